This is an optimization exercise on Yosys and OpenROAD, whose aim is small area, not a production implementation. RTL that was checked went through simulation tests only; none was proved equivalent to the original. Order is by start time. A run may have started before the one above it ended, and the first run may already hold edits. Not every run is shown, and edits may drop behaviour that the tests do not exercise. For runs 2 to 6, 13 to 16 and 18, only the layout was checked, not whether the RTL still works. In runs 23 to 28 the design's own scripts or RTL, not TritonCTS, make the clock network. The clock port is modelled as an ideal driver, which makes a skipped or thinned clock tree look cheaper than it is; a real chip needs a root buffer or a tree.

==> design/flow/design.v <==
module dff(out_a, in_a, clk);
	parameter bitwidth = 8;
	input signed[bitwidth - 1:0]in_a;
	input clk;
	output signed[bitwidth - 1:0]out_a;
	reg signed[bitwidth - 1:0]out_a;
	always@(posedge clk)
		out_a <= in_a;
 endmodule
module mul(out, in_c, in_a);
	input signed[7:0] in_a, in_c;
	output signed[13:0] out;
	wire signed[15:0]sum;
	assign sum = in_a * in_c;
	assign out = sum[15:2];
endmodule
module adder(sum, a, b, c, d);
	parameter bitwidth = 14;
	input signed[bitwidth - 1:0]a, b, c, d;
	output signed[bitwidth + 1:0]sum;
	assign sum = a + b + c + d;
endmodule
module total_fir(total_out, x_in, clk);
	input clk;
	input signed[7:0]x_in;
	output signed[15:0]total_out;
	wire signed[7:0]c0 = 8'b0_0010001;
	wire signed[7:0]c1 = 8'b1_1010111;
	wire signed[7:0]c2 = 8'b0_0011000;
	wire signed[7:0]c3 = 8'b1_1000110;
	wire signed[7:0]c4 = 8'b1_0001100;
	wire signed[7:0]c5 = 8'b0_1010110;
	wire signed[7:0]c6 = 8'b1_0011010;
	wire signed[7:0]c7 = 8'b0_0111010;
	wire signed[7:0]c8 = 8'b1_1110000;
	wire signed[7:0]c9 = 8'b0_1111111;
	wire signed[7:0]c10 = 8'b0_0001111;
	wire signed[7:0]c11 = 8'b1_1110111;
	wire signed[7:0]c12 = 8'b1_1101011;
	wire signed[7:0]c13 = 8'b1_0110110;
	wire signed[7:0]c14 = 8'b1_0111100;
	wire signed[7:0]c15 = 8'b1_1010000;
	wire signed[7:0]in_a;
	wire signed[7:0]d1_eigh_out, d2_eigh_out, d3_eigh_out, d4_eigh_out, d5_eigh_out, d6_eigh_out,
					d7_eigh_out, d8_eigh_out, d9_eigh_out, d10_eigh_out, d11_eigh_out, d12_eigh_out,
					d13_eigh_out, d14_eigh_out, d15_eigh_out, d16_eigh_out;
	wire signed[13:0]m1_out, m2_out, m3_out, m4_out, m5_out, m6_out, m7_out, m8_out, m9_out, m10_out,
					m11_out, m12_out, m13_out, m14_out, m15_out, m16_out; 
	wire signed[13:0]d1_fort_out, d2_fort_out, d3_fort_out,  d4_fort_out, d5_fort_out, d6_fort_out,
					d7_fort_out, d8_fort_out, d9_fort_out, d10_fort_out, d11_fort_out, d12_fort_out,
					d13_fort_out, d14_fort_out, d15_fort_out, d16_fort_out;
	wire signed[15:0]a1_out, a2_out, a3_out, a4_out;
	wire signed[15:0]d1_sixt_out, d2_sixt_out, d3_sixt_out, d4_sixt_out;
	wire signed[17:0]total_tmp, a5_out;
	assign in_a = x_in;
	dff #(8) dff_1_eigh( .out_a(d1_eigh_out), .in_a(in_a), .clk(clk) );
	mul mul_1( .out(m1_out), .in_c(c15), .in_a(d1_eigh_out) );
	dff #(14) dff_1_fort( .out_a(d1_fort_out), .in_a(m1_out), .clk(clk) );
	dff #(8) dff_2_eigh( .out_a(d2_eigh_out), .in_a(d1_eigh_out), .clk(clk) );
	mul mul_2( .out(m2_out), .in_c(c14), .in_a(d2_eigh_out) );
	dff #(14) dff_2_fort( .out_a(d2_fort_out), .in_a(m2_out), .clk(clk) );
	dff #(8) dff_3_eigh( .out_a(d3_eigh_out), .in_a(d2_eigh_out), .clk(clk) );
	mul mul_3( .out(m3_out), .in_c(c13), .in_a(d3_eigh_out) );
	dff #(14) dff_3_fort( .out_a(d3_fort_out), .in_a(m3_out), .clk(clk) );
	dff #(8) dff_4_eigh( .out_a(d4_eigh_out), .in_a(d3_eigh_out), .clk(clk) );
	mul mul_4( .out(m4_out), .in_c(c12), .in_a(d4_eigh_out) );
	dff #(14) dff_4_fort( .out_a(d4_fort_out), .in_a(m4_out), .clk(clk) );
	adder #(14) adder_1( .sum(a1_out), .a(d1_fort_out), .b(d2_fort_out), .c(d3_fort_out), .d(d4_fort_out) );
	dff #(16) dff_1_sixt( .out_a(d1_sixt_out), .in_a(a1_out), .clk(clk) );
	dff #(8) dff_5_eigh( .out_a(d5_eigh_out), .in_a(d4_eigh_out), .clk(clk) );
	mul mul_5( .out(m5_out), .in_c(c11), .in_a(d5_eigh_out) );
	dff #(14) dff_5_fort( .out_a(d5_fort_out), .in_a(m5_out), .clk(clk) );
	dff #(8) dff_6_eigh( .out_a(d6_eigh_out), .in_a(d5_eigh_out), .clk(clk) );
	mul mul_6( .out(m6_out), .in_c(c10), .in_a(d6_eigh_out) );
	dff #(14) dff_6_fort( .out_a(d6_fort_out), .in_a(m6_out), .clk(clk) );
	dff #(8) dff_7_eigh( .out_a(d7_eigh_out), .in_a(d6_eigh_out), .clk(clk) );
	mul mul_7( .out(m7_out), .in_c(c9), .in_a(d7_eigh_out) );
	dff #(14) dff_7_fort( .out_a(d7_fort_out), .in_a(m7_out), .clk(clk) );
	dff #(8) dff_8_eigh( .out_a(d8_eigh_out), .in_a(d7_eigh_out), .clk(clk) );
	mul mul_8( .out(m8_out), .in_c(c8), .in_a(d8_eigh_out) );
	dff #(14) dff_8_fort( .out_a(d8_fort_out), .in_a(m8_out), .clk(clk) );
	adder #(14) adder_2( .sum(a2_out), .a(d5_fort_out), .b(d6_fort_out), .c(d7_fort_out), .d(d8_fort_out) );
	dff #(16) dff_2_sixt( .out_a(d2_sixt_out), .in_a(a2_out), .clk(clk) );
	dff #(8) dff_9_eigh( .out_a(d9_eigh_out), .in_a(d8_eigh_out), .clk(clk) );
	mul mul_9( .out(m9_out), .in_c(c7), .in_a(d9_eigh_out) );
	dff #(14) dff_9_fort( .out_a(d9_fort_out), .in_a(m9_out), .clk(clk) );
	dff #(8) dff_10_eigh( .out_a(d10_eigh_out), .in_a(d9_eigh_out), .clk(clk) );
	mul mul_10( .out(m10_out), .in_c(c6), .in_a(d10_eigh_out) );
	dff #(14) dff_10_fort( .out_a(d10_fort_out), .in_a(m10_out), .clk(clk) );
	dff #(8) dff_11_eigh( .out_a(d11_eigh_out), .in_a(d10_eigh_out), .clk(clk) );
	mul mul_11( .out(m11_out), .in_c(c5), .in_a(d11_eigh_out) );
	dff #(14) dff_11_fort( .out_a(d11_fort_out), .in_a(m11_out), .clk(clk) );
	dff #(8) dff_12_eigh( .out_a(d12_eigh_out), .in_a(d11_eigh_out), .clk(clk) );
	mul mul_12( .out(m12_out), .in_c(c4), .in_a(d12_eigh_out) );
	dff #(14) dff_12_fort( .out_a(d12_fort_out), .in_a(m12_out), .clk(clk) );
	adder #(14) adder_3( .sum(a3_out), .a(d9_fort_out), .b(d10_fort_out), .c(d11_fort_out), .d(d12_fort_out) );
	dff #(16) dff_3_sixt( .out_a(d3_sixt_out), .in_a(a3_out), .clk(clk) );
	dff #(8) dff_13_eigh( .out_a(d13_eigh_out), .in_a(d12_eigh_out), .clk(clk) );
	mul mul_13( .out(m13_out), .in_c(c3), .in_a(d13_eigh_out) );
	dff #(14) dff_13_fort( .out_a(d13_fort_out), .in_a(m13_out), .clk(clk) );
	dff #(8) dff_14_eigh( .out_a(d14_eigh_out), .in_a(d13_eigh_out), .clk(clk) );
	mul mul_14( .out(m14_out), .in_c(c2), .in_a(d14_eigh_out) );
	dff #(14) dff_14_fort( .out_a(d14_fort_out), .in_a(m14_out), .clk(clk) );
	dff #(8) dff_15_eigh( .out_a(d15_eigh_out), .in_a(d14_eigh_out), .clk(clk) );
	mul mul_15( .out(m15_out), .in_c(c1), .in_a(d15_eigh_out) );
	dff #(14) dff_15_fort( .out_a(d15_fort_out), .in_a(m15_out), .clk(clk) );
	dff #(8) dff_16_eigh( .out_a(d16_eigh_out), .in_a(d15_eigh_out), .clk(clk) );
	mul mul_16( .out(m16_out), .in_c(c0), .in_a(d16_eigh_out) );
	dff #(14) dff_16_fort( .out_a(d16_fort_out), .in_a(m16_out), .clk(clk) );
	adder #(14) adder_4( .sum(a4_out), .a(d13_fort_out), .b(d14_fort_out), .c(d15_fort_out), .d(d16_fort_out) );
	dff #(16) dff_4_sixt( .out_a(d4_sixt_out), .in_a(a4_out), .clk(clk) );
	adder #(16) adder_5( .sum(a5_out), .a(d1_sixt_out), .b(d2_sixt_out), .c(d3_sixt_out), .d(d4_sixt_out) );
	dff #(18) dff_eighteen( .out_a(total_tmp), .in_a(a5_out), .clk(clk) );
	assign total_out = total_tmp[17:2];
endmodule
==> design/flow/run.sh <==
#!/bin/bash
# synth_recipe.tcl (not shown) runs the flow's synth.tcl, then flattens the netlist and writes it again
# the make line also repeats each setting of config.mk as NAME=value (left out here)
make -C /OpenROAD-flow-scripts/flow DESIGN_CONFIG=/design/flow/config.mk WORK_HOME=/design/flow/orfs CLKGATE_MAP_FILE= SYNTH_SCRIPT=/design/flow/synth_recipe.tcl finish
==> design/flow/config.mk <==
export PLATFORM = sky130hd
export DESIGN_NAME = total_fir
export DESIGN_NICKNAME = total_fir
export VERILOG_FILES = /design/flow/design.v
export SDC_FILE = /design/flow/constraint.sdc
export NUM_CORES = 4
export LEC_CHECK = 0
export CAP_MARGIN = 20
export CORE_MARGIN = 2
export CORE_UTILIZATION = 40
export SLEW_MARGIN = 20
==> design/flow/constraint.sdc <==
create_clock -name core_clock -period 5.0 [get_ports {clk}]
set_input_delay 1.0000 -clock core_clock [delete_from_list [all_inputs] [get_ports {clk}]]
set_output_delay 1.0000 -clock core_clock [all_outputs]
set_load 0.01 [all_outputs]
==> results of run 1 <==
==> cell families (layout without fill, tap and decap cells) <==
logic type,count (synthesis),after routing,synth area share [%]
XOR/XNOR,245,245,7.010
AO/OA/AOI/OAI,484,484,10.22
other,0,1,0
adder cells (fa/ha/maj),855,855,41.65
multiplexers,7,7,0.2322
buffers and inverters,630,726,7.703
AND/OR/NAND/NOR,446,446,6.921
flip-flops,403,403,26.26
==> state kept, by name, summed over array words and instances, names as in the netlist, 11 cells and up <==
| signal | flops |
|---|---|
| dff_10_fort.out_a | 13 |
| dff_11_fort.out_a | 14 |
| dff_12_fort.out_a | 13 |
| dff_13_fort.out_a | 13 |
| dff_15_fort.out_a | 13 |
| dff_16_fort.out_a | 12 |
| dff_1_sixt.out_a | 16 |
| dff_2_fort.out_a | 13 |
| dff_2_sixt.out_a | 16 |
| dff_3_fort.out_a | 14 |
| dff_3_sixt.out_a | 16 |
| dff_4_fort.out_a | 12 |
| dff_4_sixt.out_a | 16 |
| dff_5_fort.out_a | 11 |
| dff_6_fort.out_a | 11 |
| dff_7_fort.out_a | 14 |
| dff_8_fort.out_a | 11 |
| dff_9_fort.out_a | 12 |
| dff_eighteen.out_a | 16 |
==> final cells by class <==
class,instances,area [um2],area share (%)
Sequential cell,403,8068,23.81
Antenna cell,1,2.502,0.007384
Multi-Input combinational cell,2037,20280,59.85
Inverter,617,2316,6.834
Timing Repair Buffer,30,285.3,0.8418
Clock inverter,27,474.2,1.399
Tap cell,1030,1289,3.803
Clock buffer,52,1171,3.456
==> how the worst max path moves through the flow <==
stage,end,depth (start not counted)
after floorplan,dff_7_fort.out_a[11]$_DFF_P_,14
after global placement,dff_15_fort.out_a[10]$_DFF_P_,13
after detailed placement,dff_15_fort.out_a[10]$_DFF_P_,14
after CTS,dff_15_fort.out_a[12]$_DFF_P_,14
after global routing,dff_7_fort.out_a[13]$_DFF_P_,15
final,dff_15_fort.out_a[12]$_DFF_P_,14
==> through the flow <==
stage | cell area [um2] | util, % | cells | worst slack [ns] | hold slack (ns)
3_5_place_dp | 32240 | 42.45 | 4117 | 0.6534 | 0.3446
5_1_grt | 33890 | 44.62 | 4196 | 0.2448 | 0.3712
4_1_cts | 33890 | 44.62 | 4196 | 0.6120 | 0.3556
6_report | 33890 | 44.62 | 4197 | 0.6101 | 0.3570
3_3_place_gp | 32240 | 42.45 | 4117 | 0.6960 | 0.3513
2_1_floorplan | 30720 | - | 3070 | 0.4705 | 0.3308
==> routing by layer <==
layer | vias up | part of all wire [%] | routed length (um)
met4 | 0 | 1.9 | 1107
met5 | - | 0 | 0
met1 | 9273 | 50 | 29330
li1 | 10195 | - | -
met2 | 196 | 44 | 25860
met3 | 75 | 3.6 | 2094
==> worst max-delay path: cells and delay by family, from the launching register on <==
kind	cells	cell delay, ns
flip-flops	1	0.43
buffers and inverters	4	0.23
AO/OA/AOI/OAI	4	1.47
XOR/XNOR	1	0.14
adder cells (fa/ha/maj)	5	2.02
==> cells in the mapped netlist (all sizes together) (4+ instances only) <==
library cell,number,share of area (%)
or4,8,0.20
nor2,135,1.6
dfxtp,403,26
or3,11,0.22
xor2,68,2.0
nor2b,28,0.57
o21bai,18,0.44
a21boi,8,0.20
a2111oi,13,0.39
nand4,7,0.14
a31o,12,0.34
o21a,26,0.64
a41o,4,0.13
inv,617,7.5
nand3b,7,0.17
clkbuf,12,0.15
mux2i,6,0.20
ha,576,23
nor3,58,0.95
nor4,5,0.10
fa,279,18
a41oi,4,0.11
nand3,29,0.47
a21oi,149,2.5
and3,13,0.26
o21ai,91,1.5
nand2b,20,0.41
and2,7,0.14
a211oi,16,0.41
o31a,6,0.17
nand2,102,1.2
a21o,60,1.5
a211o,6,0.17
o41ai,5,0.14
a31oi,15,0.31
xnor2,177,5.0
o211ai,26,0.64
or2,7,0.14
==> impl_metrics.json, run 1 <==
{
  "nets": 3997,
  "cts_num_sinks": 403,
  "min_delay_worst_type": "register to register",
  "worst_slew_pin_slew_ns": 0.9636,
  "area_of_the_die_um2": 79030,
  "hold-path-cell-count": 0,
  "max_freq_mhz": 227.8,
  "crit_fanout": 6,
  "layout_commonest_cell": "inv_1",
  "h_tree_depth": 2,
  "clk-insertion-delay-late_ns": 0.58,
  "tritoncts.num_buffers": 44,
  "grt_util_met2_pct": 24.82,
  "busiest_metal_layer_after_global_routing": "met2",
  "antenna_left": 0,
  "final.fill_count": 7264,
  "grt_max_degree": 25,
  "syn-cell-area_um2": 30720,
  "clock_path_buffers": 3,
  "hpwlAfterDp_mm": 48.46,
  "grt_pass1_wl_mm": 98.90,
  "effective_utilization_at_floorplan_pct": 40.44,
  "cp_slowest_cell": "a2111oi_0",
  "worst_hold_startpoint": "dff_1_eigh.out_a[1]$_DFF_P_",
  "type_of_origin_of_the_critical_path": "register",
  "cts_tree": "done",
  "r2r-start": "dff_15_eigh.out_a[2]$_DFF_P_",
  "dominantRegCellSynth": "dfxtp_1",
  "clk_pin_slew_ns": 0.06,
  "cp.arrival_ns": 4.88,
  "placement_rows": 101,
  "first_pass_iters": 5,
  "grt_use_met1_pct": 22.05,
  "worstPathCellList": "inv_1 > ha_1 > inv_1 > ha_1 > fa_1 > inv_1 > fa_1 > inv_1 > ha_1 > o21a_1 > a2111oi_0 > o31ai_1 > a21oi_1 > xnor2_1",
  "place_congestion": 0.8060,
  "yosys_register_bits": 403,
  "drv_slew": 0,
  "vias_per_cell": 4.703,
  "timing.rr.end": "dff_15_fort.out_a[12]$_DFF_P_",
  "grt_pass1_vias": 19780,
  "global_route.usage.met3_pct": 2.170,
  "r2r.worst_path.cells": 14,
  "rsz0062_at_grt": "no",
  "via_count": 19739,
  "worstSetupStartpoint": "dff_15_eigh.out_a[2]$_DFF_P_",
  "vertical_die_dimension_um": 281.1,
  "finalCritPeriodShare_pct": 87.80,
  "coreArea_um2": 75950,
  "cts_root_buffer": "clkbuf_16",
  "wl_mm": 58.39,
  "synthArstFlopShare_pct": 0,
  "first_iter_violations": 725,
  "die_w_um": 281.1,
  "status": "no timing/DRC/antenna violations",
  "detail_route.wl_per_cell_um": 13.91,
  "worst-endpoint-required_ns": 5.49,
  "holdPathEnd": "dff_2_eigh.out_a[1]$_DFF_P_",
  "hold_bufs_at_cts": 0,
  "cpPeakStageDelay_ns": 0.87,
  "antenna_found_initial": 0,
  "grt_overflow": 0,
  "area_delta_synth_final_pct": 10.33,
  "synth_enable_flop_cells": 0,
  "synth-seq-area-share_pct": 26.26,
  "synth.lib_cells_used.distinct": 67,
  "post-route-min-period_ns": 4.390,
  "layout.cells.most_common_list": "inv_1 (617), ha_1 (576), dfxtp_1 (403), fa_1 (279), xnor2_1 (177)",
  "r2r_setup_slack_ns": 0.61,
  "crit_path_end_kind": "register",
  "final_hold_viol_count": 0,
  "synthesized_instance_count": 3070,
  "synth.avg_cell_area_um2": 10.01,
  "proportion_of_layout_cells_with_a_drive_suffix_above_1_pct": 3.380,
  "timing.clock.skew_ns": 0.03099,
  "crit_top_cell": "inv_1",
  "setup_violations": 0,
  "count_of_buffers_added_by_post_cts_timing_repair_for_setup": 0,
  "groute.usage.overall_pct": 15.51,
  "route.detailed.drc": 0,
  "port_buffer_count": 24,
  "mapped_nets": 3934,
  "cap_violations": 0,
  "ios": 25,
  "max-slew-margin-rel_pct": 34.10,
  "setup_tns_ns": 0,
  "synth-warning-count": 4,
  "count_of_cells_resized_by_post_cts_repair": 0,
  "criticalPathCategory": "register to register"
}
Power of run 1 is not shown: default switching activity piles up to over one toggle a cycle in this logic, so the estimate is an artifact.
==> run 2: changes to the inputs <==
==> design/flow/design.v (replaced) <==
module total_fir(total_out, x_in, clk);
	input clk;
	input signed [7:0] x_in;
	output signed [15:0] total_out;
	reg [7:0] d0;
	reg [7:0] d1;
	reg [7:0] d2;
	reg [7:0] d3;
	reg [7:0] d4;
	reg [7:0] d5;
	reg [7:0] d6;
	reg [7:0] d7;
	reg [7:0] d8;
	reg [7:0] d9;
	reg [7:0] d10;
	reg [7:0] d11;
	reg [7:0] d12;
	reg [7:0] d13;
	reg [7:0] d14;
	reg [7:0] d15;
	reg [7:0] d16;
	reg [7:0] d17;
	reg r447;
	reg r448;
	reg r449;
	reg r516;
	reg r517;
	reg r574;
	reg r575;
	reg r576;
	reg r625;
	reg r658;
	reg r659;
	reg r660;
	reg r687;
	reg r702;
	reg r703;
	reg r710;
	reg r711;
	reg r714;
	reg r715;
	reg r720;
	reg r721;
	reg r722;
	reg r723;
	wire o5;
	wire o6;
	wire o7;
	wire o8;
	wire o16;
	wire w1;
	wire w2;
	wire w3;
	wire w4;
	wire w5;
	wire w6;
	wire w7;
	wire w8;
	wire w9;
	wire w10;
	wire w11;
	wire w12;
	wire w13;
	wire w14;
	wire w15;
	wire w16;
	wire w17;
	wire w18;
	wire w19;
	wire w20;
	wire w21;
	wire w22;
	wire w23;
	wire w24;
	wire w25;
	wire w26;
	wire w27;
	wire w28;
	wire w29;
	wire w30;
	wire w31;
	wire w32;
	wire w33;
	wire w34;
	wire w35;
	wire w36;
	wire w37;
	wire w38;
	wire w39;
	wire w40;
	wire w41;
	wire w42;
	wire w43;
	wire w44;
	wire w45;
	wire w46;
	wire w47;
	wire w48;
	wire w49;
	wire w50;
	wire w51;
	wire w52;
	wire w53;
	wire w54;
	wire w55;
	wire w56;
	wire w57;
	wire w58;
	wire w59;
	wire w60;
	wire w61;
	wire w62;
	wire w63;
	wire w64;
	wire w65;
	wire w66;
	wire w67;
	wire w68;
	wire w69;
	wire w70;
	wire w71;
	wire w72;
	wire w73;
	wire w74;
	wire w75;
	wire w76;
	wire w77;
	wire w78;
	wire w79;
	wire w80;
	wire w81;
	wire w82;
	wire w83;
	wire w84;
	wire w85;
	wire w86;
	wire w87;
	wire w88;
	wire w89;
	wire w90;
	wire w91;
	wire w92;
	wire w93;
	wire w94;
	wire w95;
	wire w96;
	wire w97;
	wire w98;
	wire w99;
	wire w100;
	wire w101;
	wire w102;
	wire w103;
	wire w104;
	wire w105;
	wire w106;
	wire w107;
	wire w108;
	wire w109;
	wire w110;
	wire w111;
	wire w112;
	wire w113;
	wire w114;
	wire w115;
	wire w116;
	wire w117;
	wire w118;
	wire w119;
	wire w120;
	wire w121;
	wire w122;
	wire w123;
	wire w124;
	wire w125;
	wire w126;
	wire w127;
	wire w128;
	wire w129;
	wire w130;
	wire w131;
	wire w132;
	wire w133;
	wire w134;
	wire w135;
	wire w136;
	wire w137;
	wire w138;
	wire w139;
	wire w140;
	wire w141;
	wire w142;
	wire w143;
	wire w144;
	wire w145;
	wire w146;
	wire w147;
	wire w148;
	wire w149;
	wire w150;
	wire w151;
	wire w152;
	wire w153;
	wire w154;
	wire w155;
	wire w156;
	wire w157;
	wire w158;
	wire w159;
	wire w160;
	wire w161;
	wire w162;
	wire w163;
	wire w164;
	wire w165;
	wire w166;
	wire w167;
	wire w168;
	wire w169;
	wire w170;
	wire w171;
	wire w172;
	wire w173;
	wire w174;
	wire w175;
	wire w176;
	wire w177;
	wire w178;
	wire w179;
	wire w180;
	wire w181;
	wire w182;
	wire w183;
	wire w184;
	wire w185;
	wire w186;
	wire w187;
	wire w188;
	wire w189;
	wire w190;
	wire w191;
	wire w192;
	wire w193;
	wire w194;
	wire w195;
	wire w196;
	wire w197;
	wire w198;
	wire w199;
	wire w200;
	wire w201;
	wire w202;
	wire w203;
	wire w204;
	wire w205;
	wire w206;
	wire w207;
	wire w208;
	wire w209;
	wire w210;
	wire w211;
	wire w212;
	wire w213;
	wire w214;
	wire w215;
	wire w216;
	wire w217;
	wire w218;
	wire w219;
	wire w220;
	wire w221;
	wire w222;
	wire w223;
	wire w224;
	wire w225;
	wire w226;
	wire w227;
	wire w228;
	wire w229;
	wire w230;
	wire w231;
	wire w232;
	wire w233;
	wire w234;
	wire w235;
	wire w236;
	wire w237;
	wire w238;
	wire w239;
	wire w240;
	wire w241;
	wire w242;
	wire w243;
	wire w244;
	wire w245;
	wire w246;
	wire w247;
	wire w248;
	wire w249;
	wire w250;
	wire w251;
	wire w252;
	wire w253;
	wire w254;
	wire w255;
	wire w256;
	wire w257;
	wire w258;
	wire w259;
	wire w260;
	wire w261;
	wire w262;
	wire w263;
	wire w264;
	wire w265;
	wire w266;
	wire w267;
	wire w268;
	wire w269;
	wire w270;
	wire w271;
	wire w272;
	wire w273;
	wire w274;
	wire w275;
	wire w276;
	wire w277;
	wire w278;
	wire w279;
	wire w280;
	wire w281;
	wire w282;
	wire w283;
	wire w284;
	wire w285;
	wire w286;
	wire w287;
	wire w288;
	wire w289;
	wire w290;
	wire w291;
	wire w292;
	wire w293;
	wire w294;
	wire w295;
	wire w296;
	wire w297;
	wire w298;
	wire w299;
	wire w300;
	wire w301;
	wire w302;
	wire w303;
	wire w304;
	wire w305;
	wire w306;
	wire w307;
	wire w308;
	wire w309;
	wire w310;
	wire w311;
	wire w312;
	wire w313;
	wire w314;
	wire w315;
	wire w316;
	wire w317;
	wire w318;
	wire w319;
	wire w320;
	wire w321;
	wire w322;
	wire w323;
	wire w324;
	wire w325;
	wire w326;
	wire w327;
	wire w328;
	wire w329;
	wire w330;
	wire w331;
	wire w332;
	wire w333;
	wire w334;
	wire w335;
	wire w336;
	wire w337;
	wire w338;
	wire w339;
	wire w340;
	wire w341;
	wire w342;
	wire w343;
	wire w344;
	wire w345;
	wire w346;
	wire w347;
	wire w348;
	wire w349;
	wire w350;
	wire w351;
	wire w352;
	wire w353;
	wire w354;
	wire w355;
	wire w356;
	wire w357;
	wire w358;
	wire w359;
	wire w360;
	wire w361;
	wire w362;
	wire w363;
	wire w364;
	wire w365;
	wire w366;
	wire w367;
	wire w368;
	wire w369;
	wire w370;
	wire w371;
	wire w372;
	wire w373;
	wire w374;
	wire w375;
	wire w376;
	wire w377;
	wire w378;
	wire w379;
	wire w380;
	wire w381;
	wire w382;
	wire w383;
	wire w384;
	wire w385;
	wire w386;
	wire w387;
	wire w388;
	wire w389;
	wire w390;
	wire w391;
	wire w392;
	wire w393;
	wire w394;
	wire w395;
	wire w396;
	wire w397;
	wire w398;
	wire w399;
	wire w400;
	wire w401;
	wire w402;
	wire w403;
	wire w404;
	wire w405;
	wire w406;
	wire w407;
	wire w408;
	wire w409;
	wire w410;
	wire w411;
	wire w412;
	wire w413;
	wire w414;
	wire w415;
	wire w416;
	wire w417;
	wire w418;
	wire w419;
	wire w420;
	wire w421;
	wire w422;
	wire w423;
	wire w424;
	wire w425;
	wire w426;
	wire w427;
	wire w428;
	wire w429;
	wire w430;
	wire w431;
	wire w432;
	wire w433;
	wire w434;
	wire w435;
	wire w436;
	wire w437;
	wire w438;
	wire w439;
	wire w440;
	wire w441;
	wire w442;
	wire w443;
	wire w444;
	wire w445;
	wire w446;
	wire w447;
	wire w448;
	wire w449;
	wire w450;
	wire w451;
	wire w452;
	wire w453;
	wire w454;
	wire w455;
	wire w456;
	wire w457;
	wire w458;
	wire w459;
	wire w460;
	wire w461;
	wire w462;
	wire w463;
	wire w464;
	wire w465;
	wire w466;
	wire w467;
	wire w468;
	wire w469;
	wire w470;
	wire w471;
	wire w472;
	wire w473;
	wire w474;
	wire w475;
	wire w476;
	wire w477;
	wire w478;
	wire w479;
	wire w480;
	wire w481;
	wire w482;
	wire w483;
	wire w484;
	wire w485;
	wire w486;
	wire w487;
	wire w488;
	wire w489;
	wire w490;
	wire w491;
	wire w492;
	wire w493;
	wire w494;
	wire w495;
	wire w496;
	wire w497;
	wire w498;
	wire w499;
	wire w500;
	wire w501;
	wire w502;
	wire w503;
	wire w504;
	wire w505;
	wire w506;
	wire w507;
	wire w508;
	wire w509;
	wire w510;
	wire w511;
	wire w512;
	wire w513;
	wire w514;
	wire w515;
	wire w516;
	wire w517;
	wire w518;
	wire w519;
	wire w520;
	wire w521;
	wire w522;
	wire w523;
	wire w524;
	wire w525;
	wire w526;
	wire w527;
	wire w528;
	wire w529;
	wire w530;
	wire w531;
	wire w532;
	wire w533;
	wire w534;
	wire w535;
	wire w536;
	wire w537;
	wire w538;
	wire w539;
	wire w540;
	wire w541;
	wire w542;
	wire w543;
	wire w544;
	wire w545;
	wire w546;
	wire w547;
	wire w548;
	wire w549;
	wire w550;
	wire w551;
	wire w552;
	wire w553;
	wire w554;
	wire w555;
	wire w556;
	wire w557;
	wire w558;
	wire w559;
	wire w560;
	wire w561;
	wire w562;
	wire w563;
	wire w564;
	wire w565;
	wire w566;
	wire w567;
	wire w568;
	wire w569;
	wire w570;
	wire w571;
	wire w572;
	wire w573;
	wire w574;
	wire w575;
	wire w576;
	wire w577;
	wire w578;
	wire w579;
	wire w580;
	wire w581;
	wire w582;
	wire w583;
	wire w584;
	wire w585;
	wire w586;
	wire w587;
	wire w588;
	wire w589;
	wire w590;
	wire w591;
	wire w592;
	wire w593;
	wire w594;
	wire w595;
	wire w596;
	wire w597;
	wire w598;
	wire w599;
	wire w600;
	wire w601;
	wire w602;
	wire w603;
	wire w604;
	wire w605;
	wire w606;
	wire w607;
	wire w608;
	wire w609;
	wire w610;
	wire w611;
	wire w612;
	wire w613;
	wire w614;
	wire w615;
	wire w616;
	wire w617;
	wire w618;
	wire w619;
	wire w620;
	wire w621;
	wire w622;
	wire w623;
	wire w624;
	wire w625;
	wire w626;
	wire w627;
	wire w628;
	wire w629;
	wire w630;
	wire w631;
	wire w632;
	wire w633;
	wire w634;
	wire w635;
	wire w636;
	wire w637;
	wire w638;
	wire w639;
	wire w640;
	wire w641;
	wire w642;
	wire w643;
	wire w644;
	wire w645;
	wire w646;
	wire w647;
	wire w648;
	wire w649;
	wire w650;
	wire w651;
	wire w652;
	wire w653;
	wire w654;
	wire w655;
	wire w656;
	wire w657;
	wire w658;
	wire w659;
	wire w660;
	wire w661;
	wire w662;
	wire w663;
	wire w664;
	wire w665;
	wire w666;
	wire w667;
	wire w668;
	wire w669;
	wire w670;
	wire w671;
	wire w672;
	wire w673;
	wire w674;
	wire w675;
	wire w676;
	wire w677;
	wire w678;
	wire w679;
	wire w680;
	wire w681;
	wire w682;
	wire w683;
	wire w684;
	wire w685;
	wire w686;
	wire w687;
	wire w688;
	wire w689;
	wire w690;
	wire w691;
	wire w692;
	wire w693;
	wire w694;
	wire w695;
	wire w696;
	wire w697;
	wire w698;
	wire w699;
	wire w700;
	wire w701;
	wire w702;
	wire w703;
	wire w704;
	wire w705;
	wire w706;
	wire w707;
	wire w708;
	wire w709;
	wire w710;
	wire w711;
	wire w712;
	wire w713;
	wire w714;
	wire w715;
	wire w716;
	wire w717;
	wire w718;
	wire w719;
	wire w720;
	wire w721;
	wire w722;
	wire w723;
	wire n1;
	wire n2;
	wire n3;
	wire n4;
	wire n5;
	wire n6;
	wire n7;
	wire n8;
	wire n9;
	wire n10;
	wire n11;
	wire n12;
	wire n13;
	wire n14;
	wire n15;
	wire n16;
	wire n17;
	wire n18;
	wire n19;
	wire n20;
	wire n21;
	wire n22;
	wire n23;
	wire n24;
	wire n25;
	wire n26;
	wire n27;
	wire n28;
	wire n29;
	wire n30;
	wire n31;
	wire n32;
	wire n33;
	wire n34;
	wire n35;
	wire n36;
	wire n37;
	wire n38;
	wire n39;
	wire n40;
	wire n41;
	wire n42;
	wire n43;
	wire n44;
	wire n45;
	wire n46;
	wire n47;
	wire n48;
	wire n49;
	wire n50;
	wire n51;
	wire n52;
	wire n53;
	wire n54;
	wire n55;
	wire n56;
	wire n57;
	wire n58;
	wire n59;
	wire n60;
	wire n61;
	wire n62;
	wire n63;
	wire n64;
	wire n65;
	wire n66;
	wire n67;
	wire n68;
	wire n69;
	wire n70;
	wire n71;
	wire n72;
	wire n73;
	wire n74;
	wire n75;
	wire n76;
	always @(posedge clk) begin
		d0 <= x_in;
		d1 <= d0;
		d2 <= d1;
		d3 <= d2;
		d4 <= d3;
		d5 <= d4;
		d6 <= d5;
		d7 <= d6;
		d8 <= d7;
		d9 <= d8;
		d10 <= d9;
		d11 <= d10;
		d12 <= d11;
		d13 <= d12;
		d14 <= d13;
		d15 <= d14;
		d16 <= d15;
		d17 <= d16;
		r447 <= w374;
		r448 <= w445;
		r449 <= w376;
		r516 <= w446;
		r517 <= w514;
		r574 <= w513;
		r575 <= w572;
		r576 <= w515;
		r625 <= w623;
		r658 <= w622;
		r659 <= w656;
		r660 <= w624;
		r687 <= w685;
		r702 <= w700;
		r703 <= w686;
		r710 <= w708;
		r711 <= w701;
		r714 <= w707;
		r715 <= w709;
		r720 <= w179;
		r721 <= w235;
		r722 <= w301;
		r723 <= w375;
	end
	assign o5 = d5[0] | d5[1];
	assign o6 = d6[0] | d6[1];
	assign o7 = d7[0] | d7[1];
	assign o8 = d8[0] | d8[1];
	assign o16 = d16[0] | d16[1];
	assign n1 = ~d2[7];
	assign n2 = ~d3[7];
	assign n3 = ~d4[7];
	assign n4 = ~d5[7];
	assign n5 = ~d6[7];
	assign n6 = ~d7[0];
	assign n7 = ~d7[1];
	assign n8 = ~d7[2];
	assign n9 = ~d7[3];
	assign n10 = ~d7[4];
	assign n11 = ~d7[5];
	assign n12 = ~d7[6];
	assign n13 = ~d7[7];
	assign n14 = ~d8[0];
	assign n15 = ~d8[1];
	assign n16 = ~d8[2];
	assign n17 = ~d8[3];
	assign n18 = ~d8[4];
	assign n19 = ~d8[5];
	assign n20 = ~d8[6];
	assign n21 = ~d8[7];
	assign n22 = ~d9[7];
	assign n23 = ~d10[7];
	assign n24 = ~d10[0];
	assign n25 = ~d10[1];
	assign n26 = ~d10[2];
	assign n27 = ~d10[3];
	assign n28 = ~d10[4];
	assign n29 = ~d10[5];
	assign n30 = ~d10[6];
	assign n31 = ~d11[0];
	assign n32 = ~d11[1];
	assign n33 = ~d11[2];
	assign n34 = ~d11[3];
	assign n35 = ~d11[4];
	assign n36 = ~d11[5];
	assign n37 = ~d11[6];
	assign n38 = ~d11[7];
	assign n39 = ~d12[0];
	assign n40 = ~d12[1];
	assign n41 = ~d12[2];
	assign n42 = ~d12[3];
	assign n43 = ~d12[4];
	assign n44 = ~d12[5];
	assign n45 = ~d12[6];
	assign n46 = ~d13[0];
	assign n47 = ~d13[1];
	assign n48 = ~d13[2];
	assign n49 = ~d13[3];
	assign n50 = ~d13[4];
	assign n51 = ~d13[5];
	assign n52 = ~d13[6];
	assign n53 = ~d13[7];
	assign n54 = ~d14[0];
	assign n55 = ~d14[1];
	assign n56 = ~d14[2];
	assign n57 = ~d14[3];
	assign n58 = ~d14[4];
	assign n59 = ~d14[5];
	assign n60 = ~d14[6];
	assign n61 = ~d14[7];
	assign n62 = ~d15[0];
	assign n63 = ~d15[1];
	assign n64 = ~d15[2];
	assign n65 = ~d15[3];
	assign n66 = ~d15[4];
	assign n67 = ~d15[5];
	assign n68 = ~d15[6];
	assign n69 = ~d16[7];
	assign n70 = ~d17[0];
	assign n71 = ~d17[1];
	assign n72 = ~d17[2];
	assign n73 = ~d17[3];
	assign n74 = ~d17[4];
	assign n75 = ~d17[5];
	assign n76 = ~d17[6];
	assign w77 = ~(d3[0] ^ d4[1]);
	assign w78 = d3[0] | d4[1];
	fa uw79 (.a(d4[0]), .b(d5[0]), .c(d5[2]), .s(w79), .co(w80));
	fa uw81 (.a(d6[2]), .b(d7[2]), .c(d8[2]), .s(w81), .co(w82));
	fa uw83 (.a(d16[2]), .b(n25), .c(n32), .s(w83), .co(w84));
	fa uw85 (.a(n39), .b(n40), .c(n46), .s(w85), .co(w86));
	fa uw87 (.a(n54), .b(n55), .c(n72), .s(w87), .co(w88));
	fa uw89 (.a(w77), .b(o5), .c(o6), .s(w89), .co(w90));
	fa uw91 (.a(o7), .b(o8), .c(o16), .s(w91), .co(w92));
	fa uw93 (.a(w79), .b(w81), .c(w83), .s(w93), .co(w94));
	fa uw95 (.a(w85), .b(w87), .c(w89), .s(w95), .co(w96));
	fa uw97 (.a(w91), .b(w93), .c(w95), .s(w97), .co(w98));
	fa uw99 (.a(d3[1]), .b(d4[0]), .c(d4[2]), .s(w99), .co(w100));
	fa uw101 (.a(d5[1]), .b(d5[3]), .c(d6[0]), .s(w101), .co(w102));
	fa uw103 (.a(d6[3]), .b(d7[3]), .c(d8[3]), .s(w103), .co(w104));
	fa uw105 (.a(d10[0]), .b(d16[0]), .c(d16[3]), .s(w105), .co(w106));
	fa uw107 (.a(n26), .b(n31), .c(n33), .s(w107), .co(w108));
	fa uw109 (.a(n40), .b(n41), .c(n47), .s(w109), .co(w110));
	fa uw111 (.a(n46), .b(n55), .c(n56), .s(w111), .co(w112));
	fa uw113 (.a(n62), .b(n73), .c(w78), .s(w113), .co(w114));
	fa uw115 (.a(w80), .b(w82), .c(w99), .s(w115), .co(w116));
	fa uw117 (.a(w101), .b(w103), .c(w105), .s(w117), .co(w118));
	fa uw119 (.a(w84), .b(w86), .c(w88), .s(w119), .co(w120));
	fa uw121 (.a(w107), .b(w109), .c(w111), .s(w121), .co(w122));
	fa uw123 (.a(w90), .b(w92), .c(w113), .s(w123), .co(w124));
	fa uw125 (.a(w115), .b(w117), .c(w94), .s(w125), .co(w126));
	fa uw127 (.a(w119), .b(w121), .c(w96), .s(w127), .co(w128));
	fa uw129 (.a(w123), .b(w125), .c(w98), .s(w129), .co(w130));
	ha uw131 (.a(w127), .b(w129), .s(w131), .co(w132));
	fa uw133 (.a(d2[0]), .b(d3[2]), .c(d4[1]), .s(w133), .co(w134));
	fa uw135 (.a(d4[3]), .b(d5[2]), .c(d5[0]), .s(w135), .co(w136));
	fa uw137 (.a(d5[4]), .b(d6[1]), .c(d6[4]), .s(w137), .co(w138));
	fa uw139 (.a(d7[4]), .b(d8[4]), .c(d9[0]), .s(w139), .co(w140));
	fa uw141 (.a(d10[1]), .b(d16[1]), .c(d16[4]), .s(w141), .co(w142));
	fa uw143 (.a(n6), .b(n27), .c(n32), .s(w143), .co(w144));
	fa uw145 (.a(n31), .b(n34), .c(n41), .s(w145), .co(w146));
	fa uw147 (.a(n39), .b(n42), .c(n48), .s(w147), .co(w148));
	fa uw149 (.a(n47), .b(n56), .c(n57), .s(w149), .co(w150));
	fa uw151 (.a(n63), .b(n62), .c(n70), .s(w151), .co(w152));
	fa uw153 (.a(n74), .b(w100), .c(w102), .s(w153), .co(w154));
	fa uw155 (.a(w104), .b(w106), .c(w133), .s(w155), .co(w156));
	fa uw157 (.a(w135), .b(w137), .c(w139), .s(w157), .co(w158));
	fa uw159 (.a(w141), .b(w108), .c(w110), .s(w159), .co(w160));
	fa uw161 (.a(w112), .b(w143), .c(w145), .s(w161), .co(w162));
	fa uw163 (.a(w147), .b(w149), .c(w151), .s(w163), .co(w164));
	fa uw165 (.a(w114), .b(w116), .c(w118), .s(w165), .co(w166));
	fa uw167 (.a(w153), .b(w120), .c(w155), .s(w167), .co(w168));
	fa uw169 (.a(w157), .b(w122), .c(w159), .s(w169), .co(w170));
	fa uw171 (.a(w161), .b(w163), .c(w124), .s(w171), .co(w172));
	fa uw173 (.a(w165), .b(w126), .c(w167), .s(w173), .co(w174));
	fa uw175 (.a(w169), .b(w128), .c(w171), .s(w175), .co(w176));
	fa uw177 (.a(w173), .b(w130), .c(w175), .s(w177), .co(w178));
	ha uw179 (.a(w132), .b(w177), .s(w179), .co(w180));
	fa uw181 (.a(d2[1]), .b(d2[0]), .c(d3[3]), .s(w181), .co(w182));
	fa uw183 (.a(d4[2]), .b(d4[4]), .c(d5[3]), .s(w183), .co(w184));
	fa uw185 (.a(d5[1]), .b(d5[5]), .c(d6[2]), .s(w185), .co(w186));
	fa uw187 (.a(d6[5]), .b(d7[5]), .c(d8[5]), .s(w187), .co(w188));
	fa uw189 (.a(d9[1]), .b(d10[2]), .c(d16[2]), .s(w189), .co(w190));
	fa uw191 (.a(d16[0]), .b(d16[5]), .c(n7), .s(w191), .co(w192));
	fa uw193 (.a(n28), .b(n33), .c(n32), .s(w193), .co(w194));
	fa uw195 (.a(n35), .b(n42), .c(n40), .s(w195), .co(w196));
	fa uw197 (.a(n43), .b(n49), .c(n48), .s(w197), .co(w198));
	fa uw199 (.a(n57), .b(n58), .c(n64), .s(w199), .co(w200));
	fa uw201 (.a(n63), .b(n71), .c(n75), .s(w201), .co(w202));
	fa uw203 (.a(w134), .b(w136), .c(w138), .s(w203), .co(w204));
	fa uw205 (.a(w140), .b(w142), .c(w181), .s(w205), .co(w206));
	fa uw207 (.a(w183), .b(w185), .c(w187), .s(w207), .co(w208));
	fa uw209 (.a(w189), .b(w144), .c(w146), .s(w209), .co(w210));
	fa uw211 (.a(w148), .b(w150), .c(w152), .s(w211), .co(w212));
	fa uw213 (.a(w191), .b(w193), .c(w195), .s(w213), .co(w214));
	fa uw215 (.a(w197), .b(w199), .c(w201), .s(w215), .co(w216));
	fa uw217 (.a(w154), .b(w156), .c(w158), .s(w217), .co(w218));
	fa uw219 (.a(w203), .b(w160), .c(w205), .s(w219), .co(w220));
	fa uw221 (.a(w207), .b(w162), .c(w164), .s(w221), .co(w222));
	fa uw223 (.a(w209), .b(w211), .c(w213), .s(w223), .co(w224));
	fa uw225 (.a(w215), .b(w166), .c(w168), .s(w225), .co(w226));
	fa uw227 (.a(w217), .b(w170), .c(w219), .s(w227), .co(w228));
	fa uw229 (.a(w221), .b(w223), .c(w172), .s(w229), .co(w230));
	fa uw231 (.a(w225), .b(w174), .c(w227), .s(w231), .co(w232));
	fa uw233 (.a(w229), .b(w176), .c(w231), .s(w233), .co(w234));
	fa uw235 (.a(w178), .b(w180), .c(w233), .s(w235), .co(w236));
	fa uw237 (.a(d2[2]), .b(d2[1]), .c(d3[4]), .s(w237), .co(w238));
	fa uw239 (.a(d3[0]), .b(d4[3]), .c(d4[0]), .s(w239), .co(w240));
	fa uw241 (.a(d4[5]), .b(d5[4]), .c(d5[2]), .s(w241), .co(w242));
	fa uw243 (.a(d5[6]), .b(d6[3]), .c(d6[6]), .s(w243), .co(w244));
	fa uw245 (.a(d7[6]), .b(d8[6]), .c(d9[2]), .s(w245), .co(w246));
	fa uw247 (.a(d10[3]), .b(d14[0]), .c(d16[3]), .s(w247), .co(w248));
	fa uw249 (.a(d16[1]), .b(d16[6]), .c(n8), .s(w249), .co(w250));
	fa uw251 (.a(n24), .b(n29), .c(n34), .s(w251), .co(w252));
	fa uw253 (.a(n33), .b(n36), .c(n43), .s(w253), .co(w254));
	fa uw255 (.a(n41), .b(n39), .c(n44), .s(w255), .co(w256));
	fa uw257 (.a(n50), .b(n49), .c(n58), .s(w257), .co(w258));
	fa uw259 (.a(n59), .b(n65), .c(n64), .s(w259), .co(w260));
	fa uw261 (.a(n72), .b(n76), .c(w182), .s(w261), .co(w262));
	fa uw263 (.a(w184), .b(w186), .c(w188), .s(w263), .co(w264));
	fa uw265 (.a(w190), .b(w237), .c(w239), .s(w265), .co(w266));
	fa uw267 (.a(w241), .b(w243), .c(w245), .s(w267), .co(w268));
	fa uw269 (.a(w247), .b(w192), .c(w194), .s(w269), .co(w270));
	fa uw271 (.a(w196), .b(w198), .c(w200), .s(w271), .co(w272));
	fa uw273 (.a(w202), .b(w249), .c(w251), .s(w273), .co(w274));
	fa uw275 (.a(w253), .b(w255), .c(w257), .s(w275), .co(w276));
	fa uw277 (.a(w259), .b(w204), .c(w206), .s(w277), .co(w278));
	fa uw279 (.a(w208), .b(w261), .c(w263), .s(w279), .co(w280));
	fa uw281 (.a(w210), .b(w212), .c(w265), .s(w281), .co(w282));
	fa uw283 (.a(w267), .b(w214), .c(w216), .s(w283), .co(w284));
	fa uw285 (.a(w269), .b(w271), .c(w273), .s(w285), .co(w286));
	fa uw287 (.a(w275), .b(w218), .c(w220), .s(w287), .co(w288));
	fa uw289 (.a(w277), .b(w279), .c(w222), .s(w289), .co(w290));
	fa uw291 (.a(w281), .b(w224), .c(w283), .s(w291), .co(w292));
	fa uw293 (.a(w285), .b(w226), .c(w287), .s(w293), .co(w294));
	fa uw295 (.a(w228), .b(w289), .c(w291), .s(w295), .co(w296));
	fa uw297 (.a(w230), .b(w293), .c(w232), .s(w297), .co(w298));
	fa uw299 (.a(w295), .b(w234), .c(w297), .s(w299), .co(w300));
	ha uw301 (.a(w236), .b(w299), .s(w301), .co(w302));
	assign w303 = ~(d2[3] ^ d2[2]);
	assign w304 = d2[3] | d2[2];
	fa uw305 (.a(d3[5]), .b(d3[1]), .c(d4[4]), .s(w305), .co(w306));
	fa uw307 (.a(d4[1]), .b(d4[6]), .c(d5[5]), .s(w307), .co(w308));
	fa uw309 (.a(d5[3]), .b(d6[4]), .c(d9[3]), .s(w309), .co(w310));
	fa uw311 (.a(d10[4]), .b(d11[0]), .c(d13[0]), .s(w311), .co(w312));
	fa uw313 (.a(d14[1]), .b(d16[4]), .c(d16[2]), .s(w313), .co(w314));
	fa uw315 (.a(d17[7]), .b(n4), .c(n5), .s(w315), .co(w316));
	fa uw317 (.a(n9), .b(n13), .c(n14), .s(w317), .co(w318));
	fa uw319 (.a(n21), .b(n25), .c(n30), .s(w319), .co(w320));
	fa uw321 (.a(n35), .b(n34), .c(n37), .s(w321), .co(w322));
	fa uw323 (.a(n44), .b(n42), .c(n40), .s(w323), .co(w324));
	fa uw325 (.a(n45), .b(n51), .c(n50), .s(w325), .co(w326));
	fa uw327 (.a(n59), .b(n60), .c(n66), .s(w327), .co(w328));
	fa uw329 (.a(n65), .b(n69), .c(n73), .s(w329), .co(w330));
	fa uw331 (.a(w303), .b(w238), .c(w240), .s(w331), .co(w332));
	fa uw333 (.a(w242), .b(w244), .c(w246), .s(w333), .co(w334));
	fa uw335 (.a(w248), .b(w305), .c(w307), .s(w335), .co(w336));
	fa uw337 (.a(w309), .b(w311), .c(w313), .s(w337), .co(w338));
	fa uw339 (.a(w250), .b(w252), .c(w254), .s(w339), .co(w340));
	fa uw341 (.a(w256), .b(w258), .c(w260), .s(w341), .co(w342));
	fa uw343 (.a(w315), .b(w317), .c(w319), .s(w343), .co(w344));
	fa uw345 (.a(w321), .b(w323), .c(w325), .s(w345), .co(w346));
	fa uw347 (.a(w327), .b(w329), .c(w262), .s(w347), .co(w348));
	fa uw349 (.a(w264), .b(w266), .c(w268), .s(w349), .co(w350));
	fa uw351 (.a(w331), .b(w333), .c(w270), .s(w351), .co(w352));
	fa uw353 (.a(w272), .b(w335), .c(w337), .s(w353), .co(w354));
	fa uw355 (.a(w274), .b(w276), .c(w339), .s(w355), .co(w356));
	fa uw357 (.a(w341), .b(w343), .c(w345), .s(w357), .co(w358));
	fa uw359 (.a(w278), .b(w280), .c(w347), .s(w359), .co(w360));
	fa uw361 (.a(w282), .b(w349), .c(w284), .s(w361), .co(w362));
	fa uw363 (.a(w351), .b(w353), .c(w286), .s(w363), .co(w364));
	fa uw365 (.a(w355), .b(w357), .c(w288), .s(w365), .co(w366));
	fa uw367 (.a(w359), .b(w290), .c(w292), .s(w367), .co(w368));
	fa uw369 (.a(w361), .b(w363), .c(w294), .s(w369), .co(w370));
	fa uw371 (.a(w365), .b(w296), .c(w367), .s(w371), .co(w372));
	fa uw373 (.a(w369), .b(w298), .c(w371), .s(w373), .co(w374));
	fa uw375 (.a(w300), .b(w373), .c(w302), .s(w375), .co(w376));
	assign w377 = ~(d2[4] ^ d2[3]);
	assign w378 = d2[4] | d2[3];
	fa uw379 (.a(d3[6]), .b(d3[2]), .c(d4[5]), .s(w379), .co(w380));
	fa uw381 (.a(d4[2]), .b(d5[6]), .c(d5[4]), .s(w381), .co(w382));
	fa uw383 (.a(d6[5]), .b(d9[4]), .c(d10[5]), .s(w383), .co(w384));
	fa uw385 (.a(d10[7]), .b(d11[1]), .c(d11[7]), .s(w385), .co(w386));
	fa uw387 (.a(d12[7]), .b(d13[1]), .c(d14[2]), .s(w387), .co(w388));
	fa uw389 (.a(d14[7]), .b(d16[5]), .c(d16[3]), .s(w389), .co(w390));
	fa uw391 (.a(n3), .b(n10), .c(n15), .s(w391), .co(w392));
	fa uw393 (.a(n26), .b(n36), .c(n35), .s(w393), .co(w394));
	fa uw395 (.a(n45), .b(n43), .c(n41), .s(w395), .co(w396));
	fa uw397 (.a(n52), .b(n51), .c(n60), .s(w397), .co(w398));
	fa uw399 (.a(n67), .b(n66), .c(n74), .s(w399), .co(w400));
	fa uw401 (.a(w304), .b(w377), .c(w306), .s(w401), .co(w402));
	fa uw403 (.a(w308), .b(w310), .c(w312), .s(w403), .co(w404));
	fa uw405 (.a(w314), .b(w379), .c(w381), .s(w405), .co(w406));
	fa uw407 (.a(w383), .b(w385), .c(w387), .s(w407), .co(w408));
	fa uw409 (.a(w389), .b(w316), .c(w318), .s(w409), .co(w410));
	fa uw411 (.a(w320), .b(w322), .c(w324), .s(w411), .co(w412));
	fa uw413 (.a(w326), .b(w328), .c(w330), .s(w413), .co(w414));
	fa uw415 (.a(w391), .b(w393), .c(w395), .s(w415), .co(w416));
	fa uw417 (.a(w397), .b(w399), .c(w332), .s(w417), .co(w418));
	fa uw419 (.a(w334), .b(w336), .c(w338), .s(w419), .co(w420));
	fa uw421 (.a(w401), .b(w403), .c(w340), .s(w421), .co(w422));
	fa uw423 (.a(w342), .b(w405), .c(w407), .s(w423), .co(w424));
	fa uw425 (.a(w344), .b(w346), .c(w409), .s(w425), .co(w426));
	fa uw427 (.a(w411), .b(w413), .c(w415), .s(w427), .co(w428));
	fa uw429 (.a(w348), .b(w350), .c(w417), .s(w429), .co(w430));
	fa uw431 (.a(w352), .b(w354), .c(w419), .s(w431), .co(w432));
	fa uw433 (.a(w356), .b(w421), .c(w423), .s(w433), .co(w434));
	fa uw435 (.a(w358), .b(w425), .c(w427), .s(w435), .co(w436));
	fa uw437 (.a(w360), .b(w429), .c(w362), .s(w437), .co(w438));
	fa uw439 (.a(w431), .b(w364), .c(w433), .s(w439), .co(w440));
	fa uw441 (.a(w435), .b(w366), .c(w368), .s(w441), .co(w442));
	fa uw443 (.a(w437), .b(w439), .c(w370), .s(w443), .co(w444));
	fa uw445 (.a(w372), .b(w441), .c(w443), .s(w445), .co(w446));
	fa uw450 (.a(r447), .b(r448), .c(r449), .s(w450), .co(w451));
	assign w452 = ~(d2[5] ^ d2[4]);
	assign w453 = d2[5] | d2[4];
	fa uw454 (.a(d3[3]), .b(d4[6]), .c(d4[3]), .s(w454), .co(w455));
	fa uw456 (.a(d5[5]), .b(d6[6]), .c(d9[5]), .s(w456), .co(w457));
	fa uw458 (.a(d10[6]), .b(d11[2]), .c(d12[7]), .s(w458), .co(w459));
	fa uw460 (.a(d13[7]), .b(d13[2]), .c(d14[7]), .s(w460), .co(w461));
	fa uw462 (.a(d14[3]), .b(d16[6]), .c(d16[4]), .s(w462), .co(w463));
	fa uw464 (.a(n2), .b(n4), .c(n11), .s(w464), .co(w465));
	fa uw466 (.a(n16), .b(n27), .c(n37), .s(w466), .co(w467));
	fa uw468 (.a(n36), .b(n44), .c(n42), .s(w468), .co(w469));
	fa uw470 (.a(n52), .b(n68), .c(n67), .s(w470), .co(w471));
	fa uw472 (.a(n75), .b(w378), .c(w452), .s(w472), .co(w473));
	fa uw474 (.a(w380), .b(w382), .c(w384), .s(w474), .co(w475));
	fa uw476 (.a(w386), .b(w388), .c(w390), .s(w476), .co(w477));
	fa uw478 (.a(w454), .b(w456), .c(w458), .s(w478), .co(w479));
	fa uw480 (.a(w460), .b(w462), .c(w392), .s(w480), .co(w481));
	fa uw482 (.a(w394), .b(w396), .c(w398), .s(w482), .co(w483));
	fa uw484 (.a(w400), .b(w464), .c(w466), .s(w484), .co(w485));
	fa uw486 (.a(w468), .b(w470), .c(w472), .s(w486), .co(w487));
	fa uw488 (.a(w402), .b(w404), .c(w406), .s(w488), .co(w489));
	fa uw490 (.a(w408), .b(w474), .c(w476), .s(w490), .co(w491));
	fa uw492 (.a(w410), .b(w412), .c(w414), .s(w492), .co(w493));
	fa uw494 (.a(w478), .b(w416), .c(w480), .s(w494), .co(w495));
	fa uw496 (.a(w482), .b(w484), .c(w486), .s(w496), .co(w497));
	fa uw498 (.a(w418), .b(w420), .c(w422), .s(w498), .co(w499));
	fa uw500 (.a(w424), .b(w488), .c(w490), .s(w500), .co(w501));
	fa uw502 (.a(w426), .b(w492), .c(w428), .s(w502), .co(w503));
	fa uw504 (.a(w494), .b(w496), .c(w430), .s(w504), .co(w505));
	fa uw506 (.a(w432), .b(w498), .c(w500), .s(w506), .co(w507));
	fa uw508 (.a(w434), .b(w436), .c(w502), .s(w508), .co(w509));
	fa uw510 (.a(w504), .b(w438), .c(w506), .s(w510), .co(w511));
	fa uw512 (.a(w440), .b(w508), .c(w442), .s(w512), .co(w513));
	fa uw514 (.a(w510), .b(w444), .c(w512), .s(w514), .co(w515));
	fa uw518 (.a(r516), .b(r517), .c(w451), .s(w518), .co(w519));
	fa uw520 (.a(d2[6]), .b(d2[5]), .c(d3[4]), .s(w520), .co(w521));
	fa uw522 (.a(d4[4]), .b(d5[6]), .c(d9[6]), .s(w522), .co(w523));
	fa uw524 (.a(d11[7]), .b(d11[3]), .c(d13[7]), .s(w524), .co(w525));
	fa uw526 (.a(d13[3]), .b(d14[4]), .c(d15[7]), .s(w526), .co(w527));
	fa uw528 (.a(d16[5]), .b(n3), .c(n5), .s(w528), .co(w529));
	fa uw530 (.a(n12), .b(n17), .c(n23), .s(w530), .co(w531));
	fa uw532 (.a(n28), .b(n37), .c(n45), .s(w532), .co(w533));
	fa uw534 (.a(n43), .b(n68), .c(n69), .s(w534), .co(w535));
	fa uw536 (.a(n76), .b(w453), .c(w455), .s(w536), .co(w537));
	fa uw538 (.a(w457), .b(w459), .c(w461), .s(w538), .co(w539));
	fa uw540 (.a(w463), .b(w520), .c(w522), .s(w540), .co(w541));
	fa uw542 (.a(w524), .b(w526), .c(w465), .s(w542), .co(w543));
	fa uw544 (.a(w467), .b(w469), .c(w471), .s(w544), .co(w545));
	fa uw546 (.a(w528), .b(w530), .c(w532), .s(w546), .co(w547));
	fa uw548 (.a(w534), .b(w473), .c(w475), .s(w548), .co(w549));
	fa uw550 (.a(w477), .b(w479), .c(w536), .s(w550), .co(w551));
	fa uw552 (.a(w538), .b(w481), .c(w483), .s(w552), .co(w553));
	fa uw554 (.a(w540), .b(w485), .c(w542), .s(w554), .co(w555));
	fa uw556 (.a(w544), .b(w546), .c(w487), .s(w556), .co(w557));
	fa uw558 (.a(w489), .b(w491), .c(w548), .s(w558), .co(w559));
	fa uw560 (.a(w493), .b(w550), .c(w495), .s(w560), .co(w561));
	fa uw562 (.a(w552), .b(w554), .c(w497), .s(w562), .co(w563));
	fa uw564 (.a(w556), .b(w499), .c(w501), .s(w564), .co(w565));
	fa uw566 (.a(w558), .b(w503), .c(w560), .s(w566), .co(w567));
	fa uw568 (.a(w562), .b(w505), .c(w507), .s(w568), .co(w569));
	fa uw570 (.a(w564), .b(w509), .c(w566), .s(w570), .co(w571));
	fa uw572 (.a(w511), .b(w568), .c(w570), .s(w572), .co(w573));
	fa uw577 (.a(r574), .b(r575), .c(r576), .s(w577), .co(w578));
	ha uw579 (.a(w577), .b(w519), .s(w579), .co(w580));
	fa uw581 (.a(d2[6]), .b(d3[5]), .c(d4[5]), .s(w581), .co(w582));
	fa uw583 (.a(d7[7]), .b(d11[7]), .c(d11[4]), .s(w583), .co(w584));
	fa uw585 (.a(d12[7]), .b(d13[4]), .c(d14[5]), .s(w585), .co(w586));
	fa uw587 (.a(d15[7]), .b(d16[6]), .c(d17[7]), .s(w587), .co(w588));
	fa uw589 (.a(n1), .b(n4), .c(n18), .s(w589), .co(w590));
	fa uw591 (.a(n22), .b(n29), .c(n44), .s(w591), .co(w592));
	fa uw593 (.a(w521), .b(w523), .c(w525), .s(w593), .co(w594));
	fa uw595 (.a(w527), .b(w581), .c(w583), .s(w595), .co(w596));
	fa uw597 (.a(w585), .b(w587), .c(w529), .s(w597), .co(w598));
	fa uw599 (.a(w531), .b(w533), .c(w535), .s(w599), .co(w600));
	fa uw601 (.a(w589), .b(w591), .c(w537), .s(w601), .co(w602));
	fa uw603 (.a(w539), .b(w541), .c(w593), .s(w603), .co(w604));
	fa uw605 (.a(w543), .b(w545), .c(w595), .s(w605), .co(w606));
	fa uw607 (.a(w547), .b(w597), .c(w599), .s(w607), .co(w608));
	fa uw609 (.a(w549), .b(w551), .c(w601), .s(w609), .co(w610));
	fa uw611 (.a(w553), .b(w603), .c(w555), .s(w611), .co(w612));
	fa uw613 (.a(w605), .b(w607), .c(w557), .s(w613), .co(w614));
	fa uw615 (.a(w559), .b(w609), .c(w561), .s(w615), .co(w616));
	fa uw617 (.a(w611), .b(w613), .c(w563), .s(w617), .co(w618));
	fa uw619 (.a(w565), .b(w567), .c(w615), .s(w619), .co(w620));
	fa uw621 (.a(w617), .b(w569), .c(w571), .s(w621), .co(w622));
	fa uw623 (.a(w619), .b(w573), .c(w621), .s(w623), .co(w624));
	fa uw626 (.a(r625), .b(w578), .c(w580), .s(w626), .co(w627));
	assign w628 = ~(d3[6] ^ d4[6]);
	assign w629 = d3[6] | d4[6];
	fa uw630 (.a(d11[5]), .b(d13[5]), .c(d14[6]), .s(w630), .co(w631));
	fa uw632 (.a(n1), .b(n19), .c(n30), .s(w632), .co(w633));
	fa uw634 (.a(n45), .b(n69), .c(w628), .s(w634), .co(w635));
	fa uw636 (.a(w582), .b(w584), .c(w586), .s(w636), .co(w637));
	fa uw638 (.a(w588), .b(w630), .c(w590), .s(w638), .co(w639));
	fa uw640 (.a(w592), .b(w632), .c(w634), .s(w640), .co(w641));
	fa uw642 (.a(w594), .b(w596), .c(w636), .s(w642), .co(w643));
	fa uw644 (.a(w598), .b(w600), .c(w638), .s(w644), .co(w645));
	fa uw646 (.a(w640), .b(w602), .c(w604), .s(w646), .co(w647));
	fa uw648 (.a(w606), .b(w642), .c(w608), .s(w648), .co(w649));
	fa uw650 (.a(w644), .b(w610), .c(w646), .s(w650), .co(w651));
	fa uw652 (.a(w612), .b(w648), .c(w614), .s(w652), .co(w653));
	fa uw654 (.a(w616), .b(w650), .c(w652), .s(w654), .co(w655));
	fa uw656 (.a(w618), .b(w620), .c(w654), .s(w656), .co(w657));
	fa uw661 (.a(r658), .b(r659), .c(r660), .s(w661), .co(w662));
	ha uw663 (.a(w661), .b(w627), .s(w663), .co(w664));
	fa uw665 (.a(d10[7]), .b(d11[6]), .c(d12[7]), .s(w665), .co(w666));
	fa uw667 (.a(d13[6]), .b(n2), .c(n3), .s(w667), .co(w668));
	fa uw669 (.a(n20), .b(n61), .c(w629), .s(w669), .co(w670));
	fa uw671 (.a(w631), .b(w665), .c(w633), .s(w671), .co(w672));
	fa uw673 (.a(w667), .b(w635), .c(w669), .s(w673), .co(w674));
	fa uw675 (.a(w637), .b(w639), .c(w671), .s(w675), .co(w676));
	fa uw677 (.a(w641), .b(w673), .c(w643), .s(w677), .co(w678));
	fa uw679 (.a(w645), .b(w675), .c(w647), .s(w679), .co(w680));
	fa uw681 (.a(w677), .b(w649), .c(w651), .s(w681), .co(w682));
	fa uw683 (.a(w679), .b(w653), .c(w681), .s(w683), .co(w684));
	fa uw685 (.a(w655), .b(w683), .c(w657), .s(w685), .co(w686));
	fa uw688 (.a(r687), .b(w662), .c(w664), .s(w688), .co(w689));
	fa uw690 (.a(d8[7]), .b(n38), .c(n53), .s(w690), .co(w691));
	fa uw692 (.a(w666), .b(w668), .c(w690), .s(w692), .co(w693));
	fa uw694 (.a(w670), .b(w672), .c(w692), .s(w694), .co(w695));
	fa uw696 (.a(w674), .b(w676), .c(w694), .s(w696), .co(w697));
	fa uw698 (.a(w678), .b(w696), .c(w680), .s(w698), .co(w699));
	fa uw700 (.a(w682), .b(w698), .c(w684), .s(w700), .co(w701));
	fa uw704 (.a(r702), .b(r703), .c(w689), .s(w704), .co(w705));
	fa uw706 (.a(w691), .b(w693), .c(w695), .s(w706), .co(w707));
	fa uw708 (.a(w697), .b(w706), .c(w699), .s(w708), .co(w709));
	fa uw712 (.a(r710), .b(r711), .c(w705), .s(w712), .co(w713));
	fa uw716 (.a(r714), .b(r715), .c(w713), .s(w716), .co(w717));
	assign w718 = w717 ^ 1'b1;
	assign total_out[0] = ~r720;
	assign total_out[1] = ~r721;
	assign total_out[2] = ~r722;
	assign total_out[3] = ~r723;
	assign total_out[4] = ~w450;
	assign total_out[5] = ~w518;
	assign total_out[6] = ~w579;
	assign total_out[7] = ~w626;
	assign total_out[8] = ~w663;
	assign total_out[9] = ~w688;
	assign total_out[10] = ~w704;
	assign total_out[11] = ~w712;
	assign total_out[12] = ~w716;
	assign total_out[13] = ~w718;
	assign total_out[14] = ~w718;
	assign total_out[15] = ~w718;
endmodule
module fa(input a, input b, input c, output s, output co);
	assign s = a ^ b ^ c;
	assign co = (a & b) | (a & c) | (b & c);
endmodule
module ha(input a, input b, output s, output co);
	assign s = a ^ b;
	assign co = a & b;
endmodule
--- a/design/flow/config.mk
+++ b/design/flow/config.mk
@@ -9,3 +9,5 @@
 export CORE_MARGIN = 2
 export CORE_UTILIZATION = 40
 export SLEW_MARGIN = 20
+export SYNTH_HIERARCHICAL = 1
+export SYNTH_MINIMUM_KEEP_SIZE = 0
==> run 2 against run 1 <==
- first-iteration DRC count shrank 66%
- maximum frequency fell by 11%
- worst hold slack worse by 0.030 ns
- highest routed layer unchanged
- critical path type is now register to output pin
- core utilization grew 1.5 points
- still clean on timing, DRC and antenna
- clock skew down 0.023 ns
- die area decreased by 67%
- register-to-register slack worse by 0.25 ns
- global-route usage up 2.5 points
- cell count fell by 77%
- largest cell class unchanged
==> impl_metrics.json, run 2 <==
{
  "status": "no timing/DRC/antenna violations",
  "insertedDiodeCount": 0,
  "cts_tree": "done",
  "post_synth_xor_area_fraction_pct": 0,
  "grt_pass1_vias": 5619,
  "syn-cell-area_um2": 9950,
  "rsz0062_at_grt": "yes",
  "drv_slew": 0,
  "compound_gate_fraction_of_synth_area_pct": 0,
  "grt_max_degree": 18,
  "layout_commonest_cell": "fa_1",
  "yosysTopAreaCellShare_pct": 60.56,
  "max_freq_mhz": 202.3,
  "synthArstFlopShare_pct": 0,
  "antenna_left": 0,
  "adder_and_majority_cell_fraction_of_the_synthesized_area_pct": 61.82,
  "synth.cells.most_frequent": "fa_1 (301), dfxtp_1 (167), inv_1 (107)",
  "effective_utilization_at_floorplan_pct": 40.79,
  "vias_per_cell": 4.515,
  "mapped_nets": 913,
  "detail_route.wl_per_cell_um": 21.47,
  "synth-seq-area-share_pct": 33.60,
  "worst_slew_pin_slew_ns": 0.4124,
  "crit_fanout": 1,
  "timing.clock.skew_ns": 0.008339,
  "grt_overflow": 0,
  "cts_num_sinks": 167,
  "route.detailed.drc": 0,
  "port_buffer_count": 24,
  "cts_root_buffer": "clkbuf_16",
  "yosys_register_bits": 167,
  "main_combinational_cell_family_by_area_after_synthesis": "adder cells",
  "setup_tns_ns": 0,
  "synth.most_common_cell": "fa_1",
  "cap_violations": 0,
  "dominantRegCellSynth": "dfxtp_1",
  "synth.mux.area_fraction_pct": 0,
  "crit_path_end_kind": "output pin",
  "synth.avg_cell_area_um2": 16.78,
  "criticalPathCategory": "register to output pin",
  "netlist.top_cell.by_area": "fa_1",
  "post-route-min-period_ns": 4.943,
  "first_pass_iters": 4,
  "synth.lib_cells_used.distinct": 6,
  "groute.usage.overall_pct": 18.01,
  "clk-insertion-delay-late_ns": 0.44,
  "clock_path_buffers": 2,
  "die_w_um": 161.7,
  "wl_mm": 20.85,
  "synth_enable_flop_cells": 0,
  "layout.cells.most_common_list": "fa_1 (294), dfxtp_1 (166), inv_1 (107), clkdlybuf4s50_1 (19), clkbuf_16 (17)",
  "nets": 954,
  "vertical_die_dimension_um": 161.7,
  "type_of_origin_of_the_critical_path": "register",
  "coreArea_um2": 24390,
  "min_delay_worst_type": "register to register",
  "setup_violations": 0,
  "placement_rows": 57,
  "area_delta_synth_final_pct": 12.94,
  "antenna_found_initial": 0,
  "post_synth_main_area_contributors": "fa_1 (61%), dfxtp_1 (34%), inv_1 (4.0%)",
  "place_congestion": 0.9347,
  "ios": 25,
  "hpwlAfterDp_mm": 18.82,
  "cp.arrival_ns": 3.94,
  "yosys.area_share.simple_pct": 0.3144,
  "tritoncts.num_buffers": 17,
  "synthesized_instance_count": 593,
  "first_iter_violations": 249,
  "h_tree_depth": 4,
  "grt_pass1_wl_mm": 32.88,
  "worst-endpoint-required_ns": 4.00,
  "synth-warning-count": 7,
  "count_of_buffers_added_by_post_cts_timing_repair_for_setup": 0,
  "area_of_the_die_um2": 26150,
  "via_count": 4384,
  "proportion_of_layout_cells_with_a_drive_suffix_above_1_pct": 6.955,
  "max-slew-margin-rel_pct": 72.47,
  "finalCritPeriodShare_pct": 98.86,
  "final_hold_viol_count": 0,
  "clk_pin_slew_ns": 0.07
}
## run 2: path summary, 6_finish.rpt
kind | from | to | slack [ns] | cells past startpoint
max | r447$_DFF_P_ | total_out[12] | 0.06 | 11
min | d0[3]$_DFF_P_ | d1[3]$_DFF_P_ | 0.33 | 0
max reg2reg | d10[2]$_DFF_P_ | r723$_DFF_P_ | 0.36 | 10
min reg2reg | d0[3]$_DFF_P_ | d1[3]$_DFF_P_ | 0.33 | 0
## run 2: final cells by class
class / instances / area [um2]
clock buffers: 17 / 425.4
multi-input cells: 316 / 6215
well taps: 324 / 405.4
fillers: 2152 / 13150
clock inverters: 15 / 209.0
inverters: 107 / 401.6
repair buffers: 25 / 236.5
flip-flops and latches: 167 / 3344
## run 2: cell families (layout without fill, tap and decap cells)
| family | Yosys count | in the layout |
|---|---|---|
| fa+ha+maj | 311 | 311 |
| flops | 167 | 167 |
| buf+inv | 110 | 164 |
| simple gates | 5 | 5 |
## run 2: critical path, cell delays in order, from the launching register on
cell and delay, ns:
dfxtp_2 0.33, fa_2 0.38, fa_2 0.34, ha_2 0.18, fa_2 0.37, ha_4 0.18
fa_2 0.34, fa_2 0.35, fa_2 0.34, fa_2 0.52, inv_1 0.04, buf_2 0.13
## run 2: modules after synthesis (local to each module, per instance)
module | area (um2) | cells inside | flops+latches
total_fir | 3861 | 287 | 167
fa | 20.02 | 1 | 0
ha | 12.51 | 1 | 0
## run 2: per-layer routing
metal  routed length (um)  share of wire (%)  vias up  GRT usage [%]
li1                     -                  -     1787              -
met1                 8383                 40     2470          22.97
met2                10930                 52       89          29.97
met3                  810                3.9       38          4.162
met4                  726                3.5        0          7.442
met5                    0                  0        -              0
## run 2: stage by stage
stage               worst slack [ns]  hold slack, ns  cell area, um2  instances  utilization, %
global placement             -0.1947          0.3133           10580        939           43.38
detailed placement           -0.2106          0.3121           10580        939           43.38
global route                -0.06521          0.3336           11240        971           46.07
finish                       0.05676          0.3268           11240        971           46.07
floorplan                     0.4943          0.3096            9950        593               -
CTS                         -0.07775          0.3287           11240        971           46.10
## run 2: what timing repair did
| action | in CTS | in global routing |
|---|---|---|
| pin swaps | 1 | 1 |
| cloned | 0 | 0 |
| setup endpoints to repair | 5 | 4 |
| resized for setup | 18 | 5 |
| hold buffers | 0 | 0 |
Power of run 2 is not shown: the default activity estimate is doubtful for this run.
==> run 3: too many edits to list; what changed since run 2 <==
design/flow/design.v: 1315 -> 1249 lines; modules unchanged: 2
  total_fir: edited, 1307 -> 1241 lines, shown in part
==> module total_fir, changes in run 3, first 129 of 1035 lines <==
@@ -2,47 +2,47 @@
 	input clk;
 	input signed [7:0] x_in;
 	output signed [15:0] total_out;
-	reg [7:0] d0;
-	reg [7:0] d1;
-	reg [7:0] d2;
-	reg [7:0] d3;
-	reg [7:0] d4;
-	reg [7:0] d5;
-	reg [7:0] d6;
-	reg [7:0] d7;
-	reg [7:0] d8;
-	reg [7:0] d9;
-	reg [7:0] d10;
-	reg [7:0] d11;
-	reg [7:0] d12;
-	reg [7:0] d13;
-	reg [7:0] d14;
-	reg [7:0] d15;
-	reg [7:0] d16;
-	reg [7:0] d17;
-	reg r447;
-	reg r448;
-	reg r449;
-	reg r516;
-	reg r517;
-	reg r574;
-	reg r575;
-	reg r576;
-	reg r625;
-	reg r658;
-	reg r659;
-	reg r660;
-	reg r687;
-	reg r702;
-	reg r703;
-	reg r710;
-	reg r711;
-	reg r714;
-	reg r715;
-	reg r720;
-	reg r721;
-	reg r722;
-	reg r723;
+	reg [7:0] e0;
+	reg [7:0] e1;
+	reg [7:0] e2;
+	reg [7:0] e3;
+	reg [7:0] e4;
+	reg [7:0] e5;
+	reg [7:0] e6;
+	reg [7:0] e7;
+	reg [7:0] e8;
+	reg [7:0] e9;
+	reg [7:0] e10;
+	reg [7:0] e11;
+	reg [7:0] e12;
+	reg [7:0] e13;
+	reg [7:0] e14;
+	reg [7:0] e15;
+	reg [7:0] e16;
+	reg [7:0] e17;
+	reg r425;
+	reg r426;
+	reg r427;
+	reg r494;
+	reg r495;
+	reg r552;
+	reg r553;
+	reg r554;
+	reg r603;
+	reg r636;
+	reg r637;
+	reg r638;
+	reg r665;
+	reg r680;
+	reg r681;
+	reg r688;
+	reg r689;
+	reg r692;
+	reg r693;
+	reg r698;
+	reg r699;
+	reg r700;
+	reg r701;
 	wire o5;
 	wire o6;
 	wire o7;
@@ -749,28 +749,6 @@
 	wire w699;
 	wire w700;
 	wire w701;
-	wire w702;
-	wire w703;
-	wire w704;
-	wire w705;
-	wire w706;
-	wire w707;
-	wire w708;
-	wire w709;
-	wire w710;
-	wire w711;
-	wire w712;
-	wire w713;
-	wire w714;
-	wire w715;
-	wire w716;
-	wire w717;
-	wire w718;
-	wire w719;
-	wire w720;
-	wire w721;
-	wire w722;
-	wire w723;
 	wire n1;
 	wire n2;
 	wire n3;
@@ -825,483 +803,439 @@
 	wire n52;
 	wire n53;
 	wire n54;
-	wire n55;
-	wire n56;
-	wire n57;
-	wire n58;
-	wire n59;
-	wire n60;
-	wire n61;
--- a/design/flow/config.mk
+++ b/design/flow/config.mk
@@ -8,6 +8,9 @@
 export CAP_MARGIN = 20
 export CORE_MARGIN = 2
 export CORE_UTILIZATION = 40
+export CTS_BUF_LIST = sky130_fd_sc_hd__clkbuf_8
+export CTS_CLUSTER_DIAMETER = 200
+export CTS_CLUSTER_SIZE = 50
 export SLEW_MARGIN = 20
 export SYNTH_HIERARCHICAL = 1
 export SYNTH_MINIMUM_KEEP_SIZE = 0
==> run 3 against run 2 <==
- core utilization is 0.89 points lower
- die area shrank 0.73%
- synthesized cell count is 3.0% lower
- highest routed layer unchanged
- still clean on timing, DRC and antenna
- critical endpoint unchanged
==> impl_metrics.json, run 3 <==
{
  "h_tree_depth": 4,
  "yosys_register_bits": 167,
  "cts_num_sinks": 167,
  "cap_violations": 0,
  "placement_rows": 57,
  "crit_fanout": 1,
  "cts_tree": "done",
  "worstPathCellList": "fa_2 > fa_2 > ha_4 > fa_2 > ha_4 > fa_2 > fa_2 > fa_2 > fa_2 > inv_1 > buf_2",
  "worst-endpoint-required_ns": 4.00,
  "area_of_the_die_um2": 25960,
  "area_delta_synth_final_pct": 10.95,
  "grt_pass1_vias": 5547,
  "timing.clock.skew_ns": 0.02090,
  "crit_path_end_kind": "output pin",
  "synth-seq-area-share_pct": 33.86,
  "cp_slowest_cell": "fa_2",
  "cp_num_buf_inv": 2,
  "place_congestion": 0.9157,
  "worst_slew_pin_slew_ns": 0.4284,
  "synthesized_instance_count": 575,
  "synth.avg_cell_area_um2": 17.17,
  "effective_utilization_at_floorplan_pct": 40.72,
  "status": "no timing/DRC/antenna violations",
  "synthArstFlopShare_pct": 0,
  "synth-warning-count": 7,
  "mapped_nets": 895,
  "final_hold_viol_count": 0,
  "nets": 937,
  "proportion_of_layout_cells_with_a_drive_suffix_above_1_pct": 7.619,
  "detail_route.wl_per_cell_um": 22.65,
  "post_synth_main_area_contributors": "fa_1 (61%), dfxtp_1 (34%), inv_1 (3.4%)",
  "rsz0062_at_grt": "yes",
  "route.detailed.drc": 0,
  "synth.cells.most_frequent": "fa_1 (301), dfxtp_1 (167), inv_1 (89)",
  "grt_overflow": 0,
  "finalCritPeriodShare_pct": 99.52,
  "first_iter_violations": 191,
  "max_freq_mhz": 201.0,
  "netlist.top_cell.by_area": "fa_1",
  "first_pass_iters": 4,
  "dominantRegCellSynth": "dfxtp_1",
  "layout_commonest_cell": "fa_1",
  "antenna_left": 0,
  "hold_ws_ns": 0.3269,
  "criticalPathCategory": "register to output pin",
  "setup_violations": 0,
  "type_of_origin_of_the_critical_path": "register",
  "drv_slew": 0,
  "hpwlAfterDp_mm": 19.45,
  "clock_path_buffers": 2,
  "clk-insertion-delay-late_ns": 0.48,
  "path_delay_family": "adder cells",
  "via_count": 4309,
  "vertical_die_dimension_um": 161.1,
  "synth.lib_cells_used.distinct": 7,
  "cpPeakStageDelay_ns": 0.52,
  "synth_enable_flop_cells": 0,
  "ios": 25,
  "coreArea_um2": 24250,
  "clk_pin_slew_ns": 0.10,
  "die_w_um": 161.1,
  "grt_max_degree": 17,
  "port_buffer_count": 24,
  "groute.usage.overall_pct": 18.80,
  "antenna_found_initial": 0,
  "yosysTopAreaCellShare_pct": 61.02,
  "crit_top_cell": "fa_2",
  "wl_mm": 21.61,
  "syn-cell-area_um2": 9874,
  "tritoncts.num_buffers": 17,
  "post-route-min-period_ns": 4.976,
  "hold_bufs_at_cts": 0,
  "cp.arrival_ns": 3.98,
  "insertedDiodeCount": 0,
  "vias_per_cell": 4.517,
  "layout.cells.most_common_list": "fa_1 (294), dfxtp_1 (166), inv_1 (89), clkbuf_8 (19), clkdlybuf4s50_1 (19)",
  "max-slew-margin-rel_pct": 71.40,
  "cts_root_buffer": "clkbuf_8",
  "min_delay_worst_type": "register to register",
  "synth.most_common_cell": "fa_1",
  "grt_pass1_wl_mm": 33.90
}
## run 3: worst paths after layout
kind                            slack (ns)  depth (start not counted)           start       endpoint
worst max-delay path                  0.02                         11    r425$_DFF_P_  total_out[12]
worst min-delay path                  0.33                          0   e1[0]$_DFF_P_  e2[0]$_DFF_P_
worst max register to register        0.33                          9  e12[1]$_DFF_P_   r701$_DFF_P_
worst min register to register        0.33                          0   e1[0]$_DFF_P_  e2[0]$_DFF_P_
## run 3: routing by layer
metal,share of wire [%],global-route usage [%],up-vias
met5,0,0,-
met4,4.7,8.929,0
met3,4.8,4.289,47
met2,51,30.49,124
met1,40,24.22,2382
li1,-,-,1756
## run 3: Yosys stat by module, one instance, submodules excluded
module	cell area, um2	flops+latches
total_fir	3786	167
fa	20.02	0
ha	12.51	0
## run 3: logic make-up after synthesis
kind of cell	share of synthesized area, %
adders and majority gates	62.29
and+or+nand+nor	0.2407
buffers and inverters	3.611
DFF	33.86
## run 3: cell type report
type / instances / area, um2
repair buffers: 26 / 234.0
flip-flops and latches: 167 / 3344
clock buffers: 19 / 261.5
clock inverters: 13 / 158.9
well taps: 324 / 405.4
multi-input cells: 316 / 6217
inverters: 89 / 334.1
fillers: 2155 / 13290
## run 3: repair_timing
action / CTS / global route
buffers inserted: 0 / 0
hold endpoints to repair: 0 / 0
gates resized for setup: 18 / 9
endpoints found under the setup margin: 5 / 4
pin swaps: 1 / 1
## run 3: per-stage QoR
| step | TNS, ns | utilization, % | setup slack, ns | cells | area, um2 |
|---|---|---|---|---|---|
| detailed placement | -0.5707 | 43.35 | -0.2438 | 922 | 10510 |
| CTS | -0.3289 | 45.17 | -0.1273 | 954 | 10950 |
| floorplan | 0 | - | 0.4943 | 575 | 9874 |
| global placement | -0.3191 | 43.35 | -0.1885 | 922 | 10510 |
| global route | -0.1165 | 45.18 | -0.1165 | 954 | 10960 |
| finish | 0 | 45.18 | 0.02395 | 954 | 10960 |
Power of run 3 is not shown: the default activity estimate is doubtful for this run.
==> run 4: changes to the inputs <==
==> design/flow/flow/run.sh (new file) <==
#!/bin/bash
cp standard.sh standard.sh.txt
export CTS_ARGS="-sink_clustering_enable -repair_clock_nets -dont_use_dummy_load -buf_list sky130_fd_sc_hd__clkbuf_8"
export BUFFER_PORTS_ARGS="-buffer_cell sky130_fd_sc_hd__buf_1"
bash standard.sh > standard.log 2>&1
==> design/flow/standard.sh (new file) <==
#!/bin/bash
# synth_recipe.tcl (not shown) runs the flow's synth.tcl, then flattens the netlist and writes it again
# the make line also repeats each setting of config.mk as NAME=value (left out here)
make -C /OpenROAD-flow-scripts/flow DESIGN_CONFIG=/design/flow/config.mk WORK_HOME=/design/flow/orfs CLKGATE_MAP_FILE= SYNTH_SCRIPT=/design/flow/synth_recipe.tcl "${@:-finish}"
--- a/design/flow/config.mk
+++ b/design/flow/config.mk
@@ -8,9 +8,6 @@
 export CAP_MARGIN = 20
 export CORE_MARGIN = 2
 export CORE_UTILIZATION = 40
-export CTS_BUF_LIST = sky130_fd_sc_hd__clkbuf_8
-export CTS_CLUSTER_DIAMETER = 200
-export CTS_CLUSTER_SIZE = 50
 export SLEW_MARGIN = 20
 export SYNTH_HIERARCHICAL = 1
 export SYNTH_MINIMUM_KEEP_SIZE = 0
removed: design/flow/run.sh
==> run 4 against run 3 <==
- still clean
- critical path depth stayed put
- maximum frequency rose by 1.8%
- worst hold slack improved by 0.0042 ns
- cell area fell by 3.0%
==> impl_metrics.json, run 4 <==
{
  "status": "no timing/DRC/antenna violations",
  "fin_ws_ns": 0.1108,
  "area_of_the_die_um2": 25960,
  "worst-endpoint-required_ns": 4.00,
  "worstSetupStartpoint": "r425$_DFF_P_",
  "timing.clock.skew_ns": 0.02625,
  "synth.mux.area_fraction_pct": 0,
  "route.detailed.drc": 0,
  "r2r.worst_path.cells": 9,
  "max_freq_mhz": 204.5,
  "hold_bufs_at_cts": 0,
  "worst_slew_pin_slew_ns": 0.4361,
  "min_delay_worst_type": "register to register",
  "yosys.area_share.simple_pct": 0.2408,
  "vertical_die_dimension_um": 161.1,
  "synth_enable_flop_cells": 0,
  "crit_top_cell": "fa_2",
  "layout_commonest_cell": "fa_1",
  "synth-seq-area-share_pct": 33.86,
  "proportion_of_layout_cells_with_a_drive_suffix_above_1_pct": 4.560,
  "first_pass_iters": 4,
  "wl_mm": 21.46,
  "clock_path_buffers": 2,
  "place_congestion": 0.9107,
  "area_delta_synth_final_pct": 7.564,
  "first_iter_violations": 284,
  "ios": 25,
  "coreArea_um2": 24250,
  "r2r_setup_slack_ns": 0.40,
  "post_synth_xor_area_fraction_pct": 0,
  "yosysTopAreaCellShare_pct": 61.02,
  "vias_per_cell": 4.545,
  "finalCritPeriodShare_pct": 97.78,
  "final.fill_count": 2172,
  "die_w_um": 161.1,
  "timing.rr.end": "r701$_DFF_P_",
  "crit_fanout": 1,
  "worstPathCellList": "fa_2 > fa_2 > ha_4 > fa_2 > ha_2 > fa_2 > fa_2 > fa_2 > fa_1 > inv_1 > buf_2",
  "grt_max_degree": 19,
  "layout.cells.most_common_list": "fa_1 (295), dfxtp_1 (166), inv_1 (89), buf_1 (23), clkbuf_8 (17)",
  "grt_pass1_wl_mm": 34.07,
  "cts_num_sinks": 167,
  "max-slew-margin-rel_pct": 70.89,
  "groute.usage.overall_pct": 18.69,
  "insertedDiodeCount": 0,
  "cpPeakStageDelay_ns": 0.49,
  "synth.lib_cells_used.distinct": 7,
  "post-route-min-period_ns": 4.889,
  "via_count": 4263,
  "clk-insertion-delay-late_ns": 0.46,
  "cts_tree": "done",
  "tritoncts.num_buffers": 17,
  "nets": 936,
  "port_buffer_count": 24,
  "grt_pass1_vias": 5537,
  "clk_pin_slew_ns": 0.08,
  "placedCellCount": 921,
  "holdPathEnd": "e1[1]$_DFF_P_",
  "drv_slew": 0,
  "synth.avg_cell_area_um2": 17.17,
  "cp.arrival_ns": 3.89,
  "cap_violations": 0,
  "setup_violations": 0,
  "synthesized_instance_count": 575,
  "yosys_register_bits": 167,
  "mapped_nets": 895,
  "h_tree_depth": 4,
  "final-instance-count-excl-fill": 938,
  "final_hold_viol_count": 0,
  "antenna_found_initial": 0,
  "syn-cell-area_um2": 9874,
  "netlist.top_cell.by_area": "fa_1",
  "worst_hold_startpoint": "e0[1]$_DFF_P_",
  "detail_route.wl_per_cell_um": 22.88,
  "grt_overflow": 0,
  "rsz0062_at_grt": "yes",
  "setup_tns_ns": 0,
  "antenna_left": 0,
  "compound_gate_fraction_of_synth_area_pct": 0,
  "adder_and_majority_cell_fraction_of_the_synthesized_area_pct": 62.29,
  "r2r-start": "e12[1]$_DFF_P_",
  "hold-path-cell-count": 0,
  "effective_utilization_at_floorplan_pct": 40.72,
  "cp_slowest_cell": "fa_1",
  "synth.cells.most_frequent": "fa_1 (301), dfxtp_1 (167), inv_1 (89)",
  "hpwlAfterDp_mm": 19.41,
  "placement_rows": 57,
  "synth-warning-count": 7,
  "criticalPathCategory": "register to output pin",
  "path_delay_family": "adder cells",
  "cts_root_buffer": "clkbuf_8",
  "type_of_origin_of_the_critical_path": "register",
  "synth.most_common_cell": "fa_1",
  "synthArstFlopShare_pct": 0,
  "dominantRegCellSynth": "dfxtp_1",
  "main_combinational_cell_family_by_area_after_synthesis": "adder cells",
  "cp_num_buf_inv": 2,
  "post_synth_main_area_contributors": "fa_1 (61%), dfxtp_1 (34%), inv_1 (3.4%)",
  "crit_path_end_kind": "output pin",
  "place_ws_ns": 0.1668
}
## run 4: cell types whose count changed in the layout (fill, tap and decap cells not counted), sizes merged, moves of 2 or more
cell / change
clkdlybuf4s50: -19
bufinv: -2
clkinv: -3
inv: -7
clkbuf: -4
buf: +21
## run 4: cell families (layout without fill, tap and decap cells)
group / after synthesis / in the layout
simple gates: 5 / 5
fa+ha+maj: 311 / 311
buf+inv: 92 / 131
flops: 167 / 167
## run 4: worst reg2reg max path, cell delays in order (launching register included)
cell and delay (ns):
dfxtp_1 0.56, fa_1 0.52, fa_1 0.44, fa_1 0.50
fa_1 0.41, fa_1 0.47, fa_1 0.53, fa_1 0.41
ha_1 0.23, fa_1 0.43
## run 4: layer usage
| layer | track usage (%) | vias to the layer above | share of wire [%] |
|---|---|---|---|
| met1 | 25.16 | 2399 | 41 |
| li1 | - | 1737 | - |
| met4 | 6.088 | 0 | 2.9 |
| met5 | 0 | - | 0 |
| met3 | 4.314 | 25 | 4.6 |
| met2 | 30.41 | 102 | 52 |
## run 4: cell type report
class,count,area (um2),area share (%)
multi-input cells,316,6205,58.42
flip-flops and latches,167,3344,31.49
well taps,324,405.4,3.817
inverters,89,334.1,3.145
clock buffers,17,234.0,2.203
repair buffers,25,98.84,0.9306
## run 4: how the worst max path moves through the flow
stage	endpoint	cells past startpoint
CTS	total_out[12]	11
global placement	total_out[12]	11
floorplan	total_out[13]	10
global route	total_out[12]	11
finish	total_out[12]	11
detailed placement	total_out[12]	11
## run 4: timing repair
item / CTS / global route
hold endpoints to repair: 0 / 0
buffers inserted: 0 / 0
cloned: 0 / 0
setup endpoints to repair: 4 / 4
gates resized for setup: 8 / 3
## run 4: per-module statistics from Yosys (local to each module, per instance)
module | copies in the design | cells
ha | 5 | 1
fa | 301 | 1
total_fir | 1 | 269
## run 4: stage by stage
stage / hold WS (ns) / utilization [%] / area (um2)
6_report: 0.3311 / 43.80 / 10620
5_1_grt: 0.3372 / 43.80 / 10620
4_1_cts: 0.3329 / 43.75 / 10610
3_5_place_dp: 0.3121 / 42.70 / 10350
3_3_place_gp: 0.3117 / 42.70 / 10350
2_1_floorplan: 0.3096 / - / 9874
Power of run 4 is not shown: the default activity estimate is doubtful for this run.
==> run 5: changes to the inputs <==
==> design/flow/flow/run.sh (replaced) <==
#!/bin/bash
# The standard layout (standard.sh), with ORFS variables set for two steps:
# clock tree synthesis without dummy balancing loads, and port buffers of the smallest buffer.
export CTS_ARGS="-sink_clustering_enable -repair_clock_nets -dont_use_dummy_load -buf_list sky130_fd_sc_hd__clkbuf_16 -sink_clustering_size 40 -sink_clustering_max_diameter 300"
export BUFFER_PORTS_ARGS="-buffer_cell sky130_fd_sc_hd__buf_1"
bash standard.sh > standard.log 2>&1
==> run 5 against run 4 <==
- still clean
- flip-flop and latch count stayed put
- cell area is 1.8% higher
- cell count is the same
- maximum frequency is 0.60% higher
- global-route usage grew 0.20 points
- worst hold slack worse by 0.0052 ns
- highest routed layer unchanged
- first-iteration DRC count up 1.1%
- synthesized area is the same
- sequential share of layout area decreased by 0.57 points
- via count up 0.75%
- die area stayed put
==> impl_metrics.json, run 5 <==
{
  "insertedDiodeCount": 0,
  "hold-path-cell-count": 0,
  "cap_violations": 0,
  "place_congestion": 0.9107,
  "r2r.worst_path.cells": 9,
  "status": "no timing/DRC/antenna violations",
  "cpPeakStageDelay_ns": 0.49,
  "layout_commonest_cell": "fa_1",
  "final-instance-count-excl-fill": 938,
  "min_delay_worst_type": "register to register",
  "worstSetupStartpoint": "r425$_DFF_P_",
  "cts_root_buffer": "clkbuf_16",
  "synth.avg_cell_area_um2": 17.17,
  "h_tree_depth": 4,
  "r2r_setup_slack_ns": 0.39,
  "antenna_found_initial": 0,
  "rsz0062_at_grt": "yes",
  "drv_slew": 0,
  "yosys_register_bits": 167,
  "worst-endpoint-required_ns": 4.00,
  "grt_pass1_wl_mm": 34.49,
  "tritoncts.num_buffers": 17,
  "synth-seq-area-share_pct": 33.86,
  "crit_fanout": 1,
  "synthArstFlopShare_pct": 0,
  "r2r-start": "e12[1]$_DFF_P_",
  "vias_per_cell": 4.579,
  "post_synth_main_area_contributors": "fa_1 (61%), dfxtp_1 (34%), inv_1 (3.4%)",
  "grt_overflow": 0,
  "grt_max_degree": 19,
  "setup_violations": 0,
  "placedCellCount": 921,
  "route.detailed.drc": 0,
  "cts_tree": "done",
  "cts_num_sinks": 167,
  "count_of_cells_resized_by_post_cts_repair": 8,
  "wl_mm": 21.78,
  "dominantRegCellSynth": "dfxtp_1",
  "clock_path_buffers": 2,
  "cp.arrival_ns": 3.86,
  "ios": 25,
  "synth.cells.most_frequent": "fa_1 (301), dfxtp_1 (167), inv_1 (89)",
  "antenna_left": 0,
  "clk_pin_slew_ns": 0.06,
  "synth-warning-count": 7,
  "hpwlAfterDp_mm": 19.41,
  "type_of_origin_of_the_critical_path": "register",
  "area_of_the_die_um2": 25960,
  "hold_bufs_at_cts": 0,
  "worst_setup_path_endpoint": "total_out[12]",
  "worst_slew_pin_slew_ns": 0.4430,
  "yosysTopAreaCellShare_pct": 61.02,
  "placement_rows": 57,
  "max_freq_mhz": 205.8,
  "coreArea_um2": 24250,
  "mapped_nets": 895,
  "finalCritPeriodShare_pct": 97.20,
  "grt_pass1_vias": 5609,
  "synth.most_common_cell": "fa_1",
  "detail_route.wl_per_cell_um": 23.22,
  "count_of_buffers_added_by_post_cts_timing_repair_for_setup": 0,
  "first_iter_violations": 287,
  "netlist.top_cell.by_area": "fa_1",
  "layout.cells.most_common_list": "fa_1 (295), dfxtp_1 (167), inv_1 (89), buf_1 (23), clkbuf_16 (17)",
  "timing.rr.end": "r701$_DFF_P_",
  "fin_ws_ns": 0.1398,
  "synth_enable_flop_cells": 0,
  "die_w_um": 161.1,
  "final.fill_count": 2157,
  "port_buffer_count": 24,
  "crit_path_end_kind": "output pin",
  "synth.lib_cells_used.distinct": 7,
  "placedInstanceArea_um2": 10350,
  "criticalPathCategory": "register to output pin",
  "nets": 936,
  "crit_top_cell": "fa_2",
  "groute.usage.overall_pct": 18.89,
  "syn-cell-area_um2": 9874,
  "effective_utilization_at_floorplan_pct": 40.72,
  "place_ws_ns": 0.1668,
  "max-slew-margin-rel_pct": 70.43,
  "proportion_of_layout_cells_with_a_drive_suffix_above_1_pct": 4.397,
  "cp_slowest_cell": "fa_1",
  "area_delta_synth_final_pct": 9.490,
  "worstPathCellList": "fa_2 > fa_2 > ha_4 > fa_2 > ha_2 > fa_2 > fa_2 > fa_2 > fa_1 > inv_1 > buf_2",
  "first_pass_iters": 5,
  "clk-insertion-delay-late_ns": 0.42,
  "timing.clock.skew_ns": 0.02051,
  "synthesized_instance_count": 575,
  "vertical_die_dimension_um": 161.1,
  "final_hold_viol_count": 0,
  "via_count": 4295,
  "post-route-min-period_ns": 4.860,
  "post-route-cell-area_um2": 10810
}
run 5: Yosys stat by module, one instance, submodules excluded:
module     times used  cells inside  flops+latches
ha                  5             1              0
fa                301             1              0
total_fir           1           269            167
run 5: worst min path at each step:
stage                  startpoint            end  slack, ns
CTS                 e0[0]$_DFF_P_  e1[0]$_DFF_P_       0.33
floorplan           e0[0]$_DFF_P_  e1[0]$_DFF_P_       0.31
detailed placement  e0[6]$_DFF_P_  e1[6]$_DFF_P_       0.31
finish              e1[1]$_DFF_P_  e2[1]$_DFF_P_       0.33
global route        e1[1]$_DFF_P_  e2[1]$_DFF_P_       0.33
global placement    e0[6]$_DFF_P_  e1[6]$_DFF_P_       0.31
run 5: cells by family after synthesis:
logic type	Yosys count	share of synthesized area, %
adders and majority gates	311	62.29
DFF	167	33.86
buffers and inverters	92	3.611
and+or+nand+nor	5	0.2407
run 5: area by class of cell:
class	count	area [um2]	area share [%]
Clock buffer	17	425.4	3.935
Inverter	89	334.1	3.090
Multi-Input combinational cell	316	6205	57.39
Sequential cell	167	3343	30.92
Tap cell	324	405.4	3.750
Timing Repair Buffer	25	98.84	0.9142
run 5: metrics by stage:
| step | hold slack (ns) | util [%] | TNS, ns |
|---|---|---|---|
| 2_1_floorplan | 0.3096 | - | 0 |
| 3_3_place_gp | 0.3117 | 42.70 | 0 |
| 3_5_place_dp | 0.3121 | 42.70 | 0 |
| 4_1_cts | 0.3278 | 44.54 | 0 |
| 5_1_grt | 0.3310 | 44.59 | -0.01759 |
| 6_report | 0.3260 | 44.59 | 0 |
run 5: critical path, delay by kind of cell (launching register included):
kind	cells	cell delay, ns
adders and majority gates	9	2.95
DFF	1	0.32
buffers and inverters	2	0.17
run 5: layer usage:
metal	track usage, %	share of wire (%)	wire, um	vias up
met5	0	0	0	-
met4	8.685	4.7	1028	0
met3	3.801	4.6	1009	38
met2	30.00	51	11020	113
met1	25.39	40	8729	2410
li1	-	-	-	1734
Power of run 5 is not shown: the default activity estimate is doubtful for this run.
==> run 6: changes to the inputs <==
==> design/flow/flow/run.sh (replaced) <==
#!/bin/bash
# The standard layout (standard.sh), with ORFS variables set for two steps:
# clock tree synthesis without dummy balancing loads, and port buffers of the smallest buffer.
export CTS_ARGS="-sink_clustering_enable -repair_clock_nets -dont_use_dummy_load -buf_list sky130_fd_sc_hd__clkbuf_8 -sink_clustering_size 25 -sink_clustering_max_diameter 150"
export BUFFER_PORTS_ARGS="-buffer_cell sky130_fd_sc_hd__buf_1"
bash standard.sh > standard.log 2>&1
--- a/design/flow/config.mk
+++ b/design/flow/config.mk
@@ -7,7 +7,7 @@
 export LEC_CHECK = 0
 export CAP_MARGIN = 20
 export CORE_MARGIN = 2
-export CORE_UTILIZATION = 40
+export CORE_UTILIZATION = 65
 export SLEW_MARGIN = 20
 export SYNTH_HIERARCHICAL = 1
 export SYNTH_MINIMUM_KEEP_SIZE = 0
==> run 6 against run 5 <==
- still clean
- critical path depth is the same
- maximum frequency shrank 0.72%
- register-to-register slack lost 0.04 ns
- worst hold slack lost 0.0038 ns
- core utilization grew 25 points
- cell count shrank 14%
- first-iteration DRC count grew 11%
- global-route usage grew 11 points
- sequential share of layout area grew 1.0 points
- clock skew grew 0.029 ns
==> impl_metrics.json, run 6 <==
{
  "met2_length_mm": 11.48,
  "cp_slowest_cell": "fa_1",
  "hold_bufs_at_cts": 0,
  "cts_tree": "done",
  "netlist.top_cell.by_area": "fa_1",
  "min_delay_worst_type": "register to register",
  "met3RoutedLength_mm": 1.023,
  "placedCellCount": 786,
  "worst-endpoint-required_ns": 4.00,
  "placedInstanceArea_um2": 10190,
  "synth-warning-count": 7,
  "vertical_die_dimension_um": 127.3,
  "synth.cells.most_frequent": "fa_1 (301), dfxtp_1 (167), inv_1 (89)",
  "grt_overflow": 0,
  "clock_path_buffers": 2,
  "post-route-min-period_ns": 4.896,
  "post_synth_main_area_contributors": "fa_1 (61%), dfxtp_1 (34%), inv_1 (3.4%)",
  "crit_fanout": 1,
  "ios": 25,
  "final.fill_count": 1014,
  "r2r.worst_path.cells": 9,
  "groute.usage.overall_pct": 30.30,
  "grt_pass1_vias": 5456,
  "post-route-cell-area_um2": 10470,
  "setup_violations": 0,
  "detail_route.wl_per_cell_um": 26.35,
  "criticalPathCategory": "register to output pin",
  "hpwlAfterDp_mm": 19.19,
  "finalCritPeriodShare_pct": 97.91,
  "main_combinational_cell_family_by_area_after_synthesis": "adder cells",
  "type_of_origin_of_the_critical_path": "register",
  "antenna_found_initial": 0,
  "mapped_nets": 895,
  "m1WireLength_mm": 7.653,
  "synth.avg_cell_area_um2": 17.17,
  "cp_num_buf_inv": 2,
  "status": "no timing/DRC/antenna violations",
  "effective_utilization_at_floorplan_pct": 65.68,
  "worst_slew_pin_slew_ns": 0.4169,
  "drv_slew": 0,
  "clk_pin_slew_ns": 0.10,
  "final-instance-count-excl-fill": 803,
  "nets": 937,
  "die_w_um": 127.3,
  "cap_violations": 0,
  "cp.arrival_ns": 3.90,
  "synth_enable_flop_cells": 0,
  "syn-cell-area_um2": 9874,
  "worst-path-stages": 11,
  "synth.lib_cells_used.distinct": 7,
  "cts_num_sinks": 167,
  "cpPeakStageDelay_ns": 0.48,
  "layout.cells.most_common_list": "fa_1 (295), dfxtp_1 (167), inv_1 (89), buf_1 (23), clkbuf_8 (17)",
  "wl_mm": 21.16,
  "hold-path-cell-count": 0,
  "placement_rows": 45,
  "coreArea_um2": 15030,
  "layout_commonest_cell": "fa_1",
  "first_iter_violations": 318,
  "max-slew-margin-rel_pct": 72.17,
  "yosys.area_share.simple_pct": 0.2408,
  "compound_gate_fraction_of_synth_area_pct": 0,
  "hold_ws_ns": 0.3222,
  "antenna_left": 0,
  "yosysTopAreaCellShare_pct": 61.02,
  "synthesized_instance_count": 575,
  "post_synth_xor_area_fraction_pct": 0,
  "adder_and_majority_cell_fraction_of_the_synthesized_area_pct": 62.29,
  "timing.clock.skew_ns": 0.04989,
  "area_of_the_die_um2": 16190,
  "yosys_register_bits": 167,
  "area_delta_synth_final_pct": 6.006,
  "route.detailed.drc": 0,
  "place_congestion": 0.9349,
  "crit_top_cell": "fa_2",
  "insertedDiodeCount": 0,
  "tritoncts.num_buffers": 17,
  "via_count": 4354,
  "h_tree_depth": 4,
  "proportion_of_layout_cells_with_a_drive_suffix_above_1_pct": 4.553,
  "final_hold_viol_count": 0,
  "vias_per_cell": 5.422,
  "crit_path_end_kind": "output pin",
  "clk-insertion-delay-late_ns": 0.46,
  "synth.most_common_cell": "fa_1",
  "synthArstFlopShare_pct": 0,
  "synth-seq-area-share_pct": 33.86,
  "path_delay_family": "adder cells",
  "grt_pass1_wl_mm": 33.02,
  "dominantRegCellSynth": "dfxtp_1",
  "first_pass_iters": 4,
  "cts_root_buffer": "clkbuf_8",
  "dr.max_layer_used": "met4",
  "worstPathCellList": "fa_2 > fa_2 > ha_4 > fa_2 > ha_4 > fa_2 > fa_2 > fa_2 > fa_1 > inv_1 > buf_2",
  "port_buffer_count": 24,
  "synth.mux.area_fraction_pct": 0,
  "grt_max_degree": 22,
  "max_freq_mhz": 204.3
}
run 6: per-stage QoR:
stage / TNS, ns / setup slack, ns / util, %
after floorplan: 0 / 0.4943 / -
after global placement: 0 / 0.2636 / 67.80
after detailed placement: 0 / 0.1814 / 67.80
after CTS: 0 / 0.03320 / 69.56
after global routing: -0.004130 / -0.004130 / 69.63
final: 0 / 0.1044 / 69.63
run 6: final timing paths:
| kind | from | to | slack (ns) |
|---|---|---|---|
| max | r425$_DFF_P_ | total_out[12] | 0.10 |
| min | e16[7]$_DFF_P_ | e17[7]$_DFF_P_ | 0.32 |
| max reg2reg | e12[1]$_DFF_P_ | r701$_DFF_P_ | 0.35 |
| min reg2reg | e16[7]$_DFF_P_ | e17[7]$_DFF_P_ | 0.32 |
run 6: layer usage:
metal / GRT usage, % / vias up
met1: 39.64 / 2421
li1: - / 1736
met4: 13.19 / 0
met3: 4.983 / 51
met5: 0 / -
met2: 51.45 / 146
run 6: modules after synthesis (local to each module, per instance):
module     times used  cell area, um2  cells inside
total_fir           1            3786           269
ha                  5           12.51             1
fa                301           20.02             1
run 6: layout make-up:
type                       count  area, um2  area share, %
multi-input combinational    316       6215          59.37
timing repair buffer          26      106.4          1.016
inverter                      89      334.1          3.191
clock buffer                  17      234.0          2.235
tap                          188      235.2          2.247
sequential                   167       3343          31.94
run 6: kinds of logic (layout without fill, tap and decap cells):
| kind of cell | count (synthesis) | count (layout) |
|---|---|---|
| adders and majority gates | 311 | 311 |
| DFF | 167 | 167 |
| and+or+nand+nor | 5 | 5 |
| buffers and inverters | 92 | 132 |
run 6: worst register-to-register path: stages (launching register included):
cell and delay [ns]:
dfxtp_1 0.56, fa_1 0.51, fa_1 0.45, fa_1 0.51
fa_1 0.40, fa_1 0.47, fa_1 0.53, fa_1 0.43
ha_1 0.24, fa_1 0.43
run 6: what timing repair did:
action	CTS	global route
setup buffers	0	0
resized for setup	10	1
setup endpoints to repair	4	1
pin swaps	1	1
Power of run 6 is not shown: the default activity estimate is doubtful for this run.
==> run 7: too many edits to list; what changed since run 6 <==
design/flow/design.v: 1249 -> 1249 lines; modules unchanged: 2
  total_fir: edited, 1241 -> 1241 lines, shown in part
==> module total_fir, changes in run 7, first 112 of 815 lines <==
@@ -20,26 +20,26 @@
 	reg [7:0] e15;
 	reg [7:0] e16;
 	reg [7:0] e17;
-	reg r425;
-	reg r426;
+	reg r353;
+	reg r354;
 	reg r427;
+	reg r492;
+	reg r493;
 	reg r494;
-	reg r495;
-	reg r552;
 	reg r553;
 	reg r554;
-	reg r603;
-	reg r636;
+	reg r555;
+	reg r604;
 	reg r637;
 	reg r638;
-	reg r665;
-	reg r680;
+	reg r639;
+	reg r666;
 	reg r681;
-	reg r688;
+	reg r682;
 	reg r689;
-	reg r692;
+	reg r690;
 	reg r693;
-	reg r698;
+	reg r694;
 	reg r699;
 	reg r700;
 	reg r701;
@@ -806,7 +806,7 @@
 	always @(posedge clk) begin
 		e0 <= x_in;
 		e1 <= e0;
-		e2 <= e1 ^ 8'h80;
+		e2 <= e1 ^ 8'h7f;
 		e3 <= e2;
 		e4 <= e3;
 		e5 <= e4;
@@ -814,43 +814,43 @@
 		e7 <= e6 ^ 8'h03;
 		e8 <= e7;
 		e9 <= e8;
-		e10 <= e9 ^ 8'h80;
+		e10 <= e9 ^ 8'h7c;
 		e11 <= e10;
-		e12 <= e11 ^ 8'h7c;
+		e12 <= e11 ^ 8'h80;
 		e13 <= e12;
 		e14 <= e13;
 		e15 <= e14;
 		e16 <= e15;
 		e17 <= e16;
-		r425 <= w352;
-		r426 <= w423;
-		r427 <= w354;
-		r494 <= w424;
-		r495 <= w492;
-		r552 <= w491;
-		r553 <= w550;
-		r554 <= w493;
-		r603 <= w601;
-		r636 <= w600;
-		r637 <= w634;
-		r638 <= w602;
-		r665 <= w663;
-		r680 <= w678;
-		r681 <= w664;
-		r688 <= w686;
-		r689 <= w679;
-		r692 <= w685;
-		r693 <= w687;
-		r698 <= w157;
-		r699 <= w213;
-		r700 <= w279;
-		r701 <= w353;
+		r353 <= w351;
+		r354 <= w280;
+		r427 <= w425;
+		r492 <= w424;
+		r493 <= w490;
+		r494 <= w426;
+		r553 <= w489;
+		r554 <= w551;
+		r555 <= w491;
+		r604 <= w602;
+		r637 <= w601;
+		r638 <= w635;
+		r639 <= w603;
+		r666 <= w664;
+		r681 <= w679;
+		r682 <= w665;
+		r689 <= w687;
+		r690 <= w680;
+		r693 <= w686;
+		r694 <= w688;
+		r699 <= w157;
+		r700 <= w213;
+		r701 <= w279;
 	end
-	assign o5 = e5[0] | e5[1];
-	assign o6 = e6[0] | e6[1];
-	assign o7 = ~e7[0] | ~e7[1];
-	assign o8 = ~e8[0] | ~e8[1];
==> design/flow/flow/run.sh (replaced) <==
#!/bin/bash
# The standard layout (standard.sh, the ORFS flow), with ORFS's own variables set for two steps:
#  - clock tree synthesis without dummy balancing loads, built from clkbuf_8 cells;
#  - port buffering with the smallest buffer cell (every input and output still gets a buffer).
# The full ORFS output goes to standard.log in this folder (per-step logs under orfs/logs).
export CTS_ARGS="-sink_clustering_enable -repair_clock_nets -dont_use_dummy_load -buf_list sky130_fd_sc_hd__clkbuf_8"
export BUFFER_PORTS_ARGS="-buffer_cell sky130_fd_sc_hd__buf_1"
bash standard.sh > standard.log 2>&1
--- a/design/flow/config.mk
+++ b/design/flow/config.mk
@@ -7,7 +7,7 @@
 export LEC_CHECK = 0
 export CAP_MARGIN = 20
 export CORE_MARGIN = 2
-export CORE_UTILIZATION = 65
+export CORE_UTILIZATION = 40
 export SLEW_MARGIN = 20
 export SYNTH_HIERARCHICAL = 1
 export SYNTH_MINIMUM_KEEP_SIZE = 0
==> run 7 against run 6 <==
- synthesized area increased by 0.79%
- maximum frequency fell by 2.7%
- global-route usage is 11 points lower
- critical path depth decreased by 1
- cell area grew 1.2%
- first-iteration DRC count down 24%
- now fails the layout checks on negative setup slack
- count of clock-buffer cells in the layout unchanged
- cell count up 17%
- flip-flop and latch count did not move
- critical endpoint unchanged
==> impl_metrics.json, run 7 <==
{
  "clk_pin_slew_ns": 0.08,
  "vias_per_cell": 4.563,
  "synth.most_common_cell": "fa_1",
  "setup_tns_ns": -0.03034,
  "first_iter_violations": 241,
  "synth.lib_cells_used.distinct": 8,
  "criticalPathCategory": "register to output pin",
  "first_pass_iters": 4,
  "worstPathCellList": "fa_1 > ha_2 > fa_2 > fa_2 > ha_4 > fa_2 > fa_2 > fa_2 > fa_1 > buf_2",
  "failed_layout_checks": "negative setup slack",
  "synth-warning-count": 7,
  "synth_enable_flop_cells": 0,
  "setup_violations": 1,
  "timing.clock.skew_ns": 0.04889,
  "holdPathEnd": "e17[6]$_DFF_P_",
  "compound_gate_fraction_of_synth_area_pct": 0.07543,
  "grt_pass1_wl_mm": 33.99,
  "cp_slowest_cell": "fa_1",
  "grt_pass1_vias": 5371,
  "cp_num_buf_inv": 1,
  "cts_root_buffer": "clkbuf_8",
  "synth.mux.area_fraction_pct": 0,
  "grt_max_degree": 19,
  "crit_path_end_kind": "output pin",
  "post-route-cell-area_um2": 10600,
  "groute.usage.overall_pct": 18.87,
  "netlist.top_cell.by_area": "fa_1",
  "synthArstFlopShare_pct": 0,
  "r2r_setup_slack_ns": 0.45,
  "wl_mm": 21.86,
  "syn-cell-area_um2": 9952,
  "max_freq_mhz": 198.8,
  "timing.rr.end": "r604$_DFF_P_",
  "insertedDiodeCount": 0,
  "path_delay_family": "adder cells",
  "effective_utilization_at_floorplan_pct": 40.80,
  "status": "failed layout checks",
  "clock_path_buffers": 2,
  "hold_bufs_at_cts": 0,
  "area_of_the_die_um2": 26160,
  "grt_overflow": 0,
  "post_synth_xor_area_fraction_pct": 0,
  "r2r-start": "e12[2]$_DFF_P_",
  "yosys.area_share.simple_pct": 0.2892,
  "port_buffer_count": 24,
  "mapped_nets": 907,
  "ios": 25,
  "vertical_die_dimension_um": 161.7,
  "coreArea_um2": 24390,
  "cts_tree": "done",
  "route.detailed.drc": 0,
  "synth.avg_cell_area_um2": 16.90,
  "post_synth_main_area_contributors": "fa_1 (60%), dfxtp_1 (34%), inv_1 (3.4%)",
  "hpwlAfterDp_mm": 19.38,
  "detail_route.wl_per_cell_um": 23.31,
  "finalCritPeriodShare_pct": 100.6,
  "proportion_of_layout_cells_with_a_drive_suffix_above_1_pct": 4.886,
  "final_hold_viol_count": 0,
  "crit_top_cell": "fa_2",
  "layout.cells.most_common_list": "fa_1 (295), dfxtp_1 (166), inv_1 (88), buf_1 (20), clkbuf_8 (17)",
  "placedInstanceArea_um2": 10330,
  "clk-insertion-delay-late_ns": 0.48,
  "nets": 934,
  "die_w_um": 161.7,
  "h_tree_depth": 4,
  "placement_rows": 57,
  "synth-seq-area-share_pct": 33.59,
  "main_combinational_cell_family_by_area_after_synthesis": "adder cells",
  "rsz0062_at_grt": "yes",
  "hold_ws_ns": 0.3216,
  "worst-endpoint-required_ns": 4.00,
  "final-instance-count-excl-fill": 938,
  "dominantRegCellSynth": "dfxtp_1",
  "fin_ws_ns": -0.03034,
  "yosysTopAreaCellShare_pct": 60.35,
  "worst_hold_startpoint": "e16[6]$_DFF_P_",
  "synth.cells.most_frequent": "fa_1 (300), dfxtp_1 (167), inv_1 (89)",
  "place_congestion": 0.8775,
  "tritoncts.num_buffers": 17,
  "cts_num_sinks": 167,
  "layout_commonest_cell": "fa_1",
  "max-slew-margin-rel_pct": 71.52,
  "synthesized_instance_count": 589,
  "cp.arrival_ns": 4.03,
  "cpPeakStageDelay_ns": 0.49,
  "crit_fanout": 1,
  "antenna_left": 0,
  "post-route-min-period_ns": 5.030,
  "type_of_origin_of_the_critical_path": "register",
  "drv_slew": 0,
  "yosys_register_bits": 167,
  "worst_slew_pin_slew_ns": 0.4267,
  "cap_violations": 0,
  "placedCellCount": 921,
  "r2r.worst_path.cells": 8,
  "min_delay_worst_type": "register to register",
  "area_delta_synth_final_pct": 6.463,
  "hold-path-cell-count": 0,
  "adder_and_majority_cell_fraction_of_the_synthesized_area_pct": 61.48,
  "antenna_found_initial": 0,
  "via_count": 4280
}
## run 7: per-layer routing
layer	routed length, um	up-vias	GRT usage [%]
met5	0	-	0
met4	452	0	6.114
met3	843	23	3.779
met2	11570	105	32.21
met1	8998	2419	24.48
li1	-	1733	-
## run 7: per-stage QoR
step	util [%]	setup slack (ns)
3_5_place_dp	42.34	0.07350
6_report	43.44	-0.03034
5_1_grt	43.44	-0.1658
4_1_cts	43.43	-0.1654
2_1_floorplan	-	0.4001
3_3_place_gp	42.34	0.1110
## run 7: what timing repair did
item                       in CTS  in global routing
buffers inserted                0                  0
gates resized for setup        13                  1
setup endpoints to repair       5                  4
pin swaps                       3                  4
## run 7: cells by family (layout without fill, tap and decap cells)
| kind of cell | Yosys count | count (layout) |
|---|---|---|
| buf+inv | 105 | 130 |
| flops | 167 | 167 |
| simple gates | 7 | 7 |
| compound gates | 1 | 1 |
| fa+ha+maj | 309 | 309 |
## run 7: area by class of cell
type	count	area, um2
Timing Repair Buffer	24	95.09
Tap cell	324	405.4
Sequential cell	167	3344
Clock buffer	17	234.0
Fill cell	2174	13800
Inverter	89	334.1
Multi-Input combinational cell	317	6182
## run 7: per-module statistics from Yosys, one instance, submodules excluded
module,flip-flops and latches,cell area (um2)
fa,0,20.02
ha,0,12.51
total_fir,167,3896
## run 7: how the worst max path moves through the flow
| stage | cells past startpoint | slack [ns] | to | startpoint |
|---|---|---|---|---|
| after floorplan | 10 | 0.40 | total_out[12] | r492$_DFF_P_ |
| after global placement | 10 | 0.11 | total_out[12] | r492$_DFF_P_ |
| after detailed placement | 10 | 0.07 | total_out[12] | r492$_DFF_P_ |
| after CTS | 10 | -0.17 | total_out[12] | r492$_DFF_P_ |
| after global routing | 10 | -0.17 | total_out[12] | r492$_DFF_P_ |
| final | 10 | -0.03 | total_out[12] | r492$_DFF_P_ |
Power of run 7 is not shown: the default activity estimate is doubtful for this run.
==> run 8: changes to the inputs <==
--- a/design/flow/design.v
+++ b/design/flow/design.v
@@ -20,29 +20,28 @@
 	reg [7:0] e15;
 	reg [7:0] e16;
 	reg [7:0] e17;
-	reg r353;
-	reg r354;
-	reg r427;
+	reg r425;
+	reg r426;
+	reg r491;
 	reg r492;
 	reg r493;
-	reg r494;
-	reg r553;
 	reg r554;
-	reg r555;
-	reg r604;
+	reg r601;
+	reg r602;
+	reg r635;
+	reg r636;
 	reg r637;
-	reg r638;
-	reg r639;
-	reg r666;
+	reg r664;
 	reg r681;
 	reg r682;
-	reg r689;
-	reg r690;
-	reg r693;
-	reg r694;
-	reg r699;
-	reg r700;
-	reg r701;
+	reg r691;
+	reg r692;
+	reg r697;
+	reg r698;
+	reg r705;
+	reg r706;
+	reg r707;
+	reg r708;
 	wire o5;
 	wire o6;
 	wire o7;
@@ -749,6 +748,13 @@
 	wire w699;
 	wire w700;
 	wire w701;
+	wire w702;
+	wire w703;
+	wire w704;
+	wire w705;
+	wire w706;
+	wire w707;
+	wire w708;
 	wire n1;
 	wire n2;
 	wire n3;
@@ -822,29 +828,28 @@
 		e15 <= e14;
 		e16 <= e15;
 		e17 <= e16;
-		r353 <= w351;
-		r354 <= w280;
-		r427 <= w425;
-		r492 <= w424;
-		r493 <= w490;
-		r494 <= w426;
-		r553 <= w489;
-		r554 <= w551;
-		r555 <= w491;
-		r604 <= w602;
-		r637 <= w601;
-		r638 <= w635;
-		r639 <= w603;
-		r666 <= w664;
+		r425 <= w354;
+		r426 <= w423;
+		r491 <= w422;
+		r492 <= w489;
+		r493 <= w424;
+		r554 <= w552;
+		r601 <= w599;
+		r602 <= w553;
+		r635 <= w598;
+		r636 <= w633;
+		r637 <= w600;
+		r664 <= w662;
 		r681 <= w679;
-		r682 <= w665;
-		r689 <= w687;
-		r690 <= w680;
-		r693 <= w686;
-		r694 <= w688;
-		r699 <= w157;
-		r700 <= w213;
-		r701 <= w279;
+		r682 <= w663;
+		r691 <= w689;
+		r692 <= w680;
+		r697 <= w688;
+		r698 <= w690;
+		r705 <= w157;
+		r706 <= w213;
+		r707 <= w279;
+		r708 <= w353;
 	end
 	assign o5 = ~(~e5[0] | ~e5[1]);
 	assign o6 = ~(~e6[0] | ~e6[1]);
@@ -984,7 +989,7 @@
 	fa uw203 (.a(w193), .b(w144), .c(w146), .s(w203), .co(w204));
 	fa uw205 (.a(w148), .b(w195), .c(w150), .s(w205), .co(w206));
 	fa uw207 (.a(w197), .b(w199), .c(w201), .s(w207), .co(w208));
-	fa uw209 (.a(w152), .b(w203), .c(w154), .s(w209), .co(w210));
+	fa uw209 (.a(w152), .b(w154), .c(w203), .s(w209), .co(w210));
 	fa uw211 (.a(w205), .b(w207), .c(w156), .s(w211), .co(w212));
 	fa uw213 (.a(w209), .b(w158), .c(w211), .s(w213), .co(w214));
 	assign w215 = ~(e2[2] ^ e2[1]);
@@ -1018,7 +1023,7 @@
 	fa uw269 (.a(w257), .b(w202), .c(w259), .s(w269), .co(w270));
 	fa uw271 (.a(w261), .b(w263), .c(w265), .s(w271), .co(w272));
 	fa uw273 (.a(w204), .b(w206), .c(w267), .s(w273), .co(w274));
-	fa uw275 (.a(w208), .b(w269), .c(w271), .s(w275), .co(w276));
+	fa uw275 (.a(w269), .b(w208), .c(w271), .s(w275), .co(w276));
 	fa uw277 (.a(w210), .b(w273), .c(w275), .s(w277), .co(w278));
 	fa uw279 (.a(w212), .b(w277), .c(w214), .s(w279), .co(w280));
 	fa uw281 (.a(e2[3]), .b(e2[2]), .c(e3[5]), .s(w281), .co(w282));
@@ -1046,203 +1051,211 @@
 	fa uw325 (.a(w305), .b(w307), .c(w242), .s(w325), .co(w326));
 	fa uw327 (.a(w244), .b(w246), .c(w248), .s(w327), .co(w328));
 	fa uw329 (.a(w250), .b(w252), .c(w309), .s(w329), .co(w330));
-	fa uw331 (.a(w311), .b(w313), .c(w315), .s(w331), .co(w332));
-	fa uw333 (.a(w317), .b(w319), .c(w321), .s(w333), .co(w334));
-	fa uw335 (.a(w254), .b(w256), .c(w323), .s(w335), .co(w336));
+	fa uw331 (.a(w311), .b(w313), .c(w254), .s(w331), .co(w332));
+	fa uw333 (.a(w315), .b(w317), .c(w319), .s(w333), .co(w334));
+	fa uw335 (.a(w321), .b(w256), .c(w323), .s(w335), .co(w336));
 	fa uw337 (.a(w258), .b(w260), .c(w262), .s(w337), .co(w338));
 	fa uw339 (.a(w325), .b(w264), .c(w327), .s(w339), .co(w340));
 	fa uw341 (.a(w329), .b(w331), .c(w333), .s(w341), .co(w342));
 	fa uw343 (.a(w266), .b(w335), .c(w268), .s(w343), .co(w344));
 	fa uw345 (.a(w270), .b(w337), .c(w339), .s(w345), .co(w346));
-	fa uw347 (.a(w341), .b(w272), .c(w343), .s(w347), .co(w348));
-	fa uw349 (.a(w274), .b(w345), .c(w276), .s(w349), .co(w350));
+	fa uw347 (.a(w341), .b(w272), .c(w274), .s(w347), .co(w348));
+	fa uw349 (.a(w343), .b(w345), .c(w276), .s(w349), .co(w350));
 	fa uw351 (.a(w347), .b(w278), .c(w349), .s(w351), .co(w352));
-	ha uw355 (.a(r353), .b(r354), .s(w355), .co(w356));
-	fa uw357 (.a(e2[4]), .b(e2[3]), .c(e3[6]), .s(w357), .co(w358));
-	fa uw359 (.a(e3[2]), .b(e4[5]), .c(e4[2]), .s(w359), .co(w360));
-	fa uw361 (.a(e4[7]), .b(e5[6]), .c(e5[4]), .s(w361), .co(w362));
-	fa uw363 (.a(e6[5]), .b(e8[1]), .c(e9[4]), .s(w363), .co(w364));
-	fa uw365 (.a(e10[2]), .b(e11[5]), .c(e11[4]), .s(w365), .co(w366));
-	fa uw367 (.a(e12[6]), .b(e12[4]), .c(e12[2]), .s(w367), .co(w368));
-	fa uw369 (.a(e12[7]), .b(e13[6]), .c(e13[5]), .s(w369), .co(w370));
-	fa uw371 (.a(e14[6]), .b(e14[7]), .c(e15[5]), .s(w371), .co(w372));
-	fa uw373 (.a(e15[4]), .b(e17[4]), .c(n3), .s(w373), .co(w374));
-	fa uw375 (.a(n20), .b(n22), .c(n25), .s(w375), .co(w376));
-	fa uw377 (.a(n23), .b(n32), .c(n41), .s(w377), .co(w378));
-	fa uw379 (.a(n52), .b(n50), .c(w282), .s(w379), .co(w380));
-	fa uw381 (.a(w284), .b(w286), .c(w288), .s(w381), .co(w382));
-	fa uw383 (.a(w290), .b(w292), .c(w294), .s(w383), .co(w384));
-	fa uw385 (.a(w296), .b(w298), .c(w300), .s(w385), .co(w386));
-	fa uw387 (.a(w302), .b(w357), .c(w359), .s(w387), .co(w388));
-	fa uw389 (.a(w361), .b(w363), .c(w365), .s(w389), .co(w390));
-	fa uw391 (.a(w367), .b(w369), .c(w371), .s(w391), .co(w392));
-	fa uw393 (.a(w304), .b(w306), .c(w373), .s(w393), .co(w394));
-	fa uw395 (.a(w375), .b(w377), .c(w308), .s(w395), .co(w396));
-	fa uw397 (.a(w310), .b(w312), .c(w314), .s(w397), .co(w398));
-	fa uw399 (.a(w316), .b(w318), .c(w320), .s(w399), .co(w400));
-	fa uw401 (.a(w322), .b(w379), .c(w381), .s(w401), .co(w402));
-	fa uw403 (.a(w383), .b(w385), .c(w387), .s(w403), .co(w404));
-	fa uw405 (.a(w389), .b(w391), .c(w324), .s(w405), .co(w406));
-	fa uw407 (.a(w393), .b(w395), .c(w326), .s(w407), .co(w408));
-	fa uw409 (.a(w328), .b(w330), .c(w397), .s(w409), .co(w410));
-	fa uw411 (.a(w332), .b(w334), .c(w399), .s(w411), .co(w412));
-	fa uw413 (.a(w401), .b(w403), .c(w336), .s(w413), .co(w414));
-	fa uw415 (.a(w405), .b(w338), .c(w407), .s(w415), .co(w416));
-	fa uw417 (.a(w340), .b(w409), .c(w342), .s(w417), .co(w418));
-	fa uw419 (.a(w411), .b(w413), .c(w344), .s(w419), .co(w420));
-	fa uw421 (.a(w415), .b(w346), .c(w417), .s(w421), .co(w422));
-	fa uw423 (.a(w348), .b(w419), .c(w421), .s(w423), .co(w424));
-	fa uw425 (.a(w350), .b(w423), .c(w352), .s(w425), .co(w426));
-	ha uw428 (.a(r427), .b(w356), .s(w428), .co(w429));
-	fa uw430 (.a(e2[5]), .b(e2[4]), .c(e3[7]), .s(w430), .co(w431));
-	fa uw432 (.a(e3[3]), .b(e4[6]), .c(e4[3]), .s(w432), .co(w433));
-	fa uw434 (.a(e5[7]), .b(e5[5]), .c(e6[6]), .s(w434), .co(w435));
-	fa uw436 (.a(e9[5]), .b(e10[3]), .c(e11[6]), .s(w436), .co(w437));
-	fa uw438 (.a(e11[5]), .b(e12[7]), .c(e12[5]), .s(w438), .co(w439));
-	fa uw440 (.a(e12[3]), .b(e13[7]), .c(e13[6]), .s(w440), .co(w441));
-	fa uw442 (.a(e14[7]), .b(e15[6]), .c(e15[5]), .s(w442), .co(w443));
-	fa uw444 (.a(e17[5]), .b(n4), .c(n7), .s(w444), .co(w445));
-	fa uw446 (.a(n21), .b(n26), .c(n33), .s(w446), .co(w447));
-	fa uw448 (.a(n42), .b(n53), .c(n51), .s(w448), .co(w449));
-	fa uw450 (.a(w358), .b(w360), .c(w362), .s(w450), .co(w451));
-	fa uw452 (.a(w364), .b(w366), .c(w368), .s(w452), .co(w453));
-	fa uw454 (.a(w370), .b(w372), .c(w430), .s(w454), .co(w455));
-	fa uw456 (.a(w432), .b(w434), .c(w436), .s(w456), .co(w457));
-	fa uw458 (.a(w438), .b(w440), .c(w442), .s(w458), .co(w459));
-	fa uw460 (.a(w374), .b(w376), .c(w378), .s(w460), .co(w461));
-	fa uw462 (.a(w444), .b(w446), .c(w448), .s(w462), .co(w463));
-	fa uw464 (.a(w380), .b(w382), .c(w384), .s(w464), .co(w465));
-	fa uw466 (.a(w386), .b(w388), .c(w390), .s(w466), .co(w467));
-	fa uw468 (.a(w392), .b(w450), .c(w452), .s(w468), .co(w469));
-	fa uw470 (.a(w454), .b(w456), .c(w458), .s(w470), .co(w471));
-	fa uw472 (.a(w394), .b(w460), .c(w396), .s(w472), .co(w473));
-	fa uw474 (.a(w462), .b(w398), .c(w400), .s(w474), .co(w475));
-	fa uw476 (.a(w402), .b(w464), .c(w404), .s(w476), .co(w477));
-	fa uw478 (.a(w466), .b(w468), .c(w470), .s(w478), .co(w479));
-	fa uw480 (.a(w406), .b(w472), .c(w408), .s(w480), .co(w481));
-	fa uw482 (.a(w410), .b(w412), .c(w474), .s(w482), .co(w483));
-	fa uw484 (.a(w476), .b(w478), .c(w414), .s(w484), .co(w485));
-	fa uw486 (.a(w416), .b(w480), .c(w482), .s(w486), .co(w487));
-	fa uw488 (.a(w418), .b(w484), .c(w420), .s(w488), .co(w489));
-	fa uw490 (.a(w486), .b(w422), .c(w488), .s(w490), .co(w491));
-	fa uw495 (.a(r492), .b(r493), .c(r494), .s(w495), .co(w496));
-	ha uw497 (.a(w429), .b(w495), .s(w497), .co(w498));
-	assign w499 = ~(e2[6] ^ e2[5]);
-	assign w500 = e2[6] | e2[5];
-	fa uw501 (.a(e3[4]), .b(e4[7]), .c(e4[4]), .s(w501), .co(w502));
-	fa uw503 (.a(e5[6]), .b(e6[7]), .c(e9[6]), .s(w503), .co(w504));
-	fa uw505 (.a(e10[7]), .b(e10[4]), .c(e11[6]), .s(w505), .co(w506));
-	fa uw507 (.a(e12[6]), .b(e12[4]), .c(e13[7]), .s(w507), .co(w508));
-	fa uw509 (.a(e15[7]), .b(e15[6]), .c(e17[6]), .s(w509), .co(w510));
-	fa uw511 (.a(n5), .b(n8), .c(n23), .s(w511), .co(w512));
-	fa uw513 (.a(n27), .b(n34), .c(n43), .s(w513), .co(w514));
-	fa uw515 (.a(n54), .b(n52), .c(w499), .s(w515), .co(w516));
-	fa uw517 (.a(w431), .b(w433), .c(w435), .s(w517), .co(w518));
-	fa uw519 (.a(w437), .b(w439), .c(w441), .s(w519), .co(w520));
-	fa uw521 (.a(w443), .b(w501), .c(w503), .s(w521), .co(w522));
-	fa uw523 (.a(w505), .b(w507), .c(w509), .s(w523), .co(w524));
-	fa uw525 (.a(w445), .b(w447), .c(w449), .s(w525), .co(w526));
-	fa uw527 (.a(w511), .b(w513), .c(w515), .s(w527), .co(w528));
-	fa uw529 (.a(w451), .b(w453), .c(w455), .s(w529), .co(w530));
-	fa uw531 (.a(w457), .b(w459), .c(w517), .s(w531), .co(w532));
-	fa uw533 (.a(w519), .b(w521), .c(w523), .s(w533), .co(w534));
-	fa uw535 (.a(w461), .b(w463), .c(w525), .s(w535), .co(w536));
-	fa uw537 (.a(w527), .b(w465), .c(w467), .s(w537), .co(w538));
-	fa uw539 (.a(w469), .b(w471), .c(w529), .s(w539), .co(w540));
-	fa uw541 (.a(w531), .b(w533), .c(w473), .s(w541), .co(w542));
-	fa uw543 (.a(w535), .b(w475), .c(w477), .s(w543), .co(w544));
-	fa uw545 (.a(w537), .b(w479), .c(w539), .s(w545), .co(w546));
-	fa uw547 (.a(w541), .b(w481), .c(w483), .s(w547), .co(w548));
-	fa uw549 (.a(w543), .b(w545), .c(w485), .s(w549), .co(w550));
-	fa uw551 (.a(w487), .b(w547), .c(w549), .s(w551), .co(w552));
-	fa uw556 (.a(r553), .b(r554), .c(r555), .s(w556), .co(w557));
-	fa uw558 (.a(w496), .b(w556), .c(w498), .s(w558), .co(w559));
-	fa uw560 (.a(e2[7]), .b(e2[6]), .c(e3[5]), .s(w560), .co(w561));
-	fa uw562 (.a(e4[5]), .b(e5[7]), .c(e9[7]), .s(w562), .co(w563));
-	fa uw564 (.a(e10[5]), .b(e12[7]), .c(e12[5]), .s(w564), .co(w565));
-	fa uw566 (.a(e15[7]), .b(e17[7]), .c(n6), .s(w566), .co(w567));
-	fa uw568 (.a(n9), .b(n23), .c(n28), .s(w568), .co(w569));
-	fa uw570 (.a(n35), .b(n44), .c(n53), .s(w570), .co(w571));
-	fa uw572 (.a(w500), .b(w502), .c(w504), .s(w572), .co(w573));
-	fa uw574 (.a(w506), .b(w508), .c(w510), .s(w574), .co(w575));
-	fa uw576 (.a(w560), .b(w562), .c(w564), .s(w576), .co(w577));
-	fa uw578 (.a(w512), .b(w514), .c(w566), .s(w578), .co(w579));
-	fa uw580 (.a(w568), .b(w570), .c(w516), .s(w580), .co(w581));
-	fa uw582 (.a(w518), .b(w520), .c(w522), .s(w582), .co(w583));
-	fa uw584 (.a(w524), .b(w572), .c(w574), .s(w584), .co(w585));
-	fa uw586 (.a(w576), .b(w526), .c(w578), .s(w586), .co(w587));
-	fa uw588 (.a(w528), .b(w580), .c(w530), .s(w588), .co(w589));
-	fa uw590 (.a(w532), .b(w534), .c(w582), .s(w590), .co(w591));
-	fa uw592 (.a(w584), .b(w536), .c(w586), .s(w592), .co(w593));
-	fa uw594 (.a(w538), .b(w540), .c(w588), .s(w594), .co(w595));
-	fa uw596 (.a(w590), .b(w542), .c(w592), .s(w596), .co(w597));
-	fa uw598 (.a(w544), .b(w594), .c(w546), .s(w598), .co(w599));
-	fa uw600 (.a(w596), .b(w548), .c(w598), .s(w600), .co(w601));
-	fa uw602 (.a(w550), .b(w600), .c(w552), .s(w602), .co(w603));
-	fa uw605 (.a(r604), .b(w557), .c(w559), .s(w605), .co(w606));
-	assign w607 = ~(e2[7] ^ e3[6]);
-	assign w608 = e2[7] | e3[6];
-	fa uw609 (.a(e4[6]), .b(e10[6]), .c(e12[6]), .s(w609), .co(w610));
-	fa uw611 (.a(n10), .b(n29), .c(n36), .s(w611), .co(w612));
-	fa uw613 (.a(n45), .b(n54), .c(w607), .s(w613), .co(w614));
-	fa uw615 (.a(w561), .b(w563), .c(w565), .s(w615), .co(w616));
-	fa uw617 (.a(w609), .b(w567), .c(w569), .s(w617), .co(w618));
-	fa uw619 (.a(w571), .b(w611), .c(w613), .s(w619), .co(w620));
-	fa uw621 (.a(w573), .b(w575), .c(w577), .s(w621), .co(w622));
-	fa uw623 (.a(w615), .b(w579), .c(w617), .s(w623), .co(w624));
-	fa uw625 (.a(w581), .b(w619), .c(w583), .s(w625), .co(w626));
-	fa uw627 (.a(w585), .b(w621), .c(w587), .s(w627), .co(w628));
-	fa uw629 (.a(w623), .b(w589), .c(w591), .s(w629), .co(w630));
-	fa uw631 (.a(w625), .b(w593), .c(w627), .s(w631), .co(w632));
-	fa uw633 (.a(w595), .b(w629), .c(w597), .s(w633), .co(w634));
-	fa uw635 (.a(w631), .b(w599), .c(w633), .s(w635), .co(w636));
-	fa uw640 (.a(r637), .b(r638), .c(r639), .s(w640), .co(w641));
-	ha uw642 (.a(w640), .b(w606), .s(w642), .co(w643));
-	fa uw644 (.a(e3[7]), .b(e4[7]), .c(e12[7]), .s(w644), .co(w645));
-	fa uw646 (.a(n11), .b(n22), .c(n30), .s(w646), .co(w647));
-	fa uw648 (.a(n37), .b(n46), .c(w608), .s(w648), .co(w649));
-	fa uw650 (.a(w610), .b(w644), .c(w612), .s(w650), .co(w651));
-	fa uw652 (.a(w646), .b(w614), .c(w648), .s(w652), .co(w653));
-	fa uw654 (.a(w616), .b(w618), .c(w650), .s(w654), .co(w655));
-	fa uw656 (.a(w620), .b(w652), .c(w622), .s(w656), .co(w657));
-	fa uw658 (.a(w624), .b(w654), .c(w626), .s(w658), .co(w659));
-	fa uw660 (.a(w656), .b(w628), .c(w630), .s(w660), .co(w661));
-	fa uw662 (.a(w658), .b(w632), .c(w660), .s(w662), .co(w663));
-	fa uw664 (.a(w634), .b(w662), .c(w636), .s(w664), .co(w665));
-	fa uw667 (.a(r666), .b(w641), .c(w643), .s(w667), .co(w668));
+	ha uw353 (.a(w351), .b(w280), .s(w353), .co(w354));
+	fa uw355 (.a(e2[4]), .b(e2[3]), .c(e3[6]), .s(w355), .co(w356));
+	fa uw357 (.a(e3[2]), .b(e4[5]), .c(e4[2]), .s(w357), .co(w358));
+	fa uw359 (.a(e4[7]), .b(e5[6]), .c(e5[4]), .s(w359), .co(w360));
+	fa uw361 (.a(e6[5]), .b(e8[1]), .c(e9[4]), .s(w361), .co(w362));
+	fa uw363 (.a(e10[2]), .b(e11[5]), .c(e11[4]), .s(w363), .co(w364));
+	fa uw365 (.a(e12[6]), .b(e12[4]), .c(e12[2]), .s(w365), .co(w366));
+	fa uw367 (.a(e12[7]), .b(e13[6]), .c(e13[5]), .s(w367), .co(w368));
+	fa uw369 (.a(e14[6]), .b(e14[7]), .c(e15[5]), .s(w369), .co(w370));
+	fa uw371 (.a(e15[4]), .b(e17[4]), .c(n3), .s(w371), .co(w372));
+	fa uw373 (.a(n20), .b(n22), .c(n25), .s(w373), .co(w374));
+	fa uw375 (.a(n23), .b(n32), .c(n41), .s(w375), .co(w376));
+	fa uw377 (.a(n52), .b(n50), .c(w282), .s(w377), .co(w378));
+	fa uw379 (.a(w284), .b(w286), .c(w288), .s(w379), .co(w380));
+	fa uw381 (.a(w290), .b(w292), .c(w294), .s(w381), .co(w382));
+	fa uw383 (.a(w296), .b(w298), .c(w300), .s(w383), .co(w384));
+	fa uw385 (.a(w302), .b(w355), .c(w357), .s(w385), .co(w386));
+	fa uw387 (.a(w359), .b(w361), .c(w363), .s(w387), .co(w388));
+	fa uw389 (.a(w365), .b(w367), .c(w369), .s(w389), .co(w390));
+	fa uw391 (.a(w304), .b(w306), .c(w371), .s(w391), .co(w392));
+	fa uw393 (.a(w373), .b(w375), .c(w308), .s(w393), .co(w394));
+	fa uw395 (.a(w310), .b(w312), .c(w314), .s(w395), .co(w396));
+	fa uw397 (.a(w316), .b(w318), .c(w320), .s(w397), .co(w398));
+	fa uw399 (.a(w322), .b(w377), .c(w379), .s(w399), .co(w400));
+	fa uw401 (.a(w381), .b(w383), .c(w385), .s(w401), .co(w402));
+	fa uw403 (.a(w387), .b(w389), .c(w324), .s(w403), .co(w404));
+	fa uw405 (.a(w391), .b(w393), .c(w326), .s(w405), .co(w406));
+	fa uw407 (.a(w328), .b(w330), .c(w395), .s(w407), .co(w408));
+	fa uw409 (.a(w332), .b(w334), .c(w397), .s(w409), .co(w410));
+	fa uw411 (.a(w399), .b(w401), .c(w336), .s(w411), .co(w412));
+	fa uw413 (.a(w403), .b(w338), .c(w405), .s(w413), .co(w414));
+	fa uw415 (.a(w340), .b(w407), .c(w409), .s(w415), .co(w416));
+	fa uw417 (.a(w342), .b(w411), .c(w344), .s(w417), .co(w418));
+	fa uw419 (.a(w413), .b(w346), .c(w415), .s(w419), .co(w420));
+	fa uw421 (.a(w348), .b(w417), .c(w419), .s(w421), .co(w422));
+	fa uw423 (.a(w350), .b(w421), .c(w352), .s(w423), .co(w424));
+	ha uw427 (.a(r425), .b(r426), .s(w427), .co(w428));
+	fa uw429 (.a(e2[5]), .b(e2[4]), .c(e3[7]), .s(w429), .co(w430));
+	fa uw431 (.a(e3[3]), .b(e4[6]), .c(e4[3]), .s(w431), .co(w432));
+	fa uw433 (.a(e5[7]), .b(e5[5]), .c(e6[6]), .s(w433), .co(w434));
+	fa uw435 (.a(e9[5]), .b(e10[3]), .c(e11[6]), .s(w435), .co(w436));
+	fa uw437 (.a(e11[5]), .b(e12[7]), .c(e12[5]), .s(w437), .co(w438));
+	fa uw439 (.a(e12[3]), .b(e13[7]), .c(e13[6]), .s(w439), .co(w440));
+	fa uw441 (.a(e14[7]), .b(e15[6]), .c(e15[5]), .s(w441), .co(w442));
+	fa uw443 (.a(e17[5]), .b(n4), .c(n7), .s(w443), .co(w444));
+	fa uw445 (.a(n21), .b(n26), .c(n33), .s(w445), .co(w446));
+	fa uw447 (.a(n42), .b(n53), .c(n51), .s(w447), .co(w448));
+	fa uw449 (.a(w356), .b(w358), .c(w360), .s(w449), .co(w450));
+	fa uw451 (.a(w362), .b(w364), .c(w366), .s(w451), .co(w452));
+	fa uw453 (.a(w368), .b(w370), .c(w429), .s(w453), .co(w454));
+	fa uw455 (.a(w431), .b(w433), .c(w435), .s(w455), .co(w456));
+	fa uw457 (.a(w437), .b(w439), .c(w441), .s(w457), .co(w458));
+	fa uw459 (.a(w372), .b(w374), .c(w376), .s(w459), .co(w460));
+	fa uw461 (.a(w443), .b(w445), .c(w447), .s(w461), .co(w462));
+	fa uw463 (.a(w378), .b(w380), .c(w382), .s(w463), .co(w464));
+	fa uw465 (.a(w384), .b(w386), .c(w388), .s(w465), .co(w466));
+	fa uw467 (.a(w390), .b(w449), .c(w451), .s(w467), .co(w468));
+	fa uw469 (.a(w453), .b(w455), .c(w457), .s(w469), .co(w470));
+	fa uw471 (.a(w392), .b(w459), .c(w461), .s(w471), .co(w472));
+	fa uw473 (.a(w394), .b(w396), .c(w398), .s(w473), .co(w474));
+	fa uw475 (.a(w400), .b(w463), .c(w402), .s(w475), .co(w476));
+	fa uw477 (.a(w465), .b(w467), .c(w404), .s(w477), .co(w478));
+	fa uw479 (.a(w469), .b(w471), .c(w406), .s(w479), .co(w480));
+	fa uw481 (.a(w408), .b(w410), .c(w473), .s(w481), .co(w482));
+	fa uw483 (.a(w475), .b(w412), .c(w477), .s(w483), .co(w484));
+	fa uw485 (.a(w414), .b(w479), .c(w416), .s(w485), .co(w486));
+	fa uw487 (.a(w481), .b(w483), .c(w418), .s(w487), .co(w488));
+	fa uw489 (.a(w420), .b(w485), .c(w487), .s(w489), .co(w490));
+	fa uw494 (.a(r491), .b(r492), .c(r493), .s(w494), .co(w495));
+	ha uw496 (.a(w428), .b(w494), .s(w496), .co(w497));
+	assign w498 = ~(e2[6] ^ e2[5]);
+	assign w499 = e2[6] | e2[5];
+	fa uw500 (.a(e3[4]), .b(e4[7]), .c(e4[4]), .s(w500), .co(w501));
+	fa uw502 (.a(e5[6]), .b(e6[7]), .c(e9[6]), .s(w502), .co(w503));
+	fa uw504 (.a(e10[7]), .b(e10[4]), .c(e11[6]), .s(w504), .co(w505));
+	fa uw506 (.a(e12[6]), .b(e12[4]), .c(e13[7]), .s(w506), .co(w507));
+	fa uw508 (.a(e15[7]), .b(e15[6]), .c(e17[6]), .s(w508), .co(w509));
+	fa uw510 (.a(n5), .b(n8), .c(n23), .s(w510), .co(w511));
+	fa uw512 (.a(n27), .b(n34), .c(n43), .s(w512), .co(w513));
+	fa uw514 (.a(n54), .b(n52), .c(w498), .s(w514), .co(w515));
+	fa uw516 (.a(w430), .b(w432), .c(w434), .s(w516), .co(w517));
+	fa uw518 (.a(w436), .b(w438), .c(w440), .s(w518), .co(w519));
+	fa uw520 (.a(w442), .b(w500), .c(w502), .s(w520), .co(w521));
+	fa uw522 (.a(w504), .b(w506), .c(w508), .s(w522), .co(w523));
+	fa uw524 (.a(w444), .b(w446), .c(w448), .s(w524), .co(w525));
+	fa uw526 (.a(w510), .b(w512), .c(w514), .s(w526), .co(w527));
+	fa uw528 (.a(w450), .b(w452), .c(w454), .s(w528), .co(w529));
+	fa uw530 (.a(w456), .b(w458), .c(w516), .s(w530), .co(w531));
+	fa uw532 (.a(w518), .b(w460), .c(w520), .s(w532), .co(w533));
+	fa uw534 (.a(w522), .b(w462), .c(w524), .s(w534), .co(w535));
+	fa uw536 (.a(w526), .b(w464), .c(w466), .s(w536), .co(w537));
+	fa uw538 (.a(w468), .b(w470), .c(w528), .s(w538), .co(w539));
+	fa uw540 (.a(w530), .b(w532), .c(w472), .s(w540), .co(w541));
+	fa uw542 (.a(w534), .b(w474), .c(w476), .s(w542), .co(w543));
+	fa uw544 (.a(w536), .b(w478), .c(w538), .s(w544), .co(w545));
+	fa uw546 (.a(w540), .b(w480), .c(w482), .s(w546), .co(w547));
+	fa uw548 (.a(w542), .b(w484), .c(w544), .s(w548), .co(w549));
+	fa uw550 (.a(w486), .b(w546), .c(w548), .s(w550), .co(w551));
+	fa uw552 (.a(w488), .b(w550), .c(w490), .s(w552), .co(w553));
+	fa uw555 (.a(r554), .b(w495), .c(w497), .s(w555), .co(w556));
+	fa uw557 (.a(e2[7]), .b(e2[6]), .c(e3[5]), .s(w557), .co(w558));
+	fa uw559 (.a(e4[5]), .b(e5[7]), .c(e9[7]), .s(w559), .co(w560));
+	fa uw561 (.a(e10[5]), .b(e12[7]), .c(e12[5]), .s(w561), .co(w562));
+	fa uw563 (.a(e15[7]), .b(e17[7]), .c(n6), .s(w563), .co(w564));
+	fa uw565 (.a(n9), .b(n23), .c(n28), .s(w565), .co(w566));
+	fa uw567 (.a(n35), .b(n44), .c(n53), .s(w567), .co(w568));
+	fa uw569 (.a(w499), .b(w501), .c(w503), .s(w569), .co(w570));
+	fa uw571 (.a(w505), .b(w507), .c(w509), .s(w571), .co(w572));
+	fa uw573 (.a(w557), .b(w559), .c(w561), .s(w573), .co(w574));
+	fa uw575 (.a(w511), .b(w513), .c(w563), .s(w575), .co(w576));
+	fa uw577 (.a(w565), .b(w567), .c(w515), .s(w577), .co(w578));
+	fa uw579 (.a(w517), .b(w519), .c(w521), .s(w579), .co(w580));
+	fa uw581 (.a(w523), .b(w569), .c(w571), .s(w581), .co(w582));
+	fa uw583 (.a(w525), .b(w573), .c(w575), .s(w583), .co(w584));
+	fa uw585 (.a(w527), .b(w577), .c(w529), .s(w585), .co(w586));
+	fa uw587 (.a(w531), .b(w533), .c(w579), .s(w587), .co(w588));
+	fa uw589 (.a(w581), .b(w535), .c(w583), .s(w589), .co(w590));
+	fa uw591 (.a(w537), .b(w539), .c(w585), .s(w591), .co(w592));
+	fa uw593 (.a(w587), .b(w541), .c(w589), .s(w593), .co(w594));
+	fa uw595 (.a(w543), .b(w545), .c(w591), .s(w595), .co(w596));
+	fa uw597 (.a(w593), .b(w547), .c(w549), .s(w597), .co(w598));
+	fa uw599 (.a(w595), .b(w551), .c(w597), .s(w599), .co(w600));
+	fa uw603 (.a(r601), .b(r602), .c(w556), .s(w603), .co(w604));
+	assign w605 = ~(e2[7] ^ e3[6]);
+	assign w606 = e2[7] | e3[6];
+	fa uw607 (.a(e4[6]), .b(e10[6]), .c(e12[6]), .s(w607), .co(w608));
+	fa uw609 (.a(n10), .b(n29), .c(n36), .s(w609), .co(w610));
+	fa uw611 (.a(n45), .b(n54), .c(w605), .s(w611), .co(w612));
+	fa uw613 (.a(w558), .b(w560), .c(w562), .s(w613), .co(w614));
+	fa uw615 (.a(w607), .b(w564), .c(w566), .s(w615), .co(w616));
+	fa uw617 (.a(w568), .b(w609), .c(w611), .s(w617), .co(w618));
+	fa uw619 (.a(w570), .b(w572), .c(w574), .s(w619), .co(w620));
+	fa uw621 (.a(w613), .b(w576), .c(w615), .s(w621), .co(w622));
+	fa uw623 (.a(w578), .b(w617), .c(w580), .s(w623), .co(w624));
+	fa uw625 (.a(w582), .b(w619), .c(w584), .s(w625), .co(w626));
+	fa uw627 (.a(w621), .b(w586), .c(w588), .s(w627), .co(w628));
+	fa uw629 (.a(w623), .b(w590), .c(w625), .s(w629), .co(w630));
+	fa uw631 (.a(w592), .b(w627), .c(w594), .s(w631), .co(w632));
+	fa uw633 (.a(w629), .b(w596), .c(w631), .s(w633), .co(w634));
+	fa uw638 (.a(r635), .b(r636), .c(r637), .s(w638), .co(w639));
+	ha uw640 (.a(w638), .b(w604), .s(w640), .co(w641));
+	fa uw642 (.a(e3[7]), .b(e4[7]), .c(e12[7]), .s(w642), .co(w643));
+	fa uw644 (.a(n11), .b(n22), .c(n30), .s(w644), .co(w645));
+	fa uw646 (.a(n37), .b(n46), .c(w606), .s(w646), .co(w647));
+	fa uw648 (.a(w608), .b(w642), .c(w610), .s(w648), .co(w649));
+	fa uw650 (.a(w644), .b(w612), .c(w646), .s(w650), .co(w651));
+	fa uw652 (.a(w614), .b(w616), .c(w648), .s(w652), .co(w653));
+	fa uw654 (.a(w618), .b(w650), .c(w620), .s(w654), .co(w655));
+	fa uw656 (.a(w622), .b(w652), .c(w624), .s(w656), .co(w657));
+	fa uw658 (.a(w654), .b(w626), .c(w628), .s(w658), .co(w659));
+	fa uw660 (.a(w656), .b(w630), .c(w658), .s(w660), .co(w661));
+	fa uw662 (.a(w632), .b(w660), .c(w634), .s(w662), .co(w663));
+	ha uw667 (.a(r664), .b(w639), .s(w667), .co(w668));
+	cs uw665 (.g(w668), .p(w667), .c(w641), .s(w665), .co(w666));
 	fa uw669 (.a(e11[7]), .b(n12), .c(n38), .s(w669), .co(w670));
-	fa uw671 (.a(w645), .b(w647), .c(w669), .s(w671), .co(w672));
-	fa uw673 (.a(w649), .b(w651), .c(w671), .s(w673), .co(w674));
-	fa uw675 (.a(w653), .b(w655), .c(w673), .s(w675), .co(w676));
-	fa uw677 (.a(w657), .b(w675), .c(w659), .s(w677), .co(w678));
-	fa uw679 (.a(w661), .b(w677), .c(w663), .s(w679), .co(w680));
-	fa uw683 (.a(r681), .b(r682), .c(w668), .s(w683), .co(w684));
-	fa uw685 (.a(w670), .b(w672), .c(w674), .s(w685), .co(w686));
-	fa uw687 (.a(w676), .b(w685), .c(w678), .s(w687), .co(w688));
-	fa uw691 (.a(r689), .b(r690), .c(w684), .s(w691), .co(w692));
-	fa uw695 (.a(r693), .b(r694), .c(w692), .s(w695), .co(w696));
-	assign w697 = w696 ^ 1'b1;
-	assign total_out[0] = r699;
-	assign total_out[1] = r700;
-	assign total_out[2] = r701;
-	assign total_out[3] = w355;
-	assign total_out[4] = w428;
-	assign total_out[5] = w497;
-	assign total_out[6] = w558;
-	assign total_out[7] = w605;
-	assign total_out[8] = w642;
-	assign total_out[9] = w667;
+	fa uw671 (.a(w643), .b(w645), .c(w669), .s(w671), .co(w672));
+	fa uw673 (.a(w647), .b(w649), .c(w671), .s(w673), .co(w674));
+	fa uw675 (.a(w651), .b(w653), .c(w673), .s(w675), .co(w676));
+	fa uw677 (.a(w655), .b(w675), .c(w657), .s(w677), .co(w678));
+	fa uw679 (.a(w659), .b(w677), .c(w661), .s(w679), .co(w680));
+	ha uw685 (.a(r681), .b(r682), .s(w685), .co(w686));
+	cs uw683 (.g(w686), .p(w685), .c(w666), .s(w683), .co(w684));
+	fa uw687 (.a(w670), .b(w672), .c(w674), .s(w687), .co(w688));
+	fa uw689 (.a(w676), .b(w687), .c(w678), .s(w689), .co(w690));
+	ha uw695 (.a(r691), .b(r692), .s(w695), .co(w696));
+	cs uw693 (.g(w696), .p(w695), .c(w684), .s(w693), .co(w694));
+	ha uw701 (.a(r697), .b(r698), .s(w701), .co(w702));
+	cs uw699 (.g(w702), .p(w701), .c(w694), .s(w699), .co(w700));
+	assign w703 = w700 ^ 1'b1;
+	assign total_out[0] = r705;
+	assign total_out[1] = r706;
+	assign total_out[2] = r707;
+	assign total_out[3] = r708;
+	assign total_out[4] = w427;
+	assign total_out[5] = w496;
+	assign total_out[6] = w555;
+	assign total_out[7] = w603;
+	assign total_out[8] = w640;
+	assign total_out[9] = w665;
 	assign total_out[10] = w683;
-	assign total_out[11] = w691;
-	assign total_out[12] = w695;
-	assign total_out[13] = w697;
-	assign total_out[14] = w697;
-	assign total_out[15] = w697;
+	assign total_out[11] = w693;
+	assign total_out[12] = w699;
+	assign total_out[13] = w703;
+	assign total_out[14] = w703;
+	assign total_out[15] = w703;
 endmodule
 module fa(input a, input b, input c, output s, output co);
 	assign s = a ^ b ^ c;
 	assign co = (a & b) | (a & c) | (b & c);
 endmodule
+module cs(input g, input p, input c, output s, output co);
+	assign s = p ^ c;
+	assign co = g | (p & c);
+endmodule
 module ha(input a, input b, output s, output co);
 	assign s = a ^ b;
 	assign co = a & b;
==> run 8 against run 7 <==
- still fails the layout checks on negative setup slack
- synthesized cell count rose by 1.2%
- sequential share of layout area fell by 0.37 points
- core utilization rose by 0.26 points
- critical path depth rose by 5
- via count fell by 0.23%
- critical path type unchanged
- highest routed layer unchanged
==> impl_metrics.json, run 8 <==
{
  "status": "failed layout checks",
  "failed_layout_checks": "negative setup slack",
  "post-route-min-period_ns": 5.017,
  "crit_fanout": 3,
  "groute.usage.overall_pct": 18.04,
  "netlist.top_cell.by_area": "fa_1",
  "mapped_nets": 918,
  "area_delta_synth_final_pct": 6.835,
  "nets": 945,
  "clk-insertion-delay-late_ns": 0.47,
  "first_pass_iters": 4,
  "antenna_found_initial": 0,
  "detail_route.wl_per_cell_um": 22.01,
  "coreArea_um2": 24390,
  "post_synth_xor_area_fraction_pct": 0,
  "hold_bufs_at_cts": 0,
  "max_freq_mhz": 199.3,
  "synth.mux.area_fraction_pct": 0,
  "hpwlAfterDp_mm": 18.79,
  "synth-warning-count": 7,
  "insertedDiodeCount": 0,
  "max-slew-margin-rel_pct": 72.72,
  "grt_overflow": 0,
  "synth.avg_cell_area_um2": 16.74,
  "via_count": 4270,
  "synthesized_instance_count": 596,
  "r2r_setup_slack_ns": 0.40,
  "wl_mm": 20.80,
  "final_hold_viol_count": 0,
  "syn-cell-area_um2": 9977,
  "ios": 25,
  "placement_rows": 57,
  "grt_pass1_wl_mm": 32.87,
  "layout_commonest_cell": "fa_1",
  "grt_pass1_vias": 5446,
  "dominantRegCellSynth": "dfxtp_1",
  "synth_enable_flop_cells": 0,
  "final_util_pct": 43.70,
  "setup_violations": 3,
  "post_synth_main_area_contributors": "fa_1 (59%), dfxtp_1 (33%), inv_1 (3.3%)",
  "h_tree_depth": 4,
  "timing.clock.skew_ns": 0.03655,
  "cp.arrival_ns": 4.02,
  "first_iter_violations": 207,
  "cts_num_sinks": 166,
  "yosys.area_share.simple_pct": 0.5393,
  "synth.cells.most_frequent": "fa_1 (296), dfxtp_1 (166), inv_1 (89)",
  "synth-seq-area-share_pct": 33.31,
  "clk_pin_slew_ns": 0.11,
  "vertical_die_dimension_um": 161.9,
  "synthArstFlopShare_pct": 0,
  "final.fill_count": 2221,
  "worst_slew_pin_slew_ns": 0.4087,
  "area_of_the_die_um2": 26220,
  "vias_per_cell": 4.519,
  "port_buffer_count": 24,
  "yosys_register_bits": 166,
  "die_w_um": 161.9,
  "clock_path_buffers": 2,
  "proportion_of_layout_cells_with_a_drive_suffix_above_1_pct": 5.153,
  "fin_ws_ns": -0.01696,
  "cts_root_buffer": "clkbuf_8",
  "route.detailed.drc": 0,
  "antenna_left": 0,
  "min_delay_worst_type": "register to register",
  "adder_and_majority_cell_fraction_of_the_synthesized_area_pct": 61.52,
  "grt_max_degree": 19,
  "layout.cells.most_common_list": "fa_1 (294), dfxtp_1 (164), inv_1 (88), buf_1 (20), clkbuf_8 (17)",
  "tritoncts.num_buffers": 17,
  "drv_slew": 0,
  "synth.most_common_cell": "fa_1",
  "finalCritPeriodShare_pct": 100.3,
  "yosysTopAreaCellShare_pct": 59.39,
  "effective_utilization_at_floorplan_pct": 40.90,
  "main_combinational_cell_family_by_area_after_synthesis": "adder cells",
  "count_of_buffers_added_by_post_cts_timing_repair_for_setup": 0,
  "cap_violations": 0,
  "place_congestion": 0.8852,
  "cts_tree": "done",
  "type_of_origin_of_the_critical_path": "register",
  "criticalPathCategory": "register to output pin",
  "worst-endpoint-required_ns": 4.00,
  "crit_path_end_kind": "output pin",
  "rsz0062_at_grt": "yes",
  "synth.lib_cells_used.distinct": 9,
  "compound_gate_fraction_of_synth_area_pct": 0.07524
}
==> run 8: cell count changes after synthesis, sizes merged <==
cell / change
ha: +8
fa: -4
dfxtp: -1
or2: +4
==> run 8: Yosys stat by module, one instance, submodules excluded <==
module	flip-flops and latches	copies in the design	cells	cell area (um2)
cs	0	4	2	18.77
fa	0	296	1	20.02
ha	0	8	1	12.51
total_fir	166	1	284	3876
==> run 8: per-layer routing <==
layer | part of all wire, % | vias up | global-route usage [%]
li1 | - | 1773 | -
met1 | 41 | 2385 | 23.35
met2 | 53 | 87 | 30.50
met3 | 3.2 | 25 | 3.779
met4 | 2.8 | 0 | 6.114
met5 | 0 | - | 0
==> run 8: final cells by class <==
class | instances | area (um2) | area share [%]
Clock buffer | 17 | 234.0 | 2.195
Inverter | 89 | 334.1 | 3.134
Timing Repair Buffer | 24 | 120.1 | 1.127
Tap cell | 324 | 405.4 | 3.803
Multi-Input combinational cell | 325 | 6240 | 58.54
Sequential cell | 166 | 3326 | 31.20
==> run 8: final timing paths <==
check / from / to / cells past startpoint
max: r491$_DFF_P_ / total_out[13] / 15
min: e0[7]$_DFF_P_ / e1[7]$_DFF_P_ / 0
max reg2reg: e10[1]$_DFF_P_ / r708$_DFF_P_ / 9
min reg2reg: e0[7]$_DFF_P_ / e1[7]$_DFF_P_ / 0
==> run 8: repair_timing <==
action,4_1_cts,5_1_grt
resized for setup,21,0
endpoints found under the setup margin,4,4
pin swaps,13,4
==> run 8: cell families after synthesis <==
| family | after synthesis |
|---|---|
| AO/OA/AOI/OAI | 1 |
| adder cells (fa/ha/maj) | 313 |
| buffers and inverters | 105 |
| flip-flops | 166 |
| AND/OR/NAND/NOR | 11 |
==> run 8: worst max-delay path, cell delays in order, from the launching register on <==
cell and delay (ns):
dfxtp_2 0.32, fa_1 0.47, ha_2 0.19, fa_2 0.34, fa_2 0.37, ha_4 0.18, ha_4 0.14, or2_1 0.22
ha_2 0.17, or2_1 0.22, ha_2 0.17, or2_1 0.21, ha_2 0.16, or2_1 0.21, inv_2 0.09, buf_6 0.11
==> run 8: stage by stage <==
| step | setup TNS [ns] | hold WS, ns | cell area [um2] | cells | setup slack [ns] |
|---|---|---|---|---|---|
| floorplan | 0 | 0.3096 | 9977 | 596 | 0.3564 |
| global placement | 0 | 0.3104 | 10350 | 928 | 0.1137 |
| detailed placement | 0 | 0.3121 | 10350 | 928 | 0.09270 |
| CTS | -0.4721 | 0.3164 | 10660 | 945 | -0.1539 |
| global route | -0.5059 | 0.3132 | 10660 | 945 | -0.1634 |
| finish | -0.04862 | 0.3167 | 10660 | 945 | -0.01696 |
Power of run 8 is not shown: the default activity estimate is doubtful for this run.
==> run 9: changes to the inputs <==
--- a/design/flow/config.mk
+++ b/design/flow/config.mk
@@ -7,7 +7,7 @@
 export LEC_CHECK = 0
 export CAP_MARGIN = 20
 export CORE_MARGIN = 2
-export CORE_UTILIZATION = 40
+export CORE_UTILIZATION = 60
 export SLEW_MARGIN = 20
 export SYNTH_HIERARCHICAL = 1
 export SYNTH_MINIMUM_KEEP_SIZE = 0
==> run 9 against run 8 <==
- the layout still fails its checks (negative setup slack)
- global-route usage rose by 9.9 points
- flip-flop and latch count did not move
- worst hold slack improved by 0.014 ns
- synthesized cell count did not move
- sequential share of layout area rose by 0.42 points
- first-iteration DRC count rose by 5.8%
- die area fell by 33%
- cell area fell by 1.3%
- clock skew rose by 0.0086 ns
- core utilization rose by 20 points
- wire length rose by 1.7%
- count of clock-buffer cells in the layout did not move
- critical endpoint is now total_out[15]
- largest cell class unchanged
==> impl_metrics.json, run 9 <==
{
  "synth-warning-count": 7,
  "final_hold_viol_count": 0,
  "mapped_nets": 918,
  "hold_bufs_at_cts": 0,
  "dominantRegCellSynth": "dfxtp_1",
  "hpwlAfterDp_mm": 19.24,
  "grt_pass1_vias": 5611,
  "count_of_buffers_added_by_post_cts_timing_repair_for_setup": 0,
  "detail_route.wl_per_cell_um": 25.12,
  "fin_ws_ns": -0.01935,
  "netlist.top_cell.by_area": "fa_1",
  "cp_slowest_cell": "fa_1",
  "tritoncts.num_buffers": 17,
  "port_buffer_count": 24,
  "post-route-min-period_ns": 5.019,
  "placement_rows": 47,
  "synthesized_instance_count": 596,
  "clk-insertion-delay-late_ns": 0.46,
  "proportion_of_layout_cells_with_a_drive_suffix_above_1_pct": 5.305,
  "place_congestion": 0.9058,
  "die_w_um": 133.0,
  "layout.cells.most_common_list": "fa_1 (294), dfxtp_1 (164), inv_1 (88), buf_1 (20), clkbuf_8 (17)",
  "grt_overflow": 0,
  "antenna_found_initial": 0,
  "syn-cell-area_um2": 9977,
  "groute.usage.overall_pct": 27.91,
  "route.detailed.drc": 0,
  "type_of_origin_of_the_critical_path": "register",
  "wl_mm": 21.15,
  "cp.arrival_ns": 4.02,
  "hold_ws_ns": 0.3306,
  "ios": 25,
  "synth.avg_cell_area_um2": 16.74,
  "final_util_pct": 64.10,
  "max_freq_mhz": 199.2,
  "synth.cells.most_frequent": "fa_1 (296), dfxtp_1 (166), inv_1 (89)",
  "cpPeakStageDelay_ns": 0.47,
  "coreArea_um2": 16410,
  "cts_tree": "done",
  "cts_root_buffer": "clkbuf_8",
  "synth_enable_flop_cells": 0,
  "setup_violations": 3,
  "first_pass_iters": 5,
  "yosysTopAreaCellShare_pct": 59.39,
  "cap_violations": 0,
  "worst-endpoint-required_ns": 4.00,
  "vertical_die_dimension_um": 133.0,
  "cp_num_buf_inv": 2,
  "via_count": 4310,
  "post_synth_main_area_contributors": "fa_1 (59%), dfxtp_1 (33%), inv_1 (3.3%)",
  "cts_num_sinks": 166,
  "clock_path_buffers": 2,
  "final-instance-count-excl-fill": 842,
  "crit_path_end_kind": "output pin",
  "area_delta_synth_final_pct": 5.418,
  "h_tree_depth": 4,
  "vias_per_cell": 5.119,
  "nets": 946,
  "placedCellCount": 825,
  "criticalPathCategory": "register to output pin",
  "first_iter_violations": 219,
  "grt_max_degree": 20,
  "timing.clock.skew_ns": 0.04519,
  "clk_pin_slew_ns": 0.08,
  "layout_commonest_cell": "fa_1",
  "synthArstFlopShare_pct": 0,
  "status": "failed layout checks",
  "antenna_left": 0,
  "effective_utilization_at_floorplan_pct": 60.81,
  "path_delay_family": "adder cells",
  "synth.most_common_cell": "fa_1",
  "area_of_the_die_um2": 17680,
  "drv_slew": 0,
  "insertedDiodeCount": 0,
  "min_delay_worst_type": "register to register",
  "worst_slew_pin_slew_ns": 0.3985,
  "rsz0062_at_grt": "yes",
  "synth.lib_cells_used.distinct": 9,
  "max-slew-margin-rel_pct": 73.40,
  "synth-seq-area-share_pct": 33.31,
  "finalCritPeriodShare_pct": 100.4,
  "yosys_register_bits": 166,
  "crit_fanout": 3,
  "failed_layout_checks": "negative setup slack",
  "worstPathCellList": "fa_1 > ha_2 > fa_2 > fa_2 > ha_4 > ha_4 > or2_1 > ha_2 > or2_1 > ha_2 > or2_1 > ha_2 > or2_1 > inv_2 > buf_2",
  "grt_pass1_wl_mm": 33.53
}
[run 9: final timing paths]
kind | depth (start not counted) | startpoint | end | slack (ns)
hold reg to reg | 0 | e0[0]$_DFF_P_ | e1[0]$_DFF_P_ | 0.33
hold / removal | 0 | e0[0]$_DFF_P_ | e1[0]$_DFF_P_ | 0.33
setup / recovery | 15 | r491$_DFF_P_ | total_out[15] | -0.02
setup reg to reg | 8 | e4[6]$_DFF_P_ | r554$_DFF_P_ | 0.40
[run 9: repair_timing]
action	in CTS	in global routing
pin swaps	13	4
gates resized for setup	16	2
endpoints found under the hold margin	0	0
setup endpoints to repair	4	4
[run 9: logic make-up after synthesis]
kind of cell / after synthesis / synth area share (%)
AOI/OAI and AO/OA: 1 / 0.07527
adders and majority gates: 313 / 61.52
buffers and inverters: 105 / 4.552
DFF: 166 / 33.31
and+or+nand+nor: 11 / 0.5392
[run 9: per-module statistics from Yosys (local to each module, per instance)]
module,cell area (um2),flops+latches
fa,20.02,0
ha,12.51,0
total_fir,3876,166
cs,18.77,0
[run 9: per-layer routing]
metal | vias up | share of wire (%) | global-route usage, %
li1 | 1774 | - | -
met1 | 2389 | 37 | 34.45
met2 | 105 | 55 | 47.93
met3 | 42 | 3.1 | 4.751
met4 | 0 | 5.2 | 14.34
met5 | - | 0 | 0
[run 9: layout make-up]
cell class              count  area (um2)
inverters                  89       334.1
clock buffers              17       234.0
multi-input cells         325        6240
fillers                  1219        5889
well taps                 220       275.3
repair buffers             25       108.9
flip-flops and latches    166        3326
[run 9: stage by stage]
stage	setup slack, ns	TNS, ns	area (um2)
floorplan	0.3564	0	9977
global placement	0.1332	0	10230
detailed placement	0.06665	0	10230
CTS	-0.1480	-0.4406	10520
global route	-0.2054	-0.6492	10520
finish	-0.01935	-0.05252	10520
Power of run 9 is not shown: the default activity estimate is doubtful for this run.
==> run 10: changes to the inputs <==
--- a/design/flow/design.v
+++ b/design/flow/design.v
@@ -1215,7 +1215,8 @@
 	fa uw660 (.a(w656), .b(w630), .c(w658), .s(w660), .co(w661));
 	fa uw662 (.a(w632), .b(w660), .c(w634), .s(w662), .co(w663));
 	ha uw667 (.a(r664), .b(w639), .s(w667), .co(w668));
-	cs uw665 (.g(w668), .p(w667), .c(w641), .s(w665), .co(w666));
+	xr uw665 (.a(w667), .b(w641), .s(w665));
+	ao uw666 (.g(w668), .p(w667), .c(w641), .co(w666));
 	fa uw669 (.a(e11[7]), .b(n12), .c(n38), .s(w669), .co(w670));
 	fa uw671 (.a(w643), .b(w645), .c(w669), .s(w671), .co(w672));
 	fa uw673 (.a(w647), .b(w649), .c(w671), .s(w673), .co(w674));
@@ -1223,13 +1224,16 @@
 	fa uw677 (.a(w655), .b(w675), .c(w657), .s(w677), .co(w678));
 	fa uw679 (.a(w659), .b(w677), .c(w661), .s(w679), .co(w680));
 	ha uw685 (.a(r681), .b(r682), .s(w685), .co(w686));
-	cs uw683 (.g(w686), .p(w685), .c(w666), .s(w683), .co(w684));
+	xr uw683 (.a(w685), .b(w666), .s(w683));
+	ao uw684 (.g(w686), .p(w685), .c(w666), .co(w684));
 	fa uw687 (.a(w670), .b(w672), .c(w674), .s(w687), .co(w688));
 	fa uw689 (.a(w676), .b(w687), .c(w678), .s(w689), .co(w690));
 	ha uw695 (.a(r691), .b(r692), .s(w695), .co(w696));
-	cs uw693 (.g(w696), .p(w695), .c(w684), .s(w693), .co(w694));
+	xr uw693 (.a(w695), .b(w684), .s(w693));
+	ao uw694 (.g(w696), .p(w695), .c(w684), .co(w694));
 	ha uw701 (.a(r697), .b(r698), .s(w701), .co(w702));
-	cs uw699 (.g(w702), .p(w701), .c(w694), .s(w699), .co(w700));
+	xr uw699 (.a(w701), .b(w694), .s(w699));
+	ao uw700 (.g(w702), .p(w701), .c(w694), .co(w700));
 	assign w703 = w700 ^ 1'b1;
 	assign total_out[0] = r705;
 	assign total_out[1] = r706;
@@ -1252,8 +1256,10 @@
 	assign s = a ^ b ^ c;
 	assign co = (a & b) | (a & c) | (b & c);
 endmodule
-module cs(input g, input p, input c, output s, output co);
-	assign s = p ^ c;
+module xr(input a, input b, output s);
+	assign s = a ^ b;
+endmodule
+module ao(input g, input p, input c, output co);
 	assign co = g | (p & c);
 endmodule
 module ha(input a, input b, output s, output co);
--- a/design/flow/config.mk
+++ b/design/flow/config.mk
@@ -7,7 +7,7 @@
 export LEC_CHECK = 0
 export CAP_MARGIN = 20
 export CORE_MARGIN = 2
-export CORE_UTILIZATION = 60
+export CORE_UTILIZATION = 40
 export SLEW_MARGIN = 20
 export SYNTH_HIERARCHICAL = 1
 export SYNTH_MINIMUM_KEEP_SIZE = 0
==> run 10 against run 9 <==
- now clean on timing, DRC and antenna
- flip-flop and latch count is the same
- global-route usage shrank 9.7 points
- non-clock buffer count shrank 1
- synthesized cell count is the same
- first-iteration DRC count grew 48%
- wire length grew 0.89%
- setup slack gained 0.40 ns
- critical path type is now register to register
- critical endpoint is now r554$_DFF_P_
==> impl_metrics.json, run 10 <==
{
  "status": "no timing/DRC/antenna violations",
  "placement_rows": 57,
  "clk_pin_slew_ns": 0.11,
  "worst_setup_path_endpoint": "r554$_DFF_P_",
  "max_freq_mhz": 216.3,
  "mapped_nets": 914,
  "type_of_origin_of_the_critical_path": "register",
  "main_combinational_cell_family_by_area_after_synthesis": "adder cells",
  "die_w_um": 161.9,
  "via_count": 4320,
  "vias_per_cell": 4.571,
  "r2r_setup_slack_ns": 0.38,
  "cts_tree": "done",
  "cap_violations": 0,
  "yosys.area_share.simple_pct": 0.2887,
  "proportion_of_layout_cells_with_a_drive_suffix_above_1_pct": 2.738,
  "vertical_die_dimension_um": 161.9,
  "cts_num_sinks": 166,
  "synth.cells.most_frequent": "fa_1 (296), dfxtp_1 (166), inv_1 (89)",
  "synth-warning-count": 7,
  "layout_commonest_cell": "fa_1",
  "groute.usage.overall_pct": 18.25,
  "seq_area_um2": 3323,
  "timing.rr.end": "r554$_DFF_P_",
  "r2r-start": "e12[4]$_DFF_P_",
  "synth.lib_cells_used.distinct": 10,
  "route.detailed.drc": 0,
  "multiInputGateArea_um2": 6190,
  "post_synth_xor_area_fraction_pct": 0.3515,
  "place_congestion": 0.9256,
  "worstSetupStartpoint": "e12[4]$_DFF_P_",
  "wl_mm": 21.34,
  "post_synth_main_area_contributors": "fa_1 (59%), dfxtp_1 (33%), inv_1 (3.4%)",
  "first_iter_violations": 324,
  "final.fill_count": 2183,
  "synth.mux.area_fraction_pct": 0,
  "compound_gate_fraction_of_synth_area_pct": 0.3766,
  "port_buffer_count": 24,
  "timing.clock.skew_ns": 0.04038,
  "grt_pass1_vias": 5414,
  "coreArea_um2": 24390,
  "crit_path_end_kind": "register",
  "antenna_left": 0,
  "clock_path_buffers": 2,
  "yosysTopAreaCellShare_pct": 59.45,
  "h_tree_depth": 4,
  "synth_enable_flop_cells": 0,
  "layout.cells.most_common_list": "fa_1 (296), dfxtp_1 (166), inv_1 (89), buf_1 (24), clkbuf_8 (17)",
  "ios": 25,
  "hold_bufs_at_cts": 0,
  "dominantRegCellSynth": "dfxtp_1",
  "cp.arrival_ns": 4.95,
  "setup_tns_ns": 0,
  "synth-seq-area-share_pct": 33.34,
  "crit_fanout": 5,
  "synthArstFlopShare_pct": 0,
  "drv_slew": 0,
  "insertedDiodeCount": 0,
  "worst_slew_pin_slew_ns": 0.4292,
  "finalCritPeriodShare_pct": 92.48,
  "detail_route.wl_per_cell_um": 22.59,
  "worst-endpoint-required_ns": 5.33,
  "hpwlAfterDp_mm": 19.14,
  "clk-insertion-delay-late_ns": 0.47,
  "cts_root_buffer": "clkbuf_8",
  "rsz0062_at_grt": "no",
  "syn-cell-area_um2": 9967,
  "min_delay_worst_type": "register to register",
  "synth.avg_cell_area_um2": 16.72,
  "count_of_cells_resized_by_post_cts_repair": 0,
  "post-route-min-period_ns": 4.624,
  "nets": 941,
  "grt_overflow": 0,
  "r2r.worst_path.cells": 8,
  "grt_pass1_wl_mm": 33.33,
  "yosys_register_bits": 166,
  "count_of_buffers_added_by_post_cts_timing_repair_for_setup": 0,
  "worst_hold_startpoint": "e0[4]$_DFF_P_",
  "setup_violations": 0,
  "synthesized_instance_count": 596,
  "max-slew-margin-rel_pct": 71.35,
  "final_hold_viol_count": 0,
  "antenna_found_initial": 0,
  "effective_utilization_at_floorplan_pct": 40.86,
  "adder_and_majority_cell_fraction_of_the_synthesized_area_pct": 61.08,
  "area_delta_synth_final_pct": 6.114,
  "criticalPathCategory": "register to register",
  "tritoncts.num_buffers": 17,
  "synth.most_common_cell": "fa_1",
  "first_pass_iters": 4,
  "netlist.top_cell.by_area": "fa_1",
  "grt_max_degree": 19,
  "area_of_the_die_um2": 26200
}
[run 10: final cells by class]
class / count / area share (%)
multi-input cells: 325 / 58.52
inverters: 89 / 3.159
flip-flops and latches: 166 / 31.42
clock buffers: 17 / 2.212
repair buffers: 24 / 0.8518
well taps: 324 / 3.833
[run 10: logic make-up (layout without fill, tap and decap cells)]
logic type,Yosys count,count (layout)
and+or+nand+nor,7,7
buffers and inverters,105,130
DFF,166,166
xor gates and xnor gates,4,4
AOI/OAI and AO/OA,5,5
adders and majority gates,309,309
[run 10: per-layer routing]
layer | up-vias | routed length (um) | track usage, %
met4 | 0 | 817 | 8.447
li1 | 1768 | - | -
met3 | 38 | 1149 | 4.392
met5 | - | 0 | 0
met2 | 118 | 10900 | 29.36
met1 | 2396 | 8478 | 23.62
[run 10: worst min path at each step]
stage / to / slack, ns / cells past startpoint
after global placement: e2[7]$_DFF_P_ / 0.31 / 0
after floorplan: e1[0]$_DFF_P_ / 0.31 / 0
final: e1[4]$_DFF_P_ / 0.34 / 0
after global routing: e1[6]$_DFF_P_ / 0.35 / 0
after detailed placement: e1[6]$_DFF_P_ / 0.31 / 0
after CTS: e1[6]$_DFF_P_ / 0.34 / 0
[run 10: critical path, stage by stage (launching register included)]
cell and delay, ns:
dfxtp_1 0.59, fa_1 0.53, fa_1 0.48, fa_1 0.46, fa_1 0.60, fa_1 0.44, fa_1 0.52, fa_1 0.43
fa_1 0.45
[run 10: metrics by stage]
step                      setup slack, ns  utilization [%]  hold slack [ns]  cell area, um2  instances
after detailed placement           0.3927            42.40           0.3121           10340        928
after CTS                          0.3784            43.36           0.3389           10580        945
after global placement             0.3663            42.40           0.3111           10340        928
after floorplan                    0.6876                -           0.3096            9967        596
after global routing               0.2743            43.36           0.3456           10580        945
final                              0.3760            43.36           0.3372           10580        945
[run 10: Yosys stat by module, one instance, submodules excluded]
| module | times used | flip-flops and latches | area, um2 | cells |
|---|---|---|---|---|
| total_fir | 1 | 166 | 3876 | 284 |
| fa | 296 | 0 | 20.02 | 1 |
| ha | 8 | 0 | 12.51 | 1 |
| xr | 4 | 0 | 8.758 | 1 |
| ao | 4 | 0 | 7.507 | 1 |
Power of run 10 is not shown: the default activity estimate is doubtful for this run.
==> run 11: changes to the inputs <==
--- a/design/flow/config.mk
+++ b/design/flow/config.mk
@@ -7,7 +7,7 @@
 export LEC_CHECK = 0
 export CAP_MARGIN = 20
 export CORE_MARGIN = 2
-export CORE_UTILIZATION = 40
+export CORE_UTILIZATION = 55
 export SLEW_MARGIN = 20
 export SYNTH_HIERARCHICAL = 1
 export SYNTH_MINIMUM_KEEP_SIZE = 0
==> run 11 against run 10 <==
- critical path depth rose by 1
- core utilization rose by 15 points
- via count rose by 0.46%
- cell area fell by 1.1%
- count of clock-buffer cells in the layout did not move
- setup slack got worse by 0.0075 ns
- flip-flop and latch count did not move
- worst hold slack got worse by 0.0040 ns
- register-to-register slack barely moved
- non-clock buffer count rose by 1
- highest routed layer unchanged
==> impl_metrics.json, run 11 <==
{
  "insertedDiodeCount": 0,
  "criticalPathCategory": "register to register",
  "detail_route.wl_per_cell_um": 26.13,
  "type_of_origin_of_the_critical_path": "register",
  "area_of_the_die_um2": 19210,
  "timing.clock.skew_ns": 0.04188,
  "first_iter_violations": 243,
  "placement_rows": 49,
  "worst-path-stages": 9,
  "via_count": 4340,
  "hpwlAfterDp_mm": 20.12,
  "synth.lib_cells_used.distinct": 10,
  "post-route-min-period_ns": 4.632,
  "proportion_of_layout_cells_with_a_drive_suffix_above_1_pct": 2.894,
  "setup_tns_ns": 0,
  "antenna_found_initial": 0,
  "synth.avg_cell_area_um2": 16.72,
  "crit_fanout": 5,
  "grt_overflow": 0,
  "post-route-cell-area_um2": 10470,
  "crit_path_end_kind": "register",
  "drv_slew": 0,
  "cp_slowest_cell": "dfxtp_1",
  "die_w_um": 138.6,
  "dominantRegCellSynth": "dfxtp_1",
  "cp.arrival_ns": 4.94,
  "post_synth_main_area_contributors": "fa_1 (59%), dfxtp_1 (33%), inv_1 (3.4%)",
  "status": "no timing/DRC/antenna violations",
  "timing.rr.end": "r554$_DFF_P_",
  "clk-insertion-delay-late_ns": 0.47,
  "netlist.top_cell.by_area": "fa_1",
  "placedInstanceArea_um2": 10230,
  "wl_mm": 22.24,
  "synth.most_common_cell": "fa_1",
  "yosysTopAreaCellShare_pct": 59.45,
  "effective_utilization_at_floorplan_pct": 55.87,
  "synth-warning-count": 7,
  "worst_setup_path_endpoint": "r554$_DFF_P_",
  "crit_top_cell": "fa_1",
  "cts_tree": "done",
  "port_buffer_count": 24,
  "finalCritPeriodShare_pct": 92.63,
  "syn-cell-area_um2": 9967,
  "max_freq_mhz": 215.9,
  "setup_violations": 0,
  "r2r.worst_path.cells": 9,
  "cpPeakStageDelay_ns": 0.55,
  "clock_path_buffers": 2,
  "area_delta_synth_final_pct": 4.996,
  "tritoncts.num_buffers": 17,
  "antenna_left": 0,
  "place_congestion": 0.8857,
  "clk_pin_slew_ns": 0.08,
  "mapped_nets": 914,
  "first_pass_iters": 4,
  "ios": 25,
  "r2r_setup_slack_ns": 0.37,
  "vertical_die_dimension_um": 138.6,
  "r2r-start": "e11[1]$_DFF_P_",
  "worst-endpoint-required_ns": 5.31,
  "count_of_buffers_added_by_post_cts_timing_repair_for_setup": 0,
  "final_hold_viol_count": 0,
  "groute.usage.overall_pct": 25.91,
  "synthArstFlopShare_pct": 0,
  "path_delay_family": "adder cells",
  "layout_commonest_cell": "fa_1",
  "cap_violations": 0,
  "h_tree_depth": 4,
  "count_of_cells_resized_by_post_cts_repair": 0,
  "grt_pass1_wl_mm": 34.28,
  "min_delay_worst_type": "register to register",
  "max-slew-margin-rel_pct": 71.97,
  "rsz0062_at_grt": "no",
  "cp_num_buf_inv": 0,
  "route.detailed.drc": 0,
  "yosys_register_bits": 166,
  "synth_enable_flop_cells": 0,
  "synthesized_instance_count": 596,
  "layout.cells.most_common_list": "fa_1 (296), dfxtp_1 (166), inv_1 (89), buf_1 (24), clkbuf_8 (17)",
  "coreArea_um2": 17840,
  "worst_slew_pin_slew_ns": 0.4199,
  "cts_num_sinks": 166,
  "grt_max_degree": 22,
  "vias_per_cell": 5.100,
  "hold_bufs_at_cts": 0,
  "cts_root_buffer": "clkbuf_8",
  "nets": 942,
  "grt_pass1_vias": 5560,
  "synth-seq-area-share_pct": 33.34,
  "synth.cells.most_frequent": "fa_1 (296), dfxtp_1 (166), inv_1 (89)",
  "worstPathCellList": "fa_1 > fa_1 > fa_1 > fa_1 > fa_1 > fa_1 > fa_1 > fa_1 > fa_1",
  "worstSetupStartpoint": "e11[1]$_DFF_P_"
}
run 11: logic make-up after synthesis:
| family | share of synthesized area (%) |
|---|---|
| adder cells (fa/ha/maj) | 61.08 |
| flip-flops | 33.34 |
| buffers and inverters | 4.557 |
| AND/OR/NAND/NOR | 0.2888 |
| AO/OA/AOI/OAI | 0.3766 |
| XOR/XNOR | 0.3515 |
run 11: through the flow:
stage	setup WS [ns]	util (%)	instances	hold slack [ns]
2_1_floorplan	0.6876	-	596	0.3096
5_1_grt	0.2361	58.66	851	0.3400
4_1_cts	0.3440	58.66	851	0.3360
3_3_place_gp	0.3738	57.35	834	0.3099
3_5_place_dp	0.3581	57.35	834	0.3143
6_report	0.3685	58.66	851	0.3332
run 11: worst register-to-register path: cells and delay by family (launching register included):
| kind | cells | cell delay (ns) |
|---|---|---|
| adder cells (fa/ha/maj) | 9 | 3.96 |
| flip-flops | 1 | 0.55 |
run 11: layout make-up:
class | count | area [um2]
Clock buffer | 17 | 234.0
Fill cell | 1390 | 7376
Inverter | 89 | 334.1
Multi-Input combinational cell | 325 | 6190
Sequential cell | 166 | 3323
Tap cell | 229 | 286.5
Timing Repair Buffer | 25 | 97.59
run 11: per-layer routing:
metal | track usage [%] | up-vias | wire length [um]
met3 | 4.662 | 44 | 795
met4 | 10.63 | 0 | 895
met5 | 0 | - | 0
li1 | - | 1768 | -
met2 | 46.01 | 115 | 12340
met1 | 31.72 | 2413 | 8203
run 11: how the worst min path moves through the flow:
stage	start	end	cells after the start
2_1_floorplan	e0[0]$_DFF_P_	e1[0]$_DFF_P_	0
3_3_place_gp	e0[1]$_DFF_P_	e1[1]$_DFF_P_	0
3_5_place_dp	e0[5]$_DFF_P_	e1[5]$_DFF_P_	0
4_1_cts	e16[6]$_DFF_P_	e17[6]$_DFF_P_	0
5_1_grt	e16[6]$_DFF_P_	e17[6]$_DFF_P_	0
6_report	e0[1]$_DFF_P_	e1[1]$_DFF_P_	0
run 11: modules after synthesis, one instance, submodules excluded:
module / copies in the design / cells inside / area (um2) / flops+latches
ao: 4 / 1 / 7.507 / 0
total_fir: 1 / 284 / 3876 / 166
fa: 296 / 1 / 20.02 / 0
xr: 4 / 1 / 8.758 / 0
ha: 8 / 1 / 12.51 / 0
Power of run 11 is not shown: the default activity estimate is doubtful for this run.
==> run 12: changes to the inputs <==
--- a/design/flow/design.v
+++ b/design/flow/design.v
@@ -20,28 +20,26 @@
 	reg [7:0] e15;
 	reg [7:0] e16;
 	reg [7:0] e17;
-	reg r425;
-	reg r426;
 	reg r491;
 	reg r492;
-	reg r493;
-	reg r554;
-	reg r601;
-	reg r602;
+	reg r551;
+	reg r552;
+	reg r599;
+	reg r600;
 	reg r635;
-	reg r636;
-	reg r637;
-	reg r664;
-	reg r681;
-	reg r682;
+	reg r660;
+	reg r661;
+	reg r676;
+	reg r677;
+	reg r684;
+	reg r685;
+	reg r690;
 	reg r691;
-	reg r692;
-	reg r697;
 	reg r698;
-	reg r705;
-	reg r706;
-	reg r707;
-	reg r708;
+	reg r699;
+	reg r700;
+	reg r701;
+	reg r702;
 	wire o5;
 	wire o6;
 	wire o7;
@@ -749,12 +747,6 @@
 	wire w700;
 	wire w701;
 	wire w702;
-	wire w703;
-	wire w704;
-	wire w705;
-	wire w706;
-	wire w707;
-	wire w708;
 	wire n1;
 	wire n2;
 	wire n3;
@@ -828,28 +820,26 @@
 		e15 <= e14;
 		e16 <= e15;
 		e17 <= e16;
-		r425 <= w354;
-		r426 <= w423;
-		r491 <= w422;
+		r491 <= w426;
 		r492 <= w489;
-		r493 <= w424;
-		r554 <= w552;
-		r601 <= w599;
-		r602 <= w553;
-		r635 <= w598;
-		r636 <= w633;
-		r637 <= w600;
-		r664 <= w662;
-		r681 <= w679;
-		r682 <= w663;
-		r691 <= w689;
-		r692 <= w680;
-		r697 <= w688;
-		r698 <= w690;
-		r705 <= w157;
-		r706 <= w213;
-		r707 <= w279;
-		r708 <= w353;
+		r551 <= w549;
+		r552 <= w490;
+		r599 <= w597;
+		r600 <= w550;
+		r635 <= w633;
+		r660 <= w658;
+		r661 <= w634;
+		r676 <= w674;
+		r677 <= w659;
+		r684 <= w682;
+		r685 <= w675;
+		r690 <= w681;
+		r691 <= w683;
+		r698 <= w157;
+		r699 <= w213;
+		r700 <= w279;
+		r701 <= w353;
+		r702 <= w425;
 	end
 	assign o5 = ~(~e5[0] | ~e5[1]);
 	assign o6 = ~(~e6[0] | ~e6[1]);
@@ -921,8 +911,8 @@
 	fa uw71 (.a(w59), .b(w61), .c(w63), .s(w71), .co(w72));
 	fa uw73 (.a(w65), .b(w67), .c(w69), .s(w73), .co(w74));
 	assign w76 = w71 & w73;
-	assign w77 = ~(e3[1] ^ e4[0]);
-	assign w78 = e3[1] | e4[0];
+	xn uw77 (.a(e3[1]), .b(e4[0]), .s(w77));
+	o2 uw78 (.a(e3[1]), .b(e4[0]), .co(w78));
 	fa uw79 (.a(e4[2]), .b(e5[1]), .c(e5[3]), .s(w79), .co(w80));
 	fa uw81 (.a(e6[0]), .b(e6[3]), .c(e7[3]), .s(w81), .co(w82));
 	fa uw83 (.a(e8[3]), .b(e10[2]), .c(e11[0]), .s(w83), .co(w84));
@@ -939,8 +929,8 @@
 	fa uw105 (.a(w95), .b(w97), .c(w99), .s(w105), .co(w106));
 	fa uw107 (.a(w101), .b(w74), .c(w103), .s(w107), .co(w108));
 	assign w110 = (w105 & w76) | (w105 & w107) | (w76 & w107);
-	assign w111 = ~(e2[0] ^ e3[2]);
-	assign w112 = e2[0] | e3[2];
+	xn uw111 (.a(e2[0]), .b(e3[2]), .s(w111));
+	o2 uw112 (.a(e2[0]), .b(e3[2]), .co(w112));
 	fa uw113 (.a(e4[1]), .b(e4[3]), .c(e5[2]), .s(w113), .co(w114));
 	fa uw115 (.a(e5[0]), .b(e5[4]), .c(e6[1]), .s(w115), .co(w116));
 	fa uw117 (.a(e6[4]), .b(e7[0]), .c(e7[4]), .s(w117), .co(w118));
@@ -992,8 +982,8 @@
 	fa uw209 (.a(w152), .b(w154), .c(w203), .s(w209), .co(w210));
 	fa uw211 (.a(w205), .b(w207), .c(w156), .s(w211), .co(w212));
 	fa uw213 (.a(w209), .b(w158), .c(w211), .s(w213), .co(w214));
-	assign w215 = ~(e2[2] ^ e2[1]);
-	assign w216 = e2[2] | e2[1];
+	xn uw215 (.a(e2[2]), .b(e2[1]), .s(w215));
+	o2 uw216 (.a(e2[2]), .b(e2[1]), .co(w216));
 	fa uw217 (.a(e3[4]), .b(e3[0]), .c(e4[3]), .s(w217), .co(w218));
 	fa uw219 (.a(e4[0]), .b(e4[5]), .c(e5[4]), .s(w219), .co(w220));
 	fa uw221 (.a(e5[2]), .b(e5[6]), .c(e6[3]), .s(w221), .co(w222));
@@ -1098,164 +1088,166 @@
 	fa uw419 (.a(w413), .b(w346), .c(w415), .s(w419), .co(w420));
 	fa uw421 (.a(w348), .b(w417), .c(w419), .s(w421), .co(w422));
 	fa uw423 (.a(w350), .b(w421), .c(w352), .s(w423), .co(w424));
-	ha uw427 (.a(r425), .b(r426), .s(w427), .co(w428));
-	fa uw429 (.a(e2[5]), .b(e2[4]), .c(e3[7]), .s(w429), .co(w430));
-	fa uw431 (.a(e3[3]), .b(e4[6]), .c(e4[3]), .s(w431), .co(w432));
-	fa uw433 (.a(e5[7]), .b(e5[5]), .c(e6[6]), .s(w433), .co(w434));
-	fa uw435 (.a(e9[5]), .b(e10[3]), .c(e11[6]), .s(w435), .co(w436));
-	fa uw437 (.a(e11[5]), .b(e12[7]), .c(e12[5]), .s(w437), .co(w438));
-	fa uw439 (.a(e12[3]), .b(e13[7]), .c(e13[6]), .s(w439), .co(w440));
-	fa uw441 (.a(e14[7]), .b(e15[6]), .c(e15[5]), .s(w441), .co(w442));
-	fa uw443 (.a(e17[5]), .b(n4), .c(n7), .s(w443), .co(w444));
-	fa uw445 (.a(n21), .b(n26), .c(n33), .s(w445), .co(w446));
-	fa uw447 (.a(n42), .b(n53), .c(n51), .s(w447), .co(w448));
-	fa uw449 (.a(w356), .b(w358), .c(w360), .s(w449), .co(w450));
-	fa uw451 (.a(w362), .b(w364), .c(w366), .s(w451), .co(w452));
-	fa uw453 (.a(w368), .b(w370), .c(w429), .s(w453), .co(w454));
-	fa uw455 (.a(w431), .b(w433), .c(w435), .s(w455), .co(w456));
-	fa uw457 (.a(w437), .b(w439), .c(w441), .s(w457), .co(w458));
-	fa uw459 (.a(w372), .b(w374), .c(w376), .s(w459), .co(w460));
-	fa uw461 (.a(w443), .b(w445), .c(w447), .s(w461), .co(w462));
-	fa uw463 (.a(w378), .b(w380), .c(w382), .s(w463), .co(w464));
-	fa uw465 (.a(w384), .b(w386), .c(w388), .s(w465), .co(w466));
-	fa uw467 (.a(w390), .b(w449), .c(w451), .s(w467), .co(w468));
-	fa uw469 (.a(w453), .b(w455), .c(w457), .s(w469), .co(w470));
-	fa uw471 (.a(w392), .b(w459), .c(w461), .s(w471), .co(w472));
-	fa uw473 (.a(w394), .b(w396), .c(w398), .s(w473), .co(w474));
-	fa uw475 (.a(w400), .b(w463), .c(w402), .s(w475), .co(w476));
-	fa uw477 (.a(w465), .b(w467), .c(w404), .s(w477), .co(w478));
-	fa uw479 (.a(w469), .b(w471), .c(w406), .s(w479), .co(w480));
-	fa uw481 (.a(w408), .b(w410), .c(w473), .s(w481), .co(w482));
-	fa uw483 (.a(w475), .b(w412), .c(w477), .s(w483), .co(w484));
-	fa uw485 (.a(w414), .b(w479), .c(w416), .s(w485), .co(w486));
-	fa uw487 (.a(w481), .b(w483), .c(w418), .s(w487), .co(w488));
-	fa uw489 (.a(w420), .b(w485), .c(w487), .s(w489), .co(w490));
-	fa uw494 (.a(r491), .b(r492), .c(r493), .s(w494), .co(w495));
-	ha uw496 (.a(w428), .b(w494), .s(w496), .co(w497));
-	assign w498 = ~(e2[6] ^ e2[5]);
-	assign w499 = e2[6] | e2[5];
-	fa uw500 (.a(e3[4]), .b(e4[7]), .c(e4[4]), .s(w500), .co(w501));
-	fa uw502 (.a(e5[6]), .b(e6[7]), .c(e9[6]), .s(w502), .co(w503));
-	fa uw504 (.a(e10[7]), .b(e10[4]), .c(e11[6]), .s(w504), .co(w505));
-	fa uw506 (.a(e12[6]), .b(e12[4]), .c(e13[7]), .s(w506), .co(w507));
-	fa uw508 (.a(e15[7]), .b(e15[6]), .c(e17[6]), .s(w508), .co(w509));
-	fa uw510 (.a(n5), .b(n8), .c(n23), .s(w510), .co(w511));
-	fa uw512 (.a(n27), .b(n34), .c(n43), .s(w512), .co(w513));
-	fa uw514 (.a(n54), .b(n52), .c(w498), .s(w514), .co(w515));
-	fa uw516 (.a(w430), .b(w432), .c(w434), .s(w516), .co(w517));
-	fa uw518 (.a(w436), .b(w438), .c(w440), .s(w518), .co(w519));
-	fa uw520 (.a(w442), .b(w500), .c(w502), .s(w520), .co(w521));
-	fa uw522 (.a(w504), .b(w506), .c(w508), .s(w522), .co(w523));
-	fa uw524 (.a(w444), .b(w446), .c(w448), .s(w524), .co(w525));
-	fa uw526 (.a(w510), .b(w512), .c(w514), .s(w526), .co(w527));
-	fa uw528 (.a(w450), .b(w452), .c(w454), .s(w528), .co(w529));
-	fa uw530 (.a(w456), .b(w458), .c(w516), .s(w530), .co(w531));
-	fa uw532 (.a(w518), .b(w460), .c(w520), .s(w532), .co(w533));
-	fa uw534 (.a(w522), .b(w462), .c(w524), .s(w534), .co(w535));
-	fa uw536 (.a(w526), .b(w464), .c(w466), .s(w536), .co(w537));
-	fa uw538 (.a(w468), .b(w470), .c(w528), .s(w538), .co(w539));
-	fa uw540 (.a(w530), .b(w532), .c(w472), .s(w540), .co(w541));
-	fa uw542 (.a(w534), .b(w474), .c(w476), .s(w542), .co(w543));
-	fa uw544 (.a(w536), .b(w478), .c(w538), .s(w544), .co(w545));
-	fa uw546 (.a(w540), .b(w480), .c(w482), .s(w546), .co(w547));
-	fa uw548 (.a(w542), .b(w484), .c(w544), .s(w548), .co(w549));
-	fa uw550 (.a(w486), .b(w546), .c(w548), .s(w550), .co(w551));
-	fa uw552 (.a(w488), .b(w550), .c(w490), .s(w552), .co(w553));
-	fa uw555 (.a(r554), .b(w495), .c(w497), .s(w555), .co(w556));
-	fa uw557 (.a(e2[7]), .b(e2[6]), .c(e3[5]), .s(w557), .co(w558));
-	fa uw559 (.a(e4[5]), .b(e5[7]), .c(e9[7]), .s(w559), .co(w560));
-	fa uw561 (.a(e10[5]), .b(e12[7]), .c(e12[5]), .s(w561), .co(w562));
-	fa uw563 (.a(e15[7]), .b(e17[7]), .c(n6), .s(w563), .co(w564));
-	fa uw565 (.a(n9), .b(n23), .c(n28), .s(w565), .co(w566));
-	fa uw567 (.a(n35), .b(n44), .c(n53), .s(w567), .co(w568));
-	fa uw569 (.a(w499), .b(w501), .c(w503), .s(w569), .co(w570));
-	fa uw571 (.a(w505), .b(w507), .c(w509), .s(w571), .co(w572));
-	fa uw573 (.a(w557), .b(w559), .c(w561), .s(w573), .co(w574));
-	fa uw575 (.a(w511), .b(w513), .c(w563), .s(w575), .co(w576));
-	fa uw577 (.a(w565), .b(w567), .c(w515), .s(w577), .co(w578));
-	fa uw579 (.a(w517), .b(w519), .c(w521), .s(w579), .co(w580));
-	fa uw581 (.a(w523), .b(w569), .c(w571), .s(w581), .co(w582));
-	fa uw583 (.a(w525), .b(w573), .c(w575), .s(w583), .co(w584));
-	fa uw585 (.a(w527), .b(w577), .c(w529), .s(w585), .co(w586));
-	fa uw587 (.a(w531), .b(w533), .c(w579), .s(w587), .co(w588));
-	fa uw589 (.a(w581), .b(w535), .c(w583), .s(w589), .co(w590));
-	fa uw591 (.a(w537), .b(w539), .c(w585), .s(w591), .co(w592));
-	fa uw593 (.a(w587), .b(w541), .c(w589), .s(w593), .co(w594));
-	fa uw595 (.a(w543), .b(w545), .c(w591), .s(w595), .co(w596));
-	fa uw597 (.a(w593), .b(w547), .c(w549), .s(w597), .co(w598));
-	fa uw599 (.a(w595), .b(w551), .c(w597), .s(w599), .co(w600));
-	fa uw603 (.a(r601), .b(r602), .c(w556), .s(w603), .co(w604));
-	assign w605 = ~(e2[7] ^ e3[6]);
-	assign w606 = e2[7] | e3[6];
-	fa uw607 (.a(e4[6]), .b(e10[6]), .c(e12[6]), .s(w607), .co(w608));
-	fa uw609 (.a(n10), .b(n29), .c(n36), .s(w609), .co(w610));
-	fa uw611 (.a(n45), .b(n54), .c(w605), .s(w611), .co(w612));
-	fa uw613 (.a(w558), .b(w560), .c(w562), .s(w613), .co(w614));
-	fa uw615 (.a(w607), .b(w564), .c(w566), .s(w615), .co(w616));
-	fa uw617 (.a(w568), .b(w609), .c(w611), .s(w617), .co(w618));
-	fa uw619 (.a(w570), .b(w572), .c(w574), .s(w619), .co(w620));
-	fa uw621 (.a(w613), .b(w576), .c(w615), .s(w621), .co(w622));
-	fa uw623 (.a(w578), .b(w617), .c(w580), .s(w623), .co(w624));
-	fa uw625 (.a(w582), .b(w619), .c(w584), .s(w625), .co(w626));
-	fa uw627 (.a(w621), .b(w586), .c(w588), .s(w627), .co(w628));
-	fa uw629 (.a(w623), .b(w590), .c(w625), .s(w629), .co(w630));
-	fa uw631 (.a(w592), .b(w627), .c(w594), .s(w631), .co(w632));
-	fa uw633 (.a(w629), .b(w596), .c(w631), .s(w633), .co(w634));
-	fa uw638 (.a(r635), .b(r636), .c(r637), .s(w638), .co(w639));
-	ha uw640 (.a(w638), .b(w604), .s(w640), .co(w641));
-	fa uw642 (.a(e3[7]), .b(e4[7]), .c(e12[7]), .s(w642), .co(w643));
-	fa uw644 (.a(n11), .b(n22), .c(n30), .s(w644), .co(w645));
-	fa uw646 (.a(n37), .b(n46), .c(w606), .s(w646), .co(w647));
-	fa uw648 (.a(w608), .b(w642), .c(w610), .s(w648), .co(w649));
-	fa uw650 (.a(w644), .b(w612), .c(w646), .s(w650), .co(w651));
-	fa uw652 (.a(w614), .b(w616), .c(w648), .s(w652), .co(w653));
-	fa uw654 (.a(w618), .b(w650), .c(w620), .s(w654), .co(w655));
-	fa uw656 (.a(w622), .b(w652), .c(w624), .s(w656), .co(w657));
-	fa uw658 (.a(w654), .b(w626), .c(w628), .s(w658), .co(w659));
-	fa uw660 (.a(w656), .b(w630), .c(w658), .s(w660), .co(w661));
-	fa uw662 (.a(w632), .b(w660), .c(w634), .s(w662), .co(w663));
-	ha uw667 (.a(r664), .b(w639), .s(w667), .co(w668));
-	xr uw665 (.a(w667), .b(w641), .s(w665));
-	ao uw666 (.g(w668), .p(w667), .c(w641), .co(w666));
-	fa uw669 (.a(e11[7]), .b(n12), .c(n38), .s(w669), .co(w670));
-	fa uw671 (.a(w643), .b(w645), .c(w669), .s(w671), .co(w672));
-	fa uw673 (.a(w647), .b(w649), .c(w671), .s(w673), .co(w674));
-	fa uw675 (.a(w651), .b(w653), .c(w673), .s(w675), .co(w676));
-	fa uw677 (.a(w655), .b(w675), .c(w657), .s(w677), .co(w678));
-	fa uw679 (.a(w659), .b(w677), .c(w661), .s(w679), .co(w680));
-	ha uw685 (.a(r681), .b(r682), .s(w685), .co(w686));
-	xr uw683 (.a(w685), .b(w666), .s(w683));
-	ao uw684 (.g(w686), .p(w685), .c(w666), .co(w684));
-	fa uw687 (.a(w670), .b(w672), .c(w674), .s(w687), .co(w688));
-	fa uw689 (.a(w676), .b(w687), .c(w678), .s(w689), .co(w690));
-	ha uw695 (.a(r691), .b(r692), .s(w695), .co(w696));
-	xr uw693 (.a(w695), .b(w684), .s(w693));
-	ao uw694 (.g(w696), .p(w695), .c(w684), .co(w694));
-	ha uw701 (.a(r697), .b(r698), .s(w701), .co(w702));
-	xr uw699 (.a(w701), .b(w694), .s(w699));
-	ao uw700 (.g(w702), .p(w701), .c(w694), .co(w700));
-	assign w703 = w700 ^ 1'b1;
-	assign total_out[0] = r705;
-	assign total_out[1] = r706;
-	assign total_out[2] = r707;
-	assign total_out[3] = r708;
-	assign total_out[4] = w427;
-	assign total_out[5] = w496;
-	assign total_out[6] = w555;
-	assign total_out[7] = w603;
-	assign total_out[8] = w640;
-	assign total_out[9] = w665;
-	assign total_out[10] = w683;
-	assign total_out[11] = w693;
-	assign total_out[12] = w699;
-	assign total_out[13] = w703;
-	assign total_out[14] = w703;
-	assign total_out[15] = w703;
+	ha uw425 (.a(w354), .b(w423), .s(w425), .co(w426));
+	fa uw427 (.a(e2[5]), .b(e2[4]), .c(e3[7]), .s(w427), .co(w428));
+	fa uw429 (.a(e3[3]), .b(e4[6]), .c(e4[3]), .s(w429), .co(w430));
+	fa uw431 (.a(e5[7]), .b(e5[5]), .c(e6[6]), .s(w431), .co(w432));
+	fa uw433 (.a(e9[5]), .b(e10[3]), .c(e11[6]), .s(w433), .co(w434));
+	fa uw435 (.a(e11[5]), .b(e12[7]), .c(e12[5]), .s(w435), .co(w436));
+	fa uw437 (.a(e12[3]), .b(e13[7]), .c(e13[6]), .s(w437), .co(w438));
+	fa uw439 (.a(e14[7]), .b(e15[6]), .c(e15[5]), .s(w439), .co(w440));
+	fa uw441 (.a(e17[5]), .b(n4), .c(n7), .s(w441), .co(w442));
+	fa uw443 (.a(n21), .b(n26), .c(n33), .s(w443), .co(w444));
+	fa uw445 (.a(n42), .b(n53), .c(n51), .s(w445), .co(w446));
+	fa uw447 (.a(w356), .b(w358), .c(w360), .s(w447), .co(w448));
+	fa uw449 (.a(w362), .b(w364), .c(w366), .s(w449), .co(w450));
+	fa uw451 (.a(w368), .b(w370), .c(w427), .s(w451), .co(w452));
+	fa uw453 (.a(w429), .b(w431), .c(w433), .s(w453), .co(w454));
+	fa uw455 (.a(w435), .b(w437), .c(w439), .s(w455), .co(w456));
+	fa uw457 (.a(w372), .b(w374), .c(w376), .s(w457), .co(w458));
+	fa uw459 (.a(w441), .b(w443), .c(w445), .s(w459), .co(w460));
+	fa uw461 (.a(w378), .b(w380), .c(w382), .s(w461), .co(w462));
+	fa uw463 (.a(w384), .b(w386), .c(w388), .s(w463), .co(w464));
+	fa uw465 (.a(w390), .b(w447), .c(w449), .s(w465), .co(w466));
+	fa uw467 (.a(w451), .b(w453), .c(w455), .s(w467), .co(w468));
+	fa uw469 (.a(w392), .b(w457), .c(w459), .s(w469), .co(w470));
+	fa uw471 (.a(w394), .b(w396), .c(w398), .s(w471), .co(w472));
+	fa uw473 (.a(w400), .b(w461), .c(w402), .s(w473), .co(w474));
+	fa uw475 (.a(w463), .b(w465), .c(w404), .s(w475), .co(w476));
+	fa uw477 (.a(w467), .b(w469), .c(w406), .s(w477), .co(w478));
+	fa uw479 (.a(w408), .b(w410), .c(w471), .s(w479), .co(w480));
+	fa uw481 (.a(w473), .b(w412), .c(w475), .s(w481), .co(w482));
+	fa uw483 (.a(w414), .b(w477), .c(w416), .s(w483), .co(w484));
+	fa uw485 (.a(w479), .b(w481), .c(w418), .s(w485), .co(w486));
+	fa uw487 (.a(w420), .b(w483), .c(w485), .s(w487), .co(w488));
+	fa uw489 (.a(w422), .b(w487), .c(w424), .s(w489), .co(w490));
+	ha uw493 (.a(r491), .b(r492), .s(w493), .co(w494));
+	xn uw495 (.a(e2[6]), .b(e2[5]), .s(w495));
+	o2 uw496 (.a(e2[6]), .b(e2[5]), .co(w496));
+	fa uw497 (.a(e3[4]), .b(e4[7]), .c(e4[4]), .s(w497), .co(w498));
+	fa uw499 (.a(e5[6]), .b(e6[7]), .c(e9[6]), .s(w499), .co(w500));
+	fa uw501 (.a(e10[7]), .b(e10[4]), .c(e11[6]), .s(w501), .co(w502));
+	fa uw503 (.a(e12[6]), .b(e12[4]), .c(e13[7]), .s(w503), .co(w504));
+	fa uw505 (.a(e15[7]), .b(e15[6]), .c(e17[6]), .s(w505), .co(w506));
+	fa uw507 (.a(n5), .b(n8), .c(n23), .s(w507), .co(w508));
+	fa uw509 (.a(n27), .b(n34), .c(n43), .s(w509), .co(w510));
+	fa uw511 (.a(n54), .b(n52), .c(w495), .s(w511), .co(w512));
+	fa uw513 (.a(w428), .b(w430), .c(w432), .s(w513), .co(w514));
+	fa uw515 (.a(w434), .b(w436), .c(w438), .s(w515), .co(w516));
+	fa uw517 (.a(w440), .b(w497), .c(w499), .s(w517), .co(w518));
+	fa uw519 (.a(w501), .b(w503), .c(w505), .s(w519), .co(w520));
+	fa uw521 (.a(w442), .b(w444), .c(w446), .s(w521), .co(w522));
+	fa uw523 (.a(w507), .b(w509), .c(w511), .s(w523), .co(w524));
+	fa uw525 (.a(w448), .b(w450), .c(w452), .s(w525), .co(w526));
+	fa uw527 (.a(w454), .b(w456), .c(w513), .s(w527), .co(w528));
+	fa uw529 (.a(w515), .b(w458), .c(w517), .s(w529), .co(w530));
+	fa uw531 (.a(w519), .b(w460), .c(w521), .s(w531), .co(w532));
+	fa uw533 (.a(w523), .b(w462), .c(w464), .s(w533), .co(w534));
+	fa uw535 (.a(w466), .b(w468), .c(w525), .s(w535), .co(w536));
+	fa uw537 (.a(w527), .b(w529), .c(w470), .s(w537), .co(w538));
+	fa uw539 (.a(w531), .b(w472), .c(w474), .s(w539), .co(w540));
+	fa uw541 (.a(w533), .b(w476), .c(w535), .s(w541), .co(w542));
+	fa uw543 (.a(w537), .b(w478), .c(w480), .s(w543), .co(w544));
+	fa uw545 (.a(w539), .b(w482), .c(w541), .s(w545), .co(w546));
+	fa uw547 (.a(w484), .b(w543), .c(w545), .s(w547), .co(w548));
+	fa uw549 (.a(w486), .b(w547), .c(w488), .s(w549), .co(w550));
+	fa uw553 (.a(r551), .b(r552), .c(w494), .s(w553), .co(w554));
+	fa uw555 (.a(e2[7]), .b(e2[6]), .c(e3[5]), .s(w555), .co(w556));
+	fa uw557 (.a(e4[5]), .b(e5[7]), .c(e9[7]), .s(w557), .co(w558));
+	fa uw559 (.a(e10[5]), .b(e12[7]), .c(e12[5]), .s(w559), .co(w560));
+	fa uw561 (.a(e15[7]), .b(e17[7]), .c(n6), .s(w561), .co(w562));
+	fa uw563 (.a(n9), .b(n23), .c(n28), .s(w563), .co(w564));
+	fa uw565 (.a(n35), .b(n44), .c(n53), .s(w565), .co(w566));
+	fa uw567 (.a(w496), .b(w498), .c(w500), .s(w567), .co(w568));
+	fa uw569 (.a(w502), .b(w504), .c(w506), .s(w569), .co(w570));
+	fa uw571 (.a(w555), .b(w557), .c(w559), .s(w571), .co(w572));
+	fa uw573 (.a(w508), .b(w510), .c(w561), .s(w573), .co(w574));
+	fa uw575 (.a(w563), .b(w565), .c(w512), .s(w575), .co(w576));
+	fa uw577 (.a(w514), .b(w516), .c(w518), .s(w577), .co(w578));
+	fa uw579 (.a(w520), .b(w567), .c(w569), .s(w579), .co(w580));
+	fa uw581 (.a(w522), .b(w571), .c(w573), .s(w581), .co(w582));
+	fa uw583 (.a(w524), .b(w575), .c(w526), .s(w583), .co(w584));
+	fa uw585 (.a(w528), .b(w530), .c(w577), .s(w585), .co(w586));
+	fa uw587 (.a(w579), .b(w532), .c(w581), .s(w587), .co(w588));
+	fa uw589 (.a(w534), .b(w536), .c(w583), .s(w589), .co(w590));
+	fa uw591 (.a(w585), .b(w538), .c(w587), .s(w591), .co(w592));
+	fa uw593 (.a(w540), .b(w542), .c(w589), .s(w593), .co(w594));
+	fa uw595 (.a(w591), .b(w544), .c(w546), .s(w595), .co(w596));
+	fa uw597 (.a(w593), .b(w548), .c(w595), .s(w597), .co(w598));
+	fa uw601 (.a(r599), .b(r600), .c(w554), .s(w601), .co(w602));
+	xn uw603 (.a(e2[7]), .b(e3[6]), .s(w603));
+	o2 uw604 (.a(e2[7]), .b(e3[6]), .co(w604));
+	fa uw605 (.a(e4[6]), .b(e10[6]), .c(e12[6]), .s(w605), .co(w606));
+	fa uw607 (.a(n10), .b(n29), .c(n36), .s(w607), .co(w608));
+	fa uw609 (.a(n45), .b(n54), .c(w603), .s(w609), .co(w610));
+	fa uw611 (.a(w556), .b(w558), .c(w560), .s(w611), .co(w612));
+	fa uw613 (.a(w605), .b(w562), .c(w564), .s(w613), .co(w614));
+	fa uw615 (.a(w566), .b(w607), .c(w609), .s(w615), .co(w616));
+	fa uw617 (.a(w568), .b(w570), .c(w572), .s(w617), .co(w618));
+	fa uw619 (.a(w611), .b(w574), .c(w613), .s(w619), .co(w620));
+	fa uw621 (.a(w576), .b(w615), .c(w578), .s(w621), .co(w622));
+	fa uw623 (.a(w580), .b(w617), .c(w582), .s(w623), .co(w624));
+	fa uw625 (.a(w619), .b(w584), .c(w586), .s(w625), .co(w626));
+	fa uw627 (.a(w621), .b(w588), .c(w623), .s(w627), .co(w628));
+	fa uw629 (.a(w590), .b(w625), .c(w592), .s(w629), .co(w630));
+	fa uw631 (.a(w627), .b(w594), .c(w629), .s(w631), .co(w632));
+	fa uw633 (.a(w596), .b(w631), .c(w598), .s(w633), .co(w634));
+	ha uw636 (.a(r635), .b(w602), .s(w636), .co(w637));
+	fa uw638 (.a(e3[7]), .b(e4[7]), .c(e12[7]), .s(w638), .co(w639));
+	fa uw640 (.a(n11), .b(n22), .c(n30), .s(w640), .co(w641));
+	fa uw642 (.a(n37), .b(n46), .c(w604), .s(w642), .co(w643));
+	fa uw644 (.a(w606), .b(w638), .c(w608), .s(w644), .co(w645));
+	fa uw646 (.a(w640), .b(w610), .c(w642), .s(w646), .co(w647));
+	fa uw648 (.a(w612), .b(w614), .c(w644), .s(w648), .co(w649));
+	fa uw650 (.a(w616), .b(w646), .c(w618), .s(w650), .co(w651));
+	fa uw652 (.a(w620), .b(w648), .c(w622), .s(w652), .co(w653));
+	fa uw654 (.a(w650), .b(w624), .c(w626), .s(w654), .co(w655));
+	fa uw656 (.a(w652), .b(w628), .c(w654), .s(w656), .co(w657));
+	fa uw658 (.a(w630), .b(w656), .c(w632), .s(w658), .co(w659));
+	fa uw662 (.a(r660), .b(r661), .c(w637), .s(w662), .co(w663));
+	fa uw664 (.a(e11[7]), .b(n12), .c(n38), .s(w664), .co(w665));
+	fa uw666 (.a(w639), .b(w641), .c(w664), .s(w666), .co(w667));
+	fa uw668 (.a(w643), .b(w645), .c(w666), .s(w668), .co(w669));
+	fa uw670 (.a(w647), .b(w649), .c(w668), .s(w670), .co(w671));
+	fa uw672 (.a(w651), .b(w670), .c(w653), .s(w672), .co(w673));
+	fa uw674 (.a(w655), .b(w672), .c(w657), .s(w674), .co(w675));
+	fa uw678 (.a(r676), .b(r677), .c(w663), .s(w678), .co(w679));
+	fa uw680 (.a(w665), .b(w667), .c(w669), .s(w680), .co(w681));
+	fa uw682 (.a(w671), .b(w680), .c(w673), .s(w682), .co(w683));
+	ha uw688 (.a(r684), .b(r685), .s(w688), .co(w689));
+	xr uw686 (.a(w688), .b(w679), .s(w686));
+	ao uw687 (.g(w689), .p(w688), .c(w679), .co(w687));
+	ha uw694 (.a(r690), .b(r691), .s(w694), .co(w695));
+	xr uw692 (.a(w694), .b(w687), .s(w692));
+	ao uw693 (.g(w695), .p(w694), .c(w687), .co(w693));
+	assign w696 = w693 ^ 1'b1;
+	assign total_out[0] = r698;
+	assign total_out[1] = r699;
+	assign total_out[2] = r700;
+	assign total_out[3] = r701;
+	assign total_out[4] = r702;
+	assign total_out[5] = w493;
+	assign total_out[6] = w553;
+	assign total_out[7] = w601;
+	assign total_out[8] = w636;
+	assign total_out[9] = w662;
+	assign total_out[10] = w678;
+	assign total_out[11] = w686;
+	assign total_out[12] = w692;
+	assign total_out[13] = w696;
+	assign total_out[14] = w696;
+	assign total_out[15] = w696;
 endmodule
 module fa(input a, input b, input c, output s, output co);
 	assign s = a ^ b ^ c;
 	assign co = (a & b) | (a & c) | (b & c);
 endmodule
+module xn(input a, input b, output s);
+	assign s = ~(a ^ b);
+endmodule
+module o2(input a, input b, output co);
+	assign co = a | b;
+endmodule
 module xr(input a, input b, output s);
 	assign s = a ^ b;
 endmodule
--- a/design/flow/config.mk
+++ b/design/flow/config.mk
@@ -7,7 +7,7 @@
 export LEC_CHECK = 0
 export CAP_MARGIN = 20
 export CORE_MARGIN = 2
-export CORE_UTILIZATION = 55
+export CORE_UTILIZATION = 40
 export SLEW_MARGIN = 20
 export SYNTH_HIERARCHICAL = 1
 export SYNTH_MINIMUM_KEEP_SIZE = 0
==> run 12 against run 11 <==
- global-route usage decreased by 6.6 points
- largest cell class unchanged
- critical endpoint is now r492$_DFF_P_
- still clean on timing, DRC and antenna
- sequential share of layout area decreased by 0.72 points
- via count shrank 0.69%
- worst hold slack worse by 0.028 ns
- wire length is 0.73% lower
- first-iteration DRC count fell by 4.9%
==> impl_metrics.json, run 12 <==
{
  "status": "no timing/DRC/antenna violations",
  "insertedDiodeCount": 0,
  "adder_and_majority_cell_fraction_of_the_synthesized_area_pct": 61.35,
  "yosys_register_bits": 164,
  "m1WireLength_mm": 8.665,
  "grt_max_degree": 17,
  "area_of_the_die_um2": 25890,
  "place_congestion": 0.8851,
  "criticalPathCategory": "register to register",
  "worst_slew_pin_slew_ns": 0.3505,
  "first_iter_violations": 231,
  "clk-insertion-delay-late_ns": 0.46,
  "drv_slew": 0,
  "route.detailed.drc": 0,
  "grt_pass1_wl_mm": 34.54,
  "die_w_um": 160.9,
  "placement_rows": 57,
  "proportion_of_layout_cells_with_a_drive_suffix_above_1_pct": 6.947,
  "clk_pin_slew_ns": 0.09,
  "cts_root_buffer": "clkbuf_8",
  "hold_ws_ns": 0.3056,
  "dr.max_layer_used": "met4",
  "post_synth_main_area_contributors": "fa_1 (61%), dfxtp_1 (33%), inv_1 (2.6%)",
  "compound_gate_fraction_of_synth_area_pct": 0.2287,
  "area_delta_synth_final_pct": 7.726,
  "nets": 934,
  "synth_enable_flop_cells": 0,
  "cts_num_sinks": 164,
  "yosysTopAreaCellShare_pct": 60.58,
  "finalCritPeriodShare_pct": 97.20,
  "main_combinational_cell_family_by_area_after_synthesis": "adder cells",
  "synth.most_common_cell": "fa_1",
  "worstSetupStartpoint": "e5[5]$_DFF_P_",
  "timing.rr.end": "r492$_DFF_P_",
  "vertical_die_dimension_um": 160.9,
  "wl_mm": 22.08,
  "timing.clock.skew_ns": 0.02113,
  "r2r_setup_slack_ns": 0.14,
  "setup_violations": 0,
  "max-slew-margin-rel_pct": 76.61,
  "post-route-cell-area_um2": 10610,
  "post-route-min-period_ns": 4.860,
  "grt_pass1_vias": 5587,
  "effective_utilization_at_floorplan_pct": 40.61,
  "groute.usage.overall_pct": 19.27,
  "netlist.top_cell.by_area": "fa_1",
  "layout.cells.most_common_list": "fa_1 (298), dfxtp_1 (157), inv_1 (69), buf_1 (24), buf_4 (19)",
  "syn-cell-area_um2": 9847,
  "layout_commonest_cell": "fa_1",
  "r2r-start": "e5[5]$_DFF_P_",
  "cap_violations": 0,
  "crit_path_end_kind": "register",
  "final_hold_viol_count": 0,
  "synth.mux.area_fraction_pct": 0,
  "first_pass_iters": 4,
  "setup_tns_ns": 0,
  "via_count": 4310,
  "antenna_left": 0,
  "dominantRegCellSynth": "dfxtp_1",
  "post_synth_xor_area_fraction_pct": 0.6226,
  "synth-warning-count": 7,
  "synthArstFlopShare_pct": 0,
  "synth-seq-area-share_pct": 33.34,
  "yosys.area_share.simple_pct": 0.6099,
  "coreArea_um2": 24250,
  "detail_route.wl_per_cell_um": 23.41,
  "max_freq_mhz": 205.8,
  "synth.avg_cell_area_um2": 17.13,
  "vias_per_cell": 4.571,
  "holdPathEnd": "e1[1]$_DFF_P_",
  "min_delay_worst_type": "register to register",
  "worst-endpoint-required_ns": 5.35,
  "port_buffer_count": 24,
  "mapped_nets": 888,
  "placedInstanceArea_um2": 10360,
  "met2_length_mm": 11.45,
  "final.fill_count": 2186,
  "worst_hold_startpoint": "e0[1]$_DFF_P_",
  "r2r.worst_path.cells": 9,
  "synthesized_instance_count": 575,
  "hpwlAfterDp_mm": 20.08,
  "rsz0062_at_grt": "no",
  "grt_overflow": 0,
  "crit_fanout": 4,
  "cp.arrival_ns": 5.21,
  "synth.cells.most_frequent": "fa_1 (298), dfxtp_1 (164), inv_1 (69)",
  "ios": 25,
  "type_of_origin_of_the_critical_path": "register",
  "clock_path_buffers": 2,
  "antenna_found_initial": 0,
  "hold-path-cell-count": 0,
  "met3RoutedLength_mm": 1.226,
  "cts_tree": "done",
  "synth.lib_cells_used.distinct": 12,
  "tritoncts.num_buffers": 17,
  "h_tree_depth": 4
}
## run 12: cell type report
class | count | area (um2) | area share [%]
multi-input combinational | 326 | 6185 | 58.30
sequential | 164 | 3292 | 31.03
tap | 324 | 405.4 | 3.822
clock buffer | 17 | 234.0 | 2.206
timing repair buffer | 43 | 232.7 | 2.194
inverter | 69 | 259.0 | 2.442
## run 12: worst max-delay path, cell delays in order (launching register included)
cell	delay [ns]
dfxtp_1	0.51
fa_1	0.51
fa_1	0.51
fa_1	0.43
fa_1	0.55
fa_1	0.44
fa_1	0.51
fa_1	0.43
fa_1	0.43
fa_1	0.44
## run 12: repair_timing
action / 4_1_cts / 5_1_grt
endpoints found under the setup margin: 0 / 4
setup buffers: 0 / 0
hold buffers: 0 / 0
resized for setup: 0 / 7
## run 12: worst max-delay path by stage
stage | endpoint | depth (start not counted)
5_1_grt | r635$_DFF_P_ | 9
6_report | r492$_DFF_P_ | 9
2_1_floorplan | r492$_DFF_P_ | 9
3_5_place_dp | r635$_DFF_P_ | 9
3_3_place_gp | r635$_DFF_P_ | 9
4_1_cts | r635$_DFF_P_ | 9
## run 12: Yosys stat by module (local to each module, per instance)
module	flops+latches	copies in the design	cell area, um2	cells inside
total_fir	164	1	3699	257
o2	0	5	6.256	1
xr	0	2	8.758	1
xn	0	5	8.758	1
ao	0	2	7.507	1
fa	0	298	20.02	1
ha	0	6	12.51	1
## run 12: through the flow
step / util (%) / worst slack, ns / std cells
2_1_floorplan: - / 0.3718 / 575
3_3_place_gp: 42.75 / 0.05767 / 926
3_5_place_dp: 42.75 / 0.05506 / 926
4_1_cts: 43.71 / 0.04095 / 943
5_1_grt: 43.75 / 0.003757 / 943
6_report: 43.75 / 0.1400 / 943
## run 12: routing by layer
layer | track usage (%) | vias up
met5 | 0 | -
met4 | 8.117 | 0
met3 | 4.313 | 31
met2 | 31.80 | 116
met1 | 24.78 | 2404
li1 | - | 1759
## run 12: kinds of logic after synthesis
logic type | after synthesis
AND/OR/NAND/NOR | 12
buffers and inverters | 85
flip-flops | 164
adder cells (fa/ha/maj) | 304
AO/OA/AOI/OAI | 3
XOR/XNOR | 7
Power of run 12 is not shown: the default activity estimate is doubtful for this run.
## Run 13: large edit since run 12, in outline
design/flow/design.v: 1260 -> 1281 lines; modules unchanged: 6
  total_fir: edited, 1240 -> 1261 lines, shown in part
==> module total_fir, changes in run 13, first 125 of 946 lines <==
@@ -20,31 +20,31 @@
 	reg [7:0] e15;
 	reg [7:0] e16;
 	reg [7:0] e17;
-	reg r491;
-	reg r492;
-	reg r551;
-	reg r552;
-	reg r599;
-	reg r600;
-	reg r635;
-	reg r660;
-	reg r661;
-	reg r676;
-	reg r677;
+	reg r498;
+	reg r499;
+	reg r558;
+	reg r559;
+	reg r606;
+	reg r607;
+	reg r642;
+	reg r667;
+	reg r668;
+	reg r683;
 	reg r684;
-	reg r685;
-	reg r690;
 	reg r691;
+	reg r692;
+	reg r697;
 	reg r698;
-	reg r699;
-	reg r700;
-	reg r701;
-	reg r702;
-	wire o5;
-	wire o6;
-	wire o7;
-	wire o8;
-	wire o16;
+	reg r705;
+	reg r706;
+	reg r707;
+	reg r708;
+	reg r709;
+	wire o5_0;
+	wire o6_0;
+	wire o7_0;
+	wire o8_0;
+	wire o16_0;
 	wire w1;
 	wire w2;
 	wire w3;
@@ -747,6 +747,13 @@
 	wire w700;
 	wire w701;
 	wire w702;
+	wire w703;
+	wire w704;
+	wire w705;
+	wire w706;
+	wire w707;
+	wire w708;
+	wire w709;
 	wire n1;
 	wire n2;
 	wire n3;
@@ -801,440 +808,454 @@
 	wire n52;
 	wire n53;
 	wire n54;
+	wire n55;
+	wire n56;
+	wire n57;
+	wire n58;
+	wire n59;
+	wire n60;
+	wire n61;
 	always @(posedge clk) begin
 		e0 <= x_in;
 		e1 <= e0;
-		e2 <= e1 ^ 8'h7f;
-		e3 <= e2;
+		e2 <= e1;
+		e3 <= e2 ^ 8'h7f;
 		e4 <= e3;
 		e5 <= e4;
 		e6 <= e5;
 		e7 <= e6 ^ 8'h03;
-		e8 <= e7;
-		e9 <= e8;
-		e10 <= e9 ^ 8'h7c;
-		e11 <= e10;
+		e8 <= e7 ^ 8'h7c;
+		e9 <= e8 ^ 8'h7c;
+		e10 <= e9;
+		e11 <= e10 ^ 8'h7c;
 		e12 <= e11 ^ 8'h80;
 		e13 <= e12;
-		e14 <= e13;
-		e15 <= e14;
+		e14 <= e13 ^ 8'h80;
+		e15 <= e14 ^ 8'h80;
 		e16 <= e15;
 		e17 <= e16;
-		r491 <= w426;
-		r492 <= w489;
-		r551 <= w549;
-		r552 <= w490;
-		r599 <= w597;
-		r600 <= w550;
-		r635 <= w633;
-		r660 <= w658;
-		r661 <= w634;
-		r676 <= w674;
-		r677 <= w659;
-		r684 <= w682;
-		r685 <= w675;
-		r690 <= w681;
-		r691 <= w683;
-		r698 <= w157;
-		r699 <= w213;
-		r700 <= w279;
-		r701 <= w353;
==> run 13 against run 12 <==
- synthesized cell count is 0.87% lower
- sequential share of layout area is 0.19 points higher
- critical path depth stayed put
- setup slack worse by 0.029 ns
- global-route usage is 0.44 points lower
==> impl_metrics.json, run 13 <==
{
  "synth.mux.area_fraction_pct": 0,
  "hold_bufs_at_cts": 0,
  "antenna_left": 0,
  "cp.arrival_ns": 5.23,
  "cap_violations": 0,
  "setup_tns_ns": 0,
  "coreArea_um2": 24250,
  "yosysTopAreaCellShare_pct": 60.70,
  "grt_max_degree": 20,
  "max_freq_mhz": 204.5,
  "min_delay_worst_type": "register to register",
  "grt_overflow": 0,
  "area_of_the_die_um2": 25840,
  "syn-cell-area_um2": 9828,
  "max-slew-margin-rel_pct": 73.42,
  "clk_pin_slew_ns": 0.11,
  "post_synth_xor_area_fraction_pct": 0.6238,
  "grt_pass1_vias": 5377,
  "status": "no timing/DRC/antenna violations",
  "mapped_nets": 883,
  "crit_path_end_kind": "register",
  "count_of_cells_resized_by_post_cts_repair": 0,
  "synthesized_instance_count": 570,
  "area_delta_synth_final_pct": 7.282,
  "via_count": 4222,
  "synth-seq-area-share_pct": 33.41,
  "synthArstFlopShare_pct": 0,
  "synth.avg_cell_area_um2": 17.24,
  "post_synth_main_area_contributors": "fa_1 (61%), dfxtp_1 (33%), inv_1 (2.4%)",
  "adder_and_majority_cell_fraction_of_the_synthesized_area_pct": 61.46,
  "compound_gate_fraction_of_synth_area_pct": 0.2292,
  "netlist.top_cell.by_area": "fa_1",
  "ios": 25,
  "count_of_buffers_added_by_post_cts_timing_repair_for_setup": 0,
  "nets": 923,
  "h_tree_depth": 4,
  "cts_tree": "done",
  "route.detailed.drc": 0,
  "final.fill_count": 2187,
  "yosys.area_share.simple_pct": 0.6111,
  "synth_enable_flop_cells": 0,
  "drv_slew": 0,
  "synth-warning-count": 7,
  "worst_slew_pin_slew_ns": 0.3981,
  "first_pass_iters": 4,
  "layout_commonest_cell": "fa_1",
  "proportion_of_layout_cells_with_a_drive_suffix_above_1_pct": 6.086,
  "hpwlAfterDp_mm": 19.92,
  "wl_mm": 21.84,
  "synth.cells.most_frequent": "fa_1 (298), dfxtp_1 (164), inv_1 (64)",
  "effective_utilization_at_floorplan_pct": 40.53,
  "r2r_setup_slack_ns": 0.11,
  "post-route-min-period_ns": 4.889,
  "rsz0062_at_grt": "no",
  "main_combinational_cell_family_by_area_after_synthesis": "adder cells",
  "finalCritPeriodShare_pct": 97.78,
  "synth.lib_cells_used.distinct": 12,
  "post-route-cell-area_um2": 10540,
  "placement_rows": 57,
  "tritoncts.num_buffers": 17,
  "vias_per_cell": 4.530,
  "criticalPathCategory": "register to register",
  "timing.clock.skew_ns": 0.04441,
  "layout.cells.most_common_list": "fa_1 (298), dfxtp_1 (157), inv_1 (64), buf_1 (24), clkbuf_8 (17)",
  "clock_path_buffers": 2,
  "cts_num_sinks": 164,
  "worst-endpoint-required_ns": 5.34,
  "insertedDiodeCount": 0,
  "yosys_register_bits": 164,
  "type_of_origin_of_the_critical_path": "register",
  "cts_root_buffer": "clkbuf_8",
  "synth.most_common_cell": "fa_1",
  "die_w_um": 160.8,
  "grt_pass1_wl_mm": 33.60,
  "groute.usage.overall_pct": 18.83,
  "antenna_found_initial": 0,
  "detail_route.wl_per_cell_um": 23.44,
  "clk-insertion-delay-late_ns": 0.48,
  "final_hold_viol_count": 0,
  "first_iter_violations": 218,
  "setup_violations": 0,
  "crit_fanout": 5,
  "port_buffer_count": 24,
  "placedInstanceArea_um2": 10300,
  "place_congestion": 0.8996,
  "dominantRegCellSynth": "dfxtp_1",
  "vertical_die_dimension_um": 160.8
}
## run 13: cells by family after synthesis
| group | Yosys count |
|---|---|
| AO/OA/AOI/OAI | 3 |
| AND/OR/NAND/NOR | 12 |
| adder cells (fa/ha/maj) | 304 |
| XOR/XNOR | 7 |
| flip-flops | 164 |
| buffers and inverters | 80 |
## run 13: worst max-delay path, stage by stage (launching register included)
cell     delay (ns)
dfxtp_1        0.54
fa_1           0.50
fa_1           0.52
fa_1           0.49
fa_1           0.49
fa_1           0.55
fa_1           0.45
fa_1           0.42
fa_1           0.40
fa_1           0.43
## run 13: path summary, 6_finish.rpt
kind	start	endpoint	cells past startpoint
worst min register to register	e1[4]$_DFF_P_	e2[4]$_DFF_P_	0
worst min-delay path	e1[4]$_DFF_P_	e2[4]$_DFF_P_	0
worst max register to register	e12[3]$_DFF_P_	r499$_DFF_P_	9
worst max-delay path	e12[3]$_DFF_P_	r499$_DFF_P_	9
## run 13: per-module statistics from Yosys (local to each module, per instance)
module | cells inside | area (um2) | flip-flops and latches
total_fir | 252 | 3680 | 164
fa | 1 | 20.02 | 0
ha | 1 | 12.51 | 0
xn | 1 | 8.758 | 0
xr | 1 | 8.758 | 0
ao | 1 | 7.507 | 0
o2 | 1 | 6.256 | 0
## run 13: metrics by stage
stage	hold slack (ns)	setup WS [ns]	instances	util, %
5_1_grt	0.3305	0.001380	932	43.48
2_1_floorplan	0.3096	0.3551	570	-
4_1_cts	0.3259	0.05265	932	43.45
3_3_place_gp	0.3122	0.1216	915	42.48
6_report	0.3197	0.1111	932	43.48
3_5_place_dp	0.3121	0.04873	915	42.48
## run 13: metal layers
metal	vias to the layer above	part of all wire [%]	GRT usage, %
met1	2351	41	24.65
li1	1729	-	-
met4	0	3.2	7.427
met3	31	3.9	3.719
met5	-	0	0
met2	111	52	31.27
## run 13: area by class of cell
class,instances,area [um2],share of cell area [%]
Multi-Input combinational cell,326,6185,58.66
Sequential cell,164,3292,31.22
Tap cell,324,405.4,3.845
Inverter,64,240.2,2.278
Clock buffer,17,234.0,2.219
Timing Repair Buffer,37,187.7,1.780
Power of run 13 is not shown: the default activity estimate is doubtful for this run.
==> run 14: changes to the inputs <==
--- a/design/flow/design.v
+++ b/design/flow/design.v
@@ -20,26 +20,27 @@
 	reg [7:0] e15;
 	reg [7:0] e16;
 	reg [7:0] e17;
+	reg r496;
+	reg r497;
 	reg r498;
-	reg r499;
-	reg r558;
-	reg r559;
-	reg r606;
+	reg r501;
+	reg r560;
 	reg r607;
-	reg r642;
-	reg r667;
+	reg r608;
+	reg r643;
 	reg r668;
-	reg r683;
-	reg r684;
-	reg r691;
-	reg r692;
+	reg r669;
+	reg r686;
+	reg r687;
+	reg r696;
 	reg r697;
-	reg r698;
-	reg r705;
-	reg r706;
-	reg r707;
-	reg r708;
-	reg r709;
+	reg r702;
+	reg r703;
+	reg r710;
+	reg r711;
+	reg r712;
+	reg r713;
+	reg r714;
 	wire o5_0;
 	wire o6_0;
 	wire o7_0;
@@ -754,6 +755,11 @@
 	wire w707;
 	wire w708;
 	wire w709;
+	wire w710;
+	wire w711;
+	wire w712;
+	wire w713;
+	wire w714;
 	wire n1;
 	wire n2;
 	wire n3;
@@ -834,26 +840,27 @@
 		e15 <= e14 ^ 8'h80;
 		e16 <= e15;
 		e17 <= e16;
-		r498 <= w433;
-		r499 <= w496;
-		r558 <= w556;
-		r559 <= w497;
-		r606 <= w604;
-		r607 <= w557;
-		r642 <= w640;
-		r667 <= w665;
-		r668 <= w641;
-		r683 <= w681;
-		r684 <= w666;
-		r691 <= w689;
-		r692 <= w682;
-		r697 <= w688;
-		r698 <= w690;
-		r705 <= w164;
-		r706 <= w220;
-		r707 <= w286;
-		r708 <= w360;
-		r709 <= w432;
+		r496 <= w429;
+		r497 <= w494;
+		r498 <= w431;
+		r501 <= w433;
+		r560 <= w558;
+		r607 <= w605;
+		r608 <= w559;
+		r643 <= w641;
+		r668 <= w666;
+		r669 <= w642;
+		r686 <= w684;
+		r687 <= w667;
+		r696 <= w694;
+		r697 <= w685;
+		r702 <= w693;
+		r703 <= w695;
+		r710 <= w164;
+		r711 <= w220;
+		r712 <= w286;
+		r713 <= w360;
+		r714 <= w432;
 	end
 	assign o5_0 = ~(~e5[0] | ~e5[1]);
 	assign o6_0 = ~(~e6[0] | ~e6[1]);
@@ -1141,123 +1148,127 @@
 	fa uw490 (.a(w421), .b(w484), .c(w423), .s(w490), .co(w491));
 	fa uw492 (.a(w486), .b(w488), .c(w425), .s(w492), .co(w493));
 	fa uw494 (.a(w427), .b(w490), .c(w492), .s(w494), .co(w495));
-	fa uw496 (.a(w429), .b(w494), .c(w431), .s(w496), .co(w497));
-	ha uw500 (.a(r498), .b(r499), .s(w500), .co(w501));
-	xn uw502 (.a(e3[4]), .b(e4[7]), .s(w502));
-	o2 uw503 (.a(e3[4]), .b(e4[7]), .co(w503));
-	fa uw504 (.a(e4[4]), .b(e5[6]), .c(e6[7]), .s(w504), .co(w505));
-	fa uw506 (.a(e8[3]), .b(e9[6]), .c(e10[7]), .s(w506), .co(w507));
-	fa uw508 (.a(e11[6]), .b(e12[6]), .c(e12[4]), .s(w508), .co(w509));
-	fa uw510 (.a(e13[7]), .b(e15[7]), .c(e15[6]), .s(w510), .co(w511));
-	fa uw512 (.a(e17[6]), .b(n7), .c(n6), .s(w512), .co(w513));
-	fa uw514 (.a(n12), .b(n26), .c(n30), .s(w514), .co(w515));
-	fa uw516 (.a(n34), .b(n41), .c(n51), .s(w516), .co(w517));
-	fa uw518 (.a(n61), .b(n59), .c(w502), .s(w518), .co(w519));
-	fa uw520 (.a(w435), .b(w437), .c(w439), .s(w520), .co(w521));
-	fa uw522 (.a(w441), .b(w443), .c(w445), .s(w522), .co(w523));
-	fa uw524 (.a(w504), .b(w506), .c(w508), .s(w524), .co(w525));
-	fa uw526 (.a(w510), .b(w447), .c(w449), .s(w526), .co(w527));
-	fa uw528 (.a(w451), .b(w453), .c(w512), .s(w528), .co(w529));
-	fa uw530 (.a(w514), .b(w516), .c(w518), .s(w530), .co(w531));
-	fa uw532 (.a(w455), .b(w457), .c(w459), .s(w532), .co(w533));
-	fa uw534 (.a(w461), .b(w520), .c(w522), .s(w534), .co(w535));
-	fa uw536 (.a(w463), .b(w524), .c(w465), .s(w536), .co(w537));
-	fa uw538 (.a(w467), .b(w526), .c(w528), .s(w538), .co(w539));
-	fa uw540 (.a(w530), .b(w469), .c(w471), .s(w540), .co(w541));
-	fa uw542 (.a(w473), .b(w532), .c(w534), .s(w542), .co(w543));
-	fa uw544 (.a(w475), .b(w477), .c(w536), .s(w544), .co(w545));
-	fa uw546 (.a(w538), .b(w479), .c(w481), .s(w546), .co(w547));
-	fa uw548 (.a(w540), .b(w483), .c(w542), .s(w548), .co(w549));
-	fa uw550 (.a(w544), .b(w485), .c(w487), .s(w550), .co(w551));
-	fa uw552 (.a(w546), .b(w489), .c(w548), .s(w552), .co(w553));
-	fa uw554 (.a(w491), .b(w550), .c(w552), .s(w554), .co(w555));
-	fa uw556 (.a(w493), .b(w554), .c(w495), .s(w556), .co(w557));
-	fa uw560 (.a(r558), .b(r559), .c(w501), .s(w560), .co(w561));
-	fa uw562 (.a(e2[7]), .b(e3[5]), .c(e4[5]), .s(w562), .co(w563));
-	fa uw564 (.a(e5[7]), .b(e8[4]), .c(e9[7]), .s(w564), .co(w565));
-	fa uw566 (.a(e12[7]), .b(e12[5]), .c(e15[7]), .s(w566), .co(w567));
-	fa uw568 (.a(e17[7]), .b(n7), .c(n13), .s(w568), .co(w569));
-	fa uw570 (.a(n27), .b(n30), .c(n35), .s(w570), .co(w571));
-	fa uw572 (.a(n42), .b(n52), .c(n60), .s(w572), .co(w573));
-	fa uw574 (.a(w503), .b(w505), .c(w507), .s(w574), .co(w575));
-	fa uw576 (.a(w509), .b(w511), .c(w562), .s(w576), .co(w577));
-	fa uw578 (.a(w564), .b(w566), .c(w513), .s(w578), .co(w579));
-	fa uw580 (.a(w515), .b(w517), .c(w568), .s(w580), .co(w581));
-	fa uw582 (.a(w570), .b(w572), .c(w519), .s(w582), .co(w583));
-	fa uw584 (.a(w521), .b(w523), .c(w525), .s(w584), .co(w585));
-	fa uw586 (.a(w574), .b(w527), .c(w576), .s(w586), .co(w587));
-	fa uw588 (.a(w529), .b(w578), .c(w580), .s(w588), .co(w589));
-	fa uw590 (.a(w531), .b(w582), .c(w533), .s(w590), .co(w591));
-	fa uw592 (.a(w535), .b(w584), .c(w537), .s(w592), .co(w593));
-	fa uw594 (.a(w586), .b(w539), .c(w588), .s(w594), .co(w595));
-	fa uw596 (.a(w541), .b(w543), .c(w590), .s(w596), .co(w597));
-	fa uw598 (.a(w545), .b(w592), .c(w594), .s(w598), .co(w599));
-	fa uw600 (.a(w547), .b(w549), .c(w596), .s(w600), .co(w601));
-	fa uw602 (.a(w598), .b(w551), .c(w553), .s(w602), .co(w603));
-	fa uw604 (.a(w600), .b(w555), .c(w602), .s(w604), .co(w605));
-	fa uw608 (.a(r606), .b(r607), .c(w561), .s(w608), .co(w609));
-	xn uw610 (.a(e2[7]), .b(e3[6]), .s(w610));
-	o2 uw611 (.a(e2[7]), .b(e3[6]), .co(w611));
-	fa uw612 (.a(e4[6]), .b(e8[5]), .c(e12[6]), .s(w612), .co(w613));
-	fa uw614 (.a(n28), .b(n36), .c(n43), .s(w614), .co(w615));
-	fa uw616 (.a(n53), .b(n61), .c(w610), .s(w616), .co(w617));
-	fa uw618 (.a(w563), .b(w565), .c(w567), .s(w618), .co(w619));
-	fa uw620 (.a(w612), .b(w569), .c(w571), .s(w620), .co(w621));
-	fa uw622 (.a(w573), .b(w614), .c(w616), .s(w622), .co(w623));
-	fa uw624 (.a(w575), .b(w577), .c(w618), .s(w624), .co(w625));
-	fa uw626 (.a(w579), .b(w581), .c(w620), .s(w626), .co(w627));
-	fa uw628 (.a(w583), .b(w622), .c(w585), .s(w628), .co(w629));
-	fa uw630 (.a(w587), .b(w624), .c(w589), .s(w630), .co(w631));
-	fa uw632 (.a(w626), .b(w591), .c(w628), .s(w632), .co(w633));
-	fa uw634 (.a(w593), .b(w595), .c(w630), .s(w634), .co(w635));
-	fa uw636 (.a(w597), .b(w632), .c(w599), .s(w636), .co(w637));
-	fa uw638 (.a(w634), .b(w601), .c(w636), .s(w638), .co(w639));
-	fa uw640 (.a(w603), .b(w638), .c(w605), .s(w640), .co(w641));
-	ha uw643 (.a(r642), .b(w609), .s(w643), .co(w644));
-	fa uw645 (.a(e3[7]), .b(e4[7]), .c(e8[6]), .s(w645), .co(w646));
-	fa uw647 (.a(e12[7]), .b(e14[7]), .c(n29), .s(w647), .co(w648));
-	fa uw649 (.a(n37), .b(n44), .c(w611), .s(w649), .co(w650));
-	fa uw651 (.a(w613), .b(w645), .c(w615), .s(w651), .co(w652));
-	fa uw653 (.a(w647), .b(w617), .c(w649), .s(w653), .co(w654));
-	fa uw655 (.a(w619), .b(w621), .c(w651), .s(w655), .co(w656));
-	fa uw657 (.a(w623), .b(w653), .c(w625), .s(w657), .co(w658));
-	fa uw659 (.a(w627), .b(w655), .c(w629), .s(w659), .co(w660));
-	fa uw661 (.a(w657), .b(w631), .c(w633), .s(w661), .co(w662));
-	fa uw663 (.a(w659), .b(w635), .c(w661), .s(w663), .co(w664));
-	fa uw665 (.a(w637), .b(w663), .c(w639), .s(w665), .co(w666));
-	fa uw669 (.a(r667), .b(r668), .c(w644), .s(w669), .co(w670));
-	fa uw671 (.a(e11[7]), .b(n14), .c(n45), .s(w671), .co(w672));
-	fa uw673 (.a(w646), .b(w648), .c(w671), .s(w673), .co(w674));
-	fa uw675 (.a(w650), .b(w652), .c(w673), .s(w675), .co(w676));
-	fa uw677 (.a(w654), .b(w656), .c(w675), .s(w677), .co(w678));
-	fa uw679 (.a(w658), .b(w677), .c(w660), .s(w679), .co(w680));
-	fa uw681 (.a(w662), .b(w679), .c(w664), .s(w681), .co(w682));
-	fa uw685 (.a(r683), .b(r684), .c(w670), .s(w685), .co(w686));
-	fa uw687 (.a(w672), .b(w674), .c(w676), .s(w687), .co(w688));
-	fa uw689 (.a(w678), .b(w687), .c(w680), .s(w689), .co(w690));
-	ha uw695 (.a(r691), .b(r692), .s(w695), .co(w696));
-	xr uw693 (.a(w695), .b(w686), .s(w693));
-	ao uw694 (.g(w696), .p(w695), .c(w686), .co(w694));
-	ha uw701 (.a(r697), .b(r698), .s(w701), .co(w702));
-	xr uw699 (.a(w701), .b(w694), .s(w699));
-	ao uw700 (.g(w702), .p(w701), .c(w694), .co(w700));
-	assign w703 = w700 ^ 1'b1;
-	assign total_out[0] = r705;
-	assign total_out[1] = r706;
-	assign total_out[2] = r707;
-	assign total_out[3] = r708;
-	assign total_out[4] = r709;
-	assign total_out[5] = w500;
-	assign total_out[6] = w560;
-	assign total_out[7] = w608;
-	assign total_out[8] = w643;
-	assign total_out[9] = w669;
-	assign total_out[10] = w685;
-	assign total_out[11] = w693;
-	assign total_out[12] = w699;
-	assign total_out[13] = w703;
-	assign total_out[14] = w703;
-	assign total_out[15] = w703;
+	fa uw499 (.a(r496), .b(r497), .c(r498), .s(w499), .co(w500));
+	ha uw502 (.a(r501), .b(w499), .s(w502), .co(w503));
+	xn uw504 (.a(e3[4]), .b(e4[7]), .s(w504));
+	o2 uw505 (.a(e3[4]), .b(e4[7]), .co(w505));
+	fa uw506 (.a(e4[4]), .b(e5[6]), .c(e6[7]), .s(w506), .co(w507));
+	fa uw508 (.a(e8[3]), .b(e9[6]), .c(e10[7]), .s(w508), .co(w509));
+	fa uw510 (.a(e11[6]), .b(e12[6]), .c(e12[4]), .s(w510), .co(w511));
+	fa uw512 (.a(e13[7]), .b(e15[7]), .c(e15[6]), .s(w512), .co(w513));
+	fa uw514 (.a(e17[6]), .b(n7), .c(n6), .s(w514), .co(w515));
+	fa uw516 (.a(n12), .b(n26), .c(n30), .s(w516), .co(w517));
+	fa uw518 (.a(n34), .b(n41), .c(n51), .s(w518), .co(w519));
+	fa uw520 (.a(n61), .b(n59), .c(w504), .s(w520), .co(w521));
+	fa uw522 (.a(w435), .b(w437), .c(w439), .s(w522), .co(w523));
+	fa uw524 (.a(w441), .b(w443), .c(w445), .s(w524), .co(w525));
+	fa uw526 (.a(w506), .b(w508), .c(w510), .s(w526), .co(w527));
+	fa uw528 (.a(w512), .b(w447), .c(w449), .s(w528), .co(w529));
+	fa uw530 (.a(w451), .b(w453), .c(w514), .s(w530), .co(w531));
+	fa uw532 (.a(w516), .b(w518), .c(w520), .s(w532), .co(w533));
+	fa uw534 (.a(w455), .b(w457), .c(w459), .s(w534), .co(w535));
+	fa uw536 (.a(w461), .b(w522), .c(w524), .s(w536), .co(w537));
+	fa uw538 (.a(w463), .b(w526), .c(w465), .s(w538), .co(w539));
+	fa uw540 (.a(w467), .b(w528), .c(w530), .s(w540), .co(w541));
+	fa uw542 (.a(w532), .b(w469), .c(w471), .s(w542), .co(w543));
+	fa uw544 (.a(w473), .b(w534), .c(w536), .s(w544), .co(w545));
+	fa uw546 (.a(w475), .b(w477), .c(w538), .s(w546), .co(w547));
+	fa uw548 (.a(w540), .b(w479), .c(w481), .s(w548), .co(w549));
+	fa uw550 (.a(w542), .b(w483), .c(w544), .s(w550), .co(w551));
+	fa uw552 (.a(w546), .b(w485), .c(w487), .s(w552), .co(w553));
+	fa uw554 (.a(w548), .b(w489), .c(w550), .s(w554), .co(w555));
+	fa uw556 (.a(w491), .b(w552), .c(w554), .s(w556), .co(w557));
+	fa uw558 (.a(w493), .b(w556), .c(w495), .s(w558), .co(w559));
+	fa uw561 (.a(r560), .b(w500), .c(w503), .s(w561), .co(w562));
+	fa uw563 (.a(e2[7]), .b(e3[5]), .c(e4[5]), .s(w563), .co(w564));
+	fa uw565 (.a(e5[7]), .b(e8[4]), .c(e9[7]), .s(w565), .co(w566));
+	fa uw567 (.a(e12[7]), .b(e12[5]), .c(e15[7]), .s(w567), .co(w568));
+	fa uw569 (.a(e17[7]), .b(n7), .c(n13), .s(w569), .co(w570));
+	fa uw571 (.a(n27), .b(n30), .c(n35), .s(w571), .co(w572));
+	fa uw573 (.a(n42), .b(n52), .c(n60), .s(w573), .co(w574));
+	fa uw575 (.a(w505), .b(w507), .c(w509), .s(w575), .co(w576));
+	fa uw577 (.a(w511), .b(w513), .c(w563), .s(w577), .co(w578));
+	fa uw579 (.a(w565), .b(w567), .c(w515), .s(w579), .co(w580));
+	fa uw581 (.a(w517), .b(w519), .c(w569), .s(w581), .co(w582));
+	fa uw583 (.a(w571), .b(w573), .c(w521), .s(w583), .co(w584));
+	fa uw585 (.a(w523), .b(w525), .c(w527), .s(w585), .co(w586));
+	fa uw587 (.a(w575), .b(w529), .c(w577), .s(w587), .co(w588));
+	fa uw589 (.a(w531), .b(w579), .c(w581), .s(w589), .co(w590));
+	fa uw591 (.a(w533), .b(w583), .c(w535), .s(w591), .co(w592));
+	fa uw593 (.a(w537), .b(w585), .c(w539), .s(w593), .co(w594));
+	fa uw595 (.a(w587), .b(w541), .c(w589), .s(w595), .co(w596));
+	fa uw597 (.a(w543), .b(w545), .c(w591), .s(w597), .co(w598));
+	fa uw599 (.a(w547), .b(w593), .c(w595), .s(w599), .co(w600));
+	fa uw601 (.a(w549), .b(w551), .c(w597), .s(w601), .co(w602));
+	fa uw603 (.a(w599), .b(w553), .c(w555), .s(w603), .co(w604));
+	fa uw605 (.a(w601), .b(w557), .c(w603), .s(w605), .co(w606));
+	fa uw609 (.a(r607), .b(r608), .c(w562), .s(w609), .co(w610));
+	xn uw611 (.a(e2[7]), .b(e3[6]), .s(w611));
+	o2 uw612 (.a(e2[7]), .b(e3[6]), .co(w612));
+	fa uw613 (.a(e4[6]), .b(e8[5]), .c(e12[6]), .s(w613), .co(w614));
+	fa uw615 (.a(n28), .b(n36), .c(n43), .s(w615), .co(w616));
+	fa uw617 (.a(n53), .b(n61), .c(w611), .s(w617), .co(w618));
+	fa uw619 (.a(w564), .b(w566), .c(w568), .s(w619), .co(w620));
+	fa uw621 (.a(w613), .b(w570), .c(w572), .s(w621), .co(w622));
+	fa uw623 (.a(w574), .b(w615), .c(w617), .s(w623), .co(w624));
+	fa uw625 (.a(w576), .b(w578), .c(w619), .s(w625), .co(w626));
+	fa uw627 (.a(w580), .b(w582), .c(w621), .s(w627), .co(w628));
+	fa uw629 (.a(w584), .b(w623), .c(w586), .s(w629), .co(w630));
+	fa uw631 (.a(w588), .b(w625), .c(w590), .s(w631), .co(w632));
+	fa uw633 (.a(w627), .b(w592), .c(w629), .s(w633), .co(w634));
+	fa uw635 (.a(w594), .b(w596), .c(w631), .s(w635), .co(w636));
+	fa uw637 (.a(w598), .b(w633), .c(w600), .s(w637), .co(w638));
+	fa uw639 (.a(w635), .b(w602), .c(w637), .s(w639), .co(w640));
+	fa uw641 (.a(w604), .b(w639), .c(w606), .s(w641), .co(w642));
+	ha uw644 (.a(r643), .b(w610), .s(w644), .co(w645));
+	fa uw646 (.a(e3[7]), .b(e4[7]), .c(e8[6]), .s(w646), .co(w647));
+	fa uw648 (.a(e12[7]), .b(e14[7]), .c(n29), .s(w648), .co(w649));
+	fa uw650 (.a(n37), .b(n44), .c(w612), .s(w650), .co(w651));
+	fa uw652 (.a(w614), .b(w646), .c(w616), .s(w652), .co(w653));
+	fa uw654 (.a(w648), .b(w618), .c(w650), .s(w654), .co(w655));
+	fa uw656 (.a(w620), .b(w622), .c(w652), .s(w656), .co(w657));
+	fa uw658 (.a(w624), .b(w654), .c(w626), .s(w658), .co(w659));
+	fa uw660 (.a(w628), .b(w656), .c(w630), .s(w660), .co(w661));
+	fa uw662 (.a(w658), .b(w632), .c(w634), .s(w662), .co(w663));
+	fa uw664 (.a(w660), .b(w636), .c(w662), .s(w664), .co(w665));
+	fa uw666 (.a(w638), .b(w664), .c(w640), .s(w666), .co(w667));
+	ha uw672 (.a(r668), .b(r669), .s(w672), .co(w673));
+	xr uw670 (.a(w672), .b(w645), .s(w670));
+	ao uw671 (.g(w673), .p(w672), .c(w645), .co(w671));
+	fa uw674 (.a(e11[7]), .b(n14), .c(n45), .s(w674), .co(w675));
+	fa uw676 (.a(w647), .b(w649), .c(w674), .s(w676), .co(w677));
+	fa uw678 (.a(w651), .b(w653), .c(w676), .s(w678), .co(w679));
+	fa uw680 (.a(w655), .b(w657), .c(w678), .s(w680), .co(w681));
+	fa uw682 (.a(w659), .b(w680), .c(w661), .s(w682), .co(w683));
+	fa uw684 (.a(w663), .b(w682), .c(w665), .s(w684), .co(w685));
+	ha uw690 (.a(r686), .b(r687), .s(w690), .co(w691));
+	xr uw688 (.a(w690), .b(w671), .s(w688));
+	ao uw689 (.g(w691), .p(w690), .c(w671), .co(w689));
+	fa uw692 (.a(w675), .b(w677), .c(w679), .s(w692), .co(w693));
+	fa uw694 (.a(w681), .b(w692), .c(w683), .s(w694), .co(w695));
+	ha uw700 (.a(r696), .b(r697), .s(w700), .co(w701));
+	xr uw698 (.a(w700), .b(w689), .s(w698));
+	ao uw699 (.g(w701), .p(w700), .c(w689), .co(w699));
+	ha uw706 (.a(r702), .b(r703), .s(w706), .co(w707));
+	xr uw704 (.a(w706), .b(w699), .s(w704));
+	ao uw705 (.g(w707), .p(w706), .c(w699), .co(w705));
+	assign w708 = w705 ^ 1'b1;
+	assign total_out[0] = r710;
+	assign total_out[1] = r711;
+	assign total_out[2] = r712;
+	assign total_out[3] = r713;
+	assign total_out[4] = r714;
+	assign total_out[5] = w502;
+	assign total_out[6] = w561;
+	assign total_out[7] = w609;
+	assign total_out[8] = w644;
+	assign total_out[9] = w670;
+	assign total_out[10] = w688;
+	assign total_out[11] = w698;
+	assign total_out[12] = w704;
+	assign total_out[13] = w708;
+	assign total_out[14] = w708;
+	assign total_out[15] = w708;
 endmodule
 module fa(input a, input b, input c, output s, output co);
 	assign s = a ^ b ^ c;
==> run 14 against run 13 <==
- non-clock buffer count down 4
- sequential share of layout area grew 0.15 points
- highest routed layer unchanged
- still clean on timing, DRC and antenna
- largest cell class unchanged
- wire length fell by 0.60%
- synthesized cell count up 0.88%
- count of clock-buffer cells in the layout unchanged
- cell area barely moved
- die area grew 0.37%
- global-route usage shrank 0.15 points
- maximum frequency increased by 0.61%
- cell count up 0.11%
- via count grew 0.81%
==> impl_metrics.json, run 14 <==
{
  "status": "no timing/DRC/antenna violations",
  "crit_top_cell": "fa_1",
  "netlist.top_cell.by_area": "fa_1",
  "worst_slew_pin_slew_ns": 0.3914,
  "drv_slew": 0,
  "cts_root_buffer": "clkbuf_8",
  "h_tree_depth": 4,
  "vertical_die_dimension_um": 161.1,
  "final_hold_viol_count": 0,
  "placement_rows": 57,
  "area_delta_synth_final_pct": 6.925,
  "grt_pass1_vias": 5435,
  "hold_ws_ns": 0.3289,
  "nets": 924,
  "post-route-min-period_ns": 4.859,
  "yosys_register_bits": 165,
  "clock_path_buffers": 2,
  "timing.clock.skew_ns": 0.03276,
  "max_freq_mhz": 205.8,
  "cts_num_sinks": 165,
  "cp_num_buf_inv": 0,
  "effective_utilization_at_floorplan_pct": 40.69,
  "antenna_left": 0,
  "first_pass_iters": 4,
  "grt_util_met2_pct": 31.29,
  "cp_slowest_cell": "fa_1",
  "cp.arrival_ns": 5.18,
  "placedInstanceArea_um2": 10310,
  "antenna_found_initial": 0,
  "clk-insertion-delay-late_ns": 0.45,
  "grt_use_met1_pct": 23.70,
  "synthArstFlopShare_pct": 0,
  "synth-warning-count": 7,
  "rsz0062_at_grt": "no",
  "tritoncts.num_buffers": 17,
  "cpPeakStageDelay_ns": 0.58,
  "detail_route.wl_per_cell_um": 23.27,
  "groute.usage.overall_pct": 18.69,
  "wl_mm": 21.71,
  "route.detailed.drc": 0,
  "post-route-cell-area_um2": 10550,
  "first_iter_violations": 255,
  "cts_tree": "done",
  "global_route.usage.met3_pct": 4.597,
  "yosysTopAreaCellShare_pct": 60.06,
  "grt_max_degree": 17,
  "place_congestion": 0.9211,
  "seq_area_um2": 3309,
  "busiest_metal_layer_after_global_routing": "met2",
  "worstPathCellList": "fa_1 > fa_1 > fa_1 > fa_1 > fa_1 > fa_1 > fa_1 > fa_1 > fa_1",
  "type_of_origin_of_the_critical_path": "register",
  "grt_pass1_wl_mm": 33.60,
  "criticalPathCategory": "register to register",
  "finalCritPeriodShare_pct": 97.18,
  "layout.cells.most_common_list": "fa_1 (296), dfxtp_1 (160), inv_1 (64), buf_1 (24), clkbuf_8 (17)",
  "insertedDiodeCount": 0,
  "synth_enable_flop_cells": 0,
  "synth-seq-area-share_pct": 33.48,
  "worst-path-stages": 9,
  "count_of_buffers_added_by_post_cts_timing_repair_for_setup": 0,
  "path_delay_family": "adder cells",
  "vias_per_cell": 4.562,
  "clk_pin_slew_ns": 0.09,
  "grt_overflow": 0,
  "synth.lib_cells_used.distinct": 12,
  "final.fill_count": 2174,
  "crit_path_end_kind": "register",
  "setup_violations": 0,
  "via_count": 4256,
  "synth.most_common_cell": "fa_1",
  "cap_violations": 0,
  "layout_commonest_cell": "fa_1",
  "synthesized_instance_count": 575,
  "ios": 25,
  "syn-cell-area_um2": 9866,
  "r2r.worst_path.cells": 9,
  "coreArea_um2": 24250,
  "min_delay_worst_type": "register to register",
  "synth.cells.most_frequent": "fa_1 (296), dfxtp_1 (165), inv_1 (64)",
  "hold-path-cell-count": 0,
  "crit_fanout": 4,
  "multiInputGateArea_um2": 6202,
  "setup_tns_ns": 0,
  "dominantRegCellSynth": "dfxtp_1",
  "die_w_um": 161.1,
  "max-slew-margin-rel_pct": 73.87,
  "worst-endpoint-required_ns": 5.32,
  "hpwlAfterDp_mm": 19.71,
  "area_of_the_die_um2": 25940,
  "synth.avg_cell_area_um2": 17.16,
  "port_buffer_count": 24,
  "mapped_nets": 888,
  "proportion_of_layout_cells_with_a_drive_suffix_above_1_pct": 5.090,
  "post_synth_main_area_contributors": "fa_1 (60%), dfxtp_1 (33%), inv_1 (2.4%)"
}
==> run 14: logic make-up after synthesis <==
logic type / Yosys count / share of synthesized area [%]
fa+ha+maj: 304 / 61.08
flops: 165 / 33.48
buf+inv: 80 / 3.653
simple gates: 12 / 0.6088
xor+xnor: 9 / 0.7989
compound gates: 5 / 0.3805
==> run 14: modules after synthesis (local to each module, per instance), a selection <==
module	flip-flops and latches	copies in the design	cells	area, um2
ao	0	4	1	7.507
fa	0	296	1	20.02
ha	0	8	1	12.51
o2	0	5	1	6.256
xn	0	5	1	8.758
xr	0	4	1	8.758
==> run 14: layout make-up <==
type,instances,area share (%)
inverters,64,2.277
clock buffers,17,2.218
multi-input cells,330,58.79
repair buffers,33,1.494
flip-flops and latches,165,31.37
well taps,324,3.843
==> run 14: per-layer routing <==
metal  wire length [um]  vias up
met3                986       34
met1               8641     2372
met2              11310      110
met5                  0        -
li1                   -     1740
met4                777        0
==> run 14: path summary, 6_finish.rpt <==
path                 start            end  slack, ns
min reg2reg  e1[0]$_DFF_P_  e2[0]$_DFF_P_       0.33
max          e4[5]$_DFF_P_   r643$_DFF_P_       0.14
max reg2reg  e4[5]$_DFF_P_   r643$_DFF_P_       0.14
min          e1[0]$_DFF_P_  e2[0]$_DFF_P_       0.33
==> run 14: per-stage QoR <==
stage | worst slack (ns) | instances | util, %
final | 0.1409 | 933 | 43.50
after detailed placement | 0.1033 | 916 | 42.51
after global routing | 0.004353 | 933 | 43.50
after global placement | 0.1443 | 916 | 42.51
after floorplan | 0.4347 | 575 | -
after CTS | 0.1130 | 933 | 43.48
==> run 14: timing repair <==
action                                  4_1_cts  5_1_grt
hold buffers                                  0        0
gates resized for setup                       0        5
endpoints found under the setup margin        0        1
==> run 14: worst register-to-register path, delay by kind of cell, from the launching register on <==
family,cells,cell delay [ns]
adders and majority gates,9,4.23
DFF,1,0.49
Power of run 14 is not shown: the default activity estimate is doubtful for this run.
==> run 15: changes to the inputs <==
--- a/design/flow/config.mk
+++ b/design/flow/config.mk
@@ -8,6 +8,7 @@
 export CAP_MARGIN = 20
 export CORE_MARGIN = 2
 export CORE_UTILIZATION = 40
+export GPL_TIMING_DRIVEN = 0
 export SLEW_MARGIN = 20
 export SYNTH_HIERARCHICAL = 1
 export SYNTH_MINIMUM_KEEP_SIZE = 0
==> run 15 against run 14 <==
- clock skew is 0.0018 ns higher
- die area stayed put
- register-to-register slack better by 0.02 ns
- critical path depth stayed put
- synthesized cell count stayed put
- flip-flop and latch count stayed put
- cell area is 0.56% higher
- worst hold slack hardly changed
- critical path type unchanged
- highest routed layer unchanged
- synthesized area stayed put
- critical endpoint is now r714$_DFF_P_
==> impl_metrics.json, run 15 <==
{
  "adder_and_majority_cell_fraction_of_the_synthesized_area_pct": 61.08,
  "type_of_origin_of_the_critical_path": "register",
  "effective_utilization_at_floorplan_pct": 40.69,
  "mapped_nets": 888,
  "netlist.top_cell.by_area": "fa_1",
  "worstSetupStartpoint": "e4[5]$_DFF_P_",
  "nets": 931,
  "cts_tree": "done",
  "synth.most_common_cell": "fa_1",
  "timing.clock.skew_ns": 0.03459,
  "synthArstFlopShare_pct": 0,
  "setup_tns_ns": 0,
  "worstPathCellList": "fa_1 > fa_1 > fa_1 > fa_1 > fa_1 > fa_1 > fa_1 > fa_1 > ha_1",
  "first_iter_violations": 254,
  "drv_slew": 0,
  "synth_enable_flop_cells": 0,
  "antenna_left": 0,
  "coreArea_um2": 24250,
  "insertedDiodeCount": 0,
  "post_synth_xor_area_fraction_pct": 0.7990,
  "max-slew-margin-rel_pct": 69.55,
  "hold_bufs_at_cts": 0,
  "wl_mm": 21.15,
  "layout.cells.most_common_list": "fa_1 (296), dfxtp_1 (155), inv_1 (64), buf_1 (24), clkbuf_8 (17)",
  "multiInputGateArea_um2": 6202,
  "clk-insertion-delay-late_ns": 0.46,
  "crit_fanout": 4,
  "grt_overflow": 0,
  "h_tree_depth": 4,
  "final_hold_viol_count": 0,
  "synthesized_instance_count": 575,
  "worst_slew_pin_slew_ns": 0.4561,
  "yosys_register_bits": 165,
  "max_freq_mhz": 206.8,
  "seq_area_um2": 3316,
  "synth.lib_cells_used.distinct": 12,
  "syn-cell-area_um2": 9866,
  "crit_top_cell": "fa_1",
  "detail_route.wl_per_cell_um": 22.50,
  "holdPathEnd": "e1[7]$_DFF_P_",
  "setup_violations": 0,
  "clock_path_buffers": 2,
  "placement_rows": 57,
  "grt_pass1_vias": 5416,
  "vias_per_cell": 4.619,
  "dominantRegCellSynth": "dfxtp_1",
  "synth-warning-count": 7,
  "cpPeakStageDelay_ns": 0.59,
  "final.fill_count": 2205,
  "area_of_the_die_um2": 25940,
  "rsz0062_at_grt": "no",
  "die_w_um": 161.1,
  "finalCritPeriodShare_pct": 96.69,
  "status": "no timing/DRC/antenna violations",
  "compound_gate_fraction_of_synth_area_pct": 0.3805,
  "area_delta_synth_final_pct": 7.521,
  "timing.rr.end": "r714$_DFF_P_",
  "port_buffer_count": 24,
  "criticalPathCategory": "register to register",
  "place_congestion": 0.8598,
  "cap_violations": 0,
  "groute.usage.overall_pct": 18.45,
  "crit_path_end_kind": "register",
  "antenna_found_initial": 0,
  "via_count": 4342,
  "clk_pin_slew_ns": 0.09,
  "hpwlAfterDp_mm": 18.88,
  "cp.arrival_ns": 5.18,
  "r2r.worst_path.cells": 9,
  "ios": 25,
  "synth.cells.most_frequent": "fa_1 (296), dfxtp_1 (165), inv_1 (64)",
  "cp_num_buf_inv": 0,
  "synth.avg_cell_area_um2": 17.16,
  "grt_max_degree": 17,
  "proportion_of_layout_cells_with_a_drive_suffix_above_1_pct": 6.981,
  "main_combinational_cell_family_by_area_after_synthesis": "adder cells",
  "vertical_die_dimension_um": 161.1,
  "min_delay_worst_type": "register to register",
  "synth.mux.area_fraction_pct": 0,
  "first_pass_iters": 4,
  "layout_commonest_cell": "fa_1",
  "grt_pass1_wl_mm": 33.26,
  "worst_hold_startpoint": "e0[7]$_DFF_P_",
  "worst-endpoint-required_ns": 5.35,
  "post-route-min-period_ns": 4.835,
  "yosys.area_share.simple_pct": 0.6088,
  "route.detailed.drc": 0,
  "r2r_setup_slack_ns": 0.17,
  "hold-path-cell-count": 0,
  "yosysTopAreaCellShare_pct": 60.06,
  "cts_num_sinks": 165,
  "post_synth_main_area_contributors": "fa_1 (60%), dfxtp_1 (33%), inv_1 (2.4%)",
  "tritoncts.num_buffers": 17,
  "count_of_buffers_added_by_post_cts_timing_repair_for_setup": 0,
  "synth-seq-area-share_pct": 33.48,
  "r2r-start": "e4[5]$_DFF_P_",
  "cp_slowest_cell": "fa_1",
  "cts_root_buffer": "clkbuf_8",
  "path_delay_family": "adder cells"
}
## run 15: cell families (layout without fill, tap and decap cells)
family,Yosys count,after routing
xor gates and xnor gates,9,9
adders and majority gates,304,304
DFF,165,165
AOI/OAI and AO/OA,5,5
buffers and inverters,80,121
and+or+nand+nor,12,12
## run 15: per-module statistics from Yosys, one instance, submodules excluded
| module | flops+latches | cells |
|---|---|---|
| ao | 0 | 1 |
| fa | 0 | 1 |
| ha | 0 | 1 |
| o2 | 0 | 1 |
| total_fir | 165 | 253 |
| xn | 0 | 1 |
| xr | 0 | 1 |
## run 15: worst max path at each step
| stage | end | slack (ns) | cells after the start |
|---|---|---|---|
| after global placement | r643$_DFF_P_ | 0.08 | 9 |
| final | r714$_DFF_P_ | 0.17 | 9 |
| after floorplan | r643$_DFF_P_ | 0.43 | 9 |
| after detailed placement | r643$_DFF_P_ | 0.08 | 9 |
| after global routing | r643$_DFF_P_ | 0.01 | 9 |
| after CTS | r643$_DFF_P_ | 0.1 | 9 |
## run 15: through the flow
stage / hold WS (ns) / utilization [%] / worst slack [ns] / instance area [um2] / instances
finish: 0.3293 / 43.75 / 0.1653 / 10610 / 940
global route: 0.3333 / 43.75 / 0.01092 / 10610 / 940
CTS: 0.3314 / 43.69 / 0.09897 / 10600 / 940
detailed placement: 0.3121 / 42.73 / 0.08066 / 10360 / 923
global placement: 0.3110 / 42.73 / 0.08043 / 10360 / 923
floorplan: 0.3096 / - / 0.4347 / 9866 / 575
## run 15: layout make-up
cell class | instances | area share, %
multi-input cells | 330 | 58.47
flip-flops and latches | 165 | 31.26
well taps | 324 | 3.822
inverters | 64 | 2.265
clock buffers | 17 | 2.206
plain buffers | 16 | 1.132
repair buffers | 24 | 0.8493
## run 15: per-layer routing
layer | vias to the layer above | track usage [%] | routed length, um
met1 | 2442 | 24.14 | 8548
met3 | 33 | 4.212 | 998
li1 | 1756 | - | -
met5 | - | 0 | 0
met2 | 111 | 30.59 | 11020
met4 | 0 | 6.575 | 576
## run 15: timing repair
| action | 4_1_cts | 5_1_grt |
|---|---|---|
| endpoints found under the hold margin | 0 | 0 |
| gates resized for setup | 0 | 10 |
| endpoints found under the setup margin | 0 | 2 |
## run 15: worst register-to-register path, delay by kind of cell, from the launching register on
kind,cells,cell delay [ns]
adders and majority gates,9,4.23
DFF,1,0.49
Power of run 15 is not shown: the default activity estimate is doubtful for this run.
==> run 16: changes to the inputs <==
--- a/design/flow/design.v
+++ b/design/flow/design.v
@@ -27,20 +27,21 @@
 	reg r560;
 	reg r607;
 	reg r608;
+	reg r641;
+	reg r642;
 	reg r643;
-	reg r668;
-	reg r669;
-	reg r686;
+	reg r670;
 	reg r687;
-	reg r696;
+	reg r688;
 	reg r697;
-	reg r702;
+	reg r698;
 	reg r703;
-	reg r710;
+	reg r704;
 	reg r711;
 	reg r712;
 	reg r713;
 	reg r714;
+	reg r715;
 	wire o5_0;
 	wire o6_0;
 	wire o7_0;
@@ -760,6 +761,7 @@
 	wire w712;
 	wire w713;
 	wire w714;
+	wire w715;
 	wire n1;
 	wire n2;
 	wire n3;
@@ -847,20 +849,21 @@
 		r560 <= w558;
 		r607 <= w605;
 		r608 <= w559;
-		r643 <= w641;
-		r668 <= w666;
-		r669 <= w642;
-		r686 <= w684;
-		r687 <= w667;
-		r696 <= w694;
-		r697 <= w685;
-		r702 <= w693;
-		r703 <= w695;
-		r710 <= w164;
-		r711 <= w220;
-		r712 <= w286;
-		r713 <= w360;
-		r714 <= w432;
+		r641 <= w604;
+		r642 <= w639;
+		r643 <= w606;
+		r670 <= w668;
+		r687 <= w685;
+		r688 <= w669;
+		r697 <= w695;
+		r698 <= w686;
+		r703 <= w694;
+		r704 <= w696;
+		r711 <= w164;
+		r712 <= w220;
+		r713 <= w286;
+		r714 <= w360;
+		r715 <= w432;
 	end
 	assign o5_0 = ~(~e5[0] | ~e5[1]);
 	assign o6_0 = ~(~e6[0] | ~e6[1]);
@@ -1219,56 +1222,56 @@
 	fa uw635 (.a(w594), .b(w596), .c(w631), .s(w635), .co(w636));
 	fa uw637 (.a(w598), .b(w633), .c(w600), .s(w637), .co(w638));
 	fa uw639 (.a(w635), .b(w602), .c(w637), .s(w639), .co(w640));
-	fa uw641 (.a(w604), .b(w639), .c(w606), .s(w641), .co(w642));
-	ha uw644 (.a(r643), .b(w610), .s(w644), .co(w645));
-	fa uw646 (.a(e3[7]), .b(e4[7]), .c(e8[6]), .s(w646), .co(w647));
-	fa uw648 (.a(e12[7]), .b(e14[7]), .c(n29), .s(w648), .co(w649));
-	fa uw650 (.a(n37), .b(n44), .c(w612), .s(w650), .co(w651));
-	fa uw652 (.a(w614), .b(w646), .c(w616), .s(w652), .co(w653));
-	fa uw654 (.a(w648), .b(w618), .c(w650), .s(w654), .co(w655));
-	fa uw656 (.a(w620), .b(w622), .c(w652), .s(w656), .co(w657));
-	fa uw658 (.a(w624), .b(w654), .c(w626), .s(w658), .co(w659));
-	fa uw660 (.a(w628), .b(w656), .c(w630), .s(w660), .co(w661));
-	fa uw662 (.a(w658), .b(w632), .c(w634), .s(w662), .co(w663));
-	fa uw664 (.a(w660), .b(w636), .c(w662), .s(w664), .co(w665));
-	fa uw666 (.a(w638), .b(w664), .c(w640), .s(w666), .co(w667));
-	ha uw672 (.a(r668), .b(r669), .s(w672), .co(w673));
-	xr uw670 (.a(w672), .b(w645), .s(w670));
-	ao uw671 (.g(w673), .p(w672), .c(w645), .co(w671));
-	fa uw674 (.a(e11[7]), .b(n14), .c(n45), .s(w674), .co(w675));
-	fa uw676 (.a(w647), .b(w649), .c(w674), .s(w676), .co(w677));
-	fa uw678 (.a(w651), .b(w653), .c(w676), .s(w678), .co(w679));
-	fa uw680 (.a(w655), .b(w657), .c(w678), .s(w680), .co(w681));
-	fa uw682 (.a(w659), .b(w680), .c(w661), .s(w682), .co(w683));
-	fa uw684 (.a(w663), .b(w682), .c(w665), .s(w684), .co(w685));
-	ha uw690 (.a(r686), .b(r687), .s(w690), .co(w691));
-	xr uw688 (.a(w690), .b(w671), .s(w688));
-	ao uw689 (.g(w691), .p(w690), .c(w671), .co(w689));
-	fa uw692 (.a(w675), .b(w677), .c(w679), .s(w692), .co(w693));
-	fa uw694 (.a(w681), .b(w692), .c(w683), .s(w694), .co(w695));
-	ha uw700 (.a(r696), .b(r697), .s(w700), .co(w701));
-	xr uw698 (.a(w700), .b(w689), .s(w698));
-	ao uw699 (.g(w701), .p(w700), .c(w689), .co(w699));
-	ha uw706 (.a(r702), .b(r703), .s(w706), .co(w707));
-	xr uw704 (.a(w706), .b(w699), .s(w704));
-	ao uw705 (.g(w707), .p(w706), .c(w699), .co(w705));
-	assign w708 = w705 ^ 1'b1;
-	assign total_out[0] = r710;
-	assign total_out[1] = r711;
-	assign total_out[2] = r712;
-	assign total_out[3] = r713;
-	assign total_out[4] = r714;
+	fa uw644 (.a(r641), .b(r642), .c(r643), .s(w644), .co(w645));
+	ha uw646 (.a(w644), .b(w610), .s(w646), .co(w647));
+	fa uw648 (.a(e3[7]), .b(e4[7]), .c(e8[6]), .s(w648), .co(w649));
+	fa uw650 (.a(e12[7]), .b(e14[7]), .c(n29), .s(w650), .co(w651));
+	fa uw652 (.a(n37), .b(n44), .c(w612), .s(w652), .co(w653));
+	fa uw654 (.a(w614), .b(w648), .c(w616), .s(w654), .co(w655));
+	fa uw656 (.a(w650), .b(w618), .c(w652), .s(w656), .co(w657));
+	fa uw658 (.a(w620), .b(w622), .c(w654), .s(w658), .co(w659));
+	fa uw660 (.a(w624), .b(w656), .c(w626), .s(w660), .co(w661));
+	fa uw662 (.a(w628), .b(w658), .c(w630), .s(w662), .co(w663));
+	fa uw664 (.a(w660), .b(w632), .c(w634), .s(w664), .co(w665));
+	fa uw666 (.a(w662), .b(w636), .c(w664), .s(w666), .co(w667));
+	fa uw668 (.a(w638), .b(w666), .c(w640), .s(w668), .co(w669));
+	ha uw673 (.a(r670), .b(w645), .s(w673), .co(w674));
+	xr uw671 (.a(w673), .b(w647), .s(w671));
+	ao uw672 (.g(w674), .p(w673), .c(w647), .co(w672));
+	fa uw675 (.a(e11[7]), .b(n14), .c(n45), .s(w675), .co(w676));
+	fa uw677 (.a(w649), .b(w651), .c(w675), .s(w677), .co(w678));
+	fa uw679 (.a(w653), .b(w655), .c(w677), .s(w679), .co(w680));
+	fa uw681 (.a(w657), .b(w659), .c(w679), .s(w681), .co(w682));
+	fa uw683 (.a(w661), .b(w681), .c(w663), .s(w683), .co(w684));
+	fa uw685 (.a(w665), .b(w683), .c(w667), .s(w685), .co(w686));
+	ha uw691 (.a(r687), .b(r688), .s(w691), .co(w692));
+	xr uw689 (.a(w691), .b(w672), .s(w689));
+	ao uw690 (.g(w692), .p(w691), .c(w672), .co(w690));
+	fa uw693 (.a(w676), .b(w678), .c(w680), .s(w693), .co(w694));
+	fa uw695 (.a(w682), .b(w693), .c(w684), .s(w695), .co(w696));
+	ha uw701 (.a(r697), .b(r698), .s(w701), .co(w702));
+	xr uw699 (.a(w701), .b(w690), .s(w699));
+	ao uw700 (.g(w702), .p(w701), .c(w690), .co(w700));
+	ha uw707 (.a(r703), .b(r704), .s(w707), .co(w708));
+	xr uw705 (.a(w707), .b(w700), .s(w705));
+	ao uw706 (.g(w708), .p(w707), .c(w700), .co(w706));
+	assign w709 = w706 ^ 1'b1;
+	assign total_out[0] = r711;
+	assign total_out[1] = r712;
+	assign total_out[2] = r713;
+	assign total_out[3] = r714;
+	assign total_out[4] = r715;
 	assign total_out[5] = w502;
 	assign total_out[6] = w561;
 	assign total_out[7] = w609;
-	assign total_out[8] = w644;
-	assign total_out[9] = w670;
-	assign total_out[10] = w688;
-	assign total_out[11] = w698;
-	assign total_out[12] = w704;
-	assign total_out[13] = w708;
-	assign total_out[14] = w708;
-	assign total_out[15] = w708;
+	assign total_out[8] = w646;
+	assign total_out[9] = w671;
+	assign total_out[10] = w689;
+	assign total_out[11] = w699;
+	assign total_out[12] = w705;
+	assign total_out[13] = w709;
+	assign total_out[14] = w709;
+	assign total_out[15] = w709;
 endmodule
 module fa(input a, input b, input c, output s, output co);
 	assign s = a ^ b ^ c;
--- a/design/flow/config.mk
+++ b/design/flow/config.mk
@@ -8,7 +8,6 @@
 export CAP_MARGIN = 20
 export CORE_MARGIN = 2
 export CORE_UTILIZATION = 40
-export GPL_TIMING_DRIVEN = 0
 export SLEW_MARGIN = 20
 export SYNTH_HIERARCHICAL = 1
 export SYNTH_MINIMUM_KEEP_SIZE = 0
==> run 16 against run 15 <==
- still clean on timing, DRC and antenna
- maximum frequency rose by 0.10%
- critical path depth stayed put
- synthesized cell count increased by 0.17%
- core utilization fell by 0.25 points
==> impl_metrics.json, run 16 <==
{
  "placedInstanceArea_um2": 10340,
  "wl_mm": 21.99,
  "antenna_left": 0,
  "worst_slew_pin_slew_ns": 0.4159,
  "max_freq_mhz": 207.0,
  "ios": 25,
  "cts_num_sinks": 166,
  "crit_top_cell": "fa_1",
  "setup_violations": 0,
  "vias_per_cell": 4.593,
  "synthesized_instance_count": 576,
  "crit_path_end_kind": "register",
  "grt_pass1_wl_mm": 34.32,
  "layout.cells.most_common_list": "fa_1 (296), dfxtp_1 (166), inv_1 (64), buf_1 (24), clkbuf_8 (17)",
  "synthArstFlopShare_pct": 0,
  "setup_tns_ns": 0,
  "criticalPathCategory": "register to register",
  "worst-endpoint-required_ns": 5.34,
  "finalCritPeriodShare_pct": 96.60,
  "timing.clock.skew_ns": 0.03887,
  "hold_bufs_at_cts": 0,
  "hpwlAfterDp_mm": 19.94,
  "layout_commonest_cell": "fa_1",
  "first_iter_violations": 247,
  "final_util_pct": 43.49,
  "synth-warning-count": 7,
  "route.detailed.drc": 0,
  "grt_overflow": 0,
  "count_of_buffers_added_by_post_cts_timing_repair_for_setup": 0,
  "post-route-min-period_ns": 4.830,
  "first_pass_iters": 4,
  "placement_rows": 57,
  "yosysTopAreaCellShare_pct": 59.94,
  "cts_root_buffer": "clkbuf_8",
  "synth_enable_flop_cells": 0,
  "final_hold_viol_count": 0,
  "place_congestion": 0.9126,
  "clk_pin_slew_ns": 0.11,
  "synth.cells.most_frequent": "fa_1 (296), dfxtp_1 (166), inv_1 (64)",
  "groute.usage.overall_pct": 19.02,
  "post-route-cell-area_um2": 10580,
  "drv_slew": 0,
  "cpPeakStageDelay_ns": 0.55,
  "nets": 927,
  "die_w_um": 161.2,
  "vertical_die_dimension_um": 161.2,
  "detail_route.wl_per_cell_um": 23.50,
  "proportion_of_layout_cells_with_a_drive_suffix_above_1_pct": 4.575,
  "cts_tree": "done",
  "via_count": 4299,
  "cp.arrival_ns": 5.17,
  "place_ws_ns": 0.1911,
  "path_delay_family": "adder cells",
  "port_buffer_count": 24,
  "dominantRegCellSynth": "dfxtp_1",
  "synth.lib_cells_used.distinct": 12,
  "tritoncts.num_buffers": 17,
  "netlist.top_cell.by_area": "fa_1",
  "count_of_cells_resized_by_post_cts_repair": 0,
  "clock_path_buffers": 2,
  "grt_pass1_vias": 5511,
  "clk-insertion-delay-late_ns": 0.47,
  "coreArea_um2": 24320,
  "post_synth_main_area_contributors": "fa_1 (60%), dfxtp_1 (34%), inv_1 (2.4%)",
  "cp_num_buf_inv": 0,
  "mapped_nets": 889,
  "cp_slowest_cell": "fa_1",
  "max-slew-margin-rel_pct": 72.23,
  "type_of_origin_of_the_critical_path": "register",
  "rsz0062_at_grt": "no",
  "synth.avg_cell_area_um2": 17.16,
  "yosys_register_bits": 166,
  "insertedDiodeCount": 0,
  "status": "no timing/DRC/antenna violations",
  "syn-cell-area_um2": 9886,
  "synth.most_common_cell": "fa_1",
  "area_of_the_die_um2": 25990,
  "synth-seq-area-share_pct": 33.62,
  "min_delay_worst_type": "register to register",
  "effective_utilization_at_floorplan_pct": 40.65,
  "fin_ws_ns": 0.1702,
  "cap_violations": 0,
  "antenna_found_initial": 0,
  "crit_fanout": 4,
  "worstPathCellList": "fa_1 > fa_1 > fa_1 > fa_1 > fa_1 > fa_1 > fa_1 > fa_1 > ha_1",
  "area_delta_synth_final_pct": 6.999,
  "grt_max_degree": 20,
  "h_tree_depth": 4
}
-- run 16: changes by cell type in the layout (fill, tap and decap cells not counted) --
| cell | delta |
|---|---|
| buf_4 | -5 |
| dfxtp_2 | -10 |
| dfxtp_1 | +11 |
-- run 16: final timing paths --
path | cells after the start | startpoint | end | slack, ns
max | 9 | e5[5]$_DFF_P_ | r715$_DFF_P_ | 0.17
min | 0 | e1[4]$_DFF_P_ | e2[4]$_DFF_P_ | 0.32
max reg2reg | 9 | e5[5]$_DFF_P_ | r715$_DFF_P_ | 0.17
min reg2reg | 0 | e1[4]$_DFF_P_ | e2[4]$_DFF_P_ | 0.32
-- run 16: metal layers --
| layer | part of all wire [%] | routed length [um] | vias up | global-route usage [%] |
|---|---|---|---|---|
| li1 | - | - | 1746 | - |
| met1 | 40 | 8756 | 2374 | 24.33 |
| met2 | 52 | 11340 | 142 | 31.56 |
| met4 | 3.4 | 755 | 0 | 7.102 |
| met3 | 5.2 | 1142 | 37 | 4.854 |
| met5 | 0 | 0 | - | 0 |
-- run 16: modules after synthesis (local to each module, per instance) --
module / area, um2 / cells inside / flip-flops and latches
xr: 8.758 / 1 / 0
fa: 20.02 / 1 / 0
xn: 8.758 / 1 / 0
o2: 6.256 / 1 / 0
ao: 7.507 / 1 / 0
ha: 12.51 / 1 / 0
total_fir: 3720 / 254 / 166
-- run 16: area by class of cell --
cell class / count / area [um2]
inverter: 64 / 240.2
tap: 324 / 405.4
clock buffer: 17 / 234.0
sequential: 166 / 3323
timing repair buffer: 35 / 172.7
multi-input combinational: 330 / 6202
fill: 2127 / 13740
-- run 16: kinds of logic (layout without fill, tap and decap cells) --
group                    count (synthesis)  after routing  share of synthesized area, %
AND/OR/NAND/NOR                         12             12                        0.6075
buffers and inverters                   80            116                         3.645
XOR/XNOR                                 9              9                        0.7973
AO/OA/AOI/OAI                            5              5                        0.3797
flip-flops                             166            166                         33.62
adder cells (fa/ha/maj)                304            304                         60.95
-- run 16: metrics by stage --
step / instances / hold WS [ns]
floorplan: 576 / 0.3096
global placement: 919 / 0.3117
detailed placement: 919 / 0.3121
CTS: 936 / 0.3279
global route: 936 / 0.3249
finish: 936 / 0.3174
Power of run 16 is not shown: the default activity estimate is doubtful for this run.
==> run 17: changes to the inputs <==
--- a/design/flow/design.v
+++ b/design/flow/design.v
@@ -20,28 +20,29 @@
 	reg [7:0] e15;
 	reg [7:0] e16;
 	reg [7:0] e17;
-	reg r496;
-	reg r497;
+	reg r432;
+	reg r433;
 	reg r498;
-	reg r501;
+	reg r499;
+	reg r500;
+	reg r559;
 	reg r560;
-	reg r607;
-	reg r608;
-	reg r641;
-	reg r642;
+	reg r561;
+	reg r610;
 	reg r643;
-	reg r670;
-	reg r687;
-	reg r688;
-	reg r697;
-	reg r698;
-	reg r703;
-	reg r704;
-	reg r711;
-	reg r712;
+	reg r644;
+	reg r645;
+	reg r672;
+	reg r689;
+	reg r690;
+	reg r699;
+	reg r700;
+	reg r705;
+	reg r706;
 	reg r713;
 	reg r714;
 	reg r715;
+	reg r716;
 	wire o5_0;
 	wire o6_0;
 	wire o7_0;
@@ -762,6 +763,7 @@
 	wire w713;
 	wire w714;
 	wire w715;
+	wire w716;
 	wire n1;
 	wire n2;
 	wire n3;
@@ -842,28 +844,29 @@
 		e15 <= e14 ^ 8'h80;
 		e16 <= e15;
 		e17 <= e16;
-		r496 <= w429;
-		r497 <= w494;
-		r498 <= w431;
-		r501 <= w433;
-		r560 <= w558;
-		r607 <= w605;
-		r608 <= w559;
-		r641 <= w604;
-		r642 <= w639;
-		r643 <= w606;
-		r670 <= w668;
-		r687 <= w685;
-		r688 <= w669;
-		r697 <= w695;
-		r698 <= w686;
-		r703 <= w694;
-		r704 <= w696;
-		r711 <= w164;
-		r712 <= w220;
-		r713 <= w286;
-		r714 <= w360;
-		r715 <= w432;
+		r432 <= w361;
+		r433 <= w430;
+		r498 <= w429;
+		r499 <= w496;
+		r500 <= w431;
+		r559 <= w495;
+		r560 <= w557;
+		r561 <= w497;
+		r610 <= w608;
+		r643 <= w607;
+		r644 <= w641;
+		r645 <= w609;
+		r672 <= w670;
+		r689 <= w687;
+		r690 <= w671;
+		r699 <= w697;
+		r700 <= w688;
+		r705 <= w696;
+		r706 <= w698;
+		r713 <= w164;
+		r714 <= w220;
+		r715 <= w286;
+		r716 <= w360;
 	end
 	assign o5_0 = ~(~e5[0] | ~e5[1]);
 	assign o6_0 = ~(~e6[0] | ~e6[1]);
@@ -1119,159 +1122,159 @@
 	fa uw426 (.a(w420), .b(w353), .c(w422), .s(w426), .co(w427));
 	fa uw428 (.a(w355), .b(w424), .c(w426), .s(w428), .co(w429));
 	fa uw430 (.a(w357), .b(w428), .c(w359), .s(w430), .co(w431));
-	ha uw432 (.a(w361), .b(w430), .s(w432), .co(w433));
-	fa uw434 (.a(e3[7]), .b(e3[3]), .c(e4[6]), .s(w434), .co(w435));
-	fa uw436 (.a(e4[3]), .b(e5[7]), .c(e5[5]), .s(w436), .co(w437));
-	fa uw438 (.a(e6[6]), .b(e8[2]), .c(e9[5]), .s(w438), .co(w439));
-	fa uw440 (.a(e10[6]), .b(e11[6]), .c(e11[5]), .s(w440), .co(w441));
-	fa uw442 (.a(e12[7]), .b(e12[5]), .c(e12[3]), .s(w442), .co(w443));
-	fa uw444 (.a(e13[7]), .b(e13[6]), .c(e15[6]), .s(w444), .co(w445));
-	fa uw446 (.a(e15[5]), .b(e17[5]), .c(n6), .s(w446), .co(w447));
-	fa uw448 (.a(n5), .b(n11), .c(n25), .s(w448), .co(w449));
-	fa uw450 (.a(n33), .b(n40), .c(n46), .s(w450), .co(w451));
-	fa uw452 (.a(n50), .b(n60), .c(n58), .s(w452), .co(w453));
-	fa uw454 (.a(w363), .b(w365), .c(w367), .s(w454), .co(w455));
-	fa uw456 (.a(w369), .b(w371), .c(w373), .s(w456), .co(w457));
-	fa uw458 (.a(w375), .b(w434), .c(w436), .s(w458), .co(w459));
-	fa uw460 (.a(w438), .b(w440), .c(w442), .s(w460), .co(w461));
-	fa uw462 (.a(w444), .b(w377), .c(w379), .s(w462), .co(w463));
-	fa uw464 (.a(w381), .b(w383), .c(w446), .s(w464), .co(w465));
-	fa uw466 (.a(w448), .b(w450), .c(w452), .s(w466), .co(w467));
-	fa uw468 (.a(w385), .b(w387), .c(w389), .s(w468), .co(w469));
-	fa uw470 (.a(w391), .b(w393), .c(w395), .s(w470), .co(w471));
-	fa uw472 (.a(w454), .b(w456), .c(w397), .s(w472), .co(w473));
-	fa uw474 (.a(w458), .b(w460), .c(w399), .s(w474), .co(w475));
-	fa uw476 (.a(w462), .b(w464), .c(w466), .s(w476), .co(w477));
-	fa uw478 (.a(w401), .b(w403), .c(w405), .s(w478), .co(w479));
-	fa uw480 (.a(w407), .b(w468), .c(w409), .s(w480), .co(w481));
-	fa uw482 (.a(w470), .b(w411), .c(w472), .s(w482), .co(w483));
-	fa uw484 (.a(w474), .b(w476), .c(w413), .s(w484), .co(w485));
-	fa uw486 (.a(w415), .b(w417), .c(w478), .s(w486), .co(w487));
-	fa uw488 (.a(w480), .b(w419), .c(w482), .s(w488), .co(w489));
-	fa uw490 (.a(w421), .b(w484), .c(w423), .s(w490), .co(w491));
-	fa uw492 (.a(w486), .b(w488), .c(w425), .s(w492), .co(w493));
-	fa uw494 (.a(w427), .b(w490), .c(w492), .s(w494), .co(w495));
-	fa uw499 (.a(r496), .b(r497), .c(r498), .s(w499), .co(w500));
-	ha uw502 (.a(r501), .b(w499), .s(w502), .co(w503));
-	xn uw504 (.a(e3[4]), .b(e4[7]), .s(w504));
-	o2 uw505 (.a(e3[4]), .b(e4[7]), .co(w505));
-	fa uw506 (.a(e4[4]), .b(e5[6]), .c(e6[7]), .s(w506), .co(w507));
-	fa uw508 (.a(e8[3]), .b(e9[6]), .c(e10[7]), .s(w508), .co(w509));
-	fa uw510 (.a(e11[6]), .b(e12[6]), .c(e12[4]), .s(w510), .co(w511));
-	fa uw512 (.a(e13[7]), .b(e15[7]), .c(e15[6]), .s(w512), .co(w513));
-	fa uw514 (.a(e17[6]), .b(n7), .c(n6), .s(w514), .co(w515));
-	fa uw516 (.a(n12), .b(n26), .c(n30), .s(w516), .co(w517));
-	fa uw518 (.a(n34), .b(n41), .c(n51), .s(w518), .co(w519));
-	fa uw520 (.a(n61), .b(n59), .c(w504), .s(w520), .co(w521));
-	fa uw522 (.a(w435), .b(w437), .c(w439), .s(w522), .co(w523));
-	fa uw524 (.a(w441), .b(w443), .c(w445), .s(w524), .co(w525));
-	fa uw526 (.a(w506), .b(w508), .c(w510), .s(w526), .co(w527));
-	fa uw528 (.a(w512), .b(w447), .c(w449), .s(w528), .co(w529));
-	fa uw530 (.a(w451), .b(w453), .c(w514), .s(w530), .co(w531));
-	fa uw532 (.a(w516), .b(w518), .c(w520), .s(w532), .co(w533));
-	fa uw534 (.a(w455), .b(w457), .c(w459), .s(w534), .co(w535));
-	fa uw536 (.a(w461), .b(w522), .c(w524), .s(w536), .co(w537));
-	fa uw538 (.a(w463), .b(w526), .c(w465), .s(w538), .co(w539));
-	fa uw540 (.a(w467), .b(w528), .c(w530), .s(w540), .co(w541));
-	fa uw542 (.a(w532), .b(w469), .c(w471), .s(w542), .co(w543));
-	fa uw544 (.a(w473), .b(w534), .c(w536), .s(w544), .co(w545));
-	fa uw546 (.a(w475), .b(w477), .c(w538), .s(w546), .co(w547));
-	fa uw548 (.a(w540), .b(w479), .c(w481), .s(w548), .co(w549));
-	fa uw550 (.a(w542), .b(w483), .c(w544), .s(w550), .co(w551));
-	fa uw552 (.a(w546), .b(w485), .c(w487), .s(w552), .co(w553));
-	fa uw554 (.a(w548), .b(w489), .c(w550), .s(w554), .co(w555));
-	fa uw556 (.a(w491), .b(w552), .c(w554), .s(w556), .co(w557));
-	fa uw558 (.a(w493), .b(w556), .c(w495), .s(w558), .co(w559));
-	fa uw561 (.a(r560), .b(w500), .c(w503), .s(w561), .co(w562));
-	fa uw563 (.a(e2[7]), .b(e3[5]), .c(e4[5]), .s(w563), .co(w564));
-	fa uw565 (.a(e5[7]), .b(e8[4]), .c(e9[7]), .s(w565), .co(w566));
-	fa uw567 (.a(e12[7]), .b(e12[5]), .c(e15[7]), .s(w567), .co(w568));
-	fa uw569 (.a(e17[7]), .b(n7), .c(n13), .s(w569), .co(w570));
-	fa uw571 (.a(n27), .b(n30), .c(n35), .s(w571), .co(w572));
-	fa uw573 (.a(n42), .b(n52), .c(n60), .s(w573), .co(w574));
-	fa uw575 (.a(w505), .b(w507), .c(w509), .s(w575), .co(w576));
-	fa uw577 (.a(w511), .b(w513), .c(w563), .s(w577), .co(w578));
-	fa uw579 (.a(w565), .b(w567), .c(w515), .s(w579), .co(w580));
-	fa uw581 (.a(w517), .b(w519), .c(w569), .s(w581), .co(w582));
-	fa uw583 (.a(w571), .b(w573), .c(w521), .s(w583), .co(w584));
-	fa uw585 (.a(w523), .b(w525), .c(w527), .s(w585), .co(w586));
-	fa uw587 (.a(w575), .b(w529), .c(w577), .s(w587), .co(w588));
-	fa uw589 (.a(w531), .b(w579), .c(w581), .s(w589), .co(w590));
-	fa uw591 (.a(w533), .b(w583), .c(w535), .s(w591), .co(w592));
-	fa uw593 (.a(w537), .b(w585), .c(w539), .s(w593), .co(w594));
-	fa uw595 (.a(w587), .b(w541), .c(w589), .s(w595), .co(w596));
-	fa uw597 (.a(w543), .b(w545), .c(w591), .s(w597), .co(w598));
-	fa uw599 (.a(w547), .b(w593), .c(w595), .s(w599), .co(w600));
-	fa uw601 (.a(w549), .b(w551), .c(w597), .s(w601), .co(w602));
-	fa uw603 (.a(w599), .b(w553), .c(w555), .s(w603), .co(w604));
-	fa uw605 (.a(w601), .b(w557), .c(w603), .s(w605), .co(w606));
-	fa uw609 (.a(r607), .b(r608), .c(w562), .s(w609), .co(w610));
-	xn uw611 (.a(e2[7]), .b(e3[6]), .s(w611));
-	o2 uw612 (.a(e2[7]), .b(e3[6]), .co(w612));
-	fa uw613 (.a(e4[6]), .b(e8[5]), .c(e12[6]), .s(w613), .co(w614));
-	fa uw615 (.a(n28), .b(n36), .c(n43), .s(w615), .co(w616));
-	fa uw617 (.a(n53), .b(n61), .c(w611), .s(w617), .co(w618));
-	fa uw619 (.a(w564), .b(w566), .c(w568), .s(w619), .co(w620));
-	fa uw621 (.a(w613), .b(w570), .c(w572), .s(w621), .co(w622));
-	fa uw623 (.a(w574), .b(w615), .c(w617), .s(w623), .co(w624));
-	fa uw625 (.a(w576), .b(w578), .c(w619), .s(w625), .co(w626));
-	fa uw627 (.a(w580), .b(w582), .c(w621), .s(w627), .co(w628));
-	fa uw629 (.a(w584), .b(w623), .c(w586), .s(w629), .co(w630));
-	fa uw631 (.a(w588), .b(w625), .c(w590), .s(w631), .co(w632));
-	fa uw633 (.a(w627), .b(w592), .c(w629), .s(w633), .co(w634));
-	fa uw635 (.a(w594), .b(w596), .c(w631), .s(w635), .co(w636));
-	fa uw637 (.a(w598), .b(w633), .c(w600), .s(w637), .co(w638));
-	fa uw639 (.a(w635), .b(w602), .c(w637), .s(w639), .co(w640));
-	fa uw644 (.a(r641), .b(r642), .c(r643), .s(w644), .co(w645));
-	ha uw646 (.a(w644), .b(w610), .s(w646), .co(w647));
-	fa uw648 (.a(e3[7]), .b(e4[7]), .c(e8[6]), .s(w648), .co(w649));
-	fa uw650 (.a(e12[7]), .b(e14[7]), .c(n29), .s(w650), .co(w651));
-	fa uw652 (.a(n37), .b(n44), .c(w612), .s(w652), .co(w653));
-	fa uw654 (.a(w614), .b(w648), .c(w616), .s(w654), .co(w655));
-	fa uw656 (.a(w650), .b(w618), .c(w652), .s(w656), .co(w657));
-	fa uw658 (.a(w620), .b(w622), .c(w654), .s(w658), .co(w659));
-	fa uw660 (.a(w624), .b(w656), .c(w626), .s(w660), .co(w661));
-	fa uw662 (.a(w628), .b(w658), .c(w630), .s(w662), .co(w663));
-	fa uw664 (.a(w660), .b(w632), .c(w634), .s(w664), .co(w665));
-	fa uw666 (.a(w662), .b(w636), .c(w664), .s(w666), .co(w667));
-	fa uw668 (.a(w638), .b(w666), .c(w640), .s(w668), .co(w669));
-	ha uw673 (.a(r670), .b(w645), .s(w673), .co(w674));
-	xr uw671 (.a(w673), .b(w647), .s(w671));
-	ao uw672 (.g(w674), .p(w673), .c(w647), .co(w672));
-	fa uw675 (.a(e11[7]), .b(n14), .c(n45), .s(w675), .co(w676));
-	fa uw677 (.a(w649), .b(w651), .c(w675), .s(w677), .co(w678));
-	fa uw679 (.a(w653), .b(w655), .c(w677), .s(w679), .co(w680));
-	fa uw681 (.a(w657), .b(w659), .c(w679), .s(w681), .co(w682));
-	fa uw683 (.a(w661), .b(w681), .c(w663), .s(w683), .co(w684));
-	fa uw685 (.a(w665), .b(w683), .c(w667), .s(w685), .co(w686));
-	ha uw691 (.a(r687), .b(r688), .s(w691), .co(w692));
-	xr uw689 (.a(w691), .b(w672), .s(w689));
-	ao uw690 (.g(w692), .p(w691), .c(w672), .co(w690));
-	fa uw693 (.a(w676), .b(w678), .c(w680), .s(w693), .co(w694));
-	fa uw695 (.a(w682), .b(w693), .c(w684), .s(w695), .co(w696));
-	ha uw701 (.a(r697), .b(r698), .s(w701), .co(w702));
-	xr uw699 (.a(w701), .b(w690), .s(w699));
-	ao uw700 (.g(w702), .p(w701), .c(w690), .co(w700));
-	ha uw707 (.a(r703), .b(r704), .s(w707), .co(w708));
-	xr uw705 (.a(w707), .b(w700), .s(w705));
-	ao uw706 (.g(w708), .p(w707), .c(w700), .co(w706));
-	assign w709 = w706 ^ 1'b1;
-	assign total_out[0] = r711;
-	assign total_out[1] = r712;
-	assign total_out[2] = r713;
-	assign total_out[3] = r714;
-	assign total_out[4] = r715;
-	assign total_out[5] = w502;
-	assign total_out[6] = w561;
-	assign total_out[7] = w609;
-	assign total_out[8] = w646;
-	assign total_out[9] = w671;
-	assign total_out[10] = w689;
-	assign total_out[11] = w699;
-	assign total_out[12] = w705;
-	assign total_out[13] = w709;
-	assign total_out[14] = w709;
-	assign total_out[15] = w709;
+	ha uw434 (.a(r432), .b(r433), .s(w434), .co(w435));
+	fa uw436 (.a(e3[7]), .b(e3[3]), .c(e4[6]), .s(w436), .co(w437));
+	fa uw438 (.a(e4[3]), .b(e5[7]), .c(e5[5]), .s(w438), .co(w439));
+	fa uw440 (.a(e6[6]), .b(e8[2]), .c(e9[5]), .s(w440), .co(w441));
+	fa uw442 (.a(e10[6]), .b(e11[6]), .c(e11[5]), .s(w442), .co(w443));
+	fa uw444 (.a(e12[7]), .b(e12[5]), .c(e12[3]), .s(w444), .co(w445));
+	fa uw446 (.a(e13[7]), .b(e13[6]), .c(e15[6]), .s(w446), .co(w447));
+	fa uw448 (.a(e15[5]), .b(e17[5]), .c(n6), .s(w448), .co(w449));
+	fa uw450 (.a(n5), .b(n11), .c(n25), .s(w450), .co(w451));
+	fa uw452 (.a(n33), .b(n40), .c(n46), .s(w452), .co(w453));
+	fa uw454 (.a(n50), .b(n60), .c(n58), .s(w454), .co(w455));
+	fa uw456 (.a(w363), .b(w365), .c(w367), .s(w456), .co(w457));
+	fa uw458 (.a(w369), .b(w371), .c(w373), .s(w458), .co(w459));
+	fa uw460 (.a(w375), .b(w436), .c(w438), .s(w460), .co(w461));
+	fa uw462 (.a(w440), .b(w442), .c(w444), .s(w462), .co(w463));
+	fa uw464 (.a(w446), .b(w377), .c(w379), .s(w464), .co(w465));
+	fa uw466 (.a(w381), .b(w383), .c(w448), .s(w466), .co(w467));
+	fa uw468 (.a(w450), .b(w452), .c(w454), .s(w468), .co(w469));
+	fa uw470 (.a(w385), .b(w387), .c(w389), .s(w470), .co(w471));
+	fa uw472 (.a(w391), .b(w393), .c(w395), .s(w472), .co(w473));
+	fa uw474 (.a(w456), .b(w458), .c(w397), .s(w474), .co(w475));
+	fa uw476 (.a(w460), .b(w462), .c(w399), .s(w476), .co(w477));
+	fa uw478 (.a(w464), .b(w466), .c(w468), .s(w478), .co(w479));
+	fa uw480 (.a(w401), .b(w403), .c(w405), .s(w480), .co(w481));
+	fa uw482 (.a(w407), .b(w470), .c(w409), .s(w482), .co(w483));
+	fa uw484 (.a(w472), .b(w411), .c(w474), .s(w484), .co(w485));
+	fa uw486 (.a(w476), .b(w478), .c(w413), .s(w486), .co(w487));
+	fa uw488 (.a(w415), .b(w417), .c(w480), .s(w488), .co(w489));
+	fa uw490 (.a(w482), .b(w419), .c(w484), .s(w490), .co(w491));
+	fa uw492 (.a(w421), .b(w486), .c(w423), .s(w492), .co(w493));
+	fa uw494 (.a(w488), .b(w490), .c(w425), .s(w494), .co(w495));
+	fa uw496 (.a(w427), .b(w492), .c(w494), .s(w496), .co(w497));
+	fa uw501 (.a(r498), .b(r499), .c(r500), .s(w501), .co(w502));
+	ha uw503 (.a(w435), .b(w501), .s(w503), .co(w504));
+	xn uw505 (.a(e3[4]), .b(e4[7]), .s(w505));
+	o2 uw506 (.a(e3[4]), .b(e4[7]), .co(w506));
+	fa uw507 (.a(e4[4]), .b(e5[6]), .c(e6[7]), .s(w507), .co(w508));
+	fa uw509 (.a(e8[3]), .b(e9[6]), .c(e10[7]), .s(w509), .co(w510));
+	fa uw511 (.a(e11[6]), .b(e12[6]), .c(e12[4]), .s(w511), .co(w512));
+	fa uw513 (.a(e13[7]), .b(e15[7]), .c(e15[6]), .s(w513), .co(w514));
+	fa uw515 (.a(e17[6]), .b(n7), .c(n6), .s(w515), .co(w516));
+	fa uw517 (.a(n12), .b(n26), .c(n30), .s(w517), .co(w518));
+	fa uw519 (.a(n34), .b(n41), .c(n51), .s(w519), .co(w520));
+	fa uw521 (.a(n61), .b(n59), .c(w505), .s(w521), .co(w522));
+	fa uw523 (.a(w437), .b(w439), .c(w441), .s(w523), .co(w524));
+	fa uw525 (.a(w443), .b(w445), .c(w447), .s(w525), .co(w526));
+	fa uw527 (.a(w507), .b(w509), .c(w511), .s(w527), .co(w528));
+	fa uw529 (.a(w513), .b(w449), .c(w451), .s(w529), .co(w530));
+	fa uw531 (.a(w453), .b(w455), .c(w515), .s(w531), .co(w532));
+	fa uw533 (.a(w517), .b(w519), .c(w521), .s(w533), .co(w534));
+	fa uw535 (.a(w457), .b(w459), .c(w461), .s(w535), .co(w536));
+	fa uw537 (.a(w463), .b(w523), .c(w525), .s(w537), .co(w538));
+	fa uw539 (.a(w465), .b(w527), .c(w467), .s(w539), .co(w540));
+	fa uw541 (.a(w469), .b(w529), .c(w531), .s(w541), .co(w542));
+	fa uw543 (.a(w533), .b(w471), .c(w473), .s(w543), .co(w544));
+	fa uw545 (.a(w475), .b(w535), .c(w537), .s(w545), .co(w546));
+	fa uw547 (.a(w477), .b(w479), .c(w539), .s(w547), .co(w548));
+	fa uw549 (.a(w541), .b(w481), .c(w483), .s(w549), .co(w550));
+	fa uw551 (.a(w543), .b(w485), .c(w545), .s(w551), .co(w552));
+	fa uw553 (.a(w547), .b(w487), .c(w489), .s(w553), .co(w554));
+	fa uw555 (.a(w549), .b(w491), .c(w551), .s(w555), .co(w556));
+	fa uw557 (.a(w493), .b(w553), .c(w555), .s(w557), .co(w558));
+	fa uw562 (.a(r559), .b(r560), .c(r561), .s(w562), .co(w563));
+	fa uw564 (.a(w502), .b(w562), .c(w504), .s(w564), .co(w565));
+	fa uw566 (.a(e2[7]), .b(e3[5]), .c(e4[5]), .s(w566), .co(w567));
+	fa uw568 (.a(e5[7]), .b(e8[4]), .c(e9[7]), .s(w568), .co(w569));
+	fa uw570 (.a(e12[7]), .b(e12[5]), .c(e15[7]), .s(w570), .co(w571));
+	fa uw572 (.a(e17[7]), .b(n7), .c(n13), .s(w572), .co(w573));
+	fa uw574 (.a(n27), .b(n30), .c(n35), .s(w574), .co(w575));
+	fa uw576 (.a(n42), .b(n52), .c(n60), .s(w576), .co(w577));
+	fa uw578 (.a(w506), .b(w508), .c(w510), .s(w578), .co(w579));
+	fa uw580 (.a(w512), .b(w514), .c(w566), .s(w580), .co(w581));
+	fa uw582 (.a(w568), .b(w570), .c(w516), .s(w582), .co(w583));
+	fa uw584 (.a(w518), .b(w520), .c(w572), .s(w584), .co(w585));
+	fa uw586 (.a(w574), .b(w576), .c(w522), .s(w586), .co(w587));
+	fa uw588 (.a(w524), .b(w526), .c(w528), .s(w588), .co(w589));
+	fa uw590 (.a(w578), .b(w530), .c(w580), .s(w590), .co(w591));
+	fa uw592 (.a(w532), .b(w582), .c(w584), .s(w592), .co(w593));
+	fa uw594 (.a(w534), .b(w586), .c(w536), .s(w594), .co(w595));
+	fa uw596 (.a(w538), .b(w588), .c(w540), .s(w596), .co(w597));
+	fa uw598 (.a(w590), .b(w542), .c(w592), .s(w598), .co(w599));
+	fa uw600 (.a(w544), .b(w546), .c(w594), .s(w600), .co(w601));
+	fa uw602 (.a(w548), .b(w596), .c(w598), .s(w602), .co(w603));
+	fa uw604 (.a(w550), .b(w552), .c(w600), .s(w604), .co(w605));
+	fa uw606 (.a(w602), .b(w554), .c(w556), .s(w606), .co(w607));
+	fa uw608 (.a(w604), .b(w558), .c(w606), .s(w608), .co(w609));
+	fa uw611 (.a(r610), .b(w563), .c(w565), .s(w611), .co(w612));
+	xn uw613 (.a(e2[7]), .b(e3[6]), .s(w613));
+	o2 uw614 (.a(e2[7]), .b(e3[6]), .co(w614));
+	fa uw615 (.a(e4[6]), .b(e8[5]), .c(e12[6]), .s(w615), .co(w616));
+	fa uw617 (.a(n28), .b(n36), .c(n43), .s(w617), .co(w618));
+	fa uw619 (.a(n53), .b(n61), .c(w613), .s(w619), .co(w620));
+	fa uw621 (.a(w567), .b(w569), .c(w571), .s(w621), .co(w622));
+	fa uw623 (.a(w615), .b(w573), .c(w575), .s(w623), .co(w624));
+	fa uw625 (.a(w577), .b(w617), .c(w619), .s(w625), .co(w626));
+	fa uw627 (.a(w579), .b(w581), .c(w621), .s(w627), .co(w628));
+	fa uw629 (.a(w583), .b(w585), .c(w623), .s(w629), .co(w630));
+	fa uw631 (.a(w587), .b(w625), .c(w589), .s(w631), .co(w632));
+	fa uw633 (.a(w591), .b(w627), .c(w593), .s(w633), .co(w634));
+	fa uw635 (.a(w629), .b(w595), .c(w631), .s(w635), .co(w636));
+	fa uw637 (.a(w597), .b(w599), .c(w633), .s(w637), .co(w638));
+	fa uw639 (.a(w601), .b(w635), .c(w603), .s(w639), .co(w640));
+	fa uw641 (.a(w637), .b(w605), .c(w639), .s(w641), .co(w642));
+	fa uw646 (.a(r643), .b(r644), .c(r645), .s(w646), .co(w647));
+	ha uw648 (.a(w646), .b(w612), .s(w648), .co(w649));
+	fa uw650 (.a(e3[7]), .b(e4[7]), .c(e8[6]), .s(w650), .co(w651));
+	fa uw652 (.a(e12[7]), .b(e14[7]), .c(n29), .s(w652), .co(w653));
+	fa uw654 (.a(n37), .b(n44), .c(w614), .s(w654), .co(w655));
+	fa uw656 (.a(w616), .b(w650), .c(w618), .s(w656), .co(w657));
+	fa uw658 (.a(w652), .b(w620), .c(w654), .s(w658), .co(w659));
+	fa uw660 (.a(w622), .b(w624), .c(w656), .s(w660), .co(w661));
+	fa uw662 (.a(w626), .b(w658), .c(w628), .s(w662), .co(w663));
+	fa uw664 (.a(w630), .b(w660), .c(w632), .s(w664), .co(w665));
+	fa uw666 (.a(w662), .b(w634), .c(w636), .s(w666), .co(w667));
+	fa uw668 (.a(w664), .b(w638), .c(w666), .s(w668), .co(w669));
+	fa uw670 (.a(w640), .b(w668), .c(w642), .s(w670), .co(w671));
+	ha uw675 (.a(r672), .b(w647), .s(w675), .co(w676));
+	xr uw673 (.a(w675), .b(w649), .s(w673));
+	ao uw674 (.g(w676), .p(w675), .c(w649), .co(w674));
+	fa uw677 (.a(e11[7]), .b(n14), .c(n45), .s(w677), .co(w678));
+	fa uw679 (.a(w651), .b(w653), .c(w677), .s(w679), .co(w680));
+	fa uw681 (.a(w655), .b(w657), .c(w679), .s(w681), .co(w682));
+	fa uw683 (.a(w659), .b(w661), .c(w681), .s(w683), .co(w684));
+	fa uw685 (.a(w663), .b(w683), .c(w665), .s(w685), .co(w686));
+	fa uw687 (.a(w667), .b(w685), .c(w669), .s(w687), .co(w688));
+	ha uw693 (.a(r689), .b(r690), .s(w693), .co(w694));
+	xr uw691 (.a(w693), .b(w674), .s(w691));
+	ao uw692 (.g(w694), .p(w693), .c(w674), .co(w692));
+	fa uw695 (.a(w678), .b(w680), .c(w682), .s(w695), .co(w696));
+	fa uw697 (.a(w684), .b(w695), .c(w686), .s(w697), .co(w698));
+	ha uw703 (.a(r699), .b(r700), .s(w703), .co(w704));
+	xr uw701 (.a(w703), .b(w692), .s(w701));
+	ao uw702 (.g(w704), .p(w703), .c(w692), .co(w702));
+	ha uw709 (.a(r705), .b(r706), .s(w709), .co(w710));
+	xr uw707 (.a(w709), .b(w702), .s(w707));
+	ao uw708 (.g(w710), .p(w709), .c(w702), .co(w708));
+	assign w711 = w708 ^ 1'b1;
+	assign total_out[0] = r713;
+	assign total_out[1] = r714;
+	assign total_out[2] = r715;
+	assign total_out[3] = r716;
+	assign total_out[4] = w434;
+	assign total_out[5] = w503;
+	assign total_out[6] = w564;
+	assign total_out[7] = w611;
+	assign total_out[8] = w648;
+	assign total_out[9] = w673;
+	assign total_out[10] = w691;
+	assign total_out[11] = w701;
+	assign total_out[12] = w707;
+	assign total_out[13] = w711;
+	assign total_out[14] = w711;
+	assign total_out[15] = w711;
 endmodule
 module fa(input a, input b, input c, output s, output co);
 	assign s = a ^ b ^ c;
==> run 17 against run 16 <==
- critical endpoint is now r716$_DFF_P_
- first-iteration DRC count up 6.9%
- still clean on timing, DRC and antenna
- count of clock-buffer cells in the layout unchanged
- cell area shrank 0.52%
- die area up 0.20%
- clock skew is 0.0012 ns lower
- cell count down 0.96%
- setup slack better by 0.25 ns
- via count down 0.95%
- global-route usage decreased by 0.29 points
- synthesized area rose by 0.20%
==> impl_metrics.json, run 17 <==
{
  "hpwlAfterDp_mm": 19.63,
  "synth.cells.most_frequent": "fa_1 (296), dfxtp_1 (167), inv_1 (64)",
  "wl_mm": 21.64,
  "placedCellCount": 910,
  "tritoncts.num_buffers": 17,
  "netlist.top_cell.by_area": "fa_1",
  "worst-path-stages": 9,
  "yosys_register_bits": 167,
  "crit_top_cell": "fa_1",
  "placement_rows": 57,
  "coreArea_um2": 24320,
  "timing.clock.skew_ns": 0.03771,
  "path_delay_family": "adder cells",
  "cpPeakStageDelay_ns": 0.56,
  "area_of_the_die_um2": 26040,
  "cts_tree": "done",
  "yosysTopAreaCellShare_pct": 59.82,
  "finalCritPeriodShare_pct": 91.65,
  "route.detailed.drc": 0,
  "layout_commonest_cell": "fa_1",
  "adder_and_majority_cell_fraction_of_the_synthesized_area_pct": 60.83,
  "yosys.area_share.simple_pct": 0.6063,
  "cp_num_buf_inv": 0,
  "post_synth_main_area_contributors": "fa_1 (60%), dfxtp_1 (34%), inv_1 (2.4%)",
  "setup_tns_ns": 0,
  "final_hold_viol_count": 0,
  "worst_hold_startpoint": "e0[4]$_DFF_P_",
  "hold_bufs_at_cts": 0,
  "cts_num_sinks": 167,
  "first_pass_iters": 5,
  "count_of_buffers_added_by_post_cts_timing_repair_for_setup": 0,
  "synthesized_instance_count": 577,
  "synth.avg_cell_area_um2": 17.17,
  "grt_overflow": 0,
  "grt_max_degree": 18,
  "clk-insertion-delay-late_ns": 0.47,
  "post_synth_xor_area_fraction_pct": 0.7958,
  "cp_slowest_cell": "dfxtp_1",
  "antenna_left": 0,
  "h_tree_depth": 4,
  "insertedDiodeCount": 0,
  "grt_pass1_wl_mm": 33.87,
  "synth.most_common_cell": "fa_1",
  "hold-path-cell-count": 0,
  "rsz0062_at_grt": "no",
  "proportion_of_layout_cells_with_a_drive_suffix_above_1_pct": 2.985,
  "final-instance-count-excl-fill": 927,
  "worstPathCellList": "fa_1 > fa_1 > fa_1 > fa_1 > fa_1 > fa_1 > fa_1 > fa_1 > ha_1",
  "groute.usage.overall_pct": 18.73,
  "detail_route.wl_per_cell_um": 23.35,
  "r2r.worst_path.cells": 9,
  "count_of_cells_resized_by_post_cts_repair": 0,
  "clock_path_buffers": 2,
  "mapped_nets": 890,
  "synth_enable_flop_cells": 0,
  "dominantRegCellSynth": "dfxtp_1",
  "clk_pin_slew_ns": 0.10,
  "status": "no timing/DRC/antenna violations",
  "antenna_found_initial": 0,
  "place_congestion": 0.8944,
  "setup_violations": 0,
  "min_delay_worst_type": "register to register",
  "worst-endpoint-required_ns": 5.34,
  "synth.lib_cells_used.distinct": 12,
  "first_iter_violations": 264,
  "vias_per_cell": 4.593,
  "layout.cells.most_common_list": "fa_1 (296), dfxtp_1 (167), inv_1 (64), buf_1 (24), clkbuf_8 (17)",
  "synth-seq-area-share_pct": 33.75,
  "crit_path_end_kind": "register",
  "port_buffer_count": 24,
  "main_combinational_cell_family_by_area_after_synthesis": "adder cells",
  "max-slew-margin-rel_pct": 71.23,
  "via_count": 4258,
  "post-route-min-period_ns": 4.583,
  "criticalPathCategory": "register to register",
  "drv_slew": 0,
  "crit_fanout": 5,
  "worst_slew_pin_slew_ns": 0.4309,
  "r2r-start": "e11[1]$_DFF_P_",
  "compound_gate_fraction_of_synth_area_pct": 0.3789,
  "nets": 918,
  "cap_violations": 0,
  "effective_utilization_at_floorplan_pct": 40.73,
  "type_of_origin_of_the_critical_path": "register",
  "ios": 25,
  "cts_root_buffer": "clkbuf_8",
  "die_w_um": 161.4,
  "synthArstFlopShare_pct": 0,
  "worstSetupStartpoint": "e11[1]$_DFF_P_",
  "area_delta_synth_final_pct": 6.227,
  "syn-cell-area_um2": 9906,
  "max_freq_mhz": 218.2,
  "synth-warning-count": 7,
  "grt_pass1_vias": 5398,
  "synth.mux.area_fraction_pct": 0,
  "vertical_die_dimension_um": 161.4,
  "cp.arrival_ns": 4.92
}
==> run 17: changes by cell type after synthesis <==
cell     delta
dfxtp_1     +1
==> run 17: per-stage QoR <==
| step | worst slack [ns] | instance area (um2) | util, % | hold slack [ns] |
|---|---|---|---|---|
| 2_1_floorplan | 0.7318 | 9906 | - | 0.3096 |
| 3_3_place_gp | 0.4145 | 10290 | 42.31 | 0.3118 |
| 3_5_place_dp | 0.4169 | 10290 | 42.31 | 0.3121 |
| 4_1_cts | 0.3985 | 10520 | 43.27 | 0.3317 |
| 5_1_grt | 0.2897 | 10520 | 43.27 | 0.3346 |
| 6_report | 0.4175 | 10520 | 43.27 | 0.3273 |
==> run 17: per-module statistics from Yosys, one instance, submodules excluded <==
| module | cells | area [um2] | flip-flops and latches |
|---|---|---|---|
| xr | 1 | 8.758 | 0 |
| ha | 1 | 12.51 | 0 |
| xn | 1 | 8.758 | 0 |
| fa | 1 | 20.02 | 0 |
| ao | 1 | 7.507 | 0 |
| o2 | 1 | 6.256 | 0 |
| total_fir | 255 | 3740 | 167 |
==> run 17: cell families (layout without fill, tap and decap cells) <==
group,count (synthesis),after routing
adder cells (fa/ha/maj),304,304
AND/OR/NAND/NOR,12,12
AO/OA/AOI/OAI,5,5
XOR/XNOR,9,9
flip-flops,167,167
buffers and inverters,80,106
==> run 17: path summary, 6_finish.rpt <==
kind         slack (ns)            end
min                0.33  e1[4]$_DFF_P_
max reg2reg        0.42   r716$_DFF_P_
min reg2reg        0.33  e1[4]$_DFF_P_
max                0.42   r716$_DFF_P_
==> run 17: final cells by class <==
class / count / area [um2]
Clock buffer: 17 / 234.0
Fill cell: 2181 / 13800
Inverter: 64 / 240.2
Multi-Input combinational cell: 330 / 6202
Sequential cell: 167 / 3343
Tap cell: 324 / 405.4
Timing Repair Buffer: 25 / 97.59
==> run 17: routing by layer <==
layer	track usage, %	routed length, um	part of all wire (%)	vias up
li1	-	-	-	1732
met1	24.94	8850	41	2395
met2	30.63	11120	51	105
met3	4.494	1044	4.8	26
met4	6.006	626	2.9	0
met5	0	0	0	-
Power of run 17 is not shown: the default activity estimate is doubtful for this run.
==> run 18: changes to the inputs <==
==> design/flow/design.v: back to that of run 16 <==
--- a/design/flow/flow/run.sh
+++ b/design/flow/flow/run.sh
@@ -5,4 +5,6 @@
 # The full ORFS output goes to standard.log in this folder (per-step logs under orfs/logs).
 export CTS_ARGS="-sink_clustering_enable -repair_clock_nets -dont_use_dummy_load -buf_list sky130_fd_sc_hd__clkbuf_8"
 export BUFFER_PORTS_ARGS="-buffer_cell sky130_fd_sc_hd__buf_1"
+# timing-driven global placement: use its trial buffering for net weights only, do not keep it
+export GPL_KEEP_OVERFLOW=0
 bash standard.sh > standard.log 2>&1
==> run 18 against run 17 <==
- via count rose by 0.35%
- maximum frequency fell by 5.4%
- die area fell by 0.20%
- non-clock buffer count fell by 1
- wire length fell by 0.28%
- clock skew fell by 0.0033 ns
- critical path type unchanged
- critical endpoint is now r715$_DFF_P_
- largest cell class unchanged
- highest routed layer unchanged
==> impl_metrics.json, run 18 <==
{
  "max-slew-margin-rel_pct": 69.06,
  "vias_per_cell": 4.619,
  "route.detailed.drc": 0,
  "layout.cells.most_common_list": "fa_1 (296), dfxtp_1 (166), inv_1 (64), buf_1 (24), clkbuf_8 (17)",
  "worst-endpoint-required_ns": 5.34,
  "post-route-cell-area_um2": 10500,
  "netlist.top_cell.by_area": "fa_1",
  "vertical_die_dimension_um": 161.2,
  "ios": 25,
  "yosys_register_bits": 166,
  "type_of_origin_of_the_critical_path": "register",
  "min_delay_worst_type": "register to register",
  "cts_num_sinks": 166,
  "coreArea_um2": 24320,
  "synth.most_common_cell": "fa_1",
  "hold_bufs_at_cts": 0,
  "count_of_cells_resized_by_post_cts_repair": 0,
  "timing.clock.skew_ns": 0.03439,
  "placement_rows": 57,
  "effective_utilization_at_floorplan_pct": 40.65,
  "status": "no timing/DRC/antenna violations",
  "mapped_nets": 889,
  "grt_max_degree": 20,
  "dominantRegCellSynth": "dfxtp_1",
  "place_congestion": 0.8950,
  "final.fill_count": 2158,
  "nets": 916,
  "via_count": 4273,
  "finalCritPeriodShare_pct": 96.86,
  "area_delta_synth_final_pct": 6.164,
  "groute.usage.overall_pct": 18.49,
  "clk_pin_slew_ns": 0.10,
  "area_of_the_die_um2": 25990,
  "crit_fanout": 5,
  "clock_path_buffers": 2,
  "h_tree_depth": 4,
  "setup_tns_ns": 0,
  "antenna_left": 0,
  "grt_overflow": 0,
  "syn-cell-area_um2": 9886,
  "placedInstanceArea_um2": 10260,
  "r2r_setup_slack_ns": 0.16,
  "proportion_of_layout_cells_with_a_drive_suffix_above_1_pct": 2.829,
  "synthArstFlopShare_pct": 0,
  "crit_path_end_kind": "register",
  "cp.arrival_ns": 5.18,
  "criticalPathCategory": "register to register",
  "first_pass_iters": 5,
  "wl_mm": 21.58,
  "cap_violations": 0,
  "hpwlAfterDp_mm": 19.45,
  "synth_enable_flop_cells": 0,
  "count_of_buffers_added_by_post_cts_timing_repair_for_setup": 0,
  "hold-path-cell-count": 0,
  "post_synth_main_area_contributors": "fa_1 (60%), dfxtp_1 (34%), inv_1 (2.4%)",
  "port_buffer_count": 24,
  "max_freq_mhz": 206.5,
  "yosysTopAreaCellShare_pct": 59.94,
  "detail_route.wl_per_cell_um": 23.33,
  "cts_root_buffer": "clkbuf_8",
  "grt_pass1_wl_mm": 33.59,
  "layout_commonest_cell": "fa_1",
  "rsz0062_at_grt": "no",
  "synth.cells.most_frequent": "fa_1 (296), dfxtp_1 (166), inv_1 (64)",
  "post-route-min-period_ns": 4.843,
  "r2r.worst_path.cells": 9,
  "clk-insertion-delay-late_ns": 0.46,
  "drv_slew": 0,
  "die_w_um": 161.2,
  "first_iter_violations": 271,
  "antenna_found_initial": 0,
  "tritoncts.num_buffers": 17,
  "grt_pass1_vias": 5371,
  "synthesized_instance_count": 576,
  "setup_violations": 0,
  "synth.avg_cell_area_um2": 17.16,
  "cts_tree": "done",
  "insertedDiodeCount": 0,
  "hold_ws_ns": 0.3162,
  "synth.lib_cells_used.distinct": 12,
  "synth-seq-area-share_pct": 33.62,
  "synth-warning-count": 7,
  "worst_slew_pin_slew_ns": 0.4634,
  "final_hold_viol_count": 0
}
[run 18: worst paths after layout]
kind | startpoint | to
max reg2reg | e12[5]$_DFF_P_ | r715$_DFF_P_
min reg2reg | e1[4]$_DFF_P_ | e2[4]$_DFF_P_
max | e12[5]$_DFF_P_ | r715$_DFF_P_
min | e1[4]$_DFF_P_ | e2[4]$_DFF_P_
[run 18: Yosys stat by module (local to each module, per instance), excerpt]
module / flops+latches / cells / copies in the design
fa: 0 / 1 / 296
o2: 0 / 1 / 5
total_fir: 166 / 254 / 1
ha: 0 / 1 / 8
xr: 0 / 1 / 4
ao: 0 / 1 / 4
[run 18: worst max-delay path, cell delays in order (launching register included)]
cell and delay [ns]:
dfxtp_1 0.61, fa_1 0.53, fa_1 0.45, fa_1 0.48, fa_1 0.55, fa_1 0.44, fa_1 0.51, fa_1 0.43
fa_1 0.47, ha_1 0.29
[run 18: layout make-up]
cell class / instances / area [um2] / area share [%]
clock buffers: 17 / 234.0 / 2.229
inverters: 64 / 240.2 / 2.289
multi-input cells: 330 / 6202 / 59.10
flip-flops and latches: 166 / 3323 / 31.66
well taps: 324 / 405.4 / 3.863
repair buffers: 24 / 90.09 / 0.8584
[run 18: through the flow]
step	setup WS [ns]	cells	utilization (%)
2_1_floorplan	0.4630	576	-
3_3_place_gp	0.1574	908	42.19
3_5_place_dp	0.1233	908	42.19
4_1_cts	0.1389	925	43.15
5_1_grt	0.04367	925	43.15
6_report	0.1568	925	43.15
[run 18: logic make-up after synthesis]
logic type / share of synthesized area (%)
adder cells (fa/ha/maj): 60.95
flip-flops: 33.62
XOR/XNOR: 0.7973
buffers and inverters: 3.645
AND/OR/NAND/NOR: 0.6075
AO/OA/AOI/OAI: 0.3797
[run 18: routing by layer]
metal	up-vias	wire, um	global-route usage [%]
met2	103	11090	30.67
met5	-	0	0
met3	33	1072	3.749
met1	2411	8783	24.61
met4	0	631	6.291
li1	1726	-	-
Power of run 18 is not shown: the default activity estimate is doubtful for this run.
==> run 19: changes to the inputs <==
--- a/design/flow/design.v
+++ b/design/flow/design.v
@@ -20,28 +20,26 @@
 	reg [7:0] e15;
 	reg [7:0] e16;
 	reg [7:0] e17;
-	reg r496;
-	reg r497;
 	reg r498;
-	reg r501;
-	reg r560;
+	reg r499;
+	reg r558;
+	reg r559;
+	reg r606;
 	reg r607;
-	reg r608;
-	reg r641;
 	reg r642;
-	reg r643;
-	reg r670;
-	reg r687;
-	reg r688;
-	reg r697;
-	reg r698;
+	reg r667;
+	reg r668;
+	reg r683;
+	reg r684;
+	reg r691;
+	reg r692;
+	reg r695;
+	reg r696;
 	reg r703;
 	reg r704;
-	reg r711;
-	reg r712;
-	reg r713;
-	reg r714;
-	reg r715;
+	reg r705;
+	reg r706;
+	reg r707;
 	wire o5_0;
 	wire o6_0;
 	wire o7_0;
@@ -754,14 +752,6 @@
 	wire w705;
 	wire w706;
 	wire w707;
-	wire w708;
-	wire w709;
-	wire w710;
-	wire w711;
-	wire w712;
-	wire w713;
-	wire w714;
-	wire w715;
 	wire n1;
 	wire n2;
 	wire n3;
@@ -842,28 +832,26 @@
 		e15 <= e14 ^ 8'h80;
 		e16 <= e15;
 		e17 <= e16;
-		r496 <= w429;
-		r497 <= w494;
-		r498 <= w431;
-		r501 <= w433;
-		r560 <= w558;
-		r607 <= w605;
-		r608 <= w559;
-		r641 <= w604;
-		r642 <= w639;
-		r643 <= w606;
-		r670 <= w668;
-		r687 <= w685;
-		r688 <= w669;
-		r697 <= w695;
-		r698 <= w686;
-		r703 <= w694;
-		r704 <= w696;
-		r711 <= w164;
-		r712 <= w220;
-		r713 <= w286;
-		r714 <= w360;
-		r715 <= w432;
+		r498 <= w433;
+		r499 <= w496;
+		r558 <= w556;
+		r559 <= w497;
+		r606 <= w604;
+		r607 <= w557;
+		r642 <= w640;
+		r667 <= w665;
+		r668 <= w641;
+		r683 <= w681;
+		r684 <= w666;
+		r691 <= w689;
+		r692 <= w682;
+		r695 <= w688;
+		r696 <= w690;
+		r703 <= w164;
+		r704 <= w220;
+		r705 <= w286;
+		r706 <= w360;
+		r707 <= w432;
 	end
 	assign o5_0 = ~(~e5[0] | ~e5[1]);
 	assign o6_0 = ~(~e6[0] | ~e6[1]);
@@ -1151,127 +1139,121 @@
 	fa uw490 (.a(w421), .b(w484), .c(w423), .s(w490), .co(w491));
 	fa uw492 (.a(w486), .b(w488), .c(w425), .s(w492), .co(w493));
 	fa uw494 (.a(w427), .b(w490), .c(w492), .s(w494), .co(w495));
-	fa uw499 (.a(r496), .b(r497), .c(r498), .s(w499), .co(w500));
-	ha uw502 (.a(r501), .b(w499), .s(w502), .co(w503));
-	xn uw504 (.a(e3[4]), .b(e4[7]), .s(w504));
-	o2 uw505 (.a(e3[4]), .b(e4[7]), .co(w505));
-	fa uw506 (.a(e4[4]), .b(e5[6]), .c(e6[7]), .s(w506), .co(w507));
-	fa uw508 (.a(e8[3]), .b(e9[6]), .c(e10[7]), .s(w508), .co(w509));
-	fa uw510 (.a(e11[6]), .b(e12[6]), .c(e12[4]), .s(w510), .co(w511));
-	fa uw512 (.a(e13[7]), .b(e15[7]), .c(e15[6]), .s(w512), .co(w513));
-	fa uw514 (.a(e17[6]), .b(n7), .c(n6), .s(w514), .co(w515));
-	fa uw516 (.a(n12), .b(n26), .c(n30), .s(w516), .co(w517));
-	fa uw518 (.a(n34), .b(n41), .c(n51), .s(w518), .co(w519));
-	fa uw520 (.a(n61), .b(n59), .c(w504), .s(w520), .co(w521));
-	fa uw522 (.a(w435), .b(w437), .c(w439), .s(w522), .co(w523));
-	fa uw524 (.a(w441), .b(w443), .c(w445), .s(w524), .co(w525));
-	fa uw526 (.a(w506), .b(w508), .c(w510), .s(w526), .co(w527));
-	fa uw528 (.a(w512), .b(w447), .c(w449), .s(w528), .co(w529));
-	fa uw530 (.a(w451), .b(w453), .c(w514), .s(w530), .co(w531));
-	fa uw532 (.a(w516), .b(w518), .c(w520), .s(w532), .co(w533));
-	fa uw534 (.a(w455), .b(w457), .c(w459), .s(w534), .co(w535));
-	fa uw536 (.a(w461), .b(w522), .c(w524), .s(w536), .co(w537));
-	fa uw538 (.a(w463), .b(w526), .c(w465), .s(w538), .co(w539));
-	fa uw540 (.a(w467), .b(w528), .c(w530), .s(w540), .co(w541));
-	fa uw542 (.a(w532), .b(w469), .c(w471), .s(w542), .co(w543));
-	fa uw544 (.a(w473), .b(w534), .c(w536), .s(w544), .co(w545));
-	fa uw546 (.a(w475), .b(w477), .c(w538), .s(w546), .co(w547));
-	fa uw548 (.a(w540), .b(w479), .c(w481), .s(w548), .co(w549));
-	fa uw550 (.a(w542), .b(w483), .c(w544), .s(w550), .co(w551));
-	fa uw552 (.a(w546), .b(w485), .c(w487), .s(w552), .co(w553));
-	fa uw554 (.a(w548), .b(w489), .c(w550), .s(w554), .co(w555));
-	fa uw556 (.a(w491), .b(w552), .c(w554), .s(w556), .co(w557));
-	fa uw558 (.a(w493), .b(w556), .c(w495), .s(w558), .co(w559));
-	fa uw561 (.a(r560), .b(w500), .c(w503), .s(w561), .co(w562));
-	fa uw563 (.a(e2[7]), .b(e3[5]), .c(e4[5]), .s(w563), .co(w564));
-	fa uw565 (.a(e5[7]), .b(e8[4]), .c(e9[7]), .s(w565), .co(w566));
-	fa uw567 (.a(e12[7]), .b(e12[5]), .c(e15[7]), .s(w567), .co(w568));
-	fa uw569 (.a(e17[7]), .b(n7), .c(n13), .s(w569), .co(w570));
-	fa uw571 (.a(n27), .b(n30), .c(n35), .s(w571), .co(w572));
-	fa uw573 (.a(n42), .b(n52), .c(n60), .s(w573), .co(w574));
-	fa uw575 (.a(w505), .b(w507), .c(w509), .s(w575), .co(w576));
-	fa uw577 (.a(w511), .b(w513), .c(w563), .s(w577), .co(w578));
-	fa uw579 (.a(w565), .b(w567), .c(w515), .s(w579), .co(w580));
-	fa uw581 (.a(w517), .b(w519), .c(w569), .s(w581), .co(w582));
-	fa uw583 (.a(w571), .b(w573), .c(w521), .s(w583), .co(w584));
-	fa uw585 (.a(w523), .b(w525), .c(w527), .s(w585), .co(w586));
-	fa uw587 (.a(w575), .b(w529), .c(w577), .s(w587), .co(w588));
-	fa uw589 (.a(w531), .b(w579), .c(w581), .s(w589), .co(w590));
-	fa uw591 (.a(w533), .b(w583), .c(w535), .s(w591), .co(w592));
-	fa uw593 (.a(w537), .b(w585), .c(w539), .s(w593), .co(w594));
-	fa uw595 (.a(w587), .b(w541), .c(w589), .s(w595), .co(w596));
-	fa uw597 (.a(w543), .b(w545), .c(w591), .s(w597), .co(w598));
-	fa uw599 (.a(w547), .b(w593), .c(w595), .s(w599), .co(w600));
-	fa uw601 (.a(w549), .b(w551), .c(w597), .s(w601), .co(w602));
-	fa uw603 (.a(w599), .b(w553), .c(w555), .s(w603), .co(w604));
-	fa uw605 (.a(w601), .b(w557), .c(w603), .s(w605), .co(w606));
-	fa uw609 (.a(r607), .b(r608), .c(w562), .s(w609), .co(w610));
-	xn uw611 (.a(e2[7]), .b(e3[6]), .s(w611));
-	o2 uw612 (.a(e2[7]), .b(e3[6]), .co(w612));
-	fa uw613 (.a(e4[6]), .b(e8[5]), .c(e12[6]), .s(w613), .co(w614));
-	fa uw615 (.a(n28), .b(n36), .c(n43), .s(w615), .co(w616));
-	fa uw617 (.a(n53), .b(n61), .c(w611), .s(w617), .co(w618));
-	fa uw619 (.a(w564), .b(w566), .c(w568), .s(w619), .co(w620));
-	fa uw621 (.a(w613), .b(w570), .c(w572), .s(w621), .co(w622));
-	fa uw623 (.a(w574), .b(w615), .c(w617), .s(w623), .co(w624));
-	fa uw625 (.a(w576), .b(w578), .c(w619), .s(w625), .co(w626));
-	fa uw627 (.a(w580), .b(w582), .c(w621), .s(w627), .co(w628));
-	fa uw629 (.a(w584), .b(w623), .c(w586), .s(w629), .co(w630));
-	fa uw631 (.a(w588), .b(w625), .c(w590), .s(w631), .co(w632));
-	fa uw633 (.a(w627), .b(w592), .c(w629), .s(w633), .co(w634));
-	fa uw635 (.a(w594), .b(w596), .c(w631), .s(w635), .co(w636));
-	fa uw637 (.a(w598), .b(w633), .c(w600), .s(w637), .co(w638));
-	fa uw639 (.a(w635), .b(w602), .c(w637), .s(w639), .co(w640));
-	fa uw644 (.a(r641), .b(r642), .c(r643), .s(w644), .co(w645));
-	ha uw646 (.a(w644), .b(w610), .s(w646), .co(w647));
-	fa uw648 (.a(e3[7]), .b(e4[7]), .c(e8[6]), .s(w648), .co(w649));
-	fa uw650 (.a(e12[7]), .b(e14[7]), .c(n29), .s(w650), .co(w651));
-	fa uw652 (.a(n37), .b(n44), .c(w612), .s(w652), .co(w653));
-	fa uw654 (.a(w614), .b(w648), .c(w616), .s(w654), .co(w655));
-	fa uw656 (.a(w650), .b(w618), .c(w652), .s(w656), .co(w657));
-	fa uw658 (.a(w620), .b(w622), .c(w654), .s(w658), .co(w659));
-	fa uw660 (.a(w624), .b(w656), .c(w626), .s(w660), .co(w661));
-	fa uw662 (.a(w628), .b(w658), .c(w630), .s(w662), .co(w663));
-	fa uw664 (.a(w660), .b(w632), .c(w634), .s(w664), .co(w665));
-	fa uw666 (.a(w662), .b(w636), .c(w664), .s(w666), .co(w667));
-	fa uw668 (.a(w638), .b(w666), .c(w640), .s(w668), .co(w669));
-	ha uw673 (.a(r670), .b(w645), .s(w673), .co(w674));
-	xr uw671 (.a(w673), .b(w647), .s(w671));
-	ao uw672 (.g(w674), .p(w673), .c(w647), .co(w672));
-	fa uw675 (.a(e11[7]), .b(n14), .c(n45), .s(w675), .co(w676));
-	fa uw677 (.a(w649), .b(w651), .c(w675), .s(w677), .co(w678));
-	fa uw679 (.a(w653), .b(w655), .c(w677), .s(w679), .co(w680));
-	fa uw681 (.a(w657), .b(w659), .c(w679), .s(w681), .co(w682));
-	fa uw683 (.a(w661), .b(w681), .c(w663), .s(w683), .co(w684));
-	fa uw685 (.a(w665), .b(w683), .c(w667), .s(w685), .co(w686));
-	ha uw691 (.a(r687), .b(r688), .s(w691), .co(w692));
-	xr uw689 (.a(w691), .b(w672), .s(w689));
-	ao uw690 (.g(w692), .p(w691), .c(w672), .co(w690));
-	fa uw693 (.a(w676), .b(w678), .c(w680), .s(w693), .co(w694));
-	fa uw695 (.a(w682), .b(w693), .c(w684), .s(w695), .co(w696));
-	ha uw701 (.a(r697), .b(r698), .s(w701), .co(w702));
-	xr uw699 (.a(w701), .b(w690), .s(w699));
-	ao uw700 (.g(w702), .p(w701), .c(w690), .co(w700));
-	ha uw707 (.a(r703), .b(r704), .s(w707), .co(w708));
-	xr uw705 (.a(w707), .b(w700), .s(w705));
-	ao uw706 (.g(w708), .p(w707), .c(w700), .co(w706));
-	assign w709 = w706 ^ 1'b1;
-	assign total_out[0] = r711;
-	assign total_out[1] = r712;
-	assign total_out[2] = r713;
-	assign total_out[3] = r714;
-	assign total_out[4] = r715;
-	assign total_out[5] = w502;
-	assign total_out[6] = w561;
-	assign total_out[7] = w609;
-	assign total_out[8] = w646;
-	assign total_out[9] = w671;
-	assign total_out[10] = w689;
-	assign total_out[11] = w699;
-	assign total_out[12] = w705;
-	assign total_out[13] = w709;
-	assign total_out[14] = w709;
-	assign total_out[15] = w709;
+	fa uw496 (.a(w429), .b(w494), .c(w431), .s(w496), .co(w497));
+	ha uw500 (.a(r498), .b(r499), .s(w500), .co(w501));
+	xn uw502 (.a(e3[4]), .b(e4[7]), .s(w502));
+	o2 uw503 (.a(e3[4]), .b(e4[7]), .co(w503));
+	fa uw504 (.a(e4[4]), .b(e5[6]), .c(e6[7]), .s(w504), .co(w505));
+	fa uw506 (.a(e8[3]), .b(e9[6]), .c(e10[7]), .s(w506), .co(w507));
+	fa uw508 (.a(e11[6]), .b(e12[6]), .c(e12[4]), .s(w508), .co(w509));
+	fa uw510 (.a(e13[7]), .b(e15[7]), .c(e15[6]), .s(w510), .co(w511));
+	fa uw512 (.a(e17[6]), .b(n7), .c(n6), .s(w512), .co(w513));
+	fa uw514 (.a(n12), .b(n26), .c(n30), .s(w514), .co(w515));
+	fa uw516 (.a(n34), .b(n41), .c(n51), .s(w516), .co(w517));
+	fa uw518 (.a(n61), .b(n59), .c(w502), .s(w518), .co(w519));
+	fa uw520 (.a(w435), .b(w437), .c(w439), .s(w520), .co(w521));
+	fa uw522 (.a(w441), .b(w443), .c(w445), .s(w522), .co(w523));
+	fa uw524 (.a(w504), .b(w506), .c(w508), .s(w524), .co(w525));
+	fa uw526 (.a(w510), .b(w447), .c(w449), .s(w526), .co(w527));
+	fa uw528 (.a(w451), .b(w453), .c(w512), .s(w528), .co(w529));
+	fa uw530 (.a(w514), .b(w516), .c(w518), .s(w530), .co(w531));
+	fa uw532 (.a(w455), .b(w457), .c(w459), .s(w532), .co(w533));
+	fa uw534 (.a(w461), .b(w520), .c(w522), .s(w534), .co(w535));
+	fa uw536 (.a(w463), .b(w524), .c(w465), .s(w536), .co(w537));
+	fa uw538 (.a(w467), .b(w526), .c(w528), .s(w538), .co(w539));
+	fa uw540 (.a(w530), .b(w469), .c(w471), .s(w540), .co(w541));
+	fa uw542 (.a(w473), .b(w532), .c(w534), .s(w542), .co(w543));
+	fa uw544 (.a(w475), .b(w477), .c(w536), .s(w544), .co(w545));
+	fa uw546 (.a(w538), .b(w479), .c(w481), .s(w546), .co(w547));
+	fa uw548 (.a(w540), .b(w483), .c(w542), .s(w548), .co(w549));
+	fa uw550 (.a(w544), .b(w485), .c(w487), .s(w550), .co(w551));
+	fa uw552 (.a(w546), .b(w489), .c(w548), .s(w552), .co(w553));
+	fa uw554 (.a(w491), .b(w550), .c(w552), .s(w554), .co(w555));
+	fa uw556 (.a(w493), .b(w554), .c(w495), .s(w556), .co(w557));
+	fa uw560 (.a(r558), .b(r559), .c(w501), .s(w560), .co(w561));
+	fa uw562 (.a(e2[7]), .b(e3[5]), .c(e4[5]), .s(w562), .co(w563));
+	fa uw564 (.a(e5[7]), .b(e8[4]), .c(e9[7]), .s(w564), .co(w565));
+	fa uw566 (.a(e12[7]), .b(e12[5]), .c(e15[7]), .s(w566), .co(w567));
+	fa uw568 (.a(e17[7]), .b(n7), .c(n13), .s(w568), .co(w569));
+	fa uw570 (.a(n27), .b(n30), .c(n35), .s(w570), .co(w571));
+	fa uw572 (.a(n42), .b(n52), .c(n60), .s(w572), .co(w573));
+	fa uw574 (.a(w503), .b(w505), .c(w507), .s(w574), .co(w575));
+	fa uw576 (.a(w509), .b(w511), .c(w562), .s(w576), .co(w577));
+	fa uw578 (.a(w564), .b(w566), .c(w513), .s(w578), .co(w579));
+	fa uw580 (.a(w515), .b(w517), .c(w568), .s(w580), .co(w581));
+	fa uw582 (.a(w570), .b(w572), .c(w519), .s(w582), .co(w583));
+	fa uw584 (.a(w521), .b(w523), .c(w525), .s(w584), .co(w585));
+	fa uw586 (.a(w574), .b(w527), .c(w576), .s(w586), .co(w587));
+	fa uw588 (.a(w529), .b(w578), .c(w580), .s(w588), .co(w589));
+	fa uw590 (.a(w531), .b(w582), .c(w533), .s(w590), .co(w591));
+	fa uw592 (.a(w535), .b(w584), .c(w537), .s(w592), .co(w593));
+	fa uw594 (.a(w586), .b(w539), .c(w588), .s(w594), .co(w595));
+	fa uw596 (.a(w541), .b(w543), .c(w590), .s(w596), .co(w597));
+	fa uw598 (.a(w545), .b(w592), .c(w594), .s(w598), .co(w599));
+	fa uw600 (.a(w547), .b(w549), .c(w596), .s(w600), .co(w601));
+	fa uw602 (.a(w598), .b(w551), .c(w553), .s(w602), .co(w603));
+	fa uw604 (.a(w600), .b(w555), .c(w602), .s(w604), .co(w605));
+	fa uw608 (.a(r606), .b(r607), .c(w561), .s(w608), .co(w609));
+	xn uw610 (.a(e2[7]), .b(e3[6]), .s(w610));
+	o2 uw611 (.a(e2[7]), .b(e3[6]), .co(w611));
+	fa uw612 (.a(e4[6]), .b(e8[5]), .c(e12[6]), .s(w612), .co(w613));
+	fa uw614 (.a(n28), .b(n36), .c(n43), .s(w614), .co(w615));
+	fa uw616 (.a(n53), .b(n61), .c(w610), .s(w616), .co(w617));
+	fa uw618 (.a(w563), .b(w565), .c(w567), .s(w618), .co(w619));
+	fa uw620 (.a(w612), .b(w569), .c(w571), .s(w620), .co(w621));
+	fa uw622 (.a(w573), .b(w614), .c(w616), .s(w622), .co(w623));
+	fa uw624 (.a(w575), .b(w577), .c(w618), .s(w624), .co(w625));
+	fa uw626 (.a(w579), .b(w581), .c(w620), .s(w626), .co(w627));
+	fa uw628 (.a(w583), .b(w622), .c(w585), .s(w628), .co(w629));
+	fa uw630 (.a(w587), .b(w624), .c(w589), .s(w630), .co(w631));
+	fa uw632 (.a(w626), .b(w591), .c(w628), .s(w632), .co(w633));
+	fa uw634 (.a(w593), .b(w595), .c(w630), .s(w634), .co(w635));
+	fa uw636 (.a(w597), .b(w632), .c(w599), .s(w636), .co(w637));
+	fa uw638 (.a(w634), .b(w601), .c(w636), .s(w638), .co(w639));
+	fa uw640 (.a(w603), .b(w638), .c(w605), .s(w640), .co(w641));
+	ha uw643 (.a(r642), .b(w609), .s(w643), .co(w644));
+	fa uw645 (.a(e3[7]), .b(e4[7]), .c(e8[6]), .s(w645), .co(w646));
+	fa uw647 (.a(e12[7]), .b(e14[7]), .c(n29), .s(w647), .co(w648));
+	fa uw649 (.a(n37), .b(n44), .c(w611), .s(w649), .co(w650));
+	fa uw651 (.a(w613), .b(w645), .c(w615), .s(w651), .co(w652));
+	fa uw653 (.a(w647), .b(w617), .c(w649), .s(w653), .co(w654));
+	fa uw655 (.a(w619), .b(w621), .c(w651), .s(w655), .co(w656));
+	fa uw657 (.a(w623), .b(w653), .c(w625), .s(w657), .co(w658));
+	fa uw659 (.a(w627), .b(w655), .c(w629), .s(w659), .co(w660));
+	fa uw661 (.a(w657), .b(w631), .c(w633), .s(w661), .co(w662));
+	fa uw663 (.a(w659), .b(w635), .c(w661), .s(w663), .co(w664));
+	fa uw665 (.a(w637), .b(w663), .c(w639), .s(w665), .co(w666));
+	fa uw669 (.a(r667), .b(r668), .c(w644), .s(w669), .co(w670));
+	fa uw671 (.a(e11[7]), .b(n14), .c(n45), .s(w671), .co(w672));
+	fa uw673 (.a(w646), .b(w648), .c(w671), .s(w673), .co(w674));
+	fa uw675 (.a(w650), .b(w652), .c(w673), .s(w675), .co(w676));
+	fa uw677 (.a(w654), .b(w656), .c(w675), .s(w677), .co(w678));
+	fa uw679 (.a(w658), .b(w677), .c(w660), .s(w679), .co(w680));
+	fa uw681 (.a(w662), .b(w679), .c(w664), .s(w681), .co(w682));
+	fa uw685 (.a(r683), .b(r684), .c(w670), .s(w685), .co(w686));
+	fa uw687 (.a(w672), .b(w674), .c(w676), .s(w687), .co(w688));
+	fa uw689 (.a(w678), .b(w687), .c(w680), .s(w689), .co(w690));
+	fa uw693 (.a(r691), .b(r692), .c(w686), .s(w693), .co(w694));
+	ha uw699 (.a(r695), .b(r696), .s(w699), .co(w700));
+	xr uw697 (.a(w699), .b(w694), .s(w697));
+	ao uw698 (.g(w700), .p(w699), .c(w694), .co(w698));
+	assign w701 = w698 ^ 1'b1;
+	assign total_out[0] = r703;
+	assign total_out[1] = r704;
+	assign total_out[2] = r705;
+	assign total_out[3] = r706;
+	assign total_out[4] = r707;
+	assign total_out[5] = w500;
+	assign total_out[6] = w560;
+	assign total_out[7] = w608;
+	assign total_out[8] = w643;
+	assign total_out[9] = w669;
+	assign total_out[10] = w685;
+	assign total_out[11] = w693;
+	assign total_out[12] = w697;
+	assign total_out[13] = w701;
+	assign total_out[14] = w701;
+	assign total_out[15] = w701;
 endmodule
 module fa(input a, input b, input c, output s, output co);
 	assign s = a ^ b ^ c;
==> run 19 against run 18 <==
- cell area shrank 0.48%
- maximum frequency shrank 1.3%
- count of clock-buffer cells in the layout is the same
- worst hold slack gained 0.014 ns
- core utilization is essentially flat
- cell count shrank 0.86%
- first-iteration DRC count shrank 4.4%
- synthesized cell count shrank 1.4%
- setup slack lost 0.065 ns
- critical endpoint is now r499$_DFF_P_
==> impl_metrics.json, run 19 <==
{
  "vias_per_cell": 4.602,
  "worst_slew_pin_slew_ns": 0.3915,
  "path_delay_family": "adder cells",
  "crit_top_cell": "fa_1",
  "min_delay_worst_type": "register to register",
  "cts_root_buffer": "clkbuf_8",
  "cap_violations": 0,
  "final_hold_viol_count": 0,
  "criticalPathCategory": "register to register",
  "area_delta_synth_final_pct": 6.371,
  "cp_num_buf_inv": 0,
  "synthArstFlopShare_pct": 0,
  "wl_mm": 21.56,
  "hold_bufs_at_cts": 0,
  "crit_path_end_kind": "register",
  "place_congestion": 0.8896,
  "area_of_the_die_um2": 25820,
  "detail_route.wl_per_cell_um": 23.51,
  "first_pass_iters": 4,
  "r2r_setup_slack_ns": 0.09,
  "yosys_register_bits": 164,
  "proportion_of_layout_cells_with_a_drive_suffix_above_1_pct": 5.059,
  "post_synth_main_area_contributors": "fa_1 (61%), dfxtp_1 (33%), inv_1 (2.4%)",
  "hold_ws_ns": 0.3297,
  "status": "no timing/DRC/antenna violations",
  "via_count": 4220,
  "mapped_nets": 881,
  "hpwlAfterDp_mm": 19.55,
  "grt_overflow": 0,
  "max_freq_mhz": 203.8,
  "ios": 25,
  "cpPeakStageDelay_ns": 0.57,
  "max-slew-margin-rel_pct": 73.87,
  "drv_slew": 0,
  "yosysTopAreaCellShare_pct": 60.96,
  "crit_fanout": 4,
  "hold-path-cell-count": 0,
  "grt_pass1_vias": 5311,
  "worst-endpoint-required_ns": 5.33,
  "grt_pass1_wl_mm": 33.27,
  "timing.rr.end": "r499$_DFF_P_",
  "clk_pin_slew_ns": 0.07,
  "synth-warning-count": 7,
  "post-route-min-period_ns": 4.908,
  "r2r.worst_path.cells": 9,
  "grt_max_degree": 17,
  "cts_tree": "done",
  "type_of_origin_of_the_critical_path": "register",
  "coreArea_um2": 24180,
  "insertedDiodeCount": 0,
  "finalCritPeriodShare_pct": 98.16,
  "synth.cells.most_frequent": "fa_1 (299), dfxtp_1 (164), inv_1 (64)",
  "port_buffer_count": 24,
  "vertical_die_dimension_um": 160.7,
  "clk-insertion-delay-late_ns": 0.46,
  "count_of_cells_resized_by_post_cts_repair": 0,
  "holdPathEnd": "e1[0]$_DFF_P_",
  "worst_hold_startpoint": "e0[0]$_DFF_P_",
  "route.detailed.drc": 0,
  "setup_violations": 0,
  "die_w_um": 160.7,
  "placement_rows": 57,
  "layout_commonest_cell": "fa_1",
  "nets": 908,
  "groute.usage.overall_pct": 18.72,
  "timing.clock.skew_ns": 0.02068,
  "synth.avg_cell_area_um2": 17.29,
  "synth.lib_cells_used.distinct": 12,
  "count_of_buffers_added_by_post_cts_timing_repair_for_setup": 0,
  "syn-cell-area_um2": 9819,
  "antenna_left": 0,
  "cp_slowest_cell": "fa_1",
  "tritoncts.num_buffers": 17,
  "dominantRegCellSynth": "dfxtp_1",
  "worstPathCellList": "fa_1 > fa_1 > fa_1 > fa_1 > fa_1 > fa_1 > fa_1 > fa_1 > fa_1",
  "netlist.top_cell.by_area": "fa_1",
  "synth_enable_flop_cells": 0,
  "r2r-start": "e3[1]$_DFF_P_",
  "setup_tns_ns": 0,
  "h_tree_depth": 4,
  "effective_utilization_at_floorplan_pct": 40.61,
  "layout.cells.most_common_list": "fa_1 (299), dfxtp_1 (151), inv_1 (64), buf_1 (24), clkbuf_8 (17)",
  "clock_path_buffers": 2,
  "antenna_found_initial": 0,
  "synth.most_common_cell": "fa_1",
  "first_iter_violations": 259,
  "synth-seq-area-share_pct": 33.44,
  "cts_num_sinks": 164,
  "rsz0062_at_grt": "no",
  "synthesized_instance_count": 568,
  "cp.arrival_ns": 5.24
}
-- run 19: changes by cell type after synthesis --
cell     before  now
ha_1          8    5
xor2_1        4    1
a21o_1        4    1
fa_1        296  299
dfxtp_1     166  164
-- run 19: metal layers --
layer  GRT usage (%)  up-vias  routed length, um  share of wire (%)
li1                -     1695                  -                  -
met4           5.733        0                510                2.4
met3           4.390       29               1171                5.4
met2           31.45      114              11290                 52
met1           24.38     2382               8590                 40
met5               0        -                  0                  0
-- run 19: cell type report --
cell class                 count  area [um2]
fill                        2131       13730
multi-input combinational    324        6176
sequential                   164        3299
tap                          324       405.4
inverter                      64       240.2
clock buffer                  17       234.0
timing repair buffer          24       90.09
-- run 19: cell families after synthesis --
group | after synthesis | share of synthesized area [%]
adder cells (fa/ha/maj) | 304 | 61.60
AO/OA/AOI/OAI | 2 | 0.1530
XOR/XNOR | 6 | 0.5352
buffers and inverters | 80 | 3.670
AND/OR/NAND/NOR | 12 | 0.6116
flip-flops | 164 | 33.44
-- run 19: worst register-to-register path, delay by kind of cell, from the launching register on --
family | cells | cell delay [ns]
adder cells (fa/ha/maj) | 9 | 4.33
flip-flops | 1 | 0.47
-- run 19: how the worst max path moves through the flow --
stage | startpoint | cells past startpoint | end | slack (ns)
after floorplan | e12[5]$_DFF_P_ | 9 | r499$_DFF_P_ | 0.36
after global placement | e4[1]$_DFF_P_ | 9 | r499$_DFF_P_ | 0.09
after detailed placement | e4[3]$_DFF_P_ | 9 | r499$_DFF_P_ | 0.07
after CTS | e4[3]$_DFF_P_ | 9 | r499$_DFF_P_ | 0.03
after global routing | e12[6]$_DFF_P_ | 9 | r499$_DFF_P_ | 0.002
final | e3[1]$_DFF_P_ | 9 | r499$_DFF_P_ | 0.09
-- run 19: per-stage QoR --
stage	cells	setup WS [ns]	cell area [um2]	util (%)
global route	917	0.001577	10450	43.20
finish	917	0.09218	10450	43.20
detailed placement	900	0.06575	10190	42.17
CTS	917	0.02771	10430	43.14
floorplan	568	0.3551	9819	-
global placement	900	0.09285	10190	42.17
-- run 19: Yosys stat by module (local to each module, per instance) --
module     copies in the design  cells inside
xn                            5             1
total_fir                     1           252
fa                          299             1
xr                            1             1
o2                            5             1
ha                            5             1
ao                            1             1
Power of run 19 is not shown: the default activity estimate is doubtful for this run.
==> run 20: changes to the inputs <==
--- a/design/flow/design.v
+++ b/design/flow/design.v
@@ -20,26 +20,27 @@
 	reg [7:0] e15;
 	reg [7:0] e16;
 	reg [7:0] e17;
+	reg r496;
+	reg r497;
 	reg r498;
-	reg r499;
-	reg r558;
-	reg r559;
-	reg r606;
+	reg r501;
+	reg r560;
 	reg r607;
-	reg r642;
-	reg r667;
+	reg r608;
+	reg r643;
 	reg r668;
-	reg r683;
+	reg r669;
 	reg r684;
-	reg r691;
+	reg r685;
 	reg r692;
-	reg r695;
-	reg r696;
-	reg r703;
-	reg r704;
-	reg r705;
+	reg r693;
+	reg r698;
+	reg r699;
 	reg r706;
 	reg r707;
+	reg r708;
+	reg r709;
+	reg r710;
 	wire o5_0;
 	wire o6_0;
 	wire o7_0;
@@ -752,6 +753,9 @@
 	wire w705;
 	wire w706;
 	wire w707;
+	wire w708;
+	wire w709;
+	wire w710;
 	wire n1;
 	wire n2;
 	wire n3;
@@ -832,26 +836,27 @@
 		e15 <= e14 ^ 8'h80;
 		e16 <= e15;
 		e17 <= e16;
-		r498 <= w433;
-		r499 <= w496;
-		r558 <= w556;
-		r559 <= w497;
-		r606 <= w604;
-		r607 <= w557;
-		r642 <= w640;
-		r667 <= w665;
-		r668 <= w641;
-		r683 <= w681;
-		r684 <= w666;
-		r691 <= w689;
-		r692 <= w682;
-		r695 <= w688;
-		r696 <= w690;
-		r703 <= w164;
-		r704 <= w220;
-		r705 <= w286;
-		r706 <= w360;
-		r707 <= w432;
+		r496 <= w429;
+		r497 <= w494;
+		r498 <= w431;
+		r501 <= w433;
+		r560 <= w558;
+		r607 <= w605;
+		r608 <= w559;
+		r643 <= w641;
+		r668 <= w666;
+		r669 <= w642;
+		r684 <= w682;
+		r685 <= w667;
+		r692 <= w690;
+		r693 <= w683;
+		r698 <= w689;
+		r699 <= w691;
+		r706 <= w164;
+		r707 <= w220;
+		r708 <= w286;
+		r709 <= w360;
+		r710 <= w432;
 	end
 	assign o5_0 = ~(~e5[0] | ~e5[1]);
 	assign o6_0 = ~(~e6[0] | ~e6[1]);
@@ -1139,121 +1144,123 @@
 	fa uw490 (.a(w421), .b(w484), .c(w423), .s(w490), .co(w491));
 	fa uw492 (.a(w486), .b(w488), .c(w425), .s(w492), .co(w493));
 	fa uw494 (.a(w427), .b(w490), .c(w492), .s(w494), .co(w495));
-	fa uw496 (.a(w429), .b(w494), .c(w431), .s(w496), .co(w497));
-	ha uw500 (.a(r498), .b(r499), .s(w500), .co(w501));
-	xn uw502 (.a(e3[4]), .b(e4[7]), .s(w502));
-	o2 uw503 (.a(e3[4]), .b(e4[7]), .co(w503));
-	fa uw504 (.a(e4[4]), .b(e5[6]), .c(e6[7]), .s(w504), .co(w505));
-	fa uw506 (.a(e8[3]), .b(e9[6]), .c(e10[7]), .s(w506), .co(w507));
-	fa uw508 (.a(e11[6]), .b(e12[6]), .c(e12[4]), .s(w508), .co(w509));
-	fa uw510 (.a(e13[7]), .b(e15[7]), .c(e15[6]), .s(w510), .co(w511));
-	fa uw512 (.a(e17[6]), .b(n7), .c(n6), .s(w512), .co(w513));
-	fa uw514 (.a(n12), .b(n26), .c(n30), .s(w514), .co(w515));
-	fa uw516 (.a(n34), .b(n41), .c(n51), .s(w516), .co(w517));
-	fa uw518 (.a(n61), .b(n59), .c(w502), .s(w518), .co(w519));
-	fa uw520 (.a(w435), .b(w437), .c(w439), .s(w520), .co(w521));
-	fa uw522 (.a(w441), .b(w443), .c(w445), .s(w522), .co(w523));
-	fa uw524 (.a(w504), .b(w506), .c(w508), .s(w524), .co(w525));
-	fa uw526 (.a(w510), .b(w447), .c(w449), .s(w526), .co(w527));
-	fa uw528 (.a(w451), .b(w453), .c(w512), .s(w528), .co(w529));
-	fa uw530 (.a(w514), .b(w516), .c(w518), .s(w530), .co(w531));
-	fa uw532 (.a(w455), .b(w457), .c(w459), .s(w532), .co(w533));
-	fa uw534 (.a(w461), .b(w520), .c(w522), .s(w534), .co(w535));
-	fa uw536 (.a(w463), .b(w524), .c(w465), .s(w536), .co(w537));
-	fa uw538 (.a(w467), .b(w526), .c(w528), .s(w538), .co(w539));
-	fa uw540 (.a(w530), .b(w469), .c(w471), .s(w540), .co(w541));
-	fa uw542 (.a(w473), .b(w532), .c(w534), .s(w542), .co(w543));
-	fa uw544 (.a(w475), .b(w477), .c(w536), .s(w544), .co(w545));
-	fa uw546 (.a(w538), .b(w479), .c(w481), .s(w546), .co(w547));
-	fa uw548 (.a(w540), .b(w483), .c(w542), .s(w548), .co(w549));
-	fa uw550 (.a(w544), .b(w485), .c(w487), .s(w550), .co(w551));
-	fa uw552 (.a(w546), .b(w489), .c(w548), .s(w552), .co(w553));
-	fa uw554 (.a(w491), .b(w550), .c(w552), .s(w554), .co(w555));
-	fa uw556 (.a(w493), .b(w554), .c(w495), .s(w556), .co(w557));
-	fa uw560 (.a(r558), .b(r559), .c(w501), .s(w560), .co(w561));
-	fa uw562 (.a(e2[7]), .b(e3[5]), .c(e4[5]), .s(w562), .co(w563));
-	fa uw564 (.a(e5[7]), .b(e8[4]), .c(e9[7]), .s(w564), .co(w565));
-	fa uw566 (.a(e12[7]), .b(e12[5]), .c(e15[7]), .s(w566), .co(w567));
-	fa uw568 (.a(e17[7]), .b(n7), .c(n13), .s(w568), .co(w569));
-	fa uw570 (.a(n27), .b(n30), .c(n35), .s(w570), .co(w571));
-	fa uw572 (.a(n42), .b(n52), .c(n60), .s(w572), .co(w573));
-	fa uw574 (.a(w503), .b(w505), .c(w507), .s(w574), .co(w575));
-	fa uw576 (.a(w509), .b(w511), .c(w562), .s(w576), .co(w577));
-	fa uw578 (.a(w564), .b(w566), .c(w513), .s(w578), .co(w579));
-	fa uw580 (.a(w515), .b(w517), .c(w568), .s(w580), .co(w581));
-	fa uw582 (.a(w570), .b(w572), .c(w519), .s(w582), .co(w583));
-	fa uw584 (.a(w521), .b(w523), .c(w525), .s(w584), .co(w585));
-	fa uw586 (.a(w574), .b(w527), .c(w576), .s(w586), .co(w587));
-	fa uw588 (.a(w529), .b(w578), .c(w580), .s(w588), .co(w589));
-	fa uw590 (.a(w531), .b(w582), .c(w533), .s(w590), .co(w591));
-	fa uw592 (.a(w535), .b(w584), .c(w537), .s(w592), .co(w593));
-	fa uw594 (.a(w586), .b(w539), .c(w588), .s(w594), .co(w595));
-	fa uw596 (.a(w541), .b(w543), .c(w590), .s(w596), .co(w597));
-	fa uw598 (.a(w545), .b(w592), .c(w594), .s(w598), .co(w599));
-	fa uw600 (.a(w547), .b(w549), .c(w596), .s(w600), .co(w601));
-	fa uw602 (.a(w598), .b(w551), .c(w553), .s(w602), .co(w603));
-	fa uw604 (.a(w600), .b(w555), .c(w602), .s(w604), .co(w605));
-	fa uw608 (.a(r606), .b(r607), .c(w561), .s(w608), .co(w609));
-	xn uw610 (.a(e2[7]), .b(e3[6]), .s(w610));
-	o2 uw611 (.a(e2[7]), .b(e3[6]), .co(w611));
-	fa uw612 (.a(e4[6]), .b(e8[5]), .c(e12[6]), .s(w612), .co(w613));
-	fa uw614 (.a(n28), .b(n36), .c(n43), .s(w614), .co(w615));
-	fa uw616 (.a(n53), .b(n61), .c(w610), .s(w616), .co(w617));
-	fa uw618 (.a(w563), .b(w565), .c(w567), .s(w618), .co(w619));
-	fa uw620 (.a(w612), .b(w569), .c(w571), .s(w620), .co(w621));
-	fa uw622 (.a(w573), .b(w614), .c(w616), .s(w622), .co(w623));
-	fa uw624 (.a(w575), .b(w577), .c(w618), .s(w624), .co(w625));
-	fa uw626 (.a(w579), .b(w581), .c(w620), .s(w626), .co(w627));
-	fa uw628 (.a(w583), .b(w622), .c(w585), .s(w628), .co(w629));
-	fa uw630 (.a(w587), .b(w624), .c(w589), .s(w630), .co(w631));
-	fa uw632 (.a(w626), .b(w591), .c(w628), .s(w632), .co(w633));
-	fa uw634 (.a(w593), .b(w595), .c(w630), .s(w634), .co(w635));
-	fa uw636 (.a(w597), .b(w632), .c(w599), .s(w636), .co(w637));
-	fa uw638 (.a(w634), .b(w601), .c(w636), .s(w638), .co(w639));
-	fa uw640 (.a(w603), .b(w638), .c(w605), .s(w640), .co(w641));
-	ha uw643 (.a(r642), .b(w609), .s(w643), .co(w644));
-	fa uw645 (.a(e3[7]), .b(e4[7]), .c(e8[6]), .s(w645), .co(w646));
-	fa uw647 (.a(e12[7]), .b(e14[7]), .c(n29), .s(w647), .co(w648));
-	fa uw649 (.a(n37), .b(n44), .c(w611), .s(w649), .co(w650));
-	fa uw651 (.a(w613), .b(w645), .c(w615), .s(w651), .co(w652));
-	fa uw653 (.a(w647), .b(w617), .c(w649), .s(w653), .co(w654));
-	fa uw655 (.a(w619), .b(w621), .c(w651), .s(w655), .co(w656));
-	fa uw657 (.a(w623), .b(w653), .c(w625), .s(w657), .co(w658));
-	fa uw659 (.a(w627), .b(w655), .c(w629), .s(w659), .co(w660));
-	fa uw661 (.a(w657), .b(w631), .c(w633), .s(w661), .co(w662));
-	fa uw663 (.a(w659), .b(w635), .c(w661), .s(w663), .co(w664));
-	fa uw665 (.a(w637), .b(w663), .c(w639), .s(w665), .co(w666));
-	fa uw669 (.a(r667), .b(r668), .c(w644), .s(w669), .co(w670));
-	fa uw671 (.a(e11[7]), .b(n14), .c(n45), .s(w671), .co(w672));
-	fa uw673 (.a(w646), .b(w648), .c(w671), .s(w673), .co(w674));
-	fa uw675 (.a(w650), .b(w652), .c(w673), .s(w675), .co(w676));
-	fa uw677 (.a(w654), .b(w656), .c(w675), .s(w677), .co(w678));
-	fa uw679 (.a(w658), .b(w677), .c(w660), .s(w679), .co(w680));
-	fa uw681 (.a(w662), .b(w679), .c(w664), .s(w681), .co(w682));
-	fa uw685 (.a(r683), .b(r684), .c(w670), .s(w685), .co(w686));
-	fa uw687 (.a(w672), .b(w674), .c(w676), .s(w687), .co(w688));
-	fa uw689 (.a(w678), .b(w687), .c(w680), .s(w689), .co(w690));
-	fa uw693 (.a(r691), .b(r692), .c(w686), .s(w693), .co(w694));
-	ha uw699 (.a(r695), .b(r696), .s(w699), .co(w700));
-	xr uw697 (.a(w699), .b(w694), .s(w697));
-	ao uw698 (.g(w700), .p(w699), .c(w694), .co(w698));
-	assign w701 = w698 ^ 1'b1;
-	assign total_out[0] = r703;
-	assign total_out[1] = r704;
-	assign total_out[2] = r705;
-	assign total_out[3] = r706;
-	assign total_out[4] = r707;
-	assign total_out[5] = w500;
-	assign total_out[6] = w560;
-	assign total_out[7] = w608;
-	assign total_out[8] = w643;
-	assign total_out[9] = w669;
-	assign total_out[10] = w685;
-	assign total_out[11] = w693;
-	assign total_out[12] = w697;
-	assign total_out[13] = w701;
-	assign total_out[14] = w701;
-	assign total_out[15] = w701;
+	fa uw499 (.a(r496), .b(r497), .c(r498), .s(w499), .co(w500));
+	ha uw502 (.a(r501), .b(w499), .s(w502), .co(w503));
+	xn uw504 (.a(e3[4]), .b(e4[7]), .s(w504));
+	o2 uw505 (.a(e3[4]), .b(e4[7]), .co(w505));
+	fa uw506 (.a(e4[4]), .b(e5[6]), .c(e6[7]), .s(w506), .co(w507));
+	fa uw508 (.a(e8[3]), .b(e9[6]), .c(e10[7]), .s(w508), .co(w509));
+	fa uw510 (.a(e11[6]), .b(e12[6]), .c(e12[4]), .s(w510), .co(w511));
+	fa uw512 (.a(e13[7]), .b(e15[7]), .c(e15[6]), .s(w512), .co(w513));
+	fa uw514 (.a(e17[6]), .b(n7), .c(n6), .s(w514), .co(w515));
+	fa uw516 (.a(n12), .b(n26), .c(n30), .s(w516), .co(w517));
+	fa uw518 (.a(n34), .b(n41), .c(n51), .s(w518), .co(w519));
+	fa uw520 (.a(n61), .b(n59), .c(w504), .s(w520), .co(w521));
+	fa uw522 (.a(w435), .b(w437), .c(w439), .s(w522), .co(w523));
+	fa uw524 (.a(w441), .b(w443), .c(w445), .s(w524), .co(w525));
+	fa uw526 (.a(w506), .b(w508), .c(w510), .s(w526), .co(w527));
+	fa uw528 (.a(w512), .b(w447), .c(w449), .s(w528), .co(w529));
+	fa uw530 (.a(w451), .b(w453), .c(w514), .s(w530), .co(w531));
+	fa uw532 (.a(w516), .b(w518), .c(w520), .s(w532), .co(w533));
+	fa uw534 (.a(w455), .b(w457), .c(w459), .s(w534), .co(w535));
+	fa uw536 (.a(w461), .b(w522), .c(w524), .s(w536), .co(w537));
+	fa uw538 (.a(w463), .b(w526), .c(w465), .s(w538), .co(w539));
+	fa uw540 (.a(w467), .b(w528), .c(w530), .s(w540), .co(w541));
+	fa uw542 (.a(w532), .b(w469), .c(w471), .s(w542), .co(w543));
+	fa uw544 (.a(w473), .b(w534), .c(w536), .s(w544), .co(w545));
+	fa uw546 (.a(w475), .b(w477), .c(w538), .s(w546), .co(w547));
+	fa uw548 (.a(w540), .b(w479), .c(w481), .s(w548), .co(w549));
+	fa uw550 (.a(w542), .b(w483), .c(w544), .s(w550), .co(w551));
+	fa uw552 (.a(w546), .b(w485), .c(w487), .s(w552), .co(w553));
+	fa uw554 (.a(w548), .b(w489), .c(w550), .s(w554), .co(w555));
+	fa uw556 (.a(w491), .b(w552), .c(w554), .s(w556), .co(w557));
+	fa uw558 (.a(w493), .b(w556), .c(w495), .s(w558), .co(w559));
+	fa uw561 (.a(r560), .b(w500), .c(w503), .s(w561), .co(w562));
+	fa uw563 (.a(e2[7]), .b(e3[5]), .c(e4[5]), .s(w563), .co(w564));
+	fa uw565 (.a(e5[7]), .b(e8[4]), .c(e9[7]), .s(w565), .co(w566));
+	fa uw567 (.a(e12[7]), .b(e12[5]), .c(e15[7]), .s(w567), .co(w568));
+	fa uw569 (.a(e17[7]), .b(n7), .c(n13), .s(w569), .co(w570));
+	fa uw571 (.a(n27), .b(n30), .c(n35), .s(w571), .co(w572));
+	fa uw573 (.a(n42), .b(n52), .c(n60), .s(w573), .co(w574));
+	fa uw575 (.a(w505), .b(w507), .c(w509), .s(w575), .co(w576));
+	fa uw577 (.a(w511), .b(w513), .c(w563), .s(w577), .co(w578));
+	fa uw579 (.a(w565), .b(w567), .c(w515), .s(w579), .co(w580));
+	fa uw581 (.a(w517), .b(w519), .c(w569), .s(w581), .co(w582));
+	fa uw583 (.a(w571), .b(w573), .c(w521), .s(w583), .co(w584));
+	fa uw585 (.a(w523), .b(w525), .c(w527), .s(w585), .co(w586));
+	fa uw587 (.a(w575), .b(w529), .c(w577), .s(w587), .co(w588));
+	fa uw589 (.a(w531), .b(w579), .c(w581), .s(w589), .co(w590));
+	fa uw591 (.a(w533), .b(w583), .c(w535), .s(w591), .co(w592));
+	fa uw593 (.a(w537), .b(w585), .c(w539), .s(w593), .co(w594));
+	fa uw595 (.a(w587), .b(w541), .c(w589), .s(w595), .co(w596));
+	fa uw597 (.a(w543), .b(w545), .c(w591), .s(w597), .co(w598));
+	fa uw599 (.a(w547), .b(w593), .c(w595), .s(w599), .co(w600));
+	fa uw601 (.a(w549), .b(w551), .c(w597), .s(w601), .co(w602));
+	fa uw603 (.a(w599), .b(w553), .c(w555), .s(w603), .co(w604));
+	fa uw605 (.a(w601), .b(w557), .c(w603), .s(w605), .co(w606));
+	fa uw609 (.a(r607), .b(r608), .c(w562), .s(w609), .co(w610));
+	xn uw611 (.a(e2[7]), .b(e3[6]), .s(w611));
+	o2 uw612 (.a(e2[7]), .b(e3[6]), .co(w612));
+	fa uw613 (.a(e4[6]), .b(e8[5]), .c(e12[6]), .s(w613), .co(w614));
+	fa uw615 (.a(n28), .b(n36), .c(n43), .s(w615), .co(w616));
+	fa uw617 (.a(n53), .b(n61), .c(w611), .s(w617), .co(w618));
+	fa uw619 (.a(w564), .b(w566), .c(w568), .s(w619), .co(w620));
+	fa uw621 (.a(w613), .b(w570), .c(w572), .s(w621), .co(w622));
+	fa uw623 (.a(w574), .b(w615), .c(w617), .s(w623), .co(w624));
+	fa uw625 (.a(w576), .b(w578), .c(w619), .s(w625), .co(w626));
+	fa uw627 (.a(w580), .b(w582), .c(w621), .s(w627), .co(w628));
+	fa uw629 (.a(w584), .b(w623), .c(w586), .s(w629), .co(w630));
+	fa uw631 (.a(w588), .b(w625), .c(w590), .s(w631), .co(w632));
+	fa uw633 (.a(w627), .b(w592), .c(w629), .s(w633), .co(w634));
+	fa uw635 (.a(w594), .b(w596), .c(w631), .s(w635), .co(w636));
+	fa uw637 (.a(w598), .b(w633), .c(w600), .s(w637), .co(w638));
+	fa uw639 (.a(w635), .b(w602), .c(w637), .s(w639), .co(w640));
+	fa uw641 (.a(w604), .b(w639), .c(w606), .s(w641), .co(w642));
+	ha uw644 (.a(r643), .b(w610), .s(w644), .co(w645));
+	fa uw646 (.a(e3[7]), .b(e4[7]), .c(e8[6]), .s(w646), .co(w647));
+	fa uw648 (.a(e12[7]), .b(e14[7]), .c(n29), .s(w648), .co(w649));
+	fa uw650 (.a(n37), .b(n44), .c(w612), .s(w650), .co(w651));
+	fa uw652 (.a(w614), .b(w646), .c(w616), .s(w652), .co(w653));
+	fa uw654 (.a(w648), .b(w618), .c(w650), .s(w654), .co(w655));
+	fa uw656 (.a(w620), .b(w622), .c(w652), .s(w656), .co(w657));
+	fa uw658 (.a(w624), .b(w654), .c(w626), .s(w658), .co(w659));
+	fa uw660 (.a(w628), .b(w656), .c(w630), .s(w660), .co(w661));
+	fa uw662 (.a(w658), .b(w632), .c(w634), .s(w662), .co(w663));
+	fa uw664 (.a(w660), .b(w636), .c(w662), .s(w664), .co(w665));
+	fa uw666 (.a(w638), .b(w664), .c(w640), .s(w666), .co(w667));
+	fa uw670 (.a(r668), .b(r669), .c(w645), .s(w670), .co(w671));
+	fa uw672 (.a(e11[7]), .b(n14), .c(n45), .s(w672), .co(w673));
+	fa uw674 (.a(w647), .b(w649), .c(w672), .s(w674), .co(w675));
+	fa uw676 (.a(w651), .b(w653), .c(w674), .s(w676), .co(w677));
+	fa uw678 (.a(w655), .b(w657), .c(w676), .s(w678), .co(w679));
+	fa uw680 (.a(w659), .b(w678), .c(w661), .s(w680), .co(w681));
+	fa uw682 (.a(w663), .b(w680), .c(w665), .s(w682), .co(w683));
+	fa uw686 (.a(r684), .b(r685), .c(w671), .s(w686), .co(w687));
+	fa uw688 (.a(w673), .b(w675), .c(w677), .s(w688), .co(w689));
+	fa uw690 (.a(w679), .b(w688), .c(w681), .s(w690), .co(w691));
+	ha uw696 (.a(r692), .b(r693), .s(w696), .co(w697));
+	xr uw694 (.a(w696), .b(w687), .s(w694));
+	ao uw695 (.g(w697), .p(w696), .c(w687), .co(w695));
+	ha uw702 (.a(r698), .b(r699), .s(w702), .co(w703));
+	xr uw700 (.a(w702), .b(w695), .s(w700));
+	ao uw701 (.g(w703), .p(w702), .c(w695), .co(w701));
+	assign w704 = w701 ^ 1'b1;
+	assign total_out[0] = r706;
+	assign total_out[1] = r707;
+	assign total_out[2] = r708;
+	assign total_out[3] = r709;
+	assign total_out[4] = r710;
+	assign total_out[5] = w502;
+	assign total_out[6] = w561;
+	assign total_out[7] = w609;
+	assign total_out[8] = w644;
+	assign total_out[9] = w670;
+	assign total_out[10] = w686;
+	assign total_out[11] = w694;
+	assign total_out[12] = w700;
+	assign total_out[13] = w704;
+	assign total_out[14] = w704;
+	assign total_out[15] = w704;
 endmodule
 module fa(input a, input b, input c, output s, output co);
 	assign s = a ^ b ^ c;
==> run 20 against run 19 <==
- cell count grew 0.33%
- clock skew grew 0.011 ns
- die area grew 0.29%
- global-route usage grew 0.46 points
- count of clock-buffer cells in the layout is the same
- via count grew 0.71%
- core utilization shrank 0.060 points
- setup slack gained 0.062 ns
- sequential share of layout area is essentially flat
- critical path type unchanged
- largest cell class unchanged
==> impl_metrics.json, run 20 <==
{
  "status": "no timing/DRC/antenna violations",
  "hold_bufs_at_cts": 0,
  "holdPathEnd": "e1[4]$_DFF_P_",
  "tritoncts.num_buffers": 17,
  "die_w_um": 160.9,
  "worst_slew_pin_slew_ns": 0.4621,
  "vertical_die_dimension_um": 160.9,
  "worstPathCellList": "fa_1 > fa_1 > fa_1 > fa_1 > fa_1 > fa_1 > fa_1 > fa_1 > fa_1",
  "worst-path-stages": 9,
  "yosysTopAreaCellShare_pct": 60.58,
  "proportion_of_layout_cells_with_a_drive_suffix_above_1_pct": 3.188,
  "setup_tns_ns": 0,
  "clock_path_buffers": 2,
  "max_freq_mhz": 206.4,
  "cp_num_buf_inv": 0,
  "seq_area_um2": 3304,
  "hold-path-cell-count": 0,
  "synth-warning-count": 7,
  "port_buffer_count": 24,
  "synth_enable_flop_cells": 0,
  "hpwlAfterDp_mm": 19.84,
  "criticalPathCategory": "register to register",
  "detail_route.wl_per_cell_um": 24.01,
  "timing.clock.skew_ns": 0.03118,
  "cts_root_buffer": "clkbuf_8",
  "yosys_register_bits": 165,
  "nets": 911,
  "ios": 25,
  "cp.arrival_ns": 5.18,
  "max-slew-margin-rel_pct": 69.15,
  "first_iter_violations": 209,
  "grt_max_degree": 18,
  "min_delay_worst_type": "register to register",
  "final_hold_viol_count": 0,
  "r2r_setup_slack_ns": 0.15,
  "worst_hold_startpoint": "e0[4]$_DFF_P_",
  "path_delay_family": "adder cells",
  "netlist.top_cell.by_area": "fa_1",
  "via_count": 4250,
  "final_util_pct": 43.14,
  "layout.cells.most_common_list": "fa_1 (297), dfxtp_1 (164), inv_1 (64), buf_1 (24), clkbuf_8 (17)",
  "clk-insertion-delay-late_ns": 0.46,
  "post_synth_main_area_contributors": "fa_1 (61%), dfxtp_1 (34%), inv_1 (2.4%)",
  "crit_path_end_kind": "register",
  "setup_violations": 0,
  "syn-cell-area_um2": 9848,
  "groute.usage.overall_pct": 19.18,
  "antenna_left": 0,
  "layout_commonest_cell": "fa_1",
  "grt_pass1_wl_mm": 34.38,
  "grt_overflow": 0,
  "effective_utilization_at_floorplan_pct": 40.61,
  "cts_tree": "done",
  "route.detailed.drc": 0,
  "grt_pass1_vias": 5414,
  "finalCritPeriodShare_pct": 96.92,
  "area_of_the_die_um2": 25890,
  "drv_slew": 0,
  "dominantRegCellSynth": "dfxtp_1",
  "crit_top_cell": "fa_1",
  "synth.cells.most_frequent": "fa_1 (298), dfxtp_1 (165), inv_1 (64)",
  "antenna_found_initial": 0,
  "cts_num_sinks": 165,
  "h_tree_depth": 4,
  "multiInputGateArea_um2": 6187,
  "crit_fanout": 5,
  "final.fill_count": 2198,
  "synth.avg_cell_area_um2": 17.25,
  "wl_mm": 22.09,
  "r2r.worst_path.cells": 9,
  "rsz0062_at_grt": "no",
  "type_of_origin_of_the_critical_path": "register",
  "cpPeakStageDelay_ns": 0.60,
  "insertedDiodeCount": 0,
  "synth.most_common_cell": "fa_1",
  "synthArstFlopShare_pct": 0,
  "r2r-start": "e12[6]$_DFF_P_",
  "cp_slowest_cell": "dfxtp_1",
  "placement_rows": 57,
  "clk_pin_slew_ns": 0.10,
  "vias_per_cell": 4.620,
  "synthesized_instance_count": 571,
  "synth-seq-area-share_pct": 33.54,
  "worst-endpoint-required_ns": 5.34,
  "synth.lib_cells_used.distinct": 12,
  "first_pass_iters": 4,
  "cap_violations": 0,
  "place_congestion": 0.8744,
  "timing.rr.end": "r643$_DFF_P_",
  "coreArea_um2": 24250,
  "post-route-min-period_ns": 4.846,
  "area_delta_synth_final_pct": 6.226,
  "mapped_nets": 884
}
## run 20: per-stage QoR
stage | area (um2) | setup slack [ns] | cells | hold slack, ns
6_report | 10460 | 0.1542 | 920 | 0.3293
5_1_grt | 10460 | 0.007568 | 920 | 0.3354
4_1_cts | 10460 | 0.06374 | 920 | 0.3303
3_5_place_dp | 10220 | 0.1246 | 903 | 0.3121
3_3_place_gp | 10220 | 0.1420 | 903 | 0.3112
2_1_floorplan | 9848 | 0.4347 | 571 | 0.3096
## run 20: what timing repair did
action | 4_1_cts | 5_1_grt
hold endpoints to repair | 0 | 0
resized for setup | 0 | 2
buffers inserted | 0 | 0
endpoints found under the setup margin | 0 | 5
## run 20: layer usage
layer / part of all wire, % / global-route usage, % / vias to the layer above
li1: - / - / 1701
met1: 41 / 25.22 / 2397
met2: 51 / 31.47 / 115
met3: 4.6 / 4.106 / 37
met4: 3.9 / 7.468 / 0
met5: 0 / 0 / -
## run 20: cells by family (layout without fill, tap and decap cells)
logic type	count (synthesis)	in the layout	share of synthesized area (%)
XOR/XNOR	7	7	0.6226
buffers and inverters	80	105	3.659
flip-flops	165	165	33.54
AND/OR/NAND/NOR	12	12	0.6099
AO/OA/AOI/OAI	3	3	0.2287
adder cells (fa/ha/maj)	304	304	61.34
## run 20: worst max-delay path by stage
stage                        start             to  slack [ns]
floorplan           e11[6]$_DFF_P_   r643$_DFF_P_        0.43
global placement    e11[2]$_DFF_P_   r643$_DFF_P_        0.14
detailed placement  e11[2]$_DFF_P_   r710$_DFF_P_        0.12
CTS                   r496$_DFF_P_  total_out[14]        0.06
global route        e12[6]$_DFF_P_   r643$_DFF_P_       0.008
finish              e12[6]$_DFF_P_   r643$_DFF_P_        0.15
## run 20: area by class of cell
type | instances | share of cell area [%]
repair buffers | 24 | 0.8611
clock buffers | 17 | 2.237
inverters | 64 | 2.296
multi-input cells | 326 | 59.14
well taps | 324 | 3.875
flip-flops and latches | 165 | 31.59
## run 20: modules after synthesis (local to each module, per instance)
module     times used  cell area [um2]
ao                  2            7.507
fa                298            20.02
ha                  6            12.51
o2                  5            6.256
total_fir           1             3700
xn                  5            8.758
xr                  2            8.758
Power of run 20 is not shown: the default activity estimate is doubtful for this run.
==> run 21: changes to the inputs <==
==> design/flow/design.v: back to that of run 19 <==
--- a/design/flow/config.mk
+++ b/design/flow/config.mk
@@ -7,7 +7,7 @@
 export LEC_CHECK = 0
 export CAP_MARGIN = 20
 export CORE_MARGIN = 2
-export CORE_UTILIZATION = 40
+export CORE_UTILIZATION = 60
 export SLEW_MARGIN = 20
 export SYNTH_HIERARCHICAL = 1
 export SYNTH_MINIMUM_KEEP_SIZE = 0
==> run 21 against run 20 <==
- worst hold slack worse by 0.0088 ns
- synthesized cell count shrank 0.53%
- maximum frequency shrank 1.4%
- critical path type unchanged
- largest cell class unchanged
- global-route usage up 8.8 points
- sequential share of layout area up 0.44 points
- setup slack got worse by 0.069 ns
- critical endpoint is now r642$_DFF_P_
- core utilization grew 22 points
- count of clock-buffer cells in the layout did not move
- die area down 33%
- flip-flop and latch count down 1
- via count is 1.5% lower
==> impl_metrics.json, run 21 <==
{
  "synthArstFlopShare_pct": 0,
  "post_synth_main_area_contributors": "fa_1 (61%), dfxtp_1 (33%), inv_1 (2.4%)",
  "antenna_left": 0,
  "first_iter_violations": 295,
  "first_pass_iters": 4,
  "layout_commonest_cell": "fa_1",
  "synthesized_instance_count": 568,
  "synth.mux.area_fraction_pct": 0,
  "drv_slew": 0,
  "cts_tree": "done",
  "grt_overflow": 0,
  "h_tree_depth": 4,
  "detail_route.wl_per_cell_um": 26.35,
  "setup_violations": 0,
  "route.detailed.drc": 0,
  "r2r-start": "e11[5]$_DFF_P_",
  "antenna_found_initial": 0,
  "cts_num_sinks": 164,
  "clk_pin_slew_ns": 0.09,
  "worst_slew_pin_slew_ns": 0.3997,
  "r2r_setup_slack_ns": 0.09,
  "worst_setup_path_endpoint": "r642$_DFF_P_",
  "wl_mm": 21.31,
  "r2r.worst_path.cells": 9,
  "synth.cells.most_frequent": "fa_1 (299), dfxtp_1 (164), inv_1 (64)",
  "setup_tns_ns": 0,
  "grt_pass1_vias": 5393,
  "crit_fanout": 5,
  "area_of_the_die_um2": 17410,
  "placement_rows": 46,
  "proportion_of_layout_cells_with_a_drive_suffix_above_1_pct": 5.565,
  "worstPathCellList": "fa_1 > fa_1 > fa_1 > fa_1 > fa_1 > fa_1 > fa_1 > fa_1 > fa_1",
  "dominantRegCellSynth": "dfxtp_1",
  "synth.most_common_cell": "fa_1",
  "cts_root_buffer": "clkbuf_8",
  "nets": 908,
  "rsz0062_at_grt": "no",
  "syn-cell-area_um2": 9819,
  "crit_path_end_kind": "register",
  "timing.rr.end": "r642$_DFF_P_",
  "final_util_pct": 64.69,
  "clk-insertion-delay-late_ns": 0.47,
  "hold_ws_ns": 0.3205,
  "main_combinational_cell_family_by_area_after_synthesis": "adder cells",
  "synth_enable_flop_cells": 0,
  "final_hold_viol_count": 0,
  "synth.lib_cells_used.distinct": 12,
  "synth-warning-count": 7,
  "cp.arrival_ns": 5.24,
  "cap_violations": 0,
  "placedInstanceArea_um2": 10060,
  "tritoncts.num_buffers": 17,
  "worst-endpoint-required_ns": 5.32,
  "post-route-cell-area_um2": 10310,
  "die_w_um": 131.9,
  "via_count": 4185,
  "hold_bufs_at_cts": 0,
  "ios": 25,
  "yosys_register_bits": 164,
  "criticalPathCategory": "register to register",
  "coreArea_um2": 15940,
  "layout.cells.most_common_list": "fa_1 (299), dfxtp_1 (148), inv_1 (64), buf_1 (24), clkbuf_8 (17)",
  "max-slew-margin-rel_pct": 73.31,
  "cpPeakStageDelay_ns": 0.57,
  "adder_and_majority_cell_fraction_of_the_synthesized_area_pct": 61.60,
  "worstSetupStartpoint": "e11[5]$_DFF_P_",
  "compound_gate_fraction_of_synth_area_pct": 0.1529,
  "yosysTopAreaCellShare_pct": 60.96,
  "synth.avg_cell_area_um2": 17.29,
  "min_delay_worst_type": "register to register",
  "finalCritPeriodShare_pct": 98.29,
  "vertical_die_dimension_um": 131.9,
  "area_delta_synth_final_pct": 5.033,
  "mapped_nets": 881,
  "grt_max_degree": 19,
  "port_buffer_count": 24,
  "timing.clock.skew_ns": 0.03828,
  "groute.usage.overall_pct": 27.97,
  "clock_path_buffers": 2,
  "insertedDiodeCount": 0,
  "post_synth_xor_area_fraction_pct": 0.5352,
  "synth-seq-area-share_pct": 33.44,
  "crit_top_cell": "fa_1",
  "final.fill_count": 1163,
  "cp_slowest_cell": "dfxtp_1",
  "type_of_origin_of_the_critical_path": "register",
  "netlist.top_cell.by_area": "fa_1",
  "place_congestion": 0.9149,
  "max_freq_mhz": 203.5,
  "yosys.area_share.simple_pct": 0.6116,
  "hpwlAfterDp_mm": 19.32,
  "post-route-min-period_ns": 4.915,
  "vias_per_cell": 5.173,
  "status": "no timing/DRC/antenna violations",
  "effective_utilization_at_floorplan_pct": 61.59,
  "grt_pass1_wl_mm": 33.22
}
==> run 21: cell type report <==
class	count	area, um2	share of cell area (%)
multi-input combinational	324	6176	59.88
sequential	164	3303	32.03
tap	216	270.3	2.620
inverter	64	240.2	2.329
clock buffer	17	234.0	2.269
timing repair buffer	24	90.09	0.8735
==> run 21: worst min-delay path by stage <==
| stage | startpoint | end | cells past startpoint |
|---|---|---|---|
| floorplan | e0[0]$_DFF_P_ | e1[0]$_DFF_P_ | 0 |
| global placement | e1[2]$_DFF_P_ | e2[2]$_DFF_P_ | 0 |
| detailed placement | e0[5]$_DFF_P_ | e1[5]$_DFF_P_ | 0 |
| CTS | e0[3]$_DFF_P_ | e1[3]$_DFF_P_ | 0 |
| global route | e0[3]$_DFF_P_ | e1[3]$_DFF_P_ | 0 |
| finish | e0[3]$_DFF_P_ | e1[3]$_DFF_P_ | 0 |
==> run 21: stage by stage <==
step	instances	setup WS, ns
after floorplan	568	0.3551
after global placement	792	0.1093
after detailed placement	792	0.04811
after CTS	809	0.008277
after global routing	809	0.002865
final	809	0.08545
==> run 21: logic make-up after synthesis <==
kind of cell,Yosys count
XOR/XNOR,6
flip-flops,164
adder cells (fa/ha/maj),304
buffers and inverters,80
AO/OA/AOI/OAI,2
AND/OR/NAND/NOR,12
==> run 21: modules after synthesis, one instance, submodules excluded <==
module,area (um2),times used,flops+latches
total_fir,3680,1,164
fa,20.02,299,0
ha,12.51,5,0
xn,8.758,5,0
xr,8.758,1,0
ao,7.507,1,0
o2,6.256,5,0
==> run 21: per-layer routing <==
metal	vias to the layer above	part of all wire, %	track usage, %	wire [um]
met3	50	4.2	5.882	892
li1	1697	-	-	-
met2	126	52	46.35	11160
met1	2312	38	35.73	8118
met4	0	5.4	13.53	1143
met5	-	0	0	0
==> run 21: critical path, delay by kind of cell (launching register included) <==
family                     cells  cell delay [ns]
adders and majority gates      9             4.23
DFF                            1             0.57
==> run 21: repair_timing <==
action,4_1_cts,5_1_grt
hold endpoints to repair,0,0
buffers inserted,0,0
setup endpoints to repair,0,3
gates resized for setup,0,16
Power of run 21 is not shown: the default activity estimate is doubtful for this run.
==> run 22: changes to the inputs <==
--- a/design/flow/config.mk
+++ b/design/flow/config.mk
@@ -7,7 +7,8 @@
 export LEC_CHECK = 0
 export CAP_MARGIN = 20
 export CORE_MARGIN = 2
-export CORE_UTILIZATION = 60
+export CORE_UTILIZATION = 40
+export PLACE_DENSITY = 0.75
 export SLEW_MARGIN = 20
 export SYNTH_HIERARCHICAL = 1
 export SYNTH_MINIMUM_KEEP_SIZE = 0
==> run 22 against run 21 <==
- count of clock-buffer cells in the layout did not move
- clock skew fell by 0.0092 ns
- sequential share of layout area fell by 0.51 points
- via count rose by 0.76%
- wire length fell by 4.1%
==> impl_metrics.json, run 22 <==
{
  "detail_route.wl_per_cell_um": 22.29,
  "layout.cells.most_common_list": "fa_1 (299), dfxtp_1 (160), inv_1 (64), buf_1 (24), clkbuf_8 (17)",
  "mapped_nets": 881,
  "worst-endpoint-required_ns": 5.34,
  "clock_path_buffers": 2,
  "via_count": 4217,
  "final-instance-count-excl-fill": 917,
  "effective_utilization_at_floorplan_pct": 40.61,
  "clk-insertion-delay-late_ns": 0.46,
  "grt_pass1_wl_mm": 32.17,
  "insertedDiodeCount": 0,
  "drv_slew": 0,
  "synth.avg_cell_area_um2": 17.29,
  "cts_tree": "done",
  "finalCritPeriodShare_pct": 96.84,
  "synth-seq-area-share_pct": 33.44,
  "place_ws_ns": 0.09330,
  "antenna_left": 0,
  "synthesized_instance_count": 568,
  "r2r-start": "e4[5]$_DFF_P_",
  "status": "no timing/DRC/antenna violations",
  "area_of_the_die_um2": 25820,
  "timing.rr.end": "r499$_DFF_P_",
  "proportion_of_layout_cells_with_a_drive_suffix_above_1_pct": 3.541,
  "final_hold_viol_count": 0,
  "worst_setup_path_endpoint": "r499$_DFF_P_",
  "cap_violations": 0,
  "global_route.usage.met3_pct": 3.926,
  "first_iter_violations": 306,
  "synth.cells.most_frequent": "fa_1 (299), dfxtp_1 (164), inv_1 (64)",
  "grt_overflow": 0,
  "setup_violations": 0,
  "synth_enable_flop_cells": 0,
  "placedCellCount": 900,
  "hold_ws_ns": 0.3164,
  "timing.clock.skew_ns": 0.02909,
  "type_of_origin_of_the_critical_path": "register",
  "grt_pass1_vias": 5261,
  "synth.most_common_cell": "fa_1",
  "grt_use_met1_pct": 24.14,
  "clk_pin_slew_ns": 0.09,
  "worst_slew_pin_slew_ns": 0.4009,
  "busiest_metal_layer_after_global_routing": "met2",
  "fin_ws_ns": 0.1578,
  "placement_rows": 57,
  "synth.lib_cells_used.distinct": 12,
  "grt_max_degree": 17,
  "antenna_found_initial": 0,
  "dominantRegCellSynth": "dfxtp_1",
  "setup_tns_ns": 0,
  "nets": 908,
  "yosys_register_bits": 164,
  "hold_bufs_at_cts": 0,
  "r2r_setup_slack_ns": 0.16,
  "groute.usage.overall_pct": 18.00,
  "synthArstFlopShare_pct": 0,
  "criticalPathCategory": "register to register",
  "hpwlAfterDp_mm": 18.33,
  "cts_num_sinks": 164,
  "post-route-min-period_ns": 4.842,
  "coreArea_um2": 24180,
  "h_tree_depth": 4,
  "worstSetupStartpoint": "e4[5]$_DFF_P_",
  "port_buffer_count": 24,
  "min_delay_worst_type": "register to register",
  "vias_per_cell": 4.599,
  "max_freq_mhz": 206.5,
  "die_w_um": 160.7,
  "ios": 25,
  "yosysTopAreaCellShare_pct": 60.96,
  "crit_fanout": 4,
  "route.detailed.drc": 0,
  "tritoncts.num_buffers": 17,
  "first_pass_iters": 4,
  "syn-cell-area_um2": 9819,
  "rsz0062_at_grt": "no",
  "vertical_die_dimension_um": 160.7,
  "cts_root_buffer": "clkbuf_8",
  "layout_commonest_cell": "fa_1",
  "count_of_cells_resized_by_post_cts_repair": 0,
  "cp.arrival_ns": 5.18,
  "post_synth_main_area_contributors": "fa_1 (61%), dfxtp_1 (33%), inv_1 (2.4%)",
  "max-slew-margin-rel_pct": 73.24,
  "place_congestion": 0.9243,
  "synth-warning-count": 7,
  "grt_util_met2_pct": 29.31,
  "area_delta_synth_final_pct": 6.257,
  "count_of_buffers_added_by_post_cts_timing_repair_for_setup": 0,
  "r2r.worst_path.cells": 9,
  "crit_path_end_kind": "register",
  "wl_mm": 20.44,
  "netlist.top_cell.by_area": "fa_1"
}
==> run 22: cell count changes in the layout (fill, tap and decap cells not counted) <==
cell     before  now
dfxtp_1     148  160
dfxtp_2      16    4
==> run 22: Yosys stat by module (local to each module, per instance) <==
module / times used / flops+latches / area (um2) / cells inside
total_fir: 1 / 164 / 3680 / 252
o2: 5 / 0 / 6.256 / 1
ha: 5 / 0 / 12.51 / 1
ao: 1 / 0 / 7.507 / 1
xn: 5 / 0 / 8.758 / 1
fa: 299 / 0 / 20.02 / 1
xr: 1 / 0 / 8.758 / 1
==> run 22: logic make-up after synthesis <==
group           Yosys count  synth area share, %
fa+ha+maj               304                61.60
flops                   164                33.44
buf+inv                  80                3.670
simple gates             12               0.6116
xor+xnor                  6               0.5352
compound gates            2               0.1530
==> run 22: critical path: stages (launching register included) <==
cell and delay (ns):
dfxtp_1 0.46, fa_1 0.49, fa_1 0.55, fa_1 0.46
fa_1 0.43, fa_1 0.59, fa_1 0.43, fa_1 0.46
fa_1 0.42, fa_1 0.43
==> run 22: layer usage <==
metal | part of all wire (%) | vias to the layer above
li1 | - | 1695
met1 | 40 | 2330
met2 | 51 | 149
met3 | 5.5 | 43
met4 | 3.8 | 0
met5 | 0 | -
==> run 22: layout make-up <==
cell class	instances	area, um2
fillers	2109	13740
multi-input cells	324	6176
flip-flops and latches	164	3288
well taps	324	405.4
inverters	64	240.2
clock buffers	17	234.0
repair buffers	24	90.09
==> run 22: worst min path at each step <==
stage                   from       endpoint  depth (start not counted)
2_1_floorplan  e0[0]$_DFF_P_  e1[0]$_DFF_P_                          0
3_3_place_gp   e1[7]$_DFF_P_  e2[7]$_DFF_P_                          0
3_5_place_dp   e1[4]$_DFF_P_  e2[4]$_DFF_P_                          0
4_1_cts        e1[4]$_DFF_P_  e2[4]$_DFF_P_                          0
5_1_grt        e1[4]$_DFF_P_  e2[4]$_DFF_P_                          0
6_report       e1[4]$_DFF_P_  e2[4]$_DFF_P_                          0
==> run 22: metrics by stage <==
step | area (um2) | utilization, %
5_1_grt | 10430 | 43.16
2_1_floorplan | 9819 | -
3_5_place_dp | 10190 | 42.17
6_report | 10430 | 43.16
3_3_place_gp | 10190 | 42.17
4_1_cts | 10430 | 43.14
Power of run 22 is not shown: the default activity estimate is doubtful for this run.
==> run 23: changes to the inputs <==
==> design/flow/flow/run.sh (replaced) <==
#!/bin/bash
# The standard layout (standard.sh, the ORFS flow), with ORFS's own variables set for three steps:
#  - clock tree: flow/mycts.tcl (sourced by ORFS before its CTS step) replaces TritonCTS with a
#    two-level tree: one clkbuf_16 at the clock port driving MYCTS_NLEAF clkbuf_4 cells, each
#    driving one placement cluster of flip-flops (balanced k-means on flip-flop locations);
#  - port buffering with the smallest buffer cell (every input and output still gets a buffer);
#  - timing-driven global placement keeps none of its trial buffering.
# The full ORFS output goes to standard.log in this folder (per-step logs under orfs/logs).
export PRE_CTS_TCL="$(pwd)/flow/mycts.tcl"
export MYCTS_NLEAF=20
export MYCTS_CELL=sky130_fd_sc_hd__clkbuf_4
export MYCTS_ROOT=sky130_fd_sc_hd__clkbuf_16
export BUFFER_PORTS_ARGS="-buffer_cell sky130_fd_sc_hd__buf_1"
export GPL_KEEP_OVERFLOW=0
bash standard.sh > standard.log 2>&1
==> design/flow/flow/mycts.tcl (new file) <==
# Simple one-level clock tree: the clock port drives NLEAF clock buffers, each
# buffer drives the flip-flops of one placement cluster (k-means on the flip-flop
# locations).  Replaces TritonCTS, whose H-tree always builds 16 leaf buffers here.
proc simple_clock_tree {args} {
  set nleaf [expr {[info exists ::env(MYCTS_NLEAF)] ? $::env(MYCTS_NLEAF) : 4}]
  set cell [expr {[info exists ::env(MYCTS_CELL)] ? $::env(MYCTS_CELL) : "sky130_fd_sc_hd__clkbuf_8"}]
  set block [ord::get_db_block]
  set db [ord::get_db]
  set master [$db findMaster $cell]
  set clkport [$block findBTerm clk]
  set clknet [$clkport getNet]
  set sinks {}
  foreach it [$clknet getITerms] {
    set inst [$it getInst]
    set bb [$inst getBBox]
    lappend sinks [list $it [expr {([$bb xMin] + [$bb xMax]) / 2}] [expr {([$bb yMin] + [$bb yMax]) / 2}]]
  }
  # k-means with farthest-point seeding (deterministic)
  set pts $sinks
  set cx [lindex $pts 0 1]; set cy [lindex $pts 0 2]
  set tx 0; set ty 0
  foreach p $pts { set tx [expr {$tx + [lindex $p 1]}]; set ty [expr {$ty + [lindex $p 2]}] }
  set n [llength $pts]
  set cents [list [list [expr {$tx / $n}] [expr {$ty / $n}]]]
  while {[llength $cents] < $nleaf} {
    set best -1; set bp {}
    foreach p $pts {
      set dmin 1e18
      foreach c $cents {
        set d [expr {abs([lindex $p 1] - [lindex $c 0]) + abs([lindex $p 2] - [lindex $c 1])}]
        if {$d < $dmin} { set dmin $d }
      }
      if {$dmin > $best} { set best $dmin; set bp [list [lindex $p 1] [lindex $p 2]] }
    }
    lappend cents $bp
  }
  # balanced k-means: each cluster gets at most ceil(n/k) sinks
  set cap [expr {int(ceil(double($n) / $nleaf))}]
  for {set iter 0} {$iter < 30} {incr iter} {
    set pairs {}
    set i 0
    foreach p $pts {
      set k 0
      foreach c $cents {
        lappend pairs [list [expr {abs([lindex $p 1] - [lindex $c 0]) + abs([lindex $p 2] - [lindex $c 1])}] $i $k]
        incr k
      }
      incr i
    }
    set pairs [lsort -real -index 0 $pairs]
    array unset asg; array unset cnt
    for {set k 0} {$k < $nleaf} {incr k} { set cnt($k) 0 }
    foreach pr $pairs {
      lassign $pr d i k
      if {[info exists asg($i)]} continue
      if {$cnt($k) >= $cap} continue
      set asg($i) $k; incr cnt($k)
    }
    set newc {}
    for {set k 0} {$k < $nleaf} {incr k} { set sx($k) 0; set sy($k) 0 }
    for {set i 0} {$i < $n} {incr i} {
      set k $asg($i)
      set sx($k) [expr {$sx($k) + [lindex $pts $i 1]}]; set sy($k) [expr {$sy($k) + [lindex $pts $i 2]}]
    }
    for {set k 0} {$k < $nleaf} {incr k} {
      if {$cnt($k) > 0} { lappend newc [list [expr {$sx($k) / $cnt($k)}] [expr {$sy($k) / $cnt($k)}]] } else { lappend newc [lindex $cents $k] }
    }
    set cents $newc
  }
  set drvnet $clknet
  if {$nleaf > 4} {
    set rcell [expr {[info exists ::env(MYCTS_ROOT)] ? $::env(MYCTS_ROOT) : $cell}]
    set rinst [odb::dbInst_create $block [$db findMaster $rcell] "clkbuf_root"]
    set drvnet [odb::dbNet_create $block "clknet_root"]
    $drvnet setSigType CLOCK
    [$rinst findITerm X] connect $drvnet
    [$rinst findITerm A] connect $clknet
    set mx 0; set my 0
    foreach c $cents { set mx [expr {$mx + [lindex $c 0]}]; set my [expr {$my + [lindex $c 1]}] }
    $rinst setLocation [expr {int($mx / $nleaf)}] [expr {int($my / $nleaf)}]
    $rinst setPlacementStatus PLACED
  }
  for {set k 0} {$k < $nleaf} {incr k} {
    set inst [odb::dbInst_create $block $master "clkbuf_leaf_$k"]
    set net [odb::dbNet_create $block "clknet_leaf_$k"]
    $net setSigType CLOCK
    [$inst findITerm X] connect $net
    [$inst findITerm A] connect $drvnet
    $inst setLocation [expr {int([lindex $cents $k 0])}] [expr {int([lindex $cents $k 1])}]
    $inst setPlacementStatus PLACED
    set leafnet($k) $net
  }
  for {set i 0} {$i < $n} {incr i} {
    set it [lindex $pts $i 0]
    $it disconnect
    $it connect $leafnet($asg($i))
  }
  global_connect
  set_propagated_clock [all_clocks]
  puts "simple_clock_tree: $nleaf x $cell, sinks per buffer: [array get cnt]"
}
rename clock_tree_synthesis tritoncts_clock_tree_synthesis
proc clock_tree_synthesis {args} { simple_clock_tree }
--- a/design/flow/config.mk
+++ b/design/flow/config.mk
@@ -8,7 +8,6 @@
 export CAP_MARGIN = 20
 export CORE_MARGIN = 2
 export CORE_UTILIZATION = 40
-export PLACE_DENSITY = 0.75
 export SLEW_MARGIN = 20
 export SYNTH_HIERARCHICAL = 1
 export SYNTH_MINIMUM_KEEP_SIZE = 0
==> run 23 against run 22 <==
- die area unchanged
- cell count up 0.44%
- setup slack worse by 0.048 ns
- sequential share of layout area up 0.22 points
- core utilization down 0.22 points
- via count up 1.2%
- critical endpoint unchanged
- highest routed layer unchanged
==> impl_metrics.json, run 23 <==
{
  "status": "no timing/DRC/antenna violations",
  "final.fill_count": 2124,
  "hold_ws_ns": 0.3317,
  "via_count": 4267,
  "placedCellCount": 900,
  "yosysTopAreaCellShare_pct": 60.96,
  "synthArstFlopShare_pct": 0,
  "groute.usage.overall_pct": 17.86,
  "ios": 25,
  "first_pass_iters": 4,
  "r2r.worst_path.cells": 9,
  "antenna_found_initial": 0,
  "hold-path-cell-count": 0,
  "count_of_buffers_added_by_post_cts_timing_repair_for_setup": 0,
  "place_congestion": 0.8896,
  "grt_overflow": 0,
  "rsz0062_at_grt": "no",
  "first_iter_violations": 254,
  "layout_commonest_cell": "fa_1",
  "crit_fanout": 4,
  "hpwlAfterDp_mm": 19.55,
  "final_hold_viol_count": 0,
  "effective_utilization_at_floorplan_pct": 40.61,
  "grt_max_degree": 21,
  "timing.clock.skew_ns": 0.04436,
  "r2r-start": "e3[1]$_DFF_P_",
  "synth-warning-count": 7,
  "clk_pin_slew_ns": 0.09,
  "syn-cell-area_um2": 9819,
  "synthesized_instance_count": 568,
  "worst-endpoint-required_ns": 5.30,
  "final-instance-count-excl-fill": 921,
  "cp_slowest_cell": "fa_1",
  "cp.arrival_ns": 5.19,
  "synth-seq-area-share_pct": 33.44,
  "cpPeakStageDelay_ns": 0.56,
  "post_synth_main_area_contributors": "fa_1 (61%), dfxtp_1 (33%), inv_1 (2.4%)",
  "crit_path_end_kind": "register",
  "finalCritPeriodShare_pct": 97.80,
  "holdPathEnd": "e2[7]$_DFF_P_",
  "insertedDiodeCount": 0,
  "nets": 912,
  "min_delay_worst_type": "register to register",
  "yosys_register_bits": 164,
  "synth.most_common_cell": "fa_1",
  "cp_num_buf_inv": 0,
  "timing.rr.end": "r499$_DFF_P_",
  "worst_slew_pin_slew_ns": 0.3877,
  "cap_violations": 0,
  "synth.avg_cell_area_um2": 17.29,
  "mapped_nets": 881,
  "worst_hold_startpoint": "e1[7]$_DFF_P_",
  "dominantRegCellSynth": "dfxtp_1",
  "coreArea_um2": 24180,
  "layout.cells.most_common_list": "fa_1 (299), dfxtp_1 (155), inv_1 (64), buf_1 (24), clkbuf_4 (20)",
  "netlist.top_cell.by_area": "fa_1",
  "die_w_um": 160.7,
  "grt_pass1_wl_mm": 33.24,
  "max-slew-margin-rel_pct": 74.12,
  "post-route-min-period_ns": 4.890,
  "clk-insertion-delay-late_ns": 0.43,
  "synth_enable_flop_cells": 0,
  "detail_route.wl_per_cell_um": 23.35,
  "worstSetupStartpoint": "e3[1]$_DFF_P_",
  "proportion_of_layout_cells_with_a_drive_suffix_above_1_pct": 5.025,
  "r2r_setup_slack_ns": 0.11,
  "vertical_die_dimension_um": 160.7,
  "wl_mm": 21.51,
  "drv_slew": 0,
  "type_of_origin_of_the_critical_path": "register",
  "worstPathCellList": "fa_1 > fa_1 > fa_1 > fa_1 > fa_1 > fa_1 > fa_1 > fa_1 > fa_1",
  "setup_tns_ns": 0,
  "setup_violations": 0,
  "synth.lib_cells_used.distinct": 12,
  "antenna_left": 0,
  "path_delay_family": "adder cells",
  "grt_pass1_vias": 5342,
  "vias_per_cell": 4.633,
  "area_of_the_die_um2": 25820,
  "route.detailed.drc": 0,
  "port_buffer_count": 24,
  "synth.cells.most_frequent": "fa_1 (299), dfxtp_1 (164), inv_1 (64)",
  "criticalPathCategory": "register to register",
  "placement_rows": 57,
  "area_delta_synth_final_pct": 5.721,
  "crit_top_cell": "fa_1",
  "max_freq_mhz": 204.5
}
==> run 23: cell counts after synthesis <==
Identical to the previous run, type by type.
==> run 23: cells by family (layout without fill, tap and decap cells) <==
logic type      after synthesis  count (layout)  share of synthesized area (%)
flops                       164             164                          33.44
xor+xnor                      6               6                         0.5352
fa+ha+maj                   304             304                          61.60
simple gates                 12              12                         0.6116
compound gates                2               2                         0.1530
buf+inv                      80             109                          3.670
==> run 23: layout make-up <==
cell class | instances | area [um2] | area share, %
sequential | 164 | 3294 | 31.73
tap | 324 | 405.4 | 3.905
inverter | 64 | 240.2 | 2.314
timing repair buffer | 24 | 90.09 | 0.8678
multi-input combinational | 324 | 6176 | 59.49
buffer | 21 | 175.2 | 1.687
==> run 23: per-module statistics from Yosys, one instance, submodules excluded <==
| module | cells | times used |
|---|---|---|
| ao | 1 | 1 |
| fa | 1 | 299 |
| ha | 1 | 5 |
| o2 | 1 | 5 |
| total_fir | 252 | 1 |
| xn | 1 | 5 |
| xr | 1 | 1 |
==> run 23: worst max path at each step <==
stage	end	slack, ns	cells past startpoint
after floorplan	r499$_DFF_P_	0.36	9
after global placement	r499$_DFF_P_	0.09	9
after detailed placement	r499$_DFF_P_	0.07	9
after CTS	r499$_DFF_P_	0.06	9
after global routing	r499$_DFF_P_	0.003	9
final	r499$_DFF_P_	0.11	9
==> run 23: per-stage QoR <==
step / area, um2 / utilization (%) / worst slack (ns)
floorplan: 9819 / - / 0.3551
global placement: 10190 / 42.17 / 0.09285
detailed placement: 10190 / 42.17 / 0.06575
CTS: 10370 / 42.89 / 0.06011
global route: 10380 / 42.94 / 0.002509
finish: 10380 / 42.94 / 0.1098
==> run 23: per-layer routing <==
| metal | global-route usage, % | vias up | routed length [um] | part of all wire, % |
|---|---|---|---|---|
| met4 | 4.668 | 0 | 690 | 3.2 |
| met1 | 24.03 | 2393 | 8333 | 39 |
| met5 | 0 | - | 0 | 0 |
| met3 | 2.169 | 47 | 1300 | 6.0 |
| met2 | 31.09 | 118 | 11190 | 52 |
| li1 | - | 1709 | - | - |
==> run 23: what timing repair did <==
| action | CTS | global route |
|---|---|---|
| hold endpoints to repair | 0 | 0 |
| gates resized for setup | 0 | 9 |
| hold buffers | 0 | 0 |
| setup endpoints to repair | 0 | 1 |
Power of run 23 is not shown: the default activity estimate is doubtful for this run.
==> run 24: changes to the inputs <==
--- a/design/flow/config.mk
+++ b/design/flow/config.mk
@@ -8,6 +8,7 @@
 export CAP_MARGIN = 20
 export CORE_MARGIN = 2
 export CORE_UTILIZATION = 40
+export PLACE_DENSITY = 0.75
 export SLEW_MARGIN = 20
 export SYNTH_HIERARCHICAL = 1
 export SYNTH_MINIMUM_KEEP_SIZE = 0
==> run 24 against run 23 <==
- critical path depth did not move
- setup slack improved by 0.017 ns
- worst hold slack got worse by 0.013 ns
- synthesized area did not move
- flip-flop and latch count did not move
- sequential share of layout area barely moved
- cell area barely moved
- clock skew fell by 0.016 ns
- highest routed layer unchanged
==> impl_metrics.json, run 24 <==
{
  "status": "no timing/DRC/antenna violations",
  "vias_per_cell": 4.570,
  "yosys.area_share.simple_pct": 0.6116,
  "synth.mux.area_fraction_pct": 0,
  "worst-endpoint-required_ns": 5.29,
  "cap_violations": 0,
  "post_synth_main_area_contributors": "fa_1 (61%), dfxtp_1 (33%), inv_1 (2.4%)",
  "r2r.worst_path.cells": 9,
  "synthesized_instance_count": 568,
  "grt_overflow": 0,
  "timing.clock.skew_ns": 0.02825,
  "compound_gate_fraction_of_synth_area_pct": 0.1529,
  "dominantRegCellSynth": "dfxtp_1",
  "antenna_left": 0,
  "first_iter_violations": 308,
  "layout_commonest_cell": "fa_1",
  "synth-seq-area-share_pct": 33.44,
  "drv_slew": 0,
  "criticalPathCategory": "register to register",
  "antenna_found_initial": 0,
  "hold_bufs_at_cts": 0,
  "post_synth_xor_area_fraction_pct": 0.5352,
  "final_util_pct": 42.96,
  "main_combinational_cell_family_by_area_after_synthesis": "adder cells",
  "mapped_nets": 881,
  "setup_violations": 0,
  "area_of_the_die_um2": 25820,
  "synth.cells.most_frequent": "fa_1 (299), dfxtp_1 (164), inv_1 (64)",
  "synthArstFlopShare_pct": 0,
  "hold_ws_ns": 0.3191,
  "yosysTopAreaCellShare_pct": 60.96,
  "crit_path_end_kind": "register",
  "vertical_die_dimension_um": 160.7,
  "max_freq_mhz": 205.2,
  "place_congestion": 0.9243,
  "min_delay_worst_type": "register to register",
  "insertedDiodeCount": 0,
  "placement_rows": 57,
  "hold-path-cell-count": 0,
  "grt_util_met2_pct": 29.29,
  "type_of_origin_of_the_critical_path": "register",
  "synth_enable_flop_cells": 0,
  "synth.most_common_cell": "fa_1",
  "netlist.top_cell.by_area": "fa_1",
  "rsz0062_at_grt": "no",
  "busiest_metal_layer_after_global_routing": "met2",
  "worstPathCellList": "fa_1 > fa_1 > fa_1 > fa_1 > fa_1 > fa_1 > fa_1 > fa_1 > fa_1",
  "post-route-min-period_ns": 4.873,
  "area_delta_synth_final_pct": 5.785,
  "hpwlAfterDp_mm": 18.33,
  "crit_top_cell": "fa_1",
  "route.detailed.drc": 0,
  "first_pass_iters": 4,
  "r2r-start": "e12[2]$_DFF_P_",
  "grt_use_met1_pct": 23.73,
  "cpPeakStageDelay_ns": 0.57,
  "nets": 912,
  "finalCritPeriodShare_pct": 97.47,
  "holdPathEnd": "e1[2]$_DFF_P_",
  "synth.lib_cells_used.distinct": 12,
  "via_count": 4209,
  "effective_utilization_at_floorplan_pct": 40.61,
  "worst_slew_pin_slew_ns": 0.3954,
  "grt_pass1_vias": 5259,
  "global_route.usage.met3_pct": 1.989,
  "timing.rr.end": "r499$_DFF_P_",
  "clk-insertion-delay-late_ns": 0.42,
  "adder_and_majority_cell_fraction_of_the_synthesized_area_pct": 61.60,
  "r2r_setup_slack_ns": 0.13,
  "final_hold_viol_count": 0,
  "port_buffer_count": 24,
  "synth.avg_cell_area_um2": 17.29,
  "wl_mm": 20.36,
  "cp_num_buf_inv": 0,
  "synth-warning-count": 7,
  "yosys_register_bits": 164,
  "coreArea_um2": 24180,
  "worst_hold_startpoint": "e0[2]$_DFF_P_",
  "cp.arrival_ns": 5.16,
  "syn-cell-area_um2": 9819,
  "grt_pass1_wl_mm": 31.94,
  "max-slew-margin-rel_pct": 73.61,
  "grt_max_degree": 21,
  "die_w_um": 160.7,
  "detail_route.wl_per_cell_um": 22.10,
  "clk_pin_slew_ns": 0.11,
  "layout.cells.most_common_list": "fa_1 (299), dfxtp_1 (150), inv_1 (64), buf_1 (24), clkbuf_4 (20)",
  "crit_fanout": 5,
  "ios": 25,
  "proportion_of_layout_cells_with_a_drive_suffix_above_1_pct": 5.863,
  "count_of_buffers_added_by_post_cts_timing_repair_for_setup": 0,
  "groute.usage.overall_pct": 17.17,
  "path_delay_family": "adder cells",
  "cp_slowest_cell": "dfxtp_1",
  "setup_tns_ns": 0
}
## run 24: what timing repair did
item                                    in CTS  in global routing
hold endpoints to repair                     0                  0
resized for setup                            0                 14
endpoints found under the setup margin       0                  1
## run 24: metal layers
| layer | vias up | routed length, um |
|---|---|---|
| met5 | - | 0 |
| met3 | 44 | 1115 |
| met4 | 0 | 702 |
| met2 | 122 | 10490 |
| met1 | 2332 | 8045 |
| li1 | 1711 | - |
## run 24: worst max-delay path by stage
stage | from | to | slack [ns] | cells past startpoint
after global placement | e11[4]$_DFF_P_ | r499$_DFF_P_ | 0.14 | 9
final | e12[2]$_DFF_P_ | r499$_DFF_P_ | 0.13 | 9
after global routing | e3[5]$_DFF_P_ | r499$_DFF_P_ | 0.005 | 9
after floorplan | e12[5]$_DFF_P_ | r499$_DFF_P_ | 0.36 | 9
after CTS | e11[4]$_DFF_P_ | r499$_DFF_P_ | 0.07 | 9
after detailed placement | e12[5]$_DFF_P_ | r499$_DFF_P_ | 0.09 | 9
## run 24: through the flow
stage / instances / setup WS, ns / instance area (um2)
after global routing: 921 / 0.004522 / 10390
after global placement: 900 / 0.1391 / 10190
after CTS: 921 / 0.07177 / 10370
final: 921 / 0.1266 / 10390
after floorplan: 568 / 0.3551 / 9819
after detailed placement: 900 / 0.09330 / 10190
## run 24: cells by family after synthesis
kind of cell    count (synthesis)
buf+inv                        80
flops                         164
xor+xnor                        6
fa+ha+maj                     304
simple gates                   12
compound gates                  2
## run 24: area by class of cell
type | count | area, um2
Buffer | 21 | 175.2
Tap cell | 324 | 405.4
Fill cell | 2116 | 13790
Sequential cell | 164 | 3301
Inverter | 64 | 240.2
Multi-Input combinational cell | 324 | 6176
Timing Repair Buffer | 24 | 90.09
## run 24: Yosys stat by module (local to each module, per instance)
module / cell area, um2 / times used / flip-flops and latches / cells
xr: 8.758 / 1 / 0 / 1
fa: 20.02 / 299 / 0 / 1
total_fir: 3680 / 1 / 164 / 252
o2: 6.256 / 5 / 0 / 1
xn: 8.758 / 5 / 0 / 1
ha: 12.51 / 5 / 0 / 1
ao: 7.507 / 1 / 0 / 1
Power of run 24 is not shown: the default activity estimate is doubtful for this run.
==> run 25: changes to the inputs <==
==> design/flow/flow/run.sh (replaced) <==
#!/bin/bash
# The standard layout (standard.sh, the ORFS flow), with ORFS's own variables set for three steps:
#  - clock tree: flow/mycts.tcl (sourced by ORFS before its CTS step) replaces TritonCTS with a
#    two-level tree: one clkbuf_8 at the clock port driving MYCTS_NLEAF clkbuf_4 cells, each
#    driving one placement cluster of flip-flops (balanced k-means on flip-flop locations);
#  - port buffering with the smallest buffer cell (every input and output still gets a buffer);
#  - timing-driven global placement keeps none of its trial buffering.
# The full ORFS output goes to standard.log in this folder (per-step logs under orfs/logs).
export PRE_CTS_TCL="$(pwd)/flow/mycts.tcl"
export MYCTS_NLEAF=20
export MYCTS_CELL=sky130_fd_sc_hd__clkbuf_4
export MYCTS_ROOT=sky130_fd_sc_hd__clkbuf_8
export BUFFER_PORTS_ARGS="-buffer_cell sky130_fd_sc_hd__buf_1"
export GPL_KEEP_OVERFLOW=0
bash standard.sh > standard.log 2>&1
--- a/design/flow/config.mk
+++ b/design/flow/config.mk
@@ -8,7 +8,6 @@
 export CAP_MARGIN = 20
 export CORE_MARGIN = 2
 export CORE_UTILIZATION = 40
-export PLACE_DENSITY = 0.75
 export SLEW_MARGIN = 20
 export SYNTH_HIERARCHICAL = 1
 export SYNTH_MINIMUM_KEEP_SIZE = 0
==> run 25 against run 24 <==
- synthesized cell count unchanged
- largest cell class unchanged
- core utilization decreased by 0.072 points
- worst hold slack improved by 0.013 ns
- wire length increased by 5.3%
- critical path type unchanged
- flip-flop and latch count unchanged
- setup slack got worse by 0.0099 ns
- register-to-register slack about the same
- synthesized area unchanged
- critical path depth unchanged
- first-iteration DRC count decreased by 20%
- die area unchanged
- sequential share of layout area about the same
==> impl_metrics.json, run 25 <==
{
  "status": "no timing/DRC/antenna violations",
  "worst_slew_pin_slew_ns": 0.3869,
  "hpwlAfterDp_mm": 19.55,
  "antenna_left": 0,
  "netlist.top_cell.by_area": "fa_1",
  "path_delay_family": "adder cells",
  "post-route-cell-area_um2": 10370,
  "area_delta_synth_final_pct": 5.606,
  "type_of_origin_of_the_critical_path": "register",
  "yosys_register_bits": 164,
  "yosys.area_share.simple_pct": 0.6116,
  "vias_per_cell": 4.621,
  "ios": 25,
  "timing.clock.skew_ns": 0.04094,
  "grt_use_met1_pct": 24.03,
  "die_w_um": 160.7,
  "detail_route.wl_per_cell_um": 23.28,
  "area_of_the_die_um2": 25820,
  "synth-warning-count": 7,
  "synth.lib_cells_used.distinct": 12,
  "first_iter_violations": 246,
  "yosysTopAreaCellShare_pct": 60.96,
  "rsz0062_at_grt": "no",
  "max_freq_mhz": 204.8,
  "main_combinational_cell_family_by_area_after_synthesis": "adder cells",
  "crit_top_cell": "fa_1",
  "layout_commonest_cell": "fa_1",
  "synth.cells.most_frequent": "fa_1 (299), dfxtp_1 (164), inv_1 (64)",
  "mapped_nets": 881,
  "syn-cell-area_um2": 9819,
  "cp_slowest_cell": "fa_1",
  "worstPathCellList": "fa_1 > fa_1 > fa_1 > fa_1 > fa_1 > fa_1 > fa_1 > fa_1 > fa_1",
  "post-route-min-period_ns": 4.883,
  "synth.most_common_cell": "fa_1",
  "nets": 912,
  "dominantRegCellSynth": "dfxtp_1",
  "clk_pin_slew_ns": 0.09,
  "route.detailed.drc": 0,
  "coreArea_um2": 24180,
  "placement_rows": 57,
  "post_synth_main_area_contributors": "fa_1 (61%), dfxtp_1 (33%), inv_1 (2.4%)",
  "grt_max_degree": 21,
  "setup_tns_ns": 0,
  "layout.cells.most_common_list": "fa_1 (299), dfxtp_1 (155), inv_1 (64), buf_1 (24), clkbuf_4 (20)",
  "proportion_of_layout_cells_with_a_drive_suffix_above_1_pct": 5.025,
  "setup_violations": 0,
  "cp_num_buf_inv": 0,
  "wl_mm": 21.44,
  "grt_util_met2_pct": 31.09,
  "grt_overflow": 0,
  "cap_violations": 0,
  "criticalPathCategory": "register to register",
  "synth_enable_flop_cells": 0,
  "grt_pass1_vias": 5337,
  "cpPeakStageDelay_ns": 0.56,
  "placedInstanceArea_um2": 10190,
  "post_synth_xor_area_fraction_pct": 0.5352,
  "final_hold_viol_count": 0,
  "crit_fanout": 4,
  "synth-seq-area-share_pct": 33.44,
  "worst-endpoint-required_ns": 5.39,
  "antenna_found_initial": 0,
  "via_count": 4256,
  "busiest_metal_layer_after_global_routing": "met2",
  "global_route.usage.met3_pct": 2.014,
  "min_delay_worst_type": "register to register",
  "drv_slew": 0,
  "finalCritPeriodShare_pct": 97.67,
  "groute.usage.overall_pct": 17.85,
  "vertical_die_dimension_um": 160.7,
  "clk-insertion-delay-late_ns": 0.51,
  "synth.avg_cell_area_um2": 17.29,
  "compound_gate_fraction_of_synth_area_pct": 0.1529,
  "cp.arrival_ns": 5.27,
  "place_congestion": 0.8896,
  "effective_utilization_at_floorplan_pct": 40.61,
  "port_buffer_count": 24,
  "synth.mux.area_fraction_pct": 0,
  "insertedDiodeCount": 0,
  "adder_and_majority_cell_fraction_of_the_synthesized_area_pct": 61.60,
  "first_pass_iters": 4,
  "count_of_buffers_added_by_post_cts_timing_repair_for_setup": 0,
  "max-slew-margin-rel_pct": 74.17,
  "synthesized_instance_count": 568,
  "crit_path_end_kind": "register",
  "r2r_setup_slack_ns": 0.12,
  "grt_pass1_wl_mm": 33.18,
  "synthArstFlopShare_pct": 0
}
run 25: final cells by class:
cell class              instances  area, um2
repair buffers                 24      90.09
flip-flops and latches        164       3294
inverters                      64      240.2
plain buffers                  21      163.9
well taps                     324      405.4
fillers                      2126      13810
multi-input cells             324       6176
run 25: final timing paths:
path | startpoint | end | cells after the start
worst max-delay path | e3[1]$_DFF_P_ | r499$_DFF_P_ | 9
worst min register to register | e1[7]$_DFF_P_ | e2[7]$_DFF_P_ | 0
worst max register to register | e3[1]$_DFF_P_ | r499$_DFF_P_ | 9
worst min-delay path | e1[7]$_DFF_P_ | e2[7]$_DFF_P_ | 0
run 25: logic make-up (layout without fill, tap and decap cells):
group	Yosys count	in the layout
XOR/XNOR	6	6
AND/OR/NAND/NOR	12	12
flip-flops	164	164
adder cells (fa/ha/maj)	304	304
AO/OA/AOI/OAI	2	2
buffers and inverters	80	109
run 25: worst reg2reg max path: cells and delay by family, from the launching register on:
kind                     cells  cell delay, ns
flip-flops                   1            0.48
adder cells (fa/ha/maj)      9            4.30
run 25: what timing repair did:
item / 4_1_cts / 5_1_grt
hold endpoints to repair: 0 / 0
hold buffers: 0 / 0
resized for setup: 0 / 9
setup endpoints to repair: 0 / 1
run 25: modules after synthesis, one instance, submodules excluded:
module / cells inside / flops+latches
ao: 1 / 0
fa: 1 / 0
ha: 1 / 0
o2: 1 / 0
total_fir: 252 / 164
xn: 1 / 0
xr: 1 / 0
run 25: stage by stage:
| step | utilization (%) | instances | setup WS (ns) | hold slack (ns) |
|---|---|---|---|---|
| 6_report | 42.89 | 921 | 0.1167 | 0.3320 |
| 4_1_cts | 42.85 | 921 | 0.05994 | 0.3350 |
| 3_5_place_dp | 42.17 | 900 | 0.06575 | 0.3143 |
| 3_3_place_gp | 42.17 | 900 | 0.09285 | 0.3139 |
| 5_1_grt | 42.89 | 921 | 0.002208 | 0.3351 |
| 2_1_floorplan | - | 568 | 0.3551 | 0.3096 |
run 25: metal layers:
layer  part of all wire [%]  vias to the layer above
met5                      0                        -
met4                    3.5                        0
met3                    6.1                       44
met2                     52                      116
met1                     38                     2386
li1                       -                     1710
Power of run 25 is not shown: the default activity estimate is doubtful for this run.
==> run 26: changes to the inputs <==
==> design/flow/flow/run.sh (replaced) <==
#!/bin/bash
# The standard layout (standard.sh, the ORFS flow), with ORFS's own variables set for three steps:
#  - clock tree: flow/mycts.tcl (sourced by ORFS before its CTS step) replaces TritonCTS with a
#    two-level tree: one clkbuf_16 at the clock port driving MYCTS_NLEAF clkbuf_4 cells, each
#    driving one placement cluster of flip-flops (balanced k-means on flip-flop locations);
#  - port buffering with the smallest buffer cell (every input and output still gets a buffer);
#  - timing-driven global placement keeps none of its trial buffering.
# The full ORFS output goes to standard.log in this folder (per-step logs under orfs/logs).
export PRE_CTS_TCL="$(pwd)/flow/mycts.tcl"
export MYCTS_NLEAF=18
export MYCTS_CELL=sky130_fd_sc_hd__clkbuf_4
export MYCTS_ROOT=sky130_fd_sc_hd__clkbuf_16
export BUFFER_PORTS_ARGS="-buffer_cell sky130_fd_sc_hd__buf_1"
export GPL_KEEP_OVERFLOW=0
bash standard.sh > standard.log 2>&1
==> run 26 against run 25 <==
- flip-flop and latch count stayed put
- setup slack worse by 0.022 ns
- via count decreased by 0.14%
- cell area about the same
- still clean
- critical path type unchanged
- critical endpoint unchanged
- maximum frequency is 0.45% lower
- cell count decreased by 0.22%
- die area unchanged
==> impl_metrics.json, run 26 <==
{
  "status": "no timing/DRC/antenna violations",
  "max_freq_mhz": 203.9,
  "vias_per_cell": 4.625,
  "cpPeakStageDelay_ns": 0.55,
  "post-route-min-period_ns": 4.905,
  "finalCritPeriodShare_pct": 98.11,
  "grt_max_degree": 19,
  "cp.arrival_ns": 5.20,
  "first_iter_violations": 209,
  "nets": 910,
  "synth-warning-count": 7,
  "mapped_nets": 881,
  "proportion_of_layout_cells_with_a_drive_suffix_above_1_pct": 4.706,
  "post_synth_main_area_contributors": "fa_1 (61%), dfxtp_1 (33%), inv_1 (2.4%)",
  "via_count": 4250,
  "type_of_origin_of_the_critical_path": "register",
  "placement_rows": 57,
  "insertedDiodeCount": 0,
  "route.detailed.drc": 0,
  "area_of_the_die_um2": 25820,
  "final_hold_viol_count": 0,
  "first_pass_iters": 4,
  "fin_ws_ns": 0.09464,
  "rsz0062_at_grt": "no",
  "criticalPathCategory": "register to register",
  "setup_violations": 0,
  "r2r.worst_path.cells": 9,
  "grt_pass1_vias": 5316,
  "grt_overflow": 0,
  "hold-path-cell-count": 0,
  "area_delta_synth_final_pct": 5.568,
  "count_of_buffers_added_by_post_cts_timing_repair_for_setup": 0,
  "final_util_pct": 42.88,
  "port_buffer_count": 24,
  "synthesized_instance_count": 568,
  "synth_enable_flop_cells": 0,
  "syn-cell-area_um2": 9819,
  "wl_mm": 21.48,
  "dominantRegCellSynth": "dfxtp_1",
  "effective_utilization_at_floorplan_pct": 40.61,
  "crit_fanout": 5,
  "synth.lib_cells_used.distinct": 12,
  "netlist.top_cell.by_area": "fa_1",
  "place_ws_ns": 0.06575,
  "max-slew-margin-rel_pct": 73.96,
  "hpwlAfterDp_mm": 19.55,
  "layout_commonest_cell": "fa_1",
  "worst_slew_pin_slew_ns": 0.3901,
  "groute.usage.overall_pct": 17.77,
  "clk_pin_slew_ns": 0.10,
  "layout.cells.most_common_list": "fa_1 (299), dfxtp_1 (155), inv_1 (64), buf_1 (24), clkbuf_4 (18)",
  "ios": 25,
  "crit_path_end_kind": "register",
  "grt_pass1_wl_mm": 33.00,
  "crit_top_cell": "fa_1",
  "synth.cells.most_frequent": "fa_1 (299), dfxtp_1 (164), inv_1 (64)",
  "cp_slowest_cell": "dfxtp_1",
  "yosysTopAreaCellShare_pct": 60.96,
  "timing.clock.skew_ns": 0.02758,
  "synth.most_common_cell": "fa_1",
  "drv_slew": 0,
  "detail_route.wl_per_cell_um": 23.38,
  "synth-seq-area-share_pct": 33.44,
  "vertical_die_dimension_um": 160.7,
  "yosys_register_bits": 164,
  "place_congestion": 0.8896,
  "coreArea_um2": 24180,
  "min_delay_worst_type": "register to register",
  "antenna_left": 0,
  "synth.avg_cell_area_um2": 17.29,
  "die_w_um": 160.7,
  "worst-endpoint-required_ns": 5.30,
  "cap_violations": 0,
  "setup_tns_ns": 0,
  "clk-insertion-delay-late_ns": 0.42,
  "synthArstFlopShare_pct": 0,
  "worstPathCellList": "fa_1 > fa_1 > fa_1 > fa_1 > fa_1 > fa_1 > fa_1 > fa_1 > fa_1",
  "antenna_found_initial": 0
}
-- run 26: metal layers --
metal	share of wire (%)	track usage (%)	vias to the layer above	routed length, um
met3	5.0	2.169	42	1069
met5	0	0	-	0
met4	3.4	4.750	0	736
li1	-	-	1704	-
met2	52	30.72	105	11080
met1	40	24.05	2399	8603
-- run 26: path summary, 6_finish.rpt --
path | from | end | slack, ns
max | e12[5]$_DFF_P_ | r499$_DFF_P_ | 0.09
min | e1[7]$_DFF_P_ | e2[7]$_DFF_P_ | 0.33
max reg2reg | e12[5]$_DFF_P_ | r499$_DFF_P_ | 0.09
min reg2reg | e1[7]$_DFF_P_ | e2[7]$_DFF_P_ | 0.33
-- run 26: kinds of logic (layout without fill, tap and decap cells) --
group	Yosys count	in the layout	synth area share, %
fa+ha+maj	304	304	61.60
flops	164	164	33.44
buf+inv	80	107	3.670
simple gates	12	12	0.6116
xor+xnor	6	6	0.5352
compound gates	2	2	0.1530
-- run 26: metrics by stage --
stage / std cells / hold WS [ns] / instance area (um2)
6_report: 919 / 0.3340 / 10370
5_1_grt: 919 / 0.3431 / 10370
4_1_cts: 919 / 0.3331 / 10350
3_5_place_dp: 900 / 0.3143 / 10190
3_3_place_gp: 900 / 0.3139 / 10190
2_1_floorplan: 568 / 0.3096 / 9819
-- run 26: repair_timing --
| action | 4_1_cts | 5_1_grt |
|---|---|---|
| hold buffers | 0 | 0 |
| resized for setup | 0 | 9 |
| endpoints found under the setup margin | 0 | 1 |
-- run 26: layout make-up --
| type | instances | area (um2) |
|---|---|---|
| inverter | 64 | 240.2 |
| sequential | 164 | 3294 |
| multi-input combinational | 324 | 6176 |
| tap | 324 | 405.4 |
| timing repair buffer | 24 | 90.09 |
| buffer | 19 | 160.2 |
| fill | 2117 | 13810 |
-- run 26: per-module statistics from Yosys (local to each module, per instance) --
module | cell area [um2] | cells inside | times used
total_fir | 3680 | 252 | 1
fa | 20.02 | 1 | 299
ha | 12.51 | 1 | 5
xn | 8.758 | 1 | 5
xr | 8.758 | 1 | 1
ao | 7.507 | 1 | 1
o2 | 6.256 | 1 | 5
-- run 26: critical path: cells and delay by family, from the launching register on --
kind       cells  cell delay (ns)
fa+ha+maj      9             4.25
flops          1             0.55
Power of run 26 is not shown: the default activity estimate is doubtful for this run.
==> run 27: changes to the inputs <==
--- a/design/flow/design.v
+++ b/design/flow/design.v
@@ -35,11 +35,11 @@
 	reg r692;
 	reg r695;
 	reg r696;
+	reg r701;
+	reg r702;
 	reg r703;
 	reg r704;
 	reg r705;
-	reg r706;
-	reg r707;
 	wire o5_0;
 	wire o6_0;
 	wire o7_0;
@@ -750,8 +750,6 @@
 	wire w703;
 	wire w704;
 	wire w705;
-	wire w706;
-	wire w707;
 	wire n1;
 	wire n2;
 	wire n3;
@@ -847,11 +845,11 @@
 		r692 <= w682;
 		r695 <= w688;
 		r696 <= w690;
-		r703 <= w164;
-		r704 <= w220;
-		r705 <= w286;
-		r706 <= w360;
-		r707 <= w432;
+		r701 <= w164;
+		r702 <= w220;
+		r703 <= w286;
+		r704 <= w360;
+		r705 <= w432;
 	end
 	assign o5_0 = ~(~e5[0] | ~e5[1]);
 	assign o6_0 = ~(~e6[0] | ~e6[1]);
@@ -1234,15 +1232,13 @@
 	fa uw687 (.a(w672), .b(w674), .c(w676), .s(w687), .co(w688));
 	fa uw689 (.a(w678), .b(w687), .c(w680), .s(w689), .co(w690));
 	fa uw693 (.a(r691), .b(r692), .c(w686), .s(w693), .co(w694));
-	ha uw699 (.a(r695), .b(r696), .s(w699), .co(w700));
-	xr uw697 (.a(w699), .b(w694), .s(w697));
-	ao uw698 (.g(w700), .p(w699), .c(w694), .co(w698));
-	assign w701 = w698 ^ 1'b1;
-	assign total_out[0] = r703;
-	assign total_out[1] = r704;
-	assign total_out[2] = r705;
-	assign total_out[3] = r706;
-	assign total_out[4] = r707;
+	fa uw697 (.a(r695), .b(r696), .c(w694), .s(w697), .co(w698));
+	assign w699 = w698 ^ 1'b1;
+	assign total_out[0] = r701;
+	assign total_out[1] = r702;
+	assign total_out[2] = r703;
+	assign total_out[3] = r704;
+	assign total_out[4] = r705;
 	assign total_out[5] = w500;
 	assign total_out[6] = w560;
 	assign total_out[7] = w608;
@@ -1251,9 +1247,9 @@
 	assign total_out[10] = w685;
 	assign total_out[11] = w693;
 	assign total_out[12] = w697;
-	assign total_out[13] = w701;
-	assign total_out[14] = w701;
-	assign total_out[15] = w701;
+	assign total_out[13] = w699;
+	assign total_out[14] = w699;
+	assign total_out[15] = w699;
 endmodule
 module fa(input a, input b, input c, output s, output co);
 	assign s = a ^ b ^ c;
==> design/flow/flow/run.sh (replaced) <==
#!/bin/bash
# The standard layout (standard.sh, the ORFS flow), with ORFS's own variables set for three steps:
#  - clock tree: flow/mycts.tcl (sourced by ORFS before its CTS step) replaces TritonCTS with a
#    two-level tree: one clkbuf_8 at the clock port driving MYCTS_NLEAF clkbuf_4 cells, each
#    driving one placement cluster of flip-flops (balanced k-means on flip-flop locations);
#  - port buffering with the smallest buffer cell (every input and output still gets a buffer);
#  - timing-driven global placement keeps none of its trial buffering.
# The full ORFS output goes to standard.log in this folder (per-step logs under orfs/logs).
export PRE_CTS_TCL="$(pwd)/flow/mycts.tcl"
export MYCTS_NLEAF=18
export MYCTS_CELL=sky130_fd_sc_hd__clkbuf_4
export MYCTS_ROOT=sky130_fd_sc_hd__clkbuf_8
export BUFFER_PORTS_ARGS="-buffer_cell sky130_fd_sc_hd__buf_1"
export GPL_KEEP_OVERFLOW=0
bash standard.sh > standard.log 2>&1
==> run 27 against run 26 <==
- first-iteration DRC count grew 23%
- clock skew grew 0.0058 ns
- critical path depth is the same
- largest cell class unchanged
- die area is essentially flat
- via count shrank 1.6%
- cell area is essentially flat
==> impl_metrics.json, run 27 <==
{
  "status": "no timing/DRC/antenna violations",
  "yosys_register_bits": 164,
  "synthArstFlopShare_pct": 0,
  "final.fill_count": 2181,
  "vias_per_cell": 4.563,
  "via_count": 4184,
  "nets": 908,
  "syn-cell-area_um2": 9811,
  "rsz0062_at_grt": "no",
  "yosysTopAreaCellShare_pct": 61.22,
  "synth.most_common_cell": "fa_1",
  "dominantRegCellSynth": "dfxtp_1",
  "antenna_found_initial": 0,
  "first_pass_iters": 4,
  "proportion_of_layout_cells_with_a_drive_suffix_above_1_pct": 6.239,
  "port_buffer_count": 24,
  "worst-endpoint-required_ns": 5.40,
  "synth.lib_cells_used.distinct": 10,
  "final_hold_viol_count": 0,
  "clk_pin_slew_ns": 0.11,
  "post_synth_main_area_contributors": "fa_1 (61%), dfxtp_1 (33%), inv_1 (2.4%)",
  "antenna_left": 0,
  "coreArea_um2": 24180,
  "grt_max_degree": 19,
  "max_freq_mhz": 204.5,
  "cap_violations": 0,
  "vertical_die_dimension_um": 160.6,
  "layout.cells.most_common_list": "fa_1 (299), dfxtp_1 (148), inv_1 (64), buf_1 (23), clkbuf_4 (18)",
  "finalCritPeriodShare_pct": 97.82,
  "min_delay_worst_type": "register to register",
  "cp.arrival_ns": 5.29,
  "area_of_the_die_um2": 25800,
  "global_route.usage.met3_pct": 1.446,
  "effective_utilization_at_floorplan_pct": 40.58,
  "route.detailed.drc": 0,
  "synthesized_instance_count": 566,
  "count_of_cells_resized_by_post_cts_repair": 0,
  "crit_top_cell": "fa_1",
  "grt_pass1_wl_mm": 33.77,
  "hold-path-cell-count": 0,
  "worst_hold_startpoint": "e0[0]$_DFF_P_",
  "placement_rows": 57,
  "die_w_um": 160.6,
  "grt_overflow": 0,
  "hpwlAfterDp_mm": 19.74,
  "worstPathCellList": "fa_1 > fa_1 > fa_1 > fa_1 > fa_1 > fa_1 > fa_1 > fa_1 > fa_1",
  "cpPeakStageDelay_ns": 0.56,
  "grt_use_met1_pct": 24.79,
  "drv_slew": 0,
  "synth.cells.most_frequent": "fa_1 (300), dfxtp_1 (164), inv_1 (64)",
  "busiest_metal_layer_after_global_routing": "met2",
  "crit_path_end_kind": "register",
  "post-route-min-period_ns": 4.891,
  "clk-insertion-delay-late_ns": 0.51,
  "r2r-start": "e13[5]$_DFF_P_",
  "cp_slowest_cell": "fa_1",
  "synth_enable_flop_cells": 0,
  "wl_mm": 21.79,
  "layout_commonest_cell": "fa_1",
  "final_util_pct": 42.85,
  "setup_violations": 0,
  "worst-path-stages": 9,
  "path_delay_family": "adder cells",
  "hold_bufs_at_cts": 0,
  "groute.usage.overall_pct": 18.20,
  "crit_fanout": 4,
  "synth-warning-count": 7,
  "r2r.worst_path.cells": 9,
  "area_delta_synth_final_pct": 5.586,
  "count_of_buffers_added_by_post_cts_timing_repair_for_setup": 0,
  "max-slew-margin-rel_pct": 73.86,
  "synth.avg_cell_area_um2": 17.33,
  "netlist.top_cell.by_area": "fa_1",
  "place_congestion": 0.8993,
  "mapped_nets": 879,
  "criticalPathCategory": "register to register",
  "grt_pass1_vias": 5335,
  "timing.clock.skew_ns": 0.03340,
  "synth-seq-area-share_pct": 33.47,
  "insertedDiodeCount": 0,
  "ios": 25,
  "worstSetupStartpoint": "e13[5]$_DFF_P_",
  "worst_slew_pin_slew_ns": 0.3917,
  "cp_num_buf_inv": 0,
  "setup_tns_ns": 0,
  "grt_util_met2_pct": 31.03,
  "detail_route.wl_per_cell_um": 23.76,
  "type_of_origin_of_the_critical_path": "register",
  "first_iter_violations": 257
}
## run 27: area by class of cell
| cell class | instances | area (um2) | share of cell area, % |
|---|---|---|---|
| repair buffers | 24 | 91.34 | 0.8817 |
| inverters | 64 | 240.2 | 2.319 |
| multi-input cells | 322 | 6170 | 59.56 |
| plain buffers | 19 | 148.9 | 1.437 |
| flip-flops and latches | 164 | 3303 | 31.89 |
| well taps | 324 | 405.4 | 3.914 |
## run 27: logic make-up (layout without fill, tap and decap cells)
logic type	Yosys count	count (layout)	synth area share [%]
XOR/XNOR	5	5	0.4464
adder cells (fa/ha/maj)	304	304	61.73
AO/OA/AOI/OAI	1	1	0.07655
AND/OR/NAND/NOR	12	12	0.6122
flip-flops	164	164	33.47
buffers and inverters	80	107	3.673
## run 27: path summary, 6_finish.rpt
check,to,slack (ns)
worst min register to register,e1[0]$_DFF_P_,0.33
worst max register to register,r499$_DFF_P_,0.11
worst max-delay path,r499$_DFF_P_,0.11
worst min-delay path,e1[0]$_DFF_P_,0.33
## run 27: per-module statistics from Yosys (local to each module, per instance)
| module | cell area [um2] | times used |
|---|---|---|
| o2 | 6.256 | 5 |
| ha | 12.51 | 4 |
| fa | 20.02 | 300 |
| xn | 8.758 | 5 |
| total_fir | 3680 | 1 |
## run 27: metrics by stage
stage | hold slack [ns] | setup WS (ns) | instance area (um2) | cells
floorplan | 0.3096 | 0.3551 | 9811 | 566
global placement | 0.3128 | 0.08739 | 10190 | 898
detailed placement | 0.3138 | 0.04168 | 10190 | 898
CTS | 0.3367 | 0.01081 | 10330 | 917
global route | 0.3407 | 0.001118 | 10360 | 917
finish | 0.3331 | 0.1092 | 10360 | 917
## run 27: metal layers
layer | wire (um) | vias to the layer above
met4 | 1041 | 0
met5 | 0 | -
li1 | - | 1699
met1 | 8647 | 2322
met3 | 991 | 47
met2 | 11110 | 116
Power of run 27 is not shown: the default activity estimate is doubtful for this run.
==> run 28: changes to the inputs <==
--- a/design/flow/flow/mycts.tcl
+++ b/design/flow/flow/mycts.tcl
@@ -1,6 +1,3 @@
-# Simple one-level clock tree: the clock port drives NLEAF clock buffers, each
-# buffer drives the flip-flops of one placement cluster (k-means on the flip-flop
-# locations).  Replaces TritonCTS, whose H-tree always builds 16 leaf buffers here.
 proc simple_clock_tree {args} {
   set nleaf [expr {[info exists ::env(MYCTS_NLEAF)] ? $::env(MYCTS_NLEAF) : 4}]
   set cell [expr {[info exists ::env(MYCTS_CELL)] ? $::env(MYCTS_CELL) : "sky130_fd_sc_hd__clkbuf_8"}]
--- a/design/flow/config.mk
+++ b/design/flow/config.mk
@@ -8,6 +8,7 @@
 export CAP_MARGIN = 20
 export CORE_MARGIN = 2
 export CORE_UTILIZATION = 40
+export PLACE_DENSITY = 0.75
 export SLEW_MARGIN = 20
 export SYNTH_HIERARCHICAL = 1
 export SYNTH_MINIMUM_KEEP_SIZE = 0
==> run 28 against run 27 <==
- synthesized area unchanged
- worst hold slack worse by 0.0031 ns
- sequential share of layout area about the same
- maximum frequency up 0.76%
- largest cell class unchanged
- highest routed layer unchanged
==> impl_metrics.json, run 28 <==
{
  "cp.arrival_ns": 5.22,
  "synth-seq-area-share_pct": 33.47,
  "via_count": 4233,
  "final-instance-count-excl-fill": 917,
  "setup_violations": 0,
  "insertedDiodeCount": 0,
  "dominantRegCellSynth": "dfxtp_1",
  "synth_enable_flop_cells": 0,
  "synth.avg_cell_area_um2": 17.33,
  "grt_max_degree": 19,
  "grt_overflow": 0,
  "port_buffer_count": 24,
  "proportion_of_layout_cells_with_a_drive_suffix_above_1_pct": 6.071,
  "ios": 25,
  "route.detailed.drc": 0,
  "timing.clock.skew_ns": 0.03439,
  "status": "no timing/DRC/antenna violations",
  "drv_slew": 0,
  "place_congestion": 0.9341,
  "grt_pass1_wl_mm": 32.69,
  "post_synth_main_area_contributors": "fa_1 (61%), dfxtp_1 (33%), inv_1 (2.4%)",
  "synth.cells.most_frequent": "fa_1 (300), dfxtp_1 (164), inv_1 (64)",
  "multiInputGateArea_um2": 6170,
  "effective_utilization_at_floorplan_pct": 40.58,
  "max-slew-margin-rel_pct": 73.91,
  "worst-endpoint-required_ns": 5.36,
  "groute.usage.overall_pct": 17.56,
  "mapped_nets": 879,
  "cpPeakStageDelay_ns": 0.57,
  "layout_commonest_cell": "fa_1",
  "first_iter_violations": 230,
  "cap_violations": 0,
  "final.fill_count": 2130,
  "cp_num_buf_inv": 0,
  "wl_mm": 20.93,
  "syn-cell-area_um2": 9811,
  "synthArstFlopShare_pct": 0,
  "clk-insertion-delay-late_ns": 0.51,
  "yosysTopAreaCellShare_pct": 61.22,
  "synth-warning-count": 7,
  "vias_per_cell": 4.616,
  "die_w_um": 160.6,
  "antenna_left": 0,
  "yosys_register_bits": 164,
  "placedCellCount": 898,
  "crit_path_end_kind": "register",
  "grt_pass1_vias": 5351,
  "area_of_the_die_um2": 25800,
  "vertical_die_dimension_um": 160.6,
  "worst_slew_pin_slew_ns": 0.3909,
  "final_hold_viol_count": 0,
  "coreArea_um2": 24180,
  "crit_top_cell": "fa_1",
  "cp_slowest_cell": "dfxtp_1",
  "synth.most_common_cell": "fa_1",
  "fin_ws_ns": 0.1459,
  "detail_route.wl_per_cell_um": 22.82,
  "min_delay_worst_type": "register to register",
  "type_of_origin_of_the_critical_path": "register",
  "synth.lib_cells_used.distinct": 10,
  "nets": 908,
  "antenna_found_initial": 0,
  "netlist.top_cell.by_area": "fa_1",
  "placement_rows": 57,
  "max_freq_mhz": 206.0,
  "first_pass_iters": 4,
  "finalCritPeriodShare_pct": 97.08,
  "path_delay_family": "adder cells",
  "synthesized_instance_count": 566,
  "post-route-min-period_ns": 4.854,
  "worstPathCellList": "fa_1 > fa_1 > fa_1 > fa_1 > fa_1 > fa_1 > fa_1 > fa_1 > fa_1",
  "criticalPathCategory": "register to register",
  "layout.cells.most_common_list": "fa_1 (299), dfxtp_1 (148), inv_1 (64), buf_1 (24), clkbuf_4 (18)",
  "hpwlAfterDp_mm": 18.78,
  "area_delta_synth_final_pct": 5.573,
  "crit_fanout": 5,
  "seq_area_um2": 3303,
  "count_of_buffers_added_by_post_cts_timing_repair_for_setup": 0,
  "place_ws_ns": 0.06596,
  "clk_pin_slew_ns": 0.10
}
run 28: cells by family after synthesis:
| group | Yosys count | share of synthesized area (%) |
|---|---|---|
| buffers and inverters | 80 | 3.673 |
| xor gates and xnor gates | 5 | 0.4464 |
| AOI/OAI and AO/OA | 1 | 0.07655 |
| adders and majority gates | 304 | 61.73 |
| and+or+nand+nor | 12 | 0.6122 |
| DFF | 164 | 33.47 |
run 28: path summary, 6_finish.rpt:
path,from,to,cells after the start,slack (ns)
max,e12[6]$_DFF_P_,r499$_DFF_P_,9,0.15
min reg2reg,e0[3]$_DFF_P_,e1[3]$_DFF_P_,0,0.33
min,e0[3]$_DFF_P_,e1[3]$_DFF_P_,0,0.33
max reg2reg,e12[6]$_DFF_P_,r499$_DFF_P_,9,0.15
run 28: cell type report:
type	count	area share, %
Buffer	19	1.438
Sequential cell	164	31.89
Tap cell	324	3.914
Multi-Input combinational cell	322	59.57
Inverter	64	2.319
Timing Repair Buffer	24	0.8698
run 28: timing repair:
| action | in CTS | in global routing |
|---|---|---|
| gates resized for setup | 0 | 17 |
| hold buffers | 0 | 0 |
| setup endpoints to repair | 0 | 5 |
run 28: modules after synthesis (local to each module, per instance):
module	copies in the design	cell area, um2
total_fir	1	3680
fa	300	20.02
ha	4	12.51
xn	5	8.758
o2	5	6.256
run 28: metal layers:
| metal | vias to the layer above | wire length [um] | track usage [%] |
|---|---|---|---|
| li1 | 1699 | - | - |
| met1 | 2355 | 8045 | 23.74 |
| met2 | 139 | 10820 | 29.86 |
| met3 | 40 | 1350 | 2.454 |
| met4 | 0 | 707 | 5.324 |
| met5 | - | 0 | 0 |
run 28: per-stage QoR:
step	hold slack (ns)	cell area [um2]	setup TNS (ns)	utilization, %
2_1_floorplan	0.3096	9811	0	-
3_3_place_gp	0.3098	10190	0	42.13
3_5_place_dp	0.3121	10190	0	42.13
4_1_cts	0.3333	10330	0	42.75
5_1_grt	0.3416	10360	-0.01242	42.84
6_report	0.3301	10360	0	42.84
Power of run 28 is not shown: the default activity estimate is doubtful for this run.

==> static timing again, ports no longer ideal <==
The results above use ideal ports. As a check the final layouts listed here were re-extracted and re-timed, cells and wires unchanged.
Step 1: set_driving_cell puts a clkbuf_16 on clk and a buf_2 on each other input, an assumption about the parent block.
Step 2, shift: input delay + t, output delay - t, t = (earliest + latest rising clock arrival at the registers) / 2. This alone moves slack from input paths to output paths.
Three values: ideal, step 1, step 2; two values: the first two.
run	t, ns	slack for setup (ns)	hold WS [ns]	worst setup path after step 2
run 1	0.631	0.610 / 0.610 / 0.610	0.357 / 0.357 / 0.357	register to register
run 2	0.481	0.057 / 0.013 / 0.363	0.327 / 0.327 / 0.327	register to register
run 3	0.514	0.024 / -0.015 / 0.334	0.327 / 0.327 / 0.327	register to register
run 4	0.480	0.111 / 0.074 / 0.399	0.331 / 0.331 / 0.331	register to register
run 5	0.457	0.140 / 0.098 / 0.392	0.326 / 0.326 / 0.326	register to register
run 6	0.482	0.104 / 0.066 / 0.353	0.322 / 0.322 / 0.322	register to register
run 7	0.495	-0.030 / -0.073 / 0.423	0.322 / 0.322 / 0.322	register to output
run 8	0.494	-0.017 / -0.059 / 0.396	0.317 / 0.317 / 0.317	register to register
run 9	0.484	-0.019 / -0.060 / 0.397	0.331 / 0.331 / 0.331	register to register
run 10	0.487	0.376 / 0.376 / 0.376	0.337 / 0.337 / 0.337	register to register
run 11	0.487	0.368 / 0.368 / 0.368	0.333 / 0.333 / 0.333	register to register
run 12	0.491	0.140 / 0.140 / 0.140	0.306 / 0.306 / 0.306	register to register
run 13	0.494	0.111 / 0.111 / 0.111	0.320 / 0.320 / 0.320	register to register
run 14	0.473	0.141 / 0.141 / 0.141	0.329 / 0.329 / 0.329	register to register
run 15	0.479	0.165 / 0.165 / 0.165	0.329 / 0.329 / 0.329	register to register
run 16	0.495	0.170 / 0.170 / 0.170	0.317 / 0.317 / 0.317	register to register
run 17	0.488	0.417 / 0.417 / 0.417	0.327 / 0.327 / 0.327	register to register
run 18	0.478	0.157 / 0.157 / 0.157	0.316 / 0.316 / 0.316	register to register
run 19	0.496	0.092 / 0.092 / 0.092	0.330 / 0.330 / 0.330	register to register
run 20	0.486	0.154 / 0.154 / 0.154	0.329 / 0.329 / 0.329	register to register
run 21	0.489	0.085 / 0.085 / 0.085	0.321 / 0.321 / 0.321	register to register
run 22	0.485	0.158 / 0.158 / 0.158	0.316 / 0.316 / 0.316	register to register
run 23	0.446	0.110 / 0.110 / 0.110	0.332 / 0.332 / 0.332	register to register
run 24	0.445	0.127 / 0.127 / 0.127	0.319 / 0.319 / 0.319	register to register
run 25	0.528	0.117 / 0.117 / 0.117	0.332 / 0.332 / 0.332	register to register
run 26	0.445	0.095 / 0.095 / 0.095	0.334 / 0.334 / 0.334	register to register
run 27	0.538	0.109 / 0.109 / 0.109	0.333 / 0.333 / 0.333	register to register
run 28	0.530	0.146 / 0.146 / 0.146	0.330 / 0.330 / 0.330	register to register
